Source: an optimization exercise on an open RTL-to-GDS flow (aim: small area). Production flows keep margins and buffers that such runs may drop.
At most, simulation tests tie the RTL to the original design; equivalence was not proved.
Order is by start time. A run may have started before the one above it ended, and the first run may already hold edits.
The series may have gaps, and a smaller design here may also do less where the tests do not look.
The RTL of runs 10, 14, 23 and 25 was laid out without a check of its function.
Power is estimated from default activity; no workload was simulated. No driver is modelled on the clock port, so clocking that relies on it looks cheaper here than on a real chip.

--- flow/design.v ---
module multiplier #(
    parameter LOGDEPTH = 6,
    parameter WIDTH = 32
) (
    input  logic                    clk,
    input  logic                    rst,
    input  logic                    EN_mult,
    output logic                    EN_writeMem,
    output logic [LOGDEPTH-1:0]     writeMem_addr,
    input  logic [16-1:0]           mult_input0,
    input  logic [16-1:0]           mult_input1,
    output logic [WIDTH-1:0]        writeMem_val,
    output logic                    RDY_mult,
    input  logic                    EN_blockRead,
    output logic                    VALID_memVal,
    output logic [WIDTH-1:0]        memVal_data,
    output logic                    EN_readMem,
    output logic [LOGDEPTH-1:0]     readMem_addr,
    input  logic [WIDTH-1:0]        readMem_val
);
    localparam int NSTG = 9;
    logic [15:0] a_q [NSTG];
    logic [15:0] b_q [NSTG];
    always_ff @(posedge clk) begin
        a_q[0] <= mult_input0;
        b_q[0] <= mult_input1;
        for (int i = 1; i < NSTG; i++) begin
            a_q[i] <= a_q[i-1];
            b_q[i] <= b_q[i-1];
        end
        writeMem_val <= a_q[NSTG-1] * b_q[NSTG-1];
    end
    assign memVal_data = readMem_val;
    logic       dly;
    logic [5:0] cnt;
    logic       idle_edge, cnt_last, full;
    assign idle_edge = rst | (RDY_mult & ~EN_writeMem & ~dly);
    assign cnt_last  = &cnt;
    assign full      = ~RDY_mult & ~EN_writeMem & ~EN_readMem;
    always_ff @(posedge clk) begin
        if (idle_edge) begin
            RDY_mult     <= 1'b1;
            EN_writeMem  <= 1'b0;
            EN_readMem   <= 1'b0;
            VALID_memVal <= 1'b0;
            dly          <= EN_mult;
            cnt          <= 6'd54;
        end else begin
            RDY_mult     <= dly | (EN_writeMem & (cnt < 6'd61)) |
                            (EN_readMem & cnt_last);
            EN_writeMem  <= (dly & cnt_last) | (EN_writeMem & ~cnt_last);
            EN_readMem   <= (full & EN_blockRead) | (EN_readMem & ~cnt_last);
            VALID_memVal <= EN_readMem;
            dly          <= dly & ~cnt_last;
            if (dly | EN_writeMem | EN_readMem)
                cnt <= cnt + 6'd1;
        end
    end
    assign writeMem_addr = cnt;
    assign readMem_addr  = cnt;
endmodule
--- flow/config.mk ---
export PLATFORM = sky130hd
export DESIGN_NAME = multiplier
export DESIGN_NICKNAME = multiplier
export VERILOG_FILES = /design/flow/design.v
export SDC_FILE = /design/flow/constraint.sdc
export NUM_CORES = 4
export LEC_CHECK = 0
export CAP_MARGIN = 20
export CORE_MARGIN = 2
export CORE_UTILIZATION = 40
export SLEW_MARGIN = 20
--- flow/run.sh ---
#!/bin/bash
# synth_recipe.tcl (not shown) runs the flow's synth.tcl, then flattens the netlist and writes it again
# the make line also repeats each setting of config.mk as NAME=value (left out here)
make -C /OpenROAD-flow-scripts/flow DESIGN_CONFIG=/design/flow/config.mk WORK_HOME=/design/flow/orfs CLKGATE_MAP_FILE= SYNTH_SCRIPT=/design/flow/synth_recipe.tcl finish
--- flow/constraint.sdc ---
create_clock -name core_clock -period 4.0 [get_ports {clk}]
set_input_delay 0.8000 -clock core_clock [delete_from_list [all_inputs] [get_ports {clk}]]
set_output_delay 0.8000 -clock core_clock [all_outputs]
set_load 0.01 [all_outputs]
==> impl_results.md, run 1 <==
* Status: finished with violations
* Failing layout criteria: negative setup slack
* Setup_tns at -24.89 ns
* Minimum setup slack among reg-to-reg paths at -1.32 ns
* Crit Reg-Reg Startpoint: a_q[8][7]
* Cell depth of the worst flop-to-flop path at 21
* Total clock sinks at approximately 330
* Root cell of the clock tree: clkbuf_16
* Die Ht at 203 µm
* Number of enable-type register cells in the synthesized netlist at 0
* Reg-to-reg endpoint: writeMem_val[26]
* Antenna cells at 0
* Quantity of I/O buffers inserted on ports at 83
* Number of buffers added by the clock tree synthesis step at 35
* Min-delay worst type: reg2reg
* Max Slew Vio Count at 0
* Row cnt at 72
* Path type of the worst setup path: reg2reg
* Last element of the critical path: writeMem_val[26]
* Cells after synthesis at 1,433
* Leading cell types in the layout, fill and taps excluded: dfxtp_1, inv_1, fa_1
* Wire length of the first global-routing pass at a little over 50,000 µm
* Syn-to-layout area delta at 27.6%
* Number of placed I/O pins at 148
* Yosys reg bits at between 300 and 400
* Clock latency on the worst-skew pair at 0.55 ns
* Pin count of the biggest net entering global routing at 15
* Cell count of the worst hold path at 0
* Transition time at the pin with the least slew margin at ~0.43 ns
* DRT Wirelength at between 30,000 and 40,000 µm
* Sequential-to-total area share from yosys stat at 41.9%
* Total global-route track usage at roughly 16%
* DRC violations left at 0
* Largest clock skew in the final design at between 0.015 and 0.02 ns
* Routed wire per std cell at 14.3 µm
* Total number of H-tree levels at 2
* Hold violation count in the final report at 0
* Initial detailed-routing violation count at around 360
* WP data arrival at 5.77 ns
* Max-cap violation count at 0
* Avg Vias per Cell at between 4 and 5
* Proportion of layout cells with a drive suffix above 1 at 22.1%
* Slew Limit Headroom at between 70% and 80%
* Die width at just over 200 µm
* Final hold slack at 0.312 ns
* GRT overflow at 0
* Clock Path Buffers at 3
* CORE AREA at around 39,000 µm²
* Final weighted congestion in routability-driven placement at 0.862
* Startpoint types: register
* Via count at just under 10,000
* Clock-pin slew on the worst setup and hold paths at about 0.060 ns
* Final antenna-violating net count at 0
* Nets at 2,016
* Largest fanout of any net on the critical path at 9
* First-pass iteration count of the detailed router at 4
* Layout fillers at 3,452
* Synth async-reset ratio at 0%
* Crit. End Element: register
* Distinct cell type count of the synthesized netlist at 45
* Post-layout min period at around 5.3 ns
* Die ar. at just over 40,000 µm²
* Worst-case setup margin in the final layout at -1.32 ns
* Data required time at the worst endpoint at approximately 4.5 ns
* Post-Place Worst Slack at -1.50 ns
* Most common cell after layout, fill and taps aside: dfxtp_1
* Number of global-route vias before repair at 10,346
* Crit. Startpoint: a_q[8][7]
* Setup Viol. Count Final at 24
* Top achievable clock speed at between 150 and 200 MHz
* Ratio of final minimum period to clock period at 133%
* Number of synthesis warnings at 3
* Initial antenna violation count at 0
* Unrepaired setup endpoints after global routing: yes
* Most used DFF post-synth: dfxtp_1
* Final HPWL DP at about 24,000 µm
* Clock tree from TritonCTS: done
* Syn Std Cell Area at around 16,000 µm²
* Mean instance size in the synthesized netlist at 11.0 µm²
* Starting Density at 40.7%
Yosys cell counts, drive strengths merged (2+ instances only):
library cell	instances	area [µm²]
a211oi	2	20.0
a21o	10	75.1
a21oi	35	175
a31oi	6	37.5
a41oi	2	17.5
and2	122	763
and3	8	50.1
buf	38	285
clkbuf	44	165
dfxtp	331	6630
fa	194	3880
ha	106	1330
inv	229	860
nand2	171	642
nand2b	2	12.5
nand3	9	45.0
nand4	8	50.1
nor2	24	90.1
nor3	7	35.0
nor4	2	12.5
o2111ai	2	17.5
o211ai	3	22.5
o21a	2	15.0
o21ai	19	95.1
o21bai	7	52.6
o221ai	2	17.5
or2	2	12.5
xnor2	22	193
xor2	9	78.8
sequential cells by signal, summed over array words and instances, names as in the netlist, named ones only:
| name | cells |
|---|---|
| a_q | 144 |
| b_q | 144 |
| writeMem_val | 32 |
| cnt | 6 |
| EN_readMem | 1 |
| RDY_mult | 1 |
| VALID_memVal | 1 |
| dly | 1 |
cells by family after synthesis:
family                   count (synthesis)  synth area share [%]
AO/OA/AOI/OAI                          102                  4.18
buffers and inverters                  311                  8.28
XOR/XNOR                                31                  1.72
adder cells (fa/ha/maj)                300                  32.9
AND/OR/NAND/NOR                        358                  11.0
flip-flops                             331                  41.9
metal layers:
layer	up-vias	track usage, %	share of wire [%]
li1	4758	-	-
met1	4887	19.0	41
met2	182	27.6	52
met3	58	3.08	4.7
met4	0	6.13	3.0
met5	-	0	0
per-stage QoR:
stage | std cells | cell area (µm²) | utilization, %
6_report | 2190 | 20200 | 52.0
5_1_grt | 2190 | 20200 | 52.0
2_1_floorplan | 1433 | 16400 | -
4_1_cts | 2182 | 20000 | 51.5
3_5_place_dp | 2107 | 18300 | 47.3
3_3_place_gp | 2107 | 18300 | 47.3
worst min path at each step:
stage                             to  slack (ns)        from
after floorplan           a_q[8][10]        0.31  a_q[7][10]
after global placement    b_q[8][11]        0.31  b_q[7][11]
after detailed placement   a_q[1][3]        0.31   a_q[0][3]
after CTS                  b_q[7][7]        0.32   b_q[6][7]
after global routing       b_q[7][7]        0.32   b_q[6][7]
final                      b_q[7][7]        0.31   b_q[6][7]
cell type report:
class | instances | area, µm² | area share, %
repair buffers | 260 | 2240 | 11.1
inverters | 229 | 860 | 4.26
clock inverters | 16 | 262 | 1.30
flip-flops and latches | 331 | 6710 | 33.3
well taps | 518 | 648 | 3.21
clock buffers | 45 | 973 | 4.82
multi-input cells | 791 | 8500 | 42.1
critical path, stage by stage (launching register included):
cell,delay [ns]
dfxtp_4,0.37
buf_12,0.13
nand2_2,0.06
fa_1,0.53
inv_1,0.05
fa_1,0.52
inv_1,0.06
fa_1,0.40
inv_1,0.14
fa_2,0.46
fa_1,0.48
inv_1,0.05
fa_1,0.49
inv_2,0.05
ha_4,0.23
and2_4,0.16
and3_4,0.18
o2111ai_2,0.17
a21oi_2,0.07
buf_4,0.15
o211a_1,0.21
nor4_2,0.26
timing repair:
item                                    CTS  global route
endpoints found under the setup margin   25            26
hold buffers                              0             0
gates resized for setup                  77            27
hold endpoints to repair                  0             0
pin swaps                                29            11
buffers inserted                         14             8
Power of run 1 is left out: the tool's default activity adds up to more than one toggle a clock period on the data nets, which glitch-free logic cannot reach.
==> inputs of run 2 (changes only) <==
--- a/flow/design.v
+++ b/flow/design.v
@@ -18,9 +18,11 @@
     output logic [LOGDEPTH-1:0]     readMem_addr,
     input  logic [WIDTH-1:0]        readMem_val
 );
-    localparam int NSTG = 9;
+    localparam int NSTG = 8;
     logic [15:0] a_q [NSTG];
     logic [15:0] b_q [NSTG];
+    logic [31:0] prod;
+    mul16p u_mul (.clk(clk), .a(a_q[NSTG-1]), .b(b_q[NSTG-1]), .p(prod));
     always_ff @(posedge clk) begin
         a_q[0] <= mult_input0;
         b_q[0] <= mult_input1;
@@ -28,7 +30,7 @@
             a_q[i] <= a_q[i-1];
             b_q[i] <= b_q[i-1];
         end
-        writeMem_val <= a_q[NSTG-1] * b_q[NSTG-1];
+        writeMem_val <= prod;
     end
     assign memVal_data = readMem_val;
     logic       dly;
@@ -59,3 +61,1503 @@
     assign writeMem_addr = cnt;
     assign readMem_addr  = cnt;
 endmodule
+module mul16p (input logic clk, input logic [15:0] a, input logic [15:0] b, output logic [31:0] p);
+  logic pp1;
+  logic pp2;
+  logic pp3;
+  logic pp4;
+  logic pp5;
+  logic pp6;
+  logic pp7;
+  logic pp8;
+  logic pp9;
+  logic pp10;
+  logic pp11;
+  logic pp12;
+  logic pp13;
+  logic pp14;
+  logic pp15;
+  logic pp16;
+  logic pp17;
+  logic pp18;
+  logic pp19;
+  logic pp20;
+  logic pp21;
+  logic pp22;
+  logic pp23;
+  logic pp24;
+  logic pp25;
+  logic pp26;
+  logic pp27;
+  logic pp28;
+  logic pp29;
+  logic pp30;
+  logic pp31;
+  logic pp32;
+  logic pp33;
+  logic pp34;
+  logic pp35;
+  logic pp36;
+  logic pp37;
+  logic pp38;
+  logic pp39;
+  logic pp40;
+  logic pp41;
+  logic pp42;
+  logic pp43;
+  logic pp44;
+  logic pp45;
+  logic pp46;
+  logic pp47;
+  logic pp48;
+  logic pp49;
+  logic pp50;
+  logic pp51;
+  logic pp52;
+  logic pp53;
+  logic pp54;
+  logic pp55;
+  logic pp56;
+  logic pp57;
+  logic pp58;
+  logic pp59;
+  logic pp60;
+  logic pp61;
+  logic pp62;
+  logic pp63;
+  logic pp64;
+  logic pp65;
+  logic pp66;
+  logic pp67;
+  logic pp68;
+  logic pp69;
+  logic pp70;
+  logic pp71;
+  logic pp72;
+  logic pp73;
+  logic pp74;
+  logic pp75;
+  logic pp76;
+  logic pp77;
+  logic pp78;
+  logic pp79;
+  logic pp80;
+  logic pp81;
+  logic pp82;
+  logic pp83;
+  logic pp84;
+  logic pp85;
+  logic pp86;
+  logic pp87;
+  logic pp88;
+  logic pp89;
+  logic pp90;
+  logic pp91;
+  logic pp92;
+  logic pp93;
+  logic pp94;
+  logic pp95;
+  logic pp96;
+  logic pp97;
+  logic pp98;
+  logic pp99;
+  logic pp100;
+  logic pp101;
+  logic pp102;
+  logic pp103;
+  logic pp104;
+  logic pp105;
+  logic pp106;
+  logic pp107;
+  logic pp108;
+  logic pp109;
+  logic pp110;
+  logic pp111;
+  logic pp112;
+  logic pp113;
+  logic pp114;
+  logic pp115;
+  logic pp116;
+  logic pp117;
+  logic pp118;
+  logic pp119;
+  logic pp120;
+  logic pp121;
+  logic pp122;
+  logic pp123;
+  logic pp124;
+  logic pp125;
+  logic pp126;
+  logic pp127;
+  logic pp128;
+  logic pp129;
+  logic pp130;
+  logic pp131;
+  logic pp132;
+  logic pp133;
+  logic pp134;
+  logic pp135;
+  logic pp136;
+  logic pp137;
+  logic pp138;
+  logic pp139;
+  logic pp140;
+  logic pp141;
+  logic pp142;
+  logic pp143;
+  logic pp144;
+  logic pp145;
+  logic pp146;
+  logic pp147;
+  logic pp148;
+  logic pp149;
+  logic pp150;
+  logic pp151;
+  logic pp152;
+  logic pp153;
+  logic pp154;
+  logic pp155;
+  logic pp156;
+  logic pp157;
+  logic pp158;
+  logic pp159;
+  logic pp160;
+  logic pp161;
+  logic pp162;
+  logic pp163;
+  logic pp164;
+  logic pp165;
+  logic pp166;
+  logic pp167;
+  logic pp168;
+  logic pp169;
+  logic pp170;
+  logic pp171;
+  logic pp172;
+  logic pp173;
+  logic pp174;
+  logic pp175;
+  logic pp176;
+  logic pp177;
+  logic pp178;
+  logic pp179;
+  logic pp180;
+  logic pp181;
+  logic pp182;
+  logic pp183;
+  logic pp184;
+  logic pp185;
+  logic pp186;
+  logic pp187;
+  logic pp188;
+  logic pp189;
+  logic pp190;
+  logic pp191;
+  logic pp192;
+  logic pp193;
+  logic pp194;
+  logic pp195;
+  logic pp196;
+  logic pp197;
+  logic pp198;
+  logic pp199;
+  logic pp200;
+  logic pp201;
+  logic pp202;
+  logic pp203;
+  logic pp204;
+  logic pp205;
+  logic pp206;
+  logic pp207;
+  logic pp208;
+  logic pp209;
+  logic pp210;
+  logic pp211;
+  logic pp212;
+  logic pp213;
+  logic pp214;
+  logic pp215;
+  logic pp216;
+  logic pp217;
+  logic pp218;
+  logic pp219;
+  logic pp220;
+  logic pp221;
+  logic pp222;
+  logic pp223;
+  logic pp224;
+  logic pp225;
+  logic pp226;
+  logic pp227;
+  logic pp228;
+  logic pp229;
+  logic pp230;
+  logic pp231;
+  logic pp232;
+  logic pp233;
+  logic pp234;
+  logic pp235;
+  logic pp236;
+  logic pp237;
+  logic pp238;
+  logic pp239;
+  logic pp240;
+  logic pp241;
+  logic pp242;
+  logic pp243;
+  logic pp244;
+  logic pp245;
+  logic pp246;
+  logic pp247;
+  logic pp248;
+  logic pp249;
+  logic pp250;
+  logic pp251;
+  logic pp252;
+  logic pp253;
+  logic pp254;
+  logic pp255;
+  logic pp256;
+  logic s257;
+  logic c258;
+  logic s259;
+  logic c260;
+  logic s261;
+  logic c262;
+  logic s263;
+  logic c264;
+  logic s265;
+  logic c266;
+  logic s267;
+  logic c268;
+  logic s269;
+  logic c270;
+  logic s271;
+  logic c272;
+  logic s273;
+  logic c274;
+  logic s275;
+  logic c276;
+  logic s277;
+  logic c278;
+  logic s279;
+  logic c280;
+  logic s281;
+  logic c282;
+  logic s283;
+  logic c284;
+  logic s285;
+  logic c286;
+  logic s287;
+  logic c288;
+  logic s289;
+  logic c290;
+  logic s291;
+  logic c292;
+  logic s293;
+  logic c294;
+  logic s295;
+  logic c296;
+  logic s297;
+  logic c298;
+  logic s299;
+  logic c300;
+  logic s301;
+  logic c302;
+  logic s303;
+  logic c304;
+  logic s305;
+  logic c306;
+  logic s307;
+  logic c308;
+  logic s309;
+  logic c310;
+  logic s311;
+  logic c312;
+  logic s313;
+  logic c314;
+  logic s315;
+  logic c316;
+  logic s317;
+  logic c318;
+  logic s319;
+  logic c320;
+  logic s321;
+  logic c322;
+  logic s323;
+  logic c324;
+  logic s325;
+  logic c326;
+  logic s327;
+  logic c328;
+  logic s329;
+  logic c330;
+  logic s331;
+  logic c332;
+  logic s333;
+  logic c334;
+  logic s335;
+  logic c336;
+  logic s337;
+  logic c338;
+  logic s339;
+  logic c340;
+  logic s341;
+  logic c342;
+  logic s343;
+  logic c344;
+  logic s345;
+  logic c346;
+  logic s347;
+  logic c348;
+  logic s349;
+  logic c350;
+  logic s351;
+  logic c352;
+  logic s353;
+  logic c354;
+  logic s355;
+  logic c356;
+  logic s357;
+  logic c358;
+  logic s359;
+  logic c360;
+  logic s361;
+  logic c362;
+  logic s363;
+  logic c364;
+  logic s365;
+  logic c366;
+  logic s367;
+  logic c368;
+  logic s369;
+  logic c370;
+  logic s371;
+  logic c372;
+  logic s373;
+  logic c374;
+  logic s375;
+  logic c376;
+  logic s377;
+  logic c378;
+  logic s379;
+  logic c380;
+  logic s381;
+  logic c382;
+  logic s383;
+  logic c384;
+  logic s385;
+  logic c386;
+  logic s387;
+  logic c388;
+  logic s389;
+  logic c390;
+  logic s391;
+  logic c392;
+  logic s393;
+  logic c394;
+  logic s395;
+  logic c396;
+  logic s397;
+  logic c398;
+  logic s399;
+  logic c400;
+  logic s401;
+  logic c402;
+  logic s403;
+  logic c404;
+  logic s405;
+  logic c406;
+  logic s407;
+  logic c408;
+  logic s409;
+  logic c410;
+  logic s411;
+  logic c412;
+  logic s413;
+  logic c414;
+  logic s415;
+  logic c416;
+  logic s417;
+  logic c418;
+  logic s419;
+  logic c420;
+  logic s421;
+  logic c422;
+  logic s423;
+  logic c424;
+  logic s425;
+  logic c426;
+  logic s427;
+  logic c428;
+  logic s429;
+  logic c430;
+  logic s431;
+  logic c432;
+  logic s433;
+  logic c434;
+  logic s435;
+  logic c436;
+  logic s437;
+  logic c438;
+  logic s439;
+  logic c440;
+  logic s441;
+  logic c442;
+  logic s443;
+  logic c444;
+  logic s445;
+  logic c446;
+  logic s447;
+  logic c448;
+  logic s449;
+  logic c450;
+  logic s451;
+  logic c452;
+  logic s453;
+  logic c454;
+  logic s455;
+  logic c456;
+  logic s457;
+  logic c458;
+  logic s459;
+  logic c460;
+  logic s461;
+  logic c462;
+  logic s463;
+  logic c464;
+  logic s465;
+  logic c466;
+  logic s467;
+  logic c468;
+  logic s469;
+  logic c470;
+  logic s471;
+  logic c472;
+  logic s473;
+  logic c474;
+  logic s475;
+  logic c476;
+  logic s477;
+  logic c478;
+  logic s479;
+  logic c480;
+  logic s481;
+  logic c482;
+  logic s483;
+  logic c484;
+  logic s485;
+  logic c486;
+  logic s487;
+  logic c488;
+  logic s489;
+  logic c490;
+  logic s491;
+  logic c492;
+  logic s493;
+  logic c494;
+  logic s495;
+  logic c496;
+  logic s497;
+  logic c498;
+  logic s499;
+  logic c500;
+  logic s501;
+  logic c502;
+  logic s503;
+  logic c504;
+  logic s505;
+  logic c506;
+  logic s507;
+  logic c508;
+  logic s509;
+  logic c510;
+  logic s511;
+  logic c512;
+  logic s513;
+  logic c514;
+  logic s515;
+  logic c516;
+  logic s517;
+  logic c518;
+  logic s519;
+  logic c520;
+  logic s521;
+  logic c522;
+  logic s523;
+  logic c524;
+  logic s525;
+  logic c526;
+  logic s527;
+  logic c528;
+  logic s529;
+  logic c530;
+  logic s531;
+  logic c532;
+  logic s533;
+  logic c534;
+  logic s535;
+  logic c536;
+  logic s537;
+  logic c538;
+  logic s539;
+  logic c540;
+  logic s541;
+  logic c542;
+  logic s543;
+  logic c544;
+  logic s545;
+  logic c546;
+  logic s547;
+  logic c548;
+  logic s549;
+  logic c550;
+  logic s551;
+  logic c552;
+  logic s553;
+  logic c554;
+  logic s555;
+  logic c556;
+  logic s557;
+  logic c558;
+  logic s559;
+  logic c560;
+  logic s561;
+  logic c562;
+  logic s563;
+  logic c564;
+  logic s565;
+  logic c566;
+  logic s567;
+  logic c568;
+  logic s569;
+  logic c570;
+  logic s571;
+  logic c572;
+  logic s573;
+  logic c574;
+  logic s575;
+  logic c576;
+  logic s577;
+  logic c578;
+  logic s579;
+  logic c580;
+  logic s581;
+  logic c582;
+  logic s583;
+  logic c584;
+  logic s585;
+  logic c586;
+  logic s587;
+  logic c588;
+  logic s589;
+  logic c590;
+  logic s591;
+  logic c592;
+  logic s593;
+  logic c594;
+  logic s595;
+  logic c596;
+  logic s597;
+  logic c598;
+  logic s599;
+  logic c600;
+  logic s601;
+  logic c602;
+  logic s603;
+  logic c604;
+  logic s605;
+  logic c606;
+  logic s607;
+  logic c608;
+  logic s609;
+  logic c610;
+  logic s611;
+  logic c612;
+  logic s613;
+  logic c614;
+  logic s615;
+  logic c616;
+  logic s617;
+  logic c618;
+  logic s619;
+  logic c620;
+  logic s621;
+  logic c622;
+  logic s623;
+  logic c624;
+  logic s625;
+  logic c626;
+  logic s627;
+  logic c628;
+  logic s629;
+  logic c630;
+  logic s631;
+  logic c632;
+  logic s633;
+  logic c634;
+  logic s635;
+  logic c636;
+  logic s637;
+  logic c638;
+  logic s639;
+  logic c640;
+  logic s641;
+  logic c642;
+  logic s643;
+  logic c644;
+  logic s645;
+  logic c646;
+  logic s647;
+  logic c648;
+  logic s649;
+  logic c650;
+  logic s651;
+  logic c652;
+  logic s653;
+  logic c654;
+  logic s655;
+  logic c656;
+  logic s657;
+  logic c658;
+  logic s659;
+  logic c660;
+  logic s661;
+  logic c662;
+  logic s663;
+  logic c664;
+  logic s665;
+  logic c666;
+  logic s667;
+  logic c668;
+  logic s669;
+  logic c670;
+  logic s671;
+  logic c672;
+  logic s673;
+  logic c674;
+  logic s675;
+  logic c676;
+  logic s677;
+  logic c678;
+  logic s679;
+  logic c680;
+  logic s681;
+  logic c682;
+  logic s683;
+  logic c684;
+  logic s685;
+  logic c686;
+  logic s687;
+  logic c688;
+  logic lq689;
+  logic lq690;
+  logic lq691;
+  logic lq692;
+  logic lq693;
+  logic lq694;
+  logic lq695;
+  logic cq696;
+  logic xq697;
+  logic yq698;
+  logic xq699;
+  logic yq700;
+  logic xq701;
+  logic yq702;
+  logic xq703;
+  logic yq704;
+  logic xq705;
+  logic yq706;
+  logic xq707;
+  logic yq708;
+  logic xq709;
+  logic yq710;
+  logic xq711;
+  logic yq712;
+  logic xq713;
+  logic yq714;
+  logic xq715;
+  logic yq716;
+  logic xq717;
+  logic yq718;
+  logic xq719;
+  logic yq720;
+  logic xq721;
+  logic yq722;
+  logic xq723;
+  logic yq724;
+  logic xq725;
+  logic yq726;
+  logic xq727;
+  logic yq728;
+  logic xq729;
+  logic yq730;
+  logic xq731;
+  logic yq732;
+  logic xq733;
+  logic yq734;
+  logic xq735;
+  logic yq736;
+  logic xq737;
+  logic yq738;
+  logic xq739;
+  logic yq740;
+  logic xq741;
+  logic yq742;
+  logic xq743;
+  logic yq744;
+  assign pp1 = a[0] & b[0];
+  assign pp2 = a[0] & b[1];
+  assign pp3 = a[0] & b[2];
+  assign pp4 = a[0] & b[3];
+  assign pp5 = a[0] & b[4];
+  assign pp6 = a[0] & b[5];
+  assign pp7 = a[0] & b[6];
+  assign pp8 = a[0] & b[7];
+  assign pp9 = a[0] & b[8];
+  assign pp10 = a[0] & b[9];
+  assign pp11 = a[0] & b[10];
+  assign pp12 = a[0] & b[11];
+  assign pp13 = a[0] & b[12];
+  assign pp14 = a[0] & b[13];
+  assign pp15 = a[0] & b[14];
+  assign pp16 = a[0] & b[15];
+  assign pp17 = a[1] & b[0];
+  assign pp18 = a[1] & b[1];
+  assign pp19 = a[1] & b[2];
+  assign pp20 = a[1] & b[3];
+  assign pp21 = a[1] & b[4];
+  assign pp22 = a[1] & b[5];
+  assign pp23 = a[1] & b[6];
+  assign pp24 = a[1] & b[7];
+  assign pp25 = a[1] & b[8];
+  assign pp26 = a[1] & b[9];
+  assign pp27 = a[1] & b[10];
+  assign pp28 = a[1] & b[11];
+  assign pp29 = a[1] & b[12];
+  assign pp30 = a[1] & b[13];
+  assign pp31 = a[1] & b[14];
+  assign pp32 = a[1] & b[15];
+  assign pp33 = a[2] & b[0];
+  assign pp34 = a[2] & b[1];
+  assign pp35 = a[2] & b[2];
+  assign pp36 = a[2] & b[3];
+  assign pp37 = a[2] & b[4];
+  assign pp38 = a[2] & b[5];
+  assign pp39 = a[2] & b[6];
+  assign pp40 = a[2] & b[7];
+  assign pp41 = a[2] & b[8];
+  assign pp42 = a[2] & b[9];
+  assign pp43 = a[2] & b[10];
+  assign pp44 = a[2] & b[11];
+  assign pp45 = a[2] & b[12];
+  assign pp46 = a[2] & b[13];
+  assign pp47 = a[2] & b[14];
+  assign pp48 = a[2] & b[15];
+  assign pp49 = a[3] & b[0];
+  assign pp50 = a[3] & b[1];
+  assign pp51 = a[3] & b[2];
+  assign pp52 = a[3] & b[3];
+  assign pp53 = a[3] & b[4];
+  assign pp54 = a[3] & b[5];
+  assign pp55 = a[3] & b[6];
+  assign pp56 = a[3] & b[7];
+  assign pp57 = a[3] & b[8];
+  assign pp58 = a[3] & b[9];
+  assign pp59 = a[3] & b[10];
+  assign pp60 = a[3] & b[11];
+  assign pp61 = a[3] & b[12];
+  assign pp62 = a[3] & b[13];
+  assign pp63 = a[3] & b[14];
+  assign pp64 = a[3] & b[15];
+  assign pp65 = a[4] & b[0];
+  assign pp66 = a[4] & b[1];
+  assign pp67 = a[4] & b[2];
+  assign pp68 = a[4] & b[3];
+  assign pp69 = a[4] & b[4];
+  assign pp70 = a[4] & b[5];
+  assign pp71 = a[4] & b[6];
+  assign pp72 = a[4] & b[7];
+  assign pp73 = a[4] & b[8];
+  assign pp74 = a[4] & b[9];
+  assign pp75 = a[4] & b[10];
+  assign pp76 = a[4] & b[11];
+  assign pp77 = a[4] & b[12];
+  assign pp78 = a[4] & b[13];
+  assign pp79 = a[4] & b[14];
+  assign pp80 = a[4] & b[15];
+  assign pp81 = a[5] & b[0];
+  assign pp82 = a[5] & b[1];
+  assign pp83 = a[5] & b[2];
+  assign pp84 = a[5] & b[3];
+  assign pp85 = a[5] & b[4];
+  assign pp86 = a[5] & b[5];
+  assign pp87 = a[5] & b[6];
+  assign pp88 = a[5] & b[7];
+  assign pp89 = a[5] & b[8];
+  assign pp90 = a[5] & b[9];
+  assign pp91 = a[5] & b[10];
+  assign pp92 = a[5] & b[11];
+  assign pp93 = a[5] & b[12];
+  assign pp94 = a[5] & b[13];
+  assign pp95 = a[5] & b[14];
+  assign pp96 = a[5] & b[15];
+  assign pp97 = a[6] & b[0];
+  assign pp98 = a[6] & b[1];
+  assign pp99 = a[6] & b[2];
+  assign pp100 = a[6] & b[3];
+  assign pp101 = a[6] & b[4];
+  assign pp102 = a[6] & b[5];
+  assign pp103 = a[6] & b[6];
+  assign pp104 = a[6] & b[7];
+  assign pp105 = a[6] & b[8];
+  assign pp106 = a[6] & b[9];
+  assign pp107 = a[6] & b[10];
+  assign pp108 = a[6] & b[11];
+  assign pp109 = a[6] & b[12];
+  assign pp110 = a[6] & b[13];
+  assign pp111 = a[6] & b[14];
+  assign pp112 = a[6] & b[15];
+  assign pp113 = a[7] & b[0];
+  assign pp114 = a[7] & b[1];
+  assign pp115 = a[7] & b[2];
+  assign pp116 = a[7] & b[3];
+  assign pp117 = a[7] & b[4];
+  assign pp118 = a[7] & b[5];
+  assign pp119 = a[7] & b[6];
+  assign pp120 = a[7] & b[7];
+  assign pp121 = a[7] & b[8];
+  assign pp122 = a[7] & b[9];
+  assign pp123 = a[7] & b[10];
+  assign pp124 = a[7] & b[11];
+  assign pp125 = a[7] & b[12];
+  assign pp126 = a[7] & b[13];
+  assign pp127 = a[7] & b[14];
+  assign pp128 = a[7] & b[15];
+  assign pp129 = a[8] & b[0];
+  assign pp130 = a[8] & b[1];
+  assign pp131 = a[8] & b[2];
+  assign pp132 = a[8] & b[3];
+  assign pp133 = a[8] & b[4];
+  assign pp134 = a[8] & b[5];
+  assign pp135 = a[8] & b[6];
+  assign pp136 = a[8] & b[7];
+  assign pp137 = a[8] & b[8];
+  assign pp138 = a[8] & b[9];
+  assign pp139 = a[8] & b[10];
+  assign pp140 = a[8] & b[11];
+  assign pp141 = a[8] & b[12];
+  assign pp142 = a[8] & b[13];
+  assign pp143 = a[8] & b[14];
+  assign pp144 = a[8] & b[15];
+  assign pp145 = a[9] & b[0];
+  assign pp146 = a[9] & b[1];
+  assign pp147 = a[9] & b[2];
+  assign pp148 = a[9] & b[3];
+  assign pp149 = a[9] & b[4];
+  assign pp150 = a[9] & b[5];
+  assign pp151 = a[9] & b[6];
+  assign pp152 = a[9] & b[7];
+  assign pp153 = a[9] & b[8];
+  assign pp154 = a[9] & b[9];
+  assign pp155 = a[9] & b[10];
+  assign pp156 = a[9] & b[11];
+  assign pp157 = a[9] & b[12];
+  assign pp158 = a[9] & b[13];
+  assign pp159 = a[9] & b[14];
+  assign pp160 = a[9] & b[15];
+  assign pp161 = a[10] & b[0];
+  assign pp162 = a[10] & b[1];
+  assign pp163 = a[10] & b[2];
+  assign pp164 = a[10] & b[3];
+  assign pp165 = a[10] & b[4];
+  assign pp166 = a[10] & b[5];
+  assign pp167 = a[10] & b[6];
+  assign pp168 = a[10] & b[7];
+  assign pp169 = a[10] & b[8];
+  assign pp170 = a[10] & b[9];
+  assign pp171 = a[10] & b[10];
+  assign pp172 = a[10] & b[11];
+  assign pp173 = a[10] & b[12];
+  assign pp174 = a[10] & b[13];
+  assign pp175 = a[10] & b[14];
+  assign pp176 = a[10] & b[15];
+  assign pp177 = a[11] & b[0];
+  assign pp178 = a[11] & b[1];
+  assign pp179 = a[11] & b[2];
+  assign pp180 = a[11] & b[3];
+  assign pp181 = a[11] & b[4];
+  assign pp182 = a[11] & b[5];
+  assign pp183 = a[11] & b[6];
+  assign pp184 = a[11] & b[7];
+  assign pp185 = a[11] & b[8];
+  assign pp186 = a[11] & b[9];
+  assign pp187 = a[11] & b[10];
+  assign pp188 = a[11] & b[11];
+  assign pp189 = a[11] & b[12];
+  assign pp190 = a[11] & b[13];
+  assign pp191 = a[11] & b[14];
+  assign pp192 = a[11] & b[15];
+  assign pp193 = a[12] & b[0];
+  assign pp194 = a[12] & b[1];
+  assign pp195 = a[12] & b[2];
+  assign pp196 = a[12] & b[3];
+  assign pp197 = a[12] & b[4];
+  assign pp198 = a[12] & b[5];
+  assign pp199 = a[12] & b[6];
+  assign pp200 = a[12] & b[7];
+  assign pp201 = a[12] & b[8];
+  assign pp202 = a[12] & b[9];
+  assign pp203 = a[12] & b[10];
+  assign pp204 = a[12] & b[11];
+  assign pp205 = a[12] & b[12];
+  assign pp206 = a[12] & b[13];
+  assign pp207 = a[12] & b[14];
+  assign pp208 = a[12] & b[15];
+  assign pp209 = a[13] & b[0];
+  assign pp210 = a[13] & b[1];
+  assign pp211 = a[13] & b[2];
+  assign pp212 = a[13] & b[3];
+  assign pp213 = a[13] & b[4];
+  assign pp214 = a[13] & b[5];
+  assign pp215 = a[13] & b[6];
+  assign pp216 = a[13] & b[7];
+  assign pp217 = a[13] & b[8];
+  assign pp218 = a[13] & b[9];
+  assign pp219 = a[13] & b[10];
+  assign pp220 = a[13] & b[11];
+  assign pp221 = a[13] & b[12];
+  assign pp222 = a[13] & b[13];
+  assign pp223 = a[13] & b[14];
+  assign pp224 = a[13] & b[15];
+  assign pp225 = a[14] & b[0];
+  assign pp226 = a[14] & b[1];
+  assign pp227 = a[14] & b[2];
+  assign pp228 = a[14] & b[3];
+  assign pp229 = a[14] & b[4];
+  assign pp230 = a[14] & b[5];
+  assign pp231 = a[14] & b[6];
+  assign pp232 = a[14] & b[7];
+  assign pp233 = a[14] & b[8];
+  assign pp234 = a[14] & b[9];
+  assign pp235 = a[14] & b[10];
+  assign pp236 = a[14] & b[11];
+  assign pp237 = a[14] & b[12];
+  assign pp238 = a[14] & b[13];
+  assign pp239 = a[14] & b[14];
+  assign pp240 = a[14] & b[15];
+  assign pp241 = a[15] & b[0];
+  assign pp242 = a[15] & b[1];
+  assign pp243 = a[15] & b[2];
+  assign pp244 = a[15] & b[3];
+  assign pp245 = a[15] & b[4];
+  assign pp246 = a[15] & b[5];
+  assign pp247 = a[15] & b[6];
+  assign pp248 = a[15] & b[7];
+  assign pp249 = a[15] & b[8];
+  assign pp250 = a[15] & b[9];
+  assign pp251 = a[15] & b[10];
+  assign pp252 = a[15] & b[11];
+  assign pp253 = a[15] & b[12];
+  assign pp254 = a[15] & b[13];
+  assign pp255 = a[15] & b[14];
+  assign pp256 = a[15] & b[15];
+  assign s257 = pp104 ^ pp119;
+  assign c258 = pp104 & pp119;
+  assign s259 = pp105 ^ pp120 ^ pp135;
+  assign c260 = (pp105 & pp120) | (pp105 & pp135) | (pp120 & pp135);
+  assign s261 = pp15 ^ pp150;
+  assign c262 = pp15 & pp150;
+  assign s263 = pp106 ^ pp121 ^ pp136;
+  assign c264 = (pp106 & pp121) | (pp106 & pp136) | (pp121 & pp136);
+  assign s265 = pp151 ^ pp16 ^ pp166;
+  assign c266 = (pp151 & pp16) | (pp151 & pp166) | (pp16 & pp166);
+  assign s267 = pp181 ^ pp196;
+  assign c268 = pp181 & pp196;
+  assign s269 = pp107 ^ pp122 ^ pp137;
+  assign c270 = (pp107 & pp122) | (pp107 & pp137) | (pp122 & pp137);
+  assign s271 = pp152 ^ pp167 ^ pp182;
+  assign c272 = (pp152 & pp167) | (pp152 & pp182) | (pp167 & pp182);
+  assign s273 = pp197 ^ pp212;
+  assign c274 = pp197 & pp212;
+  assign s275 = pp108 ^ pp123 ^ pp138;
+  assign c276 = (pp108 & pp123) | (pp108 & pp138) | (pp123 & pp138);
+  assign s277 = pp153 ^ pp168 ^ pp183;
+  assign c278 = (pp153 & pp168) | (pp153 & pp183) | (pp168 & pp183);
+  assign s279 = pp109 ^ pp124 ^ pp139;
+  assign c280 = (pp109 & pp124) | (pp109 & pp139) | (pp124 & pp139);
+  assign s281 = pp10 ^ pp100;
+  assign c282 = pp10 & pp100;
+  assign s283 = pp101 ^ pp11 ^ pp116;
+  assign c284 = (pp101 & pp11) | (pp101 & pp116) | (pp11 & pp116);
+  assign s285 = pp131 ^ pp146;
+  assign c286 = pp131 & pp146;
+  assign s287 = pp102 ^ pp117 ^ pp12;
+  assign c288 = (pp102 & pp117) | (pp102 & pp12) | (pp117 & pp12);
+  assign s289 = pp132 ^ pp147 ^ pp162;
+  assign c290 = (pp132 & pp147) | (pp132 & pp162) | (pp147 & pp162);
+  assign s291 = pp177 ^ pp27;
+  assign c292 = pp177 & pp27;
+  assign s293 = pp103 ^ pp118 ^ pp13;
+  assign c294 = (pp103 & pp118) | (pp103 & pp13) | (pp118 & pp13);
+  assign s295 = pp133 ^ pp148 ^ pp163;
+  assign c296 = (pp133 & pp148) | (pp133 & pp163) | (pp148 & pp163);
+  assign s297 = pp178 ^ pp193 ^ pp28;
+  assign c298 = (pp178 & pp193) | (pp178 & pp28) | (pp193 & pp28);
+  assign s299 = pp43 ^ pp58;
+  assign c300 = pp43 & pp58;
+  assign s301 = pp134 ^ pp14 ^ pp149;
+  assign c302 = (pp134 & pp14) | (pp134 & pp149) | (pp14 & pp149);
+  assign s303 = pp164 ^ pp179 ^ pp194;
+  assign c304 = (pp164 & pp179) | (pp164 & pp194) | (pp179 & pp194);
+  assign s305 = pp209 ^ pp29 ^ pp44;
+  assign c306 = (pp209 & pp29) | (pp209 & pp44) | (pp29 & pp44);
+  assign s307 = pp59 ^ pp74 ^ pp89;
+  assign c308 = (pp59 & pp74) | (pp59 & pp89) | (pp74 & pp89);
+  assign s309 = pp165 ^ pp180 ^ pp195;
+  assign c310 = (pp165 & pp180) | (pp165 & pp195) | (pp180 & pp195);
+  assign s311 = pp210 ^ pp225 ^ pp30;
+  assign c312 = (pp210 & pp225) | (pp210 & pp30) | (pp225 & pp30);
+  assign s313 = pp45 ^ pp60 ^ pp75;
+  assign c314 = (pp45 & pp60) | (pp45 & pp75) | (pp60 & pp75);
+  assign s315 = pp90 ^ c258 ^ s261;
+  assign c316 = (pp90 & c258) | (pp90 & s261) | (c258 & s261);
+  assign s317 = pp211 ^ pp226 ^ pp241;
+  assign c318 = (pp211 & pp226) | (pp211 & pp241) | (pp226 & pp241);
+  assign s319 = pp31 ^ pp46 ^ pp61;
+  assign c320 = (pp31 & pp46) | (pp31 & pp61) | (pp46 & pp61);
+  assign s321 = pp76 ^ pp91 ^ c262;
+  assign c322 = (pp76 & pp91) | (pp76 & c262) | (pp91 & c262);
+  assign s323 = s267 ^ c260 ^ s263;
+  assign c324 = (s267 & c260) | (s267 & s263) | (c260 & s263);
+  assign s325 = pp227 ^ pp242 ^ pp32;
+  assign c326 = (pp227 & pp242) | (pp227 & pp32) | (pp242 & pp32);
+  assign s327 = pp47 ^ pp62 ^ pp77;
+  assign c328 = (pp47 & pp62) | (pp47 & pp77) | (pp62 & pp77);
+  assign s329 = pp92 ^ c268 ^ s273;
+  assign c330 = (pp92 & c268) | (pp92 & s273) | (c268 & s273);
+  assign s331 = c264 ^ c266 ^ s269;
+  assign c332 = (c264 & c266) | (c264 & s269) | (c266 & s269);
+  assign s333 = pp198 ^ pp213 ^ pp228;
+  assign c334 = (pp198 & pp213) | (pp198 & pp228) | (pp213 & pp228);
+  assign s335 = pp243 ^ pp48 ^ pp63;
+  assign c336 = (pp243 & pp48) | (pp243 & pp63) | (pp48 & pp63);
+  assign s337 = pp78 ^ pp93 ^ c274;
+  assign c338 = (pp78 & pp93) | (pp78 & c274) | (pp93 & c274);
+  assign s339 = c270 ^ c272 ^ s275;
+  assign c340 = (c270 & c272) | (c270 & s275) | (c272 & s275);
+  assign s341 = pp154 ^ pp169 ^ pp184;
+  assign c342 = (pp154 & pp169) | (pp154 & pp184) | (pp169 & pp184);
+  assign s343 = pp199 ^ pp214 ^ pp229;
+  assign c344 = (pp199 & pp214) | (pp199 & pp229) | (pp214 & pp229);
+  assign s345 = pp244 ^ pp64 ^ pp79;
+  assign c346 = (pp244 & pp64) | (pp244 & pp79) | (pp64 & pp79);
+  assign s347 = pp94 ^ c276 ^ c278;
+  assign c348 = (pp94 & c276) | (pp94 & c278) | (c276 & c278);
+  assign s349 = pp110 ^ pp125 ^ pp140;
+  assign c350 = (pp110 & pp125) | (pp110 & pp140) | (pp125 & pp140);
+  assign s351 = pp155 ^ pp170 ^ pp185;
+  assign c352 = (pp155 & pp170) | (pp155 & pp185) | (pp170 & pp185);
+  assign s353 = pp200 ^ pp215 ^ pp230;
+  assign c354 = (pp200 & pp215) | (pp200 & pp230) | (pp215 & pp230);
+  assign s355 = pp245 ^ pp80 ^ pp95;
+  assign c356 = (pp245 & pp80) | (pp245 & pp95) | (pp80 & pp95);
+  assign s357 = pp111 ^ pp126 ^ pp141;
+  assign c358 = (pp111 & pp126) | (pp111 & pp141) | (pp126 & pp141);
+  assign s359 = pp156 ^ pp171 ^ pp186;
+  assign c360 = (pp156 & pp171) | (pp156 & pp186) | (pp171 & pp186);
+  assign s361 = pp201 ^ pp216 ^ pp231;
+  assign c362 = (pp201 & pp216) | (pp201 & pp231) | (pp216 & pp231);
+  assign s363 = pp112 ^ pp127 ^ pp142;
+  assign c364 = (pp112 & pp127) | (pp112 & pp142) | (pp127 & pp142);
+  assign s365 = pp157 ^ pp172 ^ pp187;
+  assign c366 = (pp157 & pp172) | (pp157 & pp187) | (pp172 & pp187);
+  assign s367 = pp128 ^ pp143 ^ pp158;
+  assign c368 = (pp128 & pp143) | (pp128 & pp158) | (pp143 & pp158);
+  assign s369 = pp22 ^ pp37;
+  assign c370 = pp22 & pp37;
+  assign s371 = pp113 ^ pp23 ^ pp38;
+  assign c372 = (pp113 & pp23) | (pp113 & pp38) | (pp23 & pp38);
+  assign s373 = pp53 ^ pp68;
+  assign c374 = pp53 & pp68;
+  assign s375 = pp114 ^ pp129 ^ pp24;
+  assign c376 = (pp114 & pp129) | (pp114 & pp24) | (pp129 & pp24);
+  assign s377 = pp39 ^ pp54 ^ pp69;
+  assign c378 = (pp39 & pp54) | (pp39 & pp69) | (pp54 & pp69);
+  assign s379 = pp84 ^ pp9;
+  assign c380 = pp84 & pp9;
+  assign s381 = pp115 ^ pp130 ^ pp145;
+  assign c382 = (pp115 & pp130) | (pp115 & pp145) | (pp130 & pp145);
+  assign s383 = pp25 ^ pp40 ^ pp55;
+  assign c384 = (pp25 & pp40) | (pp25 & pp55) | (pp40 & pp55);
+  assign s385 = pp70 ^ pp85 ^ s281;
+  assign c386 = (pp70 & pp85) | (pp70 & s281) | (pp85 & s281);
+  assign s387 = pp161 ^ pp26 ^ pp41;
+  assign c388 = (pp161 & pp26) | (pp161 & pp41) | (pp26 & pp41);
+  assign s389 = pp56 ^ pp71 ^ pp86;
+  assign c390 = (pp56 & pp71) | (pp56 & pp86) | (pp71 & pp86);
+  assign s391 = c282 ^ s285 ^ s283;
+  assign c392 = (c282 & s285) | (c282 & s283) | (s285 & s283);
+  assign s393 = pp42 ^ pp57 ^ pp72;
+  assign c394 = (pp42 & pp57) | (pp42 & pp72) | (pp57 & pp72);
+  assign s395 = pp87 ^ c286 ^ s291;
+  assign c396 = (pp87 & c286) | (pp87 & s291) | (c286 & s291);
+  assign s397 = c284 ^ s287 ^ s289;
+  assign c398 = (c284 & s287) | (c284 & s289) | (s287 & s289);
+  assign s399 = pp73 ^ pp88 ^ c292;
+  assign c400 = (pp73 & pp88) | (pp73 & c292) | (pp88 & c292);
+  assign s401 = s299 ^ c288 ^ c290;
+  assign c402 = (s299 & c288) | (s299 & c290) | (c288 & c290);
+  assign s403 = s293 ^ s295 ^ s297;
+  assign c404 = (s293 & s295) | (s293 & s297) | (s295 & s297);
+  assign s405 = c300 ^ s257 ^ c294;
+  assign c406 = (c300 & s257) | (c300 & c294) | (s257 & c294);
+  assign s407 = c296 ^ c298 ^ s301;
+  assign c408 = (c296 & c298) | (c296 & s301) | (c298 & s301);
+  assign s409 = s303 ^ s305 ^ s307;
+  assign c410 = (s303 & s305) | (s303 & s307) | (s305 & s307);
+  assign s411 = c302 ^ c304 ^ c306;
+  assign c412 = (c302 & c304) | (c302 & c306) | (c304 & c306);
+  assign s413 = c308 ^ s259 ^ s309;
+  assign c414 = (c308 & s259) | (c308 & s309) | (s259 & s309);
+  assign s415 = s311 ^ s313 ^ s315;
+  assign c416 = (s311 & s313) | (s311 & s315) | (s313 & s315);
+  assign s417 = c310 ^ c312 ^ c314;
+  assign c418 = (c310 & c312) | (c310 & c314) | (c312 & c314);
+  assign s419 = s265 ^ s317 ^ s319;
+  assign c420 = (s265 & s317) | (s265 & s319) | (s317 & s319);
+  assign s421 = c316 ^ s321 ^ s323;
+  assign c422 = (c316 & s321) | (c316 & s323) | (s321 & s323);
+  assign s423 = c318 ^ c320 ^ s271;
+  assign c424 = (c318 & c320) | (c318 & s271) | (c320 & s271);
+  assign s425 = s325 ^ s327 ^ c322;
+  assign c426 = (s325 & s327) | (s325 & c322) | (s327 & c322);
+  assign s427 = s329 ^ c324 ^ s331;
+  assign c428 = (s329 & c324) | (s329 & s331) | (c324 & s331);
+  assign s429 = c326 ^ c328 ^ s277;
+  assign c430 = (c326 & c328) | (c326 & s277) | (c328 & s277);
+  assign s431 = s333 ^ s335 ^ c330;
+  assign c432 = (s333 & s335) | (s333 & c330) | (s335 & c330);
+  assign s433 = s337 ^ c332 ^ s339;
+  assign c434 = (s337 & c332) | (s337 & s339) | (c332 & s339);
+  assign s435 = c334 ^ c336 ^ s279;
+  assign c436 = (c334 & c336) | (c334 & s279) | (c336 & s279);
+  assign s437 = s341 ^ s343 ^ s345;
+  assign c438 = (s341 & s343) | (s341 & s345) | (s343 & s345);
+  assign s439 = c338 ^ c340 ^ s347;
+  assign c440 = (c338 & c340) | (c338 & s347) | (c340 & s347);
+  assign s441 = c280 ^ c342 ^ c344;
+  assign c442 = (c280 & c342) | (c280 & c344) | (c342 & c344);
+  assign s443 = c346 ^ s349 ^ s351;
+  assign c444 = (c346 & s349) | (c346 & s351) | (s349 & s351);
+  assign s445 = s353 ^ s355 ^ c348;
+  assign c446 = (s353 & s355) | (s353 & c348) | (s355 & c348);
+  assign s447 = pp246 ^ pp96 ^ c350;
+  assign c448 = (pp246 & pp96) | (pp246 & c350) | (pp96 & c350);
+  assign s449 = c352 ^ c354 ^ c356;
+  assign c450 = (c352 & c354) | (c352 & c356) | (c354 & c356);
+  assign s451 = s357 ^ s359 ^ s361;
+  assign c452 = (s357 & s359) | (s357 & s361) | (s359 & s361);
+  assign s453 = pp202 ^ pp217 ^ pp232;
+  assign c454 = (pp202 & pp217) | (pp202 & pp232) | (pp217 & pp232);
+  assign s455 = pp247 ^ c358 ^ c360;
+  assign c456 = (pp247 & c358) | (pp247 & c360) | (c358 & c360);
+  assign s457 = c362 ^ s363 ^ s365;
+  assign c458 = (c362 & s363) | (c362 & s365) | (s363 & s365);
+  assign s459 = pp173 ^ pp188 ^ pp203;
+  assign c460 = (pp173 & pp188) | (pp173 & pp203) | (pp188 & pp203);
+  assign s461 = pp218 ^ pp233 ^ pp248;
+  assign c462 = (pp218 & pp233) | (pp218 & pp248) | (pp233 & pp248);
+  assign s463 = c364 ^ c366 ^ s367;
+  assign c464 = (c364 & c366) | (c364 & s367) | (c366 & s367);
+  assign s465 = pp144 ^ pp159 ^ pp174;
+  assign c466 = (pp144 & pp159) | (pp144 & pp174) | (pp159 & pp174);
+  assign s467 = pp189 ^ pp204 ^ pp219;
+  assign c468 = (pp189 & pp204) | (pp189 & pp219) | (pp204 & pp219);
+  assign s469 = pp234 ^ pp249 ^ c368;
+  assign c470 = (pp234 & pp249) | (pp234 & c368) | (pp249 & c368);
+  assign s471 = pp160 ^ pp175 ^ pp190;
+  assign c472 = (pp160 & pp175) | (pp160 & pp190) | (pp175 & pp190);
+  assign s473 = pp205 ^ pp220 ^ pp235;
+  assign c474 = (pp205 & pp220) | (pp205 & pp235) | (pp220 & pp235);
+  assign s475 = pp176 ^ pp191 ^ pp206;
+  assign c476 = (pp176 & pp191) | (pp176 & pp206) | (pp191 & pp206);
+  assign s477 = pp20 ^ pp35;
+  assign c478 = pp20 & pp35;
+  assign s479 = pp21 ^ pp36 ^ pp51;
+  assign c480 = (pp21 & pp36) | (pp21 & pp51) | (pp36 & pp51);
+  assign s481 = pp6 ^ pp66;
+  assign c482 = pp6 & pp66;
+  assign s483 = pp52 ^ pp67 ^ pp7;
+  assign c484 = (pp52 & pp67) | (pp52 & pp7) | (pp67 & pp7);
+  assign s485 = pp82 ^ pp97 ^ s369;
+  assign c486 = (pp82 & pp97) | (pp82 & s369) | (pp97 & s369);
+  assign s487 = pp8 ^ pp83 ^ pp98;
+  assign c488 = (pp8 & pp83) | (pp8 & pp98) | (pp83 & pp98);
+  assign s489 = c370 ^ s373 ^ s371;
+  assign c490 = (c370 & s373) | (c370 & s371) | (s373 & s371);
+  assign s491 = pp99 ^ c374 ^ s379;
+  assign c492 = (pp99 & c374) | (pp99 & s379) | (c374 & s379);
+  assign s493 = c372 ^ s375 ^ s377;
+  assign c494 = (c372 & s375) | (c372 & s377) | (s375 & s377);
+  assign s495 = c380 ^ c376 ^ c378;
+  assign c496 = (c380 & c376) | (c380 & c378) | (c376 & c378);
+  assign s497 = s381 ^ s383 ^ s385;
+  assign c498 = (s381 & s383) | (s381 & s385) | (s383 & s385);
+  assign s499 = c382 ^ c384 ^ s387;
+  assign c500 = (c382 & c384) | (c382 & s387) | (c384 & s387);
+  assign s501 = s389 ^ c386 ^ s391;
+  assign c502 = (s389 & c386) | (s389 & s391) | (c386 & s391);
+  assign s503 = c388 ^ c390 ^ s393;
+  assign c504 = (c388 & c390) | (c388 & s393) | (c390 & s393);
+  assign s505 = s395 ^ c392 ^ s397;
+  assign c506 = (s395 & c392) | (s395 & s397) | (c392 & s397);
+  assign s507 = c394 ^ c396 ^ s399;
+  assign c508 = (c394 & c396) | (c394 & s399) | (c396 & s399);
+  assign s509 = c398 ^ s401 ^ s403;
+  assign c510 = (c398 & s401) | (c398 & s403) | (s401 & s403);
+  assign s511 = c400 ^ c402 ^ c404;
+  assign c512 = (c400 & c402) | (c400 & c404) | (c402 & c404);
+  assign s513 = s405 ^ s407 ^ s409;
+  assign c514 = (s405 & s407) | (s405 & s409) | (s407 & s409);
+  assign s515 = c406 ^ c408 ^ c410;
+  assign c516 = (c406 & c408) | (c406 & c410) | (c408 & c410);
+  assign s517 = s411 ^ s413 ^ s415;
+  assign c518 = (s411 & s413) | (s411 & s415) | (s413 & s415);
+  assign s519 = c412 ^ c414 ^ s417;
+  assign c520 = (c412 & c414) | (c412 & s417) | (c414 & s417);
+  assign s521 = s419 ^ c416 ^ s421;
+  assign c522 = (s419 & c416) | (s419 & s421) | (c416 & s421);
+  assign s523 = c418 ^ c420 ^ s423;
+  assign c524 = (c418 & c420) | (c418 & s423) | (c420 & s423);
+  assign s525 = s425 ^ c422 ^ s427;
+  assign c526 = (s425 & c422) | (s425 & s427) | (c422 & s427);
+  assign s527 = c424 ^ s429 ^ c426;
+  assign c528 = (c424 & s429) | (c424 & c426) | (s429 & c426);
+  assign s529 = s431 ^ c428 ^ s433;
+  assign c530 = (s431 & c428) | (s431 & s433) | (c428 & s433);
+  assign s531 = c430 ^ s435 ^ s437;
+  assign c532 = (c430 & s435) | (c430 & s437) | (s435 & s437);
+  assign s533 = c432 ^ c434 ^ s439;
+  assign c534 = (c432 & c434) | (c432 & s439) | (c434 & s439);
+  assign s535 = c436 ^ c438 ^ s441;
+  assign c536 = (c436 & c438) | (c436 & s441) | (c438 & s441);
+  assign s537 = s443 ^ c440 ^ s445;
+  assign c538 = (s443 & c440) | (s443 & s445) | (c440 & s445);
+  assign s539 = c442 ^ c444 ^ s447;
+  assign c540 = (c442 & c444) | (c442 & s447) | (c444 & s447);
+  assign s541 = s449 ^ s451 ^ c446;
+  assign c542 = (s449 & s451) | (s449 & c446) | (s451 & c446);
+  assign s543 = s453 ^ c448 ^ c450;
+  assign c544 = (s453 & c448) | (s453 & c450) | (c448 & c450);
+  assign s545 = c452 ^ s455 ^ s457;
+  assign c546 = (c452 & s455) | (c452 & s457) | (s455 & s457);
+  assign s547 = c454 ^ s459 ^ s461;
+  assign c548 = (c454 & s459) | (c454 & s461) | (s459 & s461);
+  assign s549 = c456 ^ c458 ^ s463;
+  assign c550 = (c456 & c458) | (c456 & s463) | (c458 & s463);
+  assign s551 = c460 ^ c462 ^ s465;
+  assign c552 = (c460 & c462) | (c460 & s465) | (c462 & s465);
+  assign s553 = s467 ^ c464 ^ s469;
+  assign c554 = (s467 & c464) | (s467 & s469) | (c464 & s469);
+  assign s555 = pp250 ^ c466 ^ c468;
+  assign c556 = (pp250 & c466) | (pp250 & c468) | (c466 & c468);
+  assign s557 = s471 ^ s473 ^ c470;
+  assign c558 = (s471 & s473) | (s471 & c470) | (s473 & c470);
+  assign s559 = pp221 ^ pp236 ^ pp251;
+  assign c560 = (pp221 & pp236) | (pp221 & pp251) | (pp236 & pp251);
+  assign s561 = c472 ^ c474 ^ s475;
+  assign c562 = (c472 & c474) | (c472 & s475) | (c474 & s475);
+  assign s563 = pp192 ^ pp207 ^ pp222;
+  assign c564 = (pp192 & pp207) | (pp192 & pp222) | (pp207 & pp222);
+  assign s565 = pp237 ^ pp252 ^ c476;
+  assign c566 = (pp237 & pp252) | (pp237 & c476) | (pp252 & c476);
+  assign s567 = pp208 ^ pp223 ^ pp238;
+  assign c568 = (pp208 & pp223) | (pp208 & pp238) | (pp223 & pp238);
+  assign s569 = pp19 ^ pp34;
+  assign c570 = pp19 & pp34;
+  assign s571 = pp5 ^ pp50 ^ pp65;
+  assign c572 = (pp5 & pp50) | (pp5 & pp65) | (pp50 & pp65);
+  assign s573 = pp81 ^ c478 ^ s481;
+  assign c574 = (pp81 & c478) | (pp81 & s481) | (c478 & s481);
+  assign s575 = c482 ^ c480 ^ s483;
+  assign c576 = (c482 & c480) | (c482 & s483) | (c480 & s483);
+  assign s577 = c484 ^ s487 ^ c486;
+  assign c578 = (c484 & s487) | (c484 & c486) | (s487 & c486);
+  assign s579 = c488 ^ s491 ^ c490;
+  assign c580 = (c488 & s491) | (c488 & c490) | (s491 & c490);
+  assign s581 = c492 ^ c494 ^ s495;
+  assign c582 = (c492 & c494) | (c492 & s495) | (c494 & s495);
+  assign s583 = c496 ^ s499 ^ c498;
+  assign c584 = (c496 & s499) | (c496 & c498) | (s499 & c498);
+  assign s585 = c500 ^ s503 ^ c502;
+  assign c586 = (c500 & s503) | (c500 & c502) | (s503 & c502);
+  assign s587 = c504 ^ s507 ^ c506;
+  assign c588 = (c504 & s507) | (c504 & c506) | (s507 & c506);
+  assign s589 = c508 ^ c510 ^ s511;
+  assign c590 = (c508 & c510) | (c508 & s511) | (c510 & s511);
+  assign s591 = c512 ^ c514 ^ s515;
+  assign c592 = (c512 & c514) | (c512 & s515) | (c514 & s515);
+  assign s593 = c516 ^ s519 ^ c518;
+  assign c594 = (c516 & s519) | (c516 & c518) | (s519 & c518);
+  assign s595 = c520 ^ s523 ^ c522;
+  assign c596 = (c520 & s523) | (c520 & c522) | (s523 & c522);
+  assign s597 = c524 ^ s527 ^ c526;
+  assign c598 = (c524 & s527) | (c524 & c526) | (s527 & c526);
+  assign s599 = c528 ^ s531 ^ c530;
+  assign c600 = (c528 & s531) | (c528 & c530) | (s531 & c530);
+  assign s601 = c532 ^ s535 ^ c534;
+  assign c602 = (c532 & s535) | (c532 & c534) | (s535 & c534);
+  assign s603 = c536 ^ s539 ^ c538;
+  assign c604 = (c536 & s539) | (c536 & c538) | (s539 & c538);
+  assign s605 = c540 ^ s543 ^ s545;
+  assign c606 = (c540 & s543) | (c540 & s545) | (s543 & s545);
+  assign s607 = s547 ^ c544 ^ c546;
+  assign c608 = (s547 & c544) | (s547 & c546) | (c544 & c546);
+  assign s609 = c548 ^ s551 ^ c550;
+  assign c610 = (c548 & s551) | (c548 & c550) | (s551 & c550);
+  assign s611 = c552 ^ s555 ^ c554;
+  assign c612 = (c552 & s555) | (c552 & c554) | (s555 & c554);
+  assign s613 = s559 ^ c556 ^ s561;
+  assign c614 = (s559 & c556) | (s559 & s561) | (c556 & s561);
+  assign s615 = c560 ^ s563 ^ c562;
+  assign c616 = (c560 & s563) | (c560 & c562) | (s563 & c562);
+  assign s617 = pp253 ^ c564 ^ s567;
+  assign c618 = (pp253 & c564) | (pp253 & s567) | (c564 & s567);
+  assign s619 = pp224 ^ pp239 ^ pp254;
+  assign c620 = (pp224 & pp239) | (pp224 & pp254) | (pp239 & pp254);
+  assign s621 = pp18 ^ pp3;
+  assign c622 = pp18 & pp3;
+  assign s623 = pp4 ^ pp49 ^ s569;
+  assign c624 = (pp4 & pp49) | (pp4 & s569) | (pp49 & s569);
+  assign s625 = c570 ^ s477 ^ s571;
+  assign c626 = (c570 & s477) | (c570 & s571) | (s477 & s571);
+  assign s627 = c572 ^ s479 ^ s573;
+  assign c628 = (c572 & s479) | (c572 & s573) | (s479 & s573);
+  assign s629 = c574 ^ s485 ^ s575;
+  assign c630 = (c574 & s485) | (c574 & s575) | (s485 & s575);
+  assign s631 = c576 ^ s489 ^ s577;
+  assign c632 = (c576 & s489) | (c576 & s577) | (s489 & s577);
+  assign s633 = s493 ^ c578 ^ s579;
+  assign c634 = (s493 & c578) | (s493 & s579) | (c578 & s579);
+  assign s635 = s497 ^ c580 ^ s581;
+  assign c636 = (s497 & c580) | (s497 & s581) | (c580 & s581);
+  assign s637 = c582 ^ s501 ^ s583;
+  assign c638 = (c582 & s501) | (c582 & s583) | (s501 & s583);
+  assign s639 = s505 ^ c584 ^ s585;
+  assign c640 = (s505 & c584) | (s505 & s585) | (c584 & s585);
+  assign s641 = s509 ^ c586 ^ s587;
+  assign c642 = (s509 & c586) | (s509 & s587) | (c586 & s587);
+  assign s643 = s513 ^ c588 ^ s589;
+  assign c644 = (s513 & c588) | (s513 & s589) | (c588 & s589);
+  assign s645 = s517 ^ c590 ^ s591;
+  assign c646 = (s517 & c590) | (s517 & s591) | (c590 & s591);
+  assign s647 = c592 ^ s521 ^ s593;
+  assign c648 = (c592 & s521) | (c592 & s593) | (s521 & s593);
+  assign s649 = s525 ^ c594 ^ s595;
+  assign c650 = (s525 & c594) | (s525 & s595) | (c594 & s595);
+  assign s651 = s529 ^ c596 ^ s597;
+  assign c652 = (s529 & c596) | (s529 & s597) | (c596 & s597);
+  assign s653 = s533 ^ c598 ^ s599;
+  assign c654 = (s533 & c598) | (s533 & s599) | (c598 & s599);
+  assign s655 = s537 ^ c600 ^ s601;
+  assign c656 = (s537 & c600) | (s537 & s601) | (c600 & s601);
+  assign s657 = s541 ^ c602 ^ s603;
+  assign c658 = (s541 & c602) | (s541 & s603) | (c602 & s603);
+  assign s659 = c542 ^ s605 ^ c604;
+  assign c660 = (c542 & s605) | (c542 & c604) | (s605 & c604);
+  assign s661 = s549 ^ c606 ^ s607;
+  assign c662 = (s549 & c606) | (s549 & s607) | (c606 & s607);
+  assign s663 = s553 ^ c608 ^ s609;
+  assign c664 = (s553 & c608) | (s553 & s609) | (c608 & s609);
+  assign s665 = s557 ^ c610 ^ s611;
+  assign c666 = (s557 & c610) | (s557 & s611) | (c610 & s611);
+  assign s667 = c558 ^ s613 ^ c612;
+  assign c668 = (c558 & s613) | (c558 & c612) | (s613 & c612);
+  assign s669 = s565 ^ c614 ^ s615;
+  assign c670 = (s565 & c614) | (s565 & s615) | (c614 & s615);
+  assign s671 = c566 ^ s617 ^ c616;
+  assign c672 = (c566 & s617) | (c566 & c616) | (s617 & c616);
+  assign s673 = c568 ^ s619 ^ c618;
+  assign c674 = (c568 & s619) | (c568 & c618) | (s619 & c618);
+  assign s675 = pp240 ^ pp255 ^ c620;
+  assign c676 = (pp240 & pp255) | (pp240 & c620) | (pp255 & c620);
+  assign s677 = pp17 ^ pp2;
+  assign c678 = pp17 & pp2;
+  assign s679 = pp33 ^ c678 ^ s621;
+  assign c680 = (pp33 & c678) | (pp33 & s621) | (c678 & s621);
+  assign s681 = c622 ^ c680 ^ s623;
+  assign c682 = (c622 & c680) | (c622 & s623) | (c680 & s623);
+  assign s683 = c624 ^ s625 ^ c682;
+  assign c684 = (c624 & s625) | (c624 & c682) | (s625 & c682);
+  assign s685 = c626 ^ s627 ^ c684;
+  assign c686 = (c626 & s627) | (c626 & c684) | (s627 & c684);
+  assign s687 = c628 ^ s629 ^ c686;
+  assign c688 = (c628 & s629) | (c628 & c686) | (s629 & c686);
+  assign p[0] = lq689;
+  assign p[1] = lq690;
+  assign p[2] = lq691;
+  assign p[3] = lq692;
+  assign p[4] = lq693;
+  assign p[5] = lq694;
+  assign p[6] = lq695;
+  assign p[31:7] = {1'b0, xq743, xq741, xq739, xq737, xq735, xq733, xq731, xq729, xq727, xq725, xq723, xq721, xq719, xq717, xq715, xq713, xq711, xq709, xq707, xq705, xq703, xq701, xq699, xq697} + {1'b0, yq744, yq742, yq740, yq738, yq736, yq734, yq732, yq730, yq728, yq726, yq724, yq722, yq720, yq718, yq716, yq714, yq712, yq710, yq708, yq706, yq704, yq702, yq700, yq698} + cq696;
+  always_ff @(posedge clk) begin
+    lq689 <= pp1;
+    lq690 <= s677;
+    lq691 <= s679;
+    lq692 <= s681;
+    lq693 <= s683;
+    lq694 <= s685;
+    lq695 <= s687;
+    cq696 <= c688;
+    xq697 <= s631;
+    yq698 <= c630;
+    xq699 <= s633;
+    yq700 <= c632;
+    xq701 <= s635;
+    yq702 <= c634;
+    xq703 <= s637;
+    yq704 <= c636;
+    xq705 <= s639;
+    yq706 <= c638;
+    xq707 <= s641;
+    yq708 <= c640;
+    xq709 <= s643;
+    yq710 <= c642;
+    xq711 <= s645;
+    yq712 <= c644;
+    xq713 <= s647;
+    yq714 <= c646;
+    xq715 <= s649;
+    yq716 <= c648;
+    xq717 <= s651;
+    yq718 <= c650;
+    xq719 <= s653;
+    yq720 <= c652;
+    xq721 <= s655;
+    yq722 <= c654;
+    xq723 <= s657;
+    yq724 <= c656;
+    xq725 <= s659;
+    yq726 <= c658;
+    xq727 <= s661;
+    yq728 <= c660;
+    xq729 <= s663;
+    yq730 <= c662;
+    xq731 <= s665;
+    yq732 <= c664;
+    xq733 <= s667;
+    yq734 <= c666;
+    xq735 <= s669;
+    yq736 <= c668;
+    xq737 <= s671;
+    yq738 <= c670;
+    xq739 <= s673;
+    yq740 <= c672;
+    xq741 <= s675;
+    yq742 <= c674;
+    xq743 <= pp256;
+    yq744 <= c676;
+  end
+endmodule
==> impl_results.md, run 2 <==
* CP Cell Sequence: nand2_1 > fa_1 > fa_1 > inv_1 > fa_1 > fa_1 > inv_1 > fa_1 > inv_1 > fa_1
* DRT Wirelength at approximately 29,000 µm
* Pin count of the biggest net entering global routing at 17
* Starting Density at about two fifths
* Max-cap violation count at 0
* Distinct cell type count of the synthesized netlist at 44
* Die Ht at 200 µm
* Worst VDD drop at roughly 0.34 mV
* Number of global-route vias before repair at just over 9,000
* Post-synth top area cell: dfxtp_1
* Mean instance size in the synthesized netlist at 11.5 µm²
* Post-CTS sizing at 0
* GRT overflow at 0
* Cell with the biggest individual delay on the critical path: dfxtp_1
* Routed wire per std cell at 14.7 µm
* Final Util at a little under half
* Critical path's largest stage delay at ~0.68 ns
* Cell Pwr Density at roughly 650 nW/µm²
* Number of synthesis warnings at 6
* Post-layout min period at ~3.8 ns
* Registers with the highest flip-flop counts: a_q x128, b_q x128, writeMem_val x32
* Flip-flop and latch area at 7110 µm²
* Min-delay worst type: reg2reg
* Yosys reg bits at 355
* Leading cell types in the layout, fill and taps excluded: dfxtp_1, inv_1, fa_1
* Path type of the worst setup path: reg2reg
* Die width at between 200 and 250 µm
* Layout fillers at ~3,500
* Transition time at the pin with the least slew margin at 0.699 ns
* Most used DFF post-synth: dfxtp_1
* Combined area of the multi-input logic cells at between 6000 and 7000 µm²
* Final antenna-violating net count at 0
* WP data arrival at 4.21 ns
* Top post-synthesis cells by area: dfxtp_1, fa_1, and2_1
* Internal power of the cells at ~8.0 mW
* Syn-to-layout area delta at 16.8%
* Root cell of the clock tree: clkbuf_16
* Row cnt at 71
* Switching share of total power at approximately a third
* Post-CTS setup buffers at 0
* Cells after synthesis at between 1,000 and 1,500
* Share of the synthesized area in the top cell type at 46.2%
* Quantity of I/O buffers inserted on ports at between 80 and 90
* Number of enable-type register cells in the synthesized netlist at 0
* Largest clock skew in the final design at between 0.02 and 0.025 ns
* Synth async-reset ratio at 0%
* Final HPWL DP at about 22,000 µm
* Unrepaired setup endpoints after global routing: no
* Setup_tns at 0 ns
* First-pass iteration count of the detailed router at 4
* DRC violations left at 0
* Nets at ~1,700
* Slew Limit Headroom at 53.0%
* Via count at ~8,400
* Top cells by instance count after synthesis: dfxtp_1, inv_1, fa_1, and2_1, nand2_1
* Proportion of layout cells with a drive suffix above 1 at just over 7%
* Sequential-to-total area share from yosys stat at between 40% and 50%
* Status: finished clean
* Most used cell along the critical path: fa_1
* Final weighted congestion in routability-driven placement at around 0.87
* Clock-pin slew on the worst setup and hold paths at 0.06 ns
* Clock latency on the worst-skew pair at 0.55 ns
* Total global-route track usage at about 15%
* Syn Std Cell Area at about 15,000 µm²
* Startpoint types: register
* Total number of H-tree levels at 2
* Hold violation count in the final report at 0
* Clock Path Buffers at 3
* Total power consumption of the routed design at 11.6 mW
* Ratio of final minimum period to clock period at a little over nine tenths
* Number of placed I/O pins at around 150
* CORE AREA at approximately 38,000 µm²
* Initial antenna violation count at 0
* Crit. End Element: register
* Avg Vias per Cell at about 4.3
* Wire length of the first global-routing pass at 46,900 µm
* Max Slew Vio Count at 0
* Relative contribution of sequential cells to total power at roughly 37%
* Combinational Power Share at 32.3%
* Initial detailed-routing violation count at 386
* Largest fanout of any net on the critical path at 13
* Number of buffers added by the clock tree synthesis step at 38
* Minimum setup slack among reg-to-reg paths at 0.20 ns
* LEAKAGE at between 8 and 9 nW
* Clock tree from TritonCTS: done
* Number of buffers inserted by hold repair at cts at 0
* Data required time at the worst endpoint at 4.41 ns
* Switching pwr at about 3.7 mW
* Setup Viol. Count Final at 0
* Most common cell after layout, fill and taps aside: dfxtp_1
* Most repeated cell in the gate-level netlist after synthesis: dfxtp_1
* Clock share of power at between 30% and 40%
* Top achievable clock speed at 263 MHz
* Total clock sinks at around 360
* Antenna cells at 0
* Die ar. at 40,000 µm²
## run 2: cell types whose count changed after synthesis, sizes merged, moves of 8 or more
cell,before,now
o21ai,19,11
nor2,24,14
fa,194,202
dfxtp,331,355
nand2,171,125
and2,122,159
ha,106,41
clkbuf,44,32
## run 2: power by group through the flow
stage	combinational, mW	clock (mW)	sequential, mW
6_report	3.76	3.54	4.34
5_1_grt	4.32	3.81	4.41
4_1_cts	3.83	3.67	4.35
3_5_place_dp	3.81	0	4.43
3_3_place_gp	3.76	0	4.42
2_1_floorplan	2.62	0	4.44
## run 2: cell type report
class                   instances  area share (%)
flip-flops and latches        355            39.5
repair buffers                113            5.88
clock inverters                20            1.33
well taps                     511            3.56
multi-input cells             671            38.8
inverters                     236            4.93
clock buffers                  49            5.97
## run 2: worst paths after layout
path	endpoint	cells past startpoint	startpoint
max	u_mul.xq717	10	b_q[7][6]
min	a_q[7][15]	0	a_q[6][15]
max reg2reg	u_mul.xq717	10	b_q[7][6]
min reg2reg	a_q[7][15]	0	a_q[6][15]
## run 2: worst max-delay path, delay by kind of cell (launching register included)
kind	cells	cell delay [ns]
buffers and inverters	3	0.19
AND/OR/NAND/NOR	1	0.16
flip-flops	1	0.68
adder cells (fa/ha/maj)	6	2.63
## run 2: cell families after synthesis
| kind of cell | share of synthesized area (%) |
|---|---|
| XOR/XNOR | 1.42 |
| multiplexers | 0.0651 |
| AO/OA/AOI/OAI | 3.23 |
| adder cells (fa/ha/maj) | 29.6 |
| buffers and inverters | 8.46 |
| AND/OR/NAND/NOR | 11.0 |
| flip-flops | 46.2 |
## run 2: metal layers
layer  global-route usage (%)  vias to the layer above  share of wire (%)
met5                        0                        -                  0
met4                     5.95                        0                2.5
met3                     3.43                       44                6.1
met2                     24.9                      216                 46
met1                     20.2                     4106                 46
li1                         -                     4079                  -
## run 2: through the flow
step	cell area [µm²]	std cells	hold slack [ns]	setup WS (ns)
after floorplan	15400	1334	0.310	0.329
after global placement	16700	1886	0.311	0.268
after detailed placement	16700	1886	0.312	0.223
after CTS	18000	1955	0.304	0.191
after global routing	18000	1955	0.315	0.0793
final	18000	1955	0.305	0.198
==> inputs of run 3 (changes only) <==
==> flow/design.v (replaced) <==
module multiplier #(
    parameter LOGDEPTH = 6,
    parameter WIDTH = 32
) (
    input  logic                    clk,
    input  logic                    rst,
    input  logic                    EN_mult,
    output logic                    EN_writeMem,
    output logic [LOGDEPTH-1:0]     writeMem_addr,
    input  logic [16-1:0]           mult_input0,
    input  logic [16-1:0]           mult_input1,
    output logic [WIDTH-1:0]        writeMem_val,
    output logic                    RDY_mult,
    input  logic                    EN_blockRead,
    output logic                    VALID_memVal,
    output logic [WIDTH-1:0]        memVal_data,
    output logic                    EN_readMem,
    output logic [LOGDEPTH-1:0]     readMem_addr,
    input  logic [WIDTH-1:0]        readMem_val
);
    localparam int NSTG = 8;
    logic [15:0] a_q [NSTG];
    logic [15:0] b_q [NSTG];
    logic [15:0] ma, mb;
    assign ma = a_q[NSTG-1];
    assign mb = b_q[NSTG-1];
    logic [31:0] mp;
    logic mpp1;
    logic mpp2;
    logic mpp3;
    logic mpp4;
    logic mpp5;
    logic mpp6;
    logic mpp7;
    logic mpp8;
    logic mpp9;
    logic mpp10;
    logic mpp11;
    logic mpp12;
    logic mpp13;
    logic mpp14;
    logic mpp15;
    logic mpp16;
    logic mpp17;
    logic mpp18;
    logic mpp19;
    logic mpp20;
    logic mpp21;
    logic mpp22;
    logic mpp23;
    logic mpp24;
    logic mpp25;
    logic mpp26;
    logic mpp27;
    logic mpp28;
    logic mpp29;
    logic mpp30;
    logic mpp31;
    logic mpp32;
    logic mpp33;
    logic mpp34;
    logic mpp35;
    logic mpp36;
    logic mpp37;
    logic mpp38;
    logic mpp39;
    logic mpp40;
    logic mpp41;
    logic mpp42;
    logic mpp43;
    logic mpp44;
    logic mpp45;
    logic mpp46;
    logic mpp47;
    logic mpp48;
    logic mpp49;
    logic mpp50;
    logic mpp51;
    logic mpp52;
    logic mpp53;
    logic mpp54;
    logic mpp55;
    logic mpp56;
    logic mpp57;
    logic mpp58;
    logic mpp59;
    logic mpp60;
    logic mpp61;
    logic mpp62;
    logic mpp63;
    logic mpp64;
    logic mpp65;
    logic mpp66;
    logic mpp67;
    logic mpp68;
    logic mpp69;
    logic mpp70;
    logic mpp71;
    logic mpp72;
    logic mpp73;
    logic mpp74;
    logic mpp75;
    logic mpp76;
    logic mpp77;
    logic mpp78;
    logic mpp79;
    logic mpp80;
    logic mpp81;
    logic mpp82;
    logic mpp83;
    logic mpp84;
    logic mpp85;
    logic mpp86;
    logic mpp87;
    logic mpp88;
    logic mpp89;
    logic mpp90;
    logic mpp91;
    logic mpp92;
    logic mpp93;
    logic mpp94;
    logic mpp95;
    logic mpp96;
    logic mpp97;
    logic mpp98;
    logic mpp99;
    logic mpp100;
    logic mpp101;
    logic mpp102;
    logic mpp103;
    logic mpp104;
    logic mpp105;
    logic mpp106;
    logic mpp107;
    logic mpp108;
    logic mpp109;
    logic mpp110;
    logic mpp111;
    logic mpp112;
    logic mpp113;
    logic mpp114;
    logic mpp115;
    logic mpp116;
    logic mpp117;
    logic mpp118;
    logic mpp119;
    logic mpp120;
    logic mpp121;
    logic mpp122;
    logic mpp123;
    logic mpp124;
    logic mpp125;
    logic mpp126;
    logic mpp127;
    logic mpp128;
    logic mpp129;
    logic mpp130;
    logic mpp131;
    logic mpp132;
    logic mpp133;
    logic mpp134;
    logic mpp135;
    logic mpp136;
    logic mpp137;
    logic mpp138;
    logic mpp139;
    logic mpp140;
    logic mpp141;
    logic mpp142;
    logic mpp143;
    logic mpp144;
    logic mpp145;
    logic mpp146;
    logic mpp147;
    logic mpp148;
    logic mpp149;
    logic mpp150;
    logic mpp151;
    logic mpp152;
    logic mpp153;
    logic mpp154;
    logic mpp155;
    logic mpp156;
    logic mpp157;
    logic mpp158;
    logic mpp159;
    logic mpp160;
    logic mpp161;
    logic mpp162;
    logic mpp163;
    logic mpp164;
    logic mpp165;
    logic mpp166;
    logic mpp167;
    logic mpp168;
    logic mpp169;
    logic mpp170;
    logic mpp171;
    logic mpp172;
    logic mpp173;
    logic mpp174;
    logic mpp175;
    logic mpp176;
    logic mpp177;
    logic mpp178;
    logic mpp179;
    logic mpp180;
    logic mpp181;
    logic mpp182;
    logic mpp183;
    logic mpp184;
    logic mpp185;
    logic mpp186;
    logic mpp187;
    logic mpp188;
    logic mpp189;
    logic mpp190;
    logic mpp191;
    logic mpp192;
    logic mpp193;
    logic mpp194;
    logic mpp195;
    logic mpp196;
    logic mpp197;
    logic mpp198;
    logic mpp199;
    logic mpp200;
    logic mpp201;
    logic mpp202;
    logic mpp203;
    logic mpp204;
    logic mpp205;
    logic mpp206;
    logic mpp207;
    logic mpp208;
    logic mpp209;
    logic mpp210;
    logic mpp211;
    logic mpp212;
    logic mpp213;
    logic mpp214;
    logic mpp215;
    logic mpp216;
    logic mpp217;
    logic mpp218;
    logic mpp219;
    logic mpp220;
    logic mpp221;
    logic mpp222;
    logic mpp223;
    logic mpp224;
    logic mpp225;
    logic mpp226;
    logic mpp227;
    logic mpp228;
    logic mpp229;
    logic mpp230;
    logic mpp231;
    logic mpp232;
    logic mpp233;
    logic mpp234;
    logic mpp235;
    logic mpp236;
    logic mpp237;
    logic mpp238;
    logic mpp239;
    logic mpp240;
    logic mpp241;
    logic mpp242;
    logic mpp243;
    logic mpp244;
    logic mpp245;
    logic mpp246;
    logic mpp247;
    logic mpp248;
    logic mpp249;
    logic mpp250;
    logic mpp251;
    logic mpp252;
    logic mpp253;
    logic mpp254;
    logic mpp255;
    logic mpp256;
    logic ms257;
    logic mc258;
    logic ms259;
    logic mc260;
    logic ms261;
    logic mc262;
    logic ms263;
    logic mc264;
    logic ms265;
    logic mc266;
    logic ms267;
    logic mc268;
    logic ms269;
    logic mc270;
    logic ms271;
    logic mc272;
    logic ms273;
    logic mc274;
    logic ms275;
    logic mc276;
    logic ms277;
    logic mc278;
    logic ms279;
    logic mc280;
    logic ms281;
    logic mc282;
    logic ms283;
    logic mc284;
    logic ms285;
    logic mc286;
    logic ms287;
    logic mc288;
    logic ms289;
    logic mc290;
    logic ms291;
    logic mc292;
    logic ms293;
    logic mc294;
    logic ms295;
    logic mc296;
    logic ms297;
    logic mc298;
    logic ms299;
    logic mc300;
    logic ms301;
    logic mc302;
    logic ms303;
    logic mc304;
    logic ms305;
    logic mc306;
    logic ms307;
    logic mc308;
    logic ms309;
    logic mc310;
    logic ms311;
    logic mc312;
    logic ms313;
    logic mc314;
    logic ms315;
    logic mc316;
    logic ms317;
    logic mc318;
    logic ms319;
    logic mc320;
    logic ms321;
    logic mc322;
    logic ms323;
    logic mc324;
    logic ms325;
    logic mc326;
    logic ms327;
    logic mc328;
    logic ms329;
    logic mc330;
    logic ms331;
    logic mc332;
    logic ms333;
    logic mc334;
    logic ms335;
    logic mc336;
    logic ms337;
    logic mc338;
    logic ms339;
    logic mc340;
    logic ms341;
    logic mc342;
    logic ms343;
    logic mc344;
    logic ms345;
    logic mc346;
    logic ms347;
    logic mc348;
    logic ms349;
    logic mc350;
    logic ms351;
    logic mc352;
    logic ms353;
    logic mc354;
    logic ms355;
    logic mc356;
    logic ms357;
    logic mc358;
    logic ms359;
    logic mc360;
    logic ms361;
    logic mc362;
    logic ms363;
    logic mc364;
    logic ms365;
    logic mc366;
    logic ms367;
    logic mc368;
    logic ms369;
    logic mc370;
    logic ms371;
    logic mc372;
    logic ms373;
    logic mc374;
    logic ms375;
    logic mc376;
    logic ms377;
    logic mc378;
    logic ms379;
    logic mc380;
    logic ms381;
    logic mc382;
    logic ms383;
    logic mc384;
    logic ms385;
    logic mc386;
    logic ms387;
    logic mc388;
    logic ms389;
    logic mc390;
    logic ms391;
    logic mc392;
    logic ms393;
    logic mc394;
    logic ms395;
    logic mc396;
    logic ms397;
    logic mc398;
    logic ms399;
    logic mc400;
    logic ms401;
    logic mc402;
    logic ms403;
    logic mc404;
    logic ms405;
    logic mc406;
    logic ms407;
    logic mc408;
    logic ms409;
    logic mc410;
    logic ms411;
    logic mc412;
    logic ms413;
    logic mc414;
    logic ms415;
    logic mc416;
    logic ms417;
    logic mc418;
    logic ms419;
    logic mc420;
    logic ms421;
    logic mc422;
    logic ms423;
    logic mc424;
    logic ms425;
    logic mc426;
    logic ms427;
    logic mc428;
    logic ms429;
    logic mc430;
    logic ms431;
    logic mc432;
    logic ms433;
    logic mc434;
    logic ms435;
    logic mc436;
    logic ms437;
    logic mc438;
    logic ms439;
    logic mc440;
    logic ms441;
    logic mc442;
    logic ms443;
    logic mc444;
    logic ms445;
    logic mc446;
    logic ms447;
    logic mc448;
    logic ms449;
    logic mc450;
    logic ms451;
    logic mc452;
    logic ms453;
    logic mc454;
    logic ms455;
    logic mc456;
    logic ms457;
    logic mc458;
    logic ms459;
    logic mc460;
    logic ms461;
    logic mc462;
    logic ms463;
    logic mc464;
    logic ms465;
    logic mc466;
    logic ms467;
    logic mc468;
    logic ms469;
    logic mc470;
    logic ms471;
    logic mc472;
    logic ms473;
    logic mc474;
    logic ms475;
    logic mc476;
    logic ms477;
    logic mc478;
    logic ms479;
    logic mc480;
    logic ms481;
    logic mc482;
    logic ms483;
    logic mc484;
    logic ms485;
    logic mc486;
    logic ms487;
    logic mc488;
    logic ms489;
    logic mc490;
    logic ms491;
    logic mc492;
    logic ms493;
    logic mc494;
    logic ms495;
    logic mc496;
    logic ms497;
    logic mc498;
    logic ms499;
    logic mc500;
    logic ms501;
    logic mc502;
    logic ms503;
    logic mc504;
    logic ms505;
    logic mc506;
    logic ms507;
    logic mc508;
    logic ms509;
    logic mc510;
    logic ms511;
    logic mc512;
    logic ms513;
    logic mc514;
    logic ms515;
    logic mc516;
    logic ms517;
    logic mc518;
    logic ms519;
    logic mc520;
    logic ms521;
    logic mc522;
    logic ms523;
    logic mc524;
    logic ms525;
    logic mc526;
    logic ms527;
    logic mc528;
    logic ms529;
    logic mc530;
    logic ms531;
    logic mc532;
    logic ms533;
    logic mc534;
    logic ms535;
    logic mc536;
    logic ms537;
    logic mc538;
    logic ms539;
    logic mc540;
    logic ms541;
    logic mc542;
    logic ms543;
    logic mc544;
    logic ms545;
    logic mc546;
    logic ms547;
    logic mc548;
    logic ms549;
    logic mc550;
    logic ms551;
    logic mc552;
    logic ms553;
    logic mc554;
    logic ms555;
    logic mc556;
    logic ms557;
    logic mc558;
    logic ms559;
    logic mc560;
    logic ms561;
    logic mc562;
    logic ms563;
    logic mc564;
    logic ms565;
    logic mc566;
    logic ms567;
    logic mc568;
    logic ms569;
    logic mc570;
    logic ms571;
    logic mc572;
    logic ms573;
    logic mc574;
    logic ms575;
    logic mc576;
    logic ms577;
    logic mc578;
    logic ms579;
    logic mc580;
    logic ms581;
    logic mc582;
    logic ms583;
    logic mc584;
    logic ms585;
    logic mc586;
    logic ms587;
    logic mc588;
    logic ms589;
    logic mc590;
    logic ms591;
    logic mc592;
    logic ms593;
    logic mc594;
    logic ms595;
    logic mc596;
    logic ms597;
    logic mc598;
    logic ms599;
    logic mc600;
    logic ms601;
    logic mc602;
    logic ms603;
    logic mc604;
    logic ms605;
    logic mc606;
    logic ms607;
    logic mc608;
    logic ms609;
    logic mc610;
    logic ms611;
    logic mc612;
    logic ms613;
    logic mc614;
    logic ms615;
    logic mc616;
    logic ms617;
    logic mc618;
    logic ms619;
    logic mc620;
    logic ms621;
    logic mc622;
    logic ms623;
    logic mc624;
    logic ms625;
    logic mc626;
    logic ms627;
    logic mc628;
    logic ms629;
    logic mc630;
    logic ms631;
    logic mc632;
    logic ms633;
    logic mc634;
    logic ms635;
    logic mc636;
    logic ms637;
    logic mc638;
    logic ms639;
    logic mc640;
    logic ms641;
    logic mc642;
    logic ms643;
    logic mc644;
    logic ms645;
    logic mc646;
    logic ms647;
    logic mc648;
    logic ms649;
    logic mc650;
    logic ms651;
    logic mc652;
    logic ms653;
    logic mc654;
    logic ms655;
    logic mc656;
    logic ms657;
    logic mc658;
    logic ms659;
    logic mc660;
    logic ms661;
    logic mc662;
    logic ms663;
    logic mc664;
    logic ms665;
    logic mc666;
    logic ms667;
    logic mc668;
    logic ms669;
    logic mc670;
    logic ms671;
    logic mc672;
    logic ms673;
    logic mc674;
    logic ms675;
    logic mc676;
    logic ms677;
    logic mc678;
    logic ms679;
    logic mc680;
    logic ms681;
    logic mc682;
    logic ms683;
    logic mc684;
    logic ms685;
    logic mc686;
    logic ms687;
    logic mc688;
    logic mP0;
    logic mG0;
    logic mP1;
    logic mG1;
    logic mP2;
    logic mG2;
    logic mP3;
    logic mG3;
    logic mP4;
    logic mG4;
    logic mP5;
    logic mG5;
    logic mP6;
    logic mG6;
    logic mP7;
    logic mG7;
    logic mP8;
    logic mG8;
    logic mP9;
    logic mG9;
    logic mP10;
    logic mG10;
    logic mP11;
    logic mG11;
    logic mP12;
    logic mG12;
    logic mP13;
    logic mG13;
    logic mP14;
    logic mG14;
    logic mP15;
    logic mG15;
    logic mP16;
    logic mG16;
    logic mP17;
    logic mG17;
    logic mP18;
    logic mG18;
    logic mP19;
    logic mG19;
    logic mP20;
    logic mG20;
    logic mP21;
    logic mG21;
    logic mP22;
    logic mG22;
    logic mP23;
    logic mG23;
    logic mP24;
    logic mG24;
    logic mg1;
    logic mg2;
    logic mgp2;
    logic mg3;
    logic mgp3;
    logic mg4;
    logic mgp4;
    logic mg5;
    logic mgp5;
    logic mg6;
    logic mgp6;
    logic mg7;
    logic mgp7;
    logic mg8;
    logic mgp8;
    logic mg9;
    logic mgp9;
    logic mg10;
    logic mgp10;
    logic mg11;
    logic mgp11;
    logic mg12;
    logic mgp12;
    logic mg13;
    logic mgp13;
    logic mg14;
    logic mg15;
    logic mgp15;
    logic mg16;
    logic mgp16;
    logic mg17;
    logic mgp17;
    logic mg18;
    logic mgp18;
    logic mg19;
    logic mgp19;
    logic mg20;
    logic mg21;
    logic mgp21;
    logic mg22;
    logic mgp22;
    logic mg23;
    logic mg24;
    logic mg25;
    logic mg26;
    logic mg27;
    logic mg28;
    logic mg29;
    logic mg30;
    logic mg31;
    logic mg32;
    logic mg33;
    logic mg34;
    logic mg35;
    logic mg36;
    logic mg37;
    logic mg38;
    logic mg39;
    logic mg40;
    logic mg41;
    logic mg42;
    logic mg43;
    logic mg44;
    logic mq_0;
    logic mq_1;
    logic mq_2;
    logic mq_3;
    logic mq_4;
    logic mq_5;
    logic mq_6;
    logic mq_7;
    logic mq_8;
    logic mq_9;
    logic mq_10;
    logic mq_11;
    logic mq_12;
    logic mq_13;
    logic mq_14;
    logic mq_15;
    logic mq_16;
    logic mq_17;
    logic mq_18;
    logic mq_19;
    logic mq_20;
    logic mq_21;
    logic mq_22;
    logic mq_23;
    logic mq_24;
    logic mq_25;
    logic mq_26;
    logic mq_27;
    logic mq_28;
    logic mq_29;
    logic mq_30;
    logic mq_31;
    logic mq_32;
    logic mq_33;
    logic mq_34;
    logic mq_35;
    logic mq_36;
    logic mq_37;
    logic mq_38;
    logic mq_39;
    logic mq_40;
    logic mq_41;
    logic mq_42;
    logic mq_43;
    logic mq_44;
    logic mq_45;
    logic mq_46;
    logic mq_47;
    logic mq_48;
    logic mq_49;
    logic mq_50;
    logic mq_51;
    logic mq_52;
    logic mq_53;
    logic mq_54;
    logic mq_55;
    assign mpp1 = ~(ma[0] & mb[0]);
    assign mpp2 = ~(ma[0] & mb[1]);
    assign mpp3 = ~(ma[0] & mb[2]);
    assign mpp4 = ~(ma[0] & mb[3]);
    assign mpp5 = ~(ma[0] & mb[4]);
    assign mpp6 = ~(ma[0] & mb[5]);
    assign mpp7 = ~(ma[0] & mb[6]);
    assign mpp8 = ~(ma[0] & mb[7]);
    assign mpp9 = ~(ma[0] & mb[8]);
    assign mpp10 = ~(ma[0] & mb[9]);
    assign mpp11 = ~(ma[0] & mb[10]);
    assign mpp12 = ~(ma[0] & mb[11]);
    assign mpp13 = ~(ma[0] & mb[12]);
    assign mpp14 = ~(ma[0] & mb[13]);
    assign mpp15 = ~(ma[0] & mb[14]);
    assign mpp16 = ~(ma[0] & mb[15]);
    assign mpp17 = ~(ma[1] & mb[0]);
    assign mpp18 = ~(ma[1] & mb[1]);
    assign mpp19 = ~(ma[1] & mb[2]);
    assign mpp20 = ~(ma[1] & mb[3]);
    assign mpp21 = ~(ma[1] & mb[4]);
    assign mpp22 = ~(ma[1] & mb[5]);
    assign mpp23 = ~(ma[1] & mb[6]);
    assign mpp24 = ~(ma[1] & mb[7]);
    assign mpp25 = ~(ma[1] & mb[8]);
    assign mpp26 = ~(ma[1] & mb[9]);
    assign mpp27 = ~(ma[1] & mb[10]);
    assign mpp28 = ~(ma[1] & mb[11]);
    assign mpp29 = ~(ma[1] & mb[12]);
    assign mpp30 = ~(ma[1] & mb[13]);
    assign mpp31 = ~(ma[1] & mb[14]);
    assign mpp32 = ~(ma[1] & mb[15]);
    assign mpp33 = ~(ma[2] & mb[0]);
    assign mpp34 = ~(ma[2] & mb[1]);
    assign mpp35 = ~(ma[2] & mb[2]);
    assign mpp36 = ~(ma[2] & mb[3]);
    assign mpp37 = ~(ma[2] & mb[4]);
    assign mpp38 = ~(ma[2] & mb[5]);
    assign mpp39 = ~(ma[2] & mb[6]);
    assign mpp40 = ~(ma[2] & mb[7]);
    assign mpp41 = ~(ma[2] & mb[8]);
    assign mpp42 = ~(ma[2] & mb[9]);
    assign mpp43 = ~(ma[2] & mb[10]);
    assign mpp44 = ~(ma[2] & mb[11]);
    assign mpp45 = ~(ma[2] & mb[12]);
    assign mpp46 = ~(ma[2] & mb[13]);
    assign mpp47 = ~(ma[2] & mb[14]);
    assign mpp48 = ~(ma[2] & mb[15]);
    assign mpp49 = ~(ma[3] & mb[0]);
    assign mpp50 = ~(ma[3] & mb[1]);
    assign mpp51 = ~(ma[3] & mb[2]);
    assign mpp52 = ~(ma[3] & mb[3]);
    assign mpp53 = ~(ma[3] & mb[4]);
    assign mpp54 = ~(ma[3] & mb[5]);
    assign mpp55 = ~(ma[3] & mb[6]);
    assign mpp56 = ~(ma[3] & mb[7]);
    assign mpp57 = ~(ma[3] & mb[8]);
    assign mpp58 = ~(ma[3] & mb[9]);
    assign mpp59 = ~(ma[3] & mb[10]);
    assign mpp60 = ~(ma[3] & mb[11]);
    assign mpp61 = ~(ma[3] & mb[12]);
    assign mpp62 = ~(ma[3] & mb[13]);
    assign mpp63 = ~(ma[3] & mb[14]);
    assign mpp64 = ~(ma[3] & mb[15]);
    assign mpp65 = ~(ma[4] & mb[0]);
    assign mpp66 = ~(ma[4] & mb[1]);
    assign mpp67 = ~(ma[4] & mb[2]);
    assign mpp68 = ~(ma[4] & mb[3]);
    assign mpp69 = ~(ma[4] & mb[4]);
    assign mpp70 = ~(ma[4] & mb[5]);
    assign mpp71 = ~(ma[4] & mb[6]);
    assign mpp72 = ~(ma[4] & mb[7]);
    assign mpp73 = ~(ma[4] & mb[8]);
    assign mpp74 = ~(ma[4] & mb[9]);
    assign mpp75 = ~(ma[4] & mb[10]);
    assign mpp76 = ~(ma[4] & mb[11]);
    assign mpp77 = ~(ma[4] & mb[12]);
    assign mpp78 = ~(ma[4] & mb[13]);
    assign mpp79 = ~(ma[4] & mb[14]);
    assign mpp80 = ~(ma[4] & mb[15]);
    assign mpp81 = ~(ma[5] & mb[0]);
    assign mpp82 = ~(ma[5] & mb[1]);
    assign mpp83 = ~(ma[5] & mb[2]);
    assign mpp84 = ~(ma[5] & mb[3]);
    assign mpp85 = ~(ma[5] & mb[4]);
    assign mpp86 = ~(ma[5] & mb[5]);
    assign mpp87 = ~(ma[5] & mb[6]);
    assign mpp88 = ~(ma[5] & mb[7]);
    assign mpp89 = ~(ma[5] & mb[8]);
    assign mpp90 = ~(ma[5] & mb[9]);
    assign mpp91 = ~(ma[5] & mb[10]);
    assign mpp92 = ~(ma[5] & mb[11]);
    assign mpp93 = ~(ma[5] & mb[12]);
    assign mpp94 = ~(ma[5] & mb[13]);
    assign mpp95 = ~(ma[5] & mb[14]);
    assign mpp96 = ~(ma[5] & mb[15]);
    assign mpp97 = ~(ma[6] & mb[0]);
    assign mpp98 = ~(ma[6] & mb[1]);
    assign mpp99 = ~(ma[6] & mb[2]);
    assign mpp100 = ~(ma[6] & mb[3]);
    assign mpp101 = ~(ma[6] & mb[4]);
    assign mpp102 = ~(ma[6] & mb[5]);
    assign mpp103 = ~(ma[6] & mb[6]);
    assign mpp104 = ~(ma[6] & mb[7]);
    assign mpp105 = ~(ma[6] & mb[8]);
    assign mpp106 = ~(ma[6] & mb[9]);
    assign mpp107 = ~(ma[6] & mb[10]);
    assign mpp108 = ~(ma[6] & mb[11]);
    assign mpp109 = ~(ma[6] & mb[12]);
    assign mpp110 = ~(ma[6] & mb[13]);
    assign mpp111 = ~(ma[6] & mb[14]);
    assign mpp112 = ~(ma[6] & mb[15]);
    assign mpp113 = ~(ma[7] & mb[0]);
    assign mpp114 = ~(ma[7] & mb[1]);
    assign mpp115 = ~(ma[7] & mb[2]);
    assign mpp116 = ~(ma[7] & mb[3]);
    assign mpp117 = ~(ma[7] & mb[4]);
    assign mpp118 = ~(ma[7] & mb[5]);
    assign mpp119 = ~(ma[7] & mb[6]);
    assign mpp120 = ~(ma[7] & mb[7]);
    assign mpp121 = ~(ma[7] & mb[8]);
    assign mpp122 = ~(ma[7] & mb[9]);
    assign mpp123 = ~(ma[7] & mb[10]);
    assign mpp124 = ~(ma[7] & mb[11]);
    assign mpp125 = ~(ma[7] & mb[12]);
    assign mpp126 = ~(ma[7] & mb[13]);
    assign mpp127 = ~(ma[7] & mb[14]);
    assign mpp128 = ~(ma[7] & mb[15]);
    assign mpp129 = ~(ma[8] & mb[0]);
    assign mpp130 = ~(ma[8] & mb[1]);
    assign mpp131 = ~(ma[8] & mb[2]);
    assign mpp132 = ~(ma[8] & mb[3]);
    assign mpp133 = ~(ma[8] & mb[4]);
    assign mpp134 = ~(ma[8] & mb[5]);
    assign mpp135 = ~(ma[8] & mb[6]);
    assign mpp136 = ~(ma[8] & mb[7]);
    assign mpp137 = ~(ma[8] & mb[8]);
    assign mpp138 = ~(ma[8] & mb[9]);
    assign mpp139 = ~(ma[8] & mb[10]);
    assign mpp140 = ~(ma[8] & mb[11]);
    assign mpp141 = ~(ma[8] & mb[12]);
    assign mpp142 = ~(ma[8] & mb[13]);
    assign mpp143 = ~(ma[8] & mb[14]);
    assign mpp144 = ~(ma[8] & mb[15]);
    assign mpp145 = ~(ma[9] & mb[0]);
    assign mpp146 = ~(ma[9] & mb[1]);
    assign mpp147 = ~(ma[9] & mb[2]);
    assign mpp148 = ~(ma[9] & mb[3]);
    assign mpp149 = ~(ma[9] & mb[4]);
    assign mpp150 = ~(ma[9] & mb[5]);
    assign mpp151 = ~(ma[9] & mb[6]);
    assign mpp152 = ~(ma[9] & mb[7]);
    assign mpp153 = ~(ma[9] & mb[8]);
    assign mpp154 = ~(ma[9] & mb[9]);
    assign mpp155 = ~(ma[9] & mb[10]);
    assign mpp156 = ~(ma[9] & mb[11]);
    assign mpp157 = ~(ma[9] & mb[12]);
    assign mpp158 = ~(ma[9] & mb[13]);
    assign mpp159 = ~(ma[9] & mb[14]);
    assign mpp160 = ~(ma[9] & mb[15]);
    assign mpp161 = ~(ma[10] & mb[0]);
    assign mpp162 = ~(ma[10] & mb[1]);
    assign mpp163 = ~(ma[10] & mb[2]);
    assign mpp164 = ~(ma[10] & mb[3]);
    assign mpp165 = ~(ma[10] & mb[4]);
    assign mpp166 = ~(ma[10] & mb[5]);
    assign mpp167 = ~(ma[10] & mb[6]);
    assign mpp168 = ~(ma[10] & mb[7]);
    assign mpp169 = ~(ma[10] & mb[8]);
    assign mpp170 = ~(ma[10] & mb[9]);
    assign mpp171 = ~(ma[10] & mb[10]);
    assign mpp172 = ~(ma[10] & mb[11]);
    assign mpp173 = ~(ma[10] & mb[12]);
    assign mpp174 = ~(ma[10] & mb[13]);
    assign mpp175 = ~(ma[10] & mb[14]);
    assign mpp176 = ~(ma[10] & mb[15]);
    assign mpp177 = ~(ma[11] & mb[0]);
    assign mpp178 = ~(ma[11] & mb[1]);
    assign mpp179 = ~(ma[11] & mb[2]);
    assign mpp180 = ~(ma[11] & mb[3]);
    assign mpp181 = ~(ma[11] & mb[4]);
    assign mpp182 = ~(ma[11] & mb[5]);
    assign mpp183 = ~(ma[11] & mb[6]);
    assign mpp184 = ~(ma[11] & mb[7]);
    assign mpp185 = ~(ma[11] & mb[8]);
    assign mpp186 = ~(ma[11] & mb[9]);
    assign mpp187 = ~(ma[11] & mb[10]);
    assign mpp188 = ~(ma[11] & mb[11]);
    assign mpp189 = ~(ma[11] & mb[12]);
    assign mpp190 = ~(ma[11] & mb[13]);
    assign mpp191 = ~(ma[11] & mb[14]);
    assign mpp192 = ~(ma[11] & mb[15]);
    assign mpp193 = ~(ma[12] & mb[0]);
    assign mpp194 = ~(ma[12] & mb[1]);
    assign mpp195 = ~(ma[12] & mb[2]);
    assign mpp196 = ~(ma[12] & mb[3]);
    assign mpp197 = ~(ma[12] & mb[4]);
    assign mpp198 = ~(ma[12] & mb[5]);
    assign mpp199 = ~(ma[12] & mb[6]);
    assign mpp200 = ~(ma[12] & mb[7]);
    assign mpp201 = ~(ma[12] & mb[8]);
    assign mpp202 = ~(ma[12] & mb[9]);
    assign mpp203 = ~(ma[12] & mb[10]);
    assign mpp204 = ~(ma[12] & mb[11]);
    assign mpp205 = ~(ma[12] & mb[12]);
    assign mpp206 = ~(ma[12] & mb[13]);
    assign mpp207 = ~(ma[12] & mb[14]);
    assign mpp208 = ~(ma[12] & mb[15]);
    assign mpp209 = ~(ma[13] & mb[0]);
    assign mpp210 = ~(ma[13] & mb[1]);
    assign mpp211 = ~(ma[13] & mb[2]);
    assign mpp212 = ~(ma[13] & mb[3]);
    assign mpp213 = ~(ma[13] & mb[4]);
    assign mpp214 = ~(ma[13] & mb[5]);
    assign mpp215 = ~(ma[13] & mb[6]);
    assign mpp216 = ~(ma[13] & mb[7]);
    assign mpp217 = ~(ma[13] & mb[8]);
    assign mpp218 = ~(ma[13] & mb[9]);
    assign mpp219 = ~(ma[13] & mb[10]);
    assign mpp220 = ~(ma[13] & mb[11]);
    assign mpp221 = ~(ma[13] & mb[12]);
    assign mpp222 = ~(ma[13] & mb[13]);
    assign mpp223 = ~(ma[13] & mb[14]);
    assign mpp224 = ~(ma[13] & mb[15]);
    assign mpp225 = ~(ma[14] & mb[0]);
    assign mpp226 = ~(ma[14] & mb[1]);
    assign mpp227 = ~(ma[14] & mb[2]);
    assign mpp228 = ~(ma[14] & mb[3]);
    assign mpp229 = ~(ma[14] & mb[4]);
    assign mpp230 = ~(ma[14] & mb[5]);
    assign mpp231 = ~(ma[14] & mb[6]);
    assign mpp232 = ~(ma[14] & mb[7]);
    assign mpp233 = ~(ma[14] & mb[8]);
    assign mpp234 = ~(ma[14] & mb[9]);
    assign mpp235 = ~(ma[14] & mb[10]);
    assign mpp236 = ~(ma[14] & mb[11]);
    assign mpp237 = ~(ma[14] & mb[12]);
    assign mpp238 = ~(ma[14] & mb[13]);
    assign mpp239 = ~(ma[14] & mb[14]);
    assign mpp240 = ~(ma[14] & mb[15]);
    assign mpp241 = ~(ma[15] & mb[0]);
    assign mpp242 = ~(ma[15] & mb[1]);
    assign mpp243 = ~(ma[15] & mb[2]);
    assign mpp244 = ~(ma[15] & mb[3]);
    assign mpp245 = ~(ma[15] & mb[4]);
    assign mpp246 = ~(ma[15] & mb[5]);
    assign mpp247 = ~(ma[15] & mb[6]);
    assign mpp248 = ~(ma[15] & mb[7]);
    assign mpp249 = ~(ma[15] & mb[8]);
    assign mpp250 = ~(ma[15] & mb[9]);
    assign mpp251 = ~(ma[15] & mb[10]);
    assign mpp252 = ~(ma[15] & mb[11]);
    assign mpp253 = ~(ma[15] & mb[12]);
    assign mpp254 = ~(ma[15] & mb[13]);
    assign mpp255 = ~(ma[15] & mb[14]);
    assign mpp256 = ~(ma[15] & mb[15]);
    mul_xnor u_ms257 (.a(mpp104), .b(mpp119), .y(ms257));
    mul_or u_mc258 (.a(mpp104), .b(mpp119), .y(mc258));
    mul_fa u_ms259 (.a(mpp105), .b(mpp120), .c(mpp135), .s(ms259), .co(mc260));
    mul_xnor u_ms261 (.a(mpp15), .b(mpp150), .y(ms261));
    mul_or u_mc262 (.a(mpp15), .b(mpp150), .y(mc262));
    mul_fa u_ms263 (.a(mpp106), .b(mpp121), .c(mpp136), .s(ms263), .co(mc264));
    mul_fa u_ms265 (.a(mpp151), .b(mpp16), .c(mpp166), .s(ms265), .co(mc266));
    mul_xnor u_ms267 (.a(mpp181), .b(mpp196), .y(ms267));
    mul_or u_mc268 (.a(mpp181), .b(mpp196), .y(mc268));
    mul_fa u_ms269 (.a(mpp107), .b(mpp122), .c(mpp137), .s(ms269), .co(mc270));
    mul_fa u_ms271 (.a(mpp152), .b(mpp167), .c(mpp182), .s(ms271), .co(mc272));
    mul_xnor u_ms273 (.a(mpp197), .b(mpp212), .y(ms273));
    mul_or u_mc274 (.a(mpp197), .b(mpp212), .y(mc274));
    mul_fa u_ms275 (.a(mpp108), .b(mpp123), .c(mpp138), .s(ms275), .co(mc276));
    mul_fa u_ms277 (.a(mpp153), .b(mpp168), .c(mpp183), .s(ms277), .co(mc278));
    mul_fa u_ms279 (.a(mpp109), .b(mpp124), .c(mpp139), .s(ms279), .co(mc280));
    mul_xnor u_ms281 (.a(mpp10), .b(mpp100), .y(ms281));
    mul_or u_mc282 (.a(mpp10), .b(mpp100), .y(mc282));
    mul_fa u_ms283 (.a(mpp101), .b(mpp11), .c(mpp116), .s(ms283), .co(mc284));
    mul_xnor u_ms285 (.a(mpp131), .b(mpp146), .y(ms285));
    mul_or u_mc286 (.a(mpp131), .b(mpp146), .y(mc286));
    mul_fa u_ms287 (.a(mpp102), .b(mpp117), .c(mpp12), .s(ms287), .co(mc288));
    mul_fa u_ms289 (.a(mpp132), .b(mpp147), .c(mpp162), .s(ms289), .co(mc290));
    mul_xnor u_ms291 (.a(mpp177), .b(mpp27), .y(ms291));
    mul_or u_mc292 (.a(mpp177), .b(mpp27), .y(mc292));
    mul_fa u_ms293 (.a(mpp103), .b(mpp118), .c(mpp13), .s(ms293), .co(mc294));
    mul_fa u_ms295 (.a(mpp133), .b(mpp148), .c(mpp163), .s(ms295), .co(mc296));
    mul_fa u_ms297 (.a(mpp178), .b(mpp193), .c(mpp28), .s(ms297), .co(mc298));
    mul_xnor u_ms299 (.a(mpp43), .b(mpp58), .y(ms299));
    mul_or u_mc300 (.a(mpp43), .b(mpp58), .y(mc300));
    mul_fa u_ms301 (.a(mpp134), .b(mpp14), .c(mpp149), .s(ms301), .co(mc302));
    mul_fa u_ms303 (.a(mpp164), .b(mpp179), .c(mpp194), .s(ms303), .co(mc304));
    mul_fa u_ms305 (.a(mpp209), .b(mpp29), .c(mpp44), .s(ms305), .co(mc306));
    mul_fa u_ms307 (.a(mpp59), .b(mpp74), .c(mpp89), .s(ms307), .co(mc308));
    mul_fa u_ms309 (.a(mpp165), .b(mpp180), .c(mpp195), .s(ms309), .co(mc310));
    mul_fa u_ms311 (.a(mpp210), .b(mpp225), .c(mpp30), .s(ms311), .co(mc312));
    mul_fa u_ms313 (.a(mpp45), .b(mpp60), .c(mpp75), .s(ms313), .co(mc314));
    mul_fa u_ms315 (.a(mpp90), .b(mc258), .c(ms261), .s(ms315), .co(mc316));
    mul_fa u_ms317 (.a(mpp211), .b(mpp226), .c(mpp241), .s(ms317), .co(mc318));
    mul_fa u_ms319 (.a(mpp31), .b(mpp46), .c(mpp61), .s(ms319), .co(mc320));
    mul_fa u_ms321 (.a(mpp76), .b(mpp91), .c(mc262), .s(ms321), .co(mc322));
    mul_fa u_ms323 (.a(ms267), .b(mc260), .c(ms263), .s(ms323), .co(mc324));
    mul_fa u_ms325 (.a(mpp227), .b(mpp242), .c(mpp32), .s(ms325), .co(mc326));
    mul_fa u_ms327 (.a(mpp47), .b(mpp62), .c(mpp77), .s(ms327), .co(mc328));
    mul_fa u_ms329 (.a(mpp92), .b(mc268), .c(ms273), .s(ms329), .co(mc330));
    mul_fa u_ms331 (.a(mc264), .b(mc266), .c(ms269), .s(ms331), .co(mc332));
    mul_fa u_ms333 (.a(mpp198), .b(mpp213), .c(mpp228), .s(ms333), .co(mc334));
    mul_fa u_ms335 (.a(mpp243), .b(mpp48), .c(mpp63), .s(ms335), .co(mc336));
    mul_fa u_ms337 (.a(mpp78), .b(mpp93), .c(mc274), .s(ms337), .co(mc338));
    mul_fa u_ms339 (.a(mc270), .b(mc272), .c(ms275), .s(ms339), .co(mc340));
    mul_fa u_ms341 (.a(mpp154), .b(mpp169), .c(mpp184), .s(ms341), .co(mc342));
    mul_fa u_ms343 (.a(mpp199), .b(mpp214), .c(mpp229), .s(ms343), .co(mc344));
    mul_fa u_ms345 (.a(mpp244), .b(mpp64), .c(mpp79), .s(ms345), .co(mc346));
    mul_fa u_ms347 (.a(mpp94), .b(mc276), .c(mc278), .s(ms347), .co(mc348));
    mul_fa u_ms349 (.a(mpp110), .b(mpp125), .c(mpp140), .s(ms349), .co(mc350));
    mul_fa u_ms351 (.a(mpp155), .b(mpp170), .c(mpp185), .s(ms351), .co(mc352));
    mul_fa u_ms353 (.a(mpp200), .b(mpp215), .c(mpp230), .s(ms353), .co(mc354));
    mul_fa u_ms355 (.a(mpp245), .b(mpp80), .c(mpp95), .s(ms355), .co(mc356));
    mul_fa u_ms357 (.a(mpp111), .b(mpp126), .c(mpp141), .s(ms357), .co(mc358));
    mul_fa u_ms359 (.a(mpp156), .b(mpp171), .c(mpp186), .s(ms359), .co(mc360));
    mul_fa u_ms361 (.a(mpp201), .b(mpp216), .c(mpp231), .s(ms361), .co(mc362));
    mul_fa u_ms363 (.a(mpp112), .b(mpp127), .c(mpp142), .s(ms363), .co(mc364));
    mul_fa u_ms365 (.a(mpp157), .b(mpp172), .c(mpp187), .s(ms365), .co(mc366));
    mul_fa u_ms367 (.a(mpp128), .b(mpp143), .c(mpp158), .s(ms367), .co(mc368));
    mul_xnor u_ms369 (.a(mpp22), .b(mpp37), .y(ms369));
    mul_or u_mc370 (.a(mpp22), .b(mpp37), .y(mc370));
    mul_fa u_ms371 (.a(mpp113), .b(mpp23), .c(mpp38), .s(ms371), .co(mc372));
    mul_xnor u_ms373 (.a(mpp53), .b(mpp68), .y(ms373));
    mul_or u_mc374 (.a(mpp53), .b(mpp68), .y(mc374));
    mul_fa u_ms375 (.a(mpp114), .b(mpp129), .c(mpp24), .s(ms375), .co(mc376));
    mul_fa u_ms377 (.a(mpp39), .b(mpp54), .c(mpp69), .s(ms377), .co(mc378));
    mul_xnor u_ms379 (.a(mpp84), .b(mpp9), .y(ms379));
    mul_or u_mc380 (.a(mpp84), .b(mpp9), .y(mc380));
    mul_fa u_ms381 (.a(mpp115), .b(mpp130), .c(mpp145), .s(ms381), .co(mc382));
    mul_fa u_ms383 (.a(mpp25), .b(mpp40), .c(mpp55), .s(ms383), .co(mc384));
    mul_fa u_ms385 (.a(mpp70), .b(mpp85), .c(ms281), .s(ms385), .co(mc386));
    mul_fa u_ms387 (.a(mpp161), .b(mpp26), .c(mpp41), .s(ms387), .co(mc388));
    mul_fa u_ms389 (.a(mpp56), .b(mpp71), .c(mpp86), .s(ms389), .co(mc390));
    mul_fa u_ms391 (.a(mc282), .b(ms285), .c(ms283), .s(ms391), .co(mc392));
    mul_fa u_ms393 (.a(mpp42), .b(mpp57), .c(mpp72), .s(ms393), .co(mc394));
    mul_fa u_ms395 (.a(mpp87), .b(mc286), .c(ms291), .s(ms395), .co(mc396));
    mul_fa u_ms397 (.a(mc284), .b(ms287), .c(ms289), .s(ms397), .co(mc398));
    mul_fa u_ms399 (.a(mpp73), .b(mpp88), .c(mc292), .s(ms399), .co(mc400));
    mul_fa u_ms401 (.a(ms299), .b(mc288), .c(mc290), .s(ms401), .co(mc402));
    mul_fa u_ms403 (.a(ms293), .b(ms295), .c(ms297), .s(ms403), .co(mc404));
    mul_fa u_ms405 (.a(mc300), .b(ms257), .c(mc294), .s(ms405), .co(mc406));
    mul_fa u_ms407 (.a(mc296), .b(mc298), .c(ms301), .s(ms407), .co(mc408));
    mul_fa u_ms409 (.a(ms303), .b(ms305), .c(ms307), .s(ms409), .co(mc410));
    mul_fa u_ms411 (.a(mc302), .b(mc304), .c(mc306), .s(ms411), .co(mc412));
    mul_fa u_ms413 (.a(mc308), .b(ms259), .c(ms309), .s(ms413), .co(mc414));
    mul_fa u_ms415 (.a(ms311), .b(ms313), .c(ms315), .s(ms415), .co(mc416));
    mul_fa u_ms417 (.a(mc310), .b(mc312), .c(mc314), .s(ms417), .co(mc418));
    mul_fa u_ms419 (.a(ms265), .b(ms317), .c(ms319), .s(ms419), .co(mc420));
    mul_fa u_ms421 (.a(mc316), .b(ms321), .c(ms323), .s(ms421), .co(mc422));
    mul_fa u_ms423 (.a(mc318), .b(mc320), .c(ms271), .s(ms423), .co(mc424));
    mul_fa u_ms425 (.a(ms325), .b(ms327), .c(mc322), .s(ms425), .co(mc426));
    mul_fa u_ms427 (.a(ms329), .b(mc324), .c(ms331), .s(ms427), .co(mc428));
    mul_fa u_ms429 (.a(mc326), .b(mc328), .c(ms277), .s(ms429), .co(mc430));
    mul_fa u_ms431 (.a(ms333), .b(ms335), .c(mc330), .s(ms431), .co(mc432));
    mul_fa u_ms433 (.a(ms337), .b(mc332), .c(ms339), .s(ms433), .co(mc434));
    mul_fa u_ms435 (.a(mc334), .b(mc336), .c(ms279), .s(ms435), .co(mc436));
    mul_fa u_ms437 (.a(ms341), .b(ms343), .c(ms345), .s(ms437), .co(mc438));
    mul_fa u_ms439 (.a(mc338), .b(mc340), .c(ms347), .s(ms439), .co(mc440));
    mul_fa u_ms441 (.a(mc280), .b(mc342), .c(mc344), .s(ms441), .co(mc442));
    mul_fa u_ms443 (.a(mc346), .b(ms349), .c(ms351), .s(ms443), .co(mc444));
    mul_fa u_ms445 (.a(ms353), .b(ms355), .c(mc348), .s(ms445), .co(mc446));
    mul_fa u_ms447 (.a(mpp246), .b(mpp96), .c(mc350), .s(ms447), .co(mc448));
    mul_fa u_ms449 (.a(mc352), .b(mc354), .c(mc356), .s(ms449), .co(mc450));
    mul_fa u_ms451 (.a(ms357), .b(ms359), .c(ms361), .s(ms451), .co(mc452));
    mul_fa u_ms453 (.a(mpp202), .b(mpp217), .c(mpp232), .s(ms453), .co(mc454));
    mul_fa u_ms455 (.a(mpp247), .b(mc358), .c(mc360), .s(ms455), .co(mc456));
    mul_fa u_ms457 (.a(mc362), .b(ms363), .c(ms365), .s(ms457), .co(mc458));
    mul_fa u_ms459 (.a(mpp173), .b(mpp188), .c(mpp203), .s(ms459), .co(mc460));
    mul_fa u_ms461 (.a(mpp218), .b(mpp233), .c(mpp248), .s(ms461), .co(mc462));
    mul_fa u_ms463 (.a(mc364), .b(mc366), .c(ms367), .s(ms463), .co(mc464));
    mul_fa u_ms465 (.a(mpp144), .b(mpp159), .c(mpp174), .s(ms465), .co(mc466));
    mul_fa u_ms467 (.a(mpp189), .b(mpp204), .c(mpp219), .s(ms467), .co(mc468));
    mul_fa u_ms469 (.a(mpp234), .b(mpp249), .c(mc368), .s(ms469), .co(mc470));
    mul_fa u_ms471 (.a(mpp160), .b(mpp175), .c(mpp190), .s(ms471), .co(mc472));
    mul_fa u_ms473 (.a(mpp205), .b(mpp220), .c(mpp235), .s(ms473), .co(mc474));
    mul_fa u_ms475 (.a(mpp176), .b(mpp191), .c(mpp206), .s(ms475), .co(mc476));
    mul_xnor u_ms477 (.a(mpp20), .b(mpp35), .y(ms477));
    mul_or u_mc478 (.a(mpp20), .b(mpp35), .y(mc478));
    mul_fa u_ms479 (.a(mpp21), .b(mpp36), .c(mpp51), .s(ms479), .co(mc480));
    mul_xnor u_ms481 (.a(mpp6), .b(mpp66), .y(ms481));
    mul_or u_mc482 (.a(mpp6), .b(mpp66), .y(mc482));
    mul_fa u_ms483 (.a(mpp52), .b(mpp67), .c(mpp7), .s(ms483), .co(mc484));
    mul_fa u_ms485 (.a(mpp82), .b(mpp97), .c(ms369), .s(ms485), .co(mc486));
    mul_fa u_ms487 (.a(mpp8), .b(mpp83), .c(mpp98), .s(ms487), .co(mc488));
    mul_fa u_ms489 (.a(mc370), .b(ms373), .c(ms371), .s(ms489), .co(mc490));
    mul_fa u_ms491 (.a(mpp99), .b(mc374), .c(ms379), .s(ms491), .co(mc492));
    mul_fa u_ms493 (.a(mc372), .b(ms375), .c(ms377), .s(ms493), .co(mc494));
    mul_fa u_ms495 (.a(mc380), .b(mc376), .c(mc378), .s(ms495), .co(mc496));
    mul_fa u_ms497 (.a(ms381), .b(ms383), .c(ms385), .s(ms497), .co(mc498));
    mul_fa u_ms499 (.a(mc382), .b(mc384), .c(ms387), .s(ms499), .co(mc500));
    mul_fa u_ms501 (.a(ms389), .b(mc386), .c(ms391), .s(ms501), .co(mc502));
    mul_fa u_ms503 (.a(mc388), .b(mc390), .c(ms393), .s(ms503), .co(mc504));
    mul_fa u_ms505 (.a(ms395), .b(mc392), .c(ms397), .s(ms505), .co(mc506));
    mul_fa u_ms507 (.a(mc394), .b(mc396), .c(ms399), .s(ms507), .co(mc508));
    mul_fa u_ms509 (.a(mc398), .b(ms401), .c(ms403), .s(ms509), .co(mc510));
    mul_fa u_ms511 (.a(mc400), .b(mc402), .c(mc404), .s(ms511), .co(mc512));
    mul_fa u_ms513 (.a(ms405), .b(ms407), .c(ms409), .s(ms513), .co(mc514));
    mul_fa u_ms515 (.a(mc406), .b(mc408), .c(mc410), .s(ms515), .co(mc516));
    mul_fa u_ms517 (.a(ms411), .b(ms413), .c(ms415), .s(ms517), .co(mc518));
    mul_fa u_ms519 (.a(mc412), .b(mc414), .c(ms417), .s(ms519), .co(mc520));
    mul_fa u_ms521 (.a(ms419), .b(mc416), .c(ms421), .s(ms521), .co(mc522));
    mul_fa u_ms523 (.a(mc418), .b(mc420), .c(ms423), .s(ms523), .co(mc524));
    mul_fa u_ms525 (.a(ms425), .b(mc422), .c(ms427), .s(ms525), .co(mc526));
    mul_fa u_ms527 (.a(mc424), .b(ms429), .c(mc426), .s(ms527), .co(mc528));
    mul_fa u_ms529 (.a(ms431), .b(mc428), .c(ms433), .s(ms529), .co(mc530));
    mul_fa u_ms531 (.a(mc430), .b(ms435), .c(ms437), .s(ms531), .co(mc532));
    mul_fa u_ms533 (.a(mc432), .b(mc434), .c(ms439), .s(ms533), .co(mc534));
    mul_fa u_ms535 (.a(mc436), .b(mc438), .c(ms441), .s(ms535), .co(mc536));
    mul_fa u_ms537 (.a(ms443), .b(mc440), .c(ms445), .s(ms537), .co(mc538));
    mul_fa u_ms539 (.a(mc442), .b(mc444), .c(ms447), .s(ms539), .co(mc540));
    mul_fa u_ms541 (.a(ms449), .b(ms451), .c(mc446), .s(ms541), .co(mc542));
    mul_fa u_ms543 (.a(ms453), .b(mc448), .c(mc450), .s(ms543), .co(mc544));
    mul_fa u_ms545 (.a(mc452), .b(ms455), .c(ms457), .s(ms545), .co(mc546));
    mul_fa u_ms547 (.a(mc454), .b(ms459), .c(ms461), .s(ms547), .co(mc548));
    mul_fa u_ms549 (.a(mc456), .b(mc458), .c(ms463), .s(ms549), .co(mc550));
    mul_fa u_ms551 (.a(mc460), .b(mc462), .c(ms465), .s(ms551), .co(mc552));
    mul_fa u_ms553 (.a(ms467), .b(mc464), .c(ms469), .s(ms553), .co(mc554));
    mul_fa u_ms555 (.a(mpp250), .b(mc466), .c(mc468), .s(ms555), .co(mc556));
    mul_fa u_ms557 (.a(ms471), .b(ms473), .c(mc470), .s(ms557), .co(mc558));
    mul_fa u_ms559 (.a(mpp221), .b(mpp236), .c(mpp251), .s(ms559), .co(mc560));
    mul_fa u_ms561 (.a(mc472), .b(mc474), .c(ms475), .s(ms561), .co(mc562));
    mul_fa u_ms563 (.a(mpp192), .b(mpp207), .c(mpp222), .s(ms563), .co(mc564));
    mul_fa u_ms565 (.a(mpp237), .b(mpp252), .c(mc476), .s(ms565), .co(mc566));
    mul_fa u_ms567 (.a(mpp208), .b(mpp223), .c(mpp238), .s(ms567), .co(mc568));
    mul_xnor u_ms569 (.a(mpp19), .b(mpp34), .y(ms569));
    mul_or u_mc570 (.a(mpp19), .b(mpp34), .y(mc570));
    mul_fa u_ms571 (.a(mpp5), .b(mpp50), .c(mpp65), .s(ms571), .co(mc572));
    mul_fa u_ms573 (.a(mpp81), .b(mc478), .c(ms481), .s(ms573), .co(mc574));
    mul_fa u_ms575 (.a(mc482), .b(mc480), .c(ms483), .s(ms575), .co(mc576));
    mul_fa u_ms577 (.a(mc484), .b(ms487), .c(mc486), .s(ms577), .co(mc578));
    mul_fa u_ms579 (.a(mc488), .b(ms491), .c(mc490), .s(ms579), .co(mc580));
    mul_fa u_ms581 (.a(mc492), .b(mc494), .c(ms495), .s(ms581), .co(mc582));
    mul_fa u_ms583 (.a(mc496), .b(ms499), .c(mc498), .s(ms583), .co(mc584));
    mul_fa u_ms585 (.a(mc500), .b(ms503), .c(mc502), .s(ms585), .co(mc586));
    mul_fa u_ms587 (.a(mc504), .b(ms507), .c(mc506), .s(ms587), .co(mc588));
    mul_fa u_ms589 (.a(mc508), .b(mc510), .c(ms511), .s(ms589), .co(mc590));
    mul_fa u_ms591 (.a(mc512), .b(mc514), .c(ms515), .s(ms591), .co(mc592));
    mul_fa u_ms593 (.a(mc516), .b(ms519), .c(mc518), .s(ms593), .co(mc594));
    mul_fa u_ms595 (.a(mc520), .b(ms523), .c(mc522), .s(ms595), .co(mc596));
    mul_fa u_ms597 (.a(mc524), .b(ms527), .c(mc526), .s(ms597), .co(mc598));
    mul_fa u_ms599 (.a(mc528), .b(ms531), .c(mc530), .s(ms599), .co(mc600));
    mul_fa u_ms601 (.a(mc532), .b(ms535), .c(mc534), .s(ms601), .co(mc602));
    mul_fa u_ms603 (.a(mc536), .b(ms539), .c(mc538), .s(ms603), .co(mc604));
    mul_fa u_ms605 (.a(mc540), .b(ms543), .c(ms545), .s(ms605), .co(mc606));
    mul_fa u_ms607 (.a(ms547), .b(mc544), .c(mc546), .s(ms607), .co(mc608));
    mul_fa u_ms609 (.a(mc548), .b(ms551), .c(mc550), .s(ms609), .co(mc610));
    mul_fa u_ms611 (.a(mc552), .b(ms555), .c(mc554), .s(ms611), .co(mc612));
    mul_fa u_ms613 (.a(ms559), .b(mc556), .c(ms561), .s(ms613), .co(mc614));
    mul_fa u_ms615 (.a(mc560), .b(ms563), .c(mc562), .s(ms615), .co(mc616));
    mul_fa u_ms617 (.a(mpp253), .b(mc564), .c(ms567), .s(ms617), .co(mc618));
    mul_fa u_ms619 (.a(mpp224), .b(mpp239), .c(mpp254), .s(ms619), .co(mc620));
    mul_xnor u_ms621 (.a(mpp18), .b(mpp3), .y(ms621));
    mul_or u_mc622 (.a(mpp18), .b(mpp3), .y(mc622));
    mul_fa u_ms623 (.a(mpp4), .b(mpp49), .c(ms569), .s(ms623), .co(mc624));
    mul_fa u_ms625 (.a(mc570), .b(ms477), .c(ms571), .s(ms625), .co(mc626));
    mul_fa u_ms627 (.a(mc572), .b(ms479), .c(ms573), .s(ms627), .co(mc628));
    mul_fa u_ms629 (.a(mc574), .b(ms485), .c(ms575), .s(ms629), .co(mc630));
    mul_fa u_ms631 (.a(mc576), .b(ms489), .c(ms577), .s(ms631), .co(mc632));
    mul_fa u_ms633 (.a(ms493), .b(mc578), .c(ms579), .s(ms633), .co(mc634));
    mul_fa u_ms635 (.a(ms497), .b(mc580), .c(ms581), .s(ms635), .co(mc636));
    mul_fa u_ms637 (.a(mc582), .b(ms501), .c(ms583), .s(ms637), .co(mc638));
    mul_fa u_ms639 (.a(ms505), .b(mc584), .c(ms585), .s(ms639), .co(mc640));
    mul_fa u_ms641 (.a(ms509), .b(mc586), .c(ms587), .s(ms641), .co(mc642));
    mul_fa u_ms643 (.a(ms513), .b(mc588), .c(ms589), .s(ms643), .co(mc644));
    mul_fa u_ms645 (.a(ms517), .b(mc590), .c(ms591), .s(ms645), .co(mc646));
    mul_fa u_ms647 (.a(mc592), .b(ms521), .c(ms593), .s(ms647), .co(mc648));
    mul_fa u_ms649 (.a(ms525), .b(mc594), .c(ms595), .s(ms649), .co(mc650));
    mul_fa u_ms651 (.a(ms529), .b(mc596), .c(ms597), .s(ms651), .co(mc652));
    mul_fa u_ms653 (.a(ms533), .b(mc598), .c(ms599), .s(ms653), .co(mc654));
    mul_fa u_ms655 (.a(ms537), .b(mc600), .c(ms601), .s(ms655), .co(mc656));
    mul_fa u_ms657 (.a(ms541), .b(mc602), .c(ms603), .s(ms657), .co(mc658));
    mul_fa u_ms659 (.a(mc542), .b(ms605), .c(mc604), .s(ms659), .co(mc660));
    mul_fa u_ms661 (.a(ms549), .b(mc606), .c(ms607), .s(ms661), .co(mc662));
    mul_fa u_ms663 (.a(ms553), .b(mc608), .c(ms609), .s(ms663), .co(mc664));
    mul_fa u_ms665 (.a(ms557), .b(mc610), .c(ms611), .s(ms665), .co(mc666));
    mul_fa u_ms667 (.a(mc558), .b(ms613), .c(mc612), .s(ms667), .co(mc668));
    mul_fa u_ms669 (.a(ms565), .b(mc614), .c(ms615), .s(ms669), .co(mc670));
    mul_fa u_ms671 (.a(mc566), .b(ms617), .c(mc616), .s(ms671), .co(mc672));
    mul_fa u_ms673 (.a(mc568), .b(ms619), .c(mc618), .s(ms673), .co(mc674));
    mul_fa u_ms675 (.a(mpp240), .b(mpp255), .c(mc620), .s(ms675), .co(mc676));
    mul_xnor u_ms677 (.a(mpp17), .b(mpp2), .y(ms677));
    mul_or u_mc678 (.a(mpp17), .b(mpp2), .y(mc678));
    mul_fa u_ms679 (.a(mpp33), .b(mc678), .c(ms621), .s(ms679), .co(mc680));
    mul_fa u_ms681 (.a(mc622), .b(mc680), .c(ms623), .s(ms681), .co(mc682));
    mul_fa u_ms683 (.a(mc624), .b(ms625), .c(mc682), .s(ms683), .co(mc684));
    mul_fa u_ms685 (.a(mc626), .b(ms627), .c(mc684), .s(ms685), .co(mc686));
    mul_fa u_ms687 (.a(mc628), .b(ms629), .c(mc686), .s(ms687), .co(mc688));
    always_ff @(posedge clk) begin
        mq_0 <= mpp1;
        mq_1 <= ms677;
        mq_2 <= ms679;
        mq_3 <= ms681;
        mq_4 <= ms683;
        mq_5 <= ms685;
        mq_6 <= ms687;
        mq_7 <= mc688;
        mq_8 <= ms631;
        mq_9 <= mc630;
        mq_10 <= ms633;
        mq_11 <= mc632;
        mq_12 <= ms635;
        mq_13 <= mc634;
        mq_14 <= ms637;
        mq_15 <= mc636;
        mq_16 <= ms639;
        mq_17 <= mc638;
        mq_18 <= ms641;
        mq_19 <= mc640;
        mq_20 <= ms643;
        mq_21 <= mc642;
        mq_22 <= ms645;
        mq_23 <= mc644;
        mq_24 <= ms647;
        mq_25 <= mc646;
        mq_26 <= ms649;
        mq_27 <= mc648;
        mq_28 <= ms651;
        mq_29 <= mc650;
        mq_30 <= ms653;
        mq_31 <= mc652;
        mq_32 <= ms655;
        mq_33 <= mc654;
        mq_34 <= ms657;
        mq_35 <= mc656;
        mq_36 <= ms659;
        mq_37 <= mc658;
        mq_38 <= ms661;
        mq_39 <= mc660;
        mq_40 <= ms663;
        mq_41 <= mc662;
        mq_42 <= ms665;
        mq_43 <= mc664;
        mq_44 <= ms667;
        mq_45 <= mc666;
        mq_46 <= ms669;
        mq_47 <= mc668;
        mq_48 <= ms671;
        mq_49 <= mc670;
        mq_50 <= ms673;
        mq_51 <= mc672;
        mq_52 <= ms675;
        mq_53 <= mc674;
        mq_54 <= mpp256;
        mq_55 <= mc676;
    end
    assign mp[0] = ~mq_0;
    assign mp[1] = ~mq_1;
    assign mp[2] = ~mq_2;
    assign mp[3] = ~mq_3;
    assign mp[4] = ~mq_4;
    assign mp[5] = ~mq_5;
    assign mp[6] = ~mq_6;
    mul_xor u_mP0 (.a(mq_8), .b(mq_9), .y(mP0));
    mul_nor u_mG0 (.a(mq_8), .b(mq_9), .y(mG0));
    mul_xor u_mP1 (.a(mq_10), .b(mq_11), .y(mP1));
    mul_nor u_mG1 (.a(mq_10), .b(mq_11), .y(mG1));
    mul_xor u_mP2 (.a(mq_12), .b(mq_13), .y(mP2));
    mul_nor u_mG2 (.a(mq_12), .b(mq_13), .y(mG2));
    mul_xor u_mP3 (.a(mq_14), .b(mq_15), .y(mP3));
    mul_nor u_mG3 (.a(mq_14), .b(mq_15), .y(mG3));
    mul_xor u_mP4 (.a(mq_16), .b(mq_17), .y(mP4));
    mul_nor u_mG4 (.a(mq_16), .b(mq_17), .y(mG4));
    mul_xor u_mP5 (.a(mq_18), .b(mq_19), .y(mP5));
    mul_nor u_mG5 (.a(mq_18), .b(mq_19), .y(mG5));
    mul_xor u_mP6 (.a(mq_20), .b(mq_21), .y(mP6));
    mul_nor u_mG6 (.a(mq_20), .b(mq_21), .y(mG6));
    mul_xor u_mP7 (.a(mq_22), .b(mq_23), .y(mP7));
    mul_nor u_mG7 (.a(mq_22), .b(mq_23), .y(mG7));
    mul_xor u_mP8 (.a(mq_24), .b(mq_25), .y(mP8));
    mul_nor u_mG8 (.a(mq_24), .b(mq_25), .y(mG8));
    mul_xor u_mP9 (.a(mq_26), .b(mq_27), .y(mP9));
    mul_nor u_mG9 (.a(mq_26), .b(mq_27), .y(mG9));
    mul_xor u_mP10 (.a(mq_28), .b(mq_29), .y(mP10));
    mul_nor u_mG10 (.a(mq_28), .b(mq_29), .y(mG10));
    mul_xor u_mP11 (.a(mq_30), .b(mq_31), .y(mP11));
    mul_nor u_mG11 (.a(mq_30), .b(mq_31), .y(mG11));
    mul_xor u_mP12 (.a(mq_32), .b(mq_33), .y(mP12));
    mul_nor u_mG12 (.a(mq_32), .b(mq_33), .y(mG12));
    mul_xor u_mP13 (.a(mq_34), .b(mq_35), .y(mP13));
    mul_nor u_mG13 (.a(mq_34), .b(mq_35), .y(mG13));
    mul_xor u_mP14 (.a(mq_36), .b(mq_37), .y(mP14));
    mul_nor u_mG14 (.a(mq_36), .b(mq_37), .y(mG14));
    mul_xor u_mP15 (.a(mq_38), .b(mq_39), .y(mP15));
    mul_nor u_mG15 (.a(mq_38), .b(mq_39), .y(mG15));
    mul_xor u_mP16 (.a(mq_40), .b(mq_41), .y(mP16));
    mul_nor u_mG16 (.a(mq_40), .b(mq_41), .y(mG16));
    mul_xor u_mP17 (.a(mq_42), .b(mq_43), .y(mP17));
    mul_nor u_mG17 (.a(mq_42), .b(mq_43), .y(mG17));
    mul_xor u_mP18 (.a(mq_44), .b(mq_45), .y(mP18));
    mul_nor u_mG18 (.a(mq_44), .b(mq_45), .y(mG18));
    mul_xor u_mP19 (.a(mq_46), .b(mq_47), .y(mP19));
    mul_nor u_mG19 (.a(mq_46), .b(mq_47), .y(mG19));
    mul_xor u_mP20 (.a(mq_48), .b(mq_49), .y(mP20));
    mul_nor u_mG20 (.a(mq_48), .b(mq_49), .y(mG20));
    mul_xor u_mP21 (.a(mq_50), .b(mq_51), .y(mP21));
    mul_nor u_mG21 (.a(mq_50), .b(mq_51), .y(mG21));
    mul_xor u_mP22 (.a(mq_52), .b(mq_53), .y(mP22));
    mul_nor u_mG22 (.a(mq_52), .b(mq_53), .y(mG22));
    mul_xor u_mP23 (.a(mq_54), .b(mq_55), .y(mP23));
    mul_nor u_mG23 (.a(mq_54), .b(mq_55), .y(mG23));
    assign mP24 = 1'b0;
    assign mG24 = 1'b0;
    assign mg1 = mG0 | (mP0 & ~mq_7);
    assign mg2 = mG2 | (mP2 & mG1);
    assign mgp2 = mP2 & mP1;
    assign mg3 = mG4 | (mP4 & mG3);
    assign mgp3 = mP4 & mP3;
    assign mg4 = mG6 | (mP6 & mG5);
    assign mgp4 = mP6 & mP5;
    assign mg5 = mG8 | (mP8 & mG7);
    assign mgp5 = mP8 & mP7;
    assign mg6 = mG10 | (mP10 & mG9);
    assign mgp6 = mP10 & mP9;
    assign mg7 = mG12 | (mP12 & mG11);
    assign mgp7 = mP12 & mP11;
    assign mg8 = mG14 | (mP14 & mG13);
    assign mgp8 = mP14 & mP13;
    assign mg9 = mG16 | (mP16 & mG15);
    assign mgp9 = mP16 & mP15;
    assign mg10 = mG18 | (mP18 & mG17);
    assign mgp10 = mP18 & mP17;
    assign mg11 = mG20 | (mP20 & mG19);
    assign mgp11 = mP20 & mP19;
    assign mg12 = mG22 | (mP22 & mG21);
    assign mgp12 = mP22 & mP21;
    assign mg13 = mG24 | (mP24 & mG23);
    assign mgp13 = mP24 & mP23;
    assign mg14 = mg2 | (mgp2 & mg1);
    assign mg15 = mg4 | (mgp4 & mg3);
    assign mgp15 = mgp4 & mgp3;
    assign mg16 = mg6 | (mgp6 & mg5);
    assign mgp16 = mgp6 & mgp5;
    assign mg17 = mg8 | (mgp8 & mg7);
    assign mgp17 = mgp8 & mgp7;
    assign mg18 = mg10 | (mgp10 & mg9);
    assign mgp18 = mgp10 & mgp9;
    assign mg19 = mg12 | (mgp12 & mg11);
    assign mgp19 = mgp12 & mgp11;
    assign mg20 = mg15 | (mgp15 & mg14);
    assign mg21 = mg17 | (mgp17 & mg16);
    assign mgp21 = mgp17 & mgp16;
    assign mg22 = mg19 | (mgp19 & mg18);
    assign mgp22 = mgp19 & mgp18;
    assign mg23 = mg21 | (mgp21 & mg20);
    assign mg24 = mg22 | (mgp22 & mg23);
    assign mg25 = mg16 | (mgp16 & mg20);
    assign mg26 = mg18 | (mgp18 & mg23);
    assign mg27 = mg3 | (mgp3 & mg14);
    assign mg28 = mg5 | (mgp5 & mg20);
    assign mg29 = mg7 | (mgp7 & mg25);
    assign mg30 = mg9 | (mgp9 & mg23);
    assign mg31 = mg11 | (mgp11 & mg26);
    assign mg32 = mg13 | (mgp13 & mg24);
    assign mg33 = mG1 | (mP1 & mg1);
    assign mg34 = mG3 | (mP3 & mg14);
    assign mg35 = mG5 | (mP5 & mg27);
    assign mg36 = mG7 | (mP7 & mg20);
    assign mg37 = mG9 | (mP9 & mg28);
    assign mg38 = mG11 | (mP11 & mg25);
    assign mg39 = mG13 | (mP13 & mg29);
    assign mg40 = mG15 | (mP15 & mg23);
    assign mg41 = mG17 | (mP17 & mg30);
    assign mg42 = mG19 | (mP19 & mg26);
    assign mg43 = mG21 | (mP21 & mg31);
    assign mg44 = mG23 | (mP23 & mg24);
    assign mp[7] = mP0 ^ ~mq_7;
    assign mp[8] = mP1 ^ mg1;
    assign mp[9] = mP2 ^ mg33;
    assign mp[10] = mP3 ^ mg14;
    assign mp[11] = mP4 ^ mg34;
    assign mp[12] = mP5 ^ mg27;
    assign mp[13] = mP6 ^ mg35;
    assign mp[14] = mP7 ^ mg20;
    assign mp[15] = mP8 ^ mg36;
    assign mp[16] = mP9 ^ mg28;
    assign mp[17] = mP10 ^ mg37;
    assign mp[18] = mP11 ^ mg25;
    assign mp[19] = mP12 ^ mg38;
    assign mp[20] = mP13 ^ mg29;
    assign mp[21] = mP14 ^ mg39;
    assign mp[22] = mP15 ^ mg23;
    assign mp[23] = mP16 ^ mg40;
    assign mp[24] = mP17 ^ mg30;
    assign mp[25] = mP18 ^ mg41;
    assign mp[26] = mP19 ^ mg26;
    assign mp[27] = mP20 ^ mg42;
    assign mp[28] = mP21 ^ mg31;
    assign mp[29] = mP22 ^ mg43;
    assign mp[30] = mP23 ^ mg24;
    assign mp[31] = mP24 ^ mg44;
    always_ff @(posedge clk) begin
        a_q[0] <= mult_input0;
        b_q[0] <= mult_input1;
        for (int i = 1; i < NSTG; i++) begin
            a_q[i] <= a_q[i-1];
            b_q[i] <= b_q[i-1];
        end
        writeMem_val <= mp;
    end
    assign memVal_data = readMem_val;
    logic       dly;
    logic [5:0] cnt;
    logic       idle_edge, cnt_last, full;
    assign idle_edge = rst | (RDY_mult & ~EN_writeMem & ~dly);
    assign cnt_last  = &cnt;
    assign full      = ~RDY_mult & ~EN_writeMem & ~EN_readMem;
    always_ff @(posedge clk) begin
        if (idle_edge) begin
            RDY_mult     <= 1'b1;
            EN_writeMem  <= 1'b0;
            EN_readMem   <= 1'b0;
            VALID_memVal <= 1'b0;
            dly          <= EN_mult;
            cnt          <= 6'd54;
        end else begin
            RDY_mult     <= dly | (EN_writeMem & (cnt < 6'd61)) |
                            (EN_readMem & cnt_last);
            EN_writeMem  <= (dly & cnt_last) | (EN_writeMem & ~cnt_last);
            EN_readMem   <= (full & EN_blockRead) | (EN_readMem & ~cnt_last);
            VALID_memVal <= EN_readMem;
            dly          <= dly & ~cnt_last;
            if (dly | EN_writeMem | EN_readMem)
                cnt <= cnt + 6'd1;
        end
    end
    assign writeMem_addr = cnt;
    assign readMem_addr  = cnt;
endmodule
module mul_fa (input logic a, input logic b, input logic c, output logic s, output logic co);
    assign s  = a ^ b ^ c;
    assign co = (a & b) | (a & c) | (b & c);
endmodule
module mul_xor (input logic a, input logic b, output logic y);
    assign y = a ^ b;
endmodule
module mul_xnor (input logic a, input logic b, output logic y);
    assign y = ~(a ^ b);
endmodule
module mul_or (input logic a, input logic b, output logic y);
    assign y = a | b;
endmodule
module mul_nor (input logic a, input logic b, output logic y);
    assign y = ~(a | b);
endmodule
--- a/flow/config.mk
+++ b/flow/config.mk
@@ -7,5 +7,7 @@
 export LEC_CHECK = 0
 export CAP_MARGIN = 20
 export CORE_MARGIN = 2
-export CORE_UTILIZATION = 40
+export CORE_UTILIZATION = 65
 export SLEW_MARGIN = 20
+export SYNTH_HIERARCHICAL = 1
+export SYNTH_MINIMUM_KEEP_SIZE = 0
==> impl_results.md, run 3 <==
* Final weighted congestion in routability-driven placement at roughly 0.94
* Total global-route track usage at about 26%
* Wire length of the first global-routing pass at around 44,000 µm
* DRT Wirelength at ~27,000 µm
* Avg Vias per Cell at between 5 and 6
* Setup_tns at 0 ns
* Cell depth of the worst flop-to-flop path at 8
* DRC violations left at 0
* Quantity of I/O buffers inserted on ports at just over 80
* Number of placed I/O pins at between 100 and 150
* Crit. End Element: register
* Number of cells after detailed placement at ~1,400
* Top post-synthesis cells by area: dfxtp_1, fa_1, nand2_1
* Post-CTS sizing at 0
* Post-CTS setup buffers at 0
* Ratio of final minimum period to clock period at just over 90%
* Clock Path Buffers at 3
* Crit Reg-Reg Startpoint: b_q[7][6]
* Cell count of the worst hold path at 0
* Clock latency on the worst-skew pair at around 0.52 ns
* Max Slew Vio Count at 0
* Initial detailed-routing violation count at between 400 and 500
* Max-cap violation count at 0
* Leading cell types in the layout, fill and taps excluded: dfxtp_1, nand2_1, fa_1
* Data required time at the worst endpoint at about 4.4 ns
* Nets at 1,464
* Status: finished clean
* Clock tree from TritonCTS: done
* Cell with the biggest individual delay on the critical path: dfxtp_1
* Top cells by instance count after synthesis: dfxtp_1, nand2_1, fa_1, clkbuf_1, nor2_1
* Final HPWL DP at 18,800 µm
* Root cell of the clock tree: clkbuf_16
* Post-layout min period at roughly 3.7 ns
* Min-delay worst type: reg2reg
* Largest fanout of any net on the critical path at 12
* Minimum setup slack among reg-to-reg paths at approximately 0.29 ns
* Row cnt at 53
* LEAKAGE at ~6.4 nW
* Unrepaired setup endpoints after global routing: no
* Synth async-reset ratio at 0%
* Transition time at the pin with the least slew margin at between 0.5 and 0.6 ns
* Antenna cells at 0
* Largest clock skew in the final design at roughly 0.018 ns
* Via count at ~7,700
* Layout fillers at ~1,300
* Syn Std Cell Area at between 10,000 and 15,000 µm²
* Cell Pwr Density at between 600 and 700 nW/µm²
* Total number of H-tree levels at 2
* Final antenna-violating net count at 0
* Sequential-to-total area share from yosys stat at 50.7%
* Hold violation count in the final report at 0
* First-pass iteration count of the detailed router at 5
* WP data arrival at between 4 and 5 ns
* Startpoint of the tightest hold check path: a_q[4][10]
* Die width at between 150 and 200 µm
* Share of the synthesized area in the top cell type at 50.7%
* Number of synthesis warnings at 9
* Routed wire per std cell at 18.2 µm
* Most used DFF post-synth: dfxtp_1
* Distinct cell type count of the synthesized netlist at 33
* Proportion of layout cells with a drive suffix above 1 at 8.06%
* Registers with the highest flip-flop counts: a_q x128, b_q x128, writeMem_val x32
* Reg-to-reg endpoint: mq_32
* CP Cell Sequence: buf_4 > nand2_1 > fa_1 > fa_1 > fa_1 > fa_1 > fa_1 > fa_1
* CORE AREA at 21,100 µm²
* Slew Limit Headroom at 61.1%
* Number of global-route vias before repair at approximately 8,300
* GRT overflow at 0
* Cells after synthesis at between 1,000 and 1,500
* Most repeated cell in the gate-level netlist after synthesis: dfxtp_1
* Pin count of the biggest net entering global routing at 17
* Endpoint with the worst hold slack: a_q[5][10]
* Clock-pin slew on the worst setup and hold paths at around 0.060 ns
* Number of buffers added by the clock tree synthesis step at 34
* Worst VDD drop at between 0.5 and 0.6 mV
* Initial antenna violation count at 0
* Die Ht at between 150 and 200 µm
* Path type of the worst setup path: reg2reg
* Starting Density at approximately 66%
* Flip-flop and latch area at 7110 µm²
* Post-synth top area cell: dfxtp_1
* Die ar. at approximately 23,000 µm²
* Yosys reg bits at around 360
* Setup Viol. Count Final at 0
* Most used cell along the critical path: fa_1
* Number of buffers inserted by hold repair at cts at 0
* Combined area of the multi-input logic cells at approximately 6300 µm²
* Startpoint types: register
* Syn-to-layout area delta at 14.8%
* Number of enable-type register cells in the synthesized netlist at 0
* Top achievable clock speed at between 200 and 300 MHz
* Most common cell after layout, fill and taps aside: dfxtp_1
* Critical path's largest stage delay at between 0.6 and 0.7 ns
* Total clock sinks at between 300 and 400
* Mean instance size in the synthesized netlist at roughly 12 µm²
* Final std cells w/o fill at about 1,500
[run 3: cells by family (layout without fill, tap and decap cells)]
group	after synthesis	count (layout)	synth area share (%)
and+or+nand+nor	342	342	9.69
AOI/OAI and AO/OA	38	38	2.04
adders and majority gates	215	215	29.9
xor gates and xnor gates	55	55	3.44
buffers and inverters	120	198	4.23
DFF	355	355	50.7
[run 3: stage by stage]
stage               cell area, µm²  util [%]  power (mW)  worst slack (ns)  hold WS, ns
floorplan                    14000         -        6.57             0.292        0.310
global placement             15000      70.9        7.43             0.431        0.310
detailed placement           15000      70.9        7.57             0.348        0.312
CTS                          16100      76.3        10.8             0.324        0.320
global route                 16100      76.3        11.4             0.160        0.326
finish                       16100      76.3        10.7             0.294        0.314
[run 3: cell type report]
class                   instances  area share [%]
flip-flops and latches        355            44.2
multi-input cells             650            39.2
repair buffers                122            6.98
clock buffers                  47            5.96
well taps                     275            2.14
clock inverters                11            1.10
inverters                      18           0.420
[run 3: metal layers]
| metal | GRT usage [%] | up-vias | routed length (µm) |
|---|---|---|---|
| met4 | 8.32 | 0 | 613 |
| met3 | 7.20 | 64 | 2340 |
| met2 | 41.0 | 364 | 12800 |
| met5 | 0 | - | 0 |
| li1 | - | 3493 | - |
| met1 | 34.3 | 3744 | 11200 |
[run 3: report_power, final]
part           internal (mW)  total, mW  switching, mW
combinational           1.51       3.08           1.57
sequential              4.15       4.43          0.274
clock                   1.90       3.21           1.31
total                   7.56       10.7           3.16
[run 3: worst max-delay path, delay by kind of cell, from the launching register on]
family,cells,cell delay (ns)
flops,1,0.61
fa+ha+maj,6,2.67
buf+inv,1,0.22
simple gates,1,0.07
[run 3: how the worst max path moves through the flow]
stage	from	end	cells after the start
6_report	b_q[7][6]	mq_32	8
5_1_grt	b_q[7][6]	mq_32	8
4_1_cts	b_q[7][6]	mq_32	8
3_5_place_dp	b_q[7][6]	mq_32	8
3_3_place_gp	b_q[7][6]	mq_32	8
2_1_floorplan	a_q[7][6]	mq_28	9
[run 3: per-module statistics from Yosys (local to each module, per instance)]
| module | cells inside | flops+latches | copies in the design | area (µm²) |
|---|---|---|---|---|
| mul_or | 1 | 0 | 16 | 6.26 |
| mul_nor | 1 | 0 | 24 | 3.75 |
| mul_xor | 1 | 0 | 24 | 8.76 |
| mul_fa | 1 | 0 | 200 | 20.0 |
| mul_xnor | 1 | 0 | 16 | 8.76 |
| multiplier | 845 | 355 | 1 | 9470 |
==> inputs of run 4 (changes only) <==
--- a/flow/config.mk
+++ b/flow/config.mk
@@ -7,7 +7,7 @@
 export LEC_CHECK = 0
 export CAP_MARGIN = 20
 export CORE_MARGIN = 2
-export CORE_UTILIZATION = 65
+export CORE_UTILIZATION = 40
 export SLEW_MARGIN = 20
 export SYNTH_HIERARCHICAL = 1
 export SYNTH_MINIMUM_KEEP_SIZE = 0
==> impl_results.md, run 4 <==
* Worst VDD drop at between 0.3 and 0.4 mV
* Final HPWL DP at about 19,000 µm
* Cell Pwr Density at around 660 nW/µm²
* Crit. End Element: register
* Number of buffers added by the clock tree synthesis step at 37
* Reg-to-reg endpoint: mq_30
* Hold violation count in the final report at 0
* Initial antenna violation count at 0
* Setup_tns at 0 ns
* Number of synthesis warnings at 9
* Most used DFF post-synth: dfxtp_1
* Starting Density at between 40 and 50%
* CORE AREA at around 35,000 µm²
* Row cnt at 68
* Critical path's largest stage delay at 0.63 ns
* Path type of the worst setup path: reg2reg
* Clock tree from TritonCTS: done
* Unrepaired setup endpoints after global routing: no
* Total clock sinks at between 300 and 400
* Die width at approximately 190 µm
* Root cell of the clock tree: clkbuf_16
* Most used cell along the critical path: fa_1
* CP Cell Sequence: nand2_1 > fa_1 > fa_1 > fa_1 > fa_1 > fa_1 > fa_1
* Max-cap violation count at 0
* Number of placed I/O pins at ~150
* Total global-route track usage at around 15%
* Number of global-route vias before repair at approximately 8,000
* Post-CTS setup buffers at 0
* Sequential-to-total area share from yosys stat at approximately half
* First-pass iteration count of the detailed router at 5
* Wire length of the first global-routing pass at roughly 42,000 µm
* Cell depth of the worst flop-to-flop path at 7
* Startpoint of the tightest hold check path: b_q[5][15]
* Distinct cell type count of the synthesized netlist at 33
* Setup Viol. Count Final at 0
* Max Slew Vio Count at 0
* Most repeated cell in the gate-level netlist after synthesis: dfxtp_1
* Pin count of the biggest net entering global routing at 17
* Transition time at the pin with the least slew margin at 0.628 ns
* Top post-synthesis cells by area: dfxtp_1, fa_1, nand2_1
* Post-CTS sizing at 0
* Avg Vias per Cell at about 4.4
* Most common cell after layout, fill and taps aside: dfxtp_1
* Min-delay worst type: reg2reg
* Worst-case setup margin in the final layout at between 0.2 and 0.3 ns
* Proportion of layout cells with a drive suffix above 1 at approximately a tenth
* Initial detailed-routing violation count at 331
* Leading cell types in the layout, fill and taps excluded: dfxtp_1, nand2_1, fa_1
* LEAKAGE at ~6.5 nW
* Worst path top cell family by delay: adder cells
* Mean instance size in the synthesized netlist at approximately 12 µm²
* Post-synth top area cell: dfxtp_1
* DRC violations left at 0
* Crit Reg-Reg Startpoint: b_q[7][7]
* Endpoint with the worst hold slack: b_q[6][15]
* GRT overflow at 0
* Share of the synthesized area in the top cell type at roughly half
* Post-Place Worst Slack at ~0.26 ns
* Post-layout min period at between 3 and 4 ns
* Number of enable-type register cells in the synthesized netlist at 0
* Buf+Inv Stages, Crit Path at 0
* Number of buffers inserted by hold repair at cts at 0
* Clock latency on the worst-skew pair at 0.53 ns
* Final weighted congestion in routability-driven placement at approximately 0.84
* Syn Std Cell Area at 14,000 µm²
* Cell with the biggest individual delay on the critical path: dfxtp_1
* Cell count of the worst hold path at 0
* Startpoint types: register
* Registers with the highest flip-flop counts: a_q x128, b_q x128, writeMem_val x32
* Slew Limit Headroom at roughly 58%
* Largest fanout of any net on the critical path at 10
* Via count at 7,436
* Ratio of final minimum period to clock period at about 93%
* Syn-to-layout area delta at 17.9%
* Status: finished clean
* Top achievable clock speed at about 270 MHz
* DRT Wirelength at between 20,000 and 30,000 µm
* WP data arrival at a little over 4 ns
* Clock-pin slew on the worst setup and hold paths at roughly 0.06 ns
* Yosys reg bits at 355
* Total number of H-tree levels at 2
* Data required time at the worst endpoint at ~4.4 ns
* Minimum setup slack among reg-to-reg paths at roughly 0.29 ns
* Quantity of I/O buffers inserted on ports at 83
* Clock Path Buffers at 3
* Synth async-reset ratio at 0%
* Die ar. at approximately 37,000 µm²
* Largest clock skew in the final design at around 0.02 ns
* Routed wire per std cell at between 15 and 20 µm
* Die Ht at roughly 190 µm
* Final antenna-violating net count at 0
* Cells after synthesis at ~1,100
* Nets at 1,476
* Top cells by instance count after synthesis: dfxtp_1, nand2_1, fa_1, clkbuf_1, nor2_1
* Antenna cells at 0
* Total power consumption of the routed design at ~11 mW
[run 4: metal layers]
layer  global-route usage, %  part of all wire [%]  vias to the layer above
met5                       0                     0                        -
met4                    6.12                   3.0                        0
met3                    2.96                   6.2                       63
met2                    23.4                    44                      227
met1                    21.1                    47                     3617
li1                        -                     -                     3529
[run 4: cell families (layout without fill, tap and decap cells)]
group | Yosys count | in the layout | share of synthesized area, %
buf+inv | 120 | 212 | 4.23
fa+ha+maj | 215 | 215 | 29.9
xor+xnor | 55 | 55 | 3.44
simple gates | 342 | 342 | 9.69
flops | 355 | 355 | 50.7
compound gates | 38 | 38 | 2.04
[run 4: report_power, final]
part           switching [mW]  total (mW)  internal, mW
Combinational            1.54        3.03          1.49
Clock                    1.34        3.47          2.13
Sequential              0.269        4.42          4.15
Total                    3.14        10.9          7.78
[run 4: cell type report]
class | count | area, µm²
clock inverters | 15 | 210
repair buffers | 131 | 1190
clock buffers | 48 | 1060
inverters | 18 | 67.6
well taps | 455 | 569
multi-input cells | 650 | 6320
fillers | 3136 | 18000
flip-flops and latches | 355 | 7110
[run 4: worst max-delay path by stage]
stage,start,endpoint,slack [ns],depth (start not counted)
2_1_floorplan,a_q[7][6],mq_28,0.29,9
3_3_place_gp,b_q[7][7],mq_30,0.35,7
3_5_place_dp,b_q[7][9],mq_26,0.26,7
4_1_cts,b_q[7][9],mq_26,0.23,7
5_1_grt,b_q[7][7],mq_30,0.17,7
6_report,b_q[7][7],mq_30,0.29,7
[run 4: per-module statistics from Yosys, one instance, submodules excluded]
module	times used	flops+latches	cell area, µm²	cells inside
mul_nor	24	0	3.75	1
mul_xor	24	0	8.76	1
mul_or	16	0	6.26	1
mul_fa	200	0	20.0	1
multiplier	1	355	9470	845
mul_xnor	16	0	8.76	1
[run 4: stage by stage]
stage	area (µm²)	hold WS [ns]	cells	utilization [%]
2_1_floorplan	14000	0.310	1125	-
3_3_place_gp	15300	0.311	1609	44.2
3_5_place_dp	15300	0.312	1609	44.2
4_1_cts	16500	0.311	1672	47.8
5_1_grt	16500	0.325	1672	47.8
6_report	16500	0.312	1672	47.8
==> inputs of run 5 (changes only) <==
==> flow/flow/run.sh (new file) <==
#!/bin/bash
# The standard layout (standard.sh), with two changes:
#  - the port buffers are buf_1 cells (buffer_ports picks a larger delay cell by default);
#  - clock tree synthesis inserts no dummy loads.
set -euo pipefail
bash standard.sh \
  BUFFER_PORTS_ARGS="-buffer_cell sky130_fd_sc_hd__buf_1" \
  CTS_ARGS="-sink_clustering_enable -repair_clock_nets -dont_use_dummy_load" \
  finish > standard.log 2>&1
==> flow/standard.sh (new file) <==
#!/bin/bash
# synth_recipe.tcl (not shown) runs the flow's synth.tcl, then flattens the netlist and writes it again
# the make line also repeats each setting of config.mk as NAME=value (left out here)
make -C /OpenROAD-flow-scripts/flow DESIGN_CONFIG=/design/flow/config.mk WORK_HOME=/design/flow/orfs CLKGATE_MAP_FILE= SYNTH_SCRIPT=/design/flow/synth_recipe.tcl "${@:-finish}"
--- a/flow/config.mk
+++ b/flow/config.mk
@@ -7,7 +7,7 @@
 export LEC_CHECK = 0
 export CAP_MARGIN = 20
 export CORE_MARGIN = 2
-export CORE_UTILIZATION = 40
+export CORE_UTILIZATION = 65
 export SLEW_MARGIN = 20
 export SYNTH_HIERARCHICAL = 1
 export SYNTH_MINIMUM_KEEP_SIZE = 0
removed: flow/run.sh
==> impl_results.md, run 5 <==
* Status: finished clean
* Total clock sinks at roughly 360
* Syn-to-layout area delta at 9.48%
* Quantity of I/O buffers inserted on ports at 83
* Unrepaired setup endpoints after global routing: no
* Antenna cells at 0
* Critical path's largest stage delay at a little under 0.6 ns
* Proportion of layout cells with a drive suffix above 1 at roughly 7.2%
* LEAKAGE at ~6.0 nW
* Post-synthesis share of cell area spent on and, or, nand and nor gates at under 10%
* Most repeated cell in the gate-level netlist after synthesis: dfxtp_1
* Total global-route track usage at approximately a quarter
* Data required time at the worst endpoint at ~4.4 ns
* Root cell of the clock tree: clkbuf_16
* Path type of the worst setup path: reg2reg
* Number of buffers inserted by hold repair at cts at 0
* Mean instance size in the synthesized netlist at between 10 and 15 µm²
* Number of synthesis warnings at 9
* Ratio of final minimum period to clock period at 91.2%
* Avg Vias per Cell at between 5 and 6
* Flip-flop and latch area at between 7000 and 8000 µm²
* Combined area of the multi-input logic cells at 6320 µm²
* Mux cell area share after synthesis at 0%
* Post-CTS setup buffers at 0
* Clock Path Buffers at 3
* Compound-cell area share of the yosys netlist at 2.04%
* Die Ht at roughly 150 µm
* Number of global-route vias before repair at 7,850
* Distinct cell type count of the synthesized netlist at 33
* Nets at about 1,500
* Total number of H-tree levels at 2
* Startpoint of the tightest hold check path: b_q[2][14]
* Largest family of logic cells by synthesized area: adder cells
* Worst-case setup margin in the final layout at ~0.35 ns
* Adder and majority gate portion of the synthesized area at ~30%
* Yosys reg bits at roughly 360
* DRC violations left at 0
* Top cells by instance count after synthesis: dfxtp_1, nand2_1, fa_1, clkbuf_1, nor2_1
* Worst VDD drop at 0.480 mV
* Number of cells after detailed placement at ~1,400
* Max Slew Vio Count at 0
* Via count at 7,562
* Max-cap violation count at 0
* Leading cell types in the layout, fill and taps excluded: dfxtp_1, nand2_1, fa_1
* Post-layout min period at approximately 3.6 ns
* Clock latency on the worst-skew pair at around 0.52 ns
* Largest clock skew in the final design at ~0.065 ns
* Registers with the highest flip-flop counts: a_q x128, b_q x128, writeMem_val x32
* Starting Density at between 60% and 70%
* Die ar. at ~23,000 µm²
* Cells after synthesis at between 1,000 and 1,500
* Initial detailed-routing violation count at 400
* Final antenna-violating net count at 0
* Hold violation count in the final report at 0
* Startpoint types: register
* Number of placed I/O pins at between 100 and 150
* Post-synth top area cell: dfxtp_1
* Most common cell after layout, fill and taps aside: dfxtp_1
* Post-CTS sizing at 0
* Top post-synthesis cells by area: dfxtp_1, fa_1, nand2_1
* Xor/xnor cell area share of the yosys netlist at 3.44%
* Post-Place Worst Slack at around 0.4 ns
* Slew Limit Headroom at about three fifths
* Synth async-reset ratio at 0%
* CORE AREA at 21,100 µm²
* Number of buffers added by the clock tree synthesis step at 35
* Routed wire per std cell at 17.5 µm
* Cell with the biggest individual delay on the critical path: fa_1
* Initial antenna violation count at 0
* Setup Viol. Count Final at 0
* Final HPWL DP at between 15,000 and 20,000 µm
* Sequential-to-total area share from yosys stat at between 50% and 60%
* Global routing's busiest layer: met2
* Setup_tns at 0 ns
* Number of enable-type register cells in the synthesized netlist at 0
* Top achievable clock speed at between 200 and 300 MHz
* Share of the synthesized area in the top cell type at between 50% and 60%
* Wire length of the first global-routing pass at a little over 40,000 µm
* Syn Std Cell Area at approximately 14,000 µm²
* Transition time at the pin with the least slew margin at just over 0.6 ns
* GRT overflow at 0
* Clock-pin slew on the worst setup and hold paths at ~0.060 ns
* WP data arrival at between 3 and 4 ns
* Final weighted congestion in routability-driven placement at between 0.8 and 0.9
* DRT Wirelength at between 20,000 and 30,000 µm
* Cell Pwr Density at around 650 nW/µm²
* Crit. Startpoint: b_q[7][10]
* Final std cells w/o fill at 1,459
* Min-delay worst type: reg2reg
* Crit. End Element: register
* GR Util met1 at 32.6%
* Crit Reg-Reg Startpoint: b_q[7][10]
* Clock tree from TritonCTS: done
* Largest fanout of any net on the critical path at 9
* Row cnt at 53
* Most used cell along the critical path: fa_1
* First-pass iteration count of the detailed router at 5
* Most used DFF post-synth: dfxtp_1
* Die width at about 150 µm
* Layout fillers at 1,442
* Pin count of the biggest net entering global routing at 17
* Minimum setup slack among reg-to-reg paths at 0.35 ns
* CP Cell Sequence: nand2_1 > fa_1 > fa_1 > fa_1 > fa_1 > fa_1 > fa_1
* Grt met2 use at between 30% and 40%
* Met3 usage at 6.02%
[run 5: final timing paths]
path                 to  cells after the start
max               mq_30                      7
min          b_q[3][14]                      0
min reg2reg  b_q[3][14]                      0
max reg2reg       mq_30                      7
[run 5: metal layers]
layer / up-vias / share of wire [%]
met1: 3732 / 43
met3: 62 / 8.0
met5: - / 0
met2: 290 / 47
met4: 0 / 2.3
li1: 3478 / -
[run 5: cell type report]
class	count	share of cell area [%]
sequential	355	46.3
tap	275	2.24
multi-input combinational	650	41.2
timing repair buffer	126	4.13
inverter	18	0.440
clock buffer	35	5.71
[run 5: logic make-up after synthesis]
group / after synthesis
AOI/OAI and AO/OA: 38
xor gates and xnor gates: 55
adders and majority gates: 215
buffers and inverters: 120
DFF: 355
and+or+nand+nor: 342
[run 5: critical path: cells and delay by family (launching register included)]
family                   cells  cell delay (ns)
adder cells (fa/ha/maj)      6             2.81
flip-flops                   1             0.53
AND/OR/NAND/NOR              1             0.14
[run 5: metrics by stage]
step / hold WS (ns) / power [mW] / area, µm² / utilization (%)
global route: 0.322 / 10.7 / 15300 / 72.8
detailed placement: 0.312 / 7.35 / 14500 / 68.6
CTS: 0.317 / 10.1 / 15300 / 72.8
floorplan: 0.310 / 6.57 / 14000 / -
finish: 0.315 / 9.93 / 15300 / 72.8
global placement: 0.310 / 7.23 / 14500 / 68.6
[run 5: Yosys stat by module, one instance, submodules excluded]
module	cells inside	copies in the design	area [µm²]
mul_xor	1	24	8.76
multiplier	845	1	9470
mul_nor	1	24	3.75
mul_or	1	16	6.26
mul_fa	1	200	20.0
mul_xnor	1	16	8.76
[run 5: where the power goes]
group          switching, mW  leakage [nW]  internal (mW)  total [mW]
combinational           1.53          2.60           1.28        2.81
clock                   1.15         0.431           1.53        2.69
sequential             0.272          2.99           4.16        4.43
==> inputs of run 6 (changes only) <==
==> flow/flow/run.sh (replaced) <==
#!/bin/bash
# The standard layout (standard.sh) with these changes:
#  - the port buffers are buf_1 cells (buffer_ports picks a larger delay cell by default);
#  - clock tree synthesis inserts no dummy loads and uses the buffers and sink
#    clusters given below;
#  - other ORFS settings as given below.
set -euo pipefail
bash standard.sh \
  BUFFER_PORTS_ARGS="-buffer_cell sky130_fd_sc_hd__buf_1" \
  CTS_ARGS="-sink_clustering_enable -repair_clock_nets -dont_use_dummy_load -buf_list {sky130_fd_sc_hd__clkbuf_8} -sink_clustering_size 20 -sink_clustering_max_diameter 80" \
  REMOVE_ABC_BUFFERS=1 RECOVER_POWER=100 \
  finish > standard.log 2>&1
==> impl_results.md, run 6 <==
* Clock-pin slew on the worst setup and hold paths at ~0.13 ns
* Hold violation count in the final report at 0
* Syn Std Cell Area at between 10,000 and 15,000 µm²
* Reg-to-reg endpoint: mq_26
* Post-layout min period at about 3.8 ns
* Die ar. at between 20,000 and 25,000 µm²
* Share of the synthesized area in the top cell type at roughly half
* Number of buffers added by the clock tree synthesis step at 22
* Most used DFF post-synth: dfxtp_1
* Number of synthesis warnings at 9
* Compound-cell area share of the yosys netlist at between 2 and 2.5%
* LEAKAGE at around 5.7 nW
* Wire length of the first global-routing pass at around 42,000 µm
* Post-CTS sizing at 0
* Worst VDD drop at roughly 0.43 mV
* CORE AREA at 21,100 µm²
* Largest family of logic cells by synthesized area: adder cells
* Adder and majority gate portion of the synthesized area at 29.9%
* Post-synthesis share of cell area spent on and, or, nand and nor gates at approximately a tenth
* Number of global-route vias before repair at about 8,000
* Layout fillers at between 1,500 and 2,000
* Sequential-to-total area share from yosys stat at between 50 and 60%
* Total global-route track usage at 24.6%
* Largest clock skew in the final design at 0.0471 ns
* Initial detailed-routing violation count at 388
* Final Util at between 60 and 70%
* Xor/xnor cell area share of the yosys netlist at under 10%
* Unrepaired setup endpoints after global routing: no
* Distinct cell type count of the synthesized netlist at 33
* Slew Limit Headroom at between 50 and 60%
* Post-synth top area cell: dfxtp_1
* Routed wire per std cell at 18.2 µm
* Crit Reg-Reg Startpoint: a_q[7][6]
* Top achievable clock speed at between 200 and 300 MHz
* Cells after synthesis at 1,125
* Startpoint types: register
* Yosys reg bits at ~360
* Clock Path Buffers at 3
* Row cnt at 53
* Die Ht at 151 µm
* Number of placed I/O pins at roughly 150
* Antenna cells at 0
* Die width at roughly 150 µm
* Final antenna-violating net count at 0
* Most common cell after layout, fill and taps aside: dfxtp_1
* Setup Viol. Count Final at 0
* Avg Vias per Cell at between 5 and 6
* Synth async-reset ratio at 0%
* Startpoint of the tightest hold check path: a_q[6][14]
* Last element of the critical path: mq_26
* Crit. End Element: register
* First-pass iteration count of the detailed router at 5
* Nets at around 1,500
* Starting Density at between 60 and 70%
* Transition time at the pin with the least slew margin at between 0.6 and 0.7 ns
* Initial antenna violation count at 0
* Total cell area at the placement stage at ~14,000 µm²
* Total clock sinks at around 360
* Setup_tns at 0 ns
* Max Slew Vio Count at 0
* WP data arrival at around 4.2 ns
* Pin count of the biggest net entering global routing at 21
* Status: finished clean
* Final weighted congestion in routability-driven placement at between 0.9 and 1
* Clock tree from TritonCTS: done
* Root cell of the clock tree: clkbuf_8
* Min-delay worst type: reg2reg
* DRT Wirelength at 26,300 µm
* Number of enable-type register cells in the synthesized netlist at 0
* Final non-filler cell area at approximately 15,000 µm²
* Registers with the highest flip-flop counts: a_q x128, b_q x128, writeMem_val x32
* Top post-synthesis cells by area: dfxtp_1, fa_1, nand2_1
* Post-CTS setup buffers at 0
* Path type of the worst setup path: reg2reg
* Clock latency on the worst-skew pair at 0.56 ns
* Largest fanout of any net on the critical path at 9
* Minimum setup slack among reg-to-reg paths at about 0.21 ns
* Cell depth of the worst flop-to-flop path at 8
* Mean instance size in the synthesized netlist at 12.5 µm²
* Number of buffers inserted by hold repair at cts at 0
* Quantity of I/O buffers inserted on ports at 83
* Syn-to-layout area delta at 5.25%
* Data required time at the worst endpoint at approximately 4.4 ns
* Proportion of layout cells with a drive suffix above 1 at 5.70%
* DRC violations left at 0
* Ratio of final minimum period to clock period at a little over nine tenths
* Final HPWL DP at around 20,000 µm
* Top cells by instance count after synthesis: dfxtp_1, nand2_1, fa_1, clkbuf_1, nor2_1
* Total number of H-tree levels at 1
* Worst-case setup margin in the final layout at 0.207 ns
* Mux cell area share after synthesis at 0%
* Via count at about 7,500
* Crit. Startpoint: a_q[7][6]
* Max-cap violation count at 0
* Most repeated cell in the gate-level netlist after synthesis: dfxtp_1
* Cell Pwr Density at 590 nW/µm²
* Post-Place Worst Slack at between 0.3 and 0.4 ns
* Leading cell types in the layout, fill and taps excluded: dfxtp_1, nand2_1, fa_1
* GRT overflow at 0
run 6: area by class of cell:
class	count	area [µm²]	area share (%)
repair buffers	130	642	4.35
inverters	18	67.6	0.458
flip-flops and latches	355	7110	48.2
clock buffers	22	303	2.05
well taps	275	344	2.33
multi-input cells	650	6290	42.6
run 6: power breakdown:
| part | switching (mW) | internal [mW] |
|---|---|---|
| clock network | 0.967 | 0.497 |
| logic | 1.53 | 1.27 |
| registers | 0.283 | 4.15 |
| total | 2.78 | 5.91 |
run 6: modules after synthesis (local to each module, per instance):
module      times used  flops+latches
mul_nor             24              0
mul_xor             24              0
mul_xnor            16              0
multiplier           1            355
mul_fa             200              0
mul_or              16              0
run 6: how the worst min path moves through the flow:
stage               slack, ns          to  cells past startpoint
CTS                      0.30  a_q[0][11]                      1
detailed placement       0.31  a_q[1][11]                      0
global route             0.30  b_q[0][15]                      1
global placement         0.31   a_q[1][0]                      0
finish                   0.32  a_q[7][14]                      0
floorplan                0.31   a_q[1][0]                      0
run 6: logic make-up (layout without fill, tap and decap cells):
group,count (synthesis),after routing
and+or+nand+nor,342,342
AOI/OAI and AO/OA,38,38
xor gates and xnor gates,55,55
buffers and inverters,120,170
DFF,355,355
adders and majority gates,215,215
run 6: critical path, stage by stage, from the launching register on:
cell and delay, ns:
dfxtp_1 0.51, clkbuf_1 0.46, nand2_1 0.16, or2_0 0.26, fa_1 0.44, fa_1 0.52, fa_1 0.41, fa_1 0.51
fa_1 0.41
run 6: through the flow:
step,power (mW),instances,hold WS (ns)
after floorplan,6.51,1023,0.310
after global placement,7.23,1428,0.310
after detailed placement,7.40,1428,0.312
after CTS,8.86,1450,0.304
after global routing,9.37,1450,0.302
final,8.70,1450,0.318
run 6: metal layers:
| metal | part of all wire, % | wire, µm | vias to the layer above | global-route usage, % |
|---|---|---|---|---|
| li1 | - | - | 3455 | - |
| met1 | 44 | 11600 | 3708 | 34.2 |
| met2 | 45 | 11900 | 306 | 39.0 |
| met3 | 8.4 | 2230 | 49 | 6.36 |
| met4 | 2.4 | 633 | 0 | 6.68 |
| met5 | 0 | 0 | - | 1.14 |
==> inputs of run 7 (changes only) <==
--- a/flow/flow/run.sh
+++ b/flow/flow/run.sh
@@ -7,6 +7,6 @@
 set -euo pipefail
 bash standard.sh \
   BUFFER_PORTS_ARGS="-buffer_cell sky130_fd_sc_hd__buf_1" \
-  CTS_ARGS="-sink_clustering_enable -repair_clock_nets -dont_use_dummy_load -buf_list {sky130_fd_sc_hd__clkbuf_8} -sink_clustering_size 20 -sink_clustering_max_diameter 80" \
+  CTS_ARGS="-sink_clustering_enable -repair_clock_nets -dont_use_dummy_load -buf_list {sky130_fd_sc_hd__clkbuf_16} -sink_clustering_size 30 -sink_clustering_max_diameter 100" \
   REMOVE_ABC_BUFFERS=1 RECOVER_POWER=100 \
   finish > standard.log 2>&1
==> impl_results.md, run 7 <==
* Slew Limit Headroom at around three fifths
* Clock tree from TritonCTS: done
* Share of the synthesized area in the top cell type at between 50 and 60%
* Initial antenna violation count at 0
* Routed wire per std cell at approximately 19 µm
* Status: finished clean
* Most common cell after layout, fill and taps aside: dfxtp_1
* Startpoint of the tightest hold check path: b_q[4][4]
* Initial detailed-routing violation count at about 440
* CP Cell Sequence: clkbuf_1 > nand2_1 > or2_0 > fa_1 > fa_1 > fa_1 > fa_1 > fa_1
* Total power consumption of the routed design at approximately 8.9 mW
* Transition time at the pin with the least slew margin at 0.620 ns
* Clock latency on the worst-skew pair at between 0.5 and 0.6 ns
* Cell with the biggest individual delay on the critical path: fa_1
* Starting Density at approximately two thirds
* Most used cell along the critical path: fa_1
* Hold violation count in the final report at 0
* Total clock sinks at ~360
* Crit. End Element: register
* Post-CTS sizing at 0
* Wire length of the first global-routing pass at about 44,000 µm
* Number of cells after detailed placement at 1,428
* Largest clock skew in the final design at between 0.04 and 0.05 ns
* Final antenna-violating net count at 0
* DRC violations left at 0
* Yosys reg bits at 355
* Worst VDD drop at 0.480 mV
* Total number of H-tree levels at 1
* Cell Pwr Density at about 600 nW/µm²
* Most used DFF post-synth: dfxtp_1
* Number of buffers inserted by hold repair at cts at 0
* Number of global-route vias before repair at 8,180
* Setup_tns at 0 ns
* Syn-to-layout area delta at 5.95%
* Final weighted congestion in routability-driven placement at approximately 0.92
* Number of placed I/O pins at between 100 and 150
* Top cells by instance count after synthesis: dfxtp_1, nand2_1, fa_1, clkbuf_1, nor2_1
* Cell count of the worst hold path at 0
* Worst path top cell family by delay: adder cells
* Final HPWL DP at ~20,000 µm
* Antenna cells at 0
* Largest fanout of any net on the critical path at 9
* Registers with the highest flip-flop counts: a_q x128, b_q x128, writeMem_val x32
* Proportion of layout cells with a drive suffix above 1 at 5.22%
* Number of buffers added by the clock tree synthesis step at 16
* Setup Viol. Count Final at 0
* CP Depth at 8
* Startpoint types: register
* Final std cells w/o fill at 1,444
* WP data arrival at 4.17 ns
* Distinct cell type count of the synthesized netlist at 33
* Pin count of the biggest net entering global routing at 31
* Top post-synthesis cells by area: dfxtp_1, fa_1, nand2_1
* Number of enable-type register cells in the synthesized netlist at 0
* Unrepaired setup endpoints after global routing: no
* Final non-filler cell area at 14,800 µm²
* Final Util at 70.4%
* Post-layout min period at 3.81 ns
* Most repeated cell in the gate-level netlist after synthesis: dfxtp_1
* Top achievable clock speed at 263 MHz
* Cells after synthesis at approximately 1,100
* Crit Reg-Reg Startpoint: a_q[7][6]
* Synth async-reset ratio at 0%
* Mean instance size in the synthesized netlist at approximately 12 µm²
* Row cnt at 53
* Ratio of final minimum period to clock period at between 90% and 100%
* Total cell area at the placement stage at 14,500 µm²
* Worst-case setup margin in the final layout at between 0.15 and 0.2 ns
* Final hold slack at 0.280 ns
* Total global-route track usage at around a quarter
* First-pass iteration count of the detailed router at 5
* Buf+Inv Stages, Crit Path at 1
* Nets at approximately 1,500
* Root cell of the clock tree: clkbuf_16
* Min-delay worst type: reg2reg
* Data required time at the worst endpoint at approximately 4.4 ns
* Crit. Startpoint: a_q[7][6]
* Critical path's largest stage delay at 0.52 ns
* Avg Vias per Cell at approximately 5.3
* DRT Wirelength at 27,300 µm
* Max Slew Vio Count at 0
* Via count at 7,582
* Post-Place Worst Slack at around 0.30 ns
* Max-cap violation count at 0
* Syn Std Cell Area at 14,000 µm²
* Clock Path Buffers at 3
* CORE AREA at between 20,000 and 25,000 µm²
* Sequential-to-total area share from yosys stat at 50.7%
* Clock-pin slew on the worst setup and hold paths at ~0.1 ns
* Post-CTS setup buffers at 0
* Path type of the worst setup path: reg2reg
* Leading cell types in the layout, fill and taps excluded: dfxtp_1, nand2_1, fa_1
* Die ar. at around 23,000 µm²
* Post-synth top area cell: dfxtp_1
* Quantity of I/O buffers inserted on ports at 83
* LEAKAGE at 5.78 nW
* Die width at approximately 150 µm
* Number of synthesis warnings at 9
* GRT overflow at 0
* Die Ht at roughly 150 µm
* Cell depth of the worst flop-to-flop path at 8
-- run 7: cell counts after synthesis --
No cell type changed its count.
-- run 7: worst paths after layout --
path | endpoint | slack (ns)
setup / recovery | mq_26 | 0.19
setup reg to reg | mq_26 | 0.19
hold reg to reg | b_q[5][4] | 0.28
hold / removal | b_q[5][4] | 0.28
-- run 7: layout make-up --
type,instances,area (µm²)
clock buffers,16,400
fillers,1482,6240
inverters,18,67.6
multi-input cells,650,6290
flip-flops and latches,355,7110
well taps,275,344
repair buffers,130,642
-- run 7: metal layers --
metal / GRT usage [%] / vias to the layer above / share of wire, %
met2: 42.1 / 330 / 47
met3: 5.60 / 36 / 8.3
met1: 35.1 / 3768 / 43
met5: 1.36 / - / 0
met4: 5.00 / 0 / 1.6
li1: - / 3448 / -
-- run 7: per-module statistics from Yosys (local to each module, per instance) --
| module | cell area (µm²) | copies in the design | flip-flops and latches | cells inside |
|---|---|---|---|---|
| mul_fa | 20.0 | 200 | 0 | 1 |
| mul_or | 6.26 | 16 | 0 | 1 |
| mul_xor | 8.76 | 24 | 0 | 1 |
| mul_xnor | 8.76 | 16 | 0 | 1 |
| mul_nor | 3.75 | 24 | 0 | 1 |
| multiplier | 9470 | 1 | 355 | 845 |
-- run 7: power breakdown --
group | switching (mW) | internal (mW)
clock | 0.982 | 0.722
sequential | 0.288 | 4.15
combinational | 1.52 | 1.27
-- run 7: logic make-up (layout without fill, tap and decap cells) --
group                      count (synthesis)  after routing  share of synthesized area, %
AOI/OAI and AO/OA                         38             38                          2.04
xor gates and xnor gates                  55             55                          3.44
adders and majority gates                215            215                          29.9
buffers and inverters                    120            164                          4.23
DFF                                      355            355                          50.7
and+or+nand+nor                          342            342                          9.69
==> inputs of run 8 (changes only) <==
==> flow/flow/run.sh (replaced) <==
#!/bin/bash
# The standard layout (standard.sh, which runs ORFS) with these changes:
#  - the port buffers are buf_1 cells (buffer_ports picks a larger delay cell by default);
#  - clock tree synthesis inserts no dummy loads and uses the clock buffers and
#    sink clusters given in CTS_ARGS;
#  - the other ORFS settings given below.
# Each make run writes its full output to its own log in this folder.
set -euo pipefail
ARGS=(
  BUFFER_PORTS_ARGS="-buffer_cell sky130_fd_sc_hd__buf_1"
  CTS_ARGS="-sink_clustering_enable -repair_clock_nets -dont_use_dummy_load -buf_list {sky130_fd_sc_hd__clkbuf_16} -sink_clustering_size 30 -sink_clustering_max_diameter 100"
  REMOVE_ABC_BUFFERS=1 RECOVER_POWER=100
)
bash standard.sh "${ARGS[@]}" finish > standard.log 2>&1
--- a/flow/config.mk
+++ b/flow/config.mk
@@ -5,9 +5,11 @@
 export SDC_FILE = /design/flow/constraint.sdc
 export NUM_CORES = 4
 export LEC_CHECK = 0
+export ABC_AREA = 1
 export CAP_MARGIN = 20
 export CORE_MARGIN = 2
-export CORE_UTILIZATION = 65
+export CORE_UTILIZATION = 80
+export GPL_TIMING_DRIVEN = 0
 export SLEW_MARGIN = 20
 export SYNTH_HIERARCHICAL = 1
 export SYNTH_MINIMUM_KEEP_SIZE = 0
==> impl_results.md, run 8 <==
* Syn-to-layout area delta at 3.00%
* Leading cell types in the layout, fill and taps excluded: nand2_1, dfxtp_1, fa_1
* Status: finished clean
* Clock-pin slew on the worst setup and hold paths at approximately 0.1 ns
* Max Slew Vio Count at 0
* Min-delay worst type: reg2reg
* Sequential-to-total area share from yosys stat at about half
* Setup_tns at 0 ns
* Final weighted congestion in routability-driven placement at about 0.94
* Mux cell area share after synthesis at 0%
* Number of enable-type register cells in the synthesized netlist at 0
* WP data arrival at between 4 and 5 ns
* Worst path top cell family by delay: adder cells
* Ratio of final minimum period to clock period at between 90% and 100%
* CP Cell Sequence: nand2_1 > fa_1 > fa_1 > fa_1 > fa_1 > fa_1 > fa_1
* Adder and majority gate portion of the synthesized area at approximately 29%
* Total power consumption of the routed design at 8.91 mW
* Initial antenna violation count at 0
* Hold violation count in the final report at 0
* Final std cells w/o fill at between 1,500 and 2,000
* Relative contribution of sequential cells to total power at 50.3%
* Xor/xnor cell area share of the yosys netlist at 0.661%
* Cells after synthesis at about 1,300
* Final HPWL DP at 20,000 µm
* Total number of H-tree levels at 1
* Clock Path Buffers at 3
* Combinational Power Share at 30.9%
* Routed wire per std cell at between 15 and 20 µm
* Most common cell after layout, fill and taps aside: nand2_1
* Crit. End Element: register
* Number of placed I/O pins at around 150
* Share of the synthesized area in the top cell type at 48.8%
* Layout fillers at around 900
* Clock tree from TritonCTS: done
* LEAKAGE at around 6.6 nW
* Post-synthesis share of cell area spent on and, or, nand and nor gates at between 10% and 20%
* Most repeated cell in the gate-level netlist after synthesis: nand2_1
* Largest fanout of any net on the critical path at 16
* Most used cell along the critical path: fa_1
* Max-cap violation count at 0
* First-pass iteration count of the detailed router at 7
* Row cnt at between 40 and 50
* Die width at 139 µm
* Compound-cell area share of the yosys netlist at approximately 1.3%
* Largest family of logic cells by synthesized area: adder cells
* Cell Pwr Density at between 500 and 600 nW/µm²
* CORE AREA at ~18,000 µm²
* Via count at approximately 9,000
* Number of global-route vias before repair at 9,693
* Die ar. at roughly 19,000 µm²
* Syn Std Cell Area at between 10,000 and 15,000 µm²
* Quantity of I/O buffers inserted on ports at 83
* Switching pwr at between 2 and 3 mW
* Final antenna-violating net count at 0
* Most used DFF post-synth: dfxtp_1
* Final hold slack at 0.323 ns
* Initial detailed-routing violation count at 793
* Slew Limit Headroom at a little over two fifths
* Distinct cell type count of the synthesized netlist at 30
* Pin count of the biggest net entering global routing at 31
* Registers with the highest flip-flop counts: a_q x128, b_q x128, writeMem_val x32
* Path type of the worst setup path: reg2reg
* Cell with the biggest individual delay on the critical path: dfxtp_1
* Clock latency on the worst-skew pair at 0.51 ns
* Top cells by instance count after synthesis: nand2_1, dfxtp_1, fa_1, inv_1, clkbuf_1
* Worst-case setup margin in the final layout at 0.123 ns
* Number of buffers added by the clock tree synthesis step at 15
* Post-synth top area cell: dfxtp_1
* Antenna cells at 0
* Mean instance size in the synthesized netlist at around 11 µm²
* Worst VDD drop at around 0.66 mV
* Switching share of total power at ~33%
* DRC violations left at 0
* Number of synthesis warnings at 9
* Total global-route track usage at about a third
* Data required time at the worst endpoint at 4.37 ns
* Wire length of the first global-routing pass at roughly 50,000 µm
* Post-CTS sizing at 6
* Transition time at the pin with the least slew margin at approximately 0.86 ns
* Setup Viol. Count Final at 0
* Critical path's largest stage delay at 0.81 ns
* GRT overflow at 0
* Yosys reg bits at approximately 360
* Post-Place Worst Slack at about 0.0021 ns
* Post-CTS setup buffers at 0
* Post-layout min period at 3.88 ns
* Total clock sinks at ~360
* Unrepaired setup endpoints after global routing: no
* Top post-synthesis cells by area: dfxtp_1, fa_1, nand2_1
* Clock share of power at between 10% and 20%
* Number of cells after detailed placement at around 1,600
* Die Ht at between 100 and 150 µm
* Starting Density at a little over 80%
* Synth async-reset ratio at 0%
* Proportion of layout cells with a drive suffix above 1 at under 10%
* Nets at roughly 1,600
* Largest clock skew in the final design at 0.0289 ns
* Root cell of the clock tree: clkbuf_16
* Number of buffers inserted by hold repair at cts at 0
* Startpoint types: register
* Buf+Inv Stages, Crit Path at 0
* Top achievable clock speed at ~260 MHz
* Internal power of the cells at 6.00 mW
* DRT Wirelength at 31,100 µm
* Avg Vias per Cell at about 5.7
## run 8: worst reg2reg max path: cells and delay by family (launching register included)
kind | cells | cell delay [ns]
flip-flops | 1 | 0.81
AND/OR/NAND/NOR | 1 | 0.16
adder cells (fa/ha/maj) | 6 | 2.78
## run 8: layer usage
metal  part of all wire, %  global-route usage (%)
met1                    34                    38.8
met2                    49                    56.8
met3                    11                    11.4
met4                   4.7                    14.3
met5                 0.090                    2.76
## run 8: logic make-up after synthesis
| kind of cell | after synthesis |
|---|---|
| DFF | 355 |
| adders and majority gates | 215 |
| buffers and inverters | 243 |
| and+or+nand+nor | 493 |
| xor gates and xnor gates | 11 |
| AOI/OAI and AO/OA | 31 |
## run 8: per-module statistics from Yosys (local to each module, per instance)
module	cells	flops+latches	cell area, µm²
mul_fa	1	0	20.0
mul_nor	1	0	3.75
mul_or	3	0	11.3
mul_xnor	5	0	18.8
mul_xor	5	0	18.8
multiplier	876	355	9550
## run 8: power by group through the flow
stage | clock network (mW) | registers (mW) | logic (mW)
6_report | 1.67 | 4.48 | 2.76
4_1_cts | 1.69 | 4.48 | 2.79
2_1_floorplan | 0 | 4.53 | 1.95
5_1_grt | 1.79 | 4.54 | 3.19
3_5_place_dp | 0 | 4.55 | 2.74
3_3_place_gp | 0 | 4.51 | 2.56
## run 8: cell type report
cell class / count / area, µm² / share of cell area (%)
multi-input cells: 750 / 6380 / 42.5
clock buffers: 15 / 375 / 2.50
repair buffers: 83 / 312 / 2.08
well taps: 229 / 287 / 1.91
inverters: 141 / 529 / 3.53
flip-flops and latches: 355 / 7120 / 47.5
## run 8: metrics by stage
step | utilization [%] | instance area [µm²]
floorplan | - | 14000
global placement | 81.8 | 14600
detailed placement | 81.8 | 14600
CTS | 83.9 | 15000
global route | 83.8 | 15000
finish | 83.8 | 15000
## run 8: final timing paths
kind,start,endpoint,slack [ns],cells after the start
hold / removal,b_q[6][10],b_q[7][10],0.32,0
hold reg to reg,b_q[6][10],b_q[7][10],0.32,0
setup reg to reg,a_q[7][11],mq_32,0.12,7
setup / recovery,a_q[7][11],mq_32,0.12,7
==> inputs of run 9 (changes only) <==
--- a/flow/config.mk
+++ b/flow/config.mk
@@ -5,11 +5,11 @@
 export SDC_FILE = /design/flow/constraint.sdc
 export NUM_CORES = 4
 export LEC_CHECK = 0
-export ABC_AREA = 1
 export CAP_MARGIN = 20
 export CORE_MARGIN = 2
 export CORE_UTILIZATION = 80
 export GPL_TIMING_DRIVEN = 0
+export SETUP_SLACK_MARGIN = 0.1
 export SLEW_MARGIN = 20
 export SYNTH_HIERARCHICAL = 1
 export SYNTH_MINIMUM_KEEP_SIZE = 0
==> impl_results.md, run 9 <==
* Status: finished with violations
* Failing layout criteria: negative setup slack
* Row cnt at 48
* Critical path's largest stage delay at approximately 0.84 ns
* Share of the synthesized area in the top cell type at between 50% and 60%
* Cell depth of the worst flop-to-flop path at 7
* Sequential-to-total area share from yosys stat at about half
* GRT overflow at 0
* Ratio of final minimum period to clock period at 100%
* LEAKAGE at ~5.6 nW
* Top achievable clock speed at 250 MHz
* Path type of the worst setup path: reg2reg
* Most used DFF post-synth: dfxtp_1
* Routed wire per std cell at ~23 µm
* Number of enable-type register cells in the synthesized netlist at 0
* Number of synthesis warnings at 9
* Pin count of the biggest net entering global routing at 31
* Total clock sinks at ~360
* CORE AREA at approximately 17,000 µm²
* Worst path top cell family by delay: adder cells
* Root cell of the clock tree: clkbuf_16
* Post-Place Worst Slack at -0.0210 ns
* Starting Density at about four fifths
* Worst-case setup margin in the final layout at -0.00559 ns
* Crit. Startpoint: b_q[7][4]
* DRC violations left at 0
* DRT Wirelength at between 30,000 and 40,000 µm
* Number of buffers added by the clock tree synthesis step at 15
* Avg Vias per Cell at 6.11
* Final non-filler cell area at around 14,000 µm²
* Most used cell along the critical path: fa_1
* Nets at 1,406
* First-pass iteration count of the detailed router at 5
* Slew Limit Headroom at 39.6%
* Clock tree from TritonCTS: done
* Total number of H-tree levels at 1
* Worst VDD drop at between 0.5 and 0.6 mV
* CP Depth at 7
* Synth async-reset ratio at 0%
* Setup Viol. Count Final at 1
* Crit Reg-Reg Startpoint: b_q[7][4]
* Data required time at the worst endpoint at 4.38 ns
* Total global-route track usage at around 35%
* Unrepaired setup endpoints after global routing: yes
* Largest fanout of any net on the critical path at 16
* Final antenna-violating net count at 0
* Number of global-route vias before repair at between 8,000 and 9,000
* Registers with the highest flip-flop counts: a_q x128, b_q x128, writeMem_val x32
* Max Slew Vio Count at 0
* Yosys reg bits at around 360
* Post-layout min period at about 4.0 ns
* Most repeated cell in the gate-level netlist after synthesis: dfxtp_1
* Layout fillers at just over 800
* Top post-synthesis cells by area: dfxtp_1, fa_1, nand2_1
* Most common cell after layout, fill and taps aside: dfxtp_1
* Clock-pin slew on the worst setup and hold paths at 0.11 ns
* Syn-to-layout area delta at 3.29%
* Die width at 136 µm
* Startpoint of the tightest hold check path: a_q[2][7]
* Final weighted congestion in routability-driven placement at between 0.9 and 1
* Initial detailed-routing violation count at 837
* Via count at roughly 8,200
* Total cell area at the placement stage at between 10,000 and 15,000 µm²
* Leading cell types in the layout, fill and taps excluded: dfxtp_1, nand2_1, fa_1
* Top cells by instance count after synthesis: dfxtp_1, nand2_1, fa_1, clkbuf_1, nor2_1
* Largest clock skew in the final design at around 0.021 ns
* Hold violation count in the final report at 0
* Crit. End Element: register
* Cell Pwr Density at around 620 nW/µm²
* Transition time at the pin with the least slew margin at roughly 0.9 ns
* Distinct cell type count of the synthesized netlist at 33
* Wire length of the first global-routing pass at 47,800 µm
* Min-delay worst type: reg2reg
* Clock Path Buffers at 3
* Syn Std Cell Area at 14,000 µm²
* Cell with the biggest individual delay on the critical path: dfxtp_1
* Initial antenna violation count at 0
* Die ar. at approximately 19,000 µm²
* Proportion of layout cells with a drive suffix above 1 at between 3 and 4%
* Post-CTS setup buffers at 0
* Final HPWL DP at a little under 20,000 µm
* Post-synth top area cell: dfxtp_1
* Clock latency on the worst-skew pair at around 0.50 ns
* Startpoint types: register
* CP Cell Sequence: nand2_1 > or2_1 > fa_1 > fa_1 > fa_1 > fa_1 > fa_1
* Max-cap violation count at 0
* Cell count of the worst hold path at 0
* Die Ht at 136 µm
* Antenna cells at 0
* WP data arrival at 4.39 ns
* Cells after synthesis at ~1,100
* Mean instance size in the synthesized netlist at 12.5 µm²
* Number of placed I/O pins at 148
* Number of buffers inserted by hold repair at cts at 0
* Buf+Inv Stages, Crit Path at 0
* Quantity of I/O buffers inserted on ports at 83
==> run 9: cell count changes after synthesis, sizes merged, moves of 4 or more <==
| cell | previous run | this run |
|---|---|---|
| a21o | 0 | 6 |
| a21oi | 18 | 11 |
| inv | 140 | 18 |
| nand2 | 434 | 268 |
| nor2 | 47 | 43 |
| or2 | 2 | 19 |
| xnor2 | 9 | 29 |
| xor2 | 2 | 26 |
==> run 9: final cells by class <==
cell class                 instances  area (µm²)  share of cell area (%)
clock buffer                      15         375                    2.59
inverter                          18        67.6                   0.467
multi-input combinational        650        6290                    43.4
sequential                       355        7150                    49.4
tap                              225         282                    1.94
timing repair buffer              83         312                    2.15
==> run 9: final timing paths <==
check / to / slack, ns
max: mq_32 / -0.006
min: a_q[3][7] / 0.33
max reg2reg: mq_32 / -0.006
min reg2reg: a_q[3][7] / 0.33
==> run 9: power by group <==
part	leakage (nW)	total (mW)	switching (mW)	internal, mW
combinational	2.38	2.89	1.60	1.29
clock	0.185	1.66	0.984	0.681
sequential	2.99	4.48	0.336	4.15
total	5.56	9.04	2.92	6.12
==> run 9: kinds of logic after synthesis <==
| group | Yosys count | share of synthesized area [%] |
|---|---|---|
| compound gates | 38 | 2.04 |
| xor+xnor | 55 | 3.44 |
| fa+ha+maj | 215 | 29.9 |
| buf+inv | 120 | 4.23 |
| flops | 355 | 50.7 |
| simple gates | 342 | 9.69 |
==> run 9: repair_timing <==
item	in CTS	in global routing
pin swaps	0	0
resized for setup	12	16
gates cloned	0	0
setup endpoints to repair	12	11
==> run 9: per-module statistics from Yosys, one instance, submodules excluded <==
module | cell area [µm²] | cells
mul_nor | 3.75 | 1
mul_xor | 8.76 | 1
mul_or | 6.26 | 1
mul_fa | 20.0 | 1
mul_xnor | 8.76 | 1
multiplier | 9470 | 845
==> run 9: metrics by stage <==
| step | hold slack, ns | instances | utilization [%] | total power, mW | TNS [ns] |
|---|---|---|---|---|---|
| 2_1_floorplan | 0.310 | 1023 | - | 6.51 | 0 |
| 6_report | 0.326 | 1346 | 84.0 | 9.04 | -0.00559 |
| 4_1_cts | 0.318 | 1346 | 84.0 | 9.06 | 0 |
| 3_3_place_gp | 0.309 | 1331 | 81.7 | 7.18 | 0 |
| 3_5_place_dp | 0.312 | 1331 | 81.7 | 7.39 | -0.0378 |
| 5_1_grt | 0.327 | 1346 | 84.0 | 9.57 | 0 |
==> run 9: per-layer routing <==
layer  global-route usage, %  share of wire [%]  up-vias
li1                        -                  -     3352
met1                    40.0                 33     3924
met2                    57.9                 48      762
met3                    13.9                 13      191
met4                    18.6                6.2        0
met5                    2.50                  0        -
==> inputs of run 10 (changes only) <==
--- a/flow/design.v
+++ b/flow/design.v
@@ -713,6 +713,20 @@
     logic mc686;
     logic ms687;
     logic mc688;
+    logic mrs0;
+    logic mrc0;
+    logic mrs1;
+    logic mrc1;
+    logic mrs2;
+    logic mrc2;
+    logic mrs3;
+    logic mrc3;
+    logic mrs4;
+    logic mrc4;
+    logic mrs5;
+    logic mrc5;
+    logic mrs6;
+    logic mrc6;
     logic mP0;
     logic mG0;
     logic mP1;
@@ -749,20 +763,6 @@
     logic mG16;
     logic mP17;
     logic mG17;
-    logic mP18;
-    logic mG18;
-    logic mP19;
-    logic mG19;
-    logic mP20;
-    logic mG20;
-    logic mP21;
-    logic mG21;
-    logic mP22;
-    logic mG22;
-    logic mP23;
-    logic mG23;
-    logic mP24;
-    logic mG24;
     logic mg1;
     logic mg2;
     logic mgp2;
@@ -781,7 +781,6 @@
     logic mg9;
     logic mgp9;
     logic mg10;
-    logic mgp10;
     logic mg11;
     logic mgp11;
     logic mg12;
@@ -792,18 +791,12 @@
     logic mg15;
     logic mgp15;
     logic mg16;
-    logic mgp16;
     logic mg17;
-    logic mgp17;
     logic mg18;
-    logic mgp18;
     logic mg19;
-    logic mgp19;
     logic mg20;
     logic mg21;
-    logic mgp21;
     logic mg22;
-    logic mgp22;
     logic mg23;
     logic mg24;
     logic mg25;
@@ -812,20 +805,6 @@
     logic mg28;
     logic mg29;
     logic mg30;
-    logic mg31;
-    logic mg32;
-    logic mg33;
-    logic mg34;
-    logic mg35;
-    logic mg36;
-    logic mg37;
-    logic mg38;
-    logic mg39;
-    logic mg40;
-    logic mg41;
-    logic mg42;
-    logic mg43;
-    logic mg44;
     logic mq_0;
     logic mq_1;
     logic mq_2;
@@ -1435,57 +1414,57 @@
     assign mp[4] = ~mq_4;
     assign mp[5] = ~mq_5;
     assign mp[6] = ~mq_6;
-    mul_xor u_mP0 (.a(mq_8), .b(mq_9), .y(mP0));
-    mul_nor u_mG0 (.a(mq_8), .b(mq_9), .y(mG0));
-    mul_xor u_mP1 (.a(mq_10), .b(mq_11), .y(mP1));
-    mul_nor u_mG1 (.a(mq_10), .b(mq_11), .y(mG1));
-    mul_xor u_mP2 (.a(mq_12), .b(mq_13), .y(mP2));
-    mul_nor u_mG2 (.a(mq_12), .b(mq_13), .y(mG2));
-    mul_xor u_mP3 (.a(mq_14), .b(mq_15), .y(mP3));
-    mul_nor u_mG3 (.a(mq_14), .b(mq_15), .y(mG3));
-    mul_xor u_mP4 (.a(mq_16), .b(mq_17), .y(mP4));
-    mul_nor u_mG4 (.a(mq_16), .b(mq_17), .y(mG4));
-    mul_xor u_mP5 (.a(mq_18), .b(mq_19), .y(mP5));
-    mul_nor u_mG5 (.a(mq_18), .b(mq_19), .y(mG5));
-    mul_xor u_mP6 (.a(mq_20), .b(mq_21), .y(mP6));
-    mul_nor u_mG6 (.a(mq_20), .b(mq_21), .y(mG6));
-    mul_xor u_mP7 (.a(mq_22), .b(mq_23), .y(mP7));
-    mul_nor u_mG7 (.a(mq_22), .b(mq_23), .y(mG7));
-    mul_xor u_mP8 (.a(mq_24), .b(mq_25), .y(mP8));
-    mul_nor u_mG8 (.a(mq_24), .b(mq_25), .y(mG8));
-    mul_xor u_mP9 (.a(mq_26), .b(mq_27), .y(mP9));
-    mul_nor u_mG9 (.a(mq_26), .b(mq_27), .y(mG9));
-    mul_xor u_mP10 (.a(mq_28), .b(mq_29), .y(mP10));
-    mul_nor u_mG10 (.a(mq_28), .b(mq_29), .y(mG10));
-    mul_xor u_mP11 (.a(mq_30), .b(mq_31), .y(mP11));
-    mul_nor u_mG11 (.a(mq_30), .b(mq_31), .y(mG11));
-    mul_xor u_mP12 (.a(mq_32), .b(mq_33), .y(mP12));
-    mul_nor u_mG12 (.a(mq_32), .b(mq_33), .y(mG12));
-    mul_xor u_mP13 (.a(mq_34), .b(mq_35), .y(mP13));
-    mul_nor u_mG13 (.a(mq_34), .b(mq_35), .y(mG13));
-    mul_xor u_mP14 (.a(mq_36), .b(mq_37), .y(mP14));
-    mul_nor u_mG14 (.a(mq_36), .b(mq_37), .y(mG14));
-    mul_xor u_mP15 (.a(mq_38), .b(mq_39), .y(mP15));
-    mul_nor u_mG15 (.a(mq_38), .b(mq_39), .y(mG15));
-    mul_xor u_mP16 (.a(mq_40), .b(mq_41), .y(mP16));
-    mul_nor u_mG16 (.a(mq_40), .b(mq_41), .y(mG16));
-    mul_xor u_mP17 (.a(mq_42), .b(mq_43), .y(mP17));
-    mul_nor u_mG17 (.a(mq_42), .b(mq_43), .y(mG17));
-    mul_xor u_mP18 (.a(mq_44), .b(mq_45), .y(mP18));
-    mul_nor u_mG18 (.a(mq_44), .b(mq_45), .y(mG18));
-    mul_xor u_mP19 (.a(mq_46), .b(mq_47), .y(mP19));
-    mul_nor u_mG19 (.a(mq_46), .b(mq_47), .y(mG19));
-    mul_xor u_mP20 (.a(mq_48), .b(mq_49), .y(mP20));
-    mul_nor u_mG20 (.a(mq_48), .b(mq_49), .y(mG20));
-    mul_xor u_mP21 (.a(mq_50), .b(mq_51), .y(mP21));
-    mul_nor u_mG21 (.a(mq_50), .b(mq_51), .y(mG21));
-    mul_xor u_mP22 (.a(mq_52), .b(mq_53), .y(mP22));
-    mul_nor u_mG22 (.a(mq_52), .b(mq_53), .y(mG22));
-    mul_xor u_mP23 (.a(mq_54), .b(mq_55), .y(mP23));
-    mul_nor u_mG23 (.a(mq_54), .b(mq_55), .y(mG23));
-    assign mP24 = 1'b0;
-    assign mG24 = 1'b0;
-    assign mg1 = mG0 | (mP0 & ~mq_7);
+    mul_fa u_mrs0 (.a(mq_8), .b(mq_9), .c(mq_7), .s(mrs0), .co(mrc0));
+    assign mp[7] = ~mrs0;
+    mul_fa u_mrs1 (.a(mq_10), .b(mq_11), .c(mrc0), .s(mrs1), .co(mrc1));
+    assign mp[8] = ~mrs1;
+    mul_fa u_mrs2 (.a(mq_12), .b(mq_13), .c(mrc1), .s(mrs2), .co(mrc2));
+    assign mp[9] = ~mrs2;
+    mul_fa u_mrs3 (.a(mq_14), .b(mq_15), .c(mrc2), .s(mrs3), .co(mrc3));
+    assign mp[10] = ~mrs3;
+    mul_fa u_mrs4 (.a(mq_16), .b(mq_17), .c(mrc3), .s(mrs4), .co(mrc4));
+    assign mp[11] = ~mrs4;
+    mul_fa u_mrs5 (.a(mq_18), .b(mq_19), .c(mrc4), .s(mrs5), .co(mrc5));
+    assign mp[12] = ~mrs5;
+    mul_fa u_mrs6 (.a(mq_20), .b(mq_21), .c(mrc5), .s(mrs6), .co(mrc6));
+    assign mp[13] = ~mrs6;
+    mul_xor u_mP0 (.a(mq_22), .b(mq_23), .y(mP0));
+    mul_nor u_mG0 (.a(mq_22), .b(mq_23), .y(mG0));
+    mul_xor u_mP1 (.a(mq_24), .b(mq_25), .y(mP1));
+    mul_nor u_mG1 (.a(mq_24), .b(mq_25), .y(mG1));
+    mul_xor u_mP2 (.a(mq_26), .b(mq_27), .y(mP2));
+    mul_nor u_mG2 (.a(mq_26), .b(mq_27), .y(mG2));
+    mul_xor u_mP3 (.a(mq_28), .b(mq_29), .y(mP3));
+    mul_nor u_mG3 (.a(mq_28), .b(mq_29), .y(mG3));
+    mul_xor u_mP4 (.a(mq_30), .b(mq_31), .y(mP4));
+    mul_nor u_mG4 (.a(mq_30), .b(mq_31), .y(mG4));
+    mul_xor u_mP5 (.a(mq_32), .b(mq_33), .y(mP5));
+    mul_nor u_mG5 (.a(mq_32), .b(mq_33), .y(mG5));
+    mul_xor u_mP6 (.a(mq_34), .b(mq_35), .y(mP6));
+    mul_nor u_mG6 (.a(mq_34), .b(mq_35), .y(mG6));
+    mul_xor u_mP7 (.a(mq_36), .b(mq_37), .y(mP7));
+    mul_nor u_mG7 (.a(mq_36), .b(mq_37), .y(mG7));
+    mul_xor u_mP8 (.a(mq_38), .b(mq_39), .y(mP8));
+    mul_nor u_mG8 (.a(mq_38), .b(mq_39), .y(mG8));
+    mul_xor u_mP9 (.a(mq_40), .b(mq_41), .y(mP9));
+    mul_nor u_mG9 (.a(mq_40), .b(mq_41), .y(mG9));
+    mul_xor u_mP10 (.a(mq_42), .b(mq_43), .y(mP10));
+    mul_nor u_mG10 (.a(mq_42), .b(mq_43), .y(mG10));
+    mul_xor u_mP11 (.a(mq_44), .b(mq_45), .y(mP11));
+    mul_nor u_mG11 (.a(mq_44), .b(mq_45), .y(mG11));
+    mul_xor u_mP12 (.a(mq_46), .b(mq_47), .y(mP12));
+    mul_nor u_mG12 (.a(mq_46), .b(mq_47), .y(mG12));
+    mul_xor u_mP13 (.a(mq_48), .b(mq_49), .y(mP13));
+    mul_nor u_mG13 (.a(mq_48), .b(mq_49), .y(mG13));
+    mul_xor u_mP14 (.a(mq_50), .b(mq_51), .y(mP14));
+    mul_nor u_mG14 (.a(mq_50), .b(mq_51), .y(mG14));
+    mul_xor u_mP15 (.a(mq_52), .b(mq_53), .y(mP15));
+    mul_nor u_mG15 (.a(mq_52), .b(mq_53), .y(mG15));
+    mul_xor u_mP16 (.a(mq_54), .b(mq_55), .y(mP16));
+    mul_nor u_mG16 (.a(mq_54), .b(mq_55), .y(mG16));
+    assign mP17 = 1'b0;
+    assign mG17 = 1'b0;
+    assign mg1 = mG0 | (mP0 & ~mrc6);
     assign mg2 = mG2 | (mP2 & mG1);
     assign mgp2 = mP2 & mP1;
     assign mg3 = mG4 | (mP4 & mG3);
@@ -1502,77 +1481,49 @@
     assign mgp8 = mP14 & mP13;
     assign mg9 = mG16 | (mP16 & mG15);
     assign mgp9 = mP16 & mP15;
-    assign mg10 = mG18 | (mP18 & mG17);
-    assign mgp10 = mP18 & mP17;
-    assign mg11 = mG20 | (mP20 & mG19);
-    assign mgp11 = mP20 & mP19;
-    assign mg12 = mG22 | (mP22 & mG21);
-    assign mgp12 = mP22 & mP21;
-    assign mg13 = mG24 | (mP24 & mG23);
-    assign mgp13 = mP24 & mP23;
-    assign mg14 = mg2 | (mgp2 & mg1);
-    assign mg15 = mg4 | (mgp4 & mg3);
-    assign mgp15 = mgp4 & mgp3;
-    assign mg16 = mg6 | (mgp6 & mg5);
-    assign mgp16 = mgp6 & mgp5;
-    assign mg17 = mg8 | (mgp8 & mg7);
-    assign mgp17 = mgp8 & mgp7;
-    assign mg18 = mg10 | (mgp10 & mg9);
-    assign mgp18 = mgp10 & mgp9;
-    assign mg19 = mg12 | (mgp12 & mg11);
-    assign mgp19 = mgp12 & mgp11;
-    assign mg20 = mg15 | (mgp15 & mg14);
-    assign mg21 = mg17 | (mgp17 & mg16);
-    assign mgp21 = mgp17 & mgp16;
-    assign mg22 = mg19 | (mgp19 & mg18);
-    assign mgp22 = mgp19 & mgp18;
-    assign mg23 = mg21 | (mgp21 & mg20);
-    assign mg24 = mg22 | (mgp22 & mg23);
-    assign mg25 = mg16 | (mgp16 & mg20);
-    assign mg26 = mg18 | (mgp18 & mg23);
-    assign mg27 = mg3 | (mgp3 & mg14);
-    assign mg28 = mg5 | (mgp5 & mg20);
-    assign mg29 = mg7 | (mgp7 & mg25);
-    assign mg30 = mg9 | (mgp9 & mg23);
-    assign mg31 = mg11 | (mgp11 & mg26);
-    assign mg32 = mg13 | (mgp13 & mg24);
-    assign mg33 = mG1 | (mP1 & mg1);
-    assign mg34 = mG3 | (mP3 & mg14);
-    assign mg35 = mG5 | (mP5 & mg27);
-    assign mg36 = mG7 | (mP7 & mg20);
-    assign mg37 = mG9 | (mP9 & mg28);
-    assign mg38 = mG11 | (mP11 & mg25);
-    assign mg39 = mG13 | (mP13 & mg29);
-    assign mg40 = mG15 | (mP15 & mg23);
-    assign mg41 = mG17 | (mP17 & mg30);
-    assign mg42 = mG19 | (mP19 & mg26);
-    assign mg43 = mG21 | (mP21 & mg31);
-    assign mg44 = mG23 | (mP23 & mg24);
-    assign mp[7] = mP0 ^ ~mq_7;
-    assign mp[8] = mP1 ^ mg1;
-    assign mp[9] = mP2 ^ mg33;
-    assign mp[10] = mP3 ^ mg14;
-    assign mp[11] = mP4 ^ mg34;
-    assign mp[12] = mP5 ^ mg27;
-    assign mp[13] = mP6 ^ mg35;
-    assign mp[14] = mP7 ^ mg20;
-    assign mp[15] = mP8 ^ mg36;
-    assign mp[16] = mP9 ^ mg28;
-    assign mp[17] = mP10 ^ mg37;
-    assign mp[18] = mP11 ^ mg25;
-    assign mp[19] = mP12 ^ mg38;
-    assign mp[20] = mP13 ^ mg29;
-    assign mp[21] = mP14 ^ mg39;
-    assign mp[22] = mP15 ^ mg23;
-    assign mp[23] = mP16 ^ mg40;
-    assign mp[24] = mP17 ^ mg30;
-    assign mp[25] = mP18 ^ mg41;
-    assign mp[26] = mP19 ^ mg26;
-    assign mp[27] = mP20 ^ mg42;
-    assign mp[28] = mP21 ^ mg31;
-    assign mp[29] = mP22 ^ mg43;
-    assign mp[30] = mP23 ^ mg24;
-    assign mp[31] = mP24 ^ mg44;
+    assign mg10 = mg2 | (mgp2 & mg1);
+    assign mg11 = mg4 | (mgp4 & mg3);
+    assign mgp11 = mgp4 & mgp3;
+    assign mg12 = mg6 | (mgp6 & mg5);
+    assign mgp12 = mgp6 & mgp5;
+    assign mg13 = mg8 | (mgp8 & mg7);
+    assign mgp13 = mgp8 & mgp7;
+    assign mg14 = mg11 | (mgp11 & mg10);
+    assign mg15 = mg13 | (mgp13 & mg12);
+    assign mgp15 = mgp13 & mgp12;
+    assign mg16 = mg15 | (mgp15 & mg14);
+    assign mg17 = mg12 | (mgp12 & mg14);
+    assign mg18 = mg3 | (mgp3 & mg10);
+    assign mg19 = mg5 | (mgp5 & mg14);
+    assign mg20 = mg7 | (mgp7 & mg17);
+    assign mg21 = mg9 | (mgp9 & mg16);
+    assign mg22 = mG1 | (mP1 & mg1);
+    assign mg23 = mG3 | (mP3 & mg10);
+    assign mg24 = mG5 | (mP5 & mg18);
+    assign mg25 = mG7 | (mP7 & mg14);
+    assign mg26 = mG9 | (mP9 & mg19);
+    assign mg27 = mG11 | (mP11 & mg17);
+    assign mg28 = mG13 | (mP13 & mg20);
+    assign mg29 = mG15 | (mP15 & mg16);
+    assign mg30 = mG17 | (mP17 & mg21);
+    assign mp[14] = mP0 ^ ~mrc6;
+    assign mp[15] = mP1 ^ mg1;
+    assign mp[16] = mP2 ^ mg22;
+    assign mp[17] = mP3 ^ mg10;
+    assign mp[18] = mP4 ^ mg23;
+    assign mp[19] = mP5 ^ mg18;
+    assign mp[20] = mP6 ^ mg24;
+    assign mp[21] = mP7 ^ mg14;
+    assign mp[22] = mP8 ^ mg25;
+    assign mp[23] = mP9 ^ mg19;
+    assign mp[24] = mP10 ^ mg26;
+    assign mp[25] = mP11 ^ mg17;
+    assign mp[26] = mP12 ^ mg27;
+    assign mp[27] = mP13 ^ mg20;
+    assign mp[28] = mP14 ^ mg28;
+    assign mp[29] = mP15 ^ mg16;
+    assign mp[30] = mP16 ^ mg29;
+    assign mp[31] = mP17 ^ mg21;
     always_ff @(posedge clk) begin
         a_q[0] <= mult_input0;
         b_q[0] <= mult_input1;
==> impl_results.md, run 10 <==
* Clock share of power at 18.5%
* Final Util at between 80% and 90%
* GRT overflow at 0
* Number of placed I/O pins at around 150
* Avg Vias per Cell at 6.18
* Number of buffers inserted by hold repair at cts at 0
* Wire length of the first global-routing pass at about 50,000 µm
* Die width at about 140 µm
* Switching pwr at around 3.1 mW
* Number of global-route vias before repair at about 9,100
* Path type of the worst setup path: reg2reg
* CORE AREA at roughly 17,000 µm²
* Routed wire per std cell at roughly 25 µm
* WP data arrival at between 4 and 5 ns
* Syn-to-layout area delta at 4.19%
* Top post-synthesis cells by area: dfxtp_1, fa_1, nand2_1
* Distinct cell type count of the synthesized netlist at 34
* Hold violation count in the final report at 0
* Crit. End Element: register
* CP Cell Sequence: fa_2 > fa_2 > fa_2 > fa_2 > fa_2 > fa_2 > fa_2 > inv_2 > ha_4 > o211ai_1 > a21oi_2 > a211oi_2 > o21ai_1 > ha_1 > nor2_1 > xnor2_1
* Worst VDD drop at slightly below 0.6 mV
* Most used DFF post-synth: dfxtp_1
* Failing layout criteria: negative setup slack
* CP Depth at 16
* Yosys reg bits at between 300 and 400
* Unrepaired setup endpoints after global routing: yes
* Combinational Power Share at between 30% and 40%
* Post-layout min period at ~4.3 ns
* Cells after synthesis at 1,108
* Most repeated cell in the gate-level netlist after synthesis: dfxtp_1
* Total number of H-tree levels at 1
* First-pass iteration count of the detailed router at 8
* Max Slew Vio Count at 0
* Buf+Inv Stages, Crit Path at 1
* Via count at around 8,200
* Switching share of total power at between 30% and 40%
* Total global-route track usage at 38.3%
* Cell depth of the worst flop-to-flop path at 16
* Clock-pin slew on the worst setup and hold paths at ~0.11 ns
* Cell with the biggest individual delay on the critical path: fa_2
* LEAKAGE at roughly 5.5 nW
* DRC violations left at 0
* Status: finished with violations
* Leading cell types in the layout, fill and taps excluded: dfxtp_1, nand2_1, fa_1
* Quantity of I/O buffers inserted on ports at 83
* Number of buffers added by the clock tree synthesis step at 15
* Critical path's largest stage delay at 0.39 ns
* Final std cells w/o fill at between 1,000 and 1,500
* Slew Limit Headroom at 42.2%
* Min-delay worst type: reg2reg
* Final antenna-violating net count at 0
* Initial detailed-routing violation count at 900
* Number of synthesis warnings at 9
* Starting Density at between 80 and 90%
* Top cells by instance count after synthesis: dfxtp_1, nand2_1, fa_1, clkbuf_1, buf_4
* Worst-case setup margin in the final layout at -0.335 ns
* Most used cell along the critical path: fa_2
* Nets at 1,393
* Clock latency on the worst-skew pair at approximately 0.52 ns
* Ratio of final minimum period to clock period at 108%
* Worst path top cell family by delay: adder cells
* Internal power of the cells at slightly above 6 mW
* Total power consumption of the routed design at 9.29 mW
* Sequential-to-total area share from yosys stat at between 50% and 60%
* DRT Wirelength at roughly 34,000 µm
* Startpoint types: register
* Largest fanout of any net on the critical path at 4
* Synth async-reset ratio at 0%
* Number of enable-type register cells in the synthesized netlist at 0
* Proportion of layout cells with a drive suffix above 1 at 5.61%
* Number of cells after detailed placement at 1,313
* Share of the synthesized area in the top cell type at 51.0%
* Most common cell after layout, fill and taps aside: dfxtp_1
* Syn Std Cell Area at roughly 14,000 µm²
* Total clock sinks at between 300 and 400
* Registers with the highest flip-flop counts: a_q x128, b_q x128, writeMem_val x32
* Cell Pwr Density at between 600 and 700 nW/µm²
* Max-cap violation count at 0
* Largest clock skew in the final design at around 0.038 ns
* Root cell of the clock tree: clkbuf_16
* Die ar. at between 15,000 and 20,000 µm²
* Clock tree from TritonCTS: done
* Mean instance size in the synthesized netlist at 12.6 µm²
* Setup Viol. Count Final at 13
* Final weighted congestion in routability-driven placement at 0.899
* Top achievable clock speed at between 200 and 250 MHz
* Setup_tns at -2.65 ns
* Cell count of the worst hold path at 0
* Data required time at the worst endpoint at about 4.4 ns
* Row cnt at 48
* Final HPWL DP at slightly below 20,000 µm
* Post-synth top area cell: dfxtp_1
* Initial antenna violation count at 1
* Die Ht at between 100 and 150 µm
* Pin count of the biggest net entering global routing at 31
* Relative contribution of sequential cells to total power at about half
* Clock Path Buffers at 3
* Transition time at the pin with the least slew margin at 0.855 ns
-- run 10: final cells by class --
type | instances | area, µm²
Tap cell | 225 | 282
Clock buffer | 15 | 375
Timing Repair Buffer | 85 | 330
Sequential cell | 355 | 7150
Multi-Input combinational cell | 628 | 6300
Antenna cell | 1 | 2.50
Inverter | 22 | 85.1
Fill cell | 769 | 2650
-- run 10: path summary, 6_finish.rpt --
check	from	end	slack, ns
worst min-delay path	a_q[6][12]	a_q[7][12]	0.32
worst min register to register	a_q[6][12]	a_q[7][12]	0.32
worst max register to register	mq_8	writeMem_val[30]	-0.34
worst max-delay path	mq_8	writeMem_val[30]	-0.34
-- run 10: cell families (layout without fill, tap and decap cells) --
family                   count (synthesis)  in the layout  share of synthesized area [%]
adder cells (fa/ha/maj)                218            218                           30.7
XOR/XNOR                                45             45                           2.83
AO/OA/AOI/OAI                           31             31                           1.46
buffers and inverters                  125            122                           4.40
AND/OR/NAND/NOR                        334            334                           9.61
flip-flops                             355            355                           51.0
other                                    0              1                              0
-- run 10: power groups by stage --
stage	logic, mW	clock network, mW	registers (mW)
after CTS	2.95	1.70	4.50
final	3.06	1.72	4.52
after floorplan	1.81	0	4.54
after detailed placement	2.79	0	4.57
after global placement	2.48	0	4.52
after global routing	3.40	1.83	4.57
-- run 10: layer usage --
layer / global-route usage [%] / up-vias / part of all wire [%]
li1: - / 3285 / -
met3: 14.3 / 175 / 13
met2: 65.3 / 691 / 50
met1: 43.8 / 4071 / 33
met4: 15.6 / 0 / 5.3
met5: 0.556 / - / 0
-- run 10: timing repair --
item | in CTS | in global routing
endpoints found under the setup margin | 28 | 23
pin swaps | 12 | 10
buffers inserted | 2 | 1
gates resized for setup | 36 | 18
-- run 10: per-module statistics from Yosys, one instance, submodules excluded --
module | flip-flops and latches | cells inside | area [µm²] | copies in the design
mul_fa | 0 | 1 | 20.0 | 207
mul_nor | 0 | 1 | 3.75 | 17
mul_or | 0 | 1 | 6.26 | 16
mul_xnor | 0 | 1 | 8.76 | 16
mul_xor | 0 | 1 | 8.76 | 17
multiplier | 355 | 835 | 9340 | 1
-- run 10: stage by stage --
stage / hold slack, ns / cell area [µm²] / setup WS (ns)
after floorplan: 0.310 / 13400 / -0.183
after global placement: 0.309 / 14000 / -0.555
after detailed placement: 0.312 / 14000 / -0.796
after CTS: 0.313 / 14500 / -0.396
after global routing: 0.314 / 14500 / -0.461
final: 0.315 / 14500 / -0.335
==> inputs of run 11 (changes only) <==
==> flow/design.v: back to that of run 3 <==
==> flow/flow/run.sh (replaced) <==
#!/bin/bash
# The standard layout (standard.sh, which runs ORFS) with these changes:
#  - the port buffers are buf_1 cells (buffer_ports picks a larger delay cell by default);
#  - clock tree synthesis inserts no dummy loads and uses the clock buffers and
#    sink clusters given in CTS_ARGS;
#  - the other ORFS settings given below.
# Each tool run writes its full output to its own log in this folder.
set -euo pipefail
ARGS=(
  BUFFER_PORTS_ARGS="-buffer_cell sky130_fd_sc_hd__buf_1"
  CTS_ARGS="-sink_clustering_enable -repair_clock_nets -dont_use_dummy_load -buf_list {sky130_fd_sc_hd__clkbuf_16} -sink_clustering_size 30 -sink_clustering_max_diameter 100"
  REMOVE_ABC_BUFFERS=1
)
bash standard.sh "${ARGS[@]}" floorplan > standard_floorplan.log 2>&1
ODB_FILE=orfs/results/sky130hd/multiplier/base/2_floorplan.odb REG_MASTER=sky130_fd_sc_hd__dfxtp_4 \
  openroad -no_init -exit flow/upsize_regs.tcl > upsize_regs.log 2>&1
bash standard.sh "${ARGS[@]}" finish > standard.log 2>&1
==> flow/flow/upsize_regs.tcl (new file) <==
set odb_file $::env(ODB_FILE)
read_db $odb_file
set db [ord::get_db]
set block [ord::get_db_block]
set big [$db findMaster $::env(REG_MASTER)]
set n 0
foreach inst [$block getInsts] {
  set name [string map {\\ {}} [$inst getName]]
  if {[[$inst getMaster] getName] ne "sky130_fd_sc_hd__dfxtp_1"} { continue }
  if {[regexp {^[ab]_q\[7\]\[[0-9]+\]} $name]} {
    $inst swapMaster $big
    incr n
  }
}
puts "upsized $n registers to $::env(REG_MASTER)"
write_db $odb_file
==> impl_results.md, run 11 <==
* Cell count of the worst hold path at 0
* Final weighted congestion in routability-driven placement at a little over 0.9
* Post-CTS sizing at 0
* Syn-to-layout area delta at 4.02%
* Pin count of the biggest net entering global routing at 31
* WP data arrival at roughly 4 ns
* Avg Vias per Cell at around 5.9
* Total clock sinks at around 360
* LEAKAGE at roughly 5.6 nW
* Mean instance size in the synthesized netlist at between 10 and 15 µm²
* Syn Std Cell Area at roughly 14,000 µm²
* Most used DFF post-synth: dfxtp_1
* Met3 wirelength from detailed routing at between 3000 and 4000 µm
* Antenna cells at 0
* Detailed-routing wirelength on met1 at ~10,000 µm
* Via count at roughly 8,000
* Sequential-to-total area share from yosys stat at about 51%
* Uppermost metal layer occupied by signal nets: met4
* Worst VDD drop at around 0.53 mV
* Hold violation count in the final report at 0
* Startpoint of the tightest hold check path: b_q[2][4]
* Min-delay worst type: reg2reg
* Number of global-route vias before repair at 8,666
* Distinct cell type count of the synthesized netlist at 33
* Die width at about 140 µm
* Die Ht at between 100 and 150 µm
* Cells after synthesis at 1,125
* Wire length of the first global-routing pass at about 46,000 µm
* Path type of the worst setup path: reg2reg
* Post-layout min period at ~3.6 ns
* Worst-case setup margin in the final layout at approximately 0.37 ns
* Clock latency on the worst-skew pair at about 0.50 ns
* Number of synthesis warnings at 9
* Number of buffers inserted by hold repair at cts at 0
* Top cells by instance count after synthesis: dfxtp_1, nand2_1, fa_1, clkbuf_1, nor2_1
* Quantity of I/O buffers inserted on ports at 83
* Transition time at the pin with the least slew margin at 0.547 ns
* Final HPWL DP at 18,500 µm
* Largest fanout of any net on the critical path at 16
* Synth async-reset ratio at 0%
* Post-synth top area cell: dfxtp_1
* Most common cell after layout, fill and taps aside: dfxtp_1
* Most repeated cell in the gate-level netlist after synthesis: dfxtp_1
* Starting Density at between 80% and 90%
* Ratio of final minimum period to clock period at ~90%
* Clock-pin slew on the worst setup and hold paths at ~0.11 ns
* Max Slew Vio Count at 0
* Nets at 1,406
* Number of buffers added by the clock tree synthesis step at 15
* Setup Viol. Count Final at 0
* Total number of H-tree levels at 1
* Number of placed I/O pins at 148
* Cell depth of the worst flop-to-flop path at 7
* Cell Pwr Density at just over 600 nW/µm²
* Crit Reg-Reg Startpoint: b_q[7][8]
* First-pass iteration count of the detailed router at 5
* Routed length on met2 at around 14,000 µm
* Root cell of the clock tree: clkbuf_16
* Die ar. at around 19,000 µm²
* DRT Wirelength at 29,600 µm
* Final antenna-violating net count at 0
* DRC violations left at 0
* Number of cells after detailed placement at around 1,300
* Post-Place Worst Slack at roughly 0.47 ns
* Post-CTS setup buffers at 0
* Initial detailed-routing violation count at approximately 700
* Proportion of layout cells with a drive suffix above 1 at a little under 5%
* Status: finished clean
* Registers with the highest flip-flop counts: a_q x128, b_q x128, writeMem_val x32
* Yosys reg bits at 355
* Setup_tns at 0 ns
* Layout fillers at roughly 780
* Crit. End Element: register
* Largest clock skew in the final design at between 0.01 and 0.015 ns
* Total global-route track usage at 33.6%
* Routed wire per std cell at 22.0 µm
* Leading cell types in the layout, fill and taps excluded: dfxtp_1, nand2_1, fa_1
* Minimum setup slack among reg-to-reg paths at roughly 0.37 ns
* Top post-synthesis cells by area: dfxtp_1, fa_1, nand2_1
* Row cnt at 48
* Clock tree from TritonCTS: done
* Endpoint with the worst hold slack: b_q[3][4]
* Initial antenna violation count at 0
* Number of enable-type register cells in the synthesized netlist at 0
* Max-cap violation count at 0
* Slew Limit Headroom at between 60% and 70%
* Final std cells w/o fill at between 1,000 and 1,500
* GRT overflow at 0
* Clock Path Buffers at 3
* Unrepaired setup endpoints after global routing: no
* Reg-to-reg endpoint: mq_30
* Share of the synthesized area in the top cell type at roughly half
* Top achievable clock speed at 275 MHz
* Startpoint types: register
* CORE AREA at about 17,000 µm²
* Data required time at the worst endpoint at between 4 and 5 ns
==> run 11: critical path, stage by stage (launching register included) <==
cell,delay (ns)
dfxtp_4,0.54
nand2_1,0.15
fa_1,0.44
fa_1,0.58
fa_1,0.43
fa_1,0.43
fa_1,0.53
fa_1,0.42
==> run 11: worst max-delay path by stage <==
| stage | end | start | slack, ns | cells after the start |
|---|---|---|---|---|
| after floorplan | mq_28 | a_q[7][6] | 0.51 | 7 |
| after CTS | mq_26 | b_q[7][9] | 0.44 | 7 |
| after detailed placement | mq_26 | b_q[7][9] | 0.47 | 7 |
| final | mq_30 | b_q[7][8] | 0.37 | 7 |
| after global placement | mq_30 | b_q[7][10] | 0.49 | 7 |
| after global routing | mq_26 | b_q[7][9] | 0.32 | 7 |
==> run 11: logic make-up after synthesis <==
logic type | count (synthesis) | synth area share [%]
AOI/OAI and AO/OA | 38 | 2.04
adders and majority gates | 215 | 29.9
and+or+nand+nor | 342 | 9.69
xor gates and xnor gates | 55 | 3.44
buffers and inverters | 120 | 4.23
DFF | 355 | 50.7
==> run 11: modules after synthesis (local to each module, per instance) <==
module,cells,flip-flops and latches
mul_fa,1,0
mul_nor,1,0
mul_or,1,0
mul_xnor,1,0
mul_xor,1,0
multiplier,845,355
==> run 11: layout make-up <==
| type | instances | area (µm²) | area share [%] |
|---|---|---|---|
| inverters | 18 | 67.6 | 0.463 |
| flip-flops and latches | 355 | 7230 | 49.6 |
| multi-input cells | 650 | 6320 | 43.3 |
| well taps | 225 | 282 | 1.93 |
| repair buffers | 83 | 312 | 2.14 |
| clock buffers | 15 | 375 | 2.57 |
==> run 11: where the power goes <==
part | internal [mW] | switching [mW]
Sequential | 4.14 | 0.331
Clock | 0.681 | 0.992
Combinational | 1.26 | 1.54
==> run 11: per-layer routing <==
metal,up-vias,GRT usage [%]
met5,-,1.94
met4,0,13.6
met3,132,11.6
met2,575,55.6
met1,3928,40.4
li1,3355,-
==> run 11: through the flow <==
step	total power [mW]	instance area (µm²)	utilization [%]	hold slack, ns
4_1_cts	8.96	14600	84.6	0.324
3_5_place_dp	7.30	14200	82.4	0.312
3_3_place_gp	7.12	14200	82.4	0.309
6_report	8.95	14600	84.6	0.330
2_1_floorplan	6.51	13500	-	0.310
5_1_grt	9.53	14600	84.6	0.331
==> inputs of run 12 (changes only) <==
--- a/flow/flow/run.sh
+++ b/flow/flow/run.sh
@@ -12,6 +12,6 @@
   REMOVE_ABC_BUFFERS=1
 )
 bash standard.sh "${ARGS[@]}" floorplan > standard_floorplan.log 2>&1
-ODB_FILE=orfs/results/sky130hd/multiplier/base/2_floorplan.odb REG_MASTER=sky130_fd_sc_hd__dfxtp_4 \
+ODB_FILE=orfs/results/sky130hd/multiplier/base/2_floorplan.odb REG_MASTER=sky130_fd_sc_hd__dfxtp_2 \
   openroad -no_init -exit flow/upsize_regs.tcl > upsize_regs.log 2>&1
 bash standard.sh "${ARGS[@]}" finish > standard.log 2>&1
--- a/flow/config.mk
+++ b/flow/config.mk
@@ -7,7 +7,7 @@
 export LEC_CHECK = 0
 export CAP_MARGIN = 20
 export CORE_MARGIN = 2
-export CORE_UTILIZATION = 80
+export CORE_UTILIZATION = 72
 export GPL_TIMING_DRIVEN = 0
 export SETUP_SLACK_MARGIN = 0.1
 export SLEW_MARGIN = 20
==> impl_results.md, run 12 <==
* Most common cell after layout, fill and taps aside: dfxtp_1
* Setup_tns at 0 ns
* Mean instance size in the synthesized netlist at approximately 12 µm²
* Cells after synthesis at between 1,000 and 1,500
* Initial detailed-routing violation count at about 500
* Synth async-reset ratio at 0%
* Share of the synthesized area in the top cell type at 50.7%
* Nets at between 1,000 and 1,500
* Unrepaired setup endpoints after global routing: no
* Starting Density at 72.7%
* Sequential-to-total area share from yosys stat at about half
* Total number of H-tree levels at 1
* Max-cap violation count at 0
* Total power consumption of the routed design at slightly below 9 mW
* Row cnt at 51
* Number of global-route vias before repair at around 8,000
* Largest clock skew in the final design at ~0.029 ns
* CORE AREA at a little under 20,000 µm²
* Total clock sinks at between 300 and 400
* Number of buffers inserted by hold repair at cts at 0
* Number of placed I/O pins at 148
* LEAKAGE at 5.57 nW
* Transition time at the pin with the least slew margin at around 0.5 ns
* Cell Pwr Density at just over 600 nW/µm²
* Layout fillers at about 1,200
* CP Cell Sequence: nand2_1 > fa_1 > fa_1 > fa_1 > fa_1 > fa_1 > fa_1
* Final std cells w/o fill at 1,386
* Die ar. at between 20,000 and 25,000 µm²
* Syn Std Cell Area at between 10,000 and 15,000 µm²
* Max Slew Vio Count at 0
* Clock tree from TritonCTS: done
* Ratio of final minimum period to clock period at 95.8%
* Via count at 7,644
* Flip-flop and latch area at approximately 7000 µm²
* Top post-synthesis cells by area: dfxtp_1, fa_1, nand2_1
* Avg Vias per Cell at roughly 5.5
* DRT Wirelength at around 27,000 µm
* Most used DFF post-synth: dfxtp_1
* Quantity of I/O buffers inserted on ports at 83
* Worst VDD drop at approximately 0.50 mV
* Min-delay worst type: reg2reg
* Clock latency on the worst-skew pair at about 0.50 ns
* Initial antenna violation count at 0
* Distinct cell type count of the synthesized netlist at 33
* Data required time at the worst endpoint at about 4.4 ns
* DRC violations left at 0
* Final HPWL DP at 17,600 µm
* Post-layout min period at around 3.8 ns
* Critical path's largest stage delay at about 0.66 ns
* Yosys reg bits at between 300 and 400
* Total global-route track usage at between 20% and 30%
* Combined area of the multi-input logic cells at between 6000 and 7000 µm²
* Cell depth of the worst flop-to-flop path at 7
* Setup Viol. Count Final at 0
* Path type of the worst setup path: reg2reg
* Minimum setup slack among reg-to-reg paths at ~0.17 ns
* Die width at 144 µm
* Routed wire per std cell at around 19 µm
* Proportion of layout cells with a drive suffix above 1 at approximately 4.8%
* Final Util at around 75%
* Number of enable-type register cells in the synthesized netlist at 0
* Root cell of the clock tree: clkbuf_16
* Syn-to-layout area delta at 3.80%
* Clock Path Buffers at 3
* Cell count of the worst hold path at 0
* Registers with the highest flip-flop counts: a_q x128, b_q x128, writeMem_val x32
* Leading cell types in the layout, fill and taps excluded: dfxtp_1, nand2_1, fa_1
* Number of synthesis warnings at 9
* Pin count of the biggest net entering global routing at 31
* Cell with the biggest individual delay on the critical path: dfxtp_2
* Wire length of the first global-routing pass at 42,700 µm
* Most repeated cell in the gate-level netlist after synthesis: dfxtp_1
* Worst path top cell family by delay: adder cells
* Crit. End Element: register
* Clock-pin slew on the worst setup and hold paths at 0.10 ns
* Post-CTS sizing at 0
* Startpoint types: register
* Post-synth top area cell: dfxtp_1
* Final antenna-violating net count at 0
* First-pass iteration count of the detailed router at 5
* Antenna cells at 0
* Status: finished clean
* Top achievable clock speed at 261 MHz
* GRT overflow at 0
* Number of buffers added by the clock tree synthesis step at 15
* Top cells by instance count after synthesis: dfxtp_1, nand2_1, fa_1, clkbuf_1, nor2_1
* Final weighted congestion in routability-driven placement at between 0.8 and 0.9
* Die Ht at roughly 140 µm
* WP data arrival at 4.22 ns
* CP Depth at 7
* Post-CTS setup buffers at 0
* Most used cell along the critical path: fa_1
* Largest fanout of any net on the critical path at 16
* Buf+Inv Stages, Crit Path at 0
* Slew Limit Headroom at 67.1%
* Hold violation count in the final report at 0
* Number of cells after detailed placement at ~1,400
## run 12: cell counts after synthesis
Identical to the previous run, type by type.
## run 12: final timing paths
| kind | startpoint | end |
|---|---|---|
| worst max register to register | b_q[7][7] | mq_30 |
| worst min register to register | b_q[5][12] | b_q[6][12] |
| worst min-delay path | b_q[5][12] | b_q[6][12] |
| worst max-delay path | b_q[7][7] | mq_30 |
## run 12: per-module statistics from Yosys, one instance, submodules excluded
| module | area (µm²) | cells | flops+latches | times used |
|---|---|---|---|---|
| mul_or | 6.26 | 1 | 0 | 16 |
| mul_nor | 3.75 | 1 | 0 | 24 |
| multiplier | 9470 | 845 | 355 | 1 |
| mul_fa | 20.0 | 1 | 0 | 200 |
| mul_xnor | 8.76 | 1 | 0 | 16 |
| mul_xor | 8.76 | 1 | 0 | 24 |
## run 12: metal layers
| metal | up-vias | global-route usage (%) | part of all wire, % |
|---|---|---|---|
| li1 | 3355 | - | - |
| met1 | 3829 | 35.1 | 39 |
| met2 | 390 | 46.3 | 48 |
| met3 | 68 | 8.60 | 10 |
| met4 | 2 | 7.69 | 2.6 |
| met5 | - | 2.51 | 0.089 |
## run 12: kinds of logic after synthesis
| family | Yosys count | synth area share, % |
|---|---|---|
| DFF | 355 | 50.7 |
| AOI/OAI and AO/OA | 38 | 2.04 |
| adders and majority gates | 215 | 29.9 |
| buffers and inverters | 120 | 4.23 |
| and+or+nand+nor | 342 | 9.69 |
| xor gates and xnor gates | 55 | 3.44 |
## run 12: where the power goes
part / switching, mW / total [mW] / internal [mW]
Clock: 0.953 / 1.63 / 0.679
Sequential: 0.318 / 4.47 / 4.15
Combinational: 1.54 / 2.84 / 1.30
Total: 2.81 / 8.94 / 6.13
## run 12: per-stage QoR
| stage | hold WS [ns] | area, µm² | worst slack (ns) |
|---|---|---|---|
| final | 0.311 | 14500 | 0.168 |
| after global routing | 0.326 | 14500 | 0.105 |
| after CTS | 0.313 | 14500 | 0.236 |
| after detailed placement | 0.312 | 14200 | 0.232 |
| after global placement | 0.310 | 14200 | 0.319 |
| after floorplan | 0.310 | 13500 | 0.512 |
## run 12: cell type report
class / instances / share of cell area [%]
multi-input cells: 650 / 43.4
flip-flops and latches: 355 / 49.1
well taps: 265 / 2.28
inverters: 18 / 0.464
clock buffers: 15 / 2.58
repair buffers: 83 / 2.14
==> inputs of run 13 (changes only) <==
--- a/flow/config.mk
+++ b/flow/config.mk
@@ -7,7 +7,7 @@
 export LEC_CHECK = 0
 export CAP_MARGIN = 20
 export CORE_MARGIN = 2
-export CORE_UTILIZATION = 72
+export CORE_UTILIZATION = 80
 export GPL_TIMING_DRIVEN = 0
 export SETUP_SLACK_MARGIN = 0.1
 export SLEW_MARGIN = 20
==> impl_results.md, run 13 <==
* Root cell of the clock tree: clkbuf_16
* Yosys reg bits at approximately 360
* Clock tree from TritonCTS: done
* CP Cell Sequence: nand2_1 > fa_1 > fa_1 > fa_1 > fa_1 > fa_1 > fa_1
* Flip-flop and latch area at between 7000 and 8000 µm²
* Antenna cells at 0
* Via count at about 8,100
* Row cnt at between 40 and 50
* Number of buffers added by the clock tree synthesis step at 15
* Routed wire per std cell at about 22 µm
* Largest clock skew in the final design at 0.0268 ns
* Avg Vias per Cell at approximately 6.0
* Syn-to-layout area delta at 3.45%
* Final std cells w/o fill at 1,346
* Post-layout min period at roughly 3.8 ns
* Number of cells after detailed placement at around 1,300
* Final non-filler cell area at ~14,000 µm²
* Setup Viol. Count Final at 0
* GRT overflow at 0
* Transition time at the pin with the least slew margin at 0.489 ns
* Total cell area at the placement stage at between 10,000 and 15,000 µm²
* Starting Density at 81.3%
* Worst-case setup margin in the final layout at about 0.19 ns
* Final hold slack at roughly 0.31 ns
* Registers with the highest flip-flop counts: a_q x128, b_q x128, writeMem_val x32
* Mean instance size in the synthesized netlist at approximately 12 µm²
* Final weighted congestion in routability-driven placement at around 0.88
* Top cells by instance count after synthesis: dfxtp_1, nand2_1, fa_1, clkbuf_1, nor2_1
* Pin count of the biggest net entering global routing at 31
* Sequential-to-total area share from yosys stat at ~51%
* Nets at between 1,000 and 1,500
* Startpoint types: register
* Wire length of the first global-routing pass at roughly 46,000 µm
* Quantity of I/O buffers inserted on ports at slightly above 80
* Initial antenna violation count at 0
* Slew Limit Headroom at a little under 70%
* Min-delay worst type: reg2reg
* Crit. End Element: register
* Clock latency on the worst-skew pair at slightly above 0.5 ns
* Leading cell types in the layout, fill and taps excluded: dfxtp_1, nand2_1, fa_1
* First-pass iteration count of the detailed router at 7
* Hold violation count in the final report at 0
* Most repeated cell in the gate-level netlist after synthesis: dfxtp_1
* Proportion of layout cells with a drive suffix above 1 at 4.82%
* Number of enable-type register cells in the synthesized netlist at 0
* Cells after synthesis at about 1,100
* Die Ht at roughly 140 µm
* Top post-synthesis cells by area: dfxtp_1, fa_1, nand2_1
* LEAKAGE at ~5.6 nW
* Total number of H-tree levels at 1
* Final antenna-violating net count at 0
* Final HPWL DP at between 15,000 and 20,000 µm
* Die width at approximately 140 µm
* Initial detailed-routing violation count at about 870
* Path type of the worst setup path: reg2reg
* Max Slew Vio Count at 0
* Top achievable clock speed at roughly 260 MHz
* Critical path's largest stage delay at around 0.61 ns
* Clock-pin slew on the worst setup and hold paths at roughly 0.10 ns
* Combined area of the multi-input logic cells at approximately 6300 µm²
* Layout fillers at around 800
* Share of the synthesized area in the top cell type at about half
* Number of global-route vias before repair at ~9,000
* Most used cell along the critical path: fa_1
* Post-Place Worst Slack at 0.309 ns
* Setup_tns at 0 ns
* Synth async-reset ratio at 0%
* Total global-route track usage at about a third
* DRC violations left at 0
* Ratio of final minimum period to clock period at a little over nine tenths
* Post-CTS setup buffers at 0
* Worst VDD drop at between 0.6 and 0.7 mV
* Post-synth top area cell: dfxtp_1
* WP data arrival at approximately 4.2 ns
* Die ar. at 18,600 µm²
* Distinct cell type count of the synthesized netlist at 33
* Most used DFF post-synth: dfxtp_1
* Syn Std Cell Area at ~14,000 µm²
* Number of synthesis warnings at 9
* Number of placed I/O pins at ~150
* Post-CTS sizing at 0
* CORE AREA at 17,200 µm²
* Total clock sinks at around 360
* Data required time at the worst endpoint at 4.38 ns
* Largest fanout of any net on the critical path at 16
* Cell with the biggest individual delay on the critical path: dfxtp_2
* Most common cell after layout, fill and taps aside: dfxtp_1
* Max-cap violation count at 0
* Number of buffers inserted by hold repair at cts at 0
* Status: finished clean
* Unrepaired setup endpoints after global routing: no
* Clock Path Buffers at 3
* DRT Wirelength at 29,300 µm
* Cell Pwr Density at between 600 and 700 nW/µm²
==> run 13: final cells by class <==
cell class | count | share of cell area [%]
clock buffers | 15 | 2.59
repair buffers | 83 | 2.15
multi-input cells | 650 | 43.6
inverters | 18 | 0.466
flip-flops and latches | 355 | 49.3
well taps | 225 | 1.94
==> run 13: metrics by stage <==
stage / util, % / power, mW
floorplan: - / 6.51
finish: 84.1 / 9.02
CTS: 84.1 / 9.02
detailed placement: 81.9 / 7.38
global route: 84.1 / 9.63
global placement: 81.9 / 7.19
==> run 13: path summary, 6_finish.rpt <==
path / slack (ns) / startpoint / end / cells after the start
setup / recovery: 0.19 / a_q[7][6] / mq_32 / 7
hold / removal: 0.31 / a_q[6][12] / a_q[7][12] / 0
setup reg to reg: 0.19 / a_q[7][6] / mq_32 / 7
hold reg to reg: 0.31 / a_q[6][12] / a_q[7][12] / 0
==> run 13: logic make-up (layout without fill, tap and decap cells) <==
logic type                 count (synthesis)  count (layout)  share of synthesized area, %
AOI/OAI and AO/OA                         38              38                          2.04
buffers and inverters                    120             116                          4.23
DFF                                      355             355                          50.7
xor gates and xnor gates                  55              55                          3.44
and+or+nand+nor                          342             342                          9.69
adders and majority gates                215             215                          29.9
==> run 13: Yosys stat by module (local to each module, per instance) <==
module / flip-flops and latches / copies in the design / cells / area [µm²]
mul_fa: 0 / 200 / 1 / 20.0
mul_nor: 0 / 24 / 1 / 3.75
mul_or: 0 / 16 / 1 / 6.26
mul_xnor: 0 / 16 / 1 / 8.76
mul_xor: 0 / 24 / 1 / 8.76
multiplier: 355 / 1 / 845 / 9470
==> run 13: layer usage <==
layer | up-vias | track usage, % | wire length [µm]
met5 | - | 1.39 | 0
met4 | 0 | 13.0 | 1250
met3 | 132 | 11.8 | 3930
met2 | 650 | 55.1 | 14000
met1 | 3936 | 40.5 | 10100
li1 | 3349 | - | -
==> run 13: critical path: cells and delay by family (launching register included) <==
kind          cells  cell delay (ns)
simple gates      1             0.16
fa+ha+maj         6             2.90
flops             1             0.61
==> run 13: where the power goes <==
part	internal, mW	total (mW)	leakage [nW]	switching (mW)
combinational	1.30	2.87	2.39	1.57
sequential	4.15	4.49	2.99	0.336
clock	0.681	1.66	0.185	0.984
total	6.13	9.02	5.57	2.89
==> inputs of run 14 (changes only) <==
--- a/flow/design.v
+++ b/flow/design.v
@@ -713,6 +713,10 @@
     logic mc686;
     logic ms687;
     logic mc688;
+    logic ms689;
+    logic mc690;
+    logic ms691;
+    logic mc692;
     logic mP0;
     logic mG0;
     logic mP1;
@@ -759,10 +763,6 @@
     logic mG21;
     logic mP22;
     logic mG22;
-    logic mP23;
-    logic mG23;
-    logic mP24;
-    logic mG24;
     logic mg1;
     logic mg2;
     logic mgp2;
@@ -787,8 +787,8 @@
     logic mg12;
     logic mgp12;
     logic mg13;
-    logic mgp13;
     logic mg14;
+    logic mgp14;
     logic mg15;
     logic mgp15;
     logic mg16;
@@ -798,12 +798,11 @@
     logic mg18;
     logic mgp18;
     logic mg19;
-    logic mgp19;
     logic mg20;
+    logic mgp20;
     logic mg21;
     logic mgp21;
     logic mg22;
-    logic mgp22;
     logic mg23;
     logic mg24;
     logic mg25;
@@ -823,9 +822,6 @@
     logic mg39;
     logic mg40;
     logic mg41;
-    logic mg42;
-    logic mg43;
-    logic mg44;
     logic mq_0;
     logic mq_1;
     logic mq_2;
@@ -880,8 +876,6 @@
     logic mq_51;
     logic mq_52;
     logic mq_53;
-    logic mq_54;
-    logic mq_55;
     assign mpp1 = ~(ma[0] & mb[0]);
     assign mpp2 = ~(ma[0] & mb[1]);
     assign mpp3 = ~(ma[0] & mb[2]);
@@ -1370,6 +1364,8 @@
     mul_fa u_ms683 (.a(mc624), .b(ms625), .c(mc682), .s(ms683), .co(mc684));
     mul_fa u_ms685 (.a(mc626), .b(ms627), .c(mc684), .s(ms685), .co(mc686));
     mul_fa u_ms687 (.a(mc628), .b(ms629), .c(mc686), .s(ms687), .co(mc688));
+    mul_fa u_ms689 (.a(mc630), .b(ms631), .c(mc688), .s(ms689), .co(mc690));
+    mul_fa u_ms691 (.a(mc632), .b(ms633), .c(mc690), .s(ms691), .co(mc692));
     always_ff @(posedge clk) begin
         mq_0 <= mpp1;
         mq_1 <= ms677;
@@ -1378,55 +1374,53 @@
         mq_4 <= ms683;
         mq_5 <= ms685;
         mq_6 <= ms687;
-        mq_7 <= mc688;
-        mq_8 <= ms631;
-        mq_9 <= mc630;
-        mq_10 <= ms633;
-        mq_11 <= mc632;
-        mq_12 <= ms635;
-        mq_13 <= mc634;
-        mq_14 <= ms637;
-        mq_15 <= mc636;
-        mq_16 <= ms639;
-        mq_17 <= mc638;
-        mq_18 <= ms641;
-        mq_19 <= mc640;
-        mq_20 <= ms643;
-        mq_21 <= mc642;
-        mq_22 <= ms645;
-        mq_23 <= mc644;
-        mq_24 <= ms647;
-        mq_25 <= mc646;
-        mq_26 <= ms649;
-        mq_27 <= mc648;
-        mq_28 <= ms651;
-        mq_29 <= mc650;
-        mq_30 <= ms653;
-        mq_31 <= mc652;
-        mq_32 <= ms655;
-        mq_33 <= mc654;
-        mq_34 <= ms657;
-        mq_35 <= mc656;
-        mq_36 <= ms659;
-        mq_37 <= mc658;
-        mq_38 <= ms661;
-        mq_39 <= mc660;
-        mq_40 <= ms663;
-        mq_41 <= mc662;
-        mq_42 <= ms665;
-        mq_43 <= mc664;
-        mq_44 <= ms667;
-        mq_45 <= mc666;
-        mq_46 <= ms669;
-        mq_47 <= mc668;
-        mq_48 <= ms671;
-        mq_49 <= mc670;
-        mq_50 <= ms673;
-        mq_51 <= mc672;
-        mq_52 <= ms675;
-        mq_53 <= mc674;
-        mq_54 <= mpp256;
-        mq_55 <= mc676;
+        mq_7 <= ms689;
+        mq_8 <= ms691;
+        mq_9 <= mc692;
+        mq_10 <= ms635;
+        mq_11 <= mc634;
+        mq_12 <= ms637;
+        mq_13 <= mc636;
+        mq_14 <= ms639;
+        mq_15 <= mc638;
+        mq_16 <= ms641;
+        mq_17 <= mc640;
+        mq_18 <= ms643;
+        mq_19 <= mc642;
+        mq_20 <= ms645;
+        mq_21 <= mc644;
+        mq_22 <= ms647;
+        mq_23 <= mc646;
+        mq_24 <= ms649;
+        mq_25 <= mc648;
+        mq_26 <= ms651;
+        mq_27 <= mc650;
+        mq_28 <= ms653;
+        mq_29 <= mc652;
+        mq_30 <= ms655;
+        mq_31 <= mc654;
+        mq_32 <= ms657;
+        mq_33 <= mc656;
+        mq_34 <= ms659;
+        mq_35 <= mc658;
+        mq_36 <= ms661;
+        mq_37 <= mc660;
+        mq_38 <= ms663;
+        mq_39 <= mc662;
+        mq_40 <= ms665;
+        mq_41 <= mc664;
+        mq_42 <= ms667;
+        mq_43 <= mc666;
+        mq_44 <= ms669;
+        mq_45 <= mc668;
+        mq_46 <= ms671;
+        mq_47 <= mc670;
+        mq_48 <= ms673;
+        mq_49 <= mc672;
+        mq_50 <= ms675;
+        mq_51 <= mc674;
+        mq_52 <= mpp256;
+        mq_53 <= mc676;
     end
     assign mp[0] = ~mq_0;
     assign mp[1] = ~mq_1;
@@ -1435,57 +1429,55 @@
     assign mp[4] = ~mq_4;
     assign mp[5] = ~mq_5;
     assign mp[6] = ~mq_6;
-    mul_xor u_mP0 (.a(mq_8), .b(mq_9), .y(mP0));
-    mul_nor u_mG0 (.a(mq_8), .b(mq_9), .y(mG0));
-    mul_xor u_mP1 (.a(mq_10), .b(mq_11), .y(mP1));
-    mul_nor u_mG1 (.a(mq_10), .b(mq_11), .y(mG1));
-    mul_xor u_mP2 (.a(mq_12), .b(mq_13), .y(mP2));
-    mul_nor u_mG2 (.a(mq_12), .b(mq_13), .y(mG2));
-    mul_xor u_mP3 (.a(mq_14), .b(mq_15), .y(mP3));
-    mul_nor u_mG3 (.a(mq_14), .b(mq_15), .y(mG3));
-    mul_xor u_mP4 (.a(mq_16), .b(mq_17), .y(mP4));
-    mul_nor u_mG4 (.a(mq_16), .b(mq_17), .y(mG4));
-    mul_xor u_mP5 (.a(mq_18), .b(mq_19), .y(mP5));
-    mul_nor u_mG5 (.a(mq_18), .b(mq_19), .y(mG5));
-    mul_xor u_mP6 (.a(mq_20), .b(mq_21), .y(mP6));
-    mul_nor u_mG6 (.a(mq_20), .b(mq_21), .y(mG6));
-    mul_xor u_mP7 (.a(mq_22), .b(mq_23), .y(mP7));
-    mul_nor u_mG7 (.a(mq_22), .b(mq_23), .y(mG7));
-    mul_xor u_mP8 (.a(mq_24), .b(mq_25), .y(mP8));
-    mul_nor u_mG8 (.a(mq_24), .b(mq_25), .y(mG8));
-    mul_xor u_mP9 (.a(mq_26), .b(mq_27), .y(mP9));
-    mul_nor u_mG9 (.a(mq_26), .b(mq_27), .y(mG9));
-    mul_xor u_mP10 (.a(mq_28), .b(mq_29), .y(mP10));
-    mul_nor u_mG10 (.a(mq_28), .b(mq_29), .y(mG10));
-    mul_xor u_mP11 (.a(mq_30), .b(mq_31), .y(mP11));
-    mul_nor u_mG11 (.a(mq_30), .b(mq_31), .y(mG11));
-    mul_xor u_mP12 (.a(mq_32), .b(mq_33), .y(mP12));
-    mul_nor u_mG12 (.a(mq_32), .b(mq_33), .y(mG12));
-    mul_xor u_mP13 (.a(mq_34), .b(mq_35), .y(mP13));
-    mul_nor u_mG13 (.a(mq_34), .b(mq_35), .y(mG13));
-    mul_xor u_mP14 (.a(mq_36), .b(mq_37), .y(mP14));
-    mul_nor u_mG14 (.a(mq_36), .b(mq_37), .y(mG14));
-    mul_xor u_mP15 (.a(mq_38), .b(mq_39), .y(mP15));
-    mul_nor u_mG15 (.a(mq_38), .b(mq_39), .y(mG15));
-    mul_xor u_mP16 (.a(mq_40), .b(mq_41), .y(mP16));
-    mul_nor u_mG16 (.a(mq_40), .b(mq_41), .y(mG16));
-    mul_xor u_mP17 (.a(mq_42), .b(mq_43), .y(mP17));
-    mul_nor u_mG17 (.a(mq_42), .b(mq_43), .y(mG17));
-    mul_xor u_mP18 (.a(mq_44), .b(mq_45), .y(mP18));
-    mul_nor u_mG18 (.a(mq_44), .b(mq_45), .y(mG18));
-    mul_xor u_mP19 (.a(mq_46), .b(mq_47), .y(mP19));
-    mul_nor u_mG19 (.a(mq_46), .b(mq_47), .y(mG19));
-    mul_xor u_mP20 (.a(mq_48), .b(mq_49), .y(mP20));
-    mul_nor u_mG20 (.a(mq_48), .b(mq_49), .y(mG20));
-    mul_xor u_mP21 (.a(mq_50), .b(mq_51), .y(mP21));
-    mul_nor u_mG21 (.a(mq_50), .b(mq_51), .y(mG21));
-    mul_xor u_mP22 (.a(mq_52), .b(mq_53), .y(mP22));
-    mul_nor u_mG22 (.a(mq_52), .b(mq_53), .y(mG22));
-    mul_xor u_mP23 (.a(mq_54), .b(mq_55), .y(mP23));
-    mul_nor u_mG23 (.a(mq_54), .b(mq_55), .y(mG23));
-    assign mP24 = 1'b0;
-    assign mG24 = 1'b0;
-    assign mg1 = mG0 | (mP0 & ~mq_7);
+    assign mp[7] = ~mq_7;
+    assign mp[8] = ~mq_8;
+    mul_xor u_mP0 (.a(mq_10), .b(mq_11), .y(mP0));
+    mul_nor u_mG0 (.a(mq_10), .b(mq_11), .y(mG0));
+    mul_xor u_mP1 (.a(mq_12), .b(mq_13), .y(mP1));
+    mul_nor u_mG1 (.a(mq_12), .b(mq_13), .y(mG1));
+    mul_xor u_mP2 (.a(mq_14), .b(mq_15), .y(mP2));
+    mul_nor u_mG2 (.a(mq_14), .b(mq_15), .y(mG2));
+    mul_xor u_mP3 (.a(mq_16), .b(mq_17), .y(mP3));
+    mul_nor u_mG3 (.a(mq_16), .b(mq_17), .y(mG3));
+    mul_xor u_mP4 (.a(mq_18), .b(mq_19), .y(mP4));
+    mul_nor u_mG4 (.a(mq_18), .b(mq_19), .y(mG4));
+    mul_xor u_mP5 (.a(mq_20), .b(mq_21), .y(mP5));
+    mul_nor u_mG5 (.a(mq_20), .b(mq_21), .y(mG5));
+    mul_xor u_mP6 (.a(mq_22), .b(mq_23), .y(mP6));
+    mul_nor u_mG6 (.a(mq_22), .b(mq_23), .y(mG6));
+    mul_xor u_mP7 (.a(mq_24), .b(mq_25), .y(mP7));
+    mul_nor u_mG7 (.a(mq_24), .b(mq_25), .y(mG7));
+    mul_xor u_mP8 (.a(mq_26), .b(mq_27), .y(mP8));
+    mul_nor u_mG8 (.a(mq_26), .b(mq_27), .y(mG8));
+    mul_xor u_mP9 (.a(mq_28), .b(mq_29), .y(mP9));
+    mul_nor u_mG9 (.a(mq_28), .b(mq_29), .y(mG9));
+    mul_xor u_mP10 (.a(mq_30), .b(mq_31), .y(mP10));
+    mul_nor u_mG10 (.a(mq_30), .b(mq_31), .y(mG10));
+    mul_xor u_mP11 (.a(mq_32), .b(mq_33), .y(mP11));
+    mul_nor u_mG11 (.a(mq_32), .b(mq_33), .y(mG11));
+    mul_xor u_mP12 (.a(mq_34), .b(mq_35), .y(mP12));
+    mul_nor u_mG12 (.a(mq_34), .b(mq_35), .y(mG12));
+    mul_xor u_mP13 (.a(mq_36), .b(mq_37), .y(mP13));
+    mul_nor u_mG13 (.a(mq_36), .b(mq_37), .y(mG13));
+    mul_xor u_mP14 (.a(mq_38), .b(mq_39), .y(mP14));
+    mul_nor u_mG14 (.a(mq_38), .b(mq_39), .y(mG14));
+    mul_xor u_mP15 (.a(mq_40), .b(mq_41), .y(mP15));
+    mul_nor u_mG15 (.a(mq_40), .b(mq_41), .y(mG15));
+    mul_xor u_mP16 (.a(mq_42), .b(mq_43), .y(mP16));
+    mul_nor u_mG16 (.a(mq_42), .b(mq_43), .y(mG16));
+    mul_xor u_mP17 (.a(mq_44), .b(mq_45), .y(mP17));
+    mul_nor u_mG17 (.a(mq_44), .b(mq_45), .y(mG17));
+    mul_xor u_mP18 (.a(mq_46), .b(mq_47), .y(mP18));
+    mul_nor u_mG18 (.a(mq_46), .b(mq_47), .y(mG18));
+    mul_xor u_mP19 (.a(mq_48), .b(mq_49), .y(mP19));
+    mul_nor u_mG19 (.a(mq_48), .b(mq_49), .y(mG19));
+    mul_xor u_mP20 (.a(mq_50), .b(mq_51), .y(mP20));
+    mul_nor u_mG20 (.a(mq_50), .b(mq_51), .y(mG20));
+    mul_xor u_mP21 (.a(mq_52), .b(mq_53), .y(mP21));
+    mul_nor u_mG21 (.a(mq_52), .b(mq_53), .y(mG21));
+    assign mP22 = 1'b0;
+    assign mG22 = 1'b0;
+    assign mg1 = mG0 | (mP0 & ~mq_9);
     assign mg2 = mG2 | (mP2 & mG1);
     assign mgp2 = mP2 & mP1;
     assign mg3 = mG4 | (mP4 & mG3);
@@ -1508,71 +1500,65 @@
     assign mgp11 = mP20 & mP19;
     assign mg12 = mG22 | (mP22 & mG21);
     assign mgp12 = mP22 & mP21;
-    assign mg13 = mG24 | (mP24 & mG23);
-    assign mgp13 = mP24 & mP23;
-    assign mg14 = mg2 | (mgp2 & mg1);
-    assign mg15 = mg4 | (mgp4 & mg3);
-    assign mgp15 = mgp4 & mgp3;
-    assign mg16 = mg6 | (mgp6 & mg5);
-    assign mgp16 = mgp6 & mgp5;
-    assign mg17 = mg8 | (mgp8 & mg7);
-    assign mgp17 = mgp8 & mgp7;
-    assign mg18 = mg10 | (mgp10 & mg9);
-    assign mgp18 = mgp10 & mgp9;
-    assign mg19 = mg12 | (mgp12 & mg11);
-    assign mgp19 = mgp12 & mgp11;
-    assign mg20 = mg15 | (mgp15 & mg14);
-    assign mg21 = mg17 | (mgp17 & mg16);
-    assign mgp21 = mgp17 & mgp16;
-    assign mg22 = mg19 | (mgp19 & mg18);
-    assign mgp22 = mgp19 & mgp18;
-    assign mg23 = mg21 | (mgp21 & mg20);
-    assign mg24 = mg22 | (mgp22 & mg23);
-    assign mg25 = mg16 | (mgp16 & mg20);
-    assign mg26 = mg18 | (mgp18 & mg23);
-    assign mg27 = mg3 | (mgp3 & mg14);
-    assign mg28 = mg5 | (mgp5 & mg20);
-    assign mg29 = mg7 | (mgp7 & mg25);
-    assign mg30 = mg9 | (mgp9 & mg23);
-    assign mg31 = mg11 | (mgp11 & mg26);
-    assign mg32 = mg13 | (mgp13 & mg24);
-    assign mg33 = mG1 | (mP1 & mg1);
-    assign mg34 = mG3 | (mP3 & mg14);
-    assign mg35 = mG5 | (mP5 & mg27);
-    assign mg36 = mG7 | (mP7 & mg20);
-    assign mg37 = mG9 | (mP9 & mg28);
-    assign mg38 = mG11 | (mP11 & mg25);
-    assign mg39 = mG13 | (mP13 & mg29);
-    assign mg40 = mG15 | (mP15 & mg23);
-    assign mg41 = mG17 | (mP17 & mg30);
-    assign mg42 = mG19 | (mP19 & mg26);
-    assign mg43 = mG21 | (mP21 & mg31);
-    assign mg44 = mG23 | (mP23 & mg24);
-    assign mp[7] = mP0 ^ ~mq_7;
-    assign mp[8] = mP1 ^ mg1;
-    assign mp[9] = mP2 ^ mg33;
-    assign mp[10] = mP3 ^ mg14;
-    assign mp[11] = mP4 ^ mg34;
-    assign mp[12] = mP5 ^ mg27;
-    assign mp[13] = mP6 ^ mg35;
-    assign mp[14] = mP7 ^ mg20;
-    assign mp[15] = mP8 ^ mg36;
-    assign mp[16] = mP9 ^ mg28;
-    assign mp[17] = mP10 ^ mg37;
-    assign mp[18] = mP11 ^ mg25;
-    assign mp[19] = mP12 ^ mg38;
-    assign mp[20] = mP13 ^ mg29;
-    assign mp[21] = mP14 ^ mg39;
-    assign mp[22] = mP15 ^ mg23;
-    assign mp[23] = mP16 ^ mg40;
-    assign mp[24] = mP17 ^ mg30;
-    assign mp[25] = mP18 ^ mg41;
-    assign mp[26] = mP19 ^ mg26;
-    assign mp[27] = mP20 ^ mg42;
-    assign mp[28] = mP21 ^ mg31;
-    assign mp[29] = mP22 ^ mg43;
-    assign mp[30] = mP23 ^ mg24;
-    assign mp[31] = mP24 ^ mg44;
+    assign mg13 = mg2 | (mgp2 & mg1);
+    assign mg14 = mg4 | (mgp4 & mg3);
+    assign mgp14 = mgp4 & mgp3;
+    assign mg15 = mg6 | (mgp6 & mg5);
+    assign mgp15 = mgp6 & mgp5;
+    assign mg16 = mg8 | (mgp8 & mg7);
+    assign mgp16 = mgp8 & mgp7;
+    assign mg17 = mg10 | (mgp10 & mg9);
+    assign mgp17 = mgp10 & mgp9;
+    assign mg18 = mg12 | (mgp12 & mg11);
+    assign mgp18 = mgp12 & mgp11;
+    assign mg19 = mg14 | (mgp14 & mg13);
+    assign mg20 = mg16 | (mgp16 & mg15);
+    assign mgp20 = mgp16 & mgp15;
+    assign mg21 = mg18 | (mgp18 & mg17);
+    assign mgp21 = mgp18 & mgp17;
+    assign mg22 = mg20 | (mgp20 & mg19);
+    assign mg23 = mg21 | (mgp21 & mg22);
+    assign mg24 = mg15 | (mgp15 & mg19);
+    assign mg25 = mg17 | (mgp17 & mg22);
+    assign mg26 = mg3 | (mgp3 & mg13);
+    assign mg27 = mg5 | (mgp5 & mg19);
+    assign mg28 = mg7 | (mgp7 & mg24);
+    assign mg29 = mg9 | (mgp9 & mg22);
+    assign mg30 = mg11 | (mgp11 & mg25);
+    assign mg31 = mG1 | (mP1 & mg1);
+    assign mg32 = mG3 | (mP3 & mg13);
+    assign mg33 = mG5 | (mP5 & mg26);
+    assign mg34 = mG7 | (mP7 & mg19);
+    assign mg35 = mG9 | (mP9 & mg27);
+    assign mg36 = mG11 | (mP11 & mg24);
+    assign mg37 = mG13 | (mP13 & mg28);
+    assign mg38 = mG15 | (mP15 & mg22);
+    assign mg39 = mG17 | (mP17 & mg29);
+    assign mg40 = mG19 | (mP19 & mg25);
+    assign mg41 = mG21 | (mP21 & mg30);
+    assign mp[9] = mP0 ^ ~mq_9;
+    assign mp[10] = mP1 ^ mg1;
+    assign mp[11] = mP2 ^ mg31;
+    assign mp[12] = mP3 ^ mg13;
+    assign mp[13] = mP4 ^ mg32;
+    assign mp[14] = mP5 ^ mg26;
+    assign mp[15] = mP6 ^ mg33;
+    assign mp[16] = mP7 ^ mg19;
+    assign mp[17] = mP8 ^ mg34;
+    assign mp[18] = mP9 ^ mg27;
+    assign mp[19] = mP10 ^ mg35;
+    assign mp[20] = mP11 ^ mg24;
+    assign mp[21] = mP12 ^ mg36;
+    assign mp[22] = mP13 ^ mg28;
+    assign mp[23] = mP14 ^ mg37;
+    assign mp[24] = mP15 ^ mg22;
+    assign mp[25] = mP16 ^ mg38;
+    assign mp[26] = mP17 ^ mg29;
+    assign mp[27] = mP18 ^ mg39;
+    assign mp[28] = mP19 ^ mg25;
+    assign mp[29] = mP20 ^ mg40;
+    assign mp[30] = mP21 ^ mg30;
+    assign mp[31] = mP22 ^ mg41;
     always_ff @(posedge clk) begin
         a_q[0] <= mult_input0;
         b_q[0] <= mult_input1;
==> impl_results.md, run 14 <==
* Status: finished clean
* Antenna cells at 0
* Top achievable clock speed at approximately 260 MHz
* Post-layout min period at 3.87 ns
* Clock latency on the worst-skew pair at between 0.5 and 0.6 ns
* Initial antenna violation count at 0
* Crit. Startpoint: b_q[7][10]
* Flip-flop and latch area at about 7100 µm²
* Registers with the highest flip-flop counts: a_q x128, b_q x128, writeMem_val x32
* Xor/xnor cell area share of the yosys netlist at 3.26%
* Cells after synthesis at between 1,000 and 1,500
* Initial detailed-routing violation count at 700
* Number of global-route vias before repair at between 9,000 and 10,000
* Root cell of the clock tree: clkbuf_16
* Cell with the biggest individual delay on the critical path: dfxtp_2
* Mean instance size in the synthesized netlist at 12.4 µm²
* Worst path top cell family by delay: adder cells
* Transition time at the pin with the least slew margin at around 0.55 ns
* Total clock sinks at between 300 and 400
* Number of placed I/O pins at around 150
* Max Slew Vio Count at 0
* Die Ht at 136 µm
* Number of enable-type register cells in the synthesized netlist at 0
* Final HPWL DP at 19,200 µm
* Final std cells w/o fill at between 1,000 and 1,500
* Minimum setup slack among reg-to-reg paths at between 0.1 and 0.15 ns
* Die ar. at about 19,000 µm²
* Setup_tns at 0 ns
* Ratio of final minimum period to clock period at a little over nine tenths
* WP data arrival at between 4 and 5 ns
* Die width at approximately 140 µm
* Total power consumption of the routed design at 8.99 mW
* Data required time at the worst endpoint at ~4.4 ns
* Largest fanout of any net on the critical path at 16
* Total number of H-tree levels at 1
* Quantity of I/O buffers inserted on ports at 83
* Yosys reg bits at around 350
* Proportion of layout cells with a drive suffix above 1 at 4.90%
* Number of synthesis warnings at 9
* Number of buffers added by the clock tree synthesis step at 15
* Final non-filler cell area at approximately 15,000 µm²
* Path type of the worst setup path: reg2reg
* Distinct cell type count of the synthesized netlist at 34
* Critical path's largest stage delay at between 0.6 and 0.7 ns
* Largest clock skew in the final design at between 0.02 and 0.025 ns
* Starting Density at between 80% and 90%
* Total global-route track usage at between 30 and 40%
* Most common cell after layout, fill and taps aside: dfxtp_1
* Cell depth of the worst flop-to-flop path at 7
* Avg Vias per Cell at 6.04
* Routed wire per std cell at 22.6 µm
* Synth async-reset ratio at 0%
* Wire length of the first global-routing pass at ~47,000 µm
* CORE AREA at between 15,000 and 20,000 µm²
* Post-synthesis share of cell area spent on and, or, nand and nor gates at around a tenth
* CP Cell Sequence: nand2_1 > fa_1 > fa_1 > fa_1 > fa_1 > fa_1 > fa_1
* Setup Viol. Count Final at 0
* Leading cell types in the layout, fill and taps excluded: dfxtp_1, nand2_1, fa_1
* Unrepaired setup endpoints after global routing: yes
* Cell Pwr Density at about 620 nW/µm²
* Reg-to-reg endpoint: mq_30
* Number of cells after detailed placement at between 1,000 and 1,500
* Largest family of logic cells by synthesized area: adder cells
* Top cells by instance count after synthesis: dfxtp_1, nand2_1, fa_1, clkbuf_1, nor2_1
* Most repeated cell in the gate-level netlist after synthesis: dfxtp_1
* Min-delay worst type: reg2reg
* Max-cap violation count at 0
* LEAKAGE at roughly 5.5 nW
* Final antenna-violating net count at 0
* Syn Std Cell Area at approximately 14,000 µm²
* Sequential-to-total area share from yosys stat at 50.6%
* Total cell area at the placement stage at roughly 14,000 µm²
* Startpoint of the tightest hold check path: b_q[6][5]
* Compound-cell area share of the yosys netlist at 1.66%
* Buf+Inv Stages, Crit Path at 0
* Clock tree from TritonCTS: done
* Endpoint with the worst hold slack: b_q[7][5]
* Post-synth top area cell: dfxtp_1
* Clock-pin slew on the worst setup and hold paths at around 0.10 ns
* Top post-synthesis cells by area: dfxtp_1, fa_1, nand2_1
* Final weighted congestion in routability-driven placement at roughly 0.92
* Slew Limit Headroom at a little over three fifths
* Crit Reg-Reg Startpoint: b_q[7][10]
* Layout fillers at around 800
* Startpoint types: register
* Most used DFF post-synth: dfxtp_1
* GRT overflow at 0
* Nets at approximately 1,400
* Pin count of the biggest net entering global routing at 31
* DRT Wirelength at 30,400 µm
* Most used cell along the critical path: fa_1
* Cell count of the worst hold path at 0
* Syn-to-layout area delta at 3.74%
* Worst VDD drop at around 0.56 mV
* Crit. End Element: register
* DRC violations left at 0
* First-pass iteration count of the detailed router at 5
* Clock Path Buffers at 3
* Mux cell area share after synthesis at 0%
* Hold violation count in the final report at 0
* Via count at a little over 8,000
* Adder and majority gate portion of the synthesized area at 30.2%
* Share of the synthesized area in the top cell type at 50.6%
* Row cnt at 48
* Combined area of the multi-input logic cells at around 6300 µm²
## run 14: kinds of logic after synthesis
logic type | Yosys count
adder cells (fa/ha/maj) | 216
AO/OA/AOI/OAI | 35
flip-flops | 353
XOR/XNOR | 52
AND/OR/NAND/NOR | 349
buffers and inverters | 119
## run 14: worst max-delay path by stage
stage | to | depth (start not counted)
final | mq_30 | 7
after detailed placement | mq_8 | 9
after global placement | mq_9 | 9
after global routing | mq_9 | 9
after floorplan | mq_8 | 9
after CTS | mq_9 | 8
## run 14: final cells by class
| cell class | instances | area share (%) |
|---|---|---|
| clock buffer | 15 | 2.59 |
| timing repair buffer | 85 | 2.25 |
| inverter | 17 | 0.440 |
| multi-input combinational | 652 | 43.6 |
| tap | 225 | 1.94 |
| sequential | 353 | 49.2 |
## run 14: modules after synthesis (local to each module, per instance)
| module | cell area (µm²) | flip-flops and latches |
|---|---|---|
| multiplier | 9420 | 353 |
| mul_fa | 20.0 | 0 |
| mul_xnor | 8.76 | 0 |
| mul_xor | 8.76 | 0 |
| mul_or | 6.26 | 0 |
| mul_nor | 3.75 | 0 |
## run 14: stage by stage
stage	util, %	hold slack [ns]	setup slack [ns]
global route	84.4	0.324	0.0932
floorplan	-	0.310	0.208
global placement	82.0	0.310	0.0840
CTS	84.3	0.317	0.130
detailed placement	82.0	0.312	0.0812
finish	84.4	0.320	0.131
## run 14: timing repair
item                       in CTS  in global routing
pin swaps                       0                  0
hold buffers                    0                  0
setup buffers                   0                  2
setup endpoints to repair       2                  3
gates resized for setup         6                  4
## run 14: where the power goes
group	switching, mW	internal (mW)
clock	0.976	0.680
combinational	1.59	1.29
sequential	0.327	4.12
total	2.89	6.09
## run 14: per-layer routing
layer	global-route usage [%]	part of all wire [%]	up-vias
li1	-	-	3351
met1	40.4	34	4026
met2	58.3	49	623
met3	10.8	12	141
met4	15.2	5.0	0
met5	1.94	0	-
==> inputs of run 15 (changes only) <==
==> flow/design.v: back to that of run 3 <==
--- a/flow/flow/run.sh
+++ b/flow/flow/run.sh
@@ -8,7 +8,7 @@
 set -euo pipefail
 ARGS=(
   BUFFER_PORTS_ARGS="-buffer_cell sky130_fd_sc_hd__buf_1"
-  CTS_ARGS="-sink_clustering_enable -repair_clock_nets -dont_use_dummy_load -buf_list {sky130_fd_sc_hd__clkbuf_16} -sink_clustering_size 30 -sink_clustering_max_diameter 100"
+  CTS_ARGS="-sink_clustering_enable -repair_clock_nets -dont_use_dummy_load -root_buf sky130_fd_sc_hd__clkbuf_16 -buf_list {sky130_fd_sc_hd__clkbuf_8} -sink_clustering_size 18 -sink_clustering_max_diameter 70"
   REMOVE_ABC_BUFFERS=1
 )
 bash standard.sh "${ARGS[@]}" floorplan > standard_floorplan.log 2>&1
--- a/flow/config.mk
+++ b/flow/config.mk
@@ -7,7 +7,7 @@
 export LEC_CHECK = 0
 export CAP_MARGIN = 20
 export CORE_MARGIN = 2
-export CORE_UTILIZATION = 80
+export CORE_UTILIZATION = 70
 export GPL_TIMING_DRIVEN = 0
 export SETUP_SLACK_MARGIN = 0.1
 export SLEW_MARGIN = 20
==> impl_results.md, run 15 <==
* Setup Viol. Count Final at 0
* DRC violations left at 0
* Clock latency on the worst-skew pair at a little over 0.5 ns
* Top cells by instance count after synthesis: dfxtp_1, nand2_1, fa_1, clkbuf_1, nor2_1
* Total global-route track usage at 24.4%
* Number of synthesis warnings at 9
* Most common cell after layout, fill and taps aside: dfxtp_1
* Unrepaired setup endpoints after global routing: no
* Yosys reg bits at roughly 360
* Number of buffers inserted by hold repair at cts at 0
* Total number of H-tree levels at 1
* Hold violation count in the final report at 0
* Starting Density at slightly above 70%
* Via count at about 7,500
* Number of buffers added by the clock tree synthesis step at 24
* Final non-filler cell area at ~15,000 µm²
* GR Util met1 at a little under a third
* Max Slew Vio Count at 0
* Critical path's largest stage delay at 0.60 ns
* Clock tree from TritonCTS: done
* Nets at 1,415
* Number of cells after detailed placement at ~1,400
* Leading cell types in the layout, fill and taps excluded: dfxtp_1, nand2_1, fa_1
* Avg Vias per Cell at about 5.4
* Wire length of the first global-routing pass at just over 40,000 µm
* Initial detailed-routing violation count at ~540
* Number of global-route vias before repair at ~8,000
* Cell count of the worst hold path at 0
* Sequential-to-total area share from yosys stat at between 50% and 60%
* Post-CTS setup buffers at 0
* Syn-to-layout area delta at 3.74%
* Slew Limit Headroom at just under 70%
* Number of enable-type register cells in the synthesized netlist at 0
* GRT overflow at 0
* Row cnt at 51
* Final antenna-violating net count at 0
* Die width at around 150 µm
* Cell Pwr Density at around 610 nW/µm²
* Post-layout min period at ~3.7 ns
* Die Ht at roughly 150 µm
* Status: finished clean
* Most repeated cell in the gate-level netlist after synthesis: dfxtp_1
* CORE AREA at 19,500 µm²
* Share of the synthesized area in the top cell type at around half
* Root cell of the clock tree: clkbuf_16
* Data required time at the worst endpoint at approximately 4.4 ns
* Grt met2 use at 38.4%
* Total clock sinks at around 360
* Total cell area at the placement stage at ~14,000 µm²
* Crit. End Element: register
* Clock Path Buffers at 3
* Post-synth top area cell: dfxtp_1
* First-pass iteration count of the detailed router at 5
* Cells after synthesis at between 1,000 and 1,500
* LEAKAGE at between 5 and 6 nW
* Largest fanout of any net on the critical path at 16
* Cell with the biggest individual delay on the critical path: dfxtp_2
* DRT Wirelength at 24,700 µm
* CP Cell Sequence: nand2_1 > fa_1 > fa_1 > fa_1 > fa_1 > fa_1 > fa_1
* WP data arrival at 4.11 ns
* Ratio of final minimum period to clock period at 93.5%
* Final weighted congestion in routability-driven placement at between 0.8 and 0.9
* Clock-pin slew on the worst setup and hold paths at 0.09 ns
* Transition time at the pin with the least slew margin at 0.476 ns
* Number of placed I/O pins at about 150
* Final std cells w/o fill at 1,395
* Final HPWL DP at 17,000 µm
* Max-cap violation count at 0
* Largest clock skew in the final design at roughly 0.037 ns
* Most used cell along the critical path: fa_1
* Syn Std Cell Area at between 10,000 and 15,000 µm²
* Routed wire per std cell at roughly 18 µm
* Pin count of the biggest net entering global routing at 19
* Setup_tns at 0 ns
* Quantity of I/O buffers inserted on ports at 83
* Met3 usage at a little under a tenth
* Most used DFF post-synth: dfxtp_1
* Worst VDD drop at 0.542 mV
* Global routing's busiest layer: met2
* Top achievable clock speed at about 270 MHz
* Distinct cell type count of the synthesized netlist at 33
* Synth async-reset ratio at 0%
* Antenna cells at 0
* Cell depth of the worst flop-to-flop path at 7
* Mean instance size in the synthesized netlist at roughly 12 µm²
* Registers with the highest flip-flop counts: a_q x128, b_q x128, writeMem_val x32
* Min-delay worst type: reg2reg
* Die ar. at 21,200 µm²
* Initial antenna violation count at 0
* Final Util at ~74%
* Proportion of layout cells with a drive suffix above 1 at under 10%
* Startpoint types: register
* Top post-synthesis cells by area: dfxtp_1, fa_1, nand2_1
* Path type of the worst setup path: reg2reg
## run 15: changes by cell type in the layout (fill, tap and decap cells not counted), moves of 3 or more
| cell | before | now |
|---|---|---|
| clkbuf_16 | 15 | 3 |
| dfxtp_2 | 22 | 31 |
| dfxtp_4 | 10 | 1 |
| nor3_1 | 4 | 1 |
| clkbuf_8 | 0 | 21 |
## run 15: timing repair
action,in CTS,in global routing
resized for setup,0,1
setup endpoints to repair,0,1
endpoints found under the hold margin,0,0
## run 15: layout make-up
cell class / instances / area [µm²]
multi-input cells: 650 / 6320
inverters: 18 / 67.6
clock buffers: 24 / 364
repair buffers: 83 / 312
flip-flops and latches: 355 / 7150
fillers: 1299 / 4990
well taps: 265 / 332
## run 15: final timing paths
check / startpoint / slack, ns / to
setup / recovery: a_q[7][6] / 0.26 / mq_30
hold / removal: b_q[1][4] / 0.28 / b_q[2][4]
setup reg to reg: a_q[7][6] / 0.26 / mq_30
hold reg to reg: b_q[1][4] / 0.28 / b_q[2][4]
## run 15: worst max-delay path: cells and delay by family (launching register included)
kind          cells  cell delay [ns]
fa+ha+maj         6             2.85
flops             1             0.60
simple gates      1             0.15
## run 15: kinds of logic (layout without fill, tap and decap cells)
group                    Yosys count  after routing  share of synthesized area (%)
flip-flops                       355            355                           50.7
AND/OR/NAND/NOR                  342            342                           9.69
adder cells (fa/ha/maj)          215            215                           29.9
buffers and inverters            120            125                           4.23
XOR/XNOR                          55             55                           3.44
AO/OA/AOI/OAI                     38             38                           2.04
## run 15: stage by stage
| step | hold slack, ns | worst slack (ns) | power (mW) |
|---|---|---|---|
| floorplan | 0.310 | 0.512 | 6.51 |
| global placement | 0.310 | 0.317 | 7.20 |
| detailed placement | 0.312 | 0.301 | 7.32 |
| CTS | 0.282 | 0.279 | 8.89 |
| global route | 0.278 | 0.123 | 9.47 |
| finish | 0.282 | 0.258 | 8.81 |
## run 15: Yosys stat by module (local to each module, per instance)
module	area [µm²]	flip-flops and latches
mul_xor	8.76	0
mul_nor	3.75	0
mul_xnor	8.76	0
mul_fa	20.0	0
mul_or	6.26	0
multiplier	9470	355
## run 15: power breakdown
| part | internal (mW) | total [mW] | switching [mW] |
|---|---|---|---|
| registers | 4.15 | 4.46 | 0.312 |
| logic | 1.27 | 2.78 | 1.50 |
| clock network | 0.610 | 1.57 | 0.958 |
## run 15: per-layer routing
metal  wire length (µm)  share of wire (%)
met1              10100                 41
met2              11200                 45
met3               2870                 12
met4                541                2.2
met5                 27               0.11
==> inputs of run 16 (changes only) <==
--- a/flow/flow/run.sh
+++ b/flow/flow/run.sh
@@ -8,7 +8,7 @@
 set -euo pipefail
 ARGS=(
   BUFFER_PORTS_ARGS="-buffer_cell sky130_fd_sc_hd__buf_1"
-  CTS_ARGS="-sink_clustering_enable -repair_clock_nets -dont_use_dummy_load -root_buf sky130_fd_sc_hd__clkbuf_16 -buf_list {sky130_fd_sc_hd__clkbuf_8} -sink_clustering_size 18 -sink_clustering_max_diameter 70"
+  CTS_ARGS="-sink_clustering_enable -repair_clock_nets -dont_use_dummy_load -buf_list {sky130_fd_sc_hd__clkbuf_16} -sink_clustering_size 36 -sink_clustering_max_diameter 110"
   REMOVE_ABC_BUFFERS=1
 )
 bash standard.sh "${ARGS[@]}" floorplan > standard_floorplan.log 2>&1
==> impl_results.md, run 16 <==
* GRT overflow at 0
* Final HPWL DP at about 17,000 µm
* Die Ht at 146 µm
* Data required time at the worst endpoint at 4.37 ns
* Final Util at between 70 and 80%
* Total number of H-tree levels at 1
* Largest fanout of any net on the critical path at 16
* Synth async-reset ratio at 0%
* Post-layout min period at between 3 and 4 ns
* Top post-synthesis cells by area: dfxtp_1, fa_1, nand2_1
* Share of the synthesized area in the top cell type at 50.7%
* Cells after synthesis at between 1,000 and 1,500
* Registers with the highest flip-flop counts: a_q x128, b_q x128, writeMem_val x32
* Cell Pwr Density at around 600 nW/µm²
* Quantity of I/O buffers inserted on ports at between 80 and 90
* Syn-to-layout area delta at 3.45%
* Clock tree from TritonCTS: done
* Die ar. at between 20,000 and 25,000 µm²
* Final antenna-violating net count at 0
* Avg Vias per Cell at around 5.5
* Top cells by instance count after synthesis: dfxtp_1, nand2_1, fa_1, clkbuf_1, nor2_1
* Number of synthesis warnings at 9
* Critical path's largest stage delay at about 0.62 ns
* Yosys reg bits at 355
* Number of global-route vias before repair at approximately 8,000
* Syn Std Cell Area at about 14,000 µm²
* Worst path top cell family by delay: adder cells
* Top achievable clock speed at about 270 MHz
* Wire length of the first global-routing pass at approximately 41,000 µm
* Post-CTS setup buffers at 0
* Post-synth top area cell: dfxtp_1
* Slew Limit Headroom at approximately 69%
* Most common cell after layout, fill and taps aside: dfxtp_1
* Number of enable-type register cells in the synthesized netlist at 0
* Initial detailed-routing violation count at approximately 570
* Distinct cell type count of the synthesized netlist at 33
* Final hold slack at around 0.33 ns
* Proportion of layout cells with a drive suffix above 1 at under 10%
* Clock-pin slew on the worst setup and hold paths at around 0.12 ns
* Layout fillers at 1,299
* Reg-to-reg endpoint: mq_32
* First-pass iteration count of the detailed router at 5
* Root cell of the clock tree: clkbuf_16
* Hold violation count in the final report at 0
* WP data arrival at roughly 4.1 ns
* Cell with the biggest individual delay on the critical path: dfxtp_2
* Sequential-to-total area share from yosys stat at roughly half
* Most repeated cell in the gate-level netlist after synthesis: dfxtp_1
* Total clock sinks at 355
* CORE AREA at roughly 20,000 µm²
* Most used DFF post-synth: dfxtp_1
* Setup Viol. Count Final at 0
* Number of buffers added by the clock tree synthesis step at 13
* CP Cell Sequence: nand2_1 > fa_1 > fa_1 > fa_1 > fa_1 > fa_1 > fa_1
* Clock Path Buffers at 3
* DRC violations left at 0
* Final weighted congestion in routability-driven placement at a little under 0.9
* Routed wire per std cell at 18.4 µm
* Nets at roughly 1,400
* Setup_tns at 0 ns
* Ratio of final minimum period to clock period at between 90% and 100%
* Crit Reg-Reg Startpoint: a_q[7][6]
* Most used cell along the critical path: fa_1
* Cell count of the worst hold path at 0
* LEAKAGE at around 5.5 nW
* Mean instance size in the synthesized netlist at 12.5 µm²
* Unrepaired setup endpoints after global routing: no
* Status: finished clean
* Startpoint of the tightest hold check path: a_q[5][4]
* Largest clock skew in the final design at between 0.02 and 0.025 ns
* Initial antenna violation count at 0
* Row cnt at around 50
* Via count at around 7,500
* Crit. End Element: register
* Total global-route track usage at about 25%
* Buf+Inv Stages, Crit Path at 0
* DRT Wirelength at 25,500 µm
* Starting Density at roughly 72%
* Die width at between 100 and 150 µm
* Pin count of the biggest net entering global routing at 37
* Min-delay worst type: reg2reg
* Max Slew Vio Count at 0
* Cell depth of the worst flop-to-flop path at 7
* Leading cell types in the layout, fill and taps excluded: dfxtp_1, nand2_1, fa_1
* Number of placed I/O pins at approximately 150
* Worst VDD drop at ~0.53 mV
* Minimum setup slack among reg-to-reg paths at 0.24 ns
* Post-CTS sizing at 0
* Clock latency on the worst-skew pair at 0.50 ns
* Transition time at the pin with the least slew margin at about 0.46 ns
* Antenna cells at 0
* Number of buffers inserted by hold repair at cts at 0
* Path type of the worst setup path: reg2reg
* Startpoint types: register
* Max-cap violation count at 0
* Endpoint with the worst hold slack: a_q[6][4]
==> run 16: cell counts after synthesis <==
No cell type changed its count.
==> run 16: power by group <==
group / internal [mW] / switching, mW
Combinational: 1.28 / 1.51
Sequential: 4.15 / 0.314
Clock: 0.594 / 0.927
Total: 6.02 / 2.75
==> run 16: per-layer routing <==
| metal | vias to the layer above | part of all wire [%] | GRT usage, % |
|---|---|---|---|
| li1 | 3349 | - | - |
| met1 | 3740 | 40 | 33.1 |
| met2 | 404 | 47 | 40.6 |
| met3 | 50 | 11 | 8.46 |
| met4 | 0 | 2.1 | 6.81 |
| met5 | - | 0 | 1.59 |
==> run 16: through the flow <==
| stage | setup WS [ns] | std cells | power [mW] | cell area [µm²] |
|---|---|---|---|---|
| after floorplan | 0.512 | 1023 | 6.51 | 13500 |
| after global placement | 0.317 | 1371 | 7.20 | 14200 |
| after detailed placement | 0.301 | 1371 | 7.32 | 14200 |
| after CTS | 0.272 | 1384 | 8.85 | 14500 |
| after global routing | 0.141 | 1384 | 9.42 | 14500 |
| final | 0.238 | 1384 | 8.77 | 14500 |
==> run 16: worst reg2reg max path, stage by stage (launching register included) <==
cell and delay, ns:
dfxtp_2 0.62, nand2_1 0.15, fa_1 0.49, fa_1 0.56, fa_1 0.45, fa_1 0.42
fa_1 0.51, fa_1 0.44
==> run 16: how the worst max path moves through the flow <==
| stage | slack [ns] | end | start | cells after the start |
|---|---|---|---|---|
| 4_1_cts | 0.27 | mq_32 | b_q[7][10] | 7 |
| 6_report | 0.24 | mq_32 | a_q[7][6] | 7 |
| 3_5_place_dp | 0.30 | mq_30 | b_q[7][10] | 7 |
| 3_3_place_gp | 0.32 | mq_30 | b_q[7][10] | 7 |
| 5_1_grt | 0.14 | mq_30 | b_q[7][7] | 7 |
| 2_1_floorplan | 0.51 | mq_28 | a_q[7][6] | 7 |
==> run 16: cells by family after synthesis <==
kind of cell | after synthesis | synth area share (%)
buffers and inverters | 120 | 4.23
AOI/OAI and AO/OA | 38 | 2.04
adders and majority gates | 215 | 29.9
and+or+nand+nor | 342 | 9.69
DFF | 355 | 50.7
xor gates and xnor gates | 55 | 3.44
==> run 16: modules after synthesis (local to each module, per instance) <==
| module | flip-flops and latches | cells inside |
|---|---|---|
| mul_xnor | 0 | 1 |
| mul_or | 0 | 1 |
| mul_nor | 0 | 1 |
| mul_fa | 0 | 1 |
| mul_xor | 0 | 1 |
| multiplier | 355 | 845 |
==> run 16: area by class of cell <==
| class | count | area, µm² | area share [%] |
|---|---|---|---|
| multi-input combinational | 650 | 6320 | 43.6 |
| timing repair buffer | 83 | 312 | 2.15 |
| inverter | 18 | 67.6 | 0.466 |
| sequential | 355 | 7150 | 49.3 |
| clock buffer | 13 | 325 | 2.24 |
| tap | 265 | 332 | 2.29 |
==> inputs of run 17 (changes only) <==
--- a/flow/flow/run.sh
+++ b/flow/flow/run.sh
@@ -8,7 +8,7 @@
 set -euo pipefail
 ARGS=(
   BUFFER_PORTS_ARGS="-buffer_cell sky130_fd_sc_hd__buf_1"
-  CTS_ARGS="-sink_clustering_enable -repair_clock_nets -dont_use_dummy_load -buf_list {sky130_fd_sc_hd__clkbuf_16} -sink_clustering_size 36 -sink_clustering_max_diameter 110"
+  CTS_ARGS="-sink_clustering_enable -repair_clock_nets -dont_use_dummy_load -root_buf sky130_fd_sc_hd__clkbuf_8 -buf_list {sky130_fd_sc_hd__clkbuf_8} -sink_clustering_size 18 -sink_clustering_max_diameter 70"
   REMOVE_ABC_BUFFERS=1
 )
 bash standard.sh "${ARGS[@]}" floorplan > standard_floorplan.log 2>&1
==> impl_results.md, run 17 <==
* Via count at approximately 7,500
* Post-synth top area cell: dfxtp_1
* Cell Pwr Density at ~600 nW/µm²
* Distinct cell type count of the synthesized netlist at 33
* Largest clock skew in the final design at a little over 0.04 ns
* Cell with the biggest individual delay on the critical path: dfxtp_2
* Post-CTS setup buffers at 0
* Clock-pin slew on the worst setup and hold paths at 0.09 ns
* Die Ht at 146 µm
* Registers with the highest flip-flop counts: a_q x128, b_q x128, writeMem_val x32
* Row cnt at between 50 and 60
* Path type of the worst setup path: reg2reg
* Final antenna-violating net count at 0
* Most repeated cell in the gate-level netlist after synthesis: dfxtp_1
* Cells after synthesis at approximately 1,100
* Setup Viol. Count Final at 0
* Number of synthesis warnings at 9
* Sequential-to-total area share from yosys stat at between 50 and 60%
* Initial antenna violation count at 0
* Unrepaired setup endpoints after global routing: no
* Quantity of I/O buffers inserted on ports at 83
* Buf+Inv Stages, Crit Path at 0
* Number of global-route vias before repair at about 8,000
* First-pass iteration count of the detailed router at 5
* Nets at ~1,400
* Clock latency on the worst-skew pair at between 0.5 and 0.6 ns
* Most common cell after layout, fill and taps aside: dfxtp_1
* Most used cell along the critical path: fa_1
* Total global-route track usage at about 24%
* Final weighted congestion in routability-driven placement at between 0.8 and 0.9
* GRT overflow at 0
* Flip-flop and latch area at about 7000 µm²
* Die width at roughly 150 µm
* Share of the synthesized area in the top cell type at approximately half
* Wire length of the first global-routing pass at between 40,000 and 50,000 µm
* Hold violation count in the final report at 0
* DRT Wirelength at 24,700 µm
* Yosys reg bits at approximately 360
* Min-delay worst type: reg2reg
* Post-layout min period at roughly 3.7 ns
* Routed wire per std cell at 17.7 µm
* Number of enable-type register cells in the synthesized netlist at 0
* Syn Std Cell Area at 14,000 µm²
* Synth async-reset ratio at 0%
* Leading cell types in the layout, fill and taps excluded: dfxtp_1, nand2_1, fa_1
* Ratio of final minimum period to clock period at 93.5%
* Most used DFF post-synth: dfxtp_1
* Top post-synthesis cells by area: dfxtp_1, fa_1, nand2_1
* WP data arrival at about 4.2 ns
* Mean instance size in the synthesized netlist at about 12 µm²
* CORE AREA at slightly below 20,000 µm²
* Final HPWL DP at roughly 17,000 µm
* Avg Vias per Cell at 5.41
* Data required time at the worst endpoint at roughly 4.4 ns
* Critical path's largest stage delay at around 0.63 ns
* LEAKAGE at 5.56 nW
* Combined area of the multi-input logic cells at around 6300 µm²
* Number of placed I/O pins at 148
* Max-cap violation count at 0
* Proportion of layout cells with a drive suffix above 1 at approximately 5.6%
* Crit. End Element: register
* Transition time at the pin with the least slew margin at about 0.46 ns
* Clock Path Buffers at 3
* Slew Limit Headroom at a little under 70%
* Antenna cells at 0
* CP Cell Sequence: nand2_1 > fa_1 > fa_1 > fa_1 > fa_1 > fa_1 > fa_1
* Pin count of the biggest net entering global routing at 19
* Root cell of the clock tree: clkbuf_8
* Total power consumption of the routed design at just under 9 mW
* Status: finished clean
* Startpoint types: register
* Worst path top cell family by delay: adder cells
* Top achievable clock speed at roughly 270 MHz
* Die ar. at approximately 21,000 µm²
* Layout fillers at 1,306
* Largest fanout of any net on the critical path at 16
* Total number of H-tree levels at 1
* DRC violations left at 0
* Syn-to-layout area delta at 3.50%
* Number of buffers added by the clock tree synthesis step at 24
* Total clock sinks at 355
* Worst VDD drop at approximately 0.53 mV
* Initial detailed-routing violation count at ~510
* Starting Density at between 70% and 80%
* Clock tree from TritonCTS: done
* Top cells by instance count after synthesis: dfxtp_1, nand2_1, fa_1, clkbuf_1, nor2_1
* Max Slew Vio Count at 0
* Setup_tns at 0 ns
## run 17: changes by cell type in the layout (fill, tap and decap cells not counted), sizes merged
cell	delta
clkbuf	+11
## run 17: cells by family (layout without fill, tap and decap cells)
family / after synthesis / in the layout / share of synthesized area (%)
buffers and inverters: 120 / 125 / 4.23
AO/OA/AOI/OAI: 38 / 38 / 2.04
adder cells (fa/ha/maj): 215 / 215 / 29.9
flip-flops: 355 / 355 / 50.7
XOR/XNOR: 55 / 55 / 3.44
AND/OR/NAND/NOR: 342 / 342 / 9.69
## run 17: area by class of cell
class,count,area share [%]
flip-flops and latches,355,49.3
multi-input cells,650,43.5
inverters,18,0.466
clock buffers,24,2.28
repair buffers,83,2.15
well taps,265,2.29
## run 17: per-module statistics from Yosys, one instance, submodules excluded
module      flip-flops and latches  cell area (µm²)
mul_fa                           0             20.0
mul_nor                          0             3.75
mul_or                           0             6.26
mul_xnor                         0             8.76
mul_xor                          0             8.76
multiplier                     355             9470
## run 17: report_power, final
| group | internal [mW] | leakage, nW | switching, mW |
|---|---|---|---|
| clock network | 0.539 | 0.173 | 0.950 |
| registers | 4.15 | 2.99 | 0.312 |
| logic | 1.27 | 2.39 | 1.50 |
## run 17: layer usage
metal	vias up	GRT usage, %	part of all wire, %	routed length, µm
li1	3365	-	-	-
met2	390	38.2	46	11300
met5	-	2.50	0.11	27
met4	2	7.06	2.0	503
met1	3737	32.0	41	10200
met3	49	9.15	11	2730
## run 17: timing repair
item / CTS / global route
endpoints found under the setup margin: 0 / 1
hold buffers: 0 / 0
resized for setup: 0 / 1
## run 17: through the flow
| stage | worst slack, ns | hold WS, ns | utilization (%) | std cells | instance area [µm²] |
|---|---|---|---|---|---|
| after detailed placement | 0.301 | 0.312 | 72.6 | 1371 | 14200 |
| after CTS | 0.279 | 0.283 | 74.3 | 1395 | 14500 |
| after global placement | 0.317 | 0.310 | 72.6 | 1371 | 14200 |
| after floorplan | 0.512 | 0.310 | - | 1023 | 13500 |
| after global routing | 0.123 | 0.278 | 74.3 | 1395 | 14500 |
| final | 0.260 | 0.282 | 74.3 | 1395 | 14500 |
## run 17: worst paths after layout
path / slack [ns] / from / cells past startpoint / end
max: 0.26 / b_q[7][8] / 7 / mq_32
min: 0.28 / b_q[1][4] / 0 / b_q[2][4]
max reg2reg: 0.26 / b_q[7][8] / 7 / mq_32
min reg2reg: 0.28 / b_q[1][4] / 0 / b_q[2][4]
## run 17: worst reg2reg max path, stage by stage (launching register included)
cell	delay, ns
dfxtp_2	0.63
nand2_1	0.16
fa_1	0.46
fa_1	0.51
fa_1	0.44
fa_1	0.43
fa_1	0.52
fa_1	0.45
==> inputs of run 18 (changes only) <==
--- a/flow/flow/run.sh
+++ b/flow/flow/run.sh
@@ -8,7 +8,7 @@
 set -euo pipefail
 ARGS=(
   BUFFER_PORTS_ARGS="-buffer_cell sky130_fd_sc_hd__buf_1"
-  CTS_ARGS="-sink_clustering_enable -repair_clock_nets -dont_use_dummy_load -root_buf sky130_fd_sc_hd__clkbuf_8 -buf_list {sky130_fd_sc_hd__clkbuf_8} -sink_clustering_size 18 -sink_clustering_max_diameter 70"
+  CTS_ARGS="-sink_clustering_enable -repair_clock_nets -dont_use_dummy_load -buf_list {sky130_fd_sc_hd__clkbuf_16} -sink_clustering_size 33 -sink_clustering_max_diameter 100"
   REMOVE_ABC_BUFFERS=1
 )
 bash standard.sh "${ARGS[@]}" floorplan > standard_floorplan.log 2>&1
==> impl_results.md, run 18 <==
* Status: finished clean
* Initial detailed-routing violation count at about 530
* Global routing's busiest layer: met2
* Nets at about 1,400
* Internal power of the cells at roughly 6.1 mW
* Most used DFF post-synth: dfxtp_1
* CORE AREA at between 15,000 and 20,000 µm²
* Row cnt at 51
* Registers with the highest flip-flop counts: a_q x128, b_q x128, writeMem_val x32
* Number of global-route vias before repair at 8,197
* Post-CTS setup buffers at 0
* Post-synth top area cell: dfxtp_1
* Top achievable clock speed at between 200 and 300 MHz
* Final hold slack at roughly 0.3 ns
* Share of the synthesized area in the top cell type at 50.7%
* Largest clock skew in the final design at between 0.04 and 0.05 ns
* Clock latency on the worst-skew pair at ~0.5 ns
* Hold violation count in the final report at 0
* Starting Density at between 70 and 80%
* Compound-cell area share of the yosys netlist at under 10%
* Post-synthesis share of cell area spent on and, or, nand and nor gates at under 10%
* Post-layout min period at 3.72 ns
* Number of enable-type register cells in the synthesized netlist at 0
* Startpoint types: register
* Unrepaired setup endpoints after global routing: no
* Yosys reg bits at approximately 360
* Relative contribution of sequential cells to total power at roughly half
* Synth async-reset ratio at 0%
* Adder and majority gate portion of the synthesized area at 29.9%
* Path type of the worst setup path: reg2reg
* Switching pwr at around 2.8 mW
* Max-cap violation count at 0
* Worst path top cell family by delay: adder cells
* Syn Std Cell Area at around 14,000 µm²
* Number of cells after detailed placement at about 1,400
* DRT Wirelength at approximately 26,000 µm
* Met3 usage at under 10%
* Most common cell after layout, fill and taps aside: dfxtp_1
* Number of buffers inserted by hold repair at cts at 0
* Avg Vias per Cell at around 5.5
* Die Ht at approximately 150 µm
* Final weighted congestion in routability-driven placement at just under 0.9
* LEAKAGE at about 5.6 nW
* Initial antenna violation count at 0
* Cells after synthesis at roughly 1,100
* Proportion of layout cells with a drive suffix above 1 at under 10%
* Critical path's largest stage delay at around 0.63 ns
* Largest fanout of any net on the critical path at 16
* Number of buffers added by the clock tree synthesis step at 15
* Die width at between 100 and 150 µm
* Distinct cell type count of the synthesized netlist at 33
* CP Cell Sequence: nand2_1 > fa_1 > fa_1 > fa_1 > fa_1 > fa_1 > fa_1
* Top post-synthesis cells by area: dfxtp_1, fa_1, nand2_1
* DRC violations left at 0
* First-pass iteration count of the detailed router at 5
* Data required time at the worst endpoint at 4.39 ns
* Final std cells w/o fill at between 1,000 and 1,500
* Buf+Inv Stages, Crit Path at 0
* Top cells by instance count after synthesis: dfxtp_1, nand2_1, fa_1, clkbuf_1, nor2_1
* Slew Limit Headroom at between 60% and 70%
* Clock tree from TritonCTS: done
* Crit. End Element: register
* Routed wire per std cell at ~19 µm
* GRT overflow at 0
* Cell with the biggest individual delay on the critical path: dfxtp_2
* Total number of H-tree levels at 1
* Final antenna-violating net count at 0
* Post-CTS sizing at 0
* GR Util met1 at between 30% and 40%
* Via count at around 7,600
* Total cell area at the placement stage at 14,200 µm²
* Clock share of power at ~18%
* Switching share of total power at 31.3%
* Wire length of the first global-routing pass at roughly 42,000 µm
* Total global-route track usage at roughly 26%
* Combinational Power Share at about 31%
* Worst VDD drop at 0.496 mV
* Cell Pwr Density at a little over 600 nW/µm²
* Min-delay worst type: reg2reg
* Final HPWL DP at between 15,000 and 20,000 µm
* Transition time at the pin with the least slew margin at between 0.4 and 0.5 ns
* Antenna cells at 0
* Setup_tns at 0 ns
* Ratio of final minimum period to clock period at between 90% and 100%
* Clock Path Buffers at 3
* Total clock sinks at around 360
* Total power consumption of the routed design at about 9 mW
* Max Slew Vio Count at 0
* Syn-to-layout area delta at 3.80%
* Root cell of the clock tree: clkbuf_16
* Grt met2 use at a little over two fifths
* Leading cell types in the layout, fill and taps excluded: dfxtp_1, nand2_1, fa_1
* Clock-pin slew on the worst setup and hold paths at ~0.11 ns
* Number of placed I/O pins at between 100 and 150
* WP data arrival at around 4 ns
* Number of synthesis warnings at 9
* Final non-filler cell area at around 15,000 µm²
* Pin count of the biggest net entering global routing at 34
* Mean instance size in the synthesized netlist at between 10 and 15 µm²
* Largest family of logic cells by synthesized area: adder cells
* Sequential-to-total area share from yosys stat at approximately half
* Quantity of I/O buffers inserted on ports at between 80 and 90
* Die ar. at between 20,000 and 25,000 µm²
* Xor/xnor cell area share of the yosys netlist at under 10%
* Mux cell area share after synthesis at 0%
* Most repeated cell in the gate-level netlist after synthesis: dfxtp_1
* Most used cell along the critical path: fa_1
* Setup Viol. Count Final at 0
## run 18: cell counts after synthesis
Identical to the previous run, type by type.
## run 18: modules after synthesis, one instance, submodules excluded
module      copies in the design  flip-flops and latches  area (µm²)  cells inside
multiplier                     1                     355        9470           845
mul_fa                       200                       0        20.0             1
mul_xnor                      16                       0        8.76             1
mul_xor                       24                       0        8.76             1
mul_or                        16                       0        6.26             1
mul_nor                       24                       0        3.75             1
## run 18: per-stage QoR
stage / setup WS, ns / util, %
floorplan: 0.512 / -
global placement: 0.317 / 72.6
detailed placement: 0.301 / 72.6
CTS: 0.311 / 74.5
global route: 0.117 / 74.5
finish: 0.281 / 74.5
## run 18: logic make-up after synthesis
family	Yosys count
XOR/XNOR	55
buffers and inverters	120
AND/OR/NAND/NOR	342
AO/OA/AOI/OAI	38
adder cells (fa/ha/maj)	215
flip-flops	355
## run 18: layout make-up
class,count,area (µm²)
Fill cell,1282,4980
Sequential cell,355,7150
Timing Repair Buffer,83,312
Inverter,18,67.6
Clock buffer,15,375
Tap cell,265,332
Multi-Input combinational cell,650,6320
## run 18: power groups by stage
| stage | Sequential, mW | Clock, mW | Combinational, mW |
|---|---|---|---|
| floorplan | 4.55 | 0 | 1.96 |
| global placement | 4.53 | 0 | 2.67 |
| detailed placement | 4.55 | 0 | 2.77 |
| CTS | 4.47 | 1.68 | 2.80 |
| global route | 4.53 | 1.80 | 3.20 |
| finish | 4.47 | 1.64 | 2.78 |
## run 18: metal layers
layer  routed length [µm]  vias to the layer above  share of wire (%)
li1                     -                     3346                  -
met1                10300                     3792                 40
met2                12300                      405                 47
met3                 2860                       50                 11
met4                  515                        0                2.0
met5                    0                        -                  0
## run 18: path summary, 6_finish.rpt
kind,start,to,slack [ns],cells past startpoint
max,b_q[7][7],mq_30,0.28,7
min reg2reg,b_q[6][14],b_q[7][14],0.30,0
max reg2reg,b_q[7][7],mq_30,0.28,7
min,b_q[6][14],b_q[7][14],0.30,0
==> inputs of run 19 (changes only) <==
--- a/flow/flow/run.sh
+++ b/flow/flow/run.sh
@@ -8,7 +8,7 @@
 set -euo pipefail
 ARGS=(
   BUFFER_PORTS_ARGS="-buffer_cell sky130_fd_sc_hd__buf_1"
-  CTS_ARGS="-sink_clustering_enable -repair_clock_nets -dont_use_dummy_load -buf_list {sky130_fd_sc_hd__clkbuf_16} -sink_clustering_size 33 -sink_clustering_max_diameter 100"
+  CTS_ARGS="-sink_clustering_enable -repair_clock_nets -dont_use_dummy_load -root_buf sky130_fd_sc_hd__clkbuf_8 -buf_list {sky130_fd_sc_hd__clkbuf_8} -sink_clustering_size 20 -sink_clustering_max_diameter 60"
   REMOVE_ABC_BUFFERS=1
 )
 bash standard.sh "${ARGS[@]}" floorplan > standard_floorplan.log 2>&1
==> impl_results.md, run 19 <==
* Status: finished clean
* Combinational Power Share at 31.8%
* Routed wire per std cell at about 18 µm
* Setup Viol. Count Final at 0
* Crit. End Element: register
* Path type of the worst setup path: reg2reg
* Setup_tns at 0 ns
* Via count at approximately 7,600
* Post-synth top area cell: dfxtp_1
* Synth async-reset ratio at 0%
* Layout fillers at around 1,300
* Initial antenna violation count at 0
* Most used cell along the critical path: fa_1
* Final std cells w/o fill at 1,394
* Final HPWL DP at between 15,000 and 20,000 µm
* Antenna cells at 0
* Top post-synthesis cells by area: dfxtp_1, fa_1, nand2_1
* Avg Vias per Cell at 5.42
* Worst VDD drop at just under 0.5 mV
* Switching pwr at ~2.7 mW
* Cell Pwr Density at approximately 600 nW/µm²
* Number of enable-type register cells in the synthesized netlist at 0
* Pin count of the biggest net entering global routing at 21
* Final antenna-violating net count at 0
* Largest clock skew in the final design at 0.0684 ns
* Cell depth of the worst flop-to-flop path at 7
* Min-delay worst type: reg2reg
* Leading cell types in the layout, fill and taps excluded: dfxtp_1, nand2_1, fa_1
* Mean instance size in the synthesized netlist at approximately 12 µm²
* Row cnt at 51
* Top achievable clock speed at roughly 270 MHz
* First-pass iteration count of the detailed router at 5
* CP Cell Sequence: nand2_1 > fa_1 > fa_1 > fa_1 > fa_1 > fa_1 > fa_1
* Critical path's largest stage delay at roughly 0.62 ns
* Clock share of power at roughly 17%
* Largest fanout of any net on the critical path at 16
* Number of global-route vias before repair at roughly 8,000
* Syn Std Cell Area at 14,000 µm²
* Most used DFF post-synth: dfxtp_1
* Internal power of the cells at 5.94 mW
* Wire length of the first global-routing pass at roughly 40,000 µm
* Die Ht at about 150 µm
* Cell with the biggest individual delay on the critical path: dfxtp_2
* Crit. Startpoint: a_q[7][7]
* Root cell of the clock tree: clkbuf_8
* Quantity of I/O buffers inserted on ports at 83
* Number of placed I/O pins at 148
* Total global-route track usage at 24.3%
* Initial detailed-routing violation count at 477
* WP data arrival at ~4.2 ns
* DRT Wirelength at roughly 25,000 µm
* Sequential-to-total area share from yosys stat at around half
* Most common cell after layout, fill and taps aside: dfxtp_1
* Clock-pin slew on the worst setup and hold paths at 0.11 ns
* Nets at approximately 1,400
* Yosys reg bits at 355
* Final weighted congestion in routability-driven placement at 0.875
* Proportion of layout cells with a drive suffix above 1 at under 10%
* CORE AREA at a little under 20,000 µm²
* Unrepaired setup endpoints after global routing: no
* Data required time at the worst endpoint at 4.42 ns
* Most repeated cell in the gate-level netlist after synthesis: dfxtp_1
* Hold violation count in the final report at 0
* Max Slew Vio Count at 0
* Max-cap violation count at 0
* Total number of H-tree levels at 1
* Clock tree from TritonCTS: done
* Ratio of final minimum period to clock period at around 94%
* Post-layout min period at between 3 and 4 ns
* Post-CTS setup buffers at 0
* Die ar. at approximately 21,000 µm²
* Switching share of total power at 31.6%
* DRC violations left at 0
* Reg-to-reg endpoint: mq_32
* Startpoint types: register
* Starting Density at between 70% and 80%
* Clock latency on the worst-skew pair at around 0.57 ns
* Syn-to-layout area delta at 3.40%
* GRT overflow at 0
* Number of buffers added by the clock tree synthesis step at 23
* Total clock sinks at around 360
* Slew Limit Headroom at between 60 and 70%
* Die width at roughly 150 µm
* Clock Path Buffers at 3
* Cells after synthesis at roughly 1,100
* Minimum setup slack among reg-to-reg paths at about 0.26 ns
* Distinct cell type count of the synthesized netlist at 33
* Top cells by instance count after synthesis: dfxtp_1, nand2_1, fa_1, clkbuf_1, nor2_1
* Transition time at the pin with the least slew margin at 0.457 ns
* Number of cells after detailed placement at around 1,400
* Relative contribution of sequential cells to total power at between 50% and 60%
* Last element of the critical path: mq_32
* Registers with the highest flip-flop counts: a_q x128, b_q x128, writeMem_val x32
* Cell count of the worst hold path at 0
* Number of synthesis warnings at 9
* LEAKAGE at between 5 and 6 nW
* Crit Reg-Reg Startpoint: a_q[7][7]
* Share of the synthesized area in the top cell type at 50.7%
==> run 19: layout make-up <==
cell class | count | area [µm²] | area share (%)
Clock buffer | 23 | 317 | 2.18
Inverter | 18 | 67.6 | 0.466
Multi-Input combinational cell | 650 | 6320 | 43.6
Sequential cell | 355 | 7150 | 49.3
Tap cell | 265 | 332 | 2.29
Timing Repair Buffer | 83 | 312 | 2.15
==> run 19: worst min-delay path by stage <==
stage / start / endpoint / slack (ns)
after floorplan: a_q[0][0] / a_q[1][0] / 0.31
after global placement: a_q[5][10] / a_q[6][10] / 0.31
after detailed placement: a_q[6][4] / a_q[7][4] / 0.31
after global routing: mult_input1[5] / b_q[0][5] / 0.28
final: b_q[4][8] / b_q[5][8] / 0.30
after CTS: mult_input0[5] / a_q[0][5] / 0.29
==> run 19: per-stage QoR <==
| step | setup WS (ns) | total power, mW | utilization [%] | hold slack (ns) | area [µm²] |
|---|---|---|---|---|---|
| after floorplan | 0.512 | 6.51 | - | 0.310 | 13500 |
| after global routing | 0.125 | 9.36 | 74.2 | 0.279 | 14500 |
| after detailed placement | 0.301 | 7.32 | 72.6 | 0.312 | 14200 |
| final | 0.256 | 8.69 | 74.2 | 0.303 | 14500 |
| after CTS | 0.289 | 8.78 | 74.2 | 0.295 | 14500 |
| after global placement | 0.317 | 7.20 | 72.6 | 0.310 | 14200 |
==> run 19: critical path, delay by kind of cell (launching register included) <==
family	cells	cell delay, ns
DFF	1	0.62
adders and majority gates	6	2.81
and+or+nand+nor	1	0.15
==> run 19: logic make-up after synthesis <==
logic type,after synthesis,share of synthesized area (%)
adders and majority gates,215,29.9
AOI/OAI and AO/OA,38,2.04
xor gates and xnor gates,55,3.44
DFF,355,50.7
and+or+nand+nor,342,9.69
buffers and inverters,120,4.23
==> run 19: layer usage <==
layer	GRT usage, %	part of all wire [%]	up-vias
li1	-	-	3361
met1	32.1	41	3738
met2	38.0	45	406
met3	9.22	12	53
met4	7.11	2.0	2
met5	2.27	0.11	-
==> run 19: power by group through the flow <==
stage	combinational [mW]	clock (mW)	sequential, mW
2_1_floorplan	1.96	0	4.55
3_3_place_gp	2.67	0	4.53
3_5_place_dp	2.77	0	4.55
4_1_cts	2.79	1.52	4.47
5_1_grt	3.19	1.64	4.53
6_report	2.76	1.46	4.46
==> run 19: timing repair <==
action,CTS,global route
setup endpoints to repair,0,1
hold buffers,0,0
resized for setup,0,1
==> run 19: Yosys stat by module, one instance, submodules excluded <==
module,copies in the design,flip-flops and latches
multiplier,1,355
mul_fa,200,0
mul_xnor,16,0
mul_xor,24,0
mul_or,16,0
mul_nor,24,0
==> inputs of run 20 (changes only) <==
==> flow/flow/run.sh (replaced) <==
#!/bin/bash
# The standard layout (standard.sh, which runs ORFS) with these changes:
#  - the port buffers are buf_1 cells (buffer_ports picks a larger delay cell by default);
#  - clock tree synthesis inserts no dummy loads and uses the clock buffers and
#    sink clusters given in CTS_ARGS;
#  - the other ORFS settings given below.
# Each make run writes its full output to its own log in this folder.
set -euo pipefail
ARGS=(
  BUFFER_PORTS_ARGS="-buffer_cell sky130_fd_sc_hd__buf_1"
  CTS_ARGS="-sink_clustering_enable -repair_clock_nets -dont_use_dummy_load -root_buf sky130_fd_sc_hd__clkbuf_8 -buf_list {sky130_fd_sc_hd__clkbuf_8} -sink_clustering_size 18 -sink_clustering_max_diameter 70"
  REMOVE_ABC_BUFFERS=1
)
bash standard.sh "${ARGS[@]}" finish > standard.log 2>&1
removed: flow/flow/upsize_regs.tcl
==> impl_results.md, run 20 <==
* Minimum setup slack among reg-to-reg paths at between 0.2 and 0.25 ns
* Number of cells after detailed placement at ~1,400
* Post-synth top area cell: dfxtp_1
* Mean instance size in the synthesized netlist at around 12 µm²
* Number of synthesis warnings at 9
* Switching pwr at between 2 and 3 mW
* Avg Vias per Cell at 5.36
* Initial antenna violation count at 0
* Antenna cells at 0
* Data required time at the worst endpoint at about 4.4 ns
* Cell with the biggest individual delay on the critical path: dfxtp_1
* Die width at between 100 and 150 µm
* Cell Pwr Density at between 500 and 600 nW/µm²
* DRT Wirelength at around 24,000 µm
* Transition time at the pin with the least slew margin at 0.834 ns
* Clock share of power at roughly 17%
* Pin count of the biggest net entering global routing at 19
* CP Cell Sequence: nand2_1 > or2_1 > fa_1 > fa_1 > fa_1 > fa_1 > fa_1
* Flip-flop and latch area at ~7100 µm²
* WP data arrival at approximately 4.2 ns
* Internal power of the cells at ~5.9 mW
* Min-delay worst type: reg2reg
* Hold violation count in the final report at 0
* Final HPWL DP at roughly 17,000 µm
* Worst VDD drop at around 0.48 mV
* Final weighted congestion in routability-driven placement at around 0.9
* Setup Viol. Count Final at 0
* Setup_tns at 0 ns
* Top cells by instance count after synthesis: dfxtp_1, nand2_1, fa_1, clkbuf_1, nor2_1
* Most used cell along the critical path: fa_1
* Nets at 1,414
* GRT overflow at 0
* Largest clock skew in the final design at 0.0277 ns
* Cells after synthesis at about 1,100
* Root cell of the clock tree: clkbuf_8
* Relative contribution of sequential cells to total power at a little over 50%
* Clock Path Buffers at 3
* Clock latency on the worst-skew pair at roughly 0.56 ns
* Proportion of layout cells with a drive suffix above 1 at between 3 and 4%
* Layout fillers at roughly 1,300
* Final std cells w/o fill at 1,394
* Post-layout min period at approximately 3.8 ns
* Row cnt at between 50 and 60
* Number of placed I/O pins at approximately 150
* Critical path's largest stage delay at roughly 0.83 ns
* Via count at 7,470
* Synth async-reset ratio at 0%
* LEAKAGE at roughly 5.5 nW
* Crit. End Element: register
* Top achievable clock speed at ~270 MHz
* Total global-route track usage at about a quarter
* Post-Place Worst Slack at roughly 0.013 ns
* DRC violations left at 0
* Die Ht at between 100 and 150 µm
* Status: finished clean
* Yosys reg bits at about 360
* Distinct cell type count of the synthesized netlist at 33
* Largest fanout of any net on the critical path at 16
* Max-cap violation count at 0
* Total clock sinks at 355
* First-pass iteration count of the detailed router at 8
* Syn-to-layout area delta at 3.22%
* Quantity of I/O buffers inserted on ports at 83
* Share of the synthesized area in the top cell type at 50.7%
* Number of global-route vias before repair at between 7,000 and 8,000
* Buf+Inv Stages, Crit Path at 0
* CORE AREA at between 15,000 and 20,000 µm²
* Combinational Power Share at a little under a third
* Die ar. at ~21,000 µm²
* Total number of H-tree levels at 1
* Final non-filler cell area at between 10,000 and 15,000 µm²
* Sequential-to-total area share from yosys stat at 50.7%
* Top post-synthesis cells by area: dfxtp_1, fa_1, nand2_1
* Combined area of the multi-input logic cells at ~6300 µm²
* Number of buffers added by the clock tree synthesis step at 23
* Switching share of total power at between 30% and 40%
* Slew Limit Headroom at between 40% and 50%
* Syn Std Cell Area at between 10,000 and 15,000 µm²
* Registers with the highest flip-flop counts: a_q x128, b_q x128, writeMem_val x32
* Initial detailed-routing violation count at 460
* Unrepaired setup endpoints after global routing: yes
* Total power consumption of the routed design at ~8.7 mW
* Worst path top cell family by delay: adder cells
* Most repeated cell in the gate-level netlist after synthesis: dfxtp_1
* Total cell area at the placement stage at roughly 14,000 µm²
* Clock-pin slew on the worst setup and hold paths at approximately 0.09 ns
* Final antenna-violating net count at 0
* Clock tree from TritonCTS: done
* Path type of the worst setup path: reg2reg
* Max Slew Vio Count at 0
* Starting Density at 71.8%
* Most common cell after layout, fill and taps aside: dfxtp_1
* Leading cell types in the layout, fill and taps excluded: dfxtp_1, nand2_1, fa_1
* Routed wire per std cell at 17.4 µm
* Ratio of final minimum period to clock period at 94.2%
* Wire length of the first global-routing pass at slightly below 40,000 µm
* Number of enable-type register cells in the synthesized netlist at 0
* Startpoint types: register
* Most used DFF post-synth: dfxtp_1
* Worst-case setup margin in the final layout at between 0.2 and 0.25 ns
[run 20: routing by layer]
layer	part of all wire, %	vias up	track usage, %
met2	46	415	37.9
met4	2.2	0	6.42
li1	-	3357	-
met1	40	3641	31.8
met3	12	57	8.34
met5	0	-	2.27
[run 20: final timing paths]
check,startpoint,endpoint,depth (start not counted)
min,b_q[5][8],b_q[6][8],0
max,a_q[7][12],mq_30,7
min reg2reg,b_q[5][8],b_q[6][8],0
max reg2reg,a_q[7][12],mq_30,7
[run 20: layout make-up]
type                    count  area share, %
flip-flops and latches    355           49.2
multi-input cells         650           43.7
inverters                  18          0.467
repair buffers             83           2.15
clock buffers              23           2.19
well taps                 265           2.29
[run 20: repair_timing]
| item | CTS | global route |
|---|---|---|
| hold buffers | 0 | 0 |
| gates resized for setup | 8 | 6 |
| setup endpoints to repair | 7 | 11 |
| setup buffers | 0 | 0 |
[run 20: power groups by stage]
stage	Sequential [mW]	Combinational, mW	Clock, mW
floorplan	4.55	1.96	0
global placement	4.52	2.67	0
detailed placement	4.54	2.77	0
CTS	4.46	2.78	1.52
global route	4.52	3.19	1.65
finish	4.46	2.75	1.46
[run 20: cell families after synthesis]
logic type,Yosys count,share of synthesized area (%)
flops,355,50.7
xor+xnor,55,3.44
buf+inv,120,4.23
fa+ha+maj,215,29.9
simple gates,342,9.69
compound gates,38,2.04
[run 20: per-stage QoR]
step | hold WS (ns) | util (%)
after global routing | 0.305 | 74.1
after detailed placement | 0.312 | 72.4
final | 0.311 | 74.1
after CTS | 0.298 | 74.1
after floorplan | 0.310 | -
after global placement | 0.310 | 72.4
[run 20: worst register-to-register path, cell delays in order, from the launching register on]
cell and delay, ns:
dfxtp_1 0.83, nand2_1 0.19, or2_1 0.29, fa_1 0.50
fa_1 0.46, fa_1 0.43, fa_1 0.52, fa_1 0.43
[run 20: per-module statistics from Yosys (local to each module, per instance)]
module      area (µm²)  cells
mul_fa            20.0      1
mul_nor           3.75      1
mul_or            6.26      1
mul_xnor          8.76      1
mul_xor           8.76      1
multiplier        9470    845
==> inputs of run 21 (changes only) <==
--- a/flow/flow/run.sh
+++ b/flow/flow/run.sh
@@ -8,7 +8,7 @@
 set -euo pipefail
 ARGS=(
   BUFFER_PORTS_ARGS="-buffer_cell sky130_fd_sc_hd__buf_1"
-  CTS_ARGS="-sink_clustering_enable -repair_clock_nets -dont_use_dummy_load -root_buf sky130_fd_sc_hd__clkbuf_8 -buf_list {sky130_fd_sc_hd__clkbuf_8} -sink_clustering_size 18 -sink_clustering_max_diameter 70"
+  CTS_ARGS="-sink_clustering_enable -repair_clock_nets -dont_use_dummy_load -root_buf sky130_fd_sc_hd__clkbuf_8 -buf_list {sky130_fd_sc_hd__clkbuf_8} -sink_clustering_size 20 -sink_clustering_max_diameter 60"
   REMOVE_ABC_BUFFERS=1
 )
 bash standard.sh "${ARGS[@]}" finish > standard.log 2>&1
==> impl_results.md, run 21 <==
* Setup_tns at 0 ns
* Cells after synthesis at approximately 1,100
* Final HPWL DP at 17,100 µm
* Die width at roughly 150 µm
* Final Util at between 70% and 80%
* Ratio of final minimum period to clock period at roughly 94%
* Clock Path Buffers at 3
* Startpoint of the tightest hold check path: b_q[6][10]
* Internal power of the cells at 5.96 mW
* Mean instance size in the synthesized netlist at between 10 and 15 µm²
* Final weighted congestion in routability-driven placement at approximately 0.9
* Switching pwr at roughly 2.7 mW
* Post-Place Worst Slack at 0.0135 ns
* Quantity of I/O buffers inserted on ports at 83
* Largest fanout of any net on the critical path at 16
* Most repeated cell in the gate-level netlist after synthesis: dfxtp_1
* Post-CTS setup buffers at 0
* Max Slew Vio Count at 0
* Startpoint types: register
* Uppermost metal layer occupied by signal nets: met4
* Layout fillers at around 1,300
* Yosys reg bits at 355
* Slew Limit Headroom at 43.8%
* Most used DFF post-synth: dfxtp_1
* Clock-pin slew on the worst setup and hold paths at approximately 0.10 ns
* Syn Std Cell Area at between 10,000 and 15,000 µm²
* Die Ht at approximately 150 µm
* DRC violations left at 0
* Transition time at the pin with the least slew margin at around 0.84 ns
* Switching share of total power at between 30% and 40%
* Cell Pwr Density at ~600 nW/µm²
* Top cells by instance count after synthesis: dfxtp_1, nand2_1, fa_1, clkbuf_1, nor2_1
* Wire length of the first global-routing pass at about 40,000 µm
* Minimum setup slack among reg-to-reg paths at 0.22 ns
* Number of enable-type register cells in the synthesized netlist at 0
* Top achievable clock speed at around 260 MHz
* Initial detailed-routing violation count at about 420
* Crit Reg-Reg Startpoint: a_q[7][12]
* Die ar. at approximately 21,000 µm²
* Met3 wirelength from detailed routing at 2700 µm
* Avg Vias per Cell at approximately 5.3
* Cell count of the worst hold path at 0
* Clock tree from TritonCTS: done
* Detailed-routing wirelength on met1 at about 10000 µm
* Antenna cells at 0
* Hold violation count in the final report at 0
* Initial antenna violation count at 0
* Sequential-to-total area share from yosys stat at 50.7%
* Total number of H-tree levels at 1
* Clock latency on the worst-skew pair at ~0.56 ns
* Reg-to-reg endpoint: mq_28
* Most common cell after layout, fill and taps aside: dfxtp_1
* DRT Wirelength at about 24,000 µm
* Endpoint with the worst hold slack: b_q[7][10]
* Number of buffers added by the clock tree synthesis step at 24
* Cell depth of the worst flop-to-flop path at 7
* Registers with the highest flip-flop counts: a_q x128, b_q x128, writeMem_val x32
* Total clock sinks at approximately 360
* Share of the synthesized area in the top cell type at 50.7%
* Routed wire per std cell at around 17 µm
* Setup Viol. Count Final at 0
* Synth async-reset ratio at 0%
* Data required time at the worst endpoint at 4.45 ns
* Number of synthesis warnings at 9
* Combinational Power Share at a little under a third
* Total global-route track usage at 23.9%
* Proportion of layout cells with a drive suffix above 1 at between 4 and 5%
* Nets at approximately 1,400
* Min-delay worst type: reg2reg
* Total power consumption of the routed design at 8.70 mW
* Distinct cell type count of the synthesized netlist at 33
* Post-synth top area cell: dfxtp_1
* Crit. End Element: register
* Unrepaired setup endpoints after global routing: yes
* Via count at 7,425
* Pin count of the biggest net entering global routing at 21
* Starting Density at 71.8%
* WP data arrival at 4.22 ns
* Root cell of the clock tree: clkbuf_8
* Row cnt at between 50 and 60
* Path type of the worst setup path: reg2reg
* Number of global-route vias before repair at 7,795
* GRT overflow at 0
* Post-layout min period at 3.78 ns
* Relative contribution of sequential cells to total power at around half
* Clock share of power at roughly 17%
* Top post-synthesis cells by area: dfxtp_1, fa_1, nand2_1
* Leading cell types in the layout, fill and taps excluded: dfxtp_1, nand2_1, fa_1
* Largest clock skew in the final design at 0.0689 ns
* Worst VDD drop at approximately 0.46 mV
* LEAKAGE at around 5.6 nW
* Routed length on met2 at approximately 11,000 µm
* Worst-case setup margin in the final layout at between 0.2 and 0.25 ns
* First-pass iteration count of the detailed router at 5
* Max-cap violation count at 0
* CORE AREA at ~20,000 µm²
* Number of placed I/O pins at 148
* Status: finished clean
* Final antenna-violating net count at 0
* Syn-to-layout area delta at 3.33%
run 21: cell count changes in the layout (fill, tap and decap cells not counted), sizes merged:
cell	delta
clkbuf	+1
run 21: worst max path at each step:
stage | start | end | slack [ns] | cells past startpoint
after CTS | a_q[7][10] | mq_30 | 0.09 | 7
final | a_q[7][12] | mq_28 | 0.22 | 7
after detailed placement | b_q[7][10] | mq_30 | 0.01 | 7
after global placement | b_q[7][10] | mq_30 | 0.02 | 7
after global routing | b_q[7][15] | mq_28 | 0.09 | 7
after floorplan | a_q[7][6] | mq_28 | 0.51 | 7
run 21: cell type report:
| type | count | area (µm²) | share of cell area [%] |
|---|---|---|---|
| flip-flops and latches | 355 | 7130 | 49.2 |
| multi-input cells | 650 | 6320 | 43.6 |
| clock buffers | 24 | 330 | 2.28 |
| inverters | 18 | 67.6 | 0.467 |
| well taps | 265 | 332 | 2.29 |
| repair buffers | 83 | 312 | 2.15 |
run 21: cell families after synthesis:
| logic type | after synthesis | synth area share, % |
|---|---|---|
| and+or+nand+nor | 342 | 9.69 |
| adders and majority gates | 215 | 29.9 |
| buffers and inverters | 120 | 4.23 |
| AOI/OAI and AO/OA | 38 | 2.04 |
| DFF | 355 | 50.7 |
| xor gates and xnor gates | 55 | 3.44 |
run 21: routing by layer:
layer	track usage (%)	vias to the layer above
li1	-	3359
met3	8.46	48
met2	38.2	395
met4	7.21	0
met5	2.50	-
met1	31.1	3623
run 21: worst max-delay path, stage by stage, from the launching register on:
cell,delay (ns)
dfxtp_1,0.83
nand2_1,0.19
or2_1,0.29
fa_1,0.49
fa_1,0.52
fa_1,0.40
fa_1,0.53
fa_1,0.41
run 21: power groups by stage:
stage	combinational, mW	sequential (mW)	clock [mW]
floorplan	1.96	4.55	0
global placement	2.67	4.52	0
detailed placement	2.77	4.54	0
CTS	2.78	4.46	1.54
global route	3.19	4.52	1.65
finish	2.75	4.46	1.49
run 21: Yosys stat by module, one instance, submodules excluded:
module | cells inside | copies in the design
mul_or | 1 | 16
mul_xor | 1 | 24
mul_nor | 1 | 24
mul_xnor | 1 | 16
mul_fa | 1 | 200
multiplier | 845 | 1
run 21: per-stage QoR:
stage / cells / hold slack, ns / instance area [µm²]
after floorplan: 1023 / 0.310 / 13500
after global placement: 1371 / 0.310 / 14100
after detailed placement: 1371 / 0.312 / 14100
after CTS: 1395 / 0.255 / 14500
after global routing: 1395 / 0.260 / 14500
final: 1395 / 0.251 / 14500
run 21: repair_timing:
action,CTS,global route
hold buffers,0,0
endpoints found under the setup margin,6,10
resized for setup,7,8
==> inputs of run 22 (changes only) <==
--- a/flow/flow/run.sh
+++ b/flow/flow/run.sh
@@ -8,7 +8,7 @@
 set -euo pipefail
 ARGS=(
   BUFFER_PORTS_ARGS="-buffer_cell sky130_fd_sc_hd__buf_1"
-  CTS_ARGS="-sink_clustering_enable -repair_clock_nets -dont_use_dummy_load -root_buf sky130_fd_sc_hd__clkbuf_8 -buf_list {sky130_fd_sc_hd__clkbuf_8} -sink_clustering_size 20 -sink_clustering_max_diameter 60"
+  CTS_ARGS="-sink_clustering_enable -repair_clock_nets -dont_use_dummy_load -root_buf sky130_fd_sc_hd__clkbuf_8 -buf_list {sky130_fd_sc_hd__clkbuf_4} -sink_clustering_size 11 -sink_clustering_max_diameter 45"
   REMOVE_ABC_BUFFERS=1
 )
 bash standard.sh "${ARGS[@]}" finish > standard.log 2>&1
==> impl_results.md, run 22 <==
* First-pass iteration count of the detailed router at 5
* Yosys reg bits at 355
* GRT overflow at 0
* Critical path's largest stage delay at 0.63 ns
* Clock-pin slew on the worst setup and hold paths at 0.10 ns
* Setup Viol. Count Final at 0
* DRT Wirelength at 24,600 µm
* Final Util at approximately three quarters
* Pin count of the biggest net entering global routing at 17
* Path type of the worst setup path: reg2reg
* Relative contribution of sequential cells to total power at about half
* Post-Place Worst Slack at ~0.013 ns
* Max-cap violation count at 0
* Initial detailed-routing violation count at around 450
* Flip-flop and latch area at 7130 µm²
* Wire length of the first global-routing pass at around 40,000 µm
* Nets at around 1,400
* Number of synthesis warnings at 9
* Worst path top cell family by delay: adder cells
* Worst-case setup margin in the final layout at just under 0.2 ns
* Distinct cell type count of the synthesized netlist at 33
* Layout fillers at about 1,300
* Number of buffers inserted by hold repair at cts at 0
* Cells after synthesis at 1,125
* Unrepaired setup endpoints after global routing: no
* Number of buffers added by the clock tree synthesis step at 41
* Row cnt at between 50 and 60
* Synth async-reset ratio at 0%
* Quantity of I/O buffers inserted on ports at between 80 and 90
* Die ar. at ~21,000 µm²
* Combinational Power Share at a little under a third
* Starting Density at 71.8%
* Last element of the critical path: mq_30
* Antenna cells at 0
* Worst VDD drop at roughly 0.43 mV
* Final antenna-violating net count at 0
* Cell depth of the worst flop-to-flop path at 7
* Startpoint types: register
* Final non-filler cell area at ~14,000 µm²
* Top achievable clock speed at between 200 and 300 MHz
* Largest clock skew in the final design at roughly 0.077 ns
* Post-CTS setup buffers at 0
* Largest fanout of any net on the critical path at 16
* Reg-to-reg endpoint: mq_30
* Post-synth top area cell: dfxtp_1
* Initial antenna violation count at 0
* Number of enable-type register cells in the synthesized netlist at 0
* Clock tree from TritonCTS: done
* Via count at around 7,600
* Number of global-route vias before repair at about 7,900
* Slew Limit Headroom at 44.9%
* Mean instance size in the synthesized netlist at between 10 and 15 µm²
* Crit. Startpoint: b_q[7][9]
* Most repeated cell in the gate-level netlist after synthesis: dfxtp_1
* Switching pwr at between 2 and 3 mW
* Transition time at the pin with the least slew margin at between 0.8 and 0.9 ns
* DRC violations left at 0
* Max Slew Vio Count at 0
* CP Cell Sequence: nand2_1 > fa_1 > fa_1 > fa_1 > fa_1 > fa_1 > fa_1
* Post-layout min period at ~3.8 ns
* Clock Path Buffers at 3
* LEAKAGE at 5.58 nW
* Number of cells after detailed placement at roughly 1,400
* Cell count of the worst hold path at 0
* CORE AREA at about 20,000 µm²
* Cell with the biggest individual delay on the critical path: dfxtp_2
* Die Ht at around 150 µm
* Avg Vias per Cell at around 5.4
* Proportion of layout cells with a drive suffix above 1 at around 5.8%
* Total global-route track usage at 24.2%
* Setup_tns at 0 ns
* Leading cell types in the layout, fill and taps excluded: dfxtp_1, nand2_1, fa_1
* Final HPWL DP at about 17,000 µm
* WP data arrival at between 4 and 5 ns
* Hold violation count in the final report at 0
* Minimum setup slack among reg-to-reg paths at slightly below 0.2 ns
* Total number of H-tree levels at 2
* Syn-to-layout area delta at 3.45%
* Clock latency on the worst-skew pair at around 0.53 ns
* Combined area of the multi-input logic cells at 6320 µm²
* Die width at ~150 µm
* Crit Reg-Reg Startpoint: b_q[7][9]
* Total cell area at the placement stage at between 10,000 and 15,000 µm²
* Root cell of the clock tree: clkbuf_8
* Clock share of power at between 10% and 20%
* Total clock sinks at about 360
* Data required time at the worst endpoint at approximately 4.3 ns
* Share of the synthesized area in the top cell type at between 50% and 60%
* Cell Pwr Density at ~600 nW/µm²
* Min-delay worst type: reg2reg
* Top cells by instance count after synthesis: dfxtp_1, nand2_1, fa_1, clkbuf_1, nor2_1
* Sequential-to-total area share from yosys stat at between 50% and 60%
* Crit. End Element: register
* Most used cell along the critical path: fa_1
* Most common cell after layout, fill and taps aside: dfxtp_1
* Buf+Inv Stages, Crit Path at 0
* CP Depth at 7
* Registers with the highest flip-flop counts: a_q x128, b_q x128, writeMem_val x32
* Syn Std Cell Area at around 14,000 µm²
* Routed wire per std cell at approximately 17 µm
* Final std cells w/o fill at about 1,400
* Internal power of the cells at about 6 mW
* Status: finished clean
* Number of placed I/O pins at 148
* Most used DFF post-synth: dfxtp_1
* Top post-synthesis cells by area: dfxtp_1, fa_1, nand2_1
* Final weighted congestion in routability-driven placement at between 0.8 and 0.9
* Ratio of final minimum period to clock period at a little over nine tenths
* Switching share of total power at between 30% and 40%
==> run 22: cell count changes in the layout (fill, tap and decap cells not counted) <==
cell      change
clkbuf_4     +36
clkbuf_8     -19
dfxtp_1       -4
dfxtp_2       +3
dfxtp_4       +1
==> run 22: modules after synthesis, one instance, submodules excluded <==
module      flip-flops and latches  area (µm²)  cells inside
mul_or                           0        6.26             1
mul_xor                          0        8.76             1
multiplier                     355        9470           845
mul_xnor                         0        8.76             1
mul_fa                           0        20.0             1
mul_nor                          0        3.75             1
==> run 22: timing repair <==
action / 4_1_cts / 5_1_grt
cloned: 0 / 0
setup endpoints to repair: 8 / 4
resized for setup: 12 / 8
==> run 22: cell families after synthesis <==
family / after synthesis / synth area share (%)
buffers and inverters: 120 / 4.23
AND/OR/NAND/NOR: 342 / 9.69
XOR/XNOR: 55 / 3.44
AO/OA/AOI/OAI: 38 / 2.04
flip-flops: 355 / 50.7
adder cells (fa/ha/maj): 215 / 29.9
==> run 22: metal layers <==
layer / part of all wire [%] / global-route usage (%) / wire (µm) / vias up
met5: 0.11 / 2.05 / 26 / -
met4: 2.0 / 7.55 / 484 / 2
met3: 12 / 10.0 / 3050 / 55
met2: 45 / 38.1 / 11200 / 429
met1: 40 / 30.9 / 9840 / 3697
li1: - / - / - / 3412
==> run 22: area by class of cell <==
| class | count | share of cell area [%] |
|---|---|---|
| clock buffer | 41 | 2.34 |
| inverter | 18 | 0.466 |
| multi-input combinational | 650 | 43.6 |
| sequential | 355 | 49.2 |
| tap | 265 | 2.29 |
| timing repair buffer | 83 | 2.15 |
==> run 22: worst register-to-register path, delay by kind of cell (launching register included) <==
kind                     cells  cell delay (ns)
adder cells (fa/ha/maj)      6             2.84
flip-flops                   1             0.63
AND/OR/NAND/NOR              1             0.14
==> run 22: per-stage QoR <==
| step | hold slack (ns) | power (mW) |
|---|---|---|
| 2_1_floorplan | 0.310 | 6.51 |
| 3_3_place_gp | 0.310 | 7.19 |
| 3_5_place_dp | 0.312 | 7.31 |
| 4_1_cts | 0.235 | 8.82 |
| 5_1_grt | 0.235 | 9.42 |
| 6_report | 0.248 | 8.71 |
==> run 22: how the worst min path moves through the flow <==
| stage | start | to | slack [ns] |
|---|---|---|---|
| after floorplan | a_q[0][0] | a_q[1][0] | 0.31 |
| after global placement | a_q[2][1] | a_q[3][1] | 0.31 |
| after detailed placement | a_q[1][8] | a_q[2][8] | 0.31 |
| after CTS | b_q[6][10] | b_q[7][10] | 0.24 |
| after global routing | b_q[6][10] | b_q[7][10] | 0.24 |
| final | b_q[6][10] | b_q[7][10] | 0.25 |
==> run 22: power groups by stage <==
stage	clock [mW]	combinational (mW)	sequential (mW)
after floorplan	0	1.96	4.55
after global placement	0	2.67	4.52
after detailed placement	0	2.77	4.54
after CTS	1.58	2.78	4.46
after global routing	1.71	3.19	4.52
final	1.50	2.75	4.46
==> inputs of run 23 (changes only) <==
==> flow/design.v: back to that of run 14 <==
--- a/flow/flow/run.sh
+++ b/flow/flow/run.sh
@@ -8,7 +8,7 @@
 set -euo pipefail
 ARGS=(
   BUFFER_PORTS_ARGS="-buffer_cell sky130_fd_sc_hd__buf_1"
-  CTS_ARGS="-sink_clustering_enable -repair_clock_nets -dont_use_dummy_load -root_buf sky130_fd_sc_hd__clkbuf_8 -buf_list {sky130_fd_sc_hd__clkbuf_4} -sink_clustering_size 11 -sink_clustering_max_diameter 45"
+  CTS_ARGS="-sink_clustering_enable -repair_clock_nets -dont_use_dummy_load -root_buf sky130_fd_sc_hd__clkbuf_8 -buf_list {sky130_fd_sc_hd__clkbuf_8} -sink_clustering_size 18 -sink_clustering_max_diameter 70"
   REMOVE_ABC_BUFFERS=1
 )
 bash standard.sh "${ARGS[@]}" finish > standard.log 2>&1
==> impl_results.md, run 23 <==
* Clock Path Buffers at 3
* Cell depth of the worst flop-to-flop path at 8
* Initial detailed-routing violation count at about 550
* Routed wire per std cell at 17.2 µm
* Proportion of layout cells with a drive suffix above 1 at between 5 and 6%
* Worst-case setup margin in the final layout at about 0.19 ns
* Ratio of final minimum period to clock period at a little over nine tenths
* Mean instance size in the synthesized netlist at roughly 12 µm²
* Top cells by instance count after synthesis: dfxtp_1, nand2_1, fa_1, clkbuf_1, nor2_1
* Final weighted congestion in routability-driven placement at 0.900
* Largest fanout of any net on the critical path at 16
* Avg Vias per Cell at 5.43
* LEAKAGE at about 5.6 nW
* Max-cap violation count at 0
* Worst VDD drop at a little under 0.6 mV
* Crit. End Element: register
* Compound-cell area share of the yosys netlist at about 1.7%
* Quantity of I/O buffers inserted on ports at 83
* Data required time at the worst endpoint at about 4.4 ns
* Top post-synthesis cells by area: dfxtp_1, fa_1, nand2_1
* Post-synth top area cell: dfxtp_1
* Path type of the worst setup path: reg2reg
* Die ar. at approximately 21,000 µm²
* Largest family of logic cells by synthesized area: adder cells
* Die Ht at ~150 µm
* Detailed-routing wirelength on met1 at 9950 µm
* Die width at around 150 µm
* GRT overflow at 0
* Routed length on met2 at 11,000 µm
* Final Util at 74.5%
* Share of the synthesized area in the top cell type at between 50% and 60%
* Hold violation count in the final report at 0
* Startpoint types: register
* Setup Viol. Count Final at 0
* Unrepaired setup endpoints after global routing: no
* Final antenna-violating net count at 0
* Crit. Startpoint: a_q[7][4]
* Via count at 7,628
* Final HPWL DP at about 17,000 µm
* Top achievable clock speed at approximately 260 MHz
* Nets at around 1,400
* Total clock sinks at 353
* First-pass iteration count of the detailed router at 5
* Most repeated cell in the gate-level netlist after synthesis: dfxtp_1
* Last element of the critical path: mq_9
* Transition time at the pin with the least slew margin at between 0.8 and 0.9 ns
* Leading cell types in the layout, fill and taps excluded: dfxtp_1, nand2_1, fa_1
* Max Slew Vio Count at 0
* Clock latency on the worst-skew pair at roughly 0.54 ns
* Clock-pin slew on the worst setup and hold paths at 0.10 ns
* Cells after synthesis at roughly 1,100
* Syn Std Cell Area at 14,000 µm²
* Number of global-route vias before repair at 7,905
* DRC violations left at 0
* Registers with the highest flip-flop counts: a_q x128, b_q x128, writeMem_val x32
* WP data arrival at between 4 and 5 ns
* Startpoint of the tightest hold check path: b_q[0][4]
* Status: finished clean
* Post-synthesis share of cell area spent on and, or, nand and nor gates at about a tenth
* Number of synthesis warnings at 9
* Met3 wirelength from detailed routing at 2620 µm
* Total number of H-tree levels at 1
* Reg-to-reg endpoint: mq_9
* Xor/xnor cell area share of the yosys netlist at approximately 3.3%
* Syn-to-layout area delta at 4.07%
* Largest clock skew in the final design at 0.0123 ns
* Pin count of the biggest net entering global routing at 19
* Uppermost metal layer occupied by signal nets: met4
* Min-delay worst type: reg2reg
* Antenna cells at 0
* Adder and majority gate portion of the synthesized area at 30.2%
* Total global-route track usage at 23.8%
* Most common cell after layout, fill and taps aside: dfxtp_1
* CORE AREA at slightly below 20,000 µm²
* Number of placed I/O pins at about 150
* Number of buffers added by the clock tree synthesis step at 23
* Number of enable-type register cells in the synthesized netlist at 0
* Starting Density at a little under three quarters
* Total power consumption of the routed design at roughly 8.6 mW
* Root cell of the clock tree: clkbuf_8
* Post-Place Worst Slack at -0.219 ns
* Synth async-reset ratio at 0%
* Cell Pwr Density at 592 nW/µm²
* Yosys reg bits at roughly 350
* Minimum setup slack among reg-to-reg paths at roughly 0.19 ns
* DRT Wirelength at about 24,000 µm
* Most used DFF post-synth: dfxtp_1
* Row cnt at 51
* Crit Reg-Reg Startpoint: a_q[7][4]
* Number of buffers inserted by hold repair at cts at 0
* Initial antenna violation count at 0
* Sequential-to-total area share from yosys stat at between 50 and 60%
* Cell count of the worst hold path at 0
* Distinct cell type count of the synthesized netlist at 34
* Mux cell area share after synthesis at 0%
* Post-layout min period at approximately 3.8 ns
* Slew Limit Headroom at around 46%
* Clock tree from TritonCTS: done
* Wire length of the first global-routing pass at about 40,000 µm
run 23: through the flow:
step           hold WS [ns]  area [µm²]  setup TNS, ns  instances
6_report              0.316       14500              0       1404
4_1_cts               0.311       14400              0       1393
3_3_place_gp          0.310       14100         -0.367       1370
5_1_grt               0.308       14500              0       1404
3_5_place_dp          0.312       14100         -0.436       1370
2_1_floorplan         0.310       13500              0       1022
run 23: how the worst min path moves through the flow:
stage,end,slack (ns)
finish,b_q[1][4],0.32
global route,a_q[0][8],0.31
CTS,a_q[0][4],0.31
detailed placement,a_q[6][0],0.31
global placement,b_q[6][8],0.31
floorplan,a_q[1][0],0.31
run 23: repair_timing:
action	CTS	global route
resized for setup	21	13
setup endpoints to repair	11	12
buffers inserted	0	11
cloned	0	0
run 23: kinds of logic after synthesis:
logic type / count (synthesis)
AO/OA/AOI/OAI: 35
buffers and inverters: 119
AND/OR/NAND/NOR: 349
flip-flops: 353
adder cells (fa/ha/maj): 216
XOR/XNOR: 52
run 23: power breakdown:
part	switching, mW	internal (mW)	leakage, nW
clock network	0.926	0.518	0.165
logic	1.49	1.26	2.43
registers	0.291	4.12	2.98
total	2.71	5.90	5.57
run 23: layout make-up:
type | instances | area, µm²
flip-flops and latches | 353 | 7120
multi-input cells | 652 | 6320
fillers | 1310 | 4980
repair buffers | 94 | 394
well taps | 265 | 332
clock buffers | 23 | 317
inverters | 17 | 63.8
run 23: critical path: stages, from the launching register on:
cell and delay (ns):
dfxtp_2 0.59, nand2_1 0.12, fa_1 0.53, fa_1 0.44
fa_1 0.41, fa_1 0.38, fa_1 0.39, fa_1 0.39
fa_1 0.43
run 23: per-module statistics from Yosys (local to each module, per instance):
module	cell area (µm²)	cells	flops+latches
multiplier	9420	846	353
mul_nor	3.75	1	0
mul_or	6.26	1	0
mul_xnor	8.76	1	0
mul_xor	8.76	1	0
mul_fa	20.0	1	0
run 23: layer usage:
layer / track usage (%) / vias to the layer above
li1: - / 3393
met1: 32.4 / 3767
met2: 37.5 / 411
met3: 6.89 / 57
met4: 7.35 / 0
met5: 2.27 / -
==> inputs of run 24 (changes only) <==
--- a/flow/design.v
+++ b/flow/design.v
@@ -715,8 +715,6 @@
     logic mc688;
     logic ms689;
     logic mc690;
-    logic ms691;
-    logic mc692;
     logic mP0;
     logic mG0;
     logic mP1;
@@ -763,6 +761,8 @@
     logic mG21;
     logic mP22;
     logic mG22;
+    logic mP23;
+    logic mG23;
     logic mg1;
     logic mg2;
     logic mgp2;
@@ -822,6 +822,7 @@
     logic mg39;
     logic mg40;
     logic mg41;
+    logic mg42;
     logic mq_0;
     logic mq_1;
     logic mq_2;
@@ -876,6 +877,7 @@
     logic mq_51;
     logic mq_52;
     logic mq_53;
+    logic mq_54;
     assign mpp1 = ~(ma[0] & mb[0]);
     assign mpp2 = ~(ma[0] & mb[1]);
     assign mpp3 = ~(ma[0] & mb[2]);
@@ -1365,7 +1367,6 @@
     mul_fa u_ms685 (.a(mc626), .b(ms627), .c(mc684), .s(ms685), .co(mc686));
     mul_fa u_ms687 (.a(mc628), .b(ms629), .c(mc686), .s(ms687), .co(mc688));
     mul_fa u_ms689 (.a(mc630), .b(ms631), .c(mc688), .s(ms689), .co(mc690));
-    mul_fa u_ms691 (.a(mc632), .b(ms633), .c(mc690), .s(ms691), .co(mc692));
     always_ff @(posedge clk) begin
         mq_0 <= mpp1;
         mq_1 <= ms677;
@@ -1375,52 +1376,53 @@
         mq_5 <= ms685;
         mq_6 <= ms687;
         mq_7 <= ms689;
-        mq_8 <= ms691;
-        mq_9 <= mc692;
-        mq_10 <= ms635;
-        mq_11 <= mc634;
-        mq_12 <= ms637;
-        mq_13 <= mc636;
-        mq_14 <= ms639;
-        mq_15 <= mc638;
-        mq_16 <= ms641;
-        mq_17 <= mc640;
-        mq_18 <= ms643;
-        mq_19 <= mc642;
-        mq_20 <= ms645;
-        mq_21 <= mc644;
-        mq_22 <= ms647;
-        mq_23 <= mc646;
-        mq_24 <= ms649;
-        mq_25 <= mc648;
-        mq_26 <= ms651;
-        mq_27 <= mc650;
-        mq_28 <= ms653;
-        mq_29 <= mc652;
-        mq_30 <= ms655;
-        mq_31 <= mc654;
-        mq_32 <= ms657;
-        mq_33 <= mc656;
-        mq_34 <= ms659;
-        mq_35 <= mc658;
-        mq_36 <= ms661;
-        mq_37 <= mc660;
-        mq_38 <= ms663;
-        mq_39 <= mc662;
-        mq_40 <= ms665;
-        mq_41 <= mc664;
-        mq_42 <= ms667;
-        mq_43 <= mc666;
-        mq_44 <= ms669;
-        mq_45 <= mc668;
-        mq_46 <= ms671;
-        mq_47 <= mc670;
-        mq_48 <= ms673;
-        mq_49 <= mc672;
-        mq_50 <= ms675;
-        mq_51 <= mc674;
-        mq_52 <= mpp256;
-        mq_53 <= mc676;
+        mq_8 <= mc690;
+        mq_9 <= ms633;
+        mq_10 <= mc632;
+        mq_11 <= ms635;
+        mq_12 <= mc634;
+        mq_13 <= ms637;
+        mq_14 <= mc636;
+        mq_15 <= ms639;
+        mq_16 <= mc638;
+        mq_17 <= ms641;
+        mq_18 <= mc640;
+        mq_19 <= ms643;
+        mq_20 <= mc642;
+        mq_21 <= ms645;
+        mq_22 <= mc644;
+        mq_23 <= ms647;
+        mq_24 <= mc646;
+        mq_25 <= ms649;
+        mq_26 <= mc648;
+        mq_27 <= ms651;
+        mq_28 <= mc650;
+        mq_29 <= ms653;
+        mq_30 <= mc652;
+        mq_31 <= ms655;
+        mq_32 <= mc654;
+        mq_33 <= ms657;
+        mq_34 <= mc656;
+        mq_35 <= ms659;
+        mq_36 <= mc658;
+        mq_37 <= ms661;
+        mq_38 <= mc660;
+        mq_39 <= ms663;
+        mq_40 <= mc662;
+        mq_41 <= ms665;
+        mq_42 <= mc664;
+        mq_43 <= ms667;
+        mq_44 <= mc666;
+        mq_45 <= ms669;
+        mq_46 <= mc668;
+        mq_47 <= ms671;
+        mq_48 <= mc670;
+        mq_49 <= ms673;
+        mq_50 <= mc672;
+        mq_51 <= ms675;
+        mq_52 <= mc674;
+        mq_53 <= mpp256;
+        mq_54 <= mc676;
     end
     assign mp[0] = ~mq_0;
     assign mp[1] = ~mq_1;
@@ -1430,54 +1432,55 @@
     assign mp[5] = ~mq_5;
     assign mp[6] = ~mq_6;
     assign mp[7] = ~mq_7;
-    assign mp[8] = ~mq_8;
-    mul_xor u_mP0 (.a(mq_10), .b(mq_11), .y(mP0));
-    mul_nor u_mG0 (.a(mq_10), .b(mq_11), .y(mG0));
-    mul_xor u_mP1 (.a(mq_12), .b(mq_13), .y(mP1));
-    mul_nor u_mG1 (.a(mq_12), .b(mq_13), .y(mG1));
-    mul_xor u_mP2 (.a(mq_14), .b(mq_15), .y(mP2));
-    mul_nor u_mG2 (.a(mq_14), .b(mq_15), .y(mG2));
-    mul_xor u_mP3 (.a(mq_16), .b(mq_17), .y(mP3));
-    mul_nor u_mG3 (.a(mq_16), .b(mq_17), .y(mG3));
-    mul_xor u_mP4 (.a(mq_18), .b(mq_19), .y(mP4));
-    mul_nor u_mG4 (.a(mq_18), .b(mq_19), .y(mG4));
-    mul_xor u_mP5 (.a(mq_20), .b(mq_21), .y(mP5));
-    mul_nor u_mG5 (.a(mq_20), .b(mq_21), .y(mG5));
-    mul_xor u_mP6 (.a(mq_22), .b(mq_23), .y(mP6));
-    mul_nor u_mG6 (.a(mq_22), .b(mq_23), .y(mG6));
-    mul_xor u_mP7 (.a(mq_24), .b(mq_25), .y(mP7));
-    mul_nor u_mG7 (.a(mq_24), .b(mq_25), .y(mG7));
-    mul_xor u_mP8 (.a(mq_26), .b(mq_27), .y(mP8));
-    mul_nor u_mG8 (.a(mq_26), .b(mq_27), .y(mG8));
-    mul_xor u_mP9 (.a(mq_28), .b(mq_29), .y(mP9));
-    mul_nor u_mG9 (.a(mq_28), .b(mq_29), .y(mG9));
-    mul_xor u_mP10 (.a(mq_30), .b(mq_31), .y(mP10));
-    mul_nor u_mG10 (.a(mq_30), .b(mq_31), .y(mG10));
-    mul_xor u_mP11 (.a(mq_32), .b(mq_33), .y(mP11));
-    mul_nor u_mG11 (.a(mq_32), .b(mq_33), .y(mG11));
-    mul_xor u_mP12 (.a(mq_34), .b(mq_35), .y(mP12));
-    mul_nor u_mG12 (.a(mq_34), .b(mq_35), .y(mG12));
-    mul_xor u_mP13 (.a(mq_36), .b(mq_37), .y(mP13));
-    mul_nor u_mG13 (.a(mq_36), .b(mq_37), .y(mG13));
-    mul_xor u_mP14 (.a(mq_38), .b(mq_39), .y(mP14));
-    mul_nor u_mG14 (.a(mq_38), .b(mq_39), .y(mG14));
-    mul_xor u_mP15 (.a(mq_40), .b(mq_41), .y(mP15));
-    mul_nor u_mG15 (.a(mq_40), .b(mq_41), .y(mG15));
-    mul_xor u_mP16 (.a(mq_42), .b(mq_43), .y(mP16));
-    mul_nor u_mG16 (.a(mq_42), .b(mq_43), .y(mG16));
-    mul_xor u_mP17 (.a(mq_44), .b(mq_45), .y(mP17));
-    mul_nor u_mG17 (.a(mq_44), .b(mq_45), .y(mG17));
-    mul_xor u_mP18 (.a(mq_46), .b(mq_47), .y(mP18));
-    mul_nor u_mG18 (.a(mq_46), .b(mq_47), .y(mG18));
-    mul_xor u_mP19 (.a(mq_48), .b(mq_49), .y(mP19));
-    mul_nor u_mG19 (.a(mq_48), .b(mq_49), .y(mG19));
-    mul_xor u_mP20 (.a(mq_50), .b(mq_51), .y(mP20));
-    mul_nor u_mG20 (.a(mq_50), .b(mq_51), .y(mG20));
-    mul_xor u_mP21 (.a(mq_52), .b(mq_53), .y(mP21));
-    mul_nor u_mG21 (.a(mq_52), .b(mq_53), .y(mG21));
-    assign mP22 = 1'b0;
-    assign mG22 = 1'b0;
-    assign mg1 = mG0 | (mP0 & ~mq_9);
+    mul_xor u_mP0 (.a(mq_9), .b(mq_10), .y(mP0));
+    mul_nor u_mG0 (.a(mq_9), .b(mq_10), .y(mG0));
+    mul_xor u_mP1 (.a(mq_11), .b(mq_12), .y(mP1));
+    mul_nor u_mG1 (.a(mq_11), .b(mq_12), .y(mG1));
+    mul_xor u_mP2 (.a(mq_13), .b(mq_14), .y(mP2));
+    mul_nor u_mG2 (.a(mq_13), .b(mq_14), .y(mG2));
+    mul_xor u_mP3 (.a(mq_15), .b(mq_16), .y(mP3));
+    mul_nor u_mG3 (.a(mq_15), .b(mq_16), .y(mG3));
+    mul_xor u_mP4 (.a(mq_17), .b(mq_18), .y(mP4));
+    mul_nor u_mG4 (.a(mq_17), .b(mq_18), .y(mG4));
+    mul_xor u_mP5 (.a(mq_19), .b(mq_20), .y(mP5));
+    mul_nor u_mG5 (.a(mq_19), .b(mq_20), .y(mG5));
+    mul_xor u_mP6 (.a(mq_21), .b(mq_22), .y(mP6));
+    mul_nor u_mG6 (.a(mq_21), .b(mq_22), .y(mG6));
+    mul_xor u_mP7 (.a(mq_23), .b(mq_24), .y(mP7));
+    mul_nor u_mG7 (.a(mq_23), .b(mq_24), .y(mG7));
+    mul_xor u_mP8 (.a(mq_25), .b(mq_26), .y(mP8));
+    mul_nor u_mG8 (.a(mq_25), .b(mq_26), .y(mG8));
+    mul_xor u_mP9 (.a(mq_27), .b(mq_28), .y(mP9));
+    mul_nor u_mG9 (.a(mq_27), .b(mq_28), .y(mG9));
+    mul_xor u_mP10 (.a(mq_29), .b(mq_30), .y(mP10));
+    mul_nor u_mG10 (.a(mq_29), .b(mq_30), .y(mG10));
+    mul_xor u_mP11 (.a(mq_31), .b(mq_32), .y(mP11));
+    mul_nor u_mG11 (.a(mq_31), .b(mq_32), .y(mG11));
+    mul_xor u_mP12 (.a(mq_33), .b(mq_34), .y(mP12));
+    mul_nor u_mG12 (.a(mq_33), .b(mq_34), .y(mG12));
+    mul_xor u_mP13 (.a(mq_35), .b(mq_36), .y(mP13));
+    mul_nor u_mG13 (.a(mq_35), .b(mq_36), .y(mG13));
+    mul_xor u_mP14 (.a(mq_37), .b(mq_38), .y(mP14));
+    mul_nor u_mG14 (.a(mq_37), .b(mq_38), .y(mG14));
+    mul_xor u_mP15 (.a(mq_39), .b(mq_40), .y(mP15));
+    mul_nor u_mG15 (.a(mq_39), .b(mq_40), .y(mG15));
+    mul_xor u_mP16 (.a(mq_41), .b(mq_42), .y(mP16));
+    mul_nor u_mG16 (.a(mq_41), .b(mq_42), .y(mG16));
+    mul_xor u_mP17 (.a(mq_43), .b(mq_44), .y(mP17));
+    mul_nor u_mG17 (.a(mq_43), .b(mq_44), .y(mG17));
+    mul_xor u_mP18 (.a(mq_45), .b(mq_46), .y(mP18));
+    mul_nor u_mG18 (.a(mq_45), .b(mq_46), .y(mG18));
+    mul_xor u_mP19 (.a(mq_47), .b(mq_48), .y(mP19));
+    mul_nor u_mG19 (.a(mq_47), .b(mq_48), .y(mG19));
+    mul_xor u_mP20 (.a(mq_49), .b(mq_50), .y(mP20));
+    mul_nor u_mG20 (.a(mq_49), .b(mq_50), .y(mG20));
+    mul_xor u_mP21 (.a(mq_51), .b(mq_52), .y(mP21));
+    mul_nor u_mG21 (.a(mq_51), .b(mq_52), .y(mG21));
+    mul_xor u_mP22 (.a(mq_53), .b(mq_54), .y(mP22));
+    mul_nor u_mG22 (.a(mq_53), .b(mq_54), .y(mG22));
+    assign mP23 = 1'b0;
+    assign mG23 = 1'b0;
+    assign mg1 = mG0 | (mP0 & ~mq_8);
     assign mg2 = mG2 | (mP2 & mG1);
     assign mgp2 = mP2 & mP1;
     assign mg3 = mG4 | (mP4 & mG3);
@@ -1536,29 +1539,31 @@
     assign mg39 = mG17 | (mP17 & mg29);
     assign mg40 = mG19 | (mP19 & mg25);
     assign mg41 = mG21 | (mP21 & mg30);
-    assign mp[9] = mP0 ^ ~mq_9;
-    assign mp[10] = mP1 ^ mg1;
-    assign mp[11] = mP2 ^ mg31;
-    assign mp[12] = mP3 ^ mg13;
-    assign mp[13] = mP4 ^ mg32;
-    assign mp[14] = mP5 ^ mg26;
-    assign mp[15] = mP6 ^ mg33;
-    assign mp[16] = mP7 ^ mg19;
-    assign mp[17] = mP8 ^ mg34;
-    assign mp[18] = mP9 ^ mg27;
-    assign mp[19] = mP10 ^ mg35;
-    assign mp[20] = mP11 ^ mg24;
-    assign mp[21] = mP12 ^ mg36;
-    assign mp[22] = mP13 ^ mg28;
-    assign mp[23] = mP14 ^ mg37;
-    assign mp[24] = mP15 ^ mg22;
-    assign mp[25] = mP16 ^ mg38;
-    assign mp[26] = mP17 ^ mg29;
-    assign mp[27] = mP18 ^ mg39;
-    assign mp[28] = mP19 ^ mg25;
-    assign mp[29] = mP20 ^ mg40;
-    assign mp[30] = mP21 ^ mg30;
-    assign mp[31] = mP22 ^ mg41;
+    assign mg42 = mG23 | (mP23 & mg23);
+    assign mp[8] = mP0 ^ ~mq_8;
+    assign mp[9] = mP1 ^ mg1;
+    assign mp[10] = mP2 ^ mg31;
+    assign mp[11] = mP3 ^ mg13;
+    assign mp[12] = mP4 ^ mg32;
+    assign mp[13] = mP5 ^ mg26;
+    assign mp[14] = mP6 ^ mg33;
+    assign mp[15] = mP7 ^ mg19;
+    assign mp[16] = mP8 ^ mg34;
+    assign mp[17] = mP9 ^ mg27;
+    assign mp[18] = mP10 ^ mg35;
+    assign mp[19] = mP11 ^ mg24;
+    assign mp[20] = mP12 ^ mg36;
+    assign mp[21] = mP13 ^ mg28;
+    assign mp[22] = mP14 ^ mg37;
+    assign mp[23] = mP15 ^ mg22;
+    assign mp[24] = mP16 ^ mg38;
+    assign mp[25] = mP17 ^ mg29;
+    assign mp[26] = mP18 ^ mg39;
+    assign mp[27] = mP19 ^ mg25;
+    assign mp[28] = mP20 ^ mg40;
+    assign mp[29] = mP21 ^ mg30;
+    assign mp[30] = mP22 ^ mg41;
+    assign mp[31] = mP23 ^ mg23;
     always_ff @(posedge clk) begin
         a_q[0] <= mult_input0;
         b_q[0] <= mult_input1;
==> impl_results.md, run 24 <==
* Die ar. at roughly 21,000 µm²
* Top post-synthesis cells by area: dfxtp_1, fa_1, nand2_1
* Die Ht at around 150 µm
* Pin count of the biggest net entering global routing at 19
* Max-cap violation count at 0
* Cell Pwr Density at roughly 600 nW/µm²
* Number of buffers added by the clock tree synthesis step at 23
* Yosys reg bits at 354
* Grt met2 use at 35.6%
* Post-synth top area cell: dfxtp_1
* Status: finished clean
* Most used DFF post-synth: dfxtp_1
* DRC violations left at 0
* Clock-pin slew on the worst setup and hold paths at ~0.10 ns
* Proportion of layout cells with a drive suffix above 1 at roughly 4.4%
* Syn Std Cell Area at ~14,000 µm²
* Most common cell after layout, fill and taps aside: dfxtp_1
* Setup_tns at 0 ns
* Clock latency on the worst-skew pair at 0.55 ns
* Number of synthesis warnings at 9
* Final weighted congestion in routability-driven placement at between 0.8 and 0.9
* Startpoint types: register
* Setup Viol. Count Final at 0
* Crit Reg-Reg Startpoint: b_q[7][15]
* Min-delay worst type: reg2reg
* Total number of H-tree levels at 1
* Most repeated cell in the gate-level netlist after synthesis: dfxtp_1
* Synth async-reset ratio at 0%
* Post-layout min period at ~3.8 ns
* LEAKAGE at ~5.5 nW
* Top cells by instance count after synthesis: dfxtp_1, nand2_1, fa_1, clkbuf_1, nor2_1
* Distinct cell type count of the synthesized netlist at 34
* Reg-to-reg endpoint: mq_27
* Cell depth of the worst flop-to-flop path at 7
* Slew Limit Headroom at 44.7%
* Final antenna-violating net count at 0
* Clock Path Buffers at 3
* Largest fanout of any net on the critical path at 16
* Total global-route track usage at 23.1%
* Crit. End Element: register
* Routed wire per std cell at 16.9 µm
* Wire length of the first global-routing pass at about 39,000 µm
* Number of cells after detailed placement at 1,368
* Registers with the highest flip-flop counts: a_q x128, b_q x128, writeMem_val x32
* Mean instance size in the synthesized netlist at about 12 µm²
* Final non-filler cell area at roughly 14,000 µm²
* Top achievable clock speed at 262 MHz
* Starting Density at a little under three quarters
* Avg Vias per Cell at 5.36
* Hold violation count in the final report at 0
* Global routing's busiest layer: met2
* Final std cells w/o fill at between 1,000 and 1,500
* Worst VDD drop at roughly 0.42 mV
* CORE AREA at 19,500 µm²
* Via count at about 7,500
* Share of the synthesized area in the top cell type at 50.7%
* WP data arrival at 4.23 ns
* Minimum setup slack among reg-to-reg paths at 0.18 ns
* Number of enable-type register cells in the synthesized netlist at 0
* Final HPWL DP at between 15,000 and 20,000 µm
* Initial detailed-routing violation count at 504
* Number of global-route vias before repair at ~7,700
* Syn-to-layout area delta at 3.28%
* Initial antenna violation count at 0
* Nets at about 1,400
* Quantity of I/O buffers inserted on ports at 83
* Data required time at the worst endpoint at ~4.4 ns
* Last element of the critical path: mq_27
* Max Slew Vio Count at 0
* Unrepaired setup endpoints after global routing: yes
* GR Util met1 at 31.9%
* Startpoint of the tightest hold check path: a_q[2][12]
* First-pass iteration count of the detailed router at 5
* Number of placed I/O pins at 148
* Path type of the worst setup path: reg2reg
* Leading cell types in the layout, fill and taps excluded: dfxtp_1, nand2_1, fa_1
* Final Util at ~74%
* Met3 usage at 7.65%
* Row cnt at 51
* Clock tree from TritonCTS: done
* Die width at 145 µm
* DRT Wirelength at approximately 24,000 µm
* Transition time at the pin with the least slew margin at roughly 0.83 ns
* Crit. Startpoint: b_q[7][15]
* Cells after synthesis at 1,122
* Sequential-to-total area share from yosys stat at 50.7%
* Total clock sinks at about 350
* Ratio of final minimum period to clock period at ~95%
* Post-CTS setup buffers at 0
* Antenna cells at 0
* Total cell area at the placement stage at ~14,000 µm²
* GRT overflow at 0
* Largest clock skew in the final design at between 0.02 and 0.03 ns
* Root cell of the clock tree: clkbuf_8
## run 24: cell count changes after synthesis, moves of 2 or more
cell / previous run / this run
inv_1: 17 / 19
o21bai_1: 0 / 2
nor3_1: 4 / 1
o21ai_1: 3 / 1
## run 24: kinds of logic (layout without fill, tap and decap cells)
family,count (synthesis),in the layout,synth area share [%]
AO/OA/AOI/OAI,38,38,2.04
XOR/XNOR,54,54,3.38
adder cells (fa/ha/maj),215,215,30.0
buffers and inverters,121,125,4.27
flip-flops,354,354,50.7
AND/OR/NAND/NOR,340,340,9.63
## run 24: cell type report
class	count	area [µm²]
clock buffers	23	317
inverters	19	71.3
multi-input cells	647	6300
repair buffers	83	312
flip-flops and latches	354	7110
fillers	1332	5080
well taps	265	332
## run 24: worst min path at each step
stage	end	slack (ns)	cells past startpoint
final	a_q[3][12]	0.32	0
after global placement	a_q[6][7]	0.31	0
after floorplan	a_q[1][0]	0.31	0
after global routing	a_q[0][2]	0.29	1
after detailed placement	a_q[1][3]	0.31	0
after CTS	a_q[0][9]	0.29	1
## run 24: power breakdown
group	internal, mW	total (mW)	leakage (nW)	switching [mW]
combinational	1.27	2.77	2.39	1.49
sequential	4.14	4.44	2.98	0.300
clock	0.518	1.45	0.165	0.935
total	5.93	8.65	5.53	2.73
## run 24: stage by stage
step	hold slack (ns)	power (mW)	setup WS, ns
after floorplan	0.310	6.48	0.512
after global placement	0.310	7.20	0.0251
after detailed placement	0.312	7.28	-0.00768
after CTS	0.294	8.73	0.111
after global routing	0.294	9.34	0.0552
final	0.316	8.65	0.181
## run 24: per-module statistics from Yosys, one instance, submodules excluded
module,cell area (µm²),flops+latches
mul_fa,20.0,0
mul_nor,3.75,0
mul_or,6.26,0
mul_xnor,8.76,0
mul_xor,8.76,0
multiplier,9440,354
## run 24: critical path, cell delays in order, from the launching register on
cell	delay (ns)
dfxtp_1	0.74
nand2_1	0.16
fa_1	0.45
fa_1	0.53
fa_1	0.46
fa_1	0.40
fa_1	0.51
fa_1	0.44
## run 24: per-layer routing
metal,vias up,part of all wire [%]
li1,3352,-
met1,3683,42
met2,379,45
met3,46,11
met4,0,2.3
met5,-,0
## run 24: what timing repair did
action,4_1_cts,5_1_grt
hold buffers,0,0
endpoints found under the setup margin,8,14
gates resized for setup,7,13
==> inputs of run 25 (changes only) <==
--- a/flow/design.v
+++ b/flow/design.v
@@ -715,6 +715,16 @@
     logic mc688;
     logic ms689;
     logic mc690;
+    logic ms691;
+    logic mc692;
+    logic ms693;
+    logic mc694;
+    logic ms695;
+    logic mc696;
+    logic ms697;
+    logic mc698;
+    logic ms699;
+    logic mc700;
     logic mP0;
     logic mG0;
     logic mP1;
@@ -751,18 +761,6 @@
     logic mG16;
     logic mP17;
     logic mG17;
-    logic mP18;
-    logic mG18;
-    logic mP19;
-    logic mG19;
-    logic mP20;
-    logic mG20;
-    logic mP21;
-    logic mG21;
-    logic mP22;
-    logic mG22;
-    logic mP23;
-    logic mG23;
     logic mg1;
     logic mg2;
     logic mgp2;
@@ -781,27 +779,21 @@
     logic mg9;
     logic mgp9;
     logic mg10;
-    logic mgp10;
     logic mg11;
     logic mgp11;
     logic mg12;
     logic mgp12;
     logic mg13;
+    logic mgp13;
     logic mg14;
-    logic mgp14;
     logic mg15;
     logic mgp15;
     logic mg16;
-    logic mgp16;
     logic mg17;
-    logic mgp17;
     logic mg18;
-    logic mgp18;
     logic mg19;
     logic mg20;
-    logic mgp20;
     logic mg21;
-    logic mgp21;
     logic mg22;
     logic mg23;
     logic mg24;
@@ -811,18 +803,11 @@
     logic mg28;
     logic mg29;
     logic mg30;
-    logic mg31;
-    logic mg32;
-    logic mg33;
-    logic mg34;
-    logic mg35;
-    logic mg36;
-    logic mg37;
-    logic mg38;
-    logic mg39;
-    logic mg40;
-    logic mg41;
-    logic mg42;
+    logic mta0;
+    logic mta1;
+    logic mta2;
+    logic mta3;
+    logic mta4;
     logic mq_0;
     logic mq_1;
     logic mq_2;
@@ -874,10 +859,6 @@
     logic mq_48;
     logic mq_49;
     logic mq_50;
-    logic mq_51;
-    logic mq_52;
-    logic mq_53;
-    logic mq_54;
     assign mpp1 = ~(ma[0] & mb[0]);
     assign mpp2 = ~(ma[0] & mb[1]);
     assign mpp3 = ~(ma[0] & mb[2]);
@@ -1367,6 +1348,12 @@
     mul_fa u_ms685 (.a(mc626), .b(ms627), .c(mc684), .s(ms685), .co(mc686));
     mul_fa u_ms687 (.a(mc628), .b(ms629), .c(mc686), .s(ms687), .co(mc688));
     mul_fa u_ms689 (.a(mc630), .b(ms631), .c(mc688), .s(ms689), .co(mc690));
+    mul_fa u_ms691 (.a(mc632), .b(ms633), .c(mc690), .s(ms691), .co(mc692));
+    mul_xnor u_ms693 (.a(mc670), .b(ms671), .y(ms693));
+    mul_or u_mc694 (.a(mc670), .b(ms671), .y(mc694));
+    mul_fa u_ms695 (.a(ms673), .b(mc672), .c(mc694), .s(ms695), .co(mc696));
+    mul_fa u_ms697 (.a(ms675), .b(mc674), .c(mc696), .s(ms697), .co(mc698));
+    mul_fa u_ms699 (.a(mpp256), .b(mc676), .c(mc698), .s(ms699), .co(mc700));
     always_ff @(posedge clk) begin
         mq_0 <= mpp1;
         mq_1 <= ms677;
@@ -1376,53 +1363,49 @@
         mq_5 <= ms685;
         mq_6 <= ms687;
         mq_7 <= ms689;
-        mq_8 <= mc690;
-        mq_9 <= ms633;
-        mq_10 <= mc632;
-        mq_11 <= ms635;
-        mq_12 <= mc634;
-        mq_13 <= ms637;
-        mq_14 <= mc636;
-        mq_15 <= ms639;
-        mq_16 <= mc638;
-        mq_17 <= ms641;
-        mq_18 <= mc640;
-        mq_19 <= ms643;
-        mq_20 <= mc642;
-        mq_21 <= ms645;
-        mq_22 <= mc644;
-        mq_23 <= ms647;
-        mq_24 <= mc646;
-        mq_25 <= ms649;
-        mq_26 <= mc648;
-        mq_27 <= ms651;
-        mq_28 <= mc650;
-        mq_29 <= ms653;
-        mq_30 <= mc652;
-        mq_31 <= ms655;
-        mq_32 <= mc654;
-        mq_33 <= ms657;
-        mq_34 <= mc656;
-        mq_35 <= ms659;
-        mq_36 <= mc658;
-        mq_37 <= ms661;
-        mq_38 <= mc660;
-        mq_39 <= ms663;
-        mq_40 <= mc662;
-        mq_41 <= ms665;
-        mq_42 <= mc664;
-        mq_43 <= ms667;
-        mq_44 <= mc666;
-        mq_45 <= ms669;
-        mq_46 <= mc668;
-        mq_47 <= ms671;
-        mq_48 <= mc670;
-        mq_49 <= ms673;
-        mq_50 <= mc672;
-        mq_51 <= ms675;
-        mq_52 <= mc674;
-        mq_53 <= mpp256;
-        mq_54 <= mc676;
+        mq_8 <= ms691;
+        mq_9 <= mc692;
+        mq_10 <= ms635;
+        mq_11 <= mc634;
+        mq_12 <= ms637;
+        mq_13 <= mc636;
+        mq_14 <= ms639;
+        mq_15 <= mc638;
+        mq_16 <= ms641;
+        mq_17 <= mc640;
+        mq_18 <= ms643;
+        mq_19 <= mc642;
+        mq_20 <= ms645;
+        mq_21 <= mc644;
+        mq_22 <= ms647;
+        mq_23 <= mc646;
+        mq_24 <= ms649;
+        mq_25 <= mc648;
+        mq_26 <= ms651;
+        mq_27 <= mc650;
+        mq_28 <= ms653;
+        mq_29 <= mc652;
+        mq_30 <= ms655;
+        mq_31 <= mc654;
+        mq_32 <= ms657;
+        mq_33 <= mc656;
+        mq_34 <= ms659;
+        mq_35 <= mc658;
+        mq_36 <= ms661;
+        mq_37 <= mc660;
+        mq_38 <= ms663;
+        mq_39 <= mc662;
+        mq_40 <= ms665;
+        mq_41 <= mc664;
+        mq_42 <= ms667;
+        mq_43 <= mc666;
+        mq_44 <= ms669;
+        mq_45 <= mc668;
+        mq_46 <= ms693;
+        mq_47 <= ms695;
+        mq_48 <= ms697;
+        mq_49 <= ms699;
+        mq_50 <= mc700;
     end
     assign mp[0] = ~mq_0;
     assign mp[1] = ~mq_1;
@@ -1432,55 +1415,44 @@
     assign mp[5] = ~mq_5;
     assign mp[6] = ~mq_6;
     assign mp[7] = ~mq_7;
-    mul_xor u_mP0 (.a(mq_9), .b(mq_10), .y(mP0));
-    mul_nor u_mG0 (.a(mq_9), .b(mq_10), .y(mG0));
-    mul_xor u_mP1 (.a(mq_11), .b(mq_12), .y(mP1));
-    mul_nor u_mG1 (.a(mq_11), .b(mq_12), .y(mG1));
-    mul_xor u_mP2 (.a(mq_13), .b(mq_14), .y(mP2));
-    mul_nor u_mG2 (.a(mq_13), .b(mq_14), .y(mG2));
-    mul_xor u_mP3 (.a(mq_15), .b(mq_16), .y(mP3));
-    mul_nor u_mG3 (.a(mq_15), .b(mq_16), .y(mG3));
-    mul_xor u_mP4 (.a(mq_17), .b(mq_18), .y(mP4));
-    mul_nor u_mG4 (.a(mq_17), .b(mq_18), .y(mG4));
-    mul_xor u_mP5 (.a(mq_19), .b(mq_20), .y(mP5));
-    mul_nor u_mG5 (.a(mq_19), .b(mq_20), .y(mG5));
-    mul_xor u_mP6 (.a(mq_21), .b(mq_22), .y(mP6));
-    mul_nor u_mG6 (.a(mq_21), .b(mq_22), .y(mG6));
-    mul_xor u_mP7 (.a(mq_23), .b(mq_24), .y(mP7));
-    mul_nor u_mG7 (.a(mq_23), .b(mq_24), .y(mG7));
-    mul_xor u_mP8 (.a(mq_25), .b(mq_26), .y(mP8));
-    mul_nor u_mG8 (.a(mq_25), .b(mq_26), .y(mG8));
-    mul_xor u_mP9 (.a(mq_27), .b(mq_28), .y(mP9));
-    mul_nor u_mG9 (.a(mq_27), .b(mq_28), .y(mG9));
-    mul_xor u_mP10 (.a(mq_29), .b(mq_30), .y(mP10));
-    mul_nor u_mG10 (.a(mq_29), .b(mq_30), .y(mG10));
-    mul_xor u_mP11 (.a(mq_31), .b(mq_32), .y(mP11));
-    mul_nor u_mG11 (.a(mq_31), .b(mq_32), .y(mG11));
-    mul_xor u_mP12 (.a(mq_33), .b(mq_34), .y(mP12));
-    mul_nor u_mG12 (.a(mq_33), .b(mq_34), .y(mG12));
-    mul_xor u_mP13 (.a(mq_35), .b(mq_36), .y(mP13));
-    mul_nor u_mG13 (.a(mq_35), .b(mq_36), .y(mG13));
-    mul_xor u_mP14 (.a(mq_37), .b(mq_38), .y(mP14));
-    mul_nor u_mG14 (.a(mq_37), .b(mq_38), .y(mG14));
-    mul_xor u_mP15 (.a(mq_39), .b(mq_40), .y(mP15));
-    mul_nor u_mG15 (.a(mq_39), .b(mq_40), .y(mG15));
-    mul_xor u_mP16 (.a(mq_41), .b(mq_42), .y(mP16));
-    mul_nor u_mG16 (.a(mq_41), .b(mq_42), .y(mG16));
-    mul_xor u_mP17 (.a(mq_43), .b(mq_44), .y(mP17));
-    mul_nor u_mG17 (.a(mq_43), .b(mq_44), .y(mG17));
-    mul_xor u_mP18 (.a(mq_45), .b(mq_46), .y(mP18));
-    mul_nor u_mG18 (.a(mq_45), .b(mq_46), .y(mG18));
-    mul_xor u_mP19 (.a(mq_47), .b(mq_48), .y(mP19));
-    mul_nor u_mG19 (.a(mq_47), .b(mq_48), .y(mG19));
-    mul_xor u_mP20 (.a(mq_49), .b(mq_50), .y(mP20));
-    mul_nor u_mG20 (.a(mq_49), .b(mq_50), .y(mG20));
-    mul_xor u_mP21 (.a(mq_51), .b(mq_52), .y(mP21));
-    mul_nor u_mG21 (.a(mq_51), .b(mq_52), .y(mG21));
-    mul_xor u_mP22 (.a(mq_53), .b(mq_54), .y(mP22));
-    mul_nor u_mG22 (.a(mq_53), .b(mq_54), .y(mG22));
-    assign mP23 = 1'b0;
-    assign mG23 = 1'b0;
-    assign mg1 = mG0 | (mP0 & ~mq_8);
+    assign mp[8] = ~mq_8;
+    mul_xor u_mP0 (.a(mq_10), .b(mq_11), .y(mP0));
+    mul_nor u_mG0 (.a(mq_10), .b(mq_11), .y(mG0));
+    mul_xor u_mP1 (.a(mq_12), .b(mq_13), .y(mP1));
+    mul_nor u_mG1 (.a(mq_12), .b(mq_13), .y(mG1));
+    mul_xor u_mP2 (.a(mq_14), .b(mq_15), .y(mP2));
+    mul_nor u_mG2 (.a(mq_14), .b(mq_15), .y(mG2));
+    mul_xor u_mP3 (.a(mq_16), .b(mq_17), .y(mP3));
+    mul_nor u_mG3 (.a(mq_16), .b(mq_17), .y(mG3));
+    mul_xor u_mP4 (.a(mq_18), .b(mq_19), .y(mP4));
+    mul_nor u_mG4 (.a(mq_18), .b(mq_19), .y(mG4));
+    mul_xor u_mP5 (.a(mq_20), .b(mq_21), .y(mP5));
+    mul_nor u_mG5 (.a(mq_20), .b(mq_21), .y(mG5));
+    mul_xor u_mP6 (.a(mq_22), .b(mq_23), .y(mP6));
+    mul_nor u_mG6 (.a(mq_22), .b(mq_23), .y(mG6));
+    mul_xor u_mP7 (.a(mq_24), .b(mq_25), .y(mP7));
+    mul_nor u_mG7 (.a(mq_24), .b(mq_25), .y(mG7));
+    mul_xor u_mP8 (.a(mq_26), .b(mq_27), .y(mP8));
+    mul_nor u_mG8 (.a(mq_26), .b(mq_27), .y(mG8));
+    mul_xor u_mP9 (.a(mq_28), .b(mq_29), .y(mP9));
+    mul_nor u_mG9 (.a(mq_28), .b(mq_29), .y(mG9));
+    mul_xor u_mP10 (.a(mq_30), .b(mq_31), .y(mP10));
+    mul_nor u_mG10 (.a(mq_30), .b(mq_31), .y(mG10));
+    mul_xor u_mP11 (.a(mq_32), .b(mq_33), .y(mP11));
+    mul_nor u_mG11 (.a(mq_32), .b(mq_33), .y(mG11));
+    mul_xor u_mP12 (.a(mq_34), .b(mq_35), .y(mP12));
+    mul_nor u_mG12 (.a(mq_34), .b(mq_35), .y(mG12));
+    mul_xor u_mP13 (.a(mq_36), .b(mq_37), .y(mP13));
+    mul_nor u_mG13 (.a(mq_36), .b(mq_37), .y(mG13));
+    mul_xor u_mP14 (.a(mq_38), .b(mq_39), .y(mP14));
+    mul_nor u_mG14 (.a(mq_38), .b(mq_39), .y(mG14));
+    mul_xor u_mP15 (.a(mq_40), .b(mq_41), .y(mP15));
+    mul_nor u_mG15 (.a(mq_40), .b(mq_41), .y(mG15));
+    mul_xor u_mP16 (.a(mq_42), .b(mq_43), .y(mP16));
+    mul_nor u_mG16 (.a(mq_42), .b(mq_43), .y(mG16));
+    mul_xor u_mP17 (.a(mq_44), .b(mq_45), .y(mP17));
+    mul_nor u_mG17 (.a(mq_44), .b(mq_45), .y(mG17));
+    assign mg1 = mG0 | (mP0 & ~mq_9);
     assign mg2 = mG2 | (mP2 & mG1);
     assign mgp2 = mP2 & mP1;
     assign mg3 = mG4 | (mP4 & mG3);
@@ -1497,73 +1469,59 @@
     assign mgp8 = mP14 & mP13;
     assign mg9 = mG16 | (mP16 & mG15);
     assign mgp9 = mP16 & mP15;
-    assign mg10 = mG18 | (mP18 & mG17);
-    assign mgp10 = mP18 & mP17;
-    assign mg11 = mG20 | (mP20 & mG19);
-    assign mgp11 = mP20 & mP19;
-    assign mg12 = mG22 | (mP22 & mG21);
-    assign mgp12 = mP22 & mP21;
-    assign mg13 = mg2 | (mgp2 & mg1);
-    assign mg14 = mg4 | (mgp4 & mg3);
-    assign mgp14 = mgp4 & mgp3;
-    assign mg15 = mg6 | (mgp6 & mg5);
-    assign mgp15 = mgp6 & mgp5;
-    assign mg16 = mg8 | (mgp8 & mg7);
-    assign mgp16 = mgp8 & mgp7;
-    assign mg17 = mg10 | (mgp10 & mg9);
-    assign mgp17 = mgp10 & mgp9;
-    assign mg18 = mg12 | (mgp12 & mg11);
-    assign mgp18 = mgp12 & mgp11;
-    assign mg19 = mg14 | (mgp14 & mg13);
-    assign mg20 = mg16 | (mgp16 & mg15);
-    assign mgp20 = mgp16 & mgp15;
-    assign mg21 = mg18 | (mgp18 & mg17);
-    assign mgp21 = mgp18 & mgp17;
-    assign mg22 = mg20 | (mgp20 & mg19);
-    assign mg23 = mg21 | (mgp21 & mg22);
-    assign mg24 = mg15 | (mgp15 & mg19);
-    assign mg25 = mg17 | (mgp17 & mg22);
-    assign mg26 = mg3 | (mgp3 & mg13);
-    assign mg27 = mg5 | (mgp5 & mg19);
-    assign mg28 = mg7 | (mgp7 & mg24);
-    assign mg29 = mg9 | (mgp9 & mg22);
-    assign mg30 = mg11 | (mgp11 & mg25);
-    assign mg31 = mG1 | (mP1 & mg1);
-    assign mg32 = mG3 | (mP3 & mg13);
-    assign mg33 = mG5 | (mP5 & mg26);
-    assign mg34 = mG7 | (mP7 & mg19);
-    assign mg35 = mG9 | (mP9 & mg27);
-    assign mg36 = mG11 | (mP11 & mg24);
-    assign mg37 = mG13 | (mP13 & mg28);
-    assign mg38 = mG15 | (mP15 & mg22);
-    assign mg39 = mG17 | (mP17 & mg29);
-    assign mg40 = mG19 | (mP19 & mg25);
-    assign mg41 = mG21 | (mP21 & mg30);
-    assign mg42 = mG23 | (mP23 & mg23);
-    assign mp[8] = mP0 ^ ~mq_8;
-    assign mp[9] = mP1 ^ mg1;
-    assign mp[10] = mP2 ^ mg31;
-    assign mp[11] = mP3 ^ mg13;
-    assign mp[12] = mP4 ^ mg32;
-    assign mp[13] = mP5 ^ mg26;
-    assign mp[14] = mP6 ^ mg33;
-    assign mp[15] = mP7 ^ mg19;
-    assign mp[16] = mP8 ^ mg34;
-    assign mp[17] = mP9 ^ mg27;
-    assign mp[18] = mP10 ^ mg35;
-    assign mp[19] = mP11 ^ mg24;
-    assign mp[20] = mP12 ^ mg36;
-    assign mp[21] = mP13 ^ mg28;
-    assign mp[22] = mP14 ^ mg37;
-    assign mp[23] = mP15 ^ mg22;
-    assign mp[24] = mP16 ^ mg38;
-    assign mp[25] = mP17 ^ mg29;
-    assign mp[26] = mP18 ^ mg39;
-    assign mp[27] = mP19 ^ mg25;
-    assign mp[28] = mP20 ^ mg40;
-    assign mp[29] = mP21 ^ mg30;
-    assign mp[30] = mP22 ^ mg41;
-    assign mp[31] = mP23 ^ mg23;
+    assign mg10 = mg2 | (mgp2 & mg1);
+    assign mg11 = mg4 | (mgp4 & mg3);
+    assign mgp11 = mgp4 & mgp3;
+    assign mg12 = mg6 | (mgp6 & mg5);
+    assign mgp12 = mgp6 & mgp5;
+    assign mg13 = mg8 | (mgp8 & mg7);
+    assign mgp13 = mgp8 & mgp7;
+    assign mg14 = mg11 | (mgp11 & mg10);
+    assign mg15 = mg13 | (mgp13 & mg12);
+    assign mgp15 = mgp13 & mgp12;
+    assign mg16 = mg15 | (mgp15 & mg14);
+    assign mg17 = mg12 | (mgp12 & mg14);
+    assign mg18 = mg3 | (mgp3 & mg10);
+    assign mg19 = mg5 | (mgp5 & mg14);
+    assign mg20 = mg7 | (mgp7 & mg17);
+    assign mg21 = mg9 | (mgp9 & mg16);
+    assign mg22 = mG1 | (mP1 & mg1);
+    assign mg23 = mG3 | (mP3 & mg10);
+    assign mg24 = mG5 | (mP5 & mg18);
+    assign mg25 = mG7 | (mP7 & mg14);
+    assign mg26 = mG9 | (mP9 & mg19);
+    assign mg27 = mG11 | (mP11 & mg17);
+    assign mg28 = mG13 | (mP13 & mg20);
+    assign mg29 = mG15 | (mP15 & mg16);
+    assign mg30 = mG17 | (mP17 & mg21);
+    assign mp[9] = mP0 ^ ~mq_9;
+    assign mp[10] = mP1 ^ mg1;
+    assign mp[11] = mP2 ^ mg22;
+    assign mp[12] = mP3 ^ mg10;
+    assign mp[13] = mP4 ^ mg23;
+    assign mp[14] = mP5 ^ mg18;
+    assign mp[15] = mP6 ^ mg24;
+    assign mp[16] = mP7 ^ mg14;
+    assign mp[17] = mP8 ^ mg25;
+    assign mp[18] = mP9 ^ mg19;
+    assign mp[19] = mP10 ^ mg26;
+    assign mp[20] = mP11 ^ mg17;
+    assign mp[21] = mP12 ^ mg27;
+    assign mp[22] = mP13 ^ mg20;
+    assign mp[23] = mP14 ^ mg28;
+    assign mp[24] = mP15 ^ mg16;
+    assign mp[25] = mP16 ^ mg29;
+    assign mp[26] = mP17 ^ mg21;
+    assign mta0 = mg30;
+    assign mp[27] = ~mq_46 ^ mta0;
+    assign mta1 = mta0 & ~mq_46;
+    assign mp[28] = ~mq_47 ^ mta1;
+    assign mta2 = mta1 & ~mq_47;
+    assign mp[29] = ~mq_48 ^ mta2;
+    assign mta3 = mta2 & ~mq_48;
+    assign mp[30] = ~mq_49 ^ mta3;
+    assign mta4 = mta3 & ~mq_49;
+    assign mp[31] = ~mq_50 ^ mta4;
     always_ff @(posedge clk) begin
         a_q[0] <= mult_input0;
         b_q[0] <= mult_input1;
==> impl_results.md, run 25 <==
* Status: finished clean
* Top post-synthesis cells by area: dfxtp_1, fa_1, nand2_1
* Die Ht at 145 µm
* DRC violations left at 0
* Synth async-reset ratio at 0%
* Max Slew Vio Count at 0
* Hold violation count in the final report at 0
* Setup_tns at 0 ns
* Reg-to-reg endpoint: mq_49
* Setup Viol. Count Final at 0
* Clock Path Buffers at 3
* Clock-pin slew on the worst setup and hold paths at roughly 0.10 ns
* Worst VDD drop at 0.604 mV
* DRT Wirelength at 23,600 µm
* Row cnt at 51
* Path type of the worst setup path: reg2reg
* Met3 wirelength from detailed routing at 2750 µm
* Ratio of final minimum period to clock period at 94.8%
* Minimum setup slack among reg-to-reg paths at about 0.21 ns
* Final antenna-violating net count at 0
* Most common cell after layout, fill and taps aside: dfxtp_1
* CORE AREA at around 20,000 µm²
* Yosys reg bits at 350
* Crit. Startpoint: a_q[7][12]
* Initial detailed-routing violation count at between 400 and 500
* Top cells by instance count after synthesis: dfxtp_1, nand2_1, fa_1, clkbuf_1, buf_4
* Registers with the highest flip-flop counts: a_q x128, b_q x128, writeMem_val x32
* Cells after synthesis at between 1,000 and 1,500
* Top achievable clock speed at 264 MHz
* Flip-flop and latch area at between 7000 and 8000 µm²
* Total global-route track usage at between 20% and 30%
* Syn-to-layout area delta at 6.77%
* Most repeated cell in the gate-level netlist after synthesis: dfxtp_1
* Sequential-to-total area share from yosys stat at between 50 and 60%
* Number of placed I/O pins at approximately 150
* Min-delay worst type: reg2reg
* Number of buffers added by the clock tree synthesis step at 23
* WP data arrival at about 4.2 ns
* Cell count of the worst hold path at 0
* Final std cells w/o fill at roughly 1,400
* Largest clock skew in the final design at between 0.02 and 0.03 ns
* Syn Std Cell Area at roughly 14,000 µm²
* Die ar. at about 21,000 µm²
* Leading cell types in the layout, fill and taps excluded: dfxtp_1, nand2_1, fa_1
* Clock tree from TritonCTS: done
* Share of the synthesized area in the top cell type at between 50 and 60%
* Cell depth of the worst flop-to-flop path at 9
* Die width at around 140 µm
* Routed wire per std cell at approximately 16 µm
* LEAKAGE at roughly 5.7 nW
* Quantity of I/O buffers inserted on ports at 83
* Pin count of the biggest net entering global routing at 19
* Slew Limit Headroom at between 60% and 70%
* Cell Pwr Density at 572 nW/µm²
* First-pass iteration count of the detailed router at 5
* Routed length on met2 at around 11,000 µm
* Largest fanout of any net on the critical path at 10
* Uppermost metal layer occupied by signal nets: met5
* Total number of H-tree levels at 1
* GRT overflow at 0
* Mean instance size in the synthesized netlist at 12.5 µm²
* Unrepaired setup endpoints after global routing: no
* Combined area of the multi-input logic cells at approximately 6300 µm²
* Final HPWL DP at about 16,000 µm
* Startpoint types: register
* Most used DFF post-synth: dfxtp_1
* Number of enable-type register cells in the synthesized netlist at 0
* Total clock sinks at 350
* Antenna cells at 0
* Number of synthesis warnings at 9
* Number of global-route vias before repair at approximately 7,600
* Proportion of layout cells with a drive suffix above 1 at a little under a tenth
* Initial antenna violation count at 0
* Avg Vias per Cell at around 5.3
* Layout fillers at roughly 1,300
* Final weighted congestion in routability-driven placement at ~0.89
* Crit. End Element: register
* Root cell of the clock tree: clkbuf_8
* Detailed-routing wirelength on met1 at slightly below 10,000 µm
* Nets at around 1,500
* Transition time at the pin with the least slew margin at ~0.47 ns
* Distinct cell type count of the synthesized netlist at 30
* Wire length of the first global-routing pass at around 38,000 µm
* Clock latency on the worst-skew pair at ~0.56 ns
* Crit Reg-Reg Startpoint: a_q[7][12]
* Data required time at the worst endpoint at 4.43 ns
* Number of cells after detailed placement at 1,356
* Max-cap violation count at 0
* Endpoint with the worst hold slack: a_q[7][1]
* Post-synth top area cell: dfxtp_1
* Post-layout min period at ~3.8 ns
* Via count at approximately 7,600
* Total cell area at the placement stage at approximately 14,000 µm²
* Final non-filler cell area at around 15,000 µm²
* Starting Density at between 70% and 80%
* Startpoint of the tightest hold check path: a_q[6][1]
run 25: critical path, stage by stage, from the launching register on:
cell	delay, ns
dfxtp_4	0.43
nand2_1	0.10
fa_1	0.44
fa_1	0.41
fa_1	0.39
fa_1	0.47
or2_1	0.25
fa_1	0.37
fa_1	0.39
fa_1	0.43
run 25: through the flow:
step | setup WS (ns) | utilization (%) | hold slack, ns | total power, mW
floorplan | 0.0290 | - | 0.310 | 6.34
global placement | -0.354 | 71.9 | 0.309 | 6.98
detailed placement | -0.388 | 71.9 | 0.312 | 7.10
CTS | 0.0632 | 74.3 | 0.296 | 8.55
global route | 0.0921 | 76.1 | 0.303 | 9.18
finish | 0.207 | 76.1 | 0.312 | 8.47
run 25: timing repair:
| action | 4_1_cts | 5_1_grt |
|---|---|---|
| hold buffers | 0 | 0 |
| cloned | 0 | 0 |
| setup endpoints to repair | 12 | 14 |
| resized for setup | 48 | 8 |
| buffers inserted | 8 | 46 |
run 25: per-module statistics from Yosys (local to each module, per instance):
module      cells inside  copies in the design  flip-flops and latches  area (µm²)
mul_fa                 1                   205                       0        20.0
mul_xor                1                    18                       0        8.76
multiplier           835                     1                     350        9290
mul_xnor               1                    17                       0        8.76
mul_or                 1                    17                       0        6.26
mul_nor                1                    18                       0        3.75
run 25: power breakdown:
group | internal, mW | total [mW] | leakage, nW | switching [mW]
logic | 1.24 | 2.68 | 2.62 | 1.44
registers | 4.09 | 4.35 | 2.96 | 0.259
clock network | 0.518 | 1.45 | 0.165 | 0.929
run 25: area by class of cell:
class / count / area share (%)
tap: 265 / 2.24
multi-input combinational: 638 / 42.3
clock buffer: 23 / 2.14
sequential: 350 / 48.0
inverter: 20 / 0.507
timing repair buffer: 137 / 4.84
run 25: worst max path at each step:
stage	endpoint	slack, ns	cells past startpoint
finish	mq_49	0.21	9
CTS	mq_49	0.06	9
floorplan	mq_49	0.03	9
detailed placement	mq_49	-0.39	9
global route	mq_8	0.09	9
global placement	mq_49	-0.35	9
run 25: cells by family (layout without fill, tap and decap cells):
group / count (synthesis) / in the layout / share of synthesized area, %
adder cells (fa/ha/maj): 221 / 221 / 31.0
XOR/XNOR: 48 / 48 / 3.03
AO/OA/AOI/OAI: 29 / 29 / 1.34
flip-flops: 350 / 350 / 50.5
AND/OR/NAND/NOR: 340 / 340 / 9.76
buffers and inverters: 122 / 180 / 4.33
run 25: per-layer routing:
layer | global-route usage (%) | up-vias
li1 | - | 3413
met4 | 7.51 | 2
met5 | 3.01 | -
met3 | 8.19 | 60
met2 | 37.3 | 368
met1 | 31.1 | 3719
==> inputs of run 26 (changes only) <==
--- a/flow/design.v
+++ b/flow/design.v
@@ -721,10 +721,6 @@
     logic mc694;
     logic ms695;
     logic mc696;
-    logic ms697;
-    logic mc698;
-    logic ms699;
-    logic mc700;
     logic mP0;
     logic mG0;
     logic mP1;
@@ -761,6 +757,10 @@
     logic mG16;
     logic mP17;
     logic mG17;
+    logic mP18;
+    logic mG18;
+    logic mP19;
+    logic mG19;
     logic mg1;
     logic mg2;
     logic mgp2;
@@ -779,17 +779,19 @@
     logic mg9;
     logic mgp9;
     logic mg10;
+    logic mgp10;
     logic mg11;
-    logic mgp11;
     logic mg12;
     logic mgp12;
     logic mg13;
     logic mgp13;
     logic mg14;
+    logic mgp14;
     logic mg15;
     logic mgp15;
     logic mg16;
     logic mg17;
+    logic mgp17;
     logic mg18;
     logic mg19;
     logic mg20;
@@ -803,11 +805,14 @@
     logic mg28;
     logic mg29;
     logic mg30;
+    logic mg31;
+    logic mg32;
+    logic mg33;
+    logic mg34;
     logic mta0;
     logic mta1;
     logic mta2;
     logic mta3;
-    logic mta4;
     logic mq_0;
     logic mq_1;
     logic mq_2;
@@ -859,6 +864,8 @@
     logic mq_48;
     logic mq_49;
     logic mq_50;
+    logic mq_51;
+    logic mq_52;
     assign mpp1 = ~(ma[0] & mb[0]);
     assign mpp2 = ~(ma[0] & mb[1]);
     assign mpp3 = ~(ma[0] & mb[2]);
@@ -1348,12 +1355,10 @@
     mul_fa u_ms685 (.a(mc626), .b(ms627), .c(mc684), .s(ms685), .co(mc686));
     mul_fa u_ms687 (.a(mc628), .b(ms629), .c(mc686), .s(ms687), .co(mc688));
     mul_fa u_ms689 (.a(mc630), .b(ms631), .c(mc688), .s(ms689), .co(mc690));
-    mul_fa u_ms691 (.a(mc632), .b(ms633), .c(mc690), .s(ms691), .co(mc692));
-    mul_xnor u_ms693 (.a(mc670), .b(ms671), .y(ms693));
-    mul_or u_mc694 (.a(mc670), .b(ms671), .y(mc694));
-    mul_fa u_ms695 (.a(ms673), .b(mc672), .c(mc694), .s(ms695), .co(mc696));
-    mul_fa u_ms697 (.a(ms675), .b(mc674), .c(mc696), .s(ms697), .co(mc698));
-    mul_fa u_ms699 (.a(mpp256), .b(mc676), .c(mc698), .s(ms699), .co(mc700));
+    mul_xnor u_ms691 (.a(ms673), .b(mc672), .y(ms691));
+    mul_or u_mc692 (.a(ms673), .b(mc672), .y(mc692));
+    mul_fa u_ms693 (.a(ms675), .b(mc674), .c(mc692), .s(ms693), .co(mc694));
+    mul_fa u_ms695 (.a(mpp256), .b(mc676), .c(mc694), .s(ms695), .co(mc696));
     always_ff @(posedge clk) begin
         mq_0 <= mpp1;
         mq_1 <= ms677;
@@ -1363,49 +1368,51 @@
         mq_5 <= ms685;
         mq_6 <= ms687;
         mq_7 <= ms689;
-        mq_8 <= ms691;
-        mq_9 <= mc692;
-        mq_10 <= ms635;
-        mq_11 <= mc634;
-        mq_12 <= ms637;
-        mq_13 <= mc636;
-        mq_14 <= ms639;
-        mq_15 <= mc638;
-        mq_16 <= ms641;
-        mq_17 <= mc640;
-        mq_18 <= ms643;
-        mq_19 <= mc642;
-        mq_20 <= ms645;
-        mq_21 <= mc644;
-        mq_22 <= ms647;
-        mq_23 <= mc646;
-        mq_24 <= ms649;
-        mq_25 <= mc648;
-        mq_26 <= ms651;
-        mq_27 <= mc650;
-        mq_28 <= ms653;
-        mq_29 <= mc652;
-        mq_30 <= ms655;
-        mq_31 <= mc654;
-        mq_32 <= ms657;
-        mq_33 <= mc656;
-        mq_34 <= ms659;
-        mq_35 <= mc658;
-        mq_36 <= ms661;
-        mq_37 <= mc660;
-        mq_38 <= ms663;
-        mq_39 <= mc662;
-        mq_40 <= ms665;
-        mq_41 <= mc664;
-        mq_42 <= ms667;
-        mq_43 <= mc666;
-        mq_44 <= ms669;
-        mq_45 <= mc668;
-        mq_46 <= ms693;
-        mq_47 <= ms695;
-        mq_48 <= ms697;
-        mq_49 <= ms699;
-        mq_50 <= mc700;
+        mq_8 <= mc690;
+        mq_9 <= ms633;
+        mq_10 <= mc632;
+        mq_11 <= ms635;
+        mq_12 <= mc634;
+        mq_13 <= ms637;
+        mq_14 <= mc636;
+        mq_15 <= ms639;
+        mq_16 <= mc638;
+        mq_17 <= ms641;
+        mq_18 <= mc640;
+        mq_19 <= ms643;
+        mq_20 <= mc642;
+        mq_21 <= ms645;
+        mq_22 <= mc644;
+        mq_23 <= ms647;
+        mq_24 <= mc646;
+        mq_25 <= ms649;
+        mq_26 <= mc648;
+        mq_27 <= ms651;
+        mq_28 <= mc650;
+        mq_29 <= ms653;
+        mq_30 <= mc652;
+        mq_31 <= ms655;
+        mq_32 <= mc654;
+        mq_33 <= ms657;
+        mq_34 <= mc656;
+        mq_35 <= ms659;
+        mq_36 <= mc658;
+        mq_37 <= ms661;
+        mq_38 <= mc660;
+        mq_39 <= ms663;
+        mq_40 <= mc662;
+        mq_41 <= ms665;
+        mq_42 <= mc664;
+        mq_43 <= ms667;
+        mq_44 <= mc666;
+        mq_45 <= ms669;
+        mq_46 <= mc668;
+        mq_47 <= ms671;
+        mq_48 <= mc670;
+        mq_49 <= ms691;
+        mq_50 <= ms693;
+        mq_51 <= ms695;
+        mq_52 <= mc696;
     end
     assign mp[0] = ~mq_0;
     assign mp[1] = ~mq_1;
@@ -1415,44 +1422,47 @@
     assign mp[5] = ~mq_5;
     assign mp[6] = ~mq_6;
     assign mp[7] = ~mq_7;
-    assign mp[8] = ~mq_8;
-    mul_xor u_mP0 (.a(mq_10), .b(mq_11), .y(mP0));
-    mul_nor u_mG0 (.a(mq_10), .b(mq_11), .y(mG0));
-    mul_xor u_mP1 (.a(mq_12), .b(mq_13), .y(mP1));
-    mul_nor u_mG1 (.a(mq_12), .b(mq_13), .y(mG1));
-    mul_xor u_mP2 (.a(mq_14), .b(mq_15), .y(mP2));
-    mul_nor u_mG2 (.a(mq_14), .b(mq_15), .y(mG2));
-    mul_xor u_mP3 (.a(mq_16), .b(mq_17), .y(mP3));
-    mul_nor u_mG3 (.a(mq_16), .b(mq_17), .y(mG3));
-    mul_xor u_mP4 (.a(mq_18), .b(mq_19), .y(mP4));
-    mul_nor u_mG4 (.a(mq_18), .b(mq_19), .y(mG4));
-    mul_xor u_mP5 (.a(mq_20), .b(mq_21), .y(mP5));
-    mul_nor u_mG5 (.a(mq_20), .b(mq_21), .y(mG5));
-    mul_xor u_mP6 (.a(mq_22), .b(mq_23), .y(mP6));
-    mul_nor u_mG6 (.a(mq_22), .b(mq_23), .y(mG6));
-    mul_xor u_mP7 (.a(mq_24), .b(mq_25), .y(mP7));
-    mul_nor u_mG7 (.a(mq_24), .b(mq_25), .y(mG7));
-    mul_xor u_mP8 (.a(mq_26), .b(mq_27), .y(mP8));
-    mul_nor u_mG8 (.a(mq_26), .b(mq_27), .y(mG8));
-    mul_xor u_mP9 (.a(mq_28), .b(mq_29), .y(mP9));
-    mul_nor u_mG9 (.a(mq_28), .b(mq_29), .y(mG9));
-    mul_xor u_mP10 (.a(mq_30), .b(mq_31), .y(mP10));
-    mul_nor u_mG10 (.a(mq_30), .b(mq_31), .y(mG10));
-    mul_xor u_mP11 (.a(mq_32), .b(mq_33), .y(mP11));
-    mul_nor u_mG11 (.a(mq_32), .b(mq_33), .y(mG11));
-    mul_xor u_mP12 (.a(mq_34), .b(mq_35), .y(mP12));
-    mul_nor u_mG12 (.a(mq_34), .b(mq_35), .y(mG12));
-    mul_xor u_mP13 (.a(mq_36), .b(mq_37), .y(mP13));
-    mul_nor u_mG13 (.a(mq_36), .b(mq_37), .y(mG13));
-    mul_xor u_mP14 (.a(mq_38), .b(mq_39), .y(mP14));
-    mul_nor u_mG14 (.a(mq_38), .b(mq_39), .y(mG14));
-    mul_xor u_mP15 (.a(mq_40), .b(mq_41), .y(mP15));
-    mul_nor u_mG15 (.a(mq_40), .b(mq_41), .y(mG15));
-    mul_xor u_mP16 (.a(mq_42), .b(mq_43), .y(mP16));
-    mul_nor u_mG16 (.a(mq_42), .b(mq_43), .y(mG16));
-    mul_xor u_mP17 (.a(mq_44), .b(mq_45), .y(mP17));
-    mul_nor u_mG17 (.a(mq_44), .b(mq_45), .y(mG17));
-    assign mg1 = mG0 | (mP0 & ~mq_9);
+    mul_xor u_mP0 (.a(mq_9), .b(mq_10), .y(mP0));
+    mul_nor u_mG0 (.a(mq_9), .b(mq_10), .y(mG0));
+    mul_xor u_mP1 (.a(mq_11), .b(mq_12), .y(mP1));
+    mul_nor u_mG1 (.a(mq_11), .b(mq_12), .y(mG1));
+    mul_xor u_mP2 (.a(mq_13), .b(mq_14), .y(mP2));
+    mul_nor u_mG2 (.a(mq_13), .b(mq_14), .y(mG2));
+    mul_xor u_mP3 (.a(mq_15), .b(mq_16), .y(mP3));
+    mul_nor u_mG3 (.a(mq_15), .b(mq_16), .y(mG3));
+    mul_xor u_mP4 (.a(mq_17), .b(mq_18), .y(mP4));
+    mul_nor u_mG4 (.a(mq_17), .b(mq_18), .y(mG4));
+    mul_xor u_mP5 (.a(mq_19), .b(mq_20), .y(mP5));
+    mul_nor u_mG5 (.a(mq_19), .b(mq_20), .y(mG5));
+    mul_xor u_mP6 (.a(mq_21), .b(mq_22), .y(mP6));
+    mul_nor u_mG6 (.a(mq_21), .b(mq_22), .y(mG6));
+    mul_xor u_mP7 (.a(mq_23), .b(mq_24), .y(mP7));
+    mul_nor u_mG7 (.a(mq_23), .b(mq_24), .y(mG7));
+    mul_xor u_mP8 (.a(mq_25), .b(mq_26), .y(mP8));
+    mul_nor u_mG8 (.a(mq_25), .b(mq_26), .y(mG8));
+    mul_xor u_mP9 (.a(mq_27), .b(mq_28), .y(mP9));
+    mul_nor u_mG9 (.a(mq_27), .b(mq_28), .y(mG9));
+    mul_xor u_mP10 (.a(mq_29), .b(mq_30), .y(mP10));
+    mul_nor u_mG10 (.a(mq_29), .b(mq_30), .y(mG10));
+    mul_xor u_mP11 (.a(mq_31), .b(mq_32), .y(mP11));
+    mul_nor u_mG11 (.a(mq_31), .b(mq_32), .y(mG11));
+    mul_xor u_mP12 (.a(mq_33), .b(mq_34), .y(mP12));
+    mul_nor u_mG12 (.a(mq_33), .b(mq_34), .y(mG12));
+    mul_xor u_mP13 (.a(mq_35), .b(mq_36), .y(mP13));
+    mul_nor u_mG13 (.a(mq_35), .b(mq_36), .y(mG13));
+    mul_xor u_mP14 (.a(mq_37), .b(mq_38), .y(mP14));
+    mul_nor u_mG14 (.a(mq_37), .b(mq_38), .y(mG14));
+    mul_xor u_mP15 (.a(mq_39), .b(mq_40), .y(mP15));
+    mul_nor u_mG15 (.a(mq_39), .b(mq_40), .y(mG15));
+    mul_xor u_mP16 (.a(mq_41), .b(mq_42), .y(mP16));
+    mul_nor u_mG16 (.a(mq_41), .b(mq_42), .y(mG16));
+    mul_xor u_mP17 (.a(mq_43), .b(mq_44), .y(mP17));
+    mul_nor u_mG17 (.a(mq_43), .b(mq_44), .y(mG17));
+    mul_xor u_mP18 (.a(mq_45), .b(mq_46), .y(mP18));
+    mul_nor u_mG18 (.a(mq_45), .b(mq_46), .y(mG18));
+    mul_xor u_mP19 (.a(mq_47), .b(mq_48), .y(mP19));
+    mul_nor u_mG19 (.a(mq_47), .b(mq_48), .y(mG19));
+    assign mg1 = mG0 | (mP0 & ~mq_8);
     assign mg2 = mG2 | (mP2 & mG1);
     assign mgp2 = mP2 & mP1;
     assign mg3 = mG4 | (mP4 & mG3);
@@ -1469,59 +1479,65 @@
     assign mgp8 = mP14 & mP13;
     assign mg9 = mG16 | (mP16 & mG15);
     assign mgp9 = mP16 & mP15;
-    assign mg10 = mg2 | (mgp2 & mg1);
-    assign mg11 = mg4 | (mgp4 & mg3);
-    assign mgp11 = mgp4 & mgp3;
-    assign mg12 = mg6 | (mgp6 & mg5);
-    assign mgp12 = mgp6 & mgp5;
-    assign mg13 = mg8 | (mgp8 & mg7);
-    assign mgp13 = mgp8 & mgp7;
-    assign mg14 = mg11 | (mgp11 & mg10);
-    assign mg15 = mg13 | (mgp13 & mg12);
-    assign mgp15 = mgp13 & mgp12;
-    assign mg16 = mg15 | (mgp15 & mg14);
-    assign mg17 = mg12 | (mgp12 & mg14);
-    assign mg18 = mg3 | (mgp3 & mg10);
-    assign mg19 = mg5 | (mgp5 & mg14);
-    assign mg20 = mg7 | (mgp7 & mg17);
-    assign mg21 = mg9 | (mgp9 & mg16);
-    assign mg22 = mG1 | (mP1 & mg1);
-    assign mg23 = mG3 | (mP3 & mg10);
-    assign mg24 = mG5 | (mP5 & mg18);
-    assign mg25 = mG7 | (mP7 & mg14);
-    assign mg26 = mG9 | (mP9 & mg19);
-    assign mg27 = mG11 | (mP11 & mg17);
-    assign mg28 = mG13 | (mP13 & mg20);
-    assign mg29 = mG15 | (mP15 & mg16);
-    assign mg30 = mG17 | (mP17 & mg21);
-    assign mp[9] = mP0 ^ ~mq_9;
-    assign mp[10] = mP1 ^ mg1;
-    assign mp[11] = mP2 ^ mg22;
-    assign mp[12] = mP3 ^ mg10;
-    assign mp[13] = mP4 ^ mg23;
-    assign mp[14] = mP5 ^ mg18;
-    assign mp[15] = mP6 ^ mg24;
-    assign mp[16] = mP7 ^ mg14;
-    assign mp[17] = mP8 ^ mg25;
-    assign mp[18] = mP9 ^ mg19;
-    assign mp[19] = mP10 ^ mg26;
-    assign mp[20] = mP11 ^ mg17;
-    assign mp[21] = mP12 ^ mg27;
-    assign mp[22] = mP13 ^ mg20;
-    assign mp[23] = mP14 ^ mg28;
-    assign mp[24] = mP15 ^ mg16;
-    assign mp[25] = mP16 ^ mg29;
-    assign mp[26] = mP17 ^ mg21;
-    assign mta0 = mg30;
-    assign mp[27] = ~mq_46 ^ mta0;
-    assign mta1 = mta0 & ~mq_46;
-    assign mp[28] = ~mq_47 ^ mta1;
-    assign mta2 = mta1 & ~mq_47;
-    assign mp[29] = ~mq_48 ^ mta2;
-    assign mta3 = mta2 & ~mq_48;
-    assign mp[30] = ~mq_49 ^ mta3;
-    assign mta4 = mta3 & ~mq_49;
-    assign mp[31] = ~mq_50 ^ mta4;
+    assign mg10 = mG18 | (mP18 & mG17);
+    assign mgp10 = mP18 & mP17;
+    assign mg11 = mg2 | (mgp2 & mg1);
+    assign mg12 = mg4 | (mgp4 & mg3);
+    assign mgp12 = mgp4 & mgp3;
+    assign mg13 = mg6 | (mgp6 & mg5);
+    assign mgp13 = mgp6 & mgp5;
+    assign mg14 = mg8 | (mgp8 & mg7);
+    assign mgp14 = mgp8 & mgp7;
+    assign mg15 = mg10 | (mgp10 & mg9);
+    assign mgp15 = mgp10 & mgp9;
+    assign mg16 = mg12 | (mgp12 & mg11);
+    assign mg17 = mg14 | (mgp14 & mg13);
+    assign mgp17 = mgp14 & mgp13;
+    assign mg18 = mg17 | (mgp17 & mg16);
+    assign mg19 = mg13 | (mgp13 & mg16);
+    assign mg20 = mg15 | (mgp15 & mg18);
+    assign mg21 = mg3 | (mgp3 & mg11);
+    assign mg22 = mg5 | (mgp5 & mg16);
+    assign mg23 = mg7 | (mgp7 & mg19);
+    assign mg24 = mg9 | (mgp9 & mg18);
+    assign mg25 = mG1 | (mP1 & mg1);
+    assign mg26 = mG3 | (mP3 & mg11);
+    assign mg27 = mG5 | (mP5 & mg21);
+    assign mg28 = mG7 | (mP7 & mg16);
+    assign mg29 = mG9 | (mP9 & mg22);
+    assign mg30 = mG11 | (mP11 & mg19);
+    assign mg31 = mG13 | (mP13 & mg23);
+    assign mg32 = mG15 | (mP15 & mg18);
+    assign mg33 = mG17 | (mP17 & mg24);
+    assign mg34 = mG19 | (mP19 & mg20);
+    assign mp[8] = mP0 ^ ~mq_8;
+    assign mp[9] = mP1 ^ mg1;
+    assign mp[10] = mP2 ^ mg25;
+    assign mp[11] = mP3 ^ mg11;
+    assign mp[12] = mP4 ^ mg26;
+    assign mp[13] = mP5 ^ mg21;
+    assign mp[14] = mP6 ^ mg27;
+    assign mp[15] = mP7 ^ mg16;
+    assign mp[16] = mP8 ^ mg28;
+    assign mp[17] = mP9 ^ mg22;
+    assign mp[18] = mP10 ^ mg29;
+    assign mp[19] = mP11 ^ mg19;
+    assign mp[20] = mP12 ^ mg30;
+    assign mp[21] = mP13 ^ mg23;
+    assign mp[22] = mP14 ^ mg31;
+    assign mp[23] = mP15 ^ mg18;
+    assign mp[24] = mP16 ^ mg32;
+    assign mp[25] = mP17 ^ mg24;
+    assign mp[26] = mP18 ^ mg33;
+    assign mp[27] = mP19 ^ mg20;
+    assign mta0 = mg34;
+    assign mp[28] = ~mq_49 ^ mta0;
+    assign mta1 = mta0 & ~mq_49;
+    assign mp[29] = ~mq_50 ^ mta1;
+    assign mta2 = mta1 & ~mq_50;
+    assign mp[30] = ~mq_51 ^ mta2;
+    assign mta3 = mta2 & ~mq_51;
+    assign mp[31] = ~mq_52 ^ mta3;
     always_ff @(posedge clk) begin
         a_q[0] <= mult_input0;
         b_q[0] <= mult_input1;
==> impl_results.md, run 26 <==
* Total global-route track usage at a little under a quarter
* Setup Viol. Count Final at 0
* Min-delay worst type: reg2reg
* Cell Pwr Density at 596 nW/µm²
* Total clock sinks at 352
* DRT Wirelength at about 24,000 µm
* Syn Std Cell Area at ~14,000 µm²
* CP Depth at 7
* Clock latency on the worst-skew pair at 0.56 ns
* Initial detailed-routing violation count at about 440
* Final weighted congestion in routability-driven placement at between 0.8 and 0.9
* Pin count of the biggest net entering global routing at 19
* Number of placed I/O pins at ~150
* Clock Path Buffers at 3
* Status: finished clean
* Die width at 145 µm
* LEAKAGE at ~5.5 nW
* DRC violations left at 0
* Yosys reg bits at 352
* Sequential-to-total area share from yosys stat at between 50% and 60%
* Most common cell after layout, fill and taps aside: dfxtp_1
* Number of buffers inserted by hold repair at cts at 0
* Clock tree from TritonCTS: done
* Cell with the biggest individual delay on the critical path: dfxtp_1
* Post-layout min period at ~3.8 ns
* Number of cells after detailed placement at approximately 1,400
* Avg Vias per Cell at about 5.3
* Die ar. at approximately 21,000 µm²
* Cell count of the worst hold path at 0
* Leading cell types in the layout, fill and taps excluded: dfxtp_1, nand2_1, fa_1
* Cells after synthesis at around 1,100
* Adder and majority gate portion of the synthesized area at 30.5%
* Worst path top cell family by delay: adder cells
* Die Ht at ~150 µm
* Ratio of final minimum period to clock period at a little over nine tenths
* Max Slew Vio Count at 0
* Largest clock skew in the final design at roughly 0.033 ns
* Compound-cell area share of the yosys netlist at roughly 1.6%
* Total power consumption of the routed design at between 8 and 9 mW
* Critical path's largest stage delay at 0.83 ns
* Registers with the highest flip-flop counts: a_q x128, b_q x128, writeMem_val x32
* WP data arrival at approximately 4.2 ns
* Flip-flop and latch area at a little over 7000 µm²
* Buf+Inv Stages, Crit Path at 0
* Crit. End Element: register
* Mean instance size in the synthesized netlist at ~12 µm²
* Root cell of the clock tree: clkbuf_8
* Proportion of layout cells with a drive suffix above 1 at under 10%
* Most used cell along the critical path: fa_1
* Row cnt at 51
* Max-cap violation count at 0
* Distinct cell type count of the synthesized netlist at 35
* Setup_tns at 0 ns
* CP Cell Sequence: nand2_1 > or2_1 > fa_1 > fa_1 > fa_1 > fa_1 > fa_1
* Layout fillers at around 1,300
* Final std cells w/o fill at 1,391
* Slew Limit Headroom at a little over two fifths
* Post-synth top area cell: dfxtp_1
* Synth async-reset ratio at 0%
* Starting Density at a little under three quarters
* Largest family of logic cells by synthesized area: adder cells
* Mux cell area share after synthesis at 0%
* Quantity of I/O buffers inserted on ports at 83
* Startpoint types: register
* Final antenna-violating net count at 0
* Wire length of the first global-routing pass at 38,900 µm
* Antenna cells at 0
* Clock-pin slew on the worst setup and hold paths at about 0.1 ns
* Total number of H-tree levels at 1
* Number of enable-type register cells in the synthesized netlist at 0
* Number of global-route vias before repair at between 7,000 and 8,000
* CORE AREA at 19,500 µm²
* Worst VDD drop at about 0.60 mV
* Combined area of the multi-input logic cells at between 6000 and 7000 µm²
* Final HPWL DP at approximately 16,000 µm
* Routed wire per std cell at around 17 µm
* Top cells by instance count after synthesis: dfxtp_1, nand2_1, fa_1, clkbuf_1, nor2_1
* Top post-synthesis cells by area: dfxtp_1, fa_1, nand2_1
* Post-synthesis share of cell area spent on and, or, nand and nor gates at 9.99%
* Top achievable clock speed at 263 MHz
* Syn-to-layout area delta at 3.34%
* Number of synthesis warnings at 9
* Most repeated cell in the gate-level netlist after synthesis: dfxtp_1
* Cell depth of the worst flop-to-flop path at 7
* Xor/xnor cell area share of the yosys netlist at under 10%
* Number of buffers added by the clock tree synthesis step at 23
* Unrepaired setup endpoints after global routing: yes
* Nets at between 1,000 and 1,500
* Hold violation count in the final report at 0
* First-pass iteration count of the detailed router at 5
* Via count at between 7,000 and 8,000
* Largest fanout of any net on the critical path at 16
* Path type of the worst setup path: reg2reg
* Initial antenna violation count at 0
* Data required time at the worst endpoint at ~4.4 ns
* GRT overflow at 0
* Transition time at the pin with the least slew margin at between 0.8 and 0.9 ns
* Most used DFF post-synth: dfxtp_1
* Share of the synthesized area in the top cell type at around 50%
==> run 26: cell count changes after synthesis, sizes merged, moves of 2 or more <==
| cell | previous run | this run |
|---|---|---|
| clkbuf | 64 | 58 |
| inv | 20 | 18 |
| dfxtp | 350 | 352 |
| nand3 | 5 | 3 |
| a21o | 6 | 4 |
| xor2 | 20 | 22 |
| a21boi | 2 | 0 |
| o21ai | 5 | 8 |
| fa | 205 | 203 |
| buf | 38 | 44 |
| nor3 | 1 | 3 |
| nor2 | 35 | 42 |
==> run 26: stage by stage <==
step                util, %  worst slack, ns  hold WS (ns)  cell area (µm²)
finish                 73.9            0.199         0.306            14400
global placement       72.1           0.0446         0.310            14100
global route           73.9           0.0854         0.302            14400
floorplan                 -            0.512         0.310            13400
CTS                    73.8            0.104         0.288            14400
detailed placement     72.1           0.0411         0.312            14100
==> run 26: final timing paths <==
check	start	endpoint	slack (ns)
worst max-delay path	b_q[7][3]	mq_31	0.20
worst min-delay path	a_q[2][0]	a_q[3][0]	0.31
worst min register to register	a_q[2][0]	a_q[3][0]	0.31
worst max register to register	b_q[7][3]	mq_31	0.20
==> run 26: cells by family (layout without fill, tap and decap cells) <==
family | Yosys count | count (layout)
AO/OA/AOI/OAI | 32 | 32
XOR/XNOR | 51 | 51
adder cells (fa/ha/maj) | 219 | 219
buffers and inverters | 120 | 124
flip-flops | 352 | 352
AND/OR/NAND/NOR | 348 | 348
==> run 26: worst reg2reg max path, delay by kind of cell (launching register included) <==
kind / cells / cell delay (ns)
DFF: 1 / 0.83
adders and majority gates: 5 / 2.38
and+or+nand+nor: 2 / 0.47
==> run 26: per-module statistics from Yosys (local to each module, per instance) <==
| module | cells inside | flops+latches | cell area [µm²] | times used |
|---|---|---|---|---|
| multiplier | 845 | 352 | 9400 | 1 |
| mul_fa | 1 | 0 | 20.0 | 203 |
| mul_xnor | 1 | 0 | 8.76 | 17 |
| mul_xor | 1 | 0 | 8.76 | 20 |
| mul_or | 1 | 0 | 6.26 | 17 |
| mul_nor | 1 | 0 | 3.75 | 20 |
==> run 26: where the power goes <==
group          total [mW]  switching [mW]  internal (mW)
clock network        1.45           0.937          0.518
registers            4.42           0.298           4.12
logic                2.73            1.48           1.25
total                8.60            2.72           5.89
==> run 26: layout make-up <==
type / count / area share (%)
Sequential cell: 352 / 49.0
Multi-Input combinational cell: 650 / 43.8
Tap cell: 265 / 2.30
Timing Repair Buffer: 83 / 2.16
Inverter: 18 / 0.468
Clock buffer: 23 / 2.19
==> run 26: per-layer routing <==
layer | wire [µm] | part of all wire [%] | track usage (%) | vias up
met2 | 10700 | 45 | 36.3 | 388
met5 | 29 | 0.12 | 2.38 | -
li1 | - | - | - | 3343
met1 | 9740 | 41 | 32.1 | 3650
met4 | 458 | 1.9 | 6.13 | 2
met3 | 2690 | 11 | 7.39 | 45
==> run 26: timing repair <==
| item | CTS | global route |
|---|---|---|
| gates resized for setup | 7 | 19 |
| pin swaps | 0 | 0 |
| setup buffers | 0 | 0 |
| setup endpoints to repair | 7 | 15 |
| endpoints found under the hold margin | 0 | 0 |

static timing again, ports no longer ideal:
The results above use ideal ports. As a check the final layouts listed here were re-extracted and re-timed, cells and wires unchanged.
Step 1: set_driving_cell puts a clkbuf_16 on clk and a buf_2 on each other input, an assumption about the parent block.
Step 2 also shifts input and output timing later by t, the mid clock arrival at the registers, as if the neighbouring blocks saw the same clock.
a / b / c = ideal ports / drivers / drivers and shift; a / b = the first two.
run	t, ns	setup WS [ns]	hold slack, ns	cell pins on the clock port's net
run 1	0.597	-1.318 / -1.318 / -1.318	0.312 / 0.312 / 0.312	1
run 2	0.587	0.198 / 0.198 / 0.198	0.305 / 0.305 / 0.305	1
run 3	0.557	0.294 / 0.294 / 0.294	0.314 / 0.314 / 0.314	1
run 4	0.564	0.285 / 0.285 / 0.285	0.312 / 0.312 / 0.312	1
run 5	0.538	0.351 / 0.351 / 0.351	0.315 / 0.315 / 0.315	1
run 6	0.585	0.207 / 0.207 / 0.207	0.318 / 0.306 / 0.318	1
run 7	0.536	0.191 / 0.191 / 0.191	0.280 / 0.280 / 0.280	1
run 8	0.546	0.123 / 0.123 / 0.123	0.323 / 0.323 / 0.323	1
run 9	0.539	-0.006 / -0.006 / -0.006	0.326 / 0.326 / 0.326	1
run 10	0.546	-0.335 / -0.335 / -0.335	0.315 / 0.315 / 0.315	1
run 11	0.543	0.368 / 0.368 / 0.368	0.330 / 0.330 / 0.330	1
run 12	0.535	0.168 / 0.168 / 0.168	0.311 / 0.311 / 0.311	1
run 13	0.544	0.190 / 0.190 / 0.190	0.313 / 0.313 / 0.313	1
run 14	0.542	0.131 / 0.131 / 0.131	0.320 / 0.320 / 0.320	1
run 15	0.534	0.258 / 0.258 / 0.258	0.282 / 0.282 / 0.282	1
run 16	0.535	0.238 / 0.238 / 0.238	0.327 / 0.327 / 0.327	1
run 17	0.588	0.260 / 0.260 / 0.260	0.282 / 0.282 / 0.282	1
run 18	0.530	0.281 / 0.281 / 0.281	0.301 / 0.301 / 0.301	1
run 19	0.580	0.256 / 0.256 / 0.256	0.303 / 0.293 / 0.303	1
run 20	0.586	0.231 / 0.231 / 0.231	0.311 / 0.302 / 0.311	1
run 21	0.572	0.223 / 0.223 / 0.223	0.251 / 0.251 / 0.251	1
run 22	0.539	0.194 / 0.194 / 0.194	0.248 / 0.248 / 0.248	1
run 23	0.577	0.190 / 0.190 / 0.190	0.316 / 0.316 / 0.316	1
run 24	0.579	0.181 / 0.181 / 0.181	0.316 / 0.311 / 0.316	1
run 25	0.587	0.207 / 0.207 / 0.207	0.312 / 0.308 / 0.312	1
run 26	0.581	0.199 / 0.199 / 0.199	0.306 / 0.304 / 0.306	1
